Context: an optimization exercise on an open-source flow, tuned for small area. The choices shown serve that exercise and are no tape-out recipe. At most, simulation tests tie the RTL to the original design; equivalence was not proved. Runs are listed by start time; runs that overlapped did not see each other's results, and the first one shown may already differ from the original design. Not every run is shown, and edits may drop behaviour that the tests do not exercise. No functional check of the RTL was part of runs 5 to 7 and 30.

--- flow/run.sh ---
#!/bin/bash
# synth_recipe.tcl (not shown) runs the flow's synth.tcl, then flattens the netlist and writes it again
# the make line also repeats each setting of config.mk as NAME=value (left out here)
make -C /OpenROAD-flow-scripts/flow DESIGN_CONFIG=/design/flow/config.mk WORK_HOME=/design/flow/orfs CLKGATE_MAP_FILE= SYNTH_SCRIPT=/design/flow/synth_recipe.tcl finish
--- flow/design.v ---
module LUT2 #(parameter [3:0] INIT = 4'h0) (input I0, I1, output O);
  assign O = INIT[{I1, I0}];
endmodule
module LUT3 #(parameter [7:0] INIT = 8'h00) (input I0, I1, I2, output O);
  assign O = INIT[{I2, I1, I0}];
endmodule
module LUT4 #(parameter [15:0] INIT = 16'h0000) (input I0, I1, I2, I3, output O);
  assign O = INIT[{I3, I2, I1, I0}];
endmodule
module MUXF5 (input I0, I1, S, output O);
  assign O = S ? I1 : I0;
endmodule
module MUXF6 (input I0, I1, S, output O);
  assign O = S ? I1 : I0;
endmodule
module MUXCY (input DI, CI, S, output O);
  assign O = S ? CI : DI;
endmodule
module XORCY (input LI, CI, output O);
  assign O = LI ^ CI;
endmodule
module MULT_AND (input I0, I1, output LO);
  assign LO = I0 & I1;
endmodule
module FD (input GSR, input D, C, output reg Q);
  always @(posedge C)
    if (GSR) Q <= 1'b0;
    else     Q <= D;
endmodule
module FDE (input GSR, input D, CE, C, output reg Q);
  always @(posedge C)
    if (GSR)     Q <= 1'b0;
    else if (CE) Q <= D;
endmodule
module FDR (input GSR, input D, R, C, output reg Q);
  always @(posedge C)
    if (GSR | R) Q <= 1'b0;
    else         Q <= D;
endmodule
module FDRE (input GSR, input D, CE, R, C, output reg Q);
  always @(posedge C)
    if (GSR | R) Q <= 1'b0;
    else if (CE) Q <= D;
endmodule
module FDRS (input GSR, input D, R, S, C, output reg Q);
  always @(posedge C)
    if (GSR | R) Q <= 1'b0;
    else if (S)  Q <= 1'b1;
    else         Q <= D;
endmodule
module SRL16E #(parameter [15:0] INIT = 16'h0000) (input GSR, input D, CE, CLK, A0, A1, A2, A3, output Q);
  reg [15:0] sr;
  always @(posedge CLK)
    if (GSR)     sr <= INIT;
    else if (CE) sr <= {sr[14:0], D};
  assign Q = sr[{A3, A2, A1, A0}];
endmodule
`timescale 1 ps / 1ps
module bbfifo_16x8
       (gsr, data_in,
   	data_out,
   	reset,
   	write,
   	read,
   	full,
		half_full,
	   data_present,
      clk);
input 	[7:0] 	data_in;
output 	[7:0] 	data_out;
input 		reset;
input 		write; 
input 		read;
output 		full;
output 		half_full;
output 		data_present;
input 		clk;
input gsr;   
wire [3:0] 	pointer;
wire [3:0] 	next_count;
wire [3:0] 	half_count;
wire [2:0] 	count_carry;
wire 		pointer_zero;
wire 		pointer_full;
wire 		decode_data_present;
wire 		data_present_int;
wire 		valid_write;
     SRL16E #(.INIT(16'h0000)) data_srl_0 
     ( .GSR(gsr),   	.D(data_in[0]),
            .CE(valid_write),
            .CLK(clk),
            .A0(pointer[0]),
            .A1(pointer[1]),
            .A2(pointer[2]),
            .A3(pointer[3]),
            .Q(data_out[0]) ) ; 
     SRL16E #(.INIT(16'h0000)) data_srl_1 
     ( .GSR(gsr),   	.D(data_in[1]),
            .CE(valid_write),
            .CLK(clk),
            .A0(pointer[0]),
            .A1(pointer[1]),
            .A2(pointer[2]),
            .A3(pointer[3]),
            .Q(data_out[1]) ) ; 
     SRL16E #(.INIT(16'h0000)) data_srl_2 
     ( .GSR(gsr),   	.D(data_in[2]),
            .CE(valid_write),
            .CLK(clk),
            .A0(pointer[0]),
            .A1(pointer[1]),
            .A2(pointer[2]),
            .A3(pointer[3]),
            .Q(data_out[2]) ) ; 
     SRL16E #(.INIT(16'h0000)) data_srl_3 
     ( .GSR(gsr),   	.D(data_in[3]),
            .CE(valid_write),
            .CLK(clk),
            .A0(pointer[0]),
            .A1(pointer[1]),
            .A2(pointer[2]),
            .A3(pointer[3]),
            .Q(data_out[3]) ) ; 
     SRL16E #(.INIT(16'h0000)) data_srl_4 
     ( .GSR(gsr),   	.D(data_in[4]),
            .CE(valid_write),
            .CLK(clk),
            .A0(pointer[0]),
            .A1(pointer[1]),
            .A2(pointer[2]),
            .A3(pointer[3]),
            .Q(data_out[4]) ) ; 
     SRL16E #(.INIT(16'h0000)) data_srl_5 
     ( .GSR(gsr),   	.D(data_in[5]),
            .CE(valid_write),
            .CLK(clk),
            .A0(pointer[0]),
            .A1(pointer[1]),
            .A2(pointer[2]),
            .A3(pointer[3]),
            .Q(data_out[5]) ) ; 
     SRL16E #(.INIT(16'h0000)) data_srl_6
     ( .GSR(gsr),   	.D(data_in[6]),
            .CE(valid_write),
            .CLK(clk),
            .A0(pointer[0]),
            .A1(pointer[1]),
            .A2(pointer[2]),
            .A3(pointer[3]),
            .Q(data_out[6]) ) ; 
     SRL16E #(.INIT(16'h0000)) data_srl_7 
     ( .GSR(gsr),   	.D(data_in[7]),
            .CE(valid_write),
            .CLK(clk),
            .A0(pointer[0]),
            .A1(pointer[1]),
            .A2(pointer[2]),
            .A3(pointer[3]),
            .Q(data_out[7]) ) ; 
     FDRE register_bit_0
     ( .GSR(gsr), 	.D(next_count[0]),
            .Q(pointer[0]),
            .CE(data_present_int),
            .R(reset),
            .C(clk) );
     LUT4 #(.INIT(16'h6606)) count_lut_0
     ( 	.I0(pointer[0]),
            .I1(read),
            .I2(pointer_zero),
            .I3(write),
            .O(half_count[0]) ) ;
     FDRE register_bit_1
     ( .GSR(gsr), 	.D(next_count[1]),
            .Q(pointer[1]),
            .CE(data_present_int),
            .R(reset),
            .C(clk) );
     LUT4 #(.INIT(16'h6606)) count_lut_1
     ( 	.I0(pointer[1]),
            .I1(read),
            .I2(pointer_zero),
            .I3(write),
            .O(half_count[1]) ) ;
     FDRE register_bit_2
     ( .GSR(gsr), 	.D(next_count[2]),
            .Q(pointer[2]),
            .CE(data_present_int),
            .R(reset),
            .C(clk) );
     LUT4 #(.INIT(16'h6606)) count_lut_2
     ( 	.I0(pointer[2]),
            .I1(read),
            .I2(pointer_zero),
            .I3(write),
            .O(half_count[2]) ) ;
     FDRE register_bit_3
     ( .GSR(gsr), 	.D(next_count[3]),
            .Q(pointer[3]),
            .CE(data_present_int),
            .R(reset),
            .C(clk) );
     LUT4 #(.INIT(16'h6606)) count_lut_3
     ( 	.I0(pointer[3]),
            .I1(read),
            .I2(pointer_zero),
            .I3(write),
            .O(half_count[3]) ) ;
     	MUXCY count_muxcy_0
      ( 	.DI(pointer[0]),
            .CI(valid_write),
            .S(half_count[0]),
            .O(count_carry[0]) );
     	XORCY count_xor_0
      ( 	.LI(half_count[0]),
            .CI(valid_write),
            .O(next_count[0]) );
      MUXCY count_muxcy_1 
      ( 	.DI(pointer[1]),
            .CI(count_carry[0]),
            .S(half_count[1]),
            .O(count_carry[1]) );
      XORCY count_xor_1
      ( 	.LI(half_count[1]),
            .CI(count_carry[0]),
            .O(next_count[1]) );
	MUXCY count_muxcy_2 
      ( 	.DI(pointer[2]),
            .CI(count_carry[1]),
            .S(half_count[2]),
            .O(count_carry[2]) );
      XORCY count_xor_2
      ( 	.LI(half_count[2]),
            .CI(count_carry[1]),
            .O(next_count[2]) );
      XORCY count_xor
      ( 	.LI(half_count[3]),
            .CI(count_carry[2]),
            .O(next_count[3]) );
  	LUT4 #(.INIT(16'h0001)) zero_lut
	( 	.I0(pointer[0]),
            .I1(pointer[1]),
            .I2(pointer[2]),
            .I3(pointer[3]),
            .O(pointer_zero ) ) ;
  	LUT4 #(.INIT(16'h8000)) full_lut
	( 	.I0(pointer[0]),
            .I1(pointer[1]),
            .I2(pointer[2]),
            .I3(pointer[3]),
            .O(pointer_full ) ) ;
  	LUT4 #(.INIT(16'hBFA0)) dp_lut
  	( 	.I0(write),
            .I1(read),
            .I2(pointer_zero),
            .I3(data_present_int),
            .O(decode_data_present ) ) ;
	FDR dp_flop
	( .GSR(gsr), 	.D(decode_data_present),
            .Q(data_present_int),
            .R(reset),
            .C(clk) );
  	LUT3 #(.INIT(8'hC4)) valid_lut
  	( 	.I0(pointer_full),
            .I1(write),
            .I2(read),
            .O(valid_write ) ) ;
  	assign full = pointer_full;  
	assign half_full = pointer[3];  
  	assign data_present = data_present_int;	 
endmodule
`timescale 1 ps / 1ps
module kcuart_tx
     (gsr, data_in,
      send_character,
      en_16_x_baud,
      serial_out,
      Tx_complete,
      clk);
input 	[7:0]	data_in;
input       	send_character;
input       	en_16_x_baud;
output		serial_out;
output		Tx_complete;
input 		clk;
input gsr;   
wire 		data_01;
wire 		data_23;
wire 		data_45;
wire 		data_67;
wire 		data_0123;
wire 		data_4567;
wire 		data_01234567;
wire 	[2:0] 	bit_select;
wire 	[2:0] 	next_count;
wire 	[2:0] 	mask_count;
wire 	[2:0] 	mask_count_carry;
wire 	[2:0] 	count_carry;
wire 		ready_to_start;
wire 		decode_Tx_start;
wire 		Tx_start;
wire 		decode_Tx_run;
wire 		Tx_run;
wire 		decode_hot_state;
wire 		hot_state;
wire 		hot_delay;
wire 		Tx_bit;
wire 		decode_Tx_stop;
wire 		Tx_stop;
wire 		decode_Tx_complete;
  	LUT4 #(.INIT(16'hE4FF))mux1_lut
  	  ( .I0(bit_select[0]),
   	    .I1(data_in[0]),
            .I2(data_in[1]),
            .I3(Tx_run),
            .O(data_01) ) ;
  	LUT4 #(.INIT(16'hE4FF)) mux2_lut 
  	(   .I0(bit_select[0]),
            .I1(data_in[2]),
            .I2(data_in[3]),
            .I3(Tx_run),
            .O(data_23) ) ;
  	LUT4 #(.INIT(16'hE4FF)) mux3_lut
  	   (.I0(bit_select[0]),
            .I1(data_in[4]),
            .I2(data_in[5]),
            .I3(Tx_run),
            .O(data_45) ) ;
  	LUT4 #(.INIT(16'hE4FF)) mux4_lut
  	   (.I0(bit_select[0]),
            .I1(data_in[6]),
            .I2(data_in[7]),
            .I3(Tx_run),
            .O(data_67) ) ;
  	MUXF5 mux5_muxf5
  		(		.I1(data_23),
            .I0(data_01),
            .S(bit_select[1]),
            .O(data_0123) );
  	MUXF5 mux6_muxf5
  		( 		.I1(data_67),
            .I0(data_45),
            .S(bit_select[1]),
            .O(data_4567) );
  	MUXF6 mux7_muxf6
  		(		.I1(data_4567),
            .I0(data_0123),
            .S(bit_select[2]),
            .O(data_01234567) );
  	FDRS pipeline_serial
   	( .GSR(gsr),   .D(data_01234567),
            .Q(serial_out),
            .R(Tx_start),
            .S(Tx_stop),
            .C(clk) ) ;
	FDRE register_bit_0
   	( .GSR(gsr),.D(next_count[0]),
         .Q(bit_select[0]),
         .CE(en_16_x_baud),
         .R(Tx_start),
         .C(clk) );
	LUT2 #(.INIT(4'h8)) count_lut_0
     	(.I0(bit_select[0]),
         .I1(Tx_run),
         .O(mask_count[0]) ) ;
   MULT_AND mask_and_0
   	(.I0(bit_select[0]),
       	 .I1(Tx_run),
         .LO(mask_count_carry[0]) );
	MUXCY count_muxcy_0
   	( .DI(mask_count_carry[0]),
         .CI(Tx_bit),
         .S(mask_count[0]),
         .O(count_carry[0]) );
	XORCY count_xor_0
   	(.LI(mask_count[0]),
         .CI(Tx_bit),
         .O(next_count[0]) );
	FDRE register_bit_1
     	( .GSR(gsr),.D(next_count[1]),
         .Q(bit_select[1]),
         .CE(en_16_x_baud),
         .R(Tx_start),
         .C(clk) );
	LUT2 #(.INIT(4'h8)) count_lut_1
     	(.I0(bit_select[1]),
         .I1(Tx_run),
         .O(mask_count[1]) ) ;
   MULT_AND mask_and_1
     	( 	.I0(bit_select[1]),
         .I1(Tx_run),
         .LO(mask_count_carry[1]) );
	MUXCY count_muxcy_1
   	( 	.DI(mask_count_carry[1]),
         .CI(count_carry[0]),
         .S(mask_count[1]),
         .O(count_carry[1]) );
	XORCY count_xor_1
     	( 	.LI(mask_count[1]),
         .CI(count_carry[0]),
         .O(next_count[1]) );
	FDRE register_bit_2
     	( .GSR(gsr), 	.D(next_count[2]),
         .Q(bit_select[2]),
         .CE(en_16_x_baud),
         .R(Tx_start),
         .C(clk) );
  	LUT2 #(.INIT(4'h8)) count_lut_2
   	( 	.I0(bit_select[2]),
         .I1(Tx_run),
         .O(mask_count[2]) ) ;
	MULT_AND mask_and_2
     	( 	.I0(bit_select[2]),
         .I1(Tx_run),
         .LO(mask_count_carry[2]) );
	MUXCY count_muxcy_2
   	( 	.DI(mask_count_carry[2]),
         .CI(count_carry[1]),
         .S(mask_count[2]) ,
         .O(count_carry[2]) );
	XORCY count_xor_2
		( 	.LI(mask_count[2]),
         .CI(count_carry[1]),
         .O(next_count[2]) );
  	LUT3 #(.INIT(8'h10)) ready_lut
  		( 	.I0(Tx_run),
         .I1(Tx_start),
         .I2(send_character),
         .O(ready_to_start ) ) ;
  	LUT4 #(.INIT(16'h0190)) start_lut
  		( 	.I0(Tx_bit),
         .I1(Tx_stop),
         .I2(ready_to_start),
         .I3(Tx_start),
         .O(decode_Tx_start ) ) ;
  	FDE Tx_start_reg
  	( .GSR(gsr),	.D(decode_Tx_start),
      .Q(Tx_start),
      .CE(en_16_x_baud),
      .C(clk) );
  	LUT4 #(.INIT(16'h1540)) run_lut
  	( 	.I0(count_carry[2]),
      .I1(Tx_bit),
      .I2(Tx_start),
      .I3(Tx_run),
		.O(decode_Tx_run ) ) ;
  	FDE Tx_run_reg
  	( .GSR(gsr),	.D(decode_Tx_run),
      .Q(Tx_run),
      .CE(en_16_x_baud),
      .C(clk) );
  	LUT3 #(.INIT(8'h94)) hot_state_lut
  	(	.I0(Tx_stop),
      .I1(ready_to_start),
      .I2(Tx_bit),
      .O(decode_hot_state) ) ;
  	FDE hot_state_reg
  	( .GSR(gsr),	.D(decode_hot_state),
      .Q(hot_state),
      .CE(en_16_x_baud),
      .C(clk) );
  	SRL16E  #(.INIT(16'h0000)) delay14_srl
  	( .GSR(gsr),	.D(hot_state),
      .CE(en_16_x_baud),
      .CLK(clk),
      .A0(1'b1),
      .A1(1'b0),
      .A2(1'b1),
      .A3(1'b1),
      .Q(hot_delay) ) ;
  	FDE Tx_bit_reg
  	( .GSR(gsr),	.D(hot_delay),
     	.Q(Tx_bit),
      .CE(en_16_x_baud),
      .C(clk) );
  	LUT4 #(.INIT(16'h0180)) stop_lut
  	(	.I0(Tx_bit),
      .I1(Tx_run),
      .I2(count_carry[2]),
      .I3(Tx_stop),	  
      .O(decode_Tx_stop) ) ;
  FDE Tx_stop_reg
  ( .GSR(gsr), 	    .D(decode_Tx_stop),
            .Q(Tx_stop),
            .CE(en_16_x_baud),
            .C(clk) );
  LUT2 #(.INIT(4'h8)) complete_lut
  ( 	    .I0(count_carry[2]),
            .I1(en_16_x_baud),
            .O(decode_Tx_complete) ) ;
  FD Tx_complete_reg
  ( .GSR(gsr), 	     .D(decode_Tx_complete),
             .Q(Tx_complete),
             .C(clk) );
endmodule
`timescale 1 ps / 1ps
module kcuart_rx
     (gsr, serial_in,
      data_out,
      data_strobe,
      en_16_x_baud,
      clk);
input 		serial_in;
output [7:0] 	data_out;
output 		data_strobe;
input 		en_16_x_baud;
input 		clk;
input gsr;   
wire 		sync_serial        ;
wire 		stop_bit           ;
wire 	[7:0] 	data_int     ;
wire 	[7:0] 	data_delay   ;
wire 		start_delay        ;
wire 		start_bit          ;
wire 		edge_delay         ;
wire 		start_edge         ;
wire 		decode_valid_char  ;
wire 		valid_char         ;
wire 		decode_purge       ;
wire 		purge              ;
wire 	[8:0] 	valid_srl_delay   ;
wire 	[8:0] 	valid_reg_delay   ;
wire 		decode_data_strobe ;
FD sync_reg
( .GSR(gsr), 	.D(serial_in),
      .Q(sync_serial),
      .C(clk) );
FD stop_reg
( .GSR(gsr), 	.D(sync_serial),
      .Q(stop_bit),
      .C(clk) );
	SRL16E #(.INIT(16'h0000)) delay15_srl_0
	( .GSR(gsr),  	.D(data_int[1]),
	      .CE(en_16_x_baud),
      	.CLK(clk),
	      .A0(1'b0),
	      .A1(1'b1),
	      .A2(1'b1),
	      .A3(1'b1),
	      .Q(data_delay[0] )) ;
       SRL16E #(.INIT(16'h0000)) delay15_srl_1
       ( .GSR(gsr),   	.D(data_int[2]),
            .CE(en_16_x_baud),
            .CLK(clk),
            .A0(1'b0),
            .A1(1'b1),
            .A2(1'b1),
            .A3(1'b1),
            .Q(data_delay[1] )) ;
      SRL16E #(.INIT(16'h0000)) delay15_srl_2
      ( .GSR(gsr),   	.D(data_int[3]),
            .CE(en_16_x_baud),
            .CLK(clk),
            .A0(1'b0),
            .A1(1'b1),
            .A2(1'b1),
            .A3(1'b1),
            .Q(data_delay[2] )) ;
      SRL16E #(.INIT(16'h0000)) delay15_srl_3
      ( .GSR(gsr),   	.D(data_int[4]),
            .CE(en_16_x_baud),
            .CLK(clk),
            .A0(1'b0),
            .A1(1'b1),
            .A2(1'b1),
            .A3(1'b1),
            .Q(data_delay[3] )) ;
      SRL16E #(.INIT(16'h0000)) delay15_srl_4
      ( .GSR(gsr),   	.D(data_int[5]),
            .CE(en_16_x_baud),
            .CLK(clk),
            .A0(1'b0),
            .A1(1'b1),
            .A2(1'b1),
            .A3(1'b1),
            .Q(data_delay[4] )) ;
      SRL16E #(.INIT(16'h0000)) delay15_srl_5
      ( .GSR(gsr),   	.D(data_int[6]),
            .CE(en_16_x_baud),
            .CLK(clk),
            .A0(1'b0),
            .A1(1'b1),
            .A2(1'b1),
            .A3(1'b1),
            .Q(data_delay[5] )) ;
      SRL16E #(.INIT(16'h0000)) delay15_srl_6
      ( .GSR(gsr),   	.D(data_int[7]),
            .CE(en_16_x_baud),
            .CLK(clk),
            .A0(1'b0),
            .A1(1'b1),
            .A2(1'b1),
            .A3(1'b1),
            .Q(data_delay[6] )) ;
	SRL16E #(.INIT(16'h0000)) delay15_srl_7
      ( .GSR(gsr),   	.D(stop_bit),
            .CE(en_16_x_baud),
            .CLK(clk),
            .A0(1'b0),
            .A1(1'b1),
            .A2(1'b1),
            .A3(1'b1),
            .Q(data_delay[7]) ) ;
	FDE data_reg_0
      ( .GSR(gsr), 	.D(data_delay[0]),
            .Q(data_int[0]),
            .CE(en_16_x_baud),
            .C(clk) );
	FDE data_reg_1
      ( .GSR(gsr), 	.D(data_delay[1]),
		.Q(data_int[1]),
            .CE(en_16_x_baud),
            .C(clk) );
	FDE data_reg_2
      ( .GSR(gsr), 	.D(data_delay[2]),
            .Q(data_int[2]),
            .CE(en_16_x_baud),
            .C(clk) );
	FDE data_reg_3
      ( .GSR(gsr), 	.D(data_delay[3]),
            .Q(data_int[3]),
            .CE(en_16_x_baud),
            .C(clk) );
	FDE data_reg_4
      ( .GSR(gsr), 	.D(data_delay[4]),
            .Q(data_int[4]),
            .CE(en_16_x_baud),
            .C(clk) );
	FDE data_reg_5
      ( .GSR(gsr), 	.D(data_delay[5]),
            .Q(data_int[5]),
            .CE(en_16_x_baud),
            .C(clk) );
	FDE data_reg_6
      ( .GSR(gsr), 	.D(data_delay[6]),
            .Q(data_int[6]),
            .CE(en_16_x_baud),
            .C(clk) );
	FDE data_reg_7
      ( .GSR(gsr), 	.D(data_delay[7]),
            .Q(data_int[7]),
            .CE(en_16_x_baud),
            .C(clk) );
  assign data_out = data_int;
  	SRL16E #(.INIT(16'h0000)) start_srl
  	( .GSR(gsr),   	.D(data_int[0]),
            .CE(en_16_x_baud),
            .CLK(clk),
            .A0(1'b0),
            .A1(1'b1),
            .A2(1'b1),
            .A3(1'b1),
            .Q(start_delay ) ) ;
	FDE start_reg
   	( .GSR(gsr), 	.D(start_delay),
            .Q(start_bit),
            .CE(en_16_x_baud),
            .C(clk) );
  	SRL16E #(.INIT(16'h0000)) edge_srl
  	( .GSR(gsr),   	.D(start_bit),
            .CE(en_16_x_baud),
            .CLK(clk),
            .A0(1'b1),
            .A1(1'b0),
            .A2(1'b1),
            .A3(1'b0),
            .Q(edge_delay ) ) ;
  	FDE edge_reg
   	( .GSR(gsr), 	.D(edge_delay),
            .Q(start_edge),
            .CE(en_16_x_baud),
            .C(clk) );
  	LUT4 #(.INIT(16'h0040)) valid_lut
	( 	.I0(purge),
            .I1(stop_bit),
            .I2(start_edge),
            .I3(edge_delay),
            .O(decode_valid_char ) ) ;  
  	FDE valid_reg
   	( .GSR(gsr), 	.D(decode_valid_char),
            .Q(valid_char),
            .CE(en_16_x_baud),
            .C(clk) );
  	LUT3 #(.INIT(8'h54)) purge_lut
  	( 	.I0(valid_reg_delay[8]),
            .I1(valid_char),
            .I2(purge),
            .O(decode_purge ) ) ;
  	FDE purge_reg
   	( .GSR(gsr), 	.D(decode_purge),
            .Q(purge),
            .CE(en_16_x_baud),
            .C(clk) );
	SRL16E #(.INIT(16'h0000)) valid_delay15_srl_0
      ( .GSR(gsr),   	.D(valid_char),
            .CE(en_16_x_baud),
            .CLK(clk),
            .A0(1'b0),
            .A1(1'b1),
            .A2(1'b1),
            .A3(1'b1),
            .Q(valid_srl_delay[0] ) ) ;
	SRL16E #(.INIT(16'h0000)) valid_delay16_srl_1
      ( .GSR(gsr),   	.D(valid_reg_delay[0]),
            .CE(en_16_x_baud),
            .CLK(clk),
            .A0(1'b1),
            .A1(1'b1),
            .A2(1'b1),
            .A3(1'b1),
            .Q(valid_srl_delay[1] ) ) ;
	SRL16E #(.INIT(16'h0000)) valid_delay16_srl_2
      ( .GSR(gsr),   	.D(valid_reg_delay[1]),
            .CE(en_16_x_baud),
            .CLK(clk),
            .A0(1'b1),
            .A1(1'b1),
            .A2(1'b1),
            .A3(1'b1),
            .Q(valid_srl_delay[2] ) ) ;
	SRL16E #(.INIT(16'h0000)) valid_delay16_srl_3
      ( .GSR(gsr),   	.D(valid_reg_delay[2]),
            .CE(en_16_x_baud),
            .CLK(clk),
            .A0(1'b1),
            .A1(1'b1),
            .A2(1'b1),
            .A3(1'b1),
            .Q(valid_srl_delay[3] ) ) ;
	SRL16E #(.INIT(16'h0000)) valid_delay16_srl_4
      ( .GSR(gsr),   	.D(valid_reg_delay[3]),
            .CE(en_16_x_baud),
            .CLK(clk),
            .A0(1'b1),
            .A1(1'b1),
            .A2(1'b1),
            .A3(1'b1),
            .Q(valid_srl_delay[4] ) ) ;
	SRL16E #(.INIT(16'h0000)) valid_delay16_srl_5
      ( .GSR(gsr),   	.D(valid_reg_delay[4]),
            .CE(en_16_x_baud),
            .CLK(clk),
            .A0(1'b1),
            .A1(1'b1),
            .A2(1'b1),
            .A3(1'b1),
            .Q(valid_srl_delay[5] ) ) ;
	SRL16E #(.INIT(16'h0000)) valid_delay16_srl_6
      ( .GSR(gsr),   	.D(valid_reg_delay[5]),
            .CE(en_16_x_baud),
            .CLK(clk),
            .A0(1'b1),
            .A1(1'b1),
            .A2(1'b1),
            .A3(1'b1),
            .Q(valid_srl_delay[6] ) ) ;
	SRL16E #(.INIT(16'h0000)) valid_delay16_srl_7
      ( .GSR(gsr),   	.D(valid_reg_delay[6]),
            .CE(en_16_x_baud),
            .CLK(clk),
            .A0(1'b1),
            .A1(1'b1),
            .A2(1'b1),
            .A3(1'b1),
            .Q(valid_srl_delay[7] ) ) ;
	SRL16E #(.INIT(16'h0000)) valid_delay16_srl_8
      ( .GSR(gsr),   	.D(valid_reg_delay[7]),
            .CE(en_16_x_baud),
            .CLK(clk),
            .A0(1'b1),
            .A1(1'b1),
            .A2(1'b1),
            .A3(1'b1),
            .Q(valid_srl_delay[8] ) ) ;
     	FDE valid_data_reg_0
      ( .GSR(gsr), 	.D(valid_srl_delay[0]),
            .Q(valid_reg_delay[0]),
            .CE(en_16_x_baud),
            .C(clk) );
	FDE valid_data_reg_1
      ( .GSR(gsr), 	.D(valid_srl_delay[1]),
            .Q(valid_reg_delay[1]),
            .CE(en_16_x_baud),
            .C(clk) );
	FDE valid_data_reg_2
      ( .GSR(gsr), 	.D(valid_srl_delay[2]),
            .Q(valid_reg_delay[2]),
            .CE(en_16_x_baud),
            .C(clk) );
     	FDE valid_data_reg_3
     	( .GSR(gsr), 	.D(valid_srl_delay[3]),
            .Q(valid_reg_delay[3]),
            .CE(en_16_x_baud),
            .C(clk) );
     	FDE valid_data_reg_4
     	( .GSR(gsr), 	.D(valid_srl_delay[4]),
            .Q(valid_reg_delay[4]),
            .CE(en_16_x_baud),
            .C(clk) );
     	FDE valid_data_reg_5
     	( .GSR(gsr), 	.D(valid_srl_delay[5]),
            .Q(valid_reg_delay[5]),
            .CE(en_16_x_baud),
            .C(clk) );
	FDE valid_data_reg_6
      ( .GSR(gsr), 	.D(valid_srl_delay[6]),
            .Q(valid_reg_delay[6]),
            .CE(en_16_x_baud),
            .C(clk) );
     FDE valid_data_reg_7
     ( .GSR(gsr), 	.D(valid_srl_delay[7]),
            .Q(valid_reg_delay[7]),
            .CE(en_16_x_baud),
            .C(clk) );
     FDE valid_data_reg_8
     ( .GSR(gsr), 	.D(valid_srl_delay[8]),
            .Q(valid_reg_delay[8]),
            .CE(en_16_x_baud),
            .C(clk) );
		LUT2 #(.INIT(4'h8)) strobe_lut
  		( 		.I0(valid_char),
         	.I1(en_16_x_baud),
            .O(decode_data_strobe ) ) ;
  		FD strobe_reg
   	( .GSR(gsr), 		.D(decode_data_strobe),
            .Q(data_strobe),
            .C(clk) );
endmodule
`timescale 1 ps / 1ps
module uart_tx
(
input [7:0] 	data_in,
input 	write_buffer,
input 	reset_buffer,
input   en_16_x_baud,
output 	serial_out,
output 	buffer_full,
output 	buffer_half_full,
input 	clk,
input   gsr   
);
wire [7:0] 	fifo_data_out;
wire  	fifo_data_present;
wire  	fifo_read;
kcuart_tx kcuart
(	.data_in(fifo_data_out),
    	.send_character(fifo_data_present),
    	.en_16_x_baud(en_16_x_baud),
    	.serial_out(serial_out),
    	.Tx_complete(fifo_read),
    	.clk(clk),
    	.gsr(gsr));
bbfifo_16x8 buf_0
(	.data_in(data_in),
    	.data_out(fifo_data_out),
    	.reset(reset_buffer),
    	.write(write_buffer),
    	.read(fifo_read),
    	.full(buffer_full),
    	.half_full(buffer_half_full),
    	.data_present(fifo_data_present),
    	.clk(clk),
    	.gsr(gsr));
endmodule
`timescale 1 ps / 1ps
module uart_rx
(	
input 	serial_in,
output [7:0] data_out,
input 	read_buffer,
input 	reset_buffer,
input 	en_16_x_baud,
output 	buffer_data_present,
output 	buffer_full,
output 	buffer_half_full,
input 	clk,
input   gsr   
);
wire [7:0] uart_data_out;
wire  fifo_write;
kcuart_rx kcuart
(	.serial_in(serial_in),
    	.data_out(uart_data_out),
    	.data_strobe(fifo_write),
    	.en_16_x_baud(en_16_x_baud),
    	.clk(clk),
    	.gsr(gsr));
bbfifo_16x8 buf_0
(	.data_in(uart_data_out),
    	.data_out(data_out),
    	.reset(reset_buffer),
    	.write(fifo_write),
    	.read(read_buffer),
    	.full(buffer_full),
    	.half_full(buffer_half_full),
    	.data_present(buffer_data_present),
    	.clk(clk),
    	.gsr(gsr));
endmodule
module uart (
  input        clk,
  input        rst,               
  input        en_16_x_baud,      
  input  [7:0] tx_data_in,
  input        tx_write_buffer,
  input        tx_reset_buffer,
  output       tx_serial_out,
  output       tx_buffer_full,
  output       tx_buffer_half_full,
  input        rx_serial_in,
  output [7:0] rx_data_out,
  input        rx_read_buffer,
  input        rx_reset_buffer,
  output       rx_buffer_data_present,
  output       rx_buffer_full,
  output       rx_buffer_half_full
);
  uart_tx transmit (
    .data_in(tx_data_in),
    .write_buffer(tx_write_buffer),
    .reset_buffer(tx_reset_buffer),
    .en_16_x_baud(en_16_x_baud),
    .serial_out(tx_serial_out),
    .buffer_full(tx_buffer_full),
    .buffer_half_full(tx_buffer_half_full),
    .clk(clk),
    .gsr(rst));
  uart_rx receive (
    .serial_in(rx_serial_in),
    .data_out(rx_data_out),
    .read_buffer(rx_read_buffer),
    .reset_buffer(rx_reset_buffer),
    .en_16_x_baud(en_16_x_baud),
    .buffer_data_present(rx_buffer_data_present),
    .buffer_full(rx_buffer_full),
    .buffer_half_full(rx_buffer_half_full),
    .clk(clk),
    .gsr(rst));
endmodule
--- flow/constraint.sdc ---
create_clock -name core_clock -period 5.0 [get_ports {clk}]
set_input_delay 1.0000 -clock core_clock [delete_from_list [all_inputs] [get_ports {clk}]]
set_output_delay 1.0000 -clock core_clock [all_outputs]
set_load 0.01 [all_outputs]
--- flow/config.mk ---
export PLATFORM = sky130hd
export DESIGN_NAME = uart
export DESIGN_NICKNAME = uart
export VERILOG_FILES = /design/flow/design.v
export SDC_FILE = /design/flow/constraint.sdc
export NUM_CORES = 8
export LEC_CHECK = 0
export CAP_MARGIN = 20
export CORE_MARGIN = 2
export CORE_UTILIZATION = 40
export SLEW_MARGIN = 20
==> results.rst, run 1 <==
.. list-table::
   :header-rows: 1

   * - Metric
     - Value
   * - Status
     - complete, no violations
   * - CTS tree
     - yes
   * - Clk Latency, worst-skew pair
     - about 0.62 ns
   * - I/O pins
     - 30
   * - Kind of critical path
     - flop to output port
   * - Worst path required time
     - 4.00 ns
   * - Crit. End Element
     - output port
   * - Number of CTS-inserted buffers
     - 60
   * - Max-cap viol count
     - 0
   * - First drt pass iteration count
     - 5
   * - Sum of routed wire length over all layers
     - about 42 mm
   * - Most common library cells after synthesis
     - 598 x sky130_fd_sc_hd__dfxtp_1, 548 x sky130_fd_sc_hd__nand2_1, 382 x sky130_fd_sc_hd__mux2i_1, 339 x sky130_fd_sc_hd__nor2_1, 275 x sky130_fd_sc_hd__a21oi_1
   * - PostCTS Resize Cnt
     - 0
   * - Routability congestion estimate
     - between 0.7 and 0.8
   * - CTS clk-pin slew, worst paths
     - approximately 0.060 ns
   * - Cell chain of the critical path
     - buf_4 -> mux4_2 -> mux4_2 -> clkdlybuf4s50_1
   * - Pins Over Slew Limit
     - 0
   * - Combined global-route utilization of all metal layers
     - between 10% and 20%
   * - CTS H-Tree Depth
     - 2
   * - Category of cells accounting for the largest share of critical-path delay
     - buffers and inverters
   * - Time the worst path needs with I/O delays and setup
     - approximately 4.2 ns
   * - Antenna Violating Nets Remaining
     - 0
   * - Post-synthesis async set-or-reset flop share
     - 0%
   * - Library cell with the highest instance count after synthesis
     - sky130_fd_sc_hd__dfxtp_1
   * - Die boundary height
     - about 250 µm
   * - Area grow syn2layout
     - 11.75%
   * - Initial antenna violation count
     - 0
   * - Worst Path Buf+Inv
     - 2
   * - Final clock period utilization by the worst path
     - a little over four fifths
   * - Primary flip-flop cell chosen by synthesis mapping
     - sky130_fd_sc_hd__dfxtp_1
   * - Via count
     - 16.36k
   * - CTS Sinks
     - between 500 and 600
   * - Post-DR vias/cell
     - ~5.0
   * - Cell seen most often among critical-path stages
     - sky130_fd_sc_hd__mux4_2
   * - Unique masters post-synth
     - 48
   * - Number of enable-type register cells in the synthesized netlist
     - 0
   * - Cell type contributing the most total cell area after synthesis
     - sky130_fd_sc_hd__dfxtp_1
   * - Transition time of the tightest slew-check pin
     - ~1.0 ns
   * - Warning count from the yosys run
     - 6
   * - Buffers inserted during post-CTS setup optimization
     - 0
   * - Site row count
     - 88
   * - Total congestion overflow after global routing
     - 0
   * - WL/cell
     - roughly 13 µm
   * - Cell chosen for the clock root
     - sky130_fd_sc_hd__clkbuf_16
   * - Worst Setup Start Kind
     - flop
   * - Die footprint
     - approximately 0.06 mm²
   * - Global-route wire length before repair
     - roughly 73 mm
   * - Final-stage net count
     - 2,468
   * - Critical path fanouts, max
     - 21
   * - Remaining design rule violation count
     - 0
   * - Syn_area_per_cell
     - 9.196 µm²
   * - Final-report hold violation count
     - 0
   * - Worst slew margin relative to its limit
     - between 30% and 40%
   * - Peak per-stage delay on the critical path
     - between 0.7 and 0.8 ns
   * - Maximum count of clock buffers along a single path
     - 3
   * - Placed wire-length estimate after detailed placement
     - around 25 mm
   * - Class of the tightest hold or removal check
     - flop to flop
   * - Share of the synthesized area in the top cell type
     - 51.34%
   * - Synthesized netlist net count
     - 2,557
   * - Worst clock skew
     - between 0.02 and 0.025 ns
   * - Via count of the first global-routing pass
     - between 15k and 20k
   * - Final-layout fill cell count
     - around 5.5k
   * - Critical-path top delay cell
     - sky130_fd_sc_hd__dfxtp_1
   * - Buffers added on ports
     - 29
   * - Core area
     - a little under 0.06 mm²
   * - Gate Count Post-Synth
     - between 2k and 3k
   * - Die outline width
     - approximately 250 µm
   * - Total of flip-flops plus latches after synthesis
     - 598
   * - Netlist area before placement
     - 0.02332 mm²
   * - Final setup fails
     - 0
   * - Most area-consuming cells after synthesis
     - sky130_fd_sc_hd__dfxtp_1 51%, sky130_fd_sc_hd__mux2i_1 16%, sky130_fd_sc_hd__nand2_1 8.8%
   * - Highest achievable clock rate
     - roughly 240 MHz
   * - Diode count
     - 0
   * - Fraction of layout cells with a size suffix above 1
     - 7.246%
   * - Starting utilization of the core area
     - slightly above 40%
   * - Hold_buf cts
     - 0
   * - RSZ-0062 raised after global routing
     - false
   * - Final sum of negative setup slack
     - 0 ns
   * - Pin count of the biggest net entering global routing
     - 140
   * - Endpoint arrival time on the critical path
     - 3.18 ns
   * - Sequential-to-total area share from yosys stat
     - approximately 51%
   * - Number of design-rule violations left by the first detailed-router iteration
     - ~1.1k
==> cells in the final DEF, fill, tap and decap left out, drive strengths merged, types with 10 or more instances in the layout <==
cell             n
dfxtp          598
nand2          548
mux2i          382
nor2           339
a21oi          275
clkbuf          84
mux4            41
clkdlybuf4s50   27
buf             25
o21ai           23
clkinv          19
inv             14
a22oi           13
nor3            10
==> final timing paths <==
kind | cells past startpoint | slack [ns] | endpoint | from
worst max-delay path | 4 | 0.82 | rx_data_out[2] | receive.buf_0.register_bit_1.Q
worst min-delay path | 2 | 0.45 | receive.buf_0.data_srl_1.sr[15] | receive.buf_0.data_srl_1.sr[15]
worst max register to register | 7 | 2.23 | transmit.kcuart.pipeline_serial.Q | transmit.kcuart.register_bit_1.Q
worst min register to register | 2 | 0.45 | receive.buf_0.data_srl_1.sr[15] | receive.buf_0.data_srl_1.sr[15]
==> metrics by stage <==
step / cells / hold WS [ns] / worst slack, ns / utilization, % / cell area, µm²
after floorplan: 2536 / 0.4138 / 2.240 / - / 23320
after global placement: 3149 / 0.4396 / 1.469 / 41.54 / 23970
after detailed placement: 3149 / 0.4469 / 1.408 / 41.54 / 23970
after CTS: 3262 / 0.4513 / 0.7478 / 45.13 / 26040
after global routing: 3263 / 0.4693 / 0.6691 / 45.17 / 26060
final: 3263 / 0.4527 / 0.8184 / 45.17 / 26060
==> worst reg2reg max path, cell delays in order, from the launching register on <==
cell,delay [ns]
sky130_fd_sc_hd__dfxtp_2,0.56
sky130_fd_sc_hd__buf_4,0.43
sky130_fd_sc_hd__mux4_1,0.62
sky130_fd_sc_hd__mux2_2,0.29
sky130_fd_sc_hd__nand2_1,0.09
sky130_fd_sc_hd__a41oi_1,0.17
sky130_fd_sc_hd__o21ai_1,0.16
sky130_fd_sc_hd__o2111ai_1,0.25
==> metal layers <==
metal  vias to the layer above  global-route usage [%]  wire length, µm
met1                      7723                   18.59            20780
met3                        65                   2.128             1335
li1                       8347                       -                -
met4                         0                   5.062             1032
met2                       220                   22.91            19040
met5                         -                       0                0
==> layout make-up <==
type / count / area (µm²) / area share, %
Inverter: 12 / 45.04 / 0.1728
Clock inverter: 29 / 311.5 / 1.196
Timing Repair Buffer: 52 / 585.6 / 2.247
Clock buffer: 84 / 1762 / 6.760
Multi-Input combinational cell: 1723 / 10420 / 40.00
Sequential cell: 598 / 11980 / 45.95
Tap cell: 765 / 957.2 / 3.673
==> cells by family after synthesis <==
family	Yosys count	synth area share, %
adders and majority gates	5	0.2683
DFF	598	51.34
AOI/OAI and AO/OA	343	7.817
and+or+nand+nor	950	15.97
muxes	425	20.49
buffers and inverters	215	4.126
Power of run 1 is not shown: the default activity estimate is doubtful for this run.
==> run 2, diff against run 1 <==
==> flow/design.v (replaced) <==
module bbfifo_16x8 (
  input        clk,
  input        gsr,
  input  [7:0] data_in,
  output [7:0] data_out,
  input        reset,
  input        write,
  input        read,
  output       full,
  output       half_full,
  output       data_present
);
  reg [127:0] sr;
  reg [3:0]   pointer;
  reg         dp;
  wire pz = (pointer == 4'd0);
  wire valid_write = write & (~full | read);
  always @(posedge clk)
    if (valid_write) sr <= {sr[119:0], data_in};
  always @(posedge clk)
    if (gsr | reset) begin
      pointer <= 4'd0;
      dp      <= 1'b0;
    end else if (dp) begin
      if (pz & ~write) begin
        pointer <= 4'd0;
        if (read) dp <= 1'b0;
      end else
        pointer <= pointer + {3'b000, valid_write} - {3'b000, read};
    end else
      dp <= write;
  assign data_out     = sr[{pointer, 3'b000} +: 8];
  assign full         = &pointer;
  assign half_full    = pointer[3];
  assign data_present = dp;
endmodule
module kcuart_tx (
  input        clk,
  input        gsr,
  input  [7:0] data_in,
  input        send_character,
  input        en_16_x_baud,
  output reg   serial_out,
  output reg   Tx_complete
);
  reg [3:0] state;
  reg [3:0] phase;
  wire idle     = (state == 4'd9);
  wire bit_end  = en_16_x_baud & (&phase);
  always @(posedge clk)
    if (gsr) begin
      state <= 4'd9;
      phase <= 4'd0;
    end else begin
      if (en_16_x_baud & ~idle) phase <= phase + 4'd1;
      if (idle) begin
        if (en_16_x_baud & send_character) state <= 4'd15;
      end else if (bit_end) begin
        if (state == 4'd8) state <= send_character ? 4'd15 : 4'd9;
        else               state <= state + 4'd1;
      end
    end
  always @(posedge clk) begin
    serial_out  <= ~gsr & (state != 4'd15) & (state[3] | data_in[state[2:0]]);
    Tx_complete <= ~gsr & bit_end & (state == 4'd7);
  end
endmodule
module kcuart_rx (
  input            clk,
  input            gsr,
  input            serial_in,
  output reg [7:0] data_out,
  output reg       data_strobe,
  input            en_16_x_baud
);
  reg       sync_serial, stop_bit;
  reg       armed;     
  reg       active;
  reg [7:0] count;     
  wire sample = active & (count[3:0] == 4'd7) & (count[7:4] >= 4'd1) & (count[7:4] <= 4'd8);
  wire done   = active & (count == 8'd150);
  always @(posedge clk) begin
    sync_serial <= ~gsr & serial_in;
    stop_bit    <= ~gsr & sync_serial;
    data_strobe <= ~gsr & en_16_x_baud & done;
  end
  always @(posedge clk)
    if (gsr) begin
      armed  <= 1'b0;
      active <= 1'b0;
      count  <= 8'd0;
    end else if (en_16_x_baud) begin
      if (active) begin
        count <= count + 8'd1;
        if (done) begin
          active <= 1'b0;
          armed  <= 1'b1;
        end
      end else begin
        armed <= stop_bit;
        if (armed & ~stop_bit) begin
          active <= 1'b1;
          count  <= 8'd0;
        end
      end
    end
  always @(posedge clk)
    if (en_16_x_baud & sample) data_out <= {stop_bit, data_out[7:1]};
endmodule
module uart_tx (
  input  [7:0] data_in,
  input        write_buffer,
  input        reset_buffer,
  input        en_16_x_baud,
  output       serial_out,
  output       buffer_full,
  output       buffer_half_full,
  input        clk,
  input        gsr
);
  wire [7:0] fifo_data_out;
  wire       fifo_data_present;
  wire       fifo_read;
  kcuart_tx kcuart (
    .clk(clk), .gsr(gsr), .data_in(fifo_data_out), .send_character(fifo_data_present),
    .en_16_x_baud(en_16_x_baud), .serial_out(serial_out), .Tx_complete(fifo_read));
  bbfifo_16x8 buf_0 (
    .clk(clk), .gsr(gsr), .data_in(data_in), .data_out(fifo_data_out), .reset(reset_buffer),
    .write(write_buffer), .read(fifo_read), .full(buffer_full), .half_full(buffer_half_full),
    .data_present(fifo_data_present));
endmodule
module uart_rx (
  input        serial_in,
  output [7:0] data_out,
  input        read_buffer,
  input        reset_buffer,
  input        en_16_x_baud,
  output       buffer_data_present,
  output       buffer_full,
  output       buffer_half_full,
  input        clk,
  input        gsr
);
  wire [7:0] uart_data_out;
  wire       fifo_write;
  kcuart_rx kcuart (
    .clk(clk), .gsr(gsr), .serial_in(serial_in), .data_out(uart_data_out),
    .data_strobe(fifo_write), .en_16_x_baud(en_16_x_baud));
  bbfifo_16x8 buf_0 (
    .clk(clk), .gsr(gsr), .data_in(uart_data_out), .data_out(data_out), .reset(reset_buffer),
    .write(fifo_write), .read(read_buffer), .full(buffer_full), .half_full(buffer_half_full),
    .data_present(buffer_data_present));
endmodule
module uart (
  input        clk,
  input        rst,               
  input        en_16_x_baud,      
  input  [7:0] tx_data_in,
  input        tx_write_buffer,
  input        tx_reset_buffer,
  output       tx_serial_out,
  output       tx_buffer_full,
  output       tx_buffer_half_full,
  input        rx_serial_in,
  output [7:0] rx_data_out,
  input        rx_read_buffer,
  input        rx_reset_buffer,
  output       rx_buffer_data_present,
  output       rx_buffer_full,
  output       rx_buffer_half_full
);
  uart_tx transmit (
    .data_in(tx_data_in),
    .write_buffer(tx_write_buffer),
    .reset_buffer(tx_reset_buffer),
    .en_16_x_baud(en_16_x_baud),
    .serial_out(tx_serial_out),
    .buffer_full(tx_buffer_full),
    .buffer_half_full(tx_buffer_half_full),
    .clk(clk),
    .gsr(rst));
  uart_rx receive (
    .serial_in(rx_serial_in),
    .data_out(rx_data_out),
    .read_buffer(rx_read_buffer),
    .reset_buffer(rx_reset_buffer),
    .en_16_x_baud(en_16_x_baud),
    .buffer_data_present(rx_buffer_data_present),
    .buffer_full(rx_buffer_full),
    .buffer_half_full(rx_buffer_half_full),
    .clk(clk),
    .gsr(rst));
endmodule
==> results.rst, run 2 <==
.. list-table::
   :header-rows: 1

   * - Metric
     - Value
   * - Xor and xnor area share after synthesis
     - 0.9675%
   * - Cell type contributing the most total cell area after synthesis
     - sky130_fd_sc_hd__edfxtp_1
   * - Diode count
     - 0
   * - Die boundary height
     - approximately 180 µm
   * - Cell chain of the critical path
     - buf_4 -> mux4_2 -> mux4_2 -> clkdlybuf4s50_1
   * - CTS tree
     - yes
   * - Max-cap viol count
     - 0
   * - Class of the tightest hold or removal check
     - flop to flop
   * - Netlist area before placement
     - 0.01177 mm²
   * - Buffers inserted during post-CTS setup optimization
     - 0
   * - Clk Latency, worst-skew pair
     - between 0.5 and 0.6 ns
   * - Post-synthesis async set-or-reset flop share
     - 0%
   * - Critical-path top delay cell
     - sky130_fd_sc_hd__dfxtp_2
   * - Die outline width
     - between 150 and 200 µm
   * - Largest registers
     - receive.buf_0.sr (128), transmit.buf_0.sr (128)
   * - Placed wire-length estimate after detailed placement
     - 12.35 mm
   * - Share of the synthesized area in the top cell type
     - ~67%
   * - Critical path fanouts, max
     - 18
   * - Die footprint
     - about 0.031 mm²
   * - Fraction of synthesized area in multiplexers
     - around 15%
   * - Number of design-rule violations left by the first detailed-router iteration
     - between 500 and 600
   * - Post-synthesis share of cell area spent on and, or, nand and nor gates
     - 4.497%
   * - Sequential cell area
     - 0.008591 mm²
   * - Remaining design rule violation count
     - 0
   * - CTS Sinks
     - slightly below 300
   * - Commonest non-fill, non-tap cells in the layout
     - 264 x sky130_fd_sc_hd__edfxtp_1, 63 x sky130_fd_sc_hd__mux4_2, 31 x sky130_fd_sc_hd__clkbuf_16, 31 x sky130_fd_sc_hd__dfxtp_1, 29 x sky130_fd_sc_hd__clkdlybuf4s50_1
   * - Final sum of negative setup slack
     - 0 ns
   * - Worst clock skew
     - 0.01935 ns
   * - RSZ-0062 raised after global routing
     - false
   * - CTS clk-pin slew, worst paths
     - about 0.06 ns
   * - Kind of critical path
     - flop to output port
   * - Core utilization of the finished layout
     - between 40% and 50%
   * - Global-route wire length before repair
     - about 33 mm
   * - Warning count from the yosys run
     - 3
   * - Category of cells accounting for the largest share of critical-path delay
     - multiplexers
   * - Endpoint arrival time on the critical path
     - 3.14 ns
   * - Syn_area_per_cell
     - just under 20 µm²
   * - PostCTS Resize Cnt
     - 0
   * - WL/cell
     - about 19 µm
   * - Final-layout fill cell count
     - roughly 2.4k
   * - Worst slew margin relative to its limit
     - between 20 and 30%
   * - Commonest non-fill, non-tap cell in the layout
     - sky130_fd_sc_hd__edfxtp_1
   * - Maximum count of clock buffers along a single path
     - 3
   * - Cell seen most often among critical-path stages
     - sky130_fd_sc_hd__mux4_2
   * - Layout Cell Area excl Fill
     - between 0.01 and 0.015 mm²
   * - Highest achievable clock rate
     - approximately 240 MHz
   * - Time the worst path needs with I/O delays and setup
     - slightly above 4 ns
   * - Buffers added on ports
     - 29
   * - Via count of the first global-routing pass
     - slightly below 6k
   * - Routability congestion estimate
     - roughly 0.8
   * - Synth Area in Compound Gates
     - just under 3%
   * - Post-DR vias/cell
     - between 5 and 6
   * - CTS H-Tree Depth
     - 1
   * - Number of CTS-inserted buffers
     - 31
   * - Most area-consuming cells after synthesis
     - sky130_fd_sc_hd__edfxtp_1 67%, sky130_fd_sc_hd__mux4_2 12%, sky130_fd_sc_hd__dfxtp_1 5.6%
   * - Final clock period utilization by the worst path
     - between 80% and 90%
   * - Placed standard-cell area
     - ~0.013 mm²
   * - Site row count
     - 62
   * - Primary flip-flop cell chosen by synthesis mapping
     - sky130_fd_sc_hd__edfxtp_1
   * - Worst path required time
     - around 4 ns
   * - Pin count of the biggest net entering global routing
     - between 90 and 100
   * - Final-stage net count
     - 687
   * - Number of enable-type register cells in the synthesized netlist
     - between 200 and 300
   * - Core area
     - around 0.029 mm²
   * - Worst Setup Start Kind
     - flop
   * - Pins Over Slew Limit
     - 0
   * - Library cell with the highest instance count after synthesis
     - sky130_fd_sc_hd__edfxtp_1
   * - Most common library cells after synthesis
     - 264 x sky130_fd_sc_hd__edfxtp_1, 63 x sky130_fd_sc_hd__mux4_2, 33 x sky130_fd_sc_hd__dfxtp_1, 26 x sky130_fd_sc_hd__nand2_1, 20 x sky130_fd_sc_hd__nor2_1
   * - Main combinational cell family by area after synthesis
     - multiplexers
   * - Gate Count Post-Synth
     - ~600
   * - Crit. End Element
     - output port
   * - Transition time of the tightest slew-check pin
     - between 1 and 1.5 ns
   * - Total congestion overflow after global routing
     - 0
   * - Starting utilization of the core area
     - roughly two fifths
   * - Sum of routed wire length over all layers
     - slightly above 20 mm
   * - Status
     - complete, no violations
   * - Peak per-stage delay on the critical path
     - approximately 0.73 ns
   * - Final setup fails
     - 0
   * - Synthesized netlist net count
     - 638
   * - Multi-input combinational cell area
     - around 0.003 mm²
   * - Unique masters post-synth
     - 52
   * - Final-report hold violation count
     - 0
   * - Initial antenna violation count
     - 0
   * - Worst Path Buf+Inv
     - 2
   * - Cell chosen for the clock root
     - sky130_fd_sc_hd__clkbuf_16
   * - Antenna Violating Nets Remaining
     - 0
   * - Combined global-route utilization of all metal layers
     - between 10% and 20%
   * - Area grow syn2layout
     - 14.76%
   * - Hold_buf cts
     - 0
   * - Fraction of layout cells with a size suffix above 1
     - roughly a fifth
   * - Sequential-to-total area share from yosys stat
     - approximately 73%
   * - Adder-cell area share of the yosys netlist
     - between 2 and 2.5%
   * - I/O pins
     - 30
   * - Total of flip-flops plus latches after synthesis
     - about 300
   * - Via count
     - between 5k and 6k
   * - First drt pass iteration count
     - 5
-- run 2: cell count changes after synthesis, moves of 16 or more --
cell	delta
sky130_fd_sc_hd__a21oi_1	-262
sky130_fd_sc_hd__buf_2	-66
sky130_fd_sc_hd__mux2i_1	-378
sky130_fd_sc_hd__o21ai_0	-16
sky130_fd_sc_hd__mux4_2	+24
sky130_fd_sc_hd__edfxtp_1	+264
sky130_fd_sc_hd__dfxtp_1	-565
sky130_fd_sc_hd__nand2_1	-522
sky130_fd_sc_hd__clkbuf_1	-97
sky130_fd_sc_hd__nor2_1	-319
-- run 2: per-stage QoR --
| stage | std cells | setup slack [ns] | hold WS, ns |
|---|---|---|---|
| global route | 1062 | 0.6443 | 0.4406 |
| floorplan | 604 | 0.04822 | 0.4003 |
| CTS | 1062 | 0.7778 | 0.4255 |
| finish | 1062 | 0.8643 | 0.4264 |
| detailed placement | 1004 | 1.369 | 0.4185 |
| global placement | 1003 | 1.414 | 0.4065 |
-- run 2: cells by family (layout without fill, tap and decap cells) --
kind of cell               count (synthesis)  count (layout)
and+or+nand+nor                          108             108
DFF                                      297             297
buffers and inverters                     39             113
AOI/OAI and AO/OA                         51              51
adders and majority gates                 18              18
xor gates and xnor gates                  13              13
muxes                                     78              78
-- run 2: cell type report --
cell class / instances / share of cell area, %
clock buffers: 37 / 6.059
inverters: 14 / 0.3891
multi-input cells: 268 / 22.13
repair buffers: 41 / 3.178
clock inverters: 21 / 1.075
well taps: 384 / 3.558
flip-flops and latches: 297 / 63.61
-- run 2: path summary, 6_finish.rpt --
path | start | to | slack [ns] | cells after the start
max | receive.buf_0.pointer[0] | rx_data_out[6] | 0.86 | 4
min | receive.kcuart.data_out[0] | receive.buf_0.sr[0] | 0.43 | 0
max reg2reg | receive.buf_0.pointer[1] | receive.buf_0.pointer[2] | 2.26 | 8
min reg2reg | receive.kcuart.data_out[0] | receive.buf_0.sr[0] | 0.43 | 0
-- run 2: worst register-to-register path: stages (launching register included) --
cell                        delay, ns
sky130_fd_sc_hd__dfxtp_1         0.57
sky130_fd_sc_hd__buf_4           0.45
sky130_fd_sc_hd__and3_1          0.39
sky130_fd_sc_hd__o21ai_0         0.14
sky130_fd_sc_hd__ha_1            0.25
sky130_fd_sc_hd__fa_1            0.42
sky130_fd_sc_hd__xor2_1          0.17
sky130_fd_sc_hd__a2bb2oi_1       0.13
sky130_fd_sc_hd__nor3_1          0.06
-- run 2: per-layer routing --
metal,wire length (µm),share of wire (%),GRT usage [%]
met2,9882,49,22.28
met1,9073,45,18.03
met5,0,0,0
met3,874,4.3,2.727
met4,324,1.6,3.099
Power of run 2 is not shown: the default activity estimate is doubtful for this run.
==> run 3, diff against run 2 <==
--- a/flow/config.mk
+++ b/flow/config.mk
@@ -10,2 +10,3 @@
 export CORE_UTILIZATION = 40
+export CTS_BUF_LIST = sky130_fd_sc_hd__clkbuf_4
 export SLEW_MARGIN = 20
==> results.rst, run 3 <==
.. list-table::
   :header-rows: 1

   * - Metric
     - Value
   * - Library cell with the highest instance count after synthesis
     - sky130_fd_sc_hd__edfxtp_1
   * - Endpoint arrival time on the critical path
     - 3.27 ns
   * - Starting utilization of the core area
     - 40.78%
   * - PostCTS Resize Cnt
     - 0
   * - Worst clock skew
     - between 0.05 and 0.06 ns
   * - Commonest non-fill, non-tap cells in the layout
     - 264 x sky130_fd_sc_hd__edfxtp_1, 117 x sky130_fd_sc_hd__clkbuf_4, 63 x sky130_fd_sc_hd__mux4_2
   * - Via count of the first global-routing pass
     - 6,442
   * - Share of the synthesized area in the top cell type
     - about two thirds
   * - Cell type contributing the most total cell area after synthesis
     - sky130_fd_sc_hd__edfxtp_1
   * - Kind of critical path
     - flop to output port
   * - Fraction of layout cells with a size suffix above 1
     - roughly 28%
   * - Clk Latency, worst-skew pair
     - 0.68 ns
   * - Number of placed instances, taps included
     - between 1k and 1.5k
   * - Via count
     - roughly 6k
   * - Worst Setup Start Kind
     - flop
   * - Class of the tightest hold or removal check
     - flop to flop
   * - Number of CTS-inserted buffers
     - 79
   * - Initial antenna violation count
     - 1
   * - Final setup fails
     - 0
   * - WL/cell
     - roughly 18 µm
   * - Critical path fanouts, max
     - 18
   * - Sum of routed wire length over all layers
     - between 20 and 25 mm
   * - Gate Count Post-Synth
     - 604
   * - Global-route wire length before repair
     - roughly 34 mm
   * - Syn_area_per_cell
     - 19.48 µm²
   * - Unique masters post-synth
     - 52
   * - RSZ-0062 raised after global routing
     - false
   * - Total of flip-flops plus latches after synthesis
     - about 300
   * - First drt pass iteration count
     - 7
   * - I/O pins
     - 30
   * - Primary flip-flop cell chosen by synthesis mapping
     - sky130_fd_sc_hd__edfxtp_1
   * - Placed wire-length estimate after detailed placement
     - ~12 mm
   * - CTS clk-pin slew, worst paths
     - around 0.070 ns
   * - Die boundary height
     - 175.5 µm
   * - Routability congestion estimate
     - between 0.7 and 0.8
   * - Total congestion overflow after global routing
     - 0
   * - Site row count
     - between 60 and 70
   * - Final-report hold violation count
     - 0
   * - CTS tree
     - yes
   * - Die footprint
     - a little over 0.03 mm²
   * - Highest achievable clock rate
     - ~230 MHz
   * - CTS Sinks
     - ~300
   * - Post-synthesis async set-or-reset flop share
     - 0%
   * - Most common library cells after synthesis
     - 264 x sky130_fd_sc_hd__edfxtp_1, 63 x sky130_fd_sc_hd__mux4_2, 33 x sky130_fd_sc_hd__dfxtp_1, 26 x sky130_fd_sc_hd__nand2_1, 20 x sky130_fd_sc_hd__nor2_1
   * - Antenna Violating Nets Remaining
     - 0
   * - Sequential-to-total area share from yosys stat
     - between 70% and 80%
   * - Pins Over Slew Limit
     - 0
   * - Status
     - complete, no violations
   * - Pin count of the biggest net entering global routing
     - between 90 and 100
   * - Transition time of the tightest slew-check pin
     - just over 1 ns
   * - Core area
     - 0.02886 mm²
   * - Remaining design rule violation count
     - 0
   * - Final sum of negative setup slack
     - 0 ns
   * - Post-route non-filler standard cell count
     - around 1.1k
   * - Crit. End Element
     - output port
   * - Worst path required time
     - 4.00 ns
   * - CTS H-Tree Depth
     - 3
   * - Final-layout fill cell count
     - 2,443
   * - Worst slew margin relative to its limit
     - a little under a third
   * - Post-DR vias/cell
     - ~5.3
   * - Final clock period utilization by the worst path
     - a little under nine tenths
   * - Die outline width
     - 175.5 µm
   * - Area grow syn2layout
     - 15.18%
   * - Commonest non-fill, non-tap cell in the layout
     - sky130_fd_sc_hd__edfxtp_1
   * - Time the worst path needs with I/O delays and setup
     - 4.266 ns
   * - Largest registers
     - receive.buf_0.sr (128), transmit.buf_0.sr (128)
   * - Most area-consuming cells after synthesis
     - sky130_fd_sc_hd__edfxtp_1 67%, sky130_fd_sc_hd__mux4_2 12%, sky130_fd_sc_hd__dfxtp_1 5.6%
   * - Buffers added on ports
     - 29
   * - Netlist area before placement
     - 0.01177 mm²
   * - Buffers inserted during post-CTS setup optimization
     - 0
   * - Hold_buf cts
     - 0
   * - Warning count from the yosys run
     - 3
   * - Max-cap viol count
     - 0
   * - Maximum count of clock buffers along a single path
     - 3
   * - Final-stage net count
     - 735
   * - Combined global-route utilization of all metal layers
     - 13.84%
   * - Number of design-rule violations left by the first detailed-router iteration
     - between 400 and 500
   * - Number of enable-type register cells in the synthesized netlist
     - ~260
   * - Synthesized netlist net count
     - roughly 640
   * - Cell chosen for the clock root
     - sky130_fd_sc_hd__clkbuf_4
## run 3: cells by family (layout without fill, tap and decap cells)
group / Yosys count / in the layout / share of synthesized area (%)
compound gates: 51 / 51 / 2.923
xor+xnor: 13 / 13 / 0.9675
fa+ha+maj: 18 / 18 / 2.041
buf+inv: 39 / 189 / 1.871
flops: 297 / 297 / 72.97
mux: 78 / 78 / 14.72
other cells: 0 / 2 / 0
simple gates: 108 / 108 / 4.497
## run 3: cell type report
cell class	count	area (µm²)	share of cell area [%]
clock buffers	117	878.3	6.480
clock inverters	17	135.1	0.9969
inverters	14	52.55	0.3877
flip-flops and latches	297	8591	63.37
diodes	2	5.005	0.03692
multi-input cells	268	2989	22.05
well taps	384	480.5	3.544
repair buffers	41	424.2	3.129
## run 3: path summary, 6_finish.rpt
check,from,to,slack [ns],cells after the start
worst min register to register,transmit.buf_0.sr[55],transmit.buf_0.sr[63],0.42,0
worst min-delay path,transmit.buf_0.sr[55],transmit.buf_0.sr[63],0.42,0
worst max-delay path,receive.buf_0.pointer[0],rx_data_out[6],0.73,4
worst max register to register,receive.buf_0.pointer[0],receive.buf_0.pointer[2],2.29,8
## run 3: per-layer routing
| metal | GRT usage [%] | vias up | part of all wire (%) | wire length (µm) |
|---|---|---|---|---|
| met1 | 18.18 | 3108 | 45 | 9263 |
| met3 | 3.420 | 38 | 4.0 | 835 |
| met5 | 0 | - | 0 | 0 |
| met4 | 6.336 | 0 | 2.2 | 459 |
| li1 | - | 2700 | - | - |
| met2 | 21.92 | 149 | 49 | 10250 |
## run 3: critical path, cell delays in order, from the launching register on
cell                              delay, ns
sky130_fd_sc_hd__dfxtp_2               0.74
sky130_fd_sc_hd__buf_4                 0.34
sky130_fd_sc_hd__mux4_2                0.52
sky130_fd_sc_hd__mux4_2                0.50
sky130_fd_sc_hd__clkdlybuf4s50_1       0.49
## run 3: metrics by stage
step / utilization, % / hold WS [ns] / area (µm²) / setup WS [ns]
6_report: 46.97 / 0.4185 / 13560 / 0.7342
5_1_grt: 46.97 / 0.4226 / 13560 / 0.4812
4_1_cts: 46.96 / 0.4107 / 13550 / 0.6237
3_5_place_dp: 43.45 / 0.4185 / 12540 / 1.369
3_3_place_gp: 43.35 / 0.4065 / 12510 / 1.414
2_1_floorplan: - / 0.4003 / 11780 / 0.04822
Power of run 3 is not shown: the default activity estimate is doubtful for this run.
==> run 4, diff against run 3 <==
--- a/flow/config.mk
+++ b/flow/config.mk
@@ -10,3 +10,4 @@
 export CORE_UTILIZATION = 40
-export CTS_BUF_LIST = sky130_fd_sc_hd__clkbuf_4
+export CTS_BUF_LIST = sky130_fd_sc_hd__clkbuf_8
+export CTS_CLUSTER_SIZE = 30
 export SLEW_MARGIN = 20
==> results.rst, run 4 <==
.. list-table::
   :header-rows: 1

   * - Metric
     - Value
   * - Status
     - complete, no violations
   * - Primary flip-flop cell chosen by synthesis mapping
     - sky130_fd_sc_hd__edfxtp_1
   * - Highest achievable clock rate
     - 241.7 MHz
   * - Final-stage net count
     - roughly 700
   * - Reg-to-reg slack, setup
     - approximately 2.3 ns
   * - Starting utilization of the core area
     - between 40% and 50%
   * - Antenna Violating Nets Remaining
     - 0
   * - Gate Count Post-Synth
     - around 600
   * - Most common library cells after synthesis
     - 264 x sky130_fd_sc_hd__edfxtp_1, 63 x sky130_fd_sc_hd__mux4_2, 33 x sky130_fd_sc_hd__dfxtp_1, 26 x sky130_fd_sc_hd__nand2_1, 20 x sky130_fd_sc_hd__nor2_1
   * - Worst slew margin relative to its limit
     - a little under a third
   * - Worst setup endpoint
     - rx_data_out[6]
   * - Worst clock skew
     - roughly 0.037 ns
   * - Crit. End Element
     - output port
   * - PostCTS Resize Cnt
     - 0
   * - Stages on worst setup path
     - 4
   * - Cell chosen for the clock root
     - sky130_fd_sc_hd__clkbuf_8
   * - Site row count
     - 62
   * - Total congestion overflow after global routing
     - 0
   * - Netlist area before placement
     - around 0.012 mm²
   * - Worst Path Buf+Inv
     - 2
   * - Synth Area in Compound Gates
     - approximately 2.9%
   * - Initial antenna violation count
     - 0
   * - Sum of routed wire length over all layers
     - 20.46 mm
   * - Crit path from
     - receive.buf_0.pointer[0]
   * - Remaining design rule violation count
     - 0
   * - Via count
     - 5,848
   * - Time the worst path needs with I/O delays and setup
     - between 4 and 5 ns
   * - Class of the tightest hold or removal check
     - flop to flop
   * - CTS tree
     - yes
   * - Worst R2R Path Depth
     - 8
   * - CTS clk-pin slew, worst paths
     - 0.06 ns
   * - Worst path required time
     - around 4.0 ns
   * - Hold_buf cts
     - 0
   * - Min-Delay Path Depth
     - 0
   * - Clk Latency, worst-skew pair
     - around 0.57 ns
   * - Syn_area_per_cell
     - 19.48 µm²
   * - Fraction of layout cells with a size suffix above 1
     - around 20%
   * - Final sum of negative setup slack
     - 0 ns
   * - WL/cell
     - around 19 µm
   * - Final-layout fill cell count
     - between 2k and 2.5k
   * - Area grow syn2layout
     - 14.49%
   * - Endpoint arrival time on the critical path
     - about 3.1 ns
   * - CTS H-Tree Depth
     - 2
   * - Commonest non-fill, non-tap cell in the layout
     - sky130_fd_sc_hd__edfxtp_1
   * - Warning count from the yosys run
     - 3
   * - Terminus of the critical flop-to-flop path
     - receive.buf_0.pointer[2]
   * - Diode count
     - 0
   * - First drt pass iteration count
     - 5
   * - Kind of critical path
     - flop to output port
   * - Buffers inserted during post-CTS setup optimization
     - 0
   * - Global-route wire length before repair
     - roughly 33 mm
   * - Cell seen most often among critical-path stages
     - sky130_fd_sc_hd__mux4_2
   * - RSZ-0062 raised after global routing
     - false
   * - Number of enable-type register cells in the synthesized netlist
     - roughly 260
   * - Worst Setup Start Kind
     - flop
   * - Final-report hold violation count
     - 0
   * - Cell chain of the critical path
     - buf_4 -> mux4_2 -> mux4_2 -> clkdlybuf4s50_1
   * - Sequential-to-total area share from yosys stat
     - ~73%
   * - Combined global-route utilization of all metal layers
     - 13.54%
   * - Total of flip-flops plus latches after synthesis
     - 297
   * - Core area
     - roughly 0.029 mm²
   * - Die outline width
     - about 180 µm
   * - Number of design-rule violations left by the first detailed-router iteration
     - about 470
   * - Share of the synthesized area in the top cell type
     - just under 70%
   * - Transition time of the tightest slew-check pin
     - between 1 and 1.5 ns
   * - Post-synthesis share of cell area spent on and, or, nand and nor gates
     - ~4.5%
   * - Max-cap viol count
     - 0
   * - Unique masters post-synth
     - between 50 and 60
   * - Pin count of the biggest net entering global routing
     - a little under 100
   * - Core utilization of the finished layout
     - approximately 47%
   * - Cell type contributing the most total cell area after synthesis
     - sky130_fd_sc_hd__edfxtp_1
   * - Synthesized netlist net count
     - 638
   * - Fraction of synthesized area in multiplexers
     - 14.72%
   * - Critical path fanouts, max
     - 18
   * - Most area-consuming cells after synthesis
     - sky130_fd_sc_hd__edfxtp_1 67%, sky130_fd_sc_hd__mux4_2 12%, sky130_fd_sc_hd__dfxtp_1 5.6%
   * - Critical-path top delay cell
     - sky130_fd_sc_hd__dfxtp_2
   * - Post-DR vias/cell
     - around 5.3
   * - Main combinational cell family by area after synthesis
     - multiplexers
   * - Die boundary height
     - roughly 180 µm
   * - Xor and xnor area share after synthesis
     - less than 1%
   * - Die footprint
     - ~0.031 mm²
   * - Category of cells accounting for the largest share of critical-path delay
     - multiplexers
   * - CTS Sinks
     - between 200 and 300
   * - Placed wire-length estimate after detailed placement
     - 12.35 mm
   * - Via count of the first global-routing pass
     - 6,135
   * - R2r startpoint
     - receive.buf_0.pointer[0]
   * - Library cell with the highest instance count after synthesis
     - sky130_fd_sc_hd__edfxtp_1
   * - Buffers added on ports
     - 29
   * - Final setup fails
     - 0
   * - Peak per-stage delay on the critical path
     - 0.73 ns
   * - Worst hold slack across all endpoints
     - 0.4125 ns
   * - Post-synthesis async set-or-reset flop share
     - 0%
   * - Pins Over Slew Limit
     - 0
   * - Final clock period utilization by the worst path
     - around 83%
   * - Number of CTS-inserted buffers
     - between 40 and 50
   * - Routability congestion estimate
     - 0.7968
   * - I/O pins
     - 30
   * - Largest registers
     - receive.buf_0.sr (128), transmit.buf_0.sr (128)
   * - Maximum count of clock buffers along a single path
     - 3
   * - Commonest non-fill, non-tap cells in the layout
     - 264 x sky130_fd_sc_hd__edfxtp_1, 63 x sky130_fd_sc_hd__mux4_2, 53 x sky130_fd_sc_hd__clkbuf_8
   * - Adder-cell area share of the yosys netlist
     - between 2 and 2.5%
==> run 4: cell type report <==
class / count / area, µm² / share of cell area (%)
well taps: 384 / 480.5 / 3.566
repair buffers: 41 / 424.2 / 3.148
flip-flops and latches: 297 / 8591 / 63.76
clock inverters: 37 / 207.7 / 1.541
clock buffers: 53 / 729.5 / 5.414
multi-input cells: 268 / 2989 / 22.18
inverters: 14 / 52.55 / 0.3900
==> run 4: cells by family (layout without fill, tap and decap cells) <==
group                      count (synthesis)  count (layout)
and+or+nand+nor                          108             108
xor gates and xnor gates                  13              13
buffers and inverters                     39             145
DFF                                      297             297
adders and majority gates                 18              18
muxes                                     78              78
AOI/OAI and AO/OA                         51              51
==> run 4: metal layers <==
layer	routed length (µm)	vias up	GRT usage [%]
li1	-	2608	-
met1	9104	3047	18.31
met2	9927	146	21.82
met3	944	47	3.117
met4	479	0	4.545
met5	0	-	0
==> run 4: worst min-delay path by stage <==
| stage | slack (ns) | endpoint | from |
|---|---|---|---|
| floorplan | 0.40 | receive.buf_0.sr[0] | receive.kcuart.data_out[0] |
| global placement | 0.41 | receive.buf_0.sr[0] | receive.kcuart.data_out[0] |
| detailed placement | 0.42 | receive.buf_0.sr[0] | receive.kcuart.data_out[0] |
| CTS | 0.42 | transmit.buf_0.sr[18] | transmit.buf_0.sr[10] |
| global route | 0.44 | transmit.buf_0.sr[58] | transmit.buf_0.sr[50] |
| finish | 0.41 | transmit.buf_0.sr[18] | transmit.buf_0.sr[10] |
==> run 4: through the flow <==
| step | worst slack (ns) | instance area (µm²) | std cells |
|---|---|---|---|
| final | 0.8627 | 13470 | 1094 |
| after global routing | 0.6362 | 13470 | 1094 |
| after CTS | 0.7539 | 13480 | 1094 |
| after detailed placement | 1.369 | 12540 | 1004 |
| after global placement | 1.414 | 12510 | 1003 |
| after floorplan | 0.04822 | 11780 | 604 |
Power of run 4 is not shown: the default activity estimate is doubtful for this run.
==> run 5, diff against run 4 <==
--- a/flow/design.v
+++ b/flow/design.v
@@ -32,2 +32,43 @@
   assign data_out     = sr[{pointer, 3'b000} +: 8];
+  assign full         = &pointer;
+  assign half_full    = pointer[3];
+  assign data_present = dp;
+endmodule
+module rxfifo_16x8 (
+  input        clk,
+  input        gsr,
+  input  [7:0] data_in,
+  output [7:0] data_out,
+  input        reset,
+  input        write,
+  input        read,
+  output       full,
+  output       half_full,
+  output       data_present
+);
+  reg [7:0]   st [0:15];
+  reg [3:0]   pointer;
+  reg         dp;
+  wire pz = (pointer == 4'd0);
+  wire valid_write = write & (~full | read);
+  always @(posedge clk)
+    if (read | ~dp) st[0] <= dp ? st[1] : data_in;
+  integer i;
+  always @(posedge clk)
+    for (i = 1; i < 16; i = i + 1)
+      if (read | ~dp | (pointer < i))
+        st[i] <= (i == 15) ? data_in : st[(i + 1) % 16];
+  always @(posedge clk)
+    if (gsr | reset) begin
+      pointer <= 4'd0;
+      dp      <= 1'b0;
+    end else if (dp) begin
+      if (pz & ~write) begin
+        pointer <= 4'd0;
+        if (read) dp <= 1'b0;
+      end else
+        pointer <= pointer + {3'b000, valid_write} - {3'b000, read};
+    end else
+      dp <= write;
+  assign data_out     = st[0];
   assign full         = &pointer;
@@ -76,10 +117,10 @@
   reg       sync_serial, stop_bit;
-  reg       armed;     
-  reg       active;
-  reg [7:0] count;     
-  wire sample = active & (count[3:0] == 4'd7) & (count[7:4] >= 4'd1) & (count[7:4] <= 4'd8);
-  wire done   = active & (count == 8'd150);
+  reg [7:0] count;
+  wire unarmed = (count == 8'd255);
+  wire idle    = (count == 8'd0);
+  wire sample  = (count[3:0] == 4'd8) & (count[7:4] >= 4'd1) & (count[7:4] <= 4'd8);
+  wire done    = (count == 8'd151);
   always @(posedge clk) begin
-    sync_serial <= ~gsr & serial_in;
-    stop_bit    <= ~gsr & sync_serial;
+    sync_serial <= serial_in;
+    stop_bit    <= sync_serial;
     data_strobe <= ~gsr & en_16_x_baud & done;
@@ -87,20 +128,9 @@
   always @(posedge clk)
-    if (gsr) begin
-      armed  <= 1'b0;
-      active <= 1'b0;
-      count  <= 8'd0;
-    end else if (en_16_x_baud) begin
-      if (active) begin
+    if (gsr)
+      count <= 8'd255;
+    else if (en_16_x_baud) begin
+      if (done)
+        count <= 8'd0;
+      else if ((unarmed & stop_bit) | (idle & ~stop_bit) | ~(unarmed | idle))
         count <= count + 8'd1;
-        if (done) begin
-          active <= 1'b0;
-          armed  <= 1'b1;
-        end
-      end else begin
-        armed <= stop_bit;
-        if (armed & ~stop_bit) begin
-          active <= 1'b1;
-          count  <= 8'd0;
-        end
-      end
     end
@@ -148,3 +178,3 @@
     .data_strobe(fifo_write), .en_16_x_baud(en_16_x_baud));
-  bbfifo_16x8 buf_0 (
+  rxfifo_16x8 buf_0 (
     .clk(clk), .gsr(gsr), .data_in(uart_data_out), .data_out(data_out), .reset(reset_buffer),
==> results.rst, run 5 <==
.. list-table::
   :header-rows: 1

   * - Metric
     - Value
   * - Status
     - complete, no violations
   * - Transition time of the tightest slew-check pin
     - 0.8695 ns
   * - Cell chain of the critical path
     - ha_1 -> and3_1 -> clkdlybuf4s50_1
   * - Time the worst path needs with I/O delays and setup
     - about 3.4 ns
   * - Fraction of layout cells with a size suffix above 1
     - 14.86%
   * - Global-route wire length before repair
     - around 31 mm
   * - Commonest non-fill, non-tap cell in the layout
     - sky130_fd_sc_hd__edfxtp_1
   * - Remaining design rule violation count
     - 0
   * - Clk Latency, worst-skew pair
     - roughly 0.57 ns
   * - Class of the tightest hold or removal check
     - flop to flop
   * - CTS clk-pin slew, worst paths
     - around 0.06 ns
   * - Die boundary height
     - roughly 170 µm
   * - Most common library cells after synthesis
     - 264 x sky130_fd_sc_hd__edfxtp_1, 34 x sky130_fd_sc_hd__nand2_1, 31 x sky130_fd_sc_hd__dfxtp_1, 25 x sky130_fd_sc_hd__mux2i_1
   * - Total of flip-flops plus latches after synthesis
     - ~300
   * - Gate Count Post-Synth
     - approximately 620
   * - Multi-input combinational cell area
     - between 0.002 and 0.0025 mm²
   * - Worst clock skew
     - just over 0.04 ns
   * - Diode count
     - 0
   * - Starting utilization of the core area
     - between 40% and 50%
   * - Buffers added on ports
     - 29
   * - Netlist area before placement
     - ~0.011 mm²
   * - Via count
     - roughly 5.5k
   * - Placed wire-length estimate after detailed placement
     - roughly 12 mm
   * - CTS tree
     - yes
   * - I/O pins
     - 30
   * - Largest registers
     - receive.buf_0.st (128), transmit.buf_0.sr (128)
   * - Routability congestion estimate
     - around 0.84
   * - Area grow syn2layout
     - 14.41%
   * - Sum of routed wire length over all layers
     - about 20 mm
   * - RSZ-0062 raised after global routing
     - false
   * - Final setup fails
     - 0
   * - Number of placed instances, taps included
     - between 1k and 1.5k
   * - Pin count of the biggest net entering global routing
     - about 50
   * - Number of enable-type register cells in the synthesized netlist
     - 264
   * - CTS Sinks
     - around 300
   * - Hold_buf cts
     - 0
   * - Synthesized netlist net count
     - 657
   * - Library cell with the highest instance count after synthesis
     - sky130_fd_sc_hd__edfxtp_1
   * - Kind of critical path
     - flop to output port
   * - CTS H-Tree Depth
     - 2
   * - Sequential-to-total area share from yosys stat
     - roughly 77%
   * - Core area
     - 0.02710 mm²
   * - Site row count
     - 60
   * - Final-report hold violation count
     - 0
   * - PostCTS Resize Cnt
     - 0
   * - Antenna Violating Nets Remaining
     - 0
   * - Primary flip-flop cell chosen by synthesis mapping
     - sky130_fd_sc_hd__edfxtp_1
   * - Worst Setup Start Kind
     - flop
   * - Max-cap viol count
     - 0
   * - Number of CTS-inserted buffers
     - 46
   * - Final-layout fill cell count
     - 2,293
   * - Initial antenna violation count
     - 0
   * - Crit. End Element
     - output port
   * - Share of the synthesized area in the top cell type
     - 71.38%
   * - Pins Over Slew Limit
     - 0
   * - Maximum count of clock buffers along a single path
     - 3
   * - Highest achievable clock rate
     - just under 300 MHz
   * - Commonest non-fill, non-tap cells in the layout
     - 264 x sky130_fd_sc_hd__edfxtp_1, 54 x sky130_fd_sc_hd__clkbuf_8, 34 x sky130_fd_sc_hd__nand2_1
   * - Unique masters post-synth
     - 55
   * - Total congestion overflow after global routing
     - 0
   * - Critical-path top delay cell
     - sky130_fd_sc_hd__dfxtp_1
   * - Combined global-route utilization of all metal layers
     - around 14%
   * - WL/cell
     - approximately 18 µm
   * - Worst path required time
     - about 4.0 ns
   * - Most area-consuming cells after synthesis
     - sky130_fd_sc_hd__edfxtp_1 71%, sky130_fd_sc_hd__dfxtp_1 5.6%, sky130_fd_sc_hd__mux4_2 3.0%
   * - Endpoint arrival time on the critical path
     - approximately 2.5 ns
   * - Worst slew margin relative to its limit
     - between 40% and 50%
   * - Post-DR vias/cell
     - ~5
   * - Final-stage net count
     - between 700 and 800
   * - Final clock period utilization by the worst path
     - 68.97%
   * - Buffers inserted during post-CTS setup optimization
     - 0
   * - Warning count from the yosys run
     - 5
   * - Critical path fanouts, max
     - 18
   * - Die outline width
     - between 150 and 200 µm
   * - First drt pass iteration count
     - 5
   * - Post-route non-filler standard cell count
     - 1,092
   * - Die footprint
     - 0.02911 mm²
   * - Cell chosen for the clock root
     - sky130_fd_sc_hd__clkbuf_8
   * - Syn_area_per_cell
     - around 18 µm²
   * - Cell type contributing the most total cell area after synthesis
     - sky130_fd_sc_hd__edfxtp_1
   * - Number of design-rule violations left by the first detailed-router iteration
     - 324
   * - Post-synthesis async set-or-reset flop share
     - 0%
   * - Final sum of negative setup slack
     - 0 ns
   * - Sequential cell area
     - around 0.0085 mm²
   * - Via count of the first global-routing pass
     - a little under 6k
   * - Peak per-stage delay on the critical path
     - about 0.78 ns
[run 5: cell count changes in the layout (fill, tap and decap cells not counted), sizes merged, moves of 6 or more]
cell   change
o21ai      +8
buf        -7
inv        -6
mux2      +11
nand2      +8
nor2       -7
mux2i     +21
mux4      -55
nand4      +8
[run 5: metal layers]
layer,part of all wire [%],global-route usage (%),vias up
met5,0,0,-
met4,2.2,5.611,0
met3,4.9,3.262,38
met2,48,21.88,138
met1,45,18.46,2800
li1,-,-,2572
[run 5: worst paths after layout]
kind	from	to	slack, ns	cells past startpoint
setup / recovery	transmit.buf_0.pointer[2]	tx_buffer_full	1.55	3
hold / removal	receive.kcuart.sync_serial	receive.kcuart.stop_bit	0.34	0
setup reg to reg	transmit.buf_0.pointer[0]	transmit.kcuart.serial_out	2.25	7
hold reg to reg	receive.kcuart.sync_serial	receive.kcuart.stop_bit	0.34	0
[run 5: cells by family after synthesis]
logic type / share of synthesized area (%)
buf+inv: 1.938
fa+ha+maj: 2.389
simple gates: 5.870
mux: 7.222
xor+xnor: 1.025
compound gates: 4.586
flops: 76.97
[run 5: cell type report]
cell class                      instances  share of cell area, %
Clock inverter                         32                  1.172
Sequential cell                       295                  67.29
Inverter                               16                 0.4727
Tap cell                              372                  3.663
Timing Repair Buffer                   36                  3.033
Multi-Input combinational cell        287                  18.52
Clock buffer                           54                  5.849
[run 5: critical path, delay by kind of cell, from the launching register on]
family        cells  cell delay, ns
flops             1            0.78
buf+inv           1            0.58
simple gates      1            0.27
fa+ha+maj         1            0.26
[run 5: through the flow]
stage                     cell area (µm²)  hold WS (ns)  worst slack, ns  util [%]
after floorplan                     11110        0.3096        0.0005205         -
after global placement              11780        0.3186            1.914     43.47
after detailed placement            11780        0.3249            1.790     43.47
after CTS                           12670        0.3385            1.488     46.76
after global routing                12710        0.3444            1.415     46.88
final                               12710        0.3392            1.552     46.88
Power of run 5 is not shown: the default activity estimate is doubtful for this run.
==> run 6, diff against run 5 <==
--- a/flow/config.mk
+++ b/flow/config.mk
@@ -10,4 +10,2 @@
 export CORE_UTILIZATION = 40
-export CTS_BUF_LIST = sky130_fd_sc_hd__clkbuf_8
-export CTS_CLUSTER_SIZE = 30
 export SLEW_MARGIN = 20
==> results.rst, run 6 <==
.. list-table::
   :header-rows: 1

   * - Metric
     - Value
   * - CTS Sinks
     - just under 300
   * - Crit path from
     - transmit.buf_0.pointer[2]
   * - Total of flip-flops plus latches after synthesis
     - a little under 300
   * - Remaining design rule violation count
     - 0
   * - Pins Over Slew Limit
     - 0
   * - Transition time of the tightest slew-check pin
     - 0.8665 ns
   * - Cell type contributing the most total cell area after synthesis
     - sky130_fd_sc_hd__edfxtp_1
   * - Buffers inserted during post-CTS setup optimization
     - 0
   * - Largest registers
     - receive.buf_0.st (128), transmit.buf_0.sr (128)
   * - Buffers added on ports
     - 29
   * - Worst Setup Start Kind
     - flop
   * - Via count of the first global-routing pass
     - 5,593
   * - Unique masters post-synth
     - 55
   * - PostCTS Resize Cnt
     - 0
   * - Worst clock skew
     - around 0.013 ns
   * - Final sum of negative setup slack
     - 0 ns
   * - Sequential-to-total area share from yosys stat
     - a little under 80%
   * - Stages on worst setup path
     - 3
   * - Reg-to-reg slack, setup
     - ~2.2 ns
   * - R2r startpoint
     - transmit.buf_0.pointer[0]
   * - Status
     - complete, no violations
   * - Most common library cells after synthesis
     - 264 x sky130_fd_sc_hd__edfxtp_1, 34 x sky130_fd_sc_hd__nand2_1, 31 x sky130_fd_sc_hd__dfxtp_1, 25 x sky130_fd_sc_hd__mux2i_1
   * - Final-layout fill cell count
     - 2,255
   * - Placed standard-cell area
     - 0.01178 mm²
   * - Share of the synthesized area in the top cell type
     - roughly 71%
   * - Via count
     - around 5.5k
   * - Antenna Violating Nets Remaining
     - 0
   * - Maximum count of clock buffers along a single path
     - 3
   * - Cell chosen for the clock root
     - sky130_fd_sc_hd__clkbuf_16
   * - Core area
     - ~0.027 mm²
   * - CTS tree
     - yes
   * - Max-cap viol count
     - 0
   * - Endpoint arrival time on the critical path
     - roughly 2.4 ns
   * - Layout Cell Area excl Fill
     - around 0.013 mm²
   * - Worst slew margin relative to its limit
     - a little over two fifths
   * - Critical-path top delay cell
     - sky130_fd_sc_hd__dfxtp_1
   * - Die footprint
     - 0.02911 mm²
   * - Time the worst path needs with I/O delays and setup
     - around 3.4 ns
   * - Final-stage net count
     - about 700
   * - Critical path fanouts, max
     - 18
   * - Cell chain of the critical path
     - ha_1 -> and3_1 -> clkdlybuf4s50_1
   * - Hold_buf cts
     - 0
   * - I/O pins
     - 30
   * - Final-report hold violation count
     - 0
   * - Die boundary height
     - 170.6 µm
   * - Combined global-route utilization of all metal layers
     - a little over an eighth
   * - CTS clk-pin slew, worst paths
     - about 0.060 ns
   * - Die outline width
     - approximately 170 µm
   * - Library cell with the highest instance count after synthesis
     - sky130_fd_sc_hd__edfxtp_1
   * - Synthesized netlist net count
     - approximately 660
   * - Initial antenna violation count
     - 0
   * - Number of enable-type register cells in the synthesized netlist
     - between 200 and 300
   * - Area grow syn2layout
     - 15.86%
   * - Worst hold slack across all endpoints
     - approximately 0.34 ns
   * - Warning count from the yosys run
     - 5
   * - Primary flip-flop cell chosen by synthesis mapping
     - sky130_fd_sc_hd__edfxtp_1
   * - Worst setup endpoint
     - tx_buffer_full
   * - Highest achievable clock rate
     - 290.8 MHz
   * - Worst path required time
     - roughly 4 ns
   * - Netlist area before placement
     - around 0.011 mm²
   * - Category of cells accounting for the largest share of critical-path delay
     - flip-flops
   * - Commonest non-fill, non-tap cell in the layout
     - sky130_fd_sc_hd__edfxtp_1
   * - Number of CTS-inserted buffers
     - 30
   * - Placed wire-length estimate after detailed placement
     - ~12 mm
   * - Terminus of the critical flop-to-flop path
     - transmit.kcuart.serial_out
   * - First drt pass iteration count
     - 7
   * - Fraction of layout cells with a size suffix above 1
     - 13.23%
   * - Gate Count Post-Synth
     - 621
   * - Final setup fails
     - 0
   * - Worst Path Buf+Inv
     - 1
   * - Number of design-rule violations left by the first detailed-router iteration
     - slightly below 400
   * - Final clock period utilization by the worst path
     - roughly 69%
   * - Worst R2R Path Depth
     - 7
   * - Peak per-stage delay on the critical path
     - 0.77 ns
   * - RSZ-0062 raised after global routing
     - false
   * - Diode count
     - 0
   * - Core utilization of the finished layout
     - ~47%
   * - Routability congestion estimate
     - about 0.84
   * - Class of the tightest hold or removal check
     - flop to flop
   * - Total congestion overflow after global routing
     - 0
   * - CTS H-Tree Depth
     - 1
   * - Pin count of the biggest net entering global routing
     - between 50 and 60
   * - Starting utilization of the core area
     - 40.98%
   * - WL/cell
     - about 18 µm
   * - Kind of critical path
     - flop to output port
   * - Crit. End Element
     - output port
   * - Post-synthesis async set-or-reset flop share
     - 0%
   * - Commonest non-fill, non-tap cells in the layout
     - 264 x sky130_fd_sc_hd__edfxtp_1, 34 x sky130_fd_sc_hd__nand2_1, 31 x sky130_fd_sc_hd__clkbuf_16
   * - Post-DR vias/cell
     - 5.157
   * - Clk Latency, worst-skew pair
     - roughly 0.55 ns
   * - Most area-consuming cells after synthesis
     - sky130_fd_sc_hd__edfxtp_1 71%, sky130_fd_sc_hd__dfxtp_1 5.6%, sky130_fd_sc_hd__mux4_2 3.0%
   * - Sum of routed wire length over all layers
     - between 15 and 20 mm
   * - Global-route wire length before repair
     - about 31 mm
   * - Syn_area_per_cell
     - between 15 and 20 µm²
   * - Site row count
     - 60
run 6: kinds of logic (layout without fill, tap and decap cells):
logic type | count (synthesis) | in the layout | share of synthesized area [%]
flip-flops | 295 | 295 | 76.97
AND/OR/NAND/NOR | 127 | 127 | 5.870
AO/OA/AOI/OAI | 72 | 72 | 4.586
multiplexers | 55 | 55 | 7.222
buffers and inverters | 39 | 106 | 1.938
adder cells (fa/ha/maj) | 20 | 20 | 2.389
XOR/XNOR | 13 | 13 | 1.025
run 6: worst reg2reg max path: cells and delay by family, from the launching register on:
kind	cells	cell delay [ns]
DFF	1	0.90
muxes	2	0.87
buffers and inverters	1	0.54
and+or+nand+nor	4	0.37
run 6: worst min path at each step:
stage / startpoint / to / slack (ns) / cells after the start
after global placement: receive.kcuart.sync_serial / receive.kcuart.stop_bit / 0.32 / 0
after CTS: receive.kcuart.sync_serial / receive.kcuart.stop_bit / 0.34 / 0
after detailed placement: receive.kcuart.sync_serial / receive.kcuart.stop_bit / 0.32 / 0
after floorplan: receive.kcuart.sync_serial / receive.kcuart.stop_bit / 0.31 / 0
final: receive.kcuart.sync_serial / receive.kcuart.stop_bit / 0.34 / 0
after global routing: receive.kcuart.sync_serial / receive.kcuart.stop_bit / 0.34 / 0
run 6: area by class of cell:
class	instances	area, µm²	share of cell area (%)
Sequential cell	295	8549	66.44
Timing Repair Buffer	35	380.4	2.956
Inverter	16	60.06	0.4667
Multi-Input combinational cell	287	2354	18.29
Clock buffer	36	814.5	6.330
Tap cell	372	465.4	3.617
Clock inverter	19	244.0	1.896
run 6: through the flow:
step / setup slack, ns / instances
after floorplan: 0.0005205 / 621
after global placement: 1.914 / 1004
after detailed placement: 1.790 / 1004
after CTS: 1.511 / 1059
after global routing: 1.443 / 1060
final: 1.561 / 1060
run 6: per-layer routing:
| metal | wire, µm | global-route usage [%] | vias to the layer above |
|---|---|---|---|
| met1 | 8676 | 18.48 | 2762 |
| li1 | - | - | 2524 |
| met5 | 0 | 0 | - |
| met4 | 491 | 4.645 | 0 |
| met2 | 9181 | 21.53 | 141 |
| met3 | 986 | 2.799 | 39 |
Power of run 6 is not shown: the default activity estimate is doubtful for this run.
==> run 7, diff against run 6 <==
--- a/flow/config.mk
+++ b/flow/config.mk
@@ -10,2 +10,5 @@
 export CORE_UTILIZATION = 40
+export CTS_BUF_LIST = sky130_fd_sc_hd__clkbuf_16
+export CTS_CLUSTER_DIAMETER = 60
+export CTS_CLUSTER_SIZE = 25
 export SLEW_MARGIN = 20
==> results.rst, run 7 <==
.. list-table::
   :header-rows: 1

   * - Metric
     - Value
   * - Status
     - complete, no violations
   * - Worst path required time
     - around 4.0 ns
   * - Diode count
     - 0
   * - Syn_area_per_cell
     - approximately 18 µm²
   * - Number of design-rule violations left by the first detailed-router iteration
     - 406
   * - Time the worst path needs with I/O delays and setup
     - 3.439 ns
   * - Fraction of layout cells with a size suffix above 1
     - a little under an eighth
   * - Antenna Violating Nets Remaining
     - 0
   * - Commonest non-fill, non-tap cell in the layout
     - sky130_fd_sc_hd__edfxtp_1
   * - Post-synthesis async set-or-reset flop share
     - 0%
   * - Most area-consuming cells after synthesis
     - sky130_fd_sc_hd__edfxtp_1 71%, sky130_fd_sc_hd__dfxtp_1 5.6%, sky130_fd_sc_hd__mux4_2 3.0%
   * - Worst slew margin relative to its limit
     - between 40 and 50%
   * - Commonest non-fill, non-tap cells in the layout
     - 264 x sky130_fd_sc_hd__edfxtp_1, 34 x sky130_fd_sc_hd__nand2_1, 30 x sky130_fd_sc_hd__dfxtp_1
   * - Total congestion overflow after global routing
     - 0
   * - Final clock period utilization by the worst path
     - between 60% and 70%
   * - Final-stage net count
     - just under 700
   * - CTS clk-pin slew, worst paths
     - about 0.090 ns
   * - Final setup fails
     - 0
   * - Global-route wire length before repair
     - between 30 and 40 mm
   * - I/O pins
     - 30
   * - Largest registers
     - receive.buf_0.st (128), transmit.buf_0.sr (128)
   * - Unique masters post-synth
     - 55
   * - Via count
     - 5,371
   * - Hold_buf cts
     - 0
   * - Cell chosen for the clock root
     - sky130_fd_sc_hd__clkbuf_16
   * - Initial antenna violation count
     - 0
   * - Buffers added on ports
     - 29
   * - Crit. End Element
     - output port
   * - Via count of the first global-routing pass
     - ~5.5k
   * - Endpoint arrival time on the critical path
     - around 2.4 ns
   * - Clk Latency, worst-skew pair
     - between 0.5 and 0.6 ns
   * - Buffers inserted during post-CTS setup optimization
     - 0
   * - Total of flip-flops plus latches after synthesis
     - 295
   * - Transition time of the tightest slew-check pin
     - ~0.9 ns
   * - Gate Count Post-Synth
     - 621
   * - Die footprint
     - around 0.029 mm²
   * - Worst Setup Start Kind
     - flop
   * - Remaining design rule violation count
     - 0
   * - Final-report hold violation count
     - 0
   * - Critical-path top delay cell
     - sky130_fd_sc_hd__dfxtp_1
   * - Maximum count of clock buffers along a single path
     - 3
   * - Combined global-route utilization of all metal layers
     - around an eighth
   * - Category of cells accounting for the largest share of critical-path delay
     - flip-flops
   * - Share of the synthesized area in the top cell type
     - a little under three quarters
   * - Library cell with the highest instance count after synthesis
     - sky130_fd_sc_hd__edfxtp_1
   * - Die outline width
     - roughly 170 µm
   * - Pin count of the biggest net entering global routing
     - 51
   * - Post-DR vias/cell
     - 5.150
   * - CTS H-Tree Depth
     - 1
   * - Peak per-stage delay on the critical path
     - a little under 0.8 ns
   * - Worst clock skew
     - around 0.014 ns
   * - Primary flip-flop cell chosen by synthesis mapping
     - sky130_fd_sc_hd__edfxtp_1
   * - Core area
     - around 0.027 mm²
   * - Starting utilization of the core area
     - between 40 and 50%
   * - Synthesized netlist net count
     - ~660
   * - Final sum of negative setup slack
     - 0 ns
   * - Cell type contributing the most total cell area after synthesis
     - sky130_fd_sc_hd__edfxtp_1
   * - WL/cell
     - roughly 18 µm
   * - Placed wire-length estimate after detailed placement
     - 12.25 mm
   * - Routability congestion estimate
     - 0.8368
   * - Kind of critical path
     - flop to output port
   * - Sequential-to-total area share from yosys stat
     - 76.97%
   * - Max-cap viol count
     - 0
   * - Site row count
     - 60
   * - First drt pass iteration count
     - 5
   * - Number of enable-type register cells in the synthesized netlist
     - between 200 and 300
   * - Area grow syn2layout
     - 13.10%
   * - Critical path fanouts, max
     - 18
   * - Netlist area before placement
     - between 0.01 and 0.015 mm²
   * - PostCTS Resize Cnt
     - 0
   * - Highest achievable clock rate
     - 290.8 MHz
   * - Most common library cells after synthesis
     - 264 x sky130_fd_sc_hd__edfxtp_1, 34 x sky130_fd_sc_hd__nand2_1, 31 x sky130_fd_sc_hd__dfxtp_1, 25 x sky130_fd_sc_hd__mux2i_1
   * - Warning count from the yosys run
     - 5
   * - CTS Sinks
     - 295
   * - Number of CTS-inserted buffers
     - 21
   * - Pins Over Slew Limit
     - 0
   * - Die boundary height
     - ~170 µm
   * - Class of the tightest hold or removal check
     - flop to flop
   * - Cell chain of the critical path
     - ha_1 -> and3_1 -> clkdlybuf4s50_1
   * - CTS tree
     - yes
   * - Worst Path Buf+Inv
     - 1
   * - RSZ-0062 raised after global routing
     - false
   * - Sum of routed wire length over all layers
     - around 19 mm
-- run 7: cell counts after synthesis --
No cell type changed its count.
-- run 7: layout make-up --
cell class / instances / area, µm²
clock buffers: 21 / 525.5
clock inverters: 17 / 226.5
fillers: 2283 / 14540
inverters: 16 / 60.06
multi-input cells: 287 / 2354
flip-flops and latches: 295 / 8549
well taps: 372 / 465.4
repair buffers: 35 / 380.4
-- run 7: path summary, 6_finish.rpt --
| path | cells past startpoint | start | end | slack (ns) |
|---|---|---|---|---|
| max | 3 | transmit.buf_0.pointer[2] | tx_buffer_full | 1.56 |
| min reg2reg | 0 | receive.kcuart.sync_serial | receive.kcuart.stop_bit | 0.34 |
| max reg2reg | 6 | transmit.buf_0.pointer[0] | transmit.kcuart.serial_out | 2.23 |
| min | 0 | receive.kcuart.sync_serial | receive.kcuart.stop_bit | 0.34 |
-- run 7: cell families after synthesis --
| group | after synthesis | synth area share, % |
|---|---|---|
| compound gates | 72 | 4.586 |
| xor+xnor | 13 | 1.025 |
| fa+ha+maj | 20 | 2.389 |
| buf+inv | 39 | 1.938 |
| flops | 295 | 76.97 |
| mux | 55 | 7.222 |
| simple gates | 127 | 5.870 |
-- run 7: worst register-to-register path, cell delays in order (launching register included) --
cell and delay, ns:
sky130_fd_sc_hd__dfxtp_2 0.90, sky130_fd_sc_hd__buf_4 0.54, sky130_fd_sc_hd__mux4_2 0.56, sky130_fd_sc_hd__o22ai_1 0.16, sky130_fd_sc_hd__nor4_1 0.09, sky130_fd_sc_hd__a2111oi_4 0.35, sky130_fd_sc_hd__nor3_2 0.06
-- run 7: metal layers --
| layer | track usage, % | wire length (µm) | vias up |
|---|---|---|---|
| li1 | - | - | 2498 |
| met1 | 18.59 | 8623 | 2730 |
| met2 | 21.25 | 9120 | 115 |
| met3 | 2.313 | 823 | 28 |
| met4 | 4.422 | 501 | 0 |
| met5 | 0 | 0 | - |
-- run 7: through the flow --
stage,util (%),setup slack [ns],hold WS [ns],std cells,instance area (µm²)
2_1_floorplan,-,0.0005205,0.3096,621,11110
3_3_place_gp,43.47,1.914,0.3186,1004,11780
3_5_place_dp,43.47,1.790,0.3249,1004,11780
4_1_cts,46.25,1.529,0.3430,1042,12530
5_1_grt,46.35,1.455,0.3491,1043,12560
6_report,46.35,1.561,0.3430,1043,12560
Power of run 7 is not shown: the default activity estimate is doubtful for this run.
==> run 8, diff against run 7 <==
--- a/flow/design.v
+++ b/flow/design.v
@@ -4,3 +4,4 @@
   input  [7:0] data_in,
-  output [7:0] data_out,
+  input  [2:0] bit_select,
+  output       data_bit,
   input        reset,
@@ -31,3 +32,12 @@
       dp <= write;
-  assign data_out     = sr[{pointer, 3'b000} +: 8];
+  wire [15:0] byte_sel = 16'd1 << pointer;
+  wire [7:0]  bit_sel  = 8'd1 << bit_select;
+  wire [15:0] bits;
+  genvar k;
+  generate
+    for (k = 0; k < 16; k = k + 1) begin : rd
+      assign bits[k] = |(sr[8*k +: 8] & bit_sel);
+    end
+  endgenerate
+  assign data_bit     = |(bits & byte_sel);
   assign full         = &pointer;
@@ -80,3 +90,4 @@
   input        gsr,
-  input  [7:0] data_in,
+  output [2:0] bit_select,
+  input        data_bit,
   input        send_character,
@@ -88,2 +99,3 @@
   reg [3:0] phase;
+  assign bit_select = state[2:0];
   wire idle     = (state == 4'd9);
@@ -104,3 +116,3 @@
   always @(posedge clk) begin
-    serial_out  <= ~gsr & (state != 4'd15) & (state[3] | data_in[state[2:0]]);
+    serial_out  <= ~gsr & (state != 4'd15) & (state[3] | data_bit);
     Tx_complete <= ~gsr & bit_end & (state == 4'd7);
@@ -150,3 +162,4 @@
 );
-  wire [7:0] fifo_data_out;
+  wire [2:0] bit_select;
+  wire       fifo_data_bit;
   wire       fifo_data_present;
@@ -154,6 +167,6 @@
   kcuart_tx kcuart (
-    .clk(clk), .gsr(gsr), .data_in(fifo_data_out), .send_character(fifo_data_present),
+    .clk(clk), .gsr(gsr), .bit_select(bit_select), .data_bit(fifo_data_bit), .send_character(fifo_data_present),
     .en_16_x_baud(en_16_x_baud), .serial_out(serial_out), .Tx_complete(fifo_read));
   bbfifo_16x8 buf_0 (
-    .clk(clk), .gsr(gsr), .data_in(data_in), .data_out(fifo_data_out), .reset(reset_buffer),
+    .clk(clk), .gsr(gsr), .data_in(data_in), .bit_select(bit_select), .data_bit(fifo_data_bit), .reset(reset_buffer),
     .write(write_buffer), .read(fifo_read), .full(buffer_full), .half_full(buffer_half_full),
--- a/flow/config.mk
+++ b/flow/config.mk
@@ -11,4 +11,4 @@
 export CTS_BUF_LIST = sky130_fd_sc_hd__clkbuf_16
-export CTS_CLUSTER_DIAMETER = 60
-export CTS_CLUSTER_SIZE = 25
+export CTS_CLUSTER_DIAMETER = 50
+export CTS_CLUSTER_SIZE = 40
 export SLEW_MARGIN = 20
==> results.rst, run 8 <==
.. list-table::
   :header-rows: 1

   * - Metric
     - Value
   * - Min-Delay Path Depth
     - 0
   * - R2r startpoint
     - transmit.kcuart.state[2]
   * - CTS tree
     - yes
   * - Hold_buf cts
     - 0
   * - Syn_area_per_cell
     - roughly 17 µm²
   * - Cell type contributing the most total cell area after synthesis
     - sky130_fd_sc_hd__edfxtp_1
   * - Clk Latency, worst-skew pair
     - about 0.55 ns
   * - Buffers added on ports
     - 29
   * - Time the worst path needs with I/O delays and setup
     - between 3 and 4 ns
   * - CTS H-Tree Depth
     - 1
   * - Worst path required time
     - 4.00 ns
   * - Kind of critical path
     - flop to output port
   * - Final-stage net count
     - between 700 and 800
   * - Worst slew margin relative to its limit
     - between 30% and 40%
   * - RSZ-0062 raised after global routing
     - false
   * - Die footprint
     - 0.02849 mm²
   * - Diode count
     - 0
   * - Die boundary height
     - between 150 and 200 µm
   * - Crit. End Element
     - output port
   * - Final-layout fill cell count
     - 2,235
   * - CTS clk-pin slew, worst paths
     - around 0.06 ns
   * - Final setup fails
     - 0
   * - Endpoint arrival time on the critical path
     - ~2.2 ns
   * - Unique masters post-synth
     - 51
   * - Site row count
     - 60
   * - Post-synthesis async set-or-reset flop share
     - 0%
   * - Final clock period utilization by the worst path
     - between 60% and 70%
   * - First drt pass iteration count
     - 5
   * - Maximum count of clock buffers along a single path
     - 3
   * - Die outline width
     - 168.8 µm
   * - Placed wire-length estimate after detailed placement
     - about 12 mm
   * - Sequential-to-total area share from yosys stat
     - 78.71%
   * - Status
     - complete, no violations
   * - Sum of routed wire length over all layers
     - around 19 mm
   * - Largest registers
     - receive.buf_0.st (128), transmit.buf_0.sr (128)
   * - Critical path fanouts, max
     - 10
   * - WL/cell
     - 18.10 µm
   * - Antenna Violating Nets Remaining
     - 0
   * - Most area-consuming cells after synthesis
     - sky130_fd_sc_hd__edfxtp_1 73%, sky130_fd_sc_hd__dfxtp_1 5.7%, sky130_fd_sc_hd__ha_1 2.4%
   * - Buffers inserted during post-CTS setup optimization
     - 0
   * - CTS Sinks
     - ~300
   * - Starting utilization of the core area
     - 40.52%
   * - Core area
     - 0.02680 mm²
   * - Warning count from the yosys run
     - 5
   * - Primary flip-flop cell chosen by synthesis mapping
     - sky130_fd_sc_hd__edfxtp_1
   * - Final-report hold violation count
     - 0
   * - Number of enable-type register cells in the synthesized netlist
     - 264
   * - Cell chosen for the clock root
     - sky130_fd_sc_hd__clkbuf_16
   * - I/O pins
     - 30
   * - PostCTS Resize Cnt
     - 0
   * - Transition time of the tightest slew-check pin
     - 1.022 ns
   * - Pins Over Slew Limit
     - 0
   * - Worst R2R Path Depth
     - 9
   * - Final sum of negative setup slack
     - 0 ns
   * - Reg-to-reg slack, setup
     - just over 2 ns
   * - Via count of the first global-routing pass
     - between 5k and 6k
   * - Number of CTS-inserted buffers
     - 28
   * - Gate Count Post-Synth
     - ~640
   * - Terminus of the critical flop-to-flop path
     - transmit.kcuart.serial_out
   * - Combined global-route utilization of all metal layers
     - between 10% and 20%
   * - Initial antenna violation count
     - 0
   * - Most common library cells after synthesis
     - 264 x sky130_fd_sc_hd__edfxtp_1, 64 x sky130_fd_sc_hd__nand2_1, 31 x sky130_fd_sc_hd__dfxtp_1, 21 x sky130_fd_sc_hd__ha_1, 20 x sky130_fd_sc_hd__a222oi_1
   * - Netlist area before placement
     - around 0.011 mm²
   * - Pin count of the biggest net entering global routing
     - a little under 60
   * - Via count
     - around 5.7k
   * - Hold path start
     - receive.kcuart.sync_serial
   * - Class of the tightest hold or removal check
     - flop to flop
   * - Number of design-rule violations left by the first detailed-router iteration
     - between 500 and 600
   * - Area grow syn2layout
     - 15.31%
   * - Library cell with the highest instance count after synthesis
     - sky130_fd_sc_hd__edfxtp_1
   * - Share of the synthesized area in the top cell type
     - about 73%
   * - Synthesized netlist net count
     - 682
   * - Total of flip-flops plus latches after synthesis
     - 295
   * - Commonest non-fill, non-tap cell in the layout
     - sky130_fd_sc_hd__edfxtp_1
   * - Highest achievable clock rate
     - about 310 MHz
   * - Fraction of layout cells with a size suffix above 1
     - between 10% and 20%
   * - Remaining design rule violation count
     - 0
   * - Total congestion overflow after global routing
     - 0
   * - Max-cap viol count
     - 0
   * - Routability congestion estimate
     - between 0.8 and 0.9
   * - Worst Setup Start Kind
     - flop
   * - Commonest non-fill, non-tap cells in the layout
     - 264 x sky130_fd_sc_hd__edfxtp_1, 64 x sky130_fd_sc_hd__nand2_1, 31 x sky130_fd_sc_hd__dfxtp_1
   * - Worst clock skew
     - roughly 0.032 ns
   * - Global-route wire length before repair
     - between 30 and 40 mm
   * - Post-DR vias/cell
     - 5.431
   * - Destination of the worst hold path
     - receive.kcuart.stop_bit
run 8: metal layers:
metal	wire (µm)	vias up	global-route usage, %
li1	-	2623	-
met5	0	-	0
met4	313	0	3.223
met2	9046	159	21.31
met1	8612	2859	18.90
met3	926	29	2.198
run 8: worst max-delay path, stage by stage, from the launching register on:
cell,delay (ns)
sky130_fd_sc_hd__dfxtp_1,0.59
sky130_fd_sc_hd__ha_1,0.21
sky130_fd_sc_hd__and3_1,0.28
sky130_fd_sc_hd__clkdlybuf4s50_1,0.59
run 8: cell families after synthesis:
kind of cell	count (synthesis)	synth area share (%)
buf+inv	48	2.051
xor+xnor	8	0.6452
compound gates	120	8.433
mux	16	1.613
simple gates	133	5.760
flops	295	78.71
fa+ha+maj	23	2.788
run 8: layout make-up:
type,instances,area [µm²],share of cell area [%]
Inverter,17,63.81,0.5095
Tap cell,341,426.7,3.407
Clock inverter,24,287.8,2.298
Multi-Input combinational cell,300,2101,16.77
Sequential cell,295,8548,68.26
Timing Repair Buffer,39,395.4,3.157
Clock buffer,28,700.7,5.595
run 8: metrics by stage:
| stage | hold WS (ns) | cell area [µm²] | utilization (%) | setup slack, ns | instances |
|---|---|---|---|---|---|
| 3_3_place_gp | 0.3165 | 11500 | 42.92 | 1.858 | 990 |
| 5_1_grt | 0.3481 | 12520 | 46.73 | 1.703 | 1044 |
| 4_1_cts | 0.3304 | 12490 | 46.61 | 1.785 | 1042 |
| 2_1_floorplan | 0.3096 | 10860 | - | 0.02146 | 643 |
| 3_5_place_dp | 0.3153 | 11500 | 42.92 | 1.763 | 990 |
| 6_report | 0.3284 | 12520 | 46.73 | 1.779 | 1044 |
run 8: how the worst max path moves through the flow:
stage,startpoint,endpoint,slack (ns),depth (start not counted)
after floorplan,tx_write_buffer,transmit.buf_0.sr[0],0.02,2
after global routing,transmit.buf_0.pointer[3],tx_buffer_full,1.70,3
final,transmit.buf_0.pointer[3],tx_buffer_full,1.78,3
after global placement,tx_write_buffer,transmit.buf_0.sr[36],1.86,4
after CTS,transmit.buf_0.pointer[3],tx_buffer_full,1.79,3
after detailed placement,tx_write_buffer,transmit.buf_0.sr[30],1.76,4
Power of run 8 is not shown: the default activity estimate is doubtful for this run.
==> run 9, diff against run 8 <==
--- a/flow/config.mk
+++ b/flow/config.mk
@@ -11,4 +11,4 @@
 export CTS_BUF_LIST = sky130_fd_sc_hd__clkbuf_16
-export CTS_CLUSTER_DIAMETER = 50
-export CTS_CLUSTER_SIZE = 40
+export CTS_CLUSTER_DIAMETER = 60
+export CTS_CLUSTER_SIZE = 30
 export SLEW_MARGIN = 20
==> results.rst, run 9 <==
.. list-table::
   :header-rows: 1

   * - Metric
     - Value
   * - Worst Setup Start Kind
     - flop
   * - Unique masters post-synth
     - 51
   * - Placed standard-cell area
     - about 0.012 mm²
   * - Via count of the first global-routing pass
     - 5,612
   * - Transition time of the tightest slew-check pin
     - around 1.1 ns
   * - Peak per-stage delay on the critical path
     - 0.61 ns
   * - Initial antenna violation count
     - 0
   * - Area grow syn2layout
     - 12.57%
   * - Pins Over Slew Limit
     - 0
   * - Pin count of the biggest net entering global routing
     - 59
   * - Fraction of layout cells with a size suffix above 1
     - under 10%
   * - Number of design-rule violations left by the first detailed-router iteration
     - approximately 590
   * - Largest registers
     - receive.buf_0.st (128), transmit.buf_0.sr (128)
   * - CTS Sinks
     - between 200 and 300
   * - Cell chosen for the clock root
     - sky130_fd_sc_hd__clkbuf_16
   * - Hold path start
     - receive.kcuart.sync_serial
   * - Final setup fails
     - 0
   * - Combined global-route utilization of all metal layers
     - 13.31%
   * - Layout Cell Area excl Fill
     - ~0.012 mm²
   * - Clk Latency, worst-skew pair
     - about 0.53 ns
   * - Sequential-to-total area share from yosys stat
     - between 70 and 80%
   * - Maximum count of clock buffers along a single path
     - 3
   * - Antenna Violating Nets Remaining
     - 0
   * - Category of cells accounting for the largest share of critical-path delay
     - flip-flops
   * - Endpoint arrival time on the critical path
     - between 2 and 2.5 ns
   * - Warning count from the yosys run
     - 5
   * - Worst slew margin relative to its limit
     - 27.04%
   * - Hold_buf cts
     - 0
   * - CTS H-Tree Depth
     - 1
   * - Primary flip-flop cell chosen by synthesis mapping
     - sky130_fd_sc_hd__edfxtp_1
   * - Worst clock skew
     - 0.02039 ns
   * - Share of the synthesized area in the top cell type
     - about 73%
   * - Worst path required time
     - about 4.0 ns
   * - Buffers inserted during post-CTS setup optimization
     - 0
   * - Library cell with the highest instance count after synthesis
     - sky130_fd_sc_hd__edfxtp_1
   * - Diode count
     - 0
   * - Core area
     - approximately 0.027 mm²
   * - Highest achievable clock rate
     - between 300 and 400 MHz
   * - Critical-path top delay cell
     - sky130_fd_sc_hd__dfxtp_1
   * - I/O pins
     - 30
   * - Number of CTS-inserted buffers
     - 20
   * - Post-synthesis async set-or-reset flop share
     - 0%
   * - Synthesized netlist net count
     - around 680
   * - Routability congestion estimate
     - roughly 0.83
   * - Status
     - complete, no violations
   * - Buffers added on ports
     - 29
   * - Sum of routed wire length over all layers
     - roughly 19 mm
   * - CTS clk-pin slew, worst paths
     - approximately 0.090 ns
   * - Class of the tightest hold or removal check
     - flop to flop
   * - Number of enable-type register cells in the synthesized netlist
     - between 200 and 300
   * - Syn_area_per_cell
     - 16.89 µm²
   * - Cell type contributing the most total cell area after synthesis
     - sky130_fd_sc_hd__edfxtp_1
   * - Global-route wire length before repair
     - a little over 30 mm
   * - First drt pass iteration count
     - 6
   * - Site row count
     - 60
   * - Netlist area before placement
     - around 0.011 mm²
   * - Final clock period utilization by the worst path
     - 64.36%
   * - Final-stage net count
     - 710
   * - Kind of critical path
     - flop to output port
   * - WL/cell
     - between 15 and 20 µm
   * - Final-layout fill cell count
     - roughly 2.3k
   * - Final sum of negative setup slack
     - 0 ns
   * - Max-cap viol count
     - 0
   * - Gate Count Post-Synth
     - 643
   * - Total of flip-flops plus latches after synthesis
     - between 200 and 300
   * - Cell chain of the critical path
     - ha_1 -> and3_1 -> clkdlybuf4s50_1
   * - Placed wire-length estimate after detailed placement
     - between 10 and 15 mm
   * - PostCTS Resize Cnt
     - 0
   * - R2r startpoint
     - transmit.kcuart.state[2]
   * - Commonest non-fill, non-tap cells in the layout
     - 264 x sky130_fd_sc_hd__edfxtp_1, 64 x sky130_fd_sc_hd__nand2_1, 31 x sky130_fd_sc_hd__dfxtp_1
   * - Remaining design rule violation count
     - 0
   * - Most area-consuming cells after synthesis
     - sky130_fd_sc_hd__edfxtp_1 73%, sky130_fd_sc_hd__dfxtp_1 5.7%, sky130_fd_sc_hd__ha_1 2.4%
   * - Via count
     - 5,632
   * - Most common library cells after synthesis
     - 264 x sky130_fd_sc_hd__edfxtp_1, 64 x sky130_fd_sc_hd__nand2_1, 31 x sky130_fd_sc_hd__dfxtp_1, 21 x sky130_fd_sc_hd__ha_1, 20 x sky130_fd_sc_hd__a222oi_1
   * - Worst Path Buf+Inv
     - 1
   * - Critical path fanouts, max
     - 10
   * - Die boundary height
     - ~170 µm
   * - Die footprint
     - approximately 0.028 mm²
   * - Die outline width
     - 168.8 µm
   * - Time the worst path needs with I/O delays and setup
     - approximately 3.2 ns
   * - Crit path from
     - transmit.buf_0.pointer[3]
   * - Starting utilization of the core area
     - about two fifths
   * - Total congestion overflow after global routing
     - 0
   * - CTS tree
     - yes
   * - RSZ-0062 raised after global routing
     - false
   * - Final-report hold violation count
     - 0
   * - Commonest non-fill, non-tap cell in the layout
     - sky130_fd_sc_hd__edfxtp_1
   * - Crit. End Element
     - output port
   * - Post-DR vias/cell
     - about 5.5
[run 9: cell counts after synthesis]
Identical to the previous run, type by type.
[run 9: layout make-up]
cell class	instances	area (µm²)	area share (%)
clock buffers	21	525.5	4.298
repair buffers	37	362.8	2.968
inverters	17	63.81	0.5220
flip-flops and latches	295	8548	69.92
multi-input cells	300	2101	17.18
clock inverters	15	197.7	1.617
well taps	341	426.7	3.490
[run 9: final timing paths]
check	to	slack (ns)	depth (start not counted)
hold reg to reg	receive.kcuart.stop_bit	0.34	0
setup / recovery	tx_buffer_full	1.78	3
hold / removal	receive.kcuart.stop_bit	0.34	0
setup reg to reg	transmit.kcuart.serial_out	2.04	9
[run 9: cell families (layout without fill, tap and decap cells)]
family	count (synthesis)	in the layout	share of synthesized area [%]
adders and majority gates	23	23	2.788
DFF	295	295	78.71
muxes	16	16	1.613
buffers and inverters	48	90	2.051
xor gates and xnor gates	8	8	0.6452
and+or+nand+nor	133	133	5.760
AOI/OAI and AO/OA	120	120	8.433
[run 9: worst register-to-register path, cell delays in order, from the launching register on]
cell and delay (ns):
sky130_fd_sc_hd__dfxtp_1 0.32, sky130_fd_sc_hd__buf_4 0.33, sky130_fd_sc_hd__inv_1 0.33, sky130_fd_sc_hd__ha_1 0.52, sky130_fd_sc_hd__a22o_1 0.30, sky130_fd_sc_hd__or3_1 0.31, sky130_fd_sc_hd__a211oi_1 0.28, sky130_fd_sc_hd__nor3_1 0.11
sky130_fd_sc_hd__nor4_2 0.24, sky130_fd_sc_hd__a21oi_1 0.09
[run 9: stage by stage]
step	hold slack, ns	utilization, %	instances	setup WS [ns]
final	0.3359	45.62	1026	1.782
after global routing	0.3537	45.62	1026	1.712
after CTS	0.3370	45.62	1026	1.789
after detailed placement	0.3153	42.92	990	1.763
after global placement	0.3165	42.92	990	1.858
after floorplan	0.3096	-	643	0.02146
[run 9: layer usage]
metal  up-vias  part of all wire (%)  track usage (%)
li1       2592                     -                -
met2       146                    48            21.56
met3        24                   4.4            1.917
met5         -                     0                0
met1      2870                    45            18.93
met4         0                   2.2            3.673
Power of run 9 is not shown: the default activity estimate is doubtful for this run.
==> run 10, diff against run 9 <==
==> flow/flow/run.sh (new file) <==
#!/bin/bash
# Own layout flow: the standard ORFS flow (same make targets, same config.mk and
# flow settings, same synthesis script and register mapping), with three changes:
#  1. ABC maps the combinational logic with the area-oriented script flow/area.abc
#     instead of ORFS's delay-oriented one (ORFS's synth.tcl is used otherwise unchanged);
#  2. clock tree synthesis gets explicit clustering settings and no dummy loads;
#  3. the port buffers that buffer_ports inserts are sky130_fd_sc_hd__buf_1.
# Each tool's output goes to orfs/logs (ORFS's own logs) and to make.log here.
set -euo pipefail
W=$(pwd)
export FLOW_OWN_ABC="$W/flow/area.abc"
export CTS_ARGS="-sink_clustering_enable -repair_clock_nets -sink_clustering_size 30 -sink_clustering_max_diameter 60 -buf_list sky130_fd_sc_hd__clkbuf_16 -dont_use_dummy_load"
export BUFFER_PORTS_ARGS="-buffer_cell sky130_fd_sc_hd__buf_1"

# standard.sh's make command line, with our synthesis script in place of synth_recipe.tcl
cmd=$(grep '^make ' standard.sh)
cmd=${cmd//"SYNTH_SCRIPT=$W/synth_recipe.tcl"/"SYNTH_SCRIPT=$W/flow/synth.tcl"}
cmd=${cmd//'"${@:-finish}"'/finish}
echo "$cmd" > make_cmd.txt
eval "$cmd" > make.log 2>&1

results=$W/orfs/results/$FLOW_PLATFORM/uart/base
: # left out here: write the final layout as DEF
==> flow/flow/area.abc (new file) <==
&get -n
&st
&dch -f
&nf -R 1000
&put
==> flow/flow/synth.tcl (new file) <==
# synth_recipe.tcl (the standard flow's synthesis), except that ORFS's synth.tcl is run with its ABC
# call using the script in $FLOW_OWN_ABC; everything else is ORFS's synth.tcl as it is.
proc synth {args} { yosys synth -nofsm -noshare {*}$args }
set fh [open $::env(SCRIPTS_DIR)/synth.tcl]
set orfs_synth [read $fh]
close $fh
set from {log_cmd abc {*}$abc_args}
set to {log_cmd abc -script $::env(FLOW_OWN_ABC) {*}[lrange $abc_args 2 end]}
if {[string first $from $orfs_synth] < 0} { error "ORFS synth.tcl has no ABC call to replace" }
set orfs_synth [string map [list $from $to] $orfs_synth]
eval $orfs_synth
# left out here: clear keep_hierarchy, flatten, clean up, hide names made inside functions, write 1_2_yosys.v
==> flow/standard.sh (new file) <==
#!/bin/bash
# synth_recipe.tcl (not shown) runs the flow's synth.tcl, then flattens the netlist and writes it again
# the make line also repeats each setting of config.mk as NAME=value (left out here)
make -C /OpenROAD-flow-scripts/flow DESIGN_CONFIG=/design/flow/config.mk WORK_HOME=/design/flow/orfs CLKGATE_MAP_FILE= SYNTH_SCRIPT=/design/flow/synth_recipe.tcl "${@:-finish}"
--- a/flow/config.mk
+++ b/flow/config.mk
@@ -10,5 +10,2 @@
 export CORE_UTILIZATION = 40
-export CTS_BUF_LIST = sky130_fd_sc_hd__clkbuf_16
-export CTS_CLUSTER_DIAMETER = 60
-export CTS_CLUSTER_SIZE = 30
 export SLEW_MARGIN = 20
removed: flow/run.sh
==> results.rst, run 10 <==
.. list-table::
   :header-rows: 1

   * - Metric
     - Value
   * - Pin count of the biggest net entering global routing
     - a little over 80
   * - Final clock period utilization by the worst path
     - between 60% and 70%
   * - Crit. End Element
     - flop
   * - Commonest non-fill, non-tap cells in the layout
     - 264 x sky130_fd_sc_hd__edfxtp_1, 32 x sky130_fd_sc_hd__a222oi_1, 31 x sky130_fd_sc_hd__dfxtp_1
   * - Kind of critical path
     - flop to flop
   * - Met1 usage
     - 18.28%
   * - Worst clock skew
     - 0.05190 ns
   * - Max-cap viol count
     - 0
   * - Post-synthesis async set-or-reset flop share
     - 0%
   * - Number of CTS-inserted buffers
     - 19
   * - Class of the tightest hold or removal check
     - flop to flop
   * - Worst R2R Path Depth
     - 11
   * - Syn_area_per_cell
     - between 15 and 20 µm²
   * - Total congestion overflow after global routing
     - 0
   * - CTS clk-pin slew, worst paths
     - ~0.08 ns
   * - Die footprint
     - around 0.028 mm²
   * - Sequential-to-total area share from yosys stat
     - 80.77%
   * - Unique masters post-synth
     - 41
   * - Worst Setup Start Kind
     - flop
   * - Netlist area before placement
     - approximately 0.011 mm²
   * - Critical path fanouts, max
     - 16
   * - Most area-consuming cells after synthesis
     - sky130_fd_sc_hd__edfxtp_1 75%, sky130_fd_sc_hd__dfxtp_1 5.9%, sky130_fd_sc_hd__a222oi_1 3.0%
   * - Site row count
     - a little under 60
   * - Final-layout fill cell count
     - 2,275
   * - CTS Sinks
     - roughly 300
   * - Status
     - complete, no violations
   * - Fraction of layout cells with a size suffix above 1
     - 4.468%
   * - Antenna Violating Nets Remaining
     - 0
   * - Global-route track usage on met3
     - 2.020%
   * - Die outline width
     - 166.7 µm
   * - Initial antenna violation count
     - 0
   * - Peak per-stage delay on the critical path
     - around 0.56 ns
   * - PostCTS Resize Cnt
     - 0
   * - Warning count from the yosys run
     - 5
   * - Number of enable-type register cells in the synthesized netlist
     - about 260
   * - Sum of routed wire length over all layers
     - between 15 and 20 mm
   * - Critical-path top delay cell
     - sky130_fd_sc_hd__and2_0
   * - Worst slew margin relative to its limit
     - 25.99%
   * - Via count of the first global-routing pass
     - approximately 5.3k
   * - Combined global-route utilization of all metal layers
     - around an eighth
   * - Final-stage net count
     - 690
   * - Min-Delay Path Depth
     - 0
   * - Maximum count of clock buffers along a single path
     - 3
   * - Number of design-rule violations left by the first detailed-router iteration
     - around 650
   * - Worst path required time
     - 5.33 ns
   * - Clk Latency, worst-skew pair
     - a little over 0.5 ns
   * - Buffers inserted during post-CTS setup optimization
     - 0
   * - Largest registers
     - receive.buf_0.st (128), transmit.buf_0.sr (128)
   * - Total of flip-flops plus latches after synthesis
     - ~300
   * - Cell chain of the critical path
     - clkinv_1 -> ha_1 -> and2_0 -> a222oi_1 -> nand3_1 -> nand4_1 -> o41ai_1 -> a311oi_1 -> nand4_1 -> nor3_1 -> a311oi_1
   * - CTS H-Tree Depth
     - 1
   * - Placed wire-length estimate after detailed placement
     - about 12 mm
   * - Routability congestion estimate
     - between 0.8 and 0.9
   * - I/O pins
     - 30
   * - Cell chosen for the clock root
     - sky130_fd_sc_hd__clkbuf_16
   * - RSZ-0062 raised after global routing
     - false
   * - Synthesized netlist net count
     - around 630
   * - Global-route wire length before repair
     - just under 30 mm
   * - Diode count
     - 0
   * - CTS tree
     - yes
   * - Library cell with the highest instance count after synthesis
     - sky130_fd_sc_hd__edfxtp_1
   * - Core area
     - about 0.026 mm²
   * - Gate Count Post-Synth
     - between 500 and 600
   * - Remaining design rule violation count
     - 0
   * - First drt pass iteration count
     - 7
   * - Via count
     - between 5k and 6k
   * - Transition time of the tightest slew-check pin
     - 1.110 ns
   * - Time the worst path needs with I/O delays and setup
     - 3.079 ns
   * - Die boundary height
     - approximately 170 µm
   * - Primary flip-flop cell chosen by synthesis mapping
     - sky130_fd_sc_hd__edfxtp_1
   * - Post-DR vias/cell
     - roughly 5.5
   * - Buffers added on ports
     - 29
   * - WL/cell
     - between 15 and 20 µm
   * - Hold_buf cts
     - 0
   * - Area grow syn2layout
     - 10.20%
   * - Final sum of negative setup slack
     - 0 ns
   * - Cell type contributing the most total cell area after synthesis
     - sky130_fd_sc_hd__edfxtp_1
   * - Met2 Use GR
     - 21.36%
   * - Endpoint arrival time on the critical path
     - ~3.4 ns
   * - Pins Over Slew Limit
     - 0
   * - Final-report hold violation count
     - 0
   * - Final setup fails
     - 0
   * - Share of the synthesized area in the top cell type
     - 74.90%
   * - Commonest non-fill, non-tap cell in the layout
     - sky130_fd_sc_hd__edfxtp_1
   * - Highest achievable clock rate
     - about 320 MHz
   * - Busiest grt layer
     - met2
   * - Starting utilization of the core area
     - about two fifths
   * - Most common library cells after synthesis
     - 264 x sky130_fd_sc_hd__edfxtp_1, 32 x sky130_fd_sc_hd__a222oi_1, 31 x sky130_fd_sc_hd__dfxtp_1, 26 x sky130_fd_sc_hd__nand3_1, 26 x sky130_fd_sc_hd__nor2_1
[run 10: worst max-delay path: cells and delay by family (launching register included)]
family | cells | cell delay [ns]
AND/OR/NAND/NOR | 5 | 1.23
AO/OA/AOI/OAI | 4 | 0.88
flip-flops | 1 | 0.42
adder cells (fa/ha/maj) | 1 | 0.23
buffers and inverters | 1 | 0.15
[run 10: worst paths after layout]
| path | startpoint | to | slack, ns |
|---|---|---|---|
| min | receive.kcuart.sync_serial | receive.kcuart.stop_bit | 0.32 |
| min reg2reg | receive.kcuart.sync_serial | receive.kcuart.stop_bit | 0.32 |
| max reg2reg | transmit.kcuart.state[0] | transmit.kcuart.serial_out | 1.92 |
| max | transmit.kcuart.state[0] | transmit.kcuart.serial_out | 1.92 |
[run 10: cell type report]
cell class | count | area, µm² | area share (%)
Clock buffer | 19 | 475.5 | 4.076
Inverter | 18 | 67.56 | 0.5793
Multi-Input combinational cell | 280 | 1984 | 17.01
Sequential cell | 295 | 8548 | 73.29
Tap cell | 335 | 419.2 | 3.594
Timing Repair Buffer | 37 | 168.9 | 1.448
[run 10: routing by layer]
layer | share of wire (%) | wire (µm) | vias to the layer above
li1 | - | - | 2508
met1 | 44 | 7995 | 2728
met2 | 49 | 8811 | 179
met4 | 1.6 | 290 | 0
met3 | 5.9 | 1067 | 22
met5 | 0 | 0 | -
[run 10: cells by family (layout without fill, tap and decap cells)]
logic type / after synthesis / in the layout / share of synthesized area [%]
DFF: 295 / 295 / 80.77
and+or+nand+nor: 133 / 133 / 6.254
AOI/OAI and AO/OA: 106 / 106 / 7.791
adders and majority gates: 23 / 23 / 2.861
buffers and inverters: 18 / 74 / 0.6383
xor gates and xnor gates: 9 / 9 / 0.7448
muxes: 9 / 9 / 0.9458
[run 10: metrics by stage]
stage | cells | area [µm²] | hold slack, ns | worst slack (ns) | util, %
2_1_floorplan | 593 | 10600 | 0.3096 | 0.5693 | -
3_3_place_gp | 965 | 11180 | 0.3105 | 1.923 | 43.04
3_5_place_dp | 965 | 11180 | 0.3147 | 1.795 | 43.04
4_1_cts | 984 | 11660 | 0.3273 | 1.977 | 44.87
5_1_grt | 984 | 11660 | 0.3366 | 1.731 | 44.89
6_report | 984 | 11660 | 0.3243 | 1.921 | 44.89
Power of run 10 is not shown: the default activity estimate is doubtful for this run.
==> run 11, diff against run 10 <==
--- a/flow/flow/run.sh
+++ b/flow/flow/run.sh
@@ -11,3 +11,3 @@
 export FLOW_OWN_ABC="$W/flow/area.abc"
-export CTS_ARGS="-sink_clustering_enable -repair_clock_nets -sink_clustering_size 30 -sink_clustering_max_diameter 60 -buf_list sky130_fd_sc_hd__clkbuf_16 -dont_use_dummy_load"
+export CTS_ARGS="-sink_clustering_enable -repair_clock_nets -sink_clustering_size 20 -sink_clustering_max_diameter 50 -buf_list sky130_fd_sc_hd__clkbuf_8 -dont_use_dummy_load"
 export BUFFER_PORTS_ARGS="-buffer_cell sky130_fd_sc_hd__buf_1"
==> results.rst, run 11 <==
.. list-table::
   :header-rows: 1

   * - Metric
     - Value
   * - Worst R2R Path Depth
     - 11
   * - Global-route wire length before repair
     - a little under 30 mm
   * - PostCTS Resize Cnt
     - 0
   * - Final-stage net count
     - 697
   * - Critical-path top delay cell
     - sky130_fd_sc_hd__and2_0
   * - Cell chosen for the clock root
     - sky130_fd_sc_hd__clkbuf_8
   * - CTS Sinks
     - approximately 300
   * - Gate Count Post-Synth
     - 593
   * - Warning count from the yosys run
     - 5
   * - Total of flip-flops plus latches after synthesis
     - about 300
   * - Hold_buf cts
     - 0
   * - Critical path fanouts, max
     - 16
   * - Terminus of the critical flop-to-flop path
     - transmit.kcuart.serial_out
   * - Commonest non-fill, non-tap cells in the layout
     - 264 x sky130_fd_sc_hd__edfxtp_1, 32 x sky130_fd_sc_hd__a222oi_1, 31 x sky130_fd_sc_hd__dfxtp_1
   * - Area grow syn2layout
     - 9.091%
   * - Crit path from
     - transmit.kcuart.state[0]
   * - Remaining design rule violation count
     - 0
   * - Met1 usage
     - between 10% and 20%
   * - Final sum of negative setup slack
     - 0 ns
   * - Most common library cells after synthesis
     - 264 x sky130_fd_sc_hd__edfxtp_1, 32 x sky130_fd_sc_hd__a222oi_1, 31 x sky130_fd_sc_hd__dfxtp_1, 26 x sky130_fd_sc_hd__nand3_1, 26 x sky130_fd_sc_hd__nor2_1
   * - Class of the tightest hold or removal check
     - flop to flop
   * - Share of the synthesized area in the top cell type
     - 74.90%
   * - Syn_area_per_cell
     - ~18 µm²
   * - CTS H-Tree Depth
     - 1
   * - Via count of the first global-routing pass
     - 5,399
   * - Pin count of the biggest net entering global routing
     - 83
   * - Placed wire-length estimate after detailed placement
     - between 10 and 15 mm
   * - Number of CTS-inserted buffers
     - 26
   * - Sequential-to-total area share from yosys stat
     - approximately 81%
   * - Most area-consuming cells after synthesis
     - sky130_fd_sc_hd__edfxtp_1 75%, sky130_fd_sc_hd__dfxtp_1 5.9%, sky130_fd_sc_hd__a222oi_1 3.0%
   * - Diode count
     - 0
   * - Clk Latency, worst-skew pair
     - between 0.5 and 0.6 ns
   * - Post-DR vias/cell
     - 5.549
   * - Unique masters post-synth
     - 41
   * - Layout Cell Area excl Fill
     - between 0.01 and 0.015 mm²
   * - Maximum count of clock buffers along a single path
     - 3
   * - Die boundary height
     - about 170 µm
   * - Synthesized netlist net count
     - 632
   * - Stages on worst setup path
     - 11
   * - Antenna Violating Nets Remaining
     - 0
   * - CTS tree
     - yes
   * - Category of cells accounting for the largest share of critical-path delay
     - simple AND/OR/NAND/NOR gates
   * - Min-Delay Path Depth
     - 0
   * - Number of design-rule violations left by the first detailed-router iteration
     - 622
   * - Final clock period utilization by the worst path
     - ~60%
   * - Highest achievable clock rate
     - 333.0 MHz
   * - Cell type contributing the most total cell area after synthesis
     - sky130_fd_sc_hd__edfxtp_1
   * - Worst Path Buf+Inv
     - 1
   * - Final-report hold violation count
     - 0
   * - Via count
     - 5,499
   * - Library cell with the highest instance count after synthesis
     - sky130_fd_sc_hd__edfxtp_1
   * - Netlist area before placement
     - 0.01058 mm²
   * - Number of enable-type register cells in the synthesized netlist
     - approximately 260
   * - I/O pins
     - 30
   * - Sum of routed wire length over all layers
     - 18.21 mm
   * - Cell chain of the critical path
     - clkinv_1 -> ha_1 -> and2_0 -> a222oi_1 -> nand3_1 -> nand4_1 -> o41ai_1 -> a311oi_1 -> nand4_1 -> nor3_1 -> a311oi_1
   * - Initial antenna violation count
     - 0
   * - Pins Over Slew Limit
     - 0
   * - Status
     - complete, no violations
   * - Total congestion overflow after global routing
     - 0
   * - WL/cell
     - 18.37 µm
   * - Worst Setup Start Kind
     - flop
   * - Transition time of the tightest slew-check pin
     - between 1 and 1.5 ns
   * - Routability congestion estimate
     - just under 0.9
   * - Starting utilization of the core area
     - slightly above 40%
   * - Site row count
     - about 60
   * - Max-cap viol count
     - 0
   * - RSZ-0062 raised after global routing
     - false
   * - Fraction of layout cells with a size suffix above 1
     - under 10%
   * - Endpoint arrival time on the critical path
     - around 3.4 ns
   * - Primary flip-flop cell chosen by synthesis mapping
     - sky130_fd_sc_hd__edfxtp_1
   * - Met2 Use GR
     - 21.42%
   * - Reg-to-reg slack, setup
     - between 1.5 and 2 ns
   * - Busiest grt layer
     - met2
   * - Placed standard-cell area
     - around 0.011 mm²
   * - CTS clk-pin slew, worst paths
     - about 0.1 ns
   * - Worst clock skew
     - 0.05165 ns
   * - Post-synthesis async set-or-reset flop share
     - 0%
   * - Die footprint
     - around 0.028 mm²
   * - Core area
     - 0.02598 mm²
   * - Commonest non-fill, non-tap cell in the layout
     - sky130_fd_sc_hd__edfxtp_1
   * - Worst slew margin relative to its limit
     - between 20% and 30%
   * - Worst path required time
     - ~5.4 ns
   * - Kind of critical path
     - flop to flop
   * - Buffers inserted during post-CTS setup optimization
     - 0
   * - Worst setup endpoint
     - transmit.kcuart.serial_out
   * - Peak per-stage delay on the critical path
     - 0.54 ns
   * - Largest registers
     - receive.buf_0.st (128), transmit.buf_0.sr (128)
   * - R2r startpoint
     - transmit.kcuart.state[0]
   * - Die outline width
     - between 150 and 200 µm
   * - Final setup fails
     - 0
   * - Combined global-route utilization of all metal layers
     - roughly an eighth
   * - First drt pass iteration count
     - 6
   * - Crit. End Element
     - flop
   * - Global-route track usage on met3
     - under 10%
   * - Buffers added on ports
     - 29
   * - Time the worst path needs with I/O delays and setup
     - 3.003 ns
==> run 11: cells by family after synthesis <==
logic type	Yosys count	share of synthesized area, %
flops	295	80.77
mux	9	0.9458
fa+ha+maj	23	2.861
buf+inv	18	0.6383
compound gates	106	7.791
xor+xnor	9	0.7448
simple gates	133	6.254
==> run 11: worst min-delay path by stage <==
stage	startpoint	slack, ns	to
floorplan	receive.kcuart.sync_serial	0.31	receive.kcuart.stop_bit
global placement	receive.kcuart.sync_serial	0.31	receive.kcuart.stop_bit
detailed placement	receive.kcuart.sync_serial	0.31	receive.kcuart.stop_bit
CTS	receive.kcuart.sync_serial	0.34	receive.kcuart.stop_bit
global route	receive.kcuart.sync_serial	0.35	receive.kcuart.stop_bit
finish	receive.kcuart.sync_serial	0.33	receive.kcuart.stop_bit
==> run 11: stage by stage <==
| step | utilization (%) | hold WS [ns] | cells | worst slack [ns] |
|---|---|---|---|---|
| floorplan | - | 0.3096 | 593 | 0.5693 |
| global placement | 43.04 | 0.3105 | 965 | 1.923 |
| detailed placement | 43.04 | 0.3147 | 965 | 1.795 |
| CTS | 44.41 | 0.3379 | 991 | 2.024 |
| global route | 44.43 | 0.3479 | 991 | 1.794 |
| finish | 44.43 | 0.3342 | 991 | 1.997 |
==> run 11: per-layer routing <==
layer,share of wire (%),vias up
met2,48,195
met5,0,-
met4,2.5,0
li1,-,2516
met1,44,2749
met3,6.2,39
==> run 11: layout make-up <==
cell class              instances  area [µm²]
fillers                      2281       14440
flip-flops and latches        295        8548
multi-input cells             280        1984
well taps                     335       419.2
clock buffers                  26       357.8
repair buffers                 37       168.9
inverters                      18       67.56
==> run 11: worst reg2reg max path: cells and delay by family (launching register included) <==
kind	cells	cell delay, ns
flops	1	0.43
buf+inv	1	0.15
compound gates	4	0.87
fa+ha+maj	1	0.23
simple gates	5	1.20
Power of run 11 is not shown: the default activity estimate is doubtful for this run.
==> run 12, diff against run 11 <==
--- a/flow/flow/run.sh
+++ b/flow/flow/run.sh
@@ -11,3 +11,3 @@
 export FLOW_OWN_ABC="$W/flow/area.abc"
-export CTS_ARGS="-sink_clustering_enable -repair_clock_nets -sink_clustering_size 20 -sink_clustering_max_diameter 50 -buf_list sky130_fd_sc_hd__clkbuf_8 -dont_use_dummy_load"
+export CTS_ARGS="-sink_clustering_enable -repair_clock_nets -sink_clustering_size 30 -sink_clustering_max_diameter 60 -buf_list {sky130_fd_sc_hd__clkbuf_4 sky130_fd_sc_hd__clkbuf_8 sky130_fd_sc_hd__clkbuf_16} -dont_use_dummy_load"
 export BUFFER_PORTS_ARGS="-buffer_cell sky130_fd_sc_hd__buf_1"
==> results.rst, run 12 <==
.. list-table::
   :header-rows: 1

   * - Metric
     - Value
   * - Worst R2R Path Depth
     - 11
   * - Die boundary height
     - roughly 170 µm
   * - Hold_buf cts
     - 0
   * - Library cell with the highest instance count after synthesis
     - sky130_fd_sc_hd__edfxtp_1
   * - Die footprint
     - about 0.028 mm²
   * - Commonest non-fill, non-tap cells in the layout
     - 264 x sky130_fd_sc_hd__edfxtp_1, 32 x sky130_fd_sc_hd__a222oi_1, 31 x sky130_fd_sc_hd__dfxtp_1
   * - Share of the synthesized area in the top cell type
     - between 70% and 80%
   * - I/O pins
     - 30
   * - Unique masters post-synth
     - 41
   * - Gate Count Post-Synth
     - 593
   * - Worst clock skew
     - a little over 0.05 ns
   * - Routability congestion estimate
     - around 0.9
   * - Min-Delay Path Depth
     - 0
   * - Most common library cells after synthesis
     - 264 x sky130_fd_sc_hd__edfxtp_1, 32 x sky130_fd_sc_hd__a222oi_1, 31 x sky130_fd_sc_hd__dfxtp_1, 26 x sky130_fd_sc_hd__nand3_1, 26 x sky130_fd_sc_hd__nor2_1
   * - Via count of the first global-routing pass
     - between 5k and 6k
   * - Final sum of negative setup slack
     - 0 ns
   * - WL/cell
     - 18.46 µm
   * - Worst path required time
     - roughly 5.3 ns
   * - Number of enable-type register cells in the synthesized netlist
     - approximately 260
   * - Antenna Violating Nets Remaining
     - 0
   * - Warning count from the yosys run
     - 5
   * - Worst slew margin relative to its limit
     - approximately a quarter
   * - Core utilization of the finished layout
     - 44.89%
   * - Global-route wire length before repair
     - ~29 mm
   * - CTS tree
     - yes
   * - CTS H-Tree Depth
     - 1
   * - Netlist area before placement
     - 0.01058 mm²
   * - Class of the tightest hold or removal check
     - flop to flop
   * - Critical path fanouts, max
     - 16
   * - Total congestion overflow after global routing
     - 0
   * - Starting utilization of the core area
     - between 40 and 50%
   * - Core area
     - around 0.026 mm²
   * - Sum of routed wire length over all layers
     - roughly 18 mm
   * - Cell type contributing the most total cell area after synthesis
     - sky130_fd_sc_hd__edfxtp_1
   * - Most area-consuming cells after synthesis
     - sky130_fd_sc_hd__edfxtp_1 75%, sky130_fd_sc_hd__dfxtp_1 5.9%, sky130_fd_sc_hd__a222oi_1 3.0%
   * - Final setup fails
     - 0
   * - Post-DR vias/cell
     - approximately 5.5
   * - Site row count
     - 59
   * - Kind of critical path
     - flop to flop
   * - Final clock period utilization by the worst path
     - between 60% and 70%
   * - Area grow syn2layout
     - 10.20%
   * - RSZ-0062 raised after global routing
     - false
   * - Highest achievable clock rate
     - around 320 MHz
   * - Sequential-to-total area share from yosys stat
     - 80.77%
   * - Post-synthesis async set-or-reset flop share
     - 0%
   * - Post-route non-filler standard cell count
     - around 980
   * - Final-report hold violation count
     - 0
   * - Endpoint arrival time on the critical path
     - approximately 3.4 ns
   * - Initial antenna violation count
     - 0
   * - CTS clk-pin slew, worst paths
     - 0.08 ns
   * - Number of CTS-inserted buffers
     - 19
   * - PostCTS Resize Cnt
     - 0
   * - Remaining design rule violation count
     - 0
   * - Crit. End Element
     - flop
   * - Placed wire-length estimate after detailed placement
     - 11.88 mm
   * - Time the worst path needs with I/O delays and setup
     - 3.079 ns
   * - Worst Setup Start Kind
     - flop
   * - Primary flip-flop cell chosen by synthesis mapping
     - sky130_fd_sc_hd__edfxtp_1
   * - Final-stage net count
     - a little under 700
   * - Cell chosen for the clock root
     - sky130_fd_sc_hd__clkbuf_16
   * - Number of design-rule violations left by the first detailed-router iteration
     - around 650
   * - Number of placed instances, taps included
     - 965
   * - Max-cap viol count
     - 0
   * - Syn_area_per_cell
     - approximately 18 µm²
   * - Buffers added on ports
     - 29
   * - Synthesized netlist net count
     - approximately 630
   * - Via count
     - 5,437
   * - Die outline width
     - about 170 µm
   * - Pin count of the biggest net entering global routing
     - 83
   * - Diode count
     - 0
   * - Commonest non-fill, non-tap cell in the layout
     - sky130_fd_sc_hd__edfxtp_1
   * - Pins Over Slew Limit
     - 0
   * - Transition time of the tightest slew-check pin
     - approximately 1.1 ns
   * - Fraction of layout cells with a size suffix above 1
     - 4.468%
   * - Largest registers
     - receive.buf_0.st (128), transmit.buf_0.sr (128)
   * - First drt pass iteration count
     - 7
   * - Maximum count of clock buffers along a single path
     - 3
   * - Buffers inserted during post-CTS setup optimization
     - 0
   * - CTS Sinks
     - 295
   * - Combined global-route utilization of all metal layers
     - roughly an eighth
   * - Status
     - complete, no violations
   * - Clk Latency, worst-skew pair
     - around 0.51 ns
   * - Total of flip-flops plus latches after synthesis
     - 295
[run 12: area by class of cell]
class | instances | area (µm²)
Clock buffer | 19 | 475.5
Sequential cell | 295 | 8548
Multi-Input combinational cell | 280 | 1984
Inverter | 18 | 67.56
Timing Repair Buffer | 37 | 168.9
Tap cell | 335 | 419.2
Fill cell | 2275 | 14320
[run 12: per-stage QoR]
stage               setup slack [ns]  hold WS [ns]  instance area (µm²)
floorplan                     0.5693        0.3096                10600
global placement               1.923        0.3105                11180
detailed placement             1.795        0.3147                11180
CTS                            1.977        0.3273                11660
global route                   1.731        0.3366                11660
finish                         1.921        0.3243                11660
[run 12: metal layers]
metal  routed length [µm]  global-route usage [%]  up-vias
li1                     -                       -     2508
met2                 8811                   21.36      179
met3                 1067                   2.020       22
met5                    0                       0        -
met4                  290                   3.223        0
met1                 7995                   18.28     2728
[run 12: final timing paths]
path                                                 start                         end  slack (ns)
worst max-delay path              transmit.kcuart.state[0]  transmit.kcuart.serial_out        1.92
worst min-delay path            receive.kcuart.sync_serial     receive.kcuart.stop_bit        0.32
worst max register to register    transmit.kcuart.state[0]  transmit.kcuart.serial_out        1.92
worst min register to register  receive.kcuart.sync_serial     receive.kcuart.stop_bit        0.32
[run 12: critical path, stage by stage, from the launching register on]
cell	delay (ns)
sky130_fd_sc_hd__dfxtp_1	0.42
sky130_fd_sc_hd__clkinv_1	0.15
sky130_fd_sc_hd__ha_1	0.23
sky130_fd_sc_hd__and2_0	0.56
sky130_fd_sc_hd__a222oi_1	0.51
sky130_fd_sc_hd__nand3_1	0.21
sky130_fd_sc_hd__nand4_1	0.16
sky130_fd_sc_hd__o41ai_1	0.08
sky130_fd_sc_hd__a311oi_1	0.22
sky130_fd_sc_hd__nand4_1	0.13
sky130_fd_sc_hd__nor3_1	0.17
sky130_fd_sc_hd__a311oi_1	0.07
[run 12: kinds of logic after synthesis]
family / share of synthesized area [%]
flip-flops: 80.77
AND/OR/NAND/NOR: 6.254
AO/OA/AOI/OAI: 7.791
adder cells (fa/ha/maj): 2.861
buffers and inverters: 0.6383
XOR/XNOR: 0.7448
multiplexers: 0.9458
Power of run 12 is not shown: the default activity estimate is doubtful for this run.
==> run 13, diff against run 12 <==
--- a/flow/design.v
+++ b/flow/design.v
@@ -130,9 +130,8 @@
   reg [7:0] count;
-  wire unarmed = (count == 8'd255);
-  wire idle    = (count == 8'd0);
-  wire sample  = (count[3:0] == 4'd8) & (count[7:4] >= 4'd1) & (count[7:4] <= 4'd8);
-  wire done    = (count == 8'd151);
+  wire idle   = (count == 8'd0);
+  wire sample = count[7] & (count[3:0] == 4'd0);
+  wire done   = (count == 8'd255);
   always @(posedge clk) begin
-    sync_serial <= serial_in;
-    stop_bit    <= sync_serial;
+    sync_serial <= gsr | serial_in;
+    stop_bit    <= gsr | sync_serial;
     data_strobe <= ~gsr & en_16_x_baud & done;
@@ -141,8 +140,6 @@
     if (gsr)
-      count <= 8'd255;
+      count <= 8'd0;
     else if (en_16_x_baud) begin
-      if (done)
-        count <= 8'd0;
-      else if ((unarmed & stop_bit) | (idle & ~stop_bit) | ~(unarmed | idle))
-        count <= count + 8'd1;
+      if (~idle)          count <= count + 8'd1;
+      else if (~stop_bit) count <= 8'd105;
     end
--- a/flow/flow/run.sh
+++ b/flow/flow/run.sh
@@ -10,4 +10,5 @@
 W=$(pwd)
+if [ -f flow/params.sh ]; then source flow/params.sh; fi
 export FLOW_OWN_ABC="$W/flow/area.abc"
-export CTS_ARGS="-sink_clustering_enable -repair_clock_nets -sink_clustering_size 30 -sink_clustering_max_diameter 60 -buf_list {sky130_fd_sc_hd__clkbuf_4 sky130_fd_sc_hd__clkbuf_8 sky130_fd_sc_hd__clkbuf_16} -dont_use_dummy_load"
+export CTS_ARGS="-sink_clustering_enable -repair_clock_nets -sink_clustering_size ${CTS_SIZE:-20} -sink_clustering_max_diameter ${CTS_DIAM:-50} -buf_list sky130_fd_sc_hd__clkbuf_${CTS_BUF:-8} -dont_use_dummy_load"
 export BUFFER_PORTS_ARGS="-buffer_cell sky130_fd_sc_hd__buf_1"
==> results.rst, run 13 <==
.. list-table::
   :header-rows: 1

   * - Metric
     - Value
   * - Status
     - complete, no violations
   * - Number of design-rule violations left by the first detailed-router iteration
     - between 600 and 700
   * - Worst clock skew
     - roughly 0.056 ns
   * - CTS Sinks
     - 295
   * - Via count of the first global-routing pass
     - roughly 5.4k
   * - Clk Latency, worst-skew pair
     - ~0.55 ns
   * - Netlist area before placement
     - 0.01054 mm²
   * - Commonest non-fill, non-tap cells in the layout
     - 264 x sky130_fd_sc_hd__edfxtp_1, 32 x sky130_fd_sc_hd__a222oi_1, 31 x sky130_fd_sc_hd__dfxtp_1
   * - Antenna Violating Nets Remaining
     - 0
   * - Gate Count Post-Synth
     - 581
   * - Worst path required time
     - ~5.4 ns
   * - DR WL met3
     - 879 µm
   * - RSZ-0062 raised after global routing
     - false
   * - Highest achievable clock rate
     - 329.6 MHz
   * - Core area
     - between 0.02 and 0.03 mm²
   * - Library cell with the highest instance count after synthesis
     - sky130_fd_sc_hd__edfxtp_1
   * - Area grow syn2layout
     - 8.621%
   * - Post-DR vias/cell
     - around 5.4
   * - Met2 layer wire length in the routed design
     - approximately 9 mm
   * - Total of flip-flops plus latches after synthesis
     - slightly below 300
   * - Largest registers
     - receive.buf_0.st (128), transmit.buf_0.sr (128)
   * - PostCTS Resize Cnt
     - 0
   * - Number of CTS-inserted buffers
     - 23
   * - Warning count from the yosys run
     - 5
   * - Time the worst path needs with I/O delays and setup
     - roughly 3.0 ns
   * - Post-synthesis async set-or-reset flop share
     - 0%
   * - Buffers added on ports
     - 29
   * - Unique masters post-synth
     - 42
   * - Cell type contributing the most total cell area after synthesis
     - sky130_fd_sc_hd__edfxtp_1
   * - Critical path fanouts, max
     - 16
   * - Share of the synthesized area in the top cell type
     - approximately three quarters
   * - Most common library cells after synthesis
     - 264 x sky130_fd_sc_hd__edfxtp_1, 32 x sky130_fd_sc_hd__a222oi_1, 31 x sky130_fd_sc_hd__dfxtp_1, 24 x sky130_fd_sc_hd__nand2_1
   * - Syn_area_per_cell
     - about 18 µm²
   * - Buffers inserted during post-CTS setup optimization
     - 0
   * - Final clock period utilization by the worst path
     - between 60% and 70%
   * - Worst Setup Start Kind
     - flop
   * - Die footprint
     - about 0.028 mm²
   * - Metal-1 WL
     - between 7 and 8 mm
   * - CTS tree
     - yes
   * - Final-stage net count
     - roughly 680
   * - Maximum count of clock buffers along a single path
     - 3
   * - Final setup fails
     - 0
   * - Cell chosen for the clock root
     - sky130_fd_sc_hd__clkbuf_8
   * - Commonest non-fill, non-tap cell in the layout
     - sky130_fd_sc_hd__edfxtp_1
   * - Max-cap viol count
     - 0
   * - Synthesized netlist net count
     - 620
   * - Final-layout fill cell count
     - about 2.2k
   * - CTS H-Tree Depth
     - 1
   * - Starting utilization of the core area
     - 40.55%
   * - Number of enable-type register cells in the synthesized netlist
     - roughly 260
   * - Remaining design rule violation count
     - 0
   * - Pins Over Slew Limit
     - 0
   * - Via count
     - about 5.3k
   * - Final-report hold violation count
     - 0
   * - First drt pass iteration count
     - 8
   * - Routability congestion estimate
     - ~0.86
   * - Endpoint arrival time on the critical path
     - 3.44 ns
   * - Class of the tightest hold or removal check
     - flop to flop
   * - Fraction of layout cells with a size suffix above 1
     - under 10%
   * - Die outline width
     - between 150 and 200 µm
   * - Global-route wire length before repair
     - approximately 28 mm
   * - Worst slew margin relative to its limit
     - between 20 and 30%
   * - CTS clk-pin slew, worst paths
     - roughly 0.11 ns
   * - Initial antenna violation count
     - 0
   * - Primary flip-flop cell chosen by synthesis mapping
     - sky130_fd_sc_hd__edfxtp_1
   * - Sum of routed wire length over all layers
     - roughly 18 mm
   * - Hold_buf cts
     - 0
   * - Transition time of the tightest slew-check pin
     - 1.078 ns
   * - Combined global-route utilization of all metal layers
     - between 10% and 20%
   * - Kind of critical path
     - flop to flop
   * - Most area-consuming cells after synthesis
     - sky130_fd_sc_hd__edfxtp_1 75%, sky130_fd_sc_hd__dfxtp_1 5.9%, sky130_fd_sc_hd__a222oi_1 3.0%
   * - Final sum of negative setup slack
     - 0 ns
   * - Die boundary height
     - 166.3 µm
   * - Pin count of the biggest net entering global routing
     - between 70 and 80
   * - Placed wire-length estimate after detailed placement
     - approximately 12 mm
   * - Crit. End Element
     - flop
   * - I/O pins
     - 30
   * - Sequential-to-total area share from yosys stat
     - 81.13%
   * - Total congestion overflow after global routing
     - 0
   * - Site row count
     - 59
   * - Top routing layer used
     - met4
   * - WL/cell
     - 18.28 µm
   * - Diode count
     - 0
[run 13: layout make-up]
class | count | area, µm² | area share [%]
clock buffer | 23 | 316.6 | 2.766
inverter | 17 | 63.81 | 0.5576
multi-input combinational | 269 | 1936 | 16.91
sequential | 295 | 8548 | 74.69
tap | 335 | 419.2 | 3.662
timing repair buffer | 36 | 161.4 | 1.410
[run 13: final timing paths]
check                                 from                    endpoint  slack, ns  cells after the start
setup reg to reg  transmit.kcuart.state[0]  transmit.kcuart.serial_out       1.97                     11
hold / removal     receive.buf_0.st[12][4]     receive.buf_0.st[11][4]       0.38                      0
hold reg to reg    receive.buf_0.st[12][4]     receive.buf_0.st[11][4]       0.38                      0
setup / recovery  transmit.kcuart.state[0]  transmit.kcuart.serial_out       1.97                     11
[run 13: worst max-delay path, cell delays in order, from the launching register on]
cell and delay, ns:
sky130_fd_sc_hd__dfxtp_1 0.45, sky130_fd_sc_hd__clkinv_1 0.16, sky130_fd_sc_hd__ha_1 0.23, sky130_fd_sc_hd__and2_0 0.54, sky130_fd_sc_hd__a222oi_1 0.40, sky130_fd_sc_hd__nand2_1 0.09
sky130_fd_sc_hd__a221oi_1 0.41, sky130_fd_sc_hd__nor3_1 0.09, sky130_fd_sc_hd__a31oi_1 0.16, sky130_fd_sc_hd__o2111ai_1 0.13, sky130_fd_sc_hd__nor2_1 0.17, sky130_fd_sc_hd__a311oi_1 0.06
[run 13: kinds of logic (layout without fill, tap and decap cells)]
family                     after synthesis  in the layout  share of synthesized area (%)
AOI/OAI and AO/OA                      103            103                          7.529
buffers and inverters                   17             76                         0.6056
DFF                                    295            295                          81.13
and+or+nand+nor                        122            122                          5.914
adders and majority gates               23             23                          2.874
muxes                                    9              9                         0.9500
xor gates and xnor gates                12             12                         0.9975
[run 13: per-layer routing]
metal | vias up | global-route usage, %
met2 | 137 | 21.23
met3 | 30 | 1.883
met4 | 0 | 3.936
li1 | 2465 | -
met1 | 2666 | 17.04
met5 | - | 0
[run 13: stage by stage]
stage               setup slack, ns  util, %  std cells  instance area, µm²  hold WS (ns)
global placement              1.878    42.83        952               11130        0.4002
CTS                           1.969    44.04        975               11440        0.3901
global route                  1.642    44.04        975               11440        0.3854
finish                        1.966    44.04        975               11440        0.3802
floorplan                    0.5693        -        581               10550        0.3909
detailed placement            1.738    42.83        952               11130        0.4045
Power of run 13 is not shown: the default activity estimate is doubtful for this run.
==> run 14, diff against run 13 <==
--- a/flow/design.v
+++ b/flow/design.v
@@ -20,2 +20,4 @@
     if (valid_write) sr <= {sr[119:0], data_in};
+  wire inc = dp & write & ~read & ~full;
+  wire dec = dp & read & ~write & ~pz;
   always @(posedge clk)
@@ -24,10 +26,10 @@
       dp      <= 1'b0;
-    end else if (dp) begin
-      if (pz & ~write) begin
-        pointer <= 4'd0;
-        if (read) dp <= 1'b0;
+    end else begin
+      if (inc)      pointer <= pointer + 4'd1;
+      else if (dec) pointer <= pointer - 4'd1;
+      if (dp) begin
+        if (pz & read & ~write) dp <= 1'b0;
       end else
-        pointer <= pointer + {3'b000, valid_write} - {3'b000, read};
-    end else
-      dp <= write;
+        dp <= write;
+    end
   wire [15:0] byte_sel = 16'd1 << pointer;
@@ -62,3 +64,2 @@
   wire pz = (pointer == 4'd0);
-  wire valid_write = write & (~full | read);
   always @(posedge clk)
@@ -70,2 +71,4 @@
         st[i] <= (i == 15) ? data_in : st[(i + 1) % 16];
+  wire inc = dp & write & ~read & ~full;
+  wire dec = dp & read & ~write & ~pz;
   always @(posedge clk)
@@ -74,10 +77,10 @@
       dp      <= 1'b0;
-    end else if (dp) begin
-      if (pz & ~write) begin
-        pointer <= 4'd0;
-        if (read) dp <= 1'b0;
+    end else begin
+      if (inc)      pointer <= pointer + 4'd1;
+      else if (dec) pointer <= pointer - 4'd1;
+      if (dp) begin
+        if (pz & read & ~write) dp <= 1'b0;
       end else
-        pointer <= pointer + {3'b000, valid_write} - {3'b000, read};
-    end else
-      dp <= write;
+        dp <= write;
+    end
   assign data_out     = st[0];
==> flow/flow/area.abc (replaced) <==
strash
&get -n
&st
&dch -f
&nf -R 1000
&put
strash
&get -n
&st
&dch -f
&nf -R 1000
&put
strash
&get -n
&st
&dch -f
&nf -R 1000
&put
strash
&get -n
&st
&dch -f
&nf -R 1000
&put
==> flow/flow/params.sh (new file) <==
CTS_SIZE=16
CTS_DIAM=45
CTS_BUF=8
--- a/flow/flow/synth.tcl
+++ b/flow/flow/synth.tcl
@@ -1,4 +1,7 @@
 # synth_recipe.tcl (the standard flow's synthesis), except that ORFS's synth.tcl is run with its ABC
-# call using the script in $FLOW_OWN_ABC; everything else is ORFS's synth.tcl as it is.
+# call using the script in $FLOW_OWN_ABC and without its adder mapping; everything else
+# is ORFS's synth.tcl as it is.
 proc synth {args} { yosys synth -nofsm -noshare {*}$args }
+# no separate full/half-adder mapping: ABC maps the counters' logic with the rest
+set ::env(ADDER_MAP_FILE) ""
 set fh [open $::env(SCRIPTS_DIR)/synth.tcl]
==> results.rst, run 14 <==
.. list-table::
   :header-rows: 1

   * - Metric
     - Value
   * - CTS Sinks
     - about 300
   * - Library cell with the highest instance count after synthesis
     - sky130_fd_sc_hd__edfxtp_1
   * - Cell chosen for the clock root
     - sky130_fd_sc_hd__clkbuf_8
   * - Buffers added on ports
     - 29
   * - Unique masters post-synth
     - approximately 40
   * - Most common library cells after synthesis
     - 264 x sky130_fd_sc_hd__edfxtp_1, 31 x sky130_fd_sc_hd__dfxtp_1, 27 x sky130_fd_sc_hd__nor2_1, 26 x sky130_fd_sc_hd__a222oi_1
   * - WL/cell
     - 18.77 µm
   * - Busiest grt layer
     - met2
   * - Die outline width
     - 163.5 µm
   * - Placed wire-length estimate after detailed placement
     - roughly 12 mm
   * - Multi-input combinational cell area
     - ~0.0016 mm²
   * - Sequential-to-total area share from yosys stat
     - between 80% and 90%
   * - Post-synthesis async set-or-reset flop share
     - 0%
   * - Met2 Use GR
     - roughly 22%
   * - Warning count from the yosys run
     - 5
   * - Class of the tightest hold or removal check
     - flop to flop
   * - Cell type contributing the most total cell area after synthesis
     - sky130_fd_sc_hd__edfxtp_1
   * - Fraction of layout cells with a size suffix above 1
     - under 10%
   * - Met1 usage
     - 17.70%
   * - Starting utilization of the core area
     - roughly two fifths
   * - Remaining design rule violation count
     - 0
   * - PostCTS Resize Cnt
     - 0
   * - Crit. End Element
     - output port
   * - Final-layout fill cell count
     - roughly 2.2k
   * - CTS clk-pin slew, worst paths
     - 0.09 ns
   * - Global-route wire length before repair
     - 27.46 mm
   * - Final-stage net count
     - ~630
   * - Worst hold slack across all endpoints
     - a little under 0.4 ns
   * - Via count
     - around 5.2k
   * - Largest registers
     - receive.buf_0.st (128), transmit.buf_0.sr (128)
   * - Combined global-route utilization of all metal layers
     - roughly an eighth
   * - Number of design-rule violations left by the first detailed-router iteration
     - 598
   * - Clk Latency, worst-skew pair
     - 0.55 ns
   * - Final clock period utilization by the worst path
     - 57.01%
   * - CTS H-Tree Depth
     - 1
   * - Syn_area_per_cell
     - about 19 µm²
   * - Commonest non-fill, non-tap cells in the layout
     - 264 x sky130_fd_sc_hd__edfxtp_1, 31 x sky130_fd_sc_hd__dfxtp_1, 29 x sky130_fd_sc_hd__buf_1
   * - Commonest non-fill, non-tap cell in the layout
     - sky130_fd_sc_hd__edfxtp_1
   * - Area grow syn2layout
     - 9.938%
   * - Gate Count Post-Synth
     - approximately 550
   * - Total congestion overflow after global routing
     - 0
   * - Kind of critical path
     - flop to output port
   * - Antenna Violating Nets Remaining
     - 0
   * - Maximum count of clock buffers along a single path
     - 3
   * - Global-route track usage on met3
     - between 2 and 2.5%
   * - Number of enable-type register cells in the synthesized netlist
     - approximately 260
   * - I/O pins
     - 30
   * - Final sum of negative setup slack
     - 0 ns
   * - Final setup fails
     - 0
   * - Netlist area before placement
     - 0.01017 mm²
   * - Initial antenna violation count
     - 0
   * - Pins Over Slew Limit
     - 0
   * - Synthesized netlist net count
     - 564
   * - Share of the synthesized area in the top cell type
     - 77.92%
   * - Primary flip-flop cell chosen by synthesis mapping
     - sky130_fd_sc_hd__edfxtp_1
   * - Die footprint
     - roughly 0.027 mm²
   * - Sequential cell area
     - 0.008548 mm²
   * - RSZ-0062 raised after global routing
     - false
   * - Worst path required time
     - around 4.0 ns
   * - Sum of routed wire length over all layers
     - about 18 mm
   * - Worst clock skew
     - 0.03534 ns
   * - Via count of the first global-routing pass
     - around 5.2k
   * - Routability congestion estimate
     - 0.8198
   * - Time the worst path needs with I/O delays and setup
     - approximately 2.9 ns
   * - Buffers inserted during post-CTS setup optimization
     - 0
   * - Endpoint arrival time on the critical path
     - approximately 1.9 ns
   * - Critical path fanouts, max
     - 7
   * - Highest achievable clock rate
     - between 300 and 400 MHz
   * - Post-DR vias/cell
     - 5.506
   * - Transition time of the tightest slew-check pin
     - 1.030 ns
   * - Site row count
     - 58
   * - Diode count
     - 0
   * - Core area
     - roughly 0.025 mm²
   * - Pin count of the biggest net entering global routing
     - 60
   * - Number of CTS-inserted buffers
     - 27
   * - Max-cap viol count
     - 0
   * - Final-report hold violation count
     - 0
   * - CTS tree
     - yes
   * - Most area-consuming cells after synthesis
     - sky130_fd_sc_hd__edfxtp_1 78%, sky130_fd_sc_hd__dfxtp_1 6.1%, sky130_fd_sc_hd__a222oi_1 2.6%
   * - First drt pass iteration count
     - 8
   * - Die boundary height
     - ~160 µm
   * - Total of flip-flops plus latches after synthesis
     - a little under 300
   * - Worst slew margin relative to its limit
     - between 30% and 40%
   * - Status
     - complete, no violations
   * - Worst Setup Start Kind
     - flop
   * - Hold_buf cts
     - 0
-- run 14: changes by cell type in the layout (fill, tap and decap cells not counted), sizes merged, moves of 4 or more --
cell | before | now
a221oi | 1 | 5
a222oi | 32 | 26
a22o | 0 | 4
a41oi | 0 | 5
and3 | 14 | 6
buf | 36 | 41
clkbuf | 23 | 27
clkinv | 17 | 7
ha | 21 | 0
nor2 | 20 | 27
nor2b | 7 | 2
nor3b | 0 | 5
xor2 | 7 | 2
-- run 14: area by class of cell --
type | instances | area share, %
clock buffer | 27 | 3.323
inverter | 7 | 0.2349
multi-input combinational | 246 | 14.54
sequential | 295 | 76.43
tap | 330 | 3.692
timing repair buffer | 41 | 1.779
-- run 14: worst paths after layout --
| path | startpoint | to | slack (ns) | cells past startpoint |
|---|---|---|---|---|
| max | transmit.buf_0.pointer[0] | tx_buffer_full | 2.15 | 4 |
| min | receive.buf_0.st[12][7] | receive.buf_0.st[11][7] | 0.40 | 0 |
| max reg2reg | transmit.kcuart.state[0] | transmit.kcuart.serial_out | 2.34 | 11 |
| min reg2reg | receive.buf_0.st[12][7] | receive.buf_0.st[11][7] | 0.40 | 0 |
-- run 14: cells by family after synthesis --
kind of cell / count (synthesis) / synth area share (%)
buffers and inverters: 7 / 0.2583
AOI/OAI and AO/OA: 110 / 8.215
muxes: 9 / 0.9839
DFF: 295 / 84.02
and+or+nand+nor: 118 / 5.744
xor gates and xnor gates: 9 / 0.7749
-- run 14: routing by layer --
| metal | part of all wire (%) | wire length (µm) |
|---|---|---|
| met5 | 0 | 0 |
| met4 | 2.0 | 352 |
| met3 | 6.0 | 1066 |
| met2 | 49 | 8763 |
| met1 | 43 | 7570 |
-- run 14: critical path: stages, from the launching register on --
cell                       delay, ns
sky130_fd_sc_hd__dfxtp_1        0.43
sky130_fd_sc_hd__and2_0         0.37
sky130_fd_sc_hd__nand3_1        0.24
sky130_fd_sc_hd__clkinv_1       0.10
sky130_fd_sc_hd__buf_1          0.15
-- run 14: metrics by stage --
step | util [%] | cells | instance area, µm² | setup WS, ns
finish | 44.54 | 946 | 11180 | 2.150
global route | 44.54 | 946 | 11180 | 2.002
CTS | 44.54 | 946 | 11180 | 2.126
detailed placement | 43.06 | 919 | 10810 | 1.950
global placement | 43.06 | 919 | 10810 | 1.978
floorplan | - | 548 | 10170 | 0.6276
Power of run 14 is not shown: the default activity estimate is doubtful for this run.
==> run 15, diff against run 14 <==
removed: flow/flow/params.sh
==> results.rst, run 15 <==
.. list-table::
   :header-rows: 1

   * - Metric
     - Value
   * - Met2 layer wire length in the routed design
     - ~8.6 mm
   * - Area grow syn2layout
     - 9.802%
   * - Cell chosen for the clock root
     - sky130_fd_sc_hd__clkbuf_8
   * - Final-report hold violation count
     - 0
   * - R2r startpoint
     - transmit.kcuart.state[1]
   * - WL/cell
     - about 19 µm
   * - Sum of routed wire length over all layers
     - between 15 and 20 mm
   * - CTS Sinks
     - just under 300
   * - Crit. End Element
     - output port
   * - Worst path required time
     - around 4.0 ns
   * - Sequential-to-total area share from yosys stat
     - approximately 84%
   * - Worst setup endpoint
     - tx_buffer_full
   * - First drt pass iteration count
     - 8
   * - Worst Setup Start Kind
     - flop
   * - I/O pins
     - 30
   * - Warning count from the yosys run
     - 5
   * - Post-DR vias/cell
     - 5.505
   * - Global-route wire length before repair
     - ~27 mm
   * - Total of flip-flops plus latches after synthesis
     - a little under 300
   * - Antenna Violating Nets Remaining
     - 0
   * - Class of the tightest hold or removal check
     - flop to flop
   * - Pin count of the biggest net entering global routing
     - 60
   * - Initial antenna violation count
     - 0
   * - Core area
     - ~0.025 mm²
   * - Status
     - complete, no violations
   * - Clk Latency, worst-skew pair
     - ~0.58 ns
   * - Highest achievable clock rate
     - between 300 and 400 MHz
   * - Unique masters post-synth
     - just over 40
   * - Die boundary height
     - approximately 160 µm
   * - Buffers inserted during post-CTS setup optimization
     - 0
   * - Diode count
     - 0
   * - Max-cap viol count
     - 0
   * - Cell type contributing the most total cell area after synthesis
     - sky130_fd_sc_hd__edfxtp_1
   * - Critical path fanouts, max
     - 7
   * - Final-stage net count
     - 633
   * - Kind of critical path
     - flop to output port
   * - DR WL met3
     - 1.077 mm
   * - Number of enable-type register cells in the synthesized netlist
     - roughly 260
   * - Pins Over Slew Limit
     - 0
   * - Commonest non-fill, non-tap cells in the layout
     - 264 x sky130_fd_sc_hd__edfxtp_1, 31 x sky130_fd_sc_hd__dfxtp_1, 29 x sky130_fd_sc_hd__buf_1
   * - Number of CTS-inserted buffers
     - 26
   * - Total congestion overflow after global routing
     - 0
   * - Buffers added on ports
     - 29
   * - Commonest non-fill, non-tap cell in the layout
     - sky130_fd_sc_hd__edfxtp_1
   * - Fraction of layout cells with a size suffix above 1
     - 6.992%
   * - Hold path start
     - receive.buf_0.st[12][7]
   * - Share of the synthesized area in the top cell type
     - a little under 80%
   * - PostCTS Resize Cnt
     - 0
   * - Starting utilization of the core area
     - about two fifths
   * - Placed wire-length estimate after detailed placement
     - ~12 mm
   * - Gate Count Post-Synth
     - approximately 550
   * - Worst slew margin relative to its limit
     - slightly above 30%
   * - Largest registers
     - receive.buf_0.st (128), transmit.buf_0.sr (128)
   * - CTS tree
     - yes
   * - Via count
     - 5,202
   * - Final setup fails
     - 0
   * - Time the worst path needs with I/O delays and setup
     - 2.877 ns
   * - Syn_area_per_cell
     - around 19 µm²
   * - CTS clk-pin slew, worst paths
     - approximately 0.11 ns
   * - Hold_buf cts
     - 0
   * - CTS H-Tree Depth
     - 1
   * - Via count of the first global-routing pass
     - between 5k and 6k
   * - Number of design-rule violations left by the first detailed-router iteration
     - ~500
   * - Endpoint arrival time on the critical path
     - 1.88 ns
   * - RSZ-0062 raised after global routing
     - false
   * - Crit path from
     - transmit.buf_0.pointer[0]
   * - Primary flip-flop cell chosen by synthesis mapping
     - sky130_fd_sc_hd__edfxtp_1
   * - Site row count
     - between 50 and 60
   * - Worst R2R Path Depth
     - 11
   * - Netlist area before placement
     - between 0.01 and 0.015 mm²
   * - Transition time of the tightest slew-check pin
     - 1.030 ns
   * - Remaining design rule violation count
     - 0
   * - Routability congestion estimate
     - just over 0.8
   * - Combined global-route utilization of all metal layers
     - roughly an eighth
   * - Post-synthesis async set-or-reset flop share
     - 0%
   * - Reg-to-reg slack, setup
     - ~2.3 ns
   * - Synthesized netlist net count
     - between 500 and 600
   * - Most common library cells after synthesis
     - 264 x sky130_fd_sc_hd__edfxtp_1, 31 x sky130_fd_sc_hd__dfxtp_1, 27 x sky130_fd_sc_hd__nor2_1, 26 x sky130_fd_sc_hd__a222oi_1
   * - Terminus of the critical flop-to-flop path
     - transmit.kcuart.serial_out
   * - Metal-1 WL
     - between 7 and 8 mm
   * - Final sum of negative setup slack
     - 0 ns
   * - Maximum count of clock buffers along a single path
     - 3
   * - Final clock period utilization by the worst path
     - between 50% and 60%
   * - Top routing layer used
     - met4
   * - Library cell with the highest instance count after synthesis
     - sky130_fd_sc_hd__edfxtp_1
   * - Most area-consuming cells after synthesis
     - sky130_fd_sc_hd__edfxtp_1 78%, sky130_fd_sc_hd__dfxtp_1 6.1%, sky130_fd_sc_hd__a222oi_1 2.6%
   * - Worst clock skew
     - a little over 0.07 ns
   * - Die footprint
     - about 0.027 mm²
   * - Die outline width
     - between 150 and 200 µm
==> run 15: changes by cell type in the layout (fill, tap and decap cells not counted) <==
| cell | delta |
|---|---|
| sky130_fd_sc_hd__clkbuf_8 | -1 |
==> run 15: cell type report <==
type                       count  area [µm²]
timing repair buffer          41       198.9
tap                          330       412.9
fill                        2168       13940
inverter                       7       26.28
multi-input combinational    246        1627
clock buffer                  26       357.8
sequential                   295        8548
==> run 15: cell families (layout without fill, tap and decap cells) <==
group	count (synthesis)	after routing	share of synthesized area [%]
multiplexers	9	9	0.9839
buffers and inverters	7	74	0.2583
AND/OR/NAND/NOR	118	118	5.744
AO/OA/AOI/OAI	110	110	8.215
XOR/XNOR	9	9	0.7749
flip-flops	295	295	84.02
==> run 15: critical path: stages, from the launching register on <==
cell	delay [ns]
sky130_fd_sc_hd__dfxtp_1	0.44
sky130_fd_sc_hd__and2_0	0.37
sky130_fd_sc_hd__nand3_1	0.24
sky130_fd_sc_hd__clkinv_1	0.10
sky130_fd_sc_hd__buf_1	0.15
==> run 15: per-layer routing <==
metal / vias to the layer above / GRT usage [%]
met4: 0 / 5.024
met1: 2625 / 17.47
li1: 2377 / -
met5: - / 0
met2: 163 / 22.02
met3: 37 / 2.285
==> run 15: worst min path at each step <==
stage | endpoint | slack [ns] | cells past startpoint
floorplan | receive.kcuart.stop_bit | 0.39 | 1
global placement | receive.kcuart.stop_bit | 0.40 | 1
detailed placement | receive.buf_0.st[11][5] | 0.40 | 0
CTS | receive.buf_0.st[11][7] | 0.36 | 0
global route | receive.buf_0.st[11][7] | 0.37 | 0
finish | receive.buf_0.st[11][7] | 0.35 | 0
==> run 15: stage by stage <==
stage	util, %	setup WS [ns]	instance area (µm²)	hold slack [ns]	instances
6_report	44.49	2.123	11170	0.3507	945
5_1_grt	44.49	1.977	11170	0.3735	945
4_1_cts	44.49	2.105	11170	0.3599	945
3_5_place_dp	43.06	1.950	10810	0.4045	919
3_3_place_gp	43.06	1.978	10810	0.3952	919
2_1_floorplan	-	0.6276	10170	0.3909	548
Power of run 15 is not shown: the default activity estimate is doubtful for this run.
==> run 16, diff against run 15 <==
--- a/flow/config.mk
+++ b/flow/config.mk
@@ -7,5 +7,5 @@
 export LEC_CHECK = 0
-export CAP_MARGIN = 20
+export CAP_MARGIN = 0
 export CORE_MARGIN = 2
 export CORE_UTILIZATION = 40
-export SLEW_MARGIN = 20
+export SLEW_MARGIN = 0
==> results.rst, run 16 <==
.. list-table::
   :header-rows: 1

   * - Metric
     - Value
   * - Cell chosen for the clock root
     - sky130_fd_sc_hd__clkbuf_8
   * - Final sum of negative setup slack
     - 0 ns
   * - Total of flip-flops plus latches after synthesis
     - roughly 300
   * - Commonest non-fill, non-tap cells in the layout
     - 264 x sky130_fd_sc_hd__edfxtp_1, 31 x sky130_fd_sc_hd__dfxtp_1, 29 x sky130_fd_sc_hd__buf_1
   * - Worst Setup Start Kind
     - flop
   * - Antenna Violating Nets Remaining
     - 0
   * - Endpoint arrival time on the critical path
     - around 1.9 ns
   * - Syn_area_per_cell
     - roughly 19 µm²
   * - Worst path required time
     - around 4 ns
   * - Final clock period utilization by the worst path
     - approximately 57%
   * - Final-stage net count
     - between 600 and 700
   * - Site row count
     - 58
   * - Number of design-rule violations left by the first detailed-router iteration
     - 510
   * - Reg-to-reg slack, setup
     - 2.31 ns
   * - Library cell with the highest instance count after synthesis
     - sky130_fd_sc_hd__edfxtp_1
   * - PostCTS Resize Cnt
     - 0
   * - DR WL met3
     - 1.056 mm
   * - Kind of critical path
     - flop to output port
   * - Critical path fanouts, max
     - 7
   * - Via count
     - roughly 5.2k
   * - Pins Over Slew Limit
     - 0
   * - Most area-consuming cells after synthesis
     - sky130_fd_sc_hd__edfxtp_1 78%, sky130_fd_sc_hd__dfxtp_1 6.1%, sky130_fd_sc_hd__a222oi_1 2.6%
   * - Number of enable-type register cells in the synthesized netlist
     - about 260
   * - Worst clock skew
     - approximately 0.069 ns
   * - Worst setup margin
     - ~2.1 ns
   * - Sum of routed wire length over all layers
     - 17.71 mm
   * - Pin count of the biggest net entering global routing
     - 60
   * - Max-cap viol count
     - 0
   * - Starting utilization of the core area
     - between 40% and 50%
   * - Primary flip-flop cell chosen by synthesis mapping
     - sky130_fd_sc_hd__edfxtp_1
   * - Global-route wire length before repair
     - approximately 27 mm
   * - Sequential-to-total area share from yosys stat
     - 84.02%
   * - Die footprint
     - ~0.027 mm²
   * - Most common library cells after synthesis
     - 264 x sky130_fd_sc_hd__edfxtp_1, 31 x sky130_fd_sc_hd__dfxtp_1, 27 x sky130_fd_sc_hd__nor2_1, 26 x sky130_fd_sc_hd__a222oi_1
   * - Worst Setup Slack post-DPL
     - 1.950 ns
   * - CTS Sinks
     - a little under 300
   * - Placed wire-length estimate after detailed placement
     - 11.53 mm
   * - I/O pins
     - 30
   * - Hold_buf cts
     - 0
   * - Final-report hold violation count
     - 0
   * - Die outline width
     - ~160 µm
   * - Routability congestion estimate
     - a little over 0.8
   * - WL/cell
     - roughly 19 µm
   * - Met2 layer wire length in the routed design
     - around 8.6 mm
   * - Class of the tightest hold or removal check
     - flop to flop
   * - Core utilization of the finished layout
     - 44.49%
   * - Initial antenna violation count
     - 0
   * - Area grow syn2layout
     - 9.802%
   * - Gate Count Post-Synth
     - 548
   * - Post-DR vias/cell
     - 5.499
   * - CTS H-Tree Depth
     - 1
   * - Final setup fails
     - 0
   * - Top routing layer used
     - met4
   * - Core area
     - ~0.025 mm²
   * - Share of the synthesized area in the top cell type
     - 77.92%
   * - First drt pass iteration count
     - 8
   * - Cell type contributing the most total cell area after synthesis
     - sky130_fd_sc_hd__edfxtp_1
   * - Clk Latency, worst-skew pair
     - around 0.58 ns
   * - Warning count from the yosys run
     - 5
   * - Unique masters post-synth
     - about 40
   * - Buffers inserted during post-CTS setup optimization
     - 0
   * - RSZ-0062 raised after global routing
     - false
   * - Die boundary height
     - about 160 µm
   * - Commonest non-fill, non-tap cell in the layout
     - sky130_fd_sc_hd__edfxtp_1
   * - Remaining design rule violation count
     - 0
   * - Fraction of layout cells with a size suffix above 1
     - under 10%
   * - CTS tree
     - yes
   * - Synthesized netlist net count
     - between 500 and 600
   * - Transition time of the tightest slew-check pin
     - roughly 1.1 ns
   * - Highest achievable clock rate
     - roughly 350 MHz
   * - Crit. End Element
     - output port
   * - Time the worst path needs with I/O delays and setup
     - between 2 and 3 ns
   * - Worst hold slack across all endpoints
     - roughly 0.35 ns
   * - Metal-1 WL
     - 7.583 mm
   * - Number of CTS-inserted buffers
     - 26
   * - Total congestion overflow after global routing
     - 0
   * - Status
     - complete, no violations
   * - Netlist area before placement
     - slightly above 0.01 mm²
   * - Post-synthesis async set-or-reset flop share
     - 0%
   * - Buffers added on ports
     - 29
   * - Diode count
     - 0
   * - Maximum count of clock buffers along a single path
     - 3
   * - Combined global-route utilization of all metal layers
     - roughly an eighth
   * - Via count of the first global-routing pass
     - around 5.3k
   * - Worst slew margin relative to its limit
     - 26.99%
   * - CTS clk-pin slew, worst paths
     - about 0.11 ns
   * - Largest registers
     - receive.buf_0.st (128), transmit.buf_0.sr (128)
-- run 16: kinds of logic (layout without fill, tap and decap cells) --
| logic type | count (synthesis) | count (layout) | synth area share, % |
|---|---|---|---|
| buf+inv | 7 | 74 | 0.2583 |
| mux | 9 | 9 | 0.9839 |
| flops | 295 | 295 | 84.02 |
| xor+xnor | 9 | 9 | 0.7749 |
| compound gates | 110 | 110 | 8.215 |
| simple gates | 118 | 118 | 5.744 |
-- run 16: worst max-delay path, stage by stage, from the launching register on --
cell	delay, ns
sky130_fd_sc_hd__dfxtp_1	0.44
sky130_fd_sc_hd__and2_0	0.37
sky130_fd_sc_hd__nand3_1	0.24
sky130_fd_sc_hd__clkinv_1	0.10
sky130_fd_sc_hd__buf_1	0.15
-- run 16: layout make-up --
| type | instances | area [µm²] |
|---|---|---|
| clock buffer | 26 | 357.8 |
| fill | 2168 | 13940 |
| inverter | 7 | 26.28 |
| multi-input combinational | 246 | 1627 |
| sequential | 295 | 8548 |
| tap | 330 | 412.9 |
| timing repair buffer | 41 | 198.9 |
-- run 16: per-stage QoR --
stage | cell area (µm²) | cells
after floorplan | 10170 | 548
after global placement | 10810 | 919
after detailed placement | 10810 | 919
after CTS | 11170 | 945
after global routing | 11170 | 945
final | 11170 | 945
-- run 16: final timing paths --
| path | depth (start not counted) | endpoint | start |
|---|---|---|---|
| setup / recovery | 4 | tx_buffer_full | transmit.buf_0.pointer[0] |
| hold / removal | 0 | receive.buf_0.st[11][7] | receive.buf_0.st[12][7] |
| setup reg to reg | 11 | transmit.kcuart.serial_out | transmit.kcuart.state[1] |
| hold reg to reg | 0 | receive.buf_0.st[11][7] | receive.buf_0.st[12][7] |
-- run 16: layer usage --
metal	GRT usage [%]	vias to the layer above
met5	0	-
met4	5.024	0
met3	2.285	35
met2	22.02	172
met1	17.47	2612
li1	-	2378
Power of run 16 is not shown: the default activity estimate is doubtful for this run.
==> run 17, diff against run 16 <==
--- a/flow/config.mk
+++ b/flow/config.mk
@@ -7,5 +7,6 @@
 export LEC_CHECK = 0
-export CAP_MARGIN = 0
+export CAP_MARGIN = 20
 export CORE_MARGIN = 2
-export CORE_UTILIZATION = 40
-export SLEW_MARGIN = 0
+export CORE_UTILIZATION = 60
+export PLACE_DENSITY = 0.8
+export SLEW_MARGIN = 20
==> results.rst, run 17 <==
.. list-table::
   :header-rows: 1

   * - Metric
     - Value
   * - Crit. End Element
     - flop
   * - CTS Sinks
     - around 300
   * - Netlist area before placement
     - 0.01017 mm²
   * - Worst setup margin
     - approximately 2.1 ns
   * - Worst slew margin relative to its limit
     - around a third
   * - Reg-to-reg slack, setup
     - between 2 and 2.5 ns
   * - I/O pins
     - 30
   * - R2r startpoint
     - transmit.kcuart.state[2]
   * - Warning count from the yosys run
     - 5
   * - Hold path start
     - receive.buf_0.st[13][6]
   * - Destination of the worst hold path
     - receive.buf_0.st[12][6]
   * - CTS H-Tree Depth
     - 1
   * - Starting utilization of the core area
     - 61.35%
   * - Met1 usage
     - between 20 and 30%
   * - Worst Setup Start Kind
     - flop
   * - Cell chain of the critical path
     - clkinv_1 -> nor3b_2 -> a22o_1 -> a21oi_1 -> nand3_1 -> nand4b_1 -> a31oi_1 -> a41oi_1 -> nand4_1 -> a311oi_1 -> a221oi_1
   * - Sequential-to-total area share from yosys stat
     - 84.02%
   * - Area grow syn2layout
     - 8.019%
   * - Worst hold slack across all endpoints
     - slightly above 0.4 ns
   * - Met2 Use GR
     - between 30% and 40%
   * - Diode count
     - 0
   * - Total congestion overflow after global routing
     - 0
   * - WL/cell
     - between 20 and 25 µm
   * - Busiest grt layer
     - met2
   * - Cell chosen for the clock root
     - sky130_fd_sc_hd__clkbuf_8
   * - Max-cap viol count
     - 0
   * - Critical path fanouts, max
     - 10
   * - Via count
     - approximately 5.3k
   * - Highest achievable clock rate
     - between 300 and 400 MHz
   * - Global-route track usage on met3
     - roughly 3.6%
   * - Die footprint
     - 0.01801 mm²
   * - Kind of critical path
     - flop to flop
   * - Clk Latency, worst-skew pair
     - around 0.54 ns
   * - Routability congestion estimate
     - approximately 0.84
   * - Syn_area_per_cell
     - between 15 and 20 µm²
   * - Crit path from
     - transmit.kcuart.state[2]
   * - Core area
     - ~0.017 mm²
   * - Worst path required time
     - about 5.4 ns
   * - Cell type contributing the most total cell area after synthesis
     - sky130_fd_sc_hd__edfxtp_1
   * - Final setup fails
     - 0
   * - Peak per-stage delay on the critical path
     - 0.84 ns
   * - Die boundary height
     - roughly 130 µm
   * - Synthesized netlist net count
     - about 560
   * - Most area-consuming cells after synthesis
     - sky130_fd_sc_hd__edfxtp_1 78%, sky130_fd_sc_hd__dfxtp_1 6.1%, sky130_fd_sc_hd__a222oi_1 2.6%
   * - Number of enable-type register cells in the synthesized netlist
     - ~260
   * - Commonest non-fill, non-tap cell in the layout
     - sky130_fd_sc_hd__edfxtp_1
   * - Post-synthesis async set-or-reset flop share
     - 0%
   * - Initial antenna violation count
     - 0
   * - Post-DR vias/cell
     - between 6 and 7
   * - Remaining design rule violation count
     - 0
   * - Placed wire-length estimate after detailed placement
     - between 10 and 15 mm
   * - Fraction of layout cells with a size suffix above 1
     - under 10%
   * - Min-Delay Path Depth
     - 0
   * - Combined global-route utilization of all metal layers
     - 19.80%
   * - Antenna Violating Nets Remaining
     - 0
   * - Class of the tightest hold or removal check
     - flop to flop
   * - Pin count of the biggest net entering global routing
     - 65
   * - Site row count
     - 47
   * - Maximum count of clock buffers along a single path
     - 3
   * - Total of flip-flops plus latches after synthesis
     - roughly 300
   * - Final-stage net count
     - 629
   * - Buffers inserted during post-CTS setup optimization
     - 0
   * - Hold_buf cts
     - 0
   * - Largest registers
     - receive.buf_0.st (128), transmit.buf_0.sr (128)
   * - Transition time of the tightest slew-check pin
     - between 1 and 1.5 ns
   * - Buffers added on ports
     - 29
   * - Sum of routed wire length over all layers
     - 17.47 mm
   * - CTS tree
     - yes
   * - Time the worst path needs with I/O delays and setup
     - 2.873 ns
   * - Number of design-rule violations left by the first detailed-router iteration
     - between 700 and 800
   * - Primary flip-flop cell chosen by synthesis mapping
     - sky130_fd_sc_hd__edfxtp_1
   * - Unique masters post-synth
     - between 40 and 50
   * - Worst clock skew
     - roughly 0.049 ns
   * - Terminus of the critical flop-to-flop path
     - transmit.kcuart.serial_out
   * - Pins Over Slew Limit
     - 0
   * - Library cell with the highest instance count after synthesis
     - sky130_fd_sc_hd__edfxtp_1
   * - CTS clk-pin slew, worst paths
     - about 0.11 ns
   * - RSZ-0062 raised after global routing
     - false
   * - Endpoint arrival time on the critical path
     - 3.29 ns
   * - Final-report hold violation count
     - 0
   * - PostCTS Resize Cnt
     - 0
   * - Final sum of negative setup slack
     - 0 ns
   * - Worst Setup Slack post-DPL
     - ~2.0 ns
   * - Final-layout fill cell count
     - 1,094
   * - Gate Count Post-Synth
     - 548
   * - Die outline width
     - roughly 130 µm
   * - Number of CTS-inserted buffers
     - 23
   * - Most common library cells after synthesis
     - 264 x sky130_fd_sc_hd__edfxtp_1, 31 x sky130_fd_sc_hd__dfxtp_1, 27 x sky130_fd_sc_hd__nor2_1, 26 x sky130_fd_sc_hd__a222oi_1
   * - Worst R2R Path Depth
     - 11
   * - First drt pass iteration count
     - 8
   * - Critical-path top delay cell
     - sky130_fd_sc_hd__nor3b_2
   * - Via count of the first global-routing pass
     - between 5k and 6k
   * - Global-route wire length before repair
     - 27.47 mm
   * - Commonest non-fill, non-tap cells in the layout
     - 264 x sky130_fd_sc_hd__edfxtp_1, 31 x sky130_fd_sc_hd__dfxtp_1, 29 x sky130_fd_sc_hd__buf_1
   * - Status
     - complete, no violations
   * - Final clock period utilization by the worst path
     - 57.46%
   * - Share of the synthesized area in the top cell type
     - just under 80%
==> run 17: cell type report <==
cell class	count	area, µm²	share of cell area (%)
clock buffers	23	316.6	2.881
inverters	7	26.28	0.2391
multi-input cells	246	1632	14.85
flip-flops and latches	295	8548	77.79
well taps	220	275.3	2.505
repair buffers	40	191.4	1.742
==> run 17: worst max-delay path by stage <==
| stage | end | slack [ns] | cells after the start |
|---|---|---|---|
| after floorplan | transmit.buf_0.sr[0] | 0.63 | 1 |
| after global placement | receive.buf_0.st[10][1] | 2.06 | 4 |
| after detailed placement | receive.buf_0.st[10][1] | 1.97 | 4 |
| after CTS | tx_buffer_full | 2.13 | 4 |
| after global routing | transmit.kcuart.serial_out | 1.92 | 11 |
| final | transmit.kcuart.serial_out | 2.13 | 11 |
==> run 17: cell families (layout without fill, tap and decap cells) <==
logic type      count (synthesis)  count (layout)  share of synthesized area [%]
buf+inv                         7              70                         0.2583
mux                             9               9                         0.9839
xor+xnor                        9               9                         0.7749
compound gates                110             110                          8.215
simple gates                  118             118                          5.744
flops                         295             295                          84.02
==> run 17: critical path: cells and delay by family, from the launching register on <==
family          cells  cell delay [ns]
simple gates        4             1.23
compound gates      6             0.86
flops               1             0.45
buf+inv             1             0.24
==> run 17: stage by stage <==
step	util, %	instance area (µm²)	cells
after CTS	66.27	10990	831
after floorplan	-	10170	548
final	66.27	10990	831
after global placement	64.33	10670	808
after detailed placement	64.36	10670	808
after global routing	66.27	10990	831
==> run 17: routing by layer <==
metal	routed length (µm)	up-vias
li1	-	2366
met1	7234	2642
met2	8389	253
met3	1530	27
met4	312	0
met5	0	-
Power of run 17 is not shown: the default activity estimate is doubtful for this run.
==> run 18, diff against run 17 <==
--- a/flow/config.mk
+++ b/flow/config.mk
@@ -9,4 +9,4 @@
 export CORE_MARGIN = 2
-export CORE_UTILIZATION = 60
-export PLACE_DENSITY = 0.8
+export CORE_UTILIZATION = 40
+export GPL_TIMING_DRIVEN = 0
 export SLEW_MARGIN = 20
==> results.rst, run 18 <==
.. list-table::
   :header-rows: 1

   * - Metric
     - Value
   * - Most common library cells after synthesis
     - 264 x sky130_fd_sc_hd__edfxtp_1, 31 x sky130_fd_sc_hd__dfxtp_1, 27 x sky130_fd_sc_hd__nor2_1, 26 x sky130_fd_sc_hd__a222oi_1
   * - Worst Path Buf+Inv
     - 2
   * - Final sum of negative setup slack
     - 0 ns
   * - Post-synthesis async set-or-reset flop share
     - 0%
   * - Global-route track usage on met3
     - under 10%
   * - Area grow syn2layout
     - 10.02%
   * - Buffers inserted during post-CTS setup optimization
     - 0
   * - Pins Over Slew Limit
     - 0
   * - Critical-path top delay cell
     - sky130_fd_sc_hd__nor3b_2
   * - Clk Latency, worst-skew pair
     - about 0.57 ns
   * - Category of cells accounting for the largest share of critical-path delay
     - simple AND/OR/NAND/NOR gates
   * - Via count of the first global-routing pass
     - about 5.2k
   * - CTS Sinks
     - a little under 300
   * - Cell chain of the critical path
     - clkinv_1 -> nor3b_2 -> buf_4 -> a22o_1 -> a21oi_1 -> nand3_1 -> nand4b_1 -> a31oi_1 -> a41oi_1 -> nand4_1 -> a311oi_1 -> a221oi_1
   * - Transition time of the tightest slew-check pin
     - between 1 and 1.5 ns
   * - Maximum count of clock buffers along a single path
     - 3
   * - Worst path required time
     - ~5.4 ns
   * - Netlist area before placement
     - just over 0.01 mm²
   * - Final-stage net count
     - 628
   * - Core utilization of the finished layout
     - between 40 and 50%
   * - Cell chosen for the clock root
     - sky130_fd_sc_hd__clkbuf_8
   * - Number of design-rule violations left by the first detailed-router iteration
     - 520
   * - Worst slew margin relative to its limit
     - 29.15%
   * - Worst Setup Start Kind
     - flop
   * - Number of enable-type register cells in the synthesized netlist
     - 264
   * - Worst clock skew
     - 0.04172 ns
   * - Kind of critical path
     - flop to flop
   * - Starting utilization of the core area
     - between 40% and 50%
   * - Worst setup margin
     - 1.934 ns
   * - Met2 Use GR
     - between 20% and 30%
   * - Library cell with the highest instance count after synthesis
     - sky130_fd_sc_hd__edfxtp_1
   * - Total of flip-flops plus latches after synthesis
     - around 300
   * - Most area-consuming cells after synthesis
     - sky130_fd_sc_hd__edfxtp_1 78%, sky130_fd_sc_hd__dfxtp_1 6.1%, sky130_fd_sc_hd__a222oi_1 2.6%
   * - Multi-input combinational cell area
     - around 0.0016 mm²
   * - Largest registers
     - receive.buf_0.st (128), transmit.buf_0.sr (128)
   * - Sum of routed wire length over all layers
     - ~17 mm
   * - CTS H-Tree Depth
     - 1
   * - CTS clk-pin slew, worst paths
     - roughly 0.080 ns
   * - Gate Count Post-Synth
     - approximately 550
   * - Crit. End Element
     - flop
   * - Final-report hold violation count
     - 0
   * - Time the worst path needs with I/O delays and setup
     - about 3.1 ns
   * - Max-cap viol count
     - 0
   * - Synthesized netlist net count
     - 564
   * - Endpoint arrival time on the critical path
     - approximately 3.5 ns
   * - Critical path fanouts, max
     - 9
   * - Sequential cell area
     - 0.008548 mm²
   * - CTS tree
     - yes
   * - Commonest non-fill, non-tap cell in the layout
     - sky130_fd_sc_hd__edfxtp_1
   * - Peak per-stage delay on the critical path
     - between 0.6 and 0.7 ns
   * - Hold_buf cts
     - 0
   * - RSZ-0062 raised after global routing
     - false
   * - Post-DR vias/cell
     - 5.526
   * - Die boundary height
     - ~160 µm
   * - Cell type contributing the most total cell area after synthesis
     - sky130_fd_sc_hd__edfxtp_1
   * - PostCTS Resize Cnt
     - 0
   * - Busiest grt layer
     - met2
   * - Status
     - complete, no violations
   * - WL/cell
     - 18.61 µm
   * - Pin count of the biggest net entering global routing
     - 55
   * - Syn_area_per_cell
     - roughly 19 µm²
   * - Fraction of layout cells with a size suffix above 1
     - roughly 7%
   * - Highest achievable clock rate
     - about 330 MHz
   * - Final-layout fill cell count
     - approximately 2.2k
   * - Die footprint
     - roughly 0.027 mm²
   * - Warning count from the yosys run
     - 5
   * - Placed wire-length estimate after detailed placement
     - between 10 and 15 mm
   * - Number of CTS-inserted buffers
     - 26
   * - Commonest non-fill, non-tap cells in the layout
     - 264 x sky130_fd_sc_hd__edfxtp_1, 31 x sky130_fd_sc_hd__dfxtp_1, 28 x sky130_fd_sc_hd__buf_1
   * - Die outline width
     - 163.5 µm
   * - Sequential-to-total area share from yosys stat
     - roughly 84%
   * - Worst Setup Slack post-DPL
     - a little under 2 ns
   * - Post-route non-filler standard cell count
     - 940
   * - Global-route wire length before repair
     - roughly 27 mm
   * - Final clock period utilization by the worst path
     - just over 60%
   * - Diode count
     - 0
   * - Class of the tightest hold or removal check
     - flop to flop
   * - Remaining design rule violation count
     - 0
   * - Site row count
     - between 50 and 60
   * - Buffers added on ports
     - 29
   * - Total congestion overflow after global routing
     - 0
   * - Met1 usage
     - between 10% and 20%
   * - Unique masters post-synth
     - around 40
   * - First drt pass iteration count
     - 6
   * - Routability congestion estimate
     - ~0.86
   * - Primary flip-flop cell chosen by synthesis mapping
     - sky130_fd_sc_hd__edfxtp_1
   * - I/O pins
     - 30
   * - Combined global-route utilization of all metal layers
     - a little over an eighth
   * - Via count
     - 5,194
   * - Antenna Violating Nets Remaining
     - 0
   * - Number of placed instances, taps included
     - roughly 910
   * - Final setup fails
     - 0
   * - Share of the synthesized area in the top cell type
     - 77.92%
   * - Initial antenna violation count
     - 1
   * - Core area
     - 0.02511 mm²
## run 18: cells by family after synthesis
kind of cell / synth area share (%)
buf+inv: 0.2583
simple gates: 5.744
flops: 84.02
xor+xnor: 0.7749
compound gates: 8.215
mux: 0.9839
## run 18: final cells by class
| cell class | instances | share of cell area, % |
|---|---|---|
| clock buffer | 26 | 3.197 |
| inverter | 7 | 0.2347 |
| multi-input combinational | 246 | 14.67 |
| sequential | 295 | 76.37 |
| tap | 330 | 3.689 |
| timing repair buffer | 36 | 1.844 |
## run 18: metal layers
layer	part of all wire (%)	up-vias
met3	5.9	26
met2	51	172
met5	0	-
met4	1.8	0
met1	42	2629
li1	-	2367
## run 18: worst paths after layout
kind	startpoint	slack, ns	depth (start not counted)	to
worst min-delay path	receive.buf_0.st[13][7]	0.40	0	receive.buf_0.st[12][7]
worst min register to register	receive.buf_0.st[13][7]	0.40	0	receive.buf_0.st[12][7]
worst max register to register	transmit.kcuart.state[2]	1.93	12	transmit.kcuart.serial_out
worst max-delay path	transmit.kcuart.state[2]	1.93	12	transmit.kcuart.serial_out
## run 18: metrics by stage
step | hold slack [ns] | area (µm²)
final | 0.3999 | 11190
after global routing | 0.3924 | 11190
after CTS | 0.3953 | 11190
after detailed placement | 0.4045 | 10830
after global placement | 0.3998 | 10700
after floorplan | 0.3909 | 10170
Power of run 18 is not shown: the default activity estimate is doubtful for this run.
==> run 19, diff against run 18 <==
==> flow/flow/params.sh (new file) <==
CTS_SIZE=10
CTS_DIAM=40
CTS_BUF=4
--- a/flow/config.mk
+++ b/flow/config.mk
@@ -10,3 +10,2 @@
 export CORE_UTILIZATION = 40
-export GPL_TIMING_DRIVEN = 0
 export SLEW_MARGIN = 20
==> results.rst, run 19 <==
.. list-table::
   :header-rows: 1

   * - Metric
     - Value
   * - Status
     - complete, no violations
   * - Min-Delay Path Depth
     - 0
   * - Warning count from the yosys run
     - 5
   * - Critical path fanouts, max
     - 7
   * - Placed standard-cell area
     - 0.01081 mm²
   * - Starting utilization of the core area
     - approximately two fifths
   * - Final clock period utilization by the worst path
     - about 60%
   * - Primary flip-flop cell chosen by synthesis mapping
     - sky130_fd_sc_hd__edfxtp_1
   * - Final-layout fill cell count
     - 2,184
   * - Final-report hold violation count
     - 0
   * - Clk Latency, worst-skew pair
     - 0.62 ns
   * - Crit. End Element
     - output port
   * - Fraction of layout cells with a size suffix above 1
     - 8.917%
   * - Sum of routed wire length over all layers
     - ~18 mm
   * - WL/cell
     - 18.72 µm
   * - Global-route wire length before repair
     - approximately 28 mm
   * - Transition time of the tightest slew-check pin
     - roughly 1.0 ns
   * - Die footprint
     - ~0.027 mm²
   * - Cell chain of the critical path
     - and2_0 -> nand3_1 -> clkinv_1 -> buf_1
   * - Kind of critical path
     - flop to output port
   * - Placed wire-length estimate after detailed placement
     - 11.53 mm
   * - Number of design-rule violations left by the first detailed-router iteration
     - between 500 and 600
   * - Class of the tightest hold or removal check
     - flop to flop
   * - Worst path required time
     - roughly 4 ns
   * - Max-cap viol count
     - 0
   * - I/O pins
     - 30
   * - Layout Cell Area excl Fill
     - between 0.01 and 0.015 mm²
   * - CTS tree
     - yes
   * - Final sum of negative setup slack
     - 0 ns
   * - PostCTS Resize Cnt
     - 0
   * - Critical-path top delay cell
     - sky130_fd_sc_hd__dfxtp_1
   * - Hold_buf cts
     - 0
   * - Worst R2R Path Depth
     - 11
   * - Post-route non-filler standard cell count
     - roughly 960
   * - Cell chosen for the clock root
     - sky130_fd_sc_hd__clkbuf_4
   * - Endpoint arrival time on the critical path
     - between 1.5 and 2 ns
   * - Core area
     - about 0.025 mm²
   * - First drt pass iteration count
     - 5
   * - Synthesized netlist net count
     - between 500 and 600
   * - Buffers added on ports
     - 29
   * - Worst slew margin relative to its limit
     - slightly above 30%
   * - Via count of the first global-routing pass
     - around 5.4k
   * - Category of cells accounting for the largest share of critical-path delay
     - simple AND/OR/NAND/NOR gates
   * - Commonest non-fill, non-tap cells in the layout
     - 264 x sky130_fd_sc_hd__edfxtp_1, 39 x sky130_fd_sc_hd__clkbuf_4, 31 x sky130_fd_sc_hd__dfxtp_1
   * - Peak per-stage delay on the critical path
     - ~0.47 ns
   * - Worst clock skew
     - 0.04814 ns
   * - Highest achievable clock rate
     - approximately 340 MHz
   * - Share of the synthesized area in the top cell type
     - between 70% and 80%
   * - Maximum count of clock buffers along a single path
     - 3
   * - Number of enable-type register cells in the synthesized netlist
     - 264
   * - Post-synthesis async set-or-reset flop share
     - 0%
   * - Total of flip-flops plus latches after synthesis
     - between 200 and 300
   * - Die outline width
     - around 160 µm
   * - Via count
     - roughly 5.3k
   * - Worst hold slack across all endpoints
     - 0.3737 ns
   * - Largest registers
     - receive.buf_0.st (128), transmit.buf_0.sr (128)
   * - Library cell with the highest instance count after synthesis
     - sky130_fd_sc_hd__edfxtp_1
   * - Sequential-to-total area share from yosys stat
     - between 80% and 90%
   * - Syn_area_per_cell
     - ~19 µm²
   * - Netlist area before placement
     - between 0.01 and 0.015 mm²
   * - Unique masters post-synth
     - roughly 40
   * - Worst Setup Start Kind
     - flop
   * - RSZ-0062 raised after global routing
     - false
   * - Routability congestion estimate
     - 0.8198
   * - Initial antenna violation count
     - 1
   * - Final setup fails
     - 0
   * - Antenna Violating Nets Remaining
     - 0
   * - Combined global-route utilization of all metal layers
     - between 10% and 20%
   * - CTS H-Tree Depth
     - 2
   * - Area grow syn2layout
     - 9.188%
   * - Number of CTS-inserted buffers
     - 39
   * - Most area-consuming cells after synthesis
     - sky130_fd_sc_hd__edfxtp_1 78%, sky130_fd_sc_hd__dfxtp_1 6.1%, sky130_fd_sc_hd__a222oi_1 2.6%
   * - Remaining design rule violation count
     - 0
   * - Number of placed instances, taps included
     - 919
   * - Gate Count Post-Synth
     - 548
   * - Site row count
     - 58
   * - Pin count of the biggest net entering global routing
     - 60
   * - Buffers inserted during post-CTS setup optimization
     - 0
   * - Time the worst path needs with I/O delays and setup
     - 2.949 ns
   * - Stages on worst setup path
     - 4
   * - Post-DR vias/cell
     - 5.475
   * - Cell type contributing the most total cell area after synthesis
     - sky130_fd_sc_hd__edfxtp_1
   * - Die boundary height
     - between 150 and 200 µm
   * - Final-stage net count
     - about 650
   * - Commonest non-fill, non-tap cell in the layout
     - sky130_fd_sc_hd__edfxtp_1
   * - Worst Path Buf+Inv
     - 2
   * - CTS clk-pin slew, worst paths
     - about 0.090 ns
   * - Total congestion overflow after global routing
     - 0
   * - Pins Over Slew Limit
     - 0
   * - CTS Sinks
     - a little under 300
   * - Most common library cells after synthesis
     - 264 x sky130_fd_sc_hd__edfxtp_1, 31 x sky130_fd_sc_hd__dfxtp_1, 27 x sky130_fd_sc_hd__nor2_1, 26 x sky130_fd_sc_hd__a222oi_1
run 19: routing by layer:
layer,global-route usage [%],wire (µm),part of all wire (%),up-vias
li1,-,-,-,2420
met5,0,0,0,-
met4,5.781,480,2.7,0
met3,2.895,1081,6.0,37
met1,17.68,7657,43,2632
met2,22.06,8732,49,162
run 19: logic make-up after synthesis:
kind of cell    share of synthesized area [%]
compound gates                          8.215
simple gates                            5.744
flops                                   84.02
buf+inv                                0.2583
xor+xnor                               0.7749
mux                                    0.9839
run 19: worst paths after layout:
| path | from | endpoint | slack [ns] |
|---|---|---|---|
| worst max-delay path | transmit.buf_0.pointer[1] | tx_buffer_full | 2.05 |
| worst min-delay path | receive.buf_0.st[15][7] | receive.buf_0.st[14][7] | 0.37 |
| worst max register to register | transmit.kcuart.state[0] | transmit.kcuart.serial_out | 2.26 |
| worst min register to register | receive.buf_0.st[15][7] | receive.buf_0.st[14][7] | 0.37 |
run 19: through the flow:
step,util (%),setup WS [ns]
6_report,44.24,2.051
5_1_grt,44.24,1.899
4_1_cts,44.23,2.022
3_5_place_dp,43.06,1.950
3_3_place_gp,43.06,1.978
2_1_floorplan,-,0.6276
run 19: cell type report:
type	count	area, µm²	share of cell area (%)
flip-flops and latches	295	8548	76.95
inverters	7	26.28	0.2365
multi-input cells	246	1627	14.64
well taps	330	412.9	3.717
clock buffers	39	292.8	2.636
repair buffers	41	198.9	1.791
diodes	1	2.502	0.02253
Power of run 19 is not shown: the default activity estimate is doubtful for this run.
==> run 20, diff against run 19 <==
--- a/flow/config.mk
+++ b/flow/config.mk
@@ -9,3 +9,4 @@
 export CORE_MARGIN = 2
-export CORE_UTILIZATION = 40
+export CORE_UTILIZATION = 75
+export PLACE_DENSITY = 0.9
 export SLEW_MARGIN = 20
removed: flow/flow/params.sh
==> results.rst, run 20 <==
.. list-table::
   :header-rows: 1

   * - Metric
     - Value
   * - Site row count
     - 42
   * - Buffers added on ports
     - 29
   * - RSZ-0062 raised after global routing
     - false
   * - Library cell with the highest instance count after synthesis
     - sky130_fd_sc_hd__edfxtp_1
   * - Terminus of the critical flop-to-flop path
     - transmit.kcuart.serial_out
   * - Placed standard-cell area
     - about 0.011 mm²
   * - Critical path fanouts, max
     - 7
   * - Post-DR vias/cell
     - 7.013
   * - Diode count
     - 0
   * - R2r startpoint
     - transmit.kcuart.state[1]
   * - Largest registers
     - receive.buf_0.st (128), transmit.buf_0.sr (128)
   * - Critical-path top delay cell
     - sky130_fd_sc_hd__dfxtp_1
   * - Global-route track usage on met3
     - 5.377%
   * - Commonest non-fill, non-tap cells in the layout
     - 264 x sky130_fd_sc_hd__edfxtp_1, 31 x sky130_fd_sc_hd__dfxtp_1, 29 x sky130_fd_sc_hd__buf_1
   * - Transition time of the tightest slew-check pin
     - just under 1 ns
   * - Total of flip-flops plus latches after synthesis
     - 295
   * - Die boundary height
     - approximately 120 µm
   * - Final-report hold violation count
     - 0
   * - Maximum count of clock buffers along a single path
     - 3
   * - Final setup fails
     - 0
   * - CTS Sinks
     - ~300
   * - Crit. End Element
     - output port
   * - Crit path from
     - transmit.buf_0.pointer[1]
   * - Die outline width
     - ~120 µm
   * - Worst clock skew
     - a little over 0.06 ns
   * - Most common library cells after synthesis
     - 264 x sky130_fd_sc_hd__edfxtp_1, 31 x sky130_fd_sc_hd__dfxtp_1, 27 x sky130_fd_sc_hd__nor2_1, 26 x sky130_fd_sc_hd__a222oi_1
   * - Final clock period utilization by the worst path
     - roughly 59%
   * - Pin count of the biggest net entering global routing
     - 79
   * - Buffers inserted during post-CTS setup optimization
     - 0
   * - Max-cap viol count
     - 0
   * - Time the worst path needs with I/O delays and setup
     - 2.973 ns
   * - Number of CTS-inserted buffers
     - 20
   * - Busiest grt layer
     - met2
   * - Remaining design rule violation count
     - 0
   * - Warning count from the yosys run
     - 5
   * - First drt pass iteration count
     - 8
   * - Total congestion overflow after global routing
     - 0
   * - Most area-consuming cells after synthesis
     - sky130_fd_sc_hd__edfxtp_1 78%, sky130_fd_sc_hd__dfxtp_1 6.1%, sky130_fd_sc_hd__a222oi_1 2.6%
   * - Reg-to-reg slack, setup
     - between 2 and 2.5 ns
   * - Syn_area_per_cell
     - between 15 and 20 µm²
   * - Cell type contributing the most total cell area after synthesis
     - sky130_fd_sc_hd__edfxtp_1
   * - I/O pins
     - 30
   * - Endpoint arrival time on the critical path
     - 1.97 ns
   * - Antenna Violating Nets Remaining
     - 0
   * - Class of the tightest hold or removal check
     - flop to flop
   * - WL/cell
     - 24.34 µm
   * - Pins Over Slew Limit
     - 0
   * - Global-route wire length before repair
     - 29.12 mm
   * - Share of the synthesized area in the top cell type
     - between 70% and 80%
   * - Unique masters post-synth
     - between 40 and 50
   * - Worst setup endpoint
     - tx_buffer_full
   * - Gate Count Post-Synth
     - about 550
   * - Sequential-to-total area share from yosys stat
     - between 80% and 90%
   * - Met1 usage
     - between 30% and 40%
   * - Cell chain of the critical path
     - and2_0 -> nand3_1 -> clkinv_1 -> buf_1
   * - Final sum of negative setup slack
     - 0 ns
   * - Placed wire-length estimate after detailed placement
     - 12.35 mm
   * - Highest achievable clock rate
     - between 300 and 400 MHz
   * - Via count of the first global-routing pass
     - 5,472
   * - Clk Latency, worst-skew pair
     - 0.54 ns
   * - Hold_buf cts
     - 0
   * - Commonest non-fill, non-tap cell in the layout
     - sky130_fd_sc_hd__edfxtp_1
   * - Number of enable-type register cells in the synthesized netlist
     - between 200 and 300
   * - Initial antenna violation count
     - 0
   * - Layout Cell Area excl Fill
     - approximately 0.011 mm²
   * - Via count
     - roughly 5.5k
   * - Worst slew margin relative to its limit
     - 34.13%
   * - Met2 Use GR
     - between 40% and 50%
   * - Netlist area before placement
     - between 0.01 and 0.015 mm²
   * - Primary flip-flop cell chosen by synthesis mapping
     - sky130_fd_sc_hd__edfxtp_1
   * - Worst path required time
     - 4.00 ns
   * - Status
     - complete, no violations
   * - Peak per-stage delay on the critical path
     - between 0.4 and 0.5 ns
   * - Core area
     - 0.01324 mm²
   * - Worst Setup Start Kind
     - flop
   * - Final-layout fill cell count
     - roughly 570
   * - CTS tree
     - yes
   * - PostCTS Resize Cnt
     - 0
   * - Sum of routed wire length over all layers
     - roughly 19 mm
   * - CTS clk-pin slew, worst paths
     - between 0.1 and 0.15 ns
   * - Area grow syn2layout
     - 7.158%
   * - Cell chosen for the clock root
     - sky130_fd_sc_hd__clkbuf_8
   * - Synthesized netlist net count
     - about 560
   * - Die footprint
     - 0.01451 mm²
   * - Worst R2R Path Depth
     - 9
   * - Kind of critical path
     - flop to output port
   * - Fraction of layout cells with a size suffix above 1
     - around 5.9%
   * - Final-stage net count
     - 625
   * - Number of design-rule violations left by the first detailed-router iteration
     - between 900 and 1k
   * - Post-synthesis async set-or-reset flop share
     - 0%
   * - CTS H-Tree Depth
     - 1
   * - Starting utilization of the core area
     - roughly three quarters
   * - Combined global-route utilization of all metal layers
     - a little over a quarter
   * - Routability congestion estimate
     - 0.8630
## run 20: changes by cell type in the layout (fill, tap and decap cells not counted), sizes merged
cell    delta
clkbuf    -19
buf        -2
diode      -1
## run 20: cell families after synthesis
kind of cell	Yosys count	synth area share [%]
DFF	295	84.02
and+or+nand+nor	118	5.744
AOI/OAI and AO/OA	110	8.215
xor gates and xnor gates	9	0.7749
muxes	9	0.9839
buffers and inverters	7	0.2583
## run 20: critical path, delay by kind of cell (launching register included)
family	cells	cell delay, ns
AND/OR/NAND/NOR	2	0.68
flip-flops	1	0.48
buffers and inverters	2	0.31
## run 20: worst min-delay path by stage
stage / from / end / slack (ns) / cells after the start
floorplan: receive.kcuart.sync_serial / receive.kcuart.stop_bit / 0.39 / 1
global placement: receive.buf_0.st[8][4] / receive.buf_0.st[7][4] / 0.40 / 0
detailed placement: receive.buf_0.st[13][4] / receive.buf_0.st[12][4] / 0.40 / 0
CTS: receive.buf_0.st[10][3] / receive.buf_0.st[9][3] / 0.39 / 0
global route: receive.buf_0.st[11][4] / receive.buf_0.st[10][4] / 0.40 / 0
finish: receive.buf_0.st[11][4] / receive.buf_0.st[10][4] / 0.38 / 0
## run 20: cell type report
class | count | area [µm²] | area share, %
Sequential cell | 295 | 8548 | 78.41
Multi-Input combinational cell | 246 | 1638 | 15.02
Clock buffer | 20 | 275.3 | 2.525
Tap cell | 176 | 220.2 | 2.020
Timing Repair Buffer | 39 | 193.9 | 1.779
Inverter | 7 | 26.28 | 0.2410
## run 20: layer usage
layer,routed length (µm),vias up
li1,-,2359
met1,7070,2673
met2,9269,401
met3,2165,58
met4,553,0
met5,0,-
## run 20: stage by stage
step	worst slack (ns)	utilization [%]	std cells	hold WS [ns]
after floorplan	0.6276	-	548	0.3909
after global placement	2.089	80.12	762	0.4006
after detailed placement	1.897	80.12	762	0.4045
after CTS	1.842	82.20	782	0.3918
after global routing	1.868	82.32	783	0.3981
final	2.027	82.32	783	0.3822
Power of run 20 is not shown: the default activity estimate is doubtful for this run.
==> run 21, diff against run 20 <==
==> flow/flow/params.sh (new file) <==
CTS_SIZE=10
CTS_DIAM=40
CTS_BUF=4
--- a/flow/config.mk
+++ b/flow/config.mk
@@ -9,4 +9,4 @@
 export CORE_MARGIN = 2
-export CORE_UTILIZATION = 75
-export PLACE_DENSITY = 0.9
+export CORE_UTILIZATION = 60
+export PLACE_DENSITY = 0.8
 export SLEW_MARGIN = 20
==> results.rst, run 21 <==
.. list-table::
   :header-rows: 1

   * - Metric
     - Value
   * - CTS H-Tree Depth
     - 2
   * - Share of the synthesized area in the top cell type
     - 77.92%
   * - Maximum count of clock buffers along a single path
     - 3
   * - Worst path required time
     - ~4.0 ns
   * - Combined global-route utilization of all metal layers
     - between 20% and 30%
   * - Global-route wire length before repair
     - 27.93 mm
   * - Sum of routed wire length over all layers
     - about 18 mm
   * - First drt pass iteration count
     - 6
   * - Crit. End Element
     - output port
   * - Time the worst path needs with I/O delays and setup
     - about 2.9 ns
   * - Number of design-rule violations left by the first detailed-router iteration
     - 716
   * - Syn_area_per_cell
     - around 19 µm²
   * - RSZ-0062 raised after global routing
     - false
   * - Post-synthesis async set-or-reset flop share
     - 0%
   * - Class of the tightest hold or removal check
     - flop to flop
   * - Initial antenna violation count
     - 1
   * - Starting utilization of the core area
     - around three fifths
   * - Synthesized netlist net count
     - about 560
   * - Remaining design rule violation count
     - 0
   * - Unique masters post-synth
     - between 40 and 50
   * - Peak per-stage delay on the critical path
     - ~0.46 ns
   * - Worst Setup Start Kind
     - flop
   * - Via count
     - between 5k and 6k
   * - Routability congestion estimate
     - between 0.8 and 0.9
   * - Fraction of layout cells with a size suffix above 1
     - ~8.6%
   * - Commonest non-fill, non-tap cells in the layout
     - 264 x sky130_fd_sc_hd__edfxtp_1, 37 x sky130_fd_sc_hd__clkbuf_4, 31 x sky130_fd_sc_hd__dfxtp_1
   * - Antenna Violating Nets Remaining
     - 0
   * - Buffers inserted during post-CTS setup optimization
     - 0
   * - Final clock period utilization by the worst path
     - 58.77%
   * - CTS Sinks
     - just under 300
   * - Total of flip-flops plus latches after synthesis
     - roughly 300
   * - Site row count
     - 47
   * - Clk Latency, worst-skew pair
     - between 0.6 and 0.7 ns
   * - Number of enable-type register cells in the synthesized netlist
     - 264
   * - Largest registers
     - receive.buf_0.st (128), transmit.buf_0.sr (128)
   * - Gate Count Post-Synth
     - approximately 550
   * - Pin count of the biggest net entering global routing
     - 65
   * - Kind of critical path
     - flop to output port
   * - Status
     - complete, no violations
   * - Final-stage net count
     - around 640
   * - Transition time of the tightest slew-check pin
     - around 1 ns
   * - Warning count from the yosys run
     - 5
   * - Final-report hold violation count
     - 0
   * - Highest achievable clock rate
     - about 340 MHz
   * - CTS clk-pin slew, worst paths
     - 0.09 ns
   * - Library cell with the highest instance count after synthesis
     - sky130_fd_sc_hd__edfxtp_1
   * - Endpoint arrival time on the critical path
     - roughly 1.9 ns
   * - Cell chosen for the clock root
     - sky130_fd_sc_hd__clkbuf_4
   * - Most common library cells after synthesis
     - 264 x sky130_fd_sc_hd__edfxtp_1, 31 x sky130_fd_sc_hd__dfxtp_1, 27 x sky130_fd_sc_hd__nor2_1, 26 x sky130_fd_sc_hd__a222oi_1
   * - Placed wire-length estimate after detailed placement
     - approximately 12 mm
   * - Critical-path top delay cell
     - sky130_fd_sc_hd__dfxtp_1
   * - Via count of the first global-routing pass
     - 5,344
   * - Post-DR vias/cell
     - roughly 6.4
   * - Pins Over Slew Limit
     - 0
   * - Final sum of negative setup slack
     - 0 ns
   * - PostCTS Resize Cnt
     - 0
   * - Area grow syn2layout
     - 7.662%
   * - Number of CTS-inserted buffers
     - 37
   * - Primary flip-flop cell chosen by synthesis mapping
     - sky130_fd_sc_hd__edfxtp_1
   * - Commonest non-fill, non-tap cell in the layout
     - sky130_fd_sc_hd__edfxtp_1
   * - Most area-consuming cells after synthesis
     - sky130_fd_sc_hd__edfxtp_1 78%, sky130_fd_sc_hd__dfxtp_1 6.1%, sky130_fd_sc_hd__a222oi_1 2.6%
   * - Cell chain of the critical path
     - and2_0 -> nand3_1 -> clkinv_1 -> buf_1
   * - Sequential-to-total area share from yosys stat
     - between 80% and 90%
   * - Final setup fails
     - 0
   * - Hold_buf cts
     - 0
   * - Buffers added on ports
     - 29
   * - Netlist area before placement
     - about 0.01 mm²
   * - I/O pins
     - 30
   * - Total congestion overflow after global routing
     - 0
   * - Worst slew margin relative to its limit
     - around a third
   * - WL/cell
     - roughly 21 µm
   * - Critical path fanouts, max
     - 7
   * - Max-cap viol count
     - 0
   * - Die footprint
     - about 0.018 mm²
   * - Core area
     - around 0.017 mm²
   * - Die outline width
     - 134.2 µm
   * - Cell type contributing the most total cell area after synthesis
     - sky130_fd_sc_hd__edfxtp_1
   * - CTS tree
     - yes
   * - Die boundary height
     - about 130 µm
   * - Worst clock skew
     - just under 0.07 ns
## run 21: cell count changes in the layout (fill, tap and decap cells not counted), sizes merged
cell    delta
buf        +1
diode      +1
clkbuf    +17
## run 21: cell families (layout without fill, tap and decap cells)
kind of cell / count (synthesis) / after routing / synth area share, %
XOR/XNOR: 9 / 9 / 0.7749
flip-flops: 295 / 295 / 84.02
AND/OR/NAND/NOR: 118 / 118 / 5.744
AO/OA/AOI/OAI: 110 / 110 / 8.215
multiplexers: 9 / 9 / 0.9839
buffers and inverters: 7 / 84 / 0.2583
other: 0 / 1 / 0
## run 21: critical path: cells and delay by family (launching register included)
family	cells	cell delay (ns)
simple gates	2	0.62
buf+inv	2	0.28
flops	1	0.46
## run 21: final cells by class
cell class / count / area (µm²)
diodes: 1 / 2.502
well taps: 220 / 275.3
inverters: 7 / 26.28
multi-input cells: 246 / 1632
repair buffers: 40 / 191.4
clock buffers: 37 / 277.8
fillers: 1124 / 5630
flip-flops and latches: 295 / 8548
## run 21: final timing paths
kind / start / end / slack [ns] / cells past startpoint
worst max register to register: transmit.kcuart.state[2] / transmit.kcuart.serial_out / 2.11 / 11
worst min register to register: transmit.buf_0.sr[20] / transmit.buf_0.sr[28] / 0.41 / 0
worst max-delay path: transmit.buf_0.pointer[0] / tx_buffer_full / 2.06 / 4
worst min-delay path: transmit.buf_0.sr[20] / transmit.buf_0.sr[28] / 0.41 / 0
## run 21: per-stage QoR
step,cells,hold slack (ns),area (µm²),util [%],worst slack (ns)
final,846,0.4082,10950,66.05,2.062
after global placement,808,0.4012,10670,64.33,2.057
after CTS,845,0.4074,10950,66.03,2.030
after floorplan,548,0.3909,10170,-,0.6276
after detailed placement,808,0.4045,10670,64.36,1.974
after global routing,846,0.4162,10950,66.05,1.890
## run 21: routing by layer
metal	routed length, µm	GRT usage (%)	vias up
li1	-	-	2408
met1	7114	28.42	2678
met2	8535	31.75	277
met3	1673	4.951	34
met4	413	7.602	0
met5	0	0	-
Power of run 21 is not shown: the default activity estimate is doubtful for this run.
==> run 22, diff against run 21 <==
==> flow/flow/params.sh (replaced) <==
CTS_SIZE=20
CTS_DIAM=65
CTS_BUF=8
--- a/flow/config.mk
+++ b/flow/config.mk
@@ -9,4 +9,3 @@
 export CORE_MARGIN = 2
-export CORE_UTILIZATION = 60
-export PLACE_DENSITY = 0.8
+export CORE_UTILIZATION = 40
 export SLEW_MARGIN = 20
==> results.rst, run 22 <==
.. list-table::
   :header-rows: 1

   * - Metric
     - Value
   * - Status
     - complete, no violations
   * - Core area
     - between 0.02 and 0.03 mm²
   * - Adder-cell area share of the yosys netlist
     - 0%
   * - Total congestion overflow after global routing
     - 0
   * - Unique masters post-synth
     - 41
   * - Cell type contributing the most total cell area after synthesis
     - sky130_fd_sc_hd__edfxtp_1
   * - Transition time of the tightest slew-check pin
     - roughly 1.0 ns
   * - Layout Cell Area excl Fill
     - between 0.01 and 0.015 mm²
   * - Final-stage net count
     - approximately 630
   * - Final-report hold violation count
     - 0
   * - Worst setup margin
     - ~2.1 ns
   * - Worst Setup Start Kind
     - flop
   * - Sequential-to-total area share from yosys stat
     - a little over four fifths
   * - CTS clk-pin slew, worst paths
     - around 0.11 ns
   * - Clk Latency, worst-skew pair
     - roughly 0.53 ns
   * - Post-DR vias/cell
     - 5.471
   * - Post-synthesis async set-or-reset flop share
     - 0%
   * - Crit. End Element
     - output port
   * - Commonest non-fill, non-tap cell in the layout
     - sky130_fd_sc_hd__edfxtp_1
   * - Combined global-route utilization of all metal layers
     - 13.14%
   * - Hold_buf cts
     - 0
   * - Buffers inserted during post-CTS setup optimization
     - 0
   * - Gate Count Post-Synth
     - between 500 and 600
   * - Fraction of synthesized area in multiplexers
     - 0.9839%
   * - Starting utilization of the core area
     - between 40% and 50%
   * - Placed standard-cell area
     - 0.01081 mm²
   * - Netlist area before placement
     - 0.01017 mm²
   * - Global-route wire length before repair
     - around 27 mm
   * - Syn_area_per_cell
     - roughly 19 µm²
   * - Post-synthesis share of cell area spent on and, or, nand and nor gates
     - 5.743%
   * - Placed wire-length estimate after detailed placement
     - roughly 12 mm
   * - PostCTS Resize Cnt
     - 0
   * - Most area-consuming cells after synthesis
     - sky130_fd_sc_hd__edfxtp_1 78%, sky130_fd_sc_hd__dfxtp_1 6.1%, sky130_fd_sc_hd__a222oi_1 2.6%
   * - Number of design-rule violations left by the first detailed-router iteration
     - between 500 and 600
   * - Number of CTS-inserted buffers
     - 19
   * - Endpoint arrival time on the critical path
     - 1.88 ns
   * - Fraction of layout cells with a size suffix above 1
     - just under 6%
   * - Buffers added on ports
     - 29
   * - Most common library cells after synthesis
     - 264 x sky130_fd_sc_hd__edfxtp_1, 31 x sky130_fd_sc_hd__dfxtp_1, 27 x sky130_fd_sc_hd__nor2_1, 26 x sky130_fd_sc_hd__a222oi_1
   * - I/O pins
     - 30
   * - Routability congestion estimate
     - around 0.82
   * - Synthesized netlist net count
     - ~560
   * - Antenna Violating Nets Remaining
     - 0
   * - Cell chosen for the clock root
     - sky130_fd_sc_hd__clkbuf_8
   * - Die boundary height
     - between 150 and 200 µm
   * - Die outline width
     - ~160 µm
   * - Area grow syn2layout
     - 8.855%
   * - Diode count
     - 0
   * - CTS Sinks
     - about 300
   * - RSZ-0062 raised after global routing
     - false
   * - Xor and xnor area share after synthesis
     - less than 1%
   * - Warning count from the yosys run
     - 5
   * - First drt pass iteration count
     - 5
   * - Highest achievable clock rate
     - between 300 and 400 MHz
   * - Worst clock skew
     - roughly 0.047 ns
   * - Post-route non-filler standard cell count
     - around 940
   * - Main combinational cell family by area after synthesis
     - compound AO/OA/AOI/OAI gates
   * - Final clock period utilization by the worst path
     - 57.66%
   * - Class of the tightest hold or removal check
     - flop to flop
   * - Via count
     - approximately 5.1k
   * - Final setup fails
     - 0
   * - Primary flip-flop cell chosen by synthesis mapping
     - sky130_fd_sc_hd__edfxtp_1
   * - Maximum count of clock buffers along a single path
     - 3
   * - Die footprint
     - between 0.02 and 0.03 mm²
   * - Worst slew margin relative to its limit
     - about a third
   * - Time the worst path needs with I/O delays and setup
     - about 2.9 ns
   * - Remaining design rule violation count
     - 0
   * - Kind of critical path
     - flop to output port
   * - Pin count of the biggest net entering global routing
     - 60
   * - Total of flip-flops plus latches after synthesis
     - about 300
   * - CTS tree
     - yes
   * - Max-cap viol count
     - 0
   * - Final sum of negative setup slack
     - 0 ns
   * - Synth Area in Compound Gates
     - ~8%
   * - Critical path fanouts, max
     - 7
   * - Commonest non-fill, non-tap cells in the layout
     - 264 x sky130_fd_sc_hd__edfxtp_1, 31 x sky130_fd_sc_hd__dfxtp_1, 29 x sky130_fd_sc_hd__buf_1
   * - CTS H-Tree Depth
     - 1
   * - Largest registers
     - receive.buf_0.st (128), transmit.buf_0.sr (128)
   * - Pins Over Slew Limit
     - 0
   * - Library cell with the highest instance count after synthesis
     - sky130_fd_sc_hd__edfxtp_1
   * - Via count of the first global-routing pass
     - 5,214
   * - Worst path required time
     - ~4.0 ns
   * - WL/cell
     - ~19 µm
   * - Sum of routed wire length over all layers
     - approximately 18 mm
   * - Worst Setup Slack post-DPL
     - 1.950 ns
   * - Site row count
     - 58
   * - Initial antenna violation count
     - 0
   * - Share of the synthesized area in the top cell type
     - around 78%
   * - Number of placed instances, taps included
     - 919
   * - Number of enable-type register cells in the synthesized netlist
     - 264
   * - Final-layout fill cell count
     - ~2.2k
## run 22: cell types whose count changed in the layout (fill, tap and decap cells not counted), sizes merged
| cell | previous run | this run |
|---|---|---|
| diode | 1 | 0 |
| buf | 40 | 41 |
| clkbuf | 37 | 19 |
## run 22: routing by layer
metal | routed length [µm] | vias up | GRT usage, % | part of all wire [%]
met5 | 0 | - | 0 | 0
met4 | 349 | 0 | 4.346 | 2.0
met3 | 1011 | 25 | 2.158 | 5.7
met2 | 8694 | 163 | 22.04 | 49
met1 | 7593 | 2585 | 17.56 | 43
li1 | - | 2359 | - | -
## run 22: layout make-up
cell class	instances	area, µm²	share of cell area (%)
clock buffers	19	261.5	2.361
inverters	7	26.28	0.2373
multi-input cells	246	1627	14.69
flip-flops and latches	295	8548	77.19
well taps	330	412.9	3.728
repair buffers	41	198.9	1.796
## run 22: path summary, 6_finish.rpt
kind                                   from                         end  slack (ns)  cells past startpoint
setup reg to reg   transmit.kcuart.state[0]  transmit.kcuart.serial_out        2.31                     11
hold reg to reg       transmit.buf_0.sr[18]       transmit.buf_0.sr[26]        0.41                      0
hold / removal        transmit.buf_0.sr[18]       transmit.buf_0.sr[26]        0.41                      0
setup / recovery  transmit.buf_0.pointer[1]              tx_buffer_full        2.12                      4
## run 22: stage by stage
stage	hold slack (ns)	util, %
3_5_place_dp	0.4045	43.06
6_report	0.4088	44.11
2_1_floorplan	0.3909	-
3_3_place_gp	0.3952	43.06
5_1_grt	0.4164	44.11
4_1_cts	0.4044	44.11
## run 22: kinds of logic (layout without fill, tap and decap cells)
kind of cell / after synthesis / count (layout)
muxes: 9 / 9
xor gates and xnor gates: 9 / 9
AOI/OAI and AO/OA: 110 / 110
DFF: 295 / 295
and+or+nand+nor: 118 / 118
buffers and inverters: 7 / 67
## run 22: critical path, cell delays in order (launching register included)
cell	delay (ns)
sky130_fd_sc_hd__dfxtp_1	0.49
sky130_fd_sc_hd__and2_0	0.38
sky130_fd_sc_hd__nand3_1	0.24
sky130_fd_sc_hd__clkinv_1	0.10
sky130_fd_sc_hd__buf_1	0.15
Power of run 22 is not shown: the default activity estimate is doubtful for this run.
==> run 23, diff against run 22 <==
--- a/flow/flow/run.sh
+++ b/flow/flow/run.sh
@@ -12,3 +12,3 @@
 export FLOW_OWN_ABC="$W/flow/area.abc"
-export CTS_ARGS="-sink_clustering_enable -repair_clock_nets -sink_clustering_size ${CTS_SIZE:-20} -sink_clustering_max_diameter ${CTS_DIAM:-50} -buf_list sky130_fd_sc_hd__clkbuf_${CTS_BUF:-8} -dont_use_dummy_load"
+export CTS_ARGS="${CTS_ARGS_OVERRIDE:--sink_clustering_enable -repair_clock_nets -sink_clustering_size ${CTS_SIZE:-20} -sink_clustering_max_diameter ${CTS_DIAM:-50} -buf_list sky130_fd_sc_hd__clkbuf_${CTS_BUF:-8} -dont_use_dummy_load}"
 export BUFFER_PORTS_ARGS="-buffer_cell sky130_fd_sc_hd__buf_1"
==> flow/flow/params.sh (replaced) <==
CTS_ARGS_OVERRIDE="-sink_clustering_enable -repair_clock_nets -buf_list sky130_fd_sc_hd__clkbuf_8 -dont_use_dummy_load"
==> results.rst, run 23 <==
.. list-table::
   :header-rows: 1

   * - Metric
     - Value
   * - Placed wire-length estimate after detailed placement
     - 11.53 mm
   * - Share of the synthesized area in the top cell type
     - a little under 80%
   * - Maximum count of clock buffers along a single path
     - 3
   * - Final-stage net count
     - 651
   * - I/O pins
     - 30
   * - Initial antenna violation count
     - 0
   * - Worst clock skew
     - a little over 0.02 ns
   * - CTS clk-pin slew, worst paths
     - 0.06 ns
   * - Worst R2R Path Depth
     - 11
   * - Sum of routed wire length over all layers
     - between 15 and 20 mm
   * - Site row count
     - 58
   * - Synthesized netlist net count
     - ~560
   * - Combined global-route utilization of all metal layers
     - around 14%
   * - Worst Setup Start Kind
     - flop
   * - Syn_area_per_cell
     - 18.56 µm²
   * - Post-synthesis async set-or-reset flop share
     - 0%
   * - RSZ-0062 raised after global routing
     - false
   * - Pins Over Slew Limit
     - 0
   * - Primary flip-flop cell chosen by synthesis mapping
     - sky130_fd_sc_hd__edfxtp_1
   * - Class of the tightest hold or removal check
     - flop to flop
   * - Final clock period utilization by the worst path
     - 56.69%
   * - CTS H-Tree Depth
     - 2
   * - CTS tree
     - yes
   * - Buffers inserted during post-CTS setup optimization
     - 0
   * - R2r startpoint
     - transmit.kcuart.state[0]
   * - Transition time of the tightest slew-check pin
     - about 1 ns
   * - Clk Latency, worst-skew pair
     - 0.53 ns
   * - Cell type contributing the most total cell area after synthesis
     - sky130_fd_sc_hd__edfxtp_1
   * - Antenna Violating Nets Remaining
     - 0
   * - Core utilization of the finished layout
     - a little under half
   * - Remaining design rule violation count
     - 0
   * - Global-route wire length before repair
     - roughly 28 mm
   * - Area grow syn2layout
     - 12.24%
   * - Post-DR vias/cell
     - ~5.5
   * - Largest registers
     - receive.buf_0.st (128), transmit.buf_0.sr (128)
   * - Worst slew margin relative to its limit
     - approximately a third
   * - Critical path fanouts, max
     - 7
   * - Endpoint arrival time on the critical path
     - ~1.8 ns
   * - Most area-consuming cells after synthesis
     - sky130_fd_sc_hd__edfxtp_1 78%, sky130_fd_sc_hd__dfxtp_1 6.1%, sky130_fd_sc_hd__a222oi_1 2.6%
   * - Warning count from the yosys run
     - 5
   * - Fraction of layout cells with a size suffix above 1
     - between 9 and 10%
   * - First drt pass iteration count
     - 5
   * - Status
     - complete, no violations
   * - Unique masters post-synth
     - 41
   * - Via count of the first global-routing pass
     - ~5.4k
   * - Buffers added on ports
     - 29
   * - Total of flip-flops plus latches after synthesis
     - between 200 and 300
   * - PostCTS Resize Cnt
     - 0
   * - Number of enable-type register cells in the synthesized netlist
     - 264
   * - Number of CTS-inserted buffers
     - 44
   * - Core area
     - ~0.025 mm²
   * - Terminus of the critical flop-to-flop path
     - transmit.kcuart.serial_out
   * - Time the worst path needs with I/O delays and setup
     - between 2 and 3 ns
   * - Kind of critical path
     - flop to output port
   * - Number of design-rule violations left by the first detailed-router iteration
     - around 580
   * - Starting utilization of the core area
     - approximately 41%
   * - Routability congestion estimate
     - around 0.8
   * - Crit. End Element
     - output port
   * - Commonest non-fill, non-tap cells in the layout
     - 264 x sky130_fd_sc_hd__edfxtp_1, 44 x sky130_fd_sc_hd__clkbuf_8, 31 x sky130_fd_sc_hd__dfxtp_1
   * - Hold_buf cts
     - 0
   * - Diode count
     - 0
   * - Final sum of negative setup slack
     - 0 ns
   * - Sequential-to-total area share from yosys stat
     - between 80% and 90%
   * - Library cell with the highest instance count after synthesis
     - sky130_fd_sc_hd__edfxtp_1
   * - Gate Count Post-Synth
     - 548
   * - Max-cap viol count
     - 0
   * - Final setup fails
     - 0
   * - Cell chosen for the clock root
     - sky130_fd_sc_hd__clkbuf_8
   * - Worst path required time
     - ~4 ns
   * - Total congestion overflow after global routing
     - 0
   * - CTS Sinks
     - 295
   * - Die outline width
     - about 160 µm
   * - Commonest non-fill, non-tap cell in the layout
     - sky130_fd_sc_hd__edfxtp_1
   * - Final-report hold violation count
     - 0
   * - Crit path from
     - transmit.buf_0.pointer[1]
   * - Worst setup endpoint
     - tx_buffer_full
   * - Netlist area before placement
     - just over 0.01 mm²
   * - Highest achievable clock rate
     - between 300 and 400 MHz
   * - WL/cell
     - 18.77 µm
   * - Most common library cells after synthesis
     - 264 x sky130_fd_sc_hd__edfxtp_1, 31 x sky130_fd_sc_hd__dfxtp_1, 27 x sky130_fd_sc_hd__nor2_1, 26 x sky130_fd_sc_hd__a222oi_1
   * - Final-layout fill cell count
     - ~2.2k
   * - Die footprint
     - approximately 0.027 mm²
   * - Via count
     - 5,305
   * - Die boundary height
     - ~160 µm
   * - Pin count of the biggest net entering global routing
     - 60
   * - Reg-to-reg slack, setup
     - 2.31 ns
[run 23: layout make-up]
| type | instances | area (µm²) | area share, % |
|---|---|---|---|
| clock buffer | 44 | 605.6 | 5.304 |
| inverter | 7 | 26.28 | 0.2301 |
| multi-input combinational | 246 | 1627 | 14.24 |
| sequential | 295 | 8548 | 74.86 |
| tap | 330 | 412.9 | 3.616 |
| timing repair buffer | 41 | 198.9 | 1.742 |
[run 23: worst min-delay path by stage]
stage	to	depth (start not counted)	from	slack (ns)
3_3_place_gp	receive.kcuart.stop_bit	1	receive.kcuart.sync_serial	0.40
4_1_cts	receive.buf_0.st[2][2]	0	receive.buf_0.st[3][2]	0.41
5_1_grt	receive.buf_0.st[11][7]	0	receive.buf_0.st[12][7]	0.42
6_report	receive.buf_0.st[2][2]	0	receive.buf_0.st[3][2]	0.40
3_5_place_dp	receive.buf_0.st[11][5]	0	receive.buf_0.st[12][5]	0.40
2_1_floorplan	receive.kcuart.stop_bit	1	receive.kcuart.sync_serial	0.39
[run 23: cell families (layout without fill, tap and decap cells)]
family / after synthesis / after routing / synth area share [%]
flip-flops: 295 / 295 / 84.02
AND/OR/NAND/NOR: 118 / 118 / 5.744
AO/OA/AOI/OAI: 110 / 110 / 8.215
XOR/XNOR: 9 / 9 / 0.7749
multiplexers: 9 / 9 / 0.9839
buffers and inverters: 7 / 92 / 0.2583
[run 23: worst max-delay path, cell delays in order, from the launching register on]
cell                       delay (ns)
sky130_fd_sc_hd__dfxtp_1         0.45
sky130_fd_sc_hd__and2_0          0.37
sky130_fd_sc_hd__nand3_1         0.24
sky130_fd_sc_hd__clkinv_1        0.10
sky130_fd_sc_hd__buf_1           0.15
[run 23: through the flow]
stage / hold slack (ns) / cell area, µm² / worst slack (ns) / std cells
6_report: 0.4018 / 11420 / 2.166 / 963
3_3_place_gp: 0.3952 / 10810 / 1.978 / 919
4_1_cts: 0.4060 / 11420 / 2.138 / 963
3_5_place_dp: 0.4045 / 10810 / 1.950 / 919
2_1_floorplan: 0.3909 / 10170 / 0.6276 / 548
5_1_grt: 0.4186 / 11420 / 1.956 / 963
[run 23: routing by layer]
metal	wire length (µm)	global-route usage, %
met5	0	0
met3	1159	3.276
met4	421	5.861
met2	8919	22.21
met1	7578	17.66
Power of run 23 is not shown: the default activity estimate is doubtful for this run.
==> run 24, diff against run 23 <==
--- a/flow/flow/run.sh
+++ b/flow/flow/run.sh
@@ -12,3 +12,3 @@
 export FLOW_OWN_ABC="$W/flow/area.abc"
-export CTS_ARGS="${CTS_ARGS_OVERRIDE:--sink_clustering_enable -repair_clock_nets -sink_clustering_size ${CTS_SIZE:-20} -sink_clustering_max_diameter ${CTS_DIAM:-50} -buf_list sky130_fd_sc_hd__clkbuf_${CTS_BUF:-8} -dont_use_dummy_load}"
+export CTS_ARGS="-sink_clustering_enable -repair_clock_nets -sink_clustering_size ${CTS_SIZE:-20} -sink_clustering_max_diameter ${CTS_DIAM:-50} -buf_list sky130_fd_sc_hd__clkbuf_${CTS_BUF:-8} -dont_use_dummy_load"
 export BUFFER_PORTS_ARGS="-buffer_cell sky130_fd_sc_hd__buf_1"
==> flow/flow/params.sh (replaced) <==
CTS_SIZE=20
CTS_DIAM=70
CTS_BUF=8
--- a/flow/config.mk
+++ b/flow/config.mk
@@ -9,3 +9,4 @@
 export CORE_MARGIN = 2
-export CORE_UTILIZATION = 40
+export CORE_UTILIZATION = 60
+export PLACE_DENSITY = 0.8
 export SLEW_MARGIN = 20
==> results.rst, run 24 <==
.. list-table::
   :header-rows: 1

   * - Metric
     - Value
   * - Status
     - complete, no violations
   * - Combined global-route utilization of all metal layers
     - 19.80%
   * - Hold_buf cts
     - 0
   * - Final-stage net count
     - 624
   * - CTS clk-pin slew, worst paths
     - 0.11 ns
   * - Unique masters post-synth
     - a little over 40
   * - Worst Setup Start Kind
     - flop
   * - Core area
     - ~0.017 mm²
   * - Final-layout fill cell count
     - roughly 1.1k
   * - Critical path fanouts, max
     - 7
   * - Antenna Violating Nets Remaining
     - 0
   * - Via count of the first global-routing pass
     - about 5.2k
   * - Remaining design rule violation count
     - 0
   * - Most common library cells after synthesis
     - 264 x sky130_fd_sc_hd__edfxtp_1, 31 x sky130_fd_sc_hd__dfxtp_1, 27 x sky130_fd_sc_hd__nor2_1, 26 x sky130_fd_sc_hd__a222oi_1
   * - Transition time of the tightest slew-check pin
     - 1.012 ns
   * - Worst clock skew
     - 0.01824 ns
   * - Reg-to-reg slack, setup
     - roughly 2.2 ns
   * - Final sum of negative setup slack
     - 0 ns
   * - Buffers inserted during post-CTS setup optimization
     - 0
   * - Cell chosen for the clock root
     - sky130_fd_sc_hd__clkbuf_8
   * - Die outline width
     - about 130 µm
   * - Clk Latency, worst-skew pair
     - 0.51 ns
   * - Largest registers
     - receive.buf_0.st (128), transmit.buf_0.sr (128)
   * - Pins Over Slew Limit
     - 0
   * - Synthesized netlist net count
     - ~560
   * - Starting utilization of the core area
     - approximately three fifths
   * - Endpoint arrival time on the critical path
     - ~1.9 ns
   * - Worst slew margin relative to its limit
     - between 30% and 40%
   * - Number of design-rule violations left by the first detailed-router iteration
     - 729
   * - Site row count
     - 47
   * - PostCTS Resize Cnt
     - 0
   * - Via count
     - ~5.3k
   * - Total congestion overflow after global routing
     - 0
   * - First drt pass iteration count
     - 7
   * - Primary flip-flop cell chosen by synthesis mapping
     - sky130_fd_sc_hd__edfxtp_1
   * - Warning count from the yosys run
     - 5
   * - Post-DR vias/cell
     - about 6.4
   * - Class of the tightest hold or removal check
     - flop to flop
   * - Area grow syn2layout
     - 7.343%
   * - Max-cap viol count
     - 0
   * - Most area-consuming cells after synthesis
     - sky130_fd_sc_hd__edfxtp_1 78%, sky130_fd_sc_hd__dfxtp_1 6.1%, sky130_fd_sc_hd__a222oi_1 2.6%
   * - Maximum count of clock buffers along a single path
     - 3
   * - Sum of routed wire length over all layers
     - ~18 mm
   * - Crit. End Element
     - output port
   * - Syn_area_per_cell
     - 18.56 µm²
   * - Routability congestion estimate
     - 0.8445
   * - Pin count of the biggest net entering global routing
     - 65
   * - Library cell with the highest instance count after synthesis
     - sky130_fd_sc_hd__edfxtp_1
   * - Number of CTS-inserted buffers
     - 18
   * - Share of the synthesized area in the top cell type
     - 77.92%
   * - CTS tree
     - yes
   * - Diode count
     - 0
   * - Worst path required time
     - approximately 4.0 ns
   * - Final-report hold violation count
     - 0
   * - Fraction of layout cells with a size suffix above 1
     - under 10%
   * - Kind of critical path
     - flop to output port
   * - Highest achievable clock rate
     - ~350 MHz
   * - Placed wire-length estimate after detailed placement
     - roughly 12 mm
   * - CTS H-Tree Depth
     - 1
   * - Gate Count Post-Synth
     - roughly 550
   * - Cell type contributing the most total cell area after synthesis
     - sky130_fd_sc_hd__edfxtp_1
   * - Number of enable-type register cells in the synthesized netlist
     - 264
   * - WL/cell
     - 21.35 µm
   * - I/O pins
     - 30
   * - Sequential-to-total area share from yosys stat
     - between 80% and 90%
   * - RSZ-0062 raised after global routing
     - false
   * - Time the worst path needs with I/O delays and setup
     - around 2.9 ns
   * - Final setup fails
     - 0
   * - Die footprint
     - ~0.018 mm²
   * - Global-route wire length before repair
     - 27.35 mm
   * - Total of flip-flops plus latches after synthesis
     - a little under 300
   * - Global-route track usage on met3
     - 3.590%
   * - Final clock period utilization by the worst path
     - a little under three fifths
   * - Initial antenna violation count
     - 0
   * - Commonest non-fill, non-tap cells in the layout
     - 264 x sky130_fd_sc_hd__edfxtp_1, 31 x sky130_fd_sc_hd__dfxtp_1, 29 x sky130_fd_sc_hd__buf_1
   * - Commonest non-fill, non-tap cell in the layout
     - sky130_fd_sc_hd__edfxtp_1
   * - Die boundary height
     - 134.2 µm
   * - Buffers added on ports
     - 29
   * - Met2 Use GR
     - roughly 32%
   * - Met1 usage
     - 27.98%
   * - Busiest grt layer
     - met2
   * - Post-synthesis async set-or-reset flop share
     - 0%
   * - Netlist area before placement
     - roughly 0.010 mm²
   * - CTS Sinks
     - just under 300
run 24: cell counts after synthesis:
Identical to the previous run, type by type.
run 24: cells by family (layout without fill, tap and decap cells):
kind of cell / Yosys count / count (layout) / share of synthesized area, %
compound gates: 110 / 110 / 8.215
xor+xnor: 9 / 9 / 0.7749
buf+inv: 7 / 65 / 0.2583
flops: 295 / 295 / 84.02
mux: 9 / 9 / 0.9839
simple gates: 118 / 118 / 5.744
run 24: per-stage QoR:
step                      hold slack [ns]  setup slack (ns)  cells  utilization [%]  cell area (µm²)
after global routing               0.4273             1.971    826            65.85            10920
after global placement             0.4012             2.057    808            64.33            10670
after CTS                          0.4243             2.134    826            65.85            10920
final                              0.4149             2.148    826            65.85            10920
after floorplan                    0.3909            0.6276    548                -            10170
after detailed placement           0.4045             1.974    808            64.36            10670
run 24: worst max-delay path, cell delays in order, from the launching register on:
cell	delay [ns]
sky130_fd_sc_hd__dfxtp_1	0.45
sky130_fd_sc_hd__and2_0	0.39
sky130_fd_sc_hd__nand3_1	0.24
sky130_fd_sc_hd__clkinv_1	0.11
sky130_fd_sc_hd__buf_1	0.16
run 24: path summary, 6_finish.rpt:
path | from | endpoint | cells after the start
setup / recovery | transmit.buf_0.pointer[0] | tx_buffer_full | 4
hold / removal | receive.buf_0.st[4][1] | receive.buf_0.st[3][1] | 0
hold reg to reg | receive.buf_0.st[4][1] | receive.buf_0.st[3][1] | 0
setup reg to reg | transmit.kcuart.state[2] | transmit.kcuart.serial_out | 11
run 24: layout make-up:
| cell class | instances | area, µm² | area share, % |
|---|---|---|---|
| Sequential cell | 295 | 8548 | 78.28 |
| Inverter | 7 | 26.28 | 0.2406 |
| Timing Repair Buffer | 40 | 191.4 | 1.753 |
| Clock buffer | 18 | 247.7 | 2.269 |
| Tap cell | 220 | 275.3 | 2.521 |
| Multi-Input combinational cell | 246 | 1632 | 14.94 |
run 24: routing by layer:
metal	up-vias	wire, µm
li1	2353	-
met1	2624	7225
met2	249	8581
met3	31	1524
met4	0	306
met5	-	0
Power of run 24 is not shown: the default activity estimate is doubtful for this run.
==> run 25, diff against run 24 <==
--- a/flow/design.v
+++ b/flow/design.v
@@ -128,3 +128,3 @@
   output reg [7:0] data_out,
-  output reg       data_strobe,
+  output           data_strobe,
   input            en_16_x_baud
@@ -133,9 +133,8 @@
   reg [7:0] count;
-  wire idle   = (count == 8'd0);
+  wire idle   = (count == 8'd1);
   wire sample = count[7] & (count[3:0] == 4'd0);
-  wire done   = (count == 8'd255);
+  assign data_strobe = (count == 8'd0);
   always @(posedge clk) begin
-    sync_serial <= gsr | serial_in;
+    sync_serial <= serial_in;
     stop_bit    <= gsr | sync_serial;
-    data_strobe <= ~gsr & en_16_x_baud & done;
   end
@@ -143,7 +142,7 @@
     if (gsr)
-      count <= 8'd0;
-    else if (en_16_x_baud) begin
-      if (~idle)          count <= count + 8'd1;
-      else if (~stop_bit) count <= 8'd105;
-    end
+      count <= 8'd1;
+    else if (data_strobe | (en_16_x_baud & ~idle))
+      count <= count + 8'd1;
+    else if (en_16_x_baud & ~stop_bit)
+      count <= 8'd105;
   always @(posedge clk)
--- a/flow/flow/run.sh
+++ b/flow/flow/run.sh
@@ -12,3 +12,3 @@
 export FLOW_OWN_ABC="$W/flow/area.abc"
-export CTS_ARGS="-sink_clustering_enable -repair_clock_nets -sink_clustering_size ${CTS_SIZE:-20} -sink_clustering_max_diameter ${CTS_DIAM:-50} -buf_list sky130_fd_sc_hd__clkbuf_${CTS_BUF:-8} -dont_use_dummy_load"
+export CTS_ARGS="${CTS_ARGS_OVERRIDE:--sink_clustering_enable -repair_clock_nets -sink_clustering_size ${CTS_SIZE:-20} -sink_clustering_max_diameter ${CTS_DIAM:-65} -buf_list sky130_fd_sc_hd__clkbuf_${CTS_BUF:-8} -dont_use_dummy_load}"
 export BUFFER_PORTS_ARGS="-buffer_cell sky130_fd_sc_hd__buf_1"
--- a/flow/config.mk
+++ b/flow/config.mk
@@ -9,4 +9,3 @@
 export CORE_MARGIN = 2
-export CORE_UTILIZATION = 60
-export PLACE_DENSITY = 0.8
+export CORE_UTILIZATION = 40
 export SLEW_MARGIN = 20
removed: flow/flow/params.sh
==> results.rst, run 25 <==
.. list-table::
   :header-rows: 1

   * - Metric
     - Value
   * - Final setup fails
     - 0
   * - Transition time of the tightest slew-check pin
     - about 1.0 ns
   * - Time the worst path needs with I/O delays and setup
     - 2.882 ns
   * - Placed wire-length estimate after detailed placement
     - between 10 and 15 mm
   * - Warning count from the yosys run
     - 5
   * - Post-synthesis async set-or-reset flop share
     - 0%
   * - Netlist area before placement
     - a little over 0.01 mm²
   * - Worst setup margin
     - 2.118 ns
   * - Unique masters post-synth
     - 42
   * - Most common library cells after synthesis
     - 264 x sky130_fd_sc_hd__edfxtp_1, 30 x sky130_fd_sc_hd__dfxtp_1, 27 x sky130_fd_sc_hd__a222oi_1, 26 x sky130_fd_sc_hd__nand2_1, 25 x sky130_fd_sc_hd__nor2_1
   * - Commonest non-fill, non-tap cells in the layout
     - 264 x sky130_fd_sc_hd__edfxtp_1, 30 x sky130_fd_sc_hd__dfxtp_1, 29 x sky130_fd_sc_hd__buf_1
   * - Routability congestion estimate
     - 0.7858
   * - Hold_buf cts
     - 0
   * - Buffers added on ports
     - 29
   * - Worst clock skew
     - around 0.027 ns
   * - Synthesized netlist net count
     - ~560
   * - Fraction of layout cells with a size suffix above 1
     - under 10%
   * - Initial antenna violation count
     - 0
   * - Syn_area_per_cell
     - between 15 and 20 µm²
   * - Via count
     - slightly above 5k
   * - CTS H-Tree Depth
     - 1
   * - Die outline width
     - 163.2 µm
   * - Primary flip-flop cell chosen by synthesis mapping
     - sky130_fd_sc_hd__edfxtp_1
   * - PostCTS Resize Cnt
     - 0
   * - Pins Over Slew Limit
     - 0
   * - Diode count
     - 0
   * - Total congestion overflow after global routing
     - 0
   * - Die footprint
     - between 0.02 and 0.03 mm²
   * - Final clock period utilization by the worst path
     - between 50 and 60%
   * - Total of flip-flops plus latches after synthesis
     - between 200 and 300
   * - First drt pass iteration count
     - 7
   * - Clk Latency, worst-skew pair
     - between 0.5 and 0.6 ns
   * - Via count of the first global-routing pass
     - between 5k and 6k
   * - Final-stage net count
     - 618
   * - Sum of routed wire length over all layers
     - 17.63 mm
   * - Final-report hold violation count
     - 0
   * - Highest achievable clock rate
     - 347.0 MHz
   * - Number of CTS-inserted buffers
     - 18
   * - Worst slew margin relative to its limit
     - between 30% and 40%
   * - CTS Sinks
     - 294
   * - Worst Setup Slack post-DPL
     - between 2 and 2.5 ns
   * - Post-route non-filler standard cell count
     - 930
   * - Post-DR vias/cell
     - approximately 5.6
   * - CTS tree
     - yes
   * - Antenna Violating Nets Remaining
     - 0
   * - Library cell with the highest instance count after synthesis
     - sky130_fd_sc_hd__edfxtp_1
   * - Share of the synthesized area in the top cell type
     - 78.20%
   * - Most area-consuming cells after synthesis
     - sky130_fd_sc_hd__edfxtp_1 78%, sky130_fd_sc_hd__dfxtp_1 5.9%, sky130_fd_sc_hd__a222oi_1 2.7%
   * - Global-route wire length before repair
     - between 20 and 30 mm
   * - Die boundary height
     - 163.2 µm
   * - Sequential-to-total area share from yosys stat
     - 84.13%
   * - Critical path fanouts, max
     - 11
   * - Kind of critical path
     - flop to output port
   * - Area grow syn2layout
     - 8.442%
   * - Number of enable-type register cells in the synthesized netlist
     - between 200 and 300
   * - Worst Setup Start Kind
     - flop
   * - Buffers inserted during post-CTS setup optimization
     - 0
   * - Layout Cell Area excl Fill
     - about 0.011 mm²
   * - RSZ-0062 raised after global routing
     - false
   * - Commonest non-fill, non-tap cell in the layout
     - sky130_fd_sc_hd__edfxtp_1
   * - Number of placed instances, taps included
     - about 910
   * - Endpoint arrival time on the critical path
     - around 1.9 ns
   * - CTS clk-pin slew, worst paths
     - 0.12 ns
   * - Worst path required time
     - about 4 ns
   * - Site row count
     - 58
   * - I/O pins
     - 30
   * - Largest registers
     - receive.buf_0.st (128), transmit.buf_0.sr (128)
   * - Cell type contributing the most total cell area after synthesis
     - sky130_fd_sc_hd__edfxtp_1
   * - Core area
     - approximately 0.025 mm²
   * - Combined global-route utilization of all metal layers
     - 13.33%
   * - Cell chosen for the clock root
     - sky130_fd_sc_hd__clkbuf_8
   * - Placed standard-cell area
     - around 0.011 mm²
   * - Maximum count of clock buffers along a single path
     - 3
   * - Crit. End Element
     - output port
   * - Starting utilization of the core area
     - between 40% and 50%
   * - Max-cap viol count
     - 0
   * - Class of the tightest hold or removal check
     - flop to flop
   * - WL/cell
     - ~19 µm
   * - Final sum of negative setup slack
     - 0 ns
   * - Gate Count Post-Synth
     - between 500 and 600
   * - Pin count of the biggest net entering global routing
     - 73
   * - Number of design-rule violations left by the first detailed-router iteration
     - between 400 and 500
   * - Status
     - complete, no violations
   * - Remaining design rule violation count
     - 0
==> run 25: cell families after synthesis <==
family | synth area share [%]
xor gates and xnor gates | 0.6912
buffers and inverters | 0.1481
AOI/OAI and AO/OA | 8.504
and+or+nand+nor | 5.640
DFF | 84.13
muxes | 0.8887
==> run 25: layer usage <==
layer	global-route usage, %	up-vias	routed length [µm]
li1	-	2357	-
met1	18.88	2603	7760
met2	21.44	177	8427
met3	2.133	29	1077
met4	3.902	0	367
met5	0	-	0
==> run 25: critical path: stages, from the launching register on <==
cell                      delay [ns]
sky130_fd_sc_hd__dfxtp_1        0.58
sky130_fd_sc_hd__nand2_1        0.25
sky130_fd_sc_hd__nor2_1         0.33
sky130_fd_sc_hd__buf_1          0.19
==> run 25: path summary, 6_finish.rpt <==
kind,from,cells after the start,endpoint,slack [ns]
worst max-delay path,transmit.buf_0.pointer[1],3,tx_buffer_full,2.12
worst min-delay path,receive.kcuart.sync_serial,1,receive.kcuart.stop_bit,0.42
worst max register to register,transmit.kcuart.state[0],9,transmit.kcuart.serial_out,2.30
worst min register to register,receive.kcuart.sync_serial,1,receive.kcuart.stop_bit,0.42
==> run 25: per-stage QoR <==
step / hold slack [ns] / utilization [%]
after global placement: 0.4013 / 42.90
final: 0.4242 / 43.91
after global routing: 0.4303 / 43.91
after floorplan: 0.3909 / -
after CTS: 0.4283 / 43.91
after detailed placement: 0.4003 / 42.92
==> run 25: final cells by class <==
type	count	area [µm²]
Clock buffer	18	247.7
Fill cell	2170	14040
Inverter	4	15.01
Multi-Input combinational cell	247	1620
Sequential cell	294	8528
Tap cell	330	412.9
Timing Repair Buffer	37	168.9
Power of run 25 is not shown: the default activity estimate is doubtful for this run.
==> run 26, diff against run 25 <==
==> flow/flow/area.abc (replaced) <==
strash
&get -n
&st
&dch -f
&nf -R 1000 -p -F 8 -C 32
&put
strash
&get -n
&st
&dch -f
&nf -R 1000 -p -F 8 -C 32
&put
strash
&get -n
&st
&dch -f
&nf -R 1000 -p -F 8 -C 32
&put
strash
&get -n
&st
&dch -f
&nf -R 1000 -p -F 8 -C 32
&put
strash
&get -n
&st
&dch -f
&nf -R 1000 -p -F 8 -C 32
&put
strash
&get -n
&st
&dch -f
&nf -R 1000 -p -F 8 -C 32
&put
strash
&get -n
&st
&dch -f
&nf -R 1000 -p -F 8 -C 32
&put
strash
&get -n
&st
&dch -f
&nf -R 1000 -p -F 8 -C 32
&put
strash
&get -n
&st
&dch -f
&nf -R 1000 -p -F 8 -C 32
&put
strash
&get -n
&st
&dch -f
&nf -R 1000 -p -F 8 -C 32
&put
strash
&get -n
&st
&dch -f
&nf -R 1000 -p -F 8 -C 32
&put
strash
&get -n
&st
&dch -f
&nf -R 1000 -p -F 8 -C 32
&put
strash
&get -n
&st
&dch -f
&nf -R 1000 -p -F 8 -C 32
&put
strash
&get -n
&st
&dch -f
&nf -R 1000 -p -F 8 -C 32
&put
strash
&get -n
&st
&dch -f
&nf -R 1000 -p -F 8 -C 32
&put
strash
&get -n
&st
&dch -f
&nf -R 1000 -p -F 8 -C 32
&put
==> results.rst, run 26 <==
.. list-table::
   :header-rows: 1

   * - Metric
     - Value
   * - Status
     - complete, no violations
   * - Commonest non-fill, non-tap cells in the layout
     - 264 x sky130_fd_sc_hd__edfxtp_1, 32 x sky130_fd_sc_hd__a222oi_1, 31 x sky130_fd_sc_hd__nand2_1
   * - Share of the synthesized area in the top cell type
     - just under 80%
   * - RSZ-0062 raised after global routing
     - false
   * - Area grow syn2layout
     - 8.822%
   * - Total of flip-flops plus latches after synthesis
     - about 300
   * - Netlist area before placement
     - roughly 0.010 mm²
   * - Post-DR vias/cell
     - ~5.6
   * - Syn_area_per_cell
     - ~19 µm²
   * - Via count of the first global-routing pass
     - between 5k and 6k
   * - Antenna Violating Nets Remaining
     - 0
   * - Routability congestion estimate
     - slightly below 0.8
   * - Most area-consuming cells after synthesis
     - sky130_fd_sc_hd__edfxtp_1 79%, sky130_fd_sc_hd__dfxtp_1 6.0%, sky130_fd_sc_hd__a222oi_1 3.2%
   * - Core area
     - about 0.025 mm²
   * - PostCTS Resize Cnt
     - 0
   * - Crit. End Element
     - output port
   * - Post-synthesis async set-or-reset flop share
     - 0%
   * - CTS clk-pin slew, worst paths
     - about 0.11 ns
   * - Buffers inserted during post-CTS setup optimization
     - 0
   * - Cell type contributing the most total cell area after synthesis
     - sky130_fd_sc_hd__edfxtp_1
   * - Final clock period utilization by the worst path
     - between 50 and 60%
   * - Most common library cells after synthesis
     - 264 x sky130_fd_sc_hd__edfxtp_1, 32 x sky130_fd_sc_hd__a222oi_1, 31 x sky130_fd_sc_hd__nand2_1, 30 x sky130_fd_sc_hd__dfxtp_1, 19 x sky130_fd_sc_hd__a21oi_1
   * - Kind of critical path
     - flop to output port
   * - Buffers added on ports
     - 29
   * - Commonest non-fill, non-tap cell in the layout
     - sky130_fd_sc_hd__edfxtp_1
   * - Transition time of the tightest slew-check pin
     - 0.9900 ns
   * - Sequential-to-total area share from yosys stat
     - about 85%
   * - Via count
     - 5,158
   * - Number of enable-type register cells in the synthesized netlist
     - 264
   * - Highest achievable clock rate
     - roughly 360 MHz
   * - Critical-path top delay cell
     - sky130_fd_sc_hd__dfxtp_1
   * - Die boundary height
     - between 150 and 200 µm
   * - Peak per-stage delay on the critical path
     - 0.73 ns
   * - Gate Count Post-Synth
     - 532
   * - Clk Latency, worst-skew pair
     - ~0.55 ns
   * - Warning count from the yosys run
     - 5
   * - Primary flip-flop cell chosen by synthesis mapping
     - sky130_fd_sc_hd__edfxtp_1
   * - Final-report hold violation count
     - 0
   * - Diode count
     - 0
   * - Initial antenna violation count
     - 2
   * - CTS tree
     - yes
   * - Fraction of layout cells with a size suffix above 1
     - under 10%
   * - Post-route non-filler standard cell count
     - 919
   * - I/O pins
     - 30
   * - Pins Over Slew Limit
     - 0
   * - Unique masters post-synth
     - 42
   * - Critical path fanouts, max
     - 13
   * - Maximum count of clock buffers along a single path
     - 3
   * - Worst clock skew
     - ~0.068 ns
   * - Remaining design rule violation count
     - 0
   * - Cell chain of the critical path
     - nand4_1 -> clkinv_1 -> buf_1
   * - Core utilization of the finished layout
     - a little over two fifths
   * - WL/cell
     - a little under 20 µm
   * - R2r startpoint
     - transmit.kcuart.state[0]
   * - Number of design-rule violations left by the first detailed-router iteration
     - between 600 and 700
   * - Pin count of the biggest net entering global routing
     - 69
   * - Die outline width
     - approximately 160 µm
   * - Endpoint arrival time on the critical path
     - ~1.8 ns
   * - Site row count
     - 58
   * - Class of the tightest hold or removal check
     - flop to flop
   * - Hold_buf cts
     - 0
   * - Category of cells accounting for the largest share of critical-path delay
     - flip-flops
   * - Hold path start
     - receive.buf_0.st[14][3]
   * - Sum of routed wire length over all layers
     - between 15 and 20 mm
   * - First drt pass iteration count
     - 6
   * - Combined global-route utilization of all metal layers
     - between 10% and 20%
   * - Largest registers
     - receive.buf_0.st (128), transmit.buf_0.sr (128)
   * - Destination of the worst hold path
     - receive.buf_0.st[13][3]
   * - Time the worst path needs with I/O delays and setup
     - about 2.8 ns
   * - Worst R2R Path Depth
     - 9
   * - Reg-to-reg slack, setup
     - 2.27 ns
   * - Number of CTS-inserted buffers
     - 20
   * - Global-route wire length before repair
     - roughly 28 mm
   * - Library cell with the highest instance count after synthesis
     - sky130_fd_sc_hd__edfxtp_1
   * - Worst path required time
     - ~4.0 ns
   * - Final-stage net count
     - between 600 and 700
   * - Synthesized netlist net count
     - about 550
   * - Die footprint
     - approximately 0.026 mm²
   * - Total congestion overflow after global routing
     - 0
   * - Starting utilization of the core area
     - between 40 and 50%
   * - Max-cap viol count
     - 0
   * - Number of placed instances, taps included
     - between 800 and 900
   * - Min-Delay Path Depth
     - 0
   * - Final sum of negative setup slack
     - 0 ns
   * - Cell chosen for the clock root
     - sky130_fd_sc_hd__clkbuf_8
   * - Terminus of the critical flop-to-flop path
     - transmit.kcuart.serial_out
   * - CTS Sinks
     - 294
   * - Worst Path Buf+Inv
     - 2
   * - Worst Setup Start Kind
     - flop
   * - CTS H-Tree Depth
     - 1
   * - Final setup fails
     - 0
   * - Placed wire-length estimate after detailed placement
     - between 10 and 15 mm
   * - Worst slew margin relative to its limit
     - roughly a third
==> run 26: cell type report <==
class / instances / area [µm²]
Fill cell: 2210 / 13990
Clock buffer: 20 / 275.3
Tap cell: 330 / 412.9
Sequential cell: 294 / 8528
Multi-Input combinational cell: 235 / 1577
Inverter: 3 / 11.26
Timing Repair Buffer: 37 / 168.9
==> run 26: kinds of logic after synthesis <==
group	count (synthesis)	share of synthesized area, %
XOR/XNOR	7	0.6080
multiplexers	9	0.9927
flip-flops	294	84.58
buffers and inverters	3	0.1117
AND/OR/NAND/NOR	97	4.740
AO/OA/AOI/OAI	122	8.971
==> run 26: metal layers <==
| layer | global-route usage (%) | wire (µm) | share of wire (%) | vias up |
|---|---|---|---|---|
| met4 | 3.540 | 362 | 2.0 | 2 |
| met2 | 22.48 | 8816 | 49 | 172 |
| met5 | 0 | 13 | 0.072 | - |
| met3 | 2.546 | 1107 | 6.1 | 28 |
| li1 | - | - | - | 2328 |
| met1 | 18.90 | 7874 | 43 | 2628 |
==> run 26: through the flow <==
step	hold WS [ns]	worst slack [ns]	instance area, µm²
after global routing	0.4118	2.056	10970
after floorplan	0.3909	0.6276	10080
final	0.4072	2.217	10970
after global placement	0.3999	2.149	10690
after detailed placement	0.4003	1.983	10700
after CTS	0.3976	2.186	10970
==> run 26: worst reg2reg max path: cells and delay by family (launching register included) <==
family | cells | cell delay [ns]
AOI/OAI and AO/OA | 6 | 1.31
and+or+nand+nor | 3 | 0.69
DFF | 1 | 0.57
==> run 26: how the worst max path moves through the flow <==
| stage | start | to | slack [ns] | cells after the start |
|---|---|---|---|---|
| final | transmit.buf_0.pointer[3] | tx_buffer_full | 2.22 | 3 |
| after global routing | transmit.kcuart.state[0] | transmit.kcuart.serial_out | 2.06 | 9 |
| after CTS | transmit.buf_0.pointer[3] | tx_buffer_full | 2.19 | 3 |
| after detailed placement | rx_read_buffer | receive.buf_0.pointer[1] | 1.98 | 7 |
| after global placement | rx_read_buffer | receive.buf_0.pointer[1] | 2.15 | 7 |
| after floorplan | tx_write_buffer | transmit.buf_0.sr[0] | 0.63 | 1 |
Power of run 26 is not shown: the default activity estimate is doubtful for this run.
==> run 27, diff against run 26 <==
==> flow/flow/params.sh (new file) <==
CTS_DIAM=70
--- a/flow/config.mk
+++ b/flow/config.mk
@@ -9,3 +9,4 @@
 export CORE_MARGIN = 2
-export CORE_UTILIZATION = 40
+export CORE_UTILIZATION = 60
+export PLACE_DENSITY = 0.8
 export SLEW_MARGIN = 20
==> results.rst, run 27 <==
.. list-table::
   :header-rows: 1

   * - Metric
     - Value
   * - Status
     - complete, no violations
   * - Final-stage net count
     - 604
   * - CTS clk-pin slew, worst paths
     - between 0.1 and 0.15 ns
   * - Fraction of synthesized area in multiplexers
     - less than 1%
   * - Post-synthesis async set-or-reset flop share
     - 0%
   * - Crit. End Element
     - flop
   * - Commonest non-fill, non-tap cell in the layout
     - sky130_fd_sc_hd__edfxtp_1
   * - Worst path required time
     - roughly 5.4 ns
   * - Number of CTS-inserted buffers
     - 18
   * - Cell chain of the critical path
     - and3b_1 -> a222oi_1 -> a31oi_1 -> nor4_1 -> a21oi_1 -> o21ai_0 -> a221oi_1
   * - Met2 layer wire length in the routed design
     - slightly above 8 mm
   * - Unique masters post-synth
     - between 40 and 50
   * - Final-report hold violation count
     - 0
   * - Worst Setup Slack post-DPL
     - between 2 and 2.5 ns
   * - Netlist area before placement
     - 0.01008 mm²
   * - Worst clock skew
     - 0.02350 ns
   * - Initial antenna violation count
     - 0
   * - Die boundary height
     - ~130 µm
   * - Final setup fails
     - 0
   * - Most area-consuming cells after synthesis
     - sky130_fd_sc_hd__edfxtp_1 79%, sky130_fd_sc_hd__dfxtp_1 6.0%, sky130_fd_sc_hd__a222oi_1 3.2%
   * - Starting utilization of the core area
     - 61.02%
   * - Die outline width
     - 133.6 µm
   * - Highest achievable clock rate
     - about 360 MHz
   * - Library cell with the highest instance count after synthesis
     - sky130_fd_sc_hd__edfxtp_1
   * - Syn_area_per_cell
     - about 19 µm²
   * - Via count of the first global-routing pass
     - between 5k and 6k
   * - Combined global-route utilization of all metal layers
     - slightly below 20%
   * - Reg-to-reg slack, setup
     - roughly 2.2 ns
   * - Placed wire-length estimate after detailed placement
     - 11.14 mm
   * - Cell chosen for the clock root
     - sky130_fd_sc_hd__clkbuf_8
   * - Transition time of the tightest slew-check pin
     - between 0.9 and 1 ns
   * - Site row count
     - 47
   * - PostCTS Resize Cnt
     - 0
   * - Total congestion overflow after global routing
     - 0
   * - Max-cap viol count
     - 0
   * - Clk Latency, worst-skew pair
     - approximately 0.52 ns
   * - Number of enable-type register cells in the synthesized netlist
     - 264
   * - Remaining design rule violation count
     - 0
   * - I/O pins
     - 30
   * - Worst Setup Start Kind
     - flop
   * - Peak per-stage delay on the critical path
     - between 0.5 and 0.6 ns
   * - Gate Count Post-Synth
     - roughly 530
   * - Routability congestion estimate
     - about 0.84
   * - Endpoint arrival time on the critical path
     - 3.15 ns
   * - Worst setup margin
     - approximately 2.2 ns
   * - First drt pass iteration count
     - 5
   * - Maximum count of clock buffers along a single path
     - 3
   * - Most common library cells after synthesis
     - 264 x sky130_fd_sc_hd__edfxtp_1, 32 x sky130_fd_sc_hd__a222oi_1, 31 x sky130_fd_sc_hd__nand2_1, 30 x sky130_fd_sc_hd__dfxtp_1, 19 x sky130_fd_sc_hd__a21oi_1
   * - Cell type contributing the most total cell area after synthesis
     - sky130_fd_sc_hd__edfxtp_1
   * - Share of the synthesized area in the top cell type
     - between 70% and 80%
   * - Diode count
     - 0
   * - Class of the tightest hold or removal check
     - flop to flop
   * - Total of flip-flops plus latches after synthesis
     - between 200 and 300
   * - Number of placed instances, taps included
     - about 790
   * - Post-synthesis share of cell area spent on and, or, nand and nor gates
     - roughly 4.7%
   * - Buffers added on ports
     - 29
   * - Category of cells accounting for the largest share of critical-path delay
     - simple AND/OR/NAND/NOR gates
   * - Warning count from the yosys run
     - 5
   * - Kind of critical path
     - flop to flop
   * - Top routing layer used
     - met4
   * - Xor and xnor area share after synthesis
     - less than 1%
   * - CTS H-Tree Depth
     - 1
   * - DR WL met3
     - 1.580 mm
   * - Fraction of layout cells with a size suffix above 1
     - approximately 5.5%
   * - Primary flip-flop cell chosen by synthesis mapping
     - sky130_fd_sc_hd__edfxtp_1
   * - RSZ-0062 raised after global routing
     - false
   * - Core area
     - 0.01652 mm²
   * - WL/cell
     - between 20 and 25 µm
   * - CTS Sinks
     - a little under 300
   * - Post-DR vias/cell
     - 6.392
   * - Number of design-rule violations left by the first detailed-router iteration
     - 799
   * - Critical-path top delay cell
     - sky130_fd_sc_hd__dfxtp_1
   * - Final clock period utilization by the worst path
     - 55.51%
   * - CTS tree
     - yes
   * - Pin count of the biggest net entering global routing
     - 71
   * - Worst slew margin relative to its limit
     - a little over a third
   * - Worst Path Buf+Inv
     - 0
   * - Commonest non-fill, non-tap cells in the layout
     - 264 x sky130_fd_sc_hd__edfxtp_1, 32 x sky130_fd_sc_hd__a222oi_1, 31 x sky130_fd_sc_hd__nand2_1
   * - Worst hold slack across all endpoints
     - 0.4086 ns
   * - Die footprint
     - roughly 0.018 mm²
   * - Synth Area in Compound Gates
     - under 10%
   * - Main combinational cell family by area after synthesis
     - compound AO/OA/AOI/OAI gates
   * - Adder-cell area share of the yosys netlist
     - 0%
   * - Via count
     - between 5k and 6k
   * - Time the worst path needs with I/O delays and setup
     - between 2 and 3 ns
   * - Antenna Violating Nets Remaining
     - 0
   * - Area grow syn2layout
     - 7.122%
   * - Synthesized netlist net count
     - ~550
   * - Global-route wire length before repair
     - roughly 26 mm
   * - Sequential-to-total area share from yosys stat
     - between 80% and 90%
   * - Buffers inserted during post-CTS setup optimization
     - 0
   * - Pins Over Slew Limit
     - 0
   * - Final sum of negative setup slack
     - 0 ns
   * - Critical path fanouts, max
     - 16
   * - Hold_buf cts
     - 0
   * - Sum of routed wire length over all layers
     - 17.25 mm
   * - Post-route non-filler standard cell count
     - ~800
   * - Largest registers
     - receive.buf_0.st (128), transmit.buf_0.sr (128)
   * - Metal-1 WL
     - between 7 and 8 mm
[run 27: cell counts after synthesis]
Identical to the previous run, type by type.
[run 27: path summary, 6_finish.rpt]
| path | end | depth (start not counted) | startpoint |
|---|---|---|---|
| min | receive.buf_0.st[8][2] | 0 | receive.buf_0.st[9][2] |
| max reg2reg | transmit.kcuart.serial_out | 7 | transmit.kcuart.state[0] |
| max | transmit.kcuart.serial_out | 7 | transmit.kcuart.state[0] |
| min reg2reg | receive.buf_0.st[8][2] | 0 | receive.buf_0.st[9][2] |
[run 27: cell type report]
type,instances,area (µm²)
flip-flops and latches,294,8528
fillers,1044,5723
multi-input cells,235,1577
well taps,220,275.3
clock buffers,18,247.7
repair buffers,36,162.7
inverters,3,11.26
[run 27: cell families after synthesis]
family,Yosys count
compound gates,122
xor+xnor,7
buf+inv,3
flops,294
mux,9
simple gates,97
[run 27: metal layers]
metal / up-vias / track usage (%)
li1: 2326 / -
met1: 2534 / 27.05
met2: 260 / 32.02
met3: 32 / 3.767
met4: 0 / 4.787
met5: - / 0
[run 27: stage by stage]
step	utilization (%)	cell area (µm²)
final	65.37	10800
after global routing	65.37	10800
after CTS	65.36	10800
after detailed placement	63.86	10550
after global placement	63.83	10550
after floorplan	-	10080
Power of run 27 is not shown: the default activity estimate is doubtful for this run.
==> run 28, diff against run 27 <==
--- a/flow/design.v
+++ b/flow/design.v
@@ -133,5 +133,5 @@
   reg [7:0] count;
-  wire idle   = (count == 8'd1);
-  wire sample = count[7] & (count[3:0] == 4'd0);
-  assign data_strobe = (count == 8'd0);
+  wire idle   = (count == 8'd0);
+  wire sample = (count[3:0] == 4'd8) & (count[7:4] != 4'd0) & (count[7:4] <= 4'd8);
+  assign data_strobe = (count == 8'd152);
   always @(posedge clk) begin
@@ -141,8 +141,6 @@
   always @(posedge clk)
-    if (gsr)
-      count <= 8'd1;
-    else if (data_strobe | (en_16_x_baud & ~idle))
+    if (gsr | data_strobe)
+      count <= 8'd0;
+    else if (en_16_x_baud & (~idle | ~stop_bit))
       count <= count + 8'd1;
-    else if (en_16_x_baud & ~stop_bit)
-      count <= 8'd105;
   always @(posedge clk)
==> results.rst, run 28 <==
.. list-table::
   :header-rows: 1

   * - Metric
     - Value
   * - Pins Over Slew Limit
     - 0
   * - Highest achievable clock rate
     - 354.5 MHz
   * - Via count of the first global-routing pass
     - 5,094
   * - Die boundary height
     - approximately 130 µm
   * - Transition time of the tightest slew-check pin
     - 1.011 ns
   * - Synthesized netlist net count
     - between 500 and 600
   * - Syn_area_per_cell
     - ~19 µm²
   * - RSZ-0062 raised after global routing
     - false
   * - First drt pass iteration count
     - 7
   * - Worst path required time
     - 4.00 ns
   * - Final clock period utilization by the worst path
     - a little under three fifths
   * - Post-DR vias/cell
     - about 6.3
   * - Number of CTS-inserted buffers
     - 18
   * - Buffers added on ports
     - 29
   * - Total congestion overflow after global routing
     - 0
   * - Diode count
     - 0
   * - CTS Sinks
     - between 200 and 300
   * - Pin count of the biggest net entering global routing
     - 63
   * - Post-route non-filler standard cell count
     - approximately 800
   * - Cell type contributing the most total cell area after synthesis
     - sky130_fd_sc_hd__edfxtp_1
   * - Hold_buf cts
     - 0
   * - Commonest non-fill, non-tap cell in the layout
     - sky130_fd_sc_hd__edfxtp_1
   * - Warning count from the yosys run
     - 5
   * - Netlist area before placement
     - approximately 0.010 mm²
   * - Reg-to-reg slack, setup
     - roughly 2.2 ns
   * - Cell chain of the critical path
     - nand2_1 -> clkinv_1 -> nand3_1 -> clkinv_1 -> buf_1
   * - Crit. End Element
     - output port
   * - Cell seen most often among critical-path stages
     - sky130_fd_sc_hd__clkinv_1
   * - Top routing layer used
     - met4
   * - CTS tree
     - yes
   * - Share of the synthesized area in the top cell type
     - between 70 and 80%
   * - CTS clk-pin slew, worst paths
     - roughly 0.11 ns
   * - Die outline width
     - between 100 and 150 µm
   * - Library cell with the highest instance count after synthesis
     - sky130_fd_sc_hd__edfxtp_1
   * - CTS H-Tree Depth
     - 1
   * - Unique masters post-synth
     - 40
   * - Max-cap viol count
     - 0
   * - Total of flip-flops plus latches after synthesis
     - between 200 and 300
   * - DR WL met3
     - between 1 and 1.5 mm
   * - Worst Setup Slack post-DPL
     - between 1.5 and 2 ns
   * - Worst slew margin relative to its limit
     - 31.87%
   * - Routability congestion estimate
     - 0.8743
   * - Buffers inserted during post-CTS setup optimization
     - 0
   * - Core utilization of the finished layout
     - 65.40%
   * - Global-route wire length before repair
     - 26.44 mm
   * - Worst setup margin
     - ~2.2 ns
   * - Clk Latency, worst-skew pair
     - 0.53 ns
   * - Die footprint
     - ~0.018 mm²
   * - Final sum of negative setup slack
     - 0 ns
   * - Core area
     - around 0.016 mm²
   * - Peak per-stage delay on the critical path
     - ~0.47 ns
   * - Post-synthesis async set-or-reset flop share
     - 0%
   * - Number of placed instances, taps included
     - 783
   * - Final-report hold violation count
     - 0
   * - Remaining design rule violation count
     - 0
   * - Metal-1 WL
     - between 7 and 8 mm
   * - Worst clock skew
     - about 0.019 ns
   * - WL/cell
     - around 21 µm
   * - Worst Setup Start Kind
     - flop
   * - Maximum count of clock buffers along a single path
     - 3
   * - Starting utilization of the core area
     - between 60% and 70%
   * - Most common library cells after synthesis
     - 264 x sky130_fd_sc_hd__edfxtp_1, 30 x sky130_fd_sc_hd__a222oi_1, 30 x sky130_fd_sc_hd__dfxtp_1, 22 x sky130_fd_sc_hd__a21oi_1, 20 x sky130_fd_sc_hd__nand2_1
   * - I/O pins
     - 30
   * - Primary flip-flop cell chosen by synthesis mapping
     - sky130_fd_sc_hd__edfxtp_1
   * - Sum of routed wire length over all layers
     - roughly 17 mm
   * - Cell chosen for the clock root
     - sky130_fd_sc_hd__clkbuf_8
   * - Placed wire-length estimate after detailed placement
     - 11.06 mm
   * - Commonest non-fill, non-tap cells in the layout
     - 264 x sky130_fd_sc_hd__edfxtp_1, 30 x sky130_fd_sc_hd__a222oi_1, 30 x sky130_fd_sc_hd__dfxtp_1
   * - Via count
     - roughly 5.1k
   * - Area grow syn2layout
     - 7.146%
   * - Number of enable-type register cells in the synthesized netlist
     - about 260
   * - Met2 layer wire length in the routed design
     - around 8.4 mm
   * - Sequential-to-total area share from yosys stat
     - roughly 85%
   * - Final setup fails
     - 0
   * - Antenna Violating Nets Remaining
     - 0
   * - Site row count
     - 47
   * - Time the worst path needs with I/O delays and setup
     - 2.821 ns
   * - Status
     - complete, no violations
   * - Kind of critical path
     - flop to output port
   * - Largest registers
     - receive.buf_0.st (128), transmit.buf_0.sr (128)
   * - Critical path fanouts, max
     - 7
   * - Critical-path top delay cell
     - sky130_fd_sc_hd__dfxtp_1
   * - Endpoint arrival time on the critical path
     - ~1.8 ns
   * - Class of the tightest hold or removal check
     - flop to flop
   * - Gate Count Post-Synth
     - 527
   * - Initial antenna violation count
     - 0
   * - Fraction of layout cells with a size suffix above 1
     - about 5.5%
   * - Final-stage net count
     - around 600
   * - Combined global-route utilization of all metal layers
     - around 19%
   * - PostCTS Resize Cnt
     - 0
   * - Number of design-rule violations left by the first detailed-router iteration
     - 616
   * - Most area-consuming cells after synthesis
     - sky130_fd_sc_hd__edfxtp_1 79%, sky130_fd_sc_hd__dfxtp_1 6.0%, sky130_fd_sc_hd__a222oi_1 3.0%
-- run 28: worst max-delay path, delay by kind of cell, from the launching register on --
kind	cells	cell delay (ns)
DFF	1	0.47
and+or+nand+nor	2	0.43
buffers and inverters	3	0.40
-- run 28: path summary, 6_finish.rpt --
| check | cells past startpoint | endpoint | from |
|---|---|---|---|
| max | 5 | tx_buffer_full | transmit.buf_0.pointer[0] |
| min | 0 | receive.buf_0.st[6][6] | receive.buf_0.st[7][6] |
| max reg2reg | 6 | receive.buf_0.pointer[1] | receive.buf_0.dp |
| min reg2reg | 0 | receive.buf_0.st[6][6] | receive.buf_0.st[7][6] |
-- run 28: layout make-up --
| cell class | instances | area, µm² |
|---|---|---|
| repair buffers | 36 | 162.7 |
| inverters | 4 | 15.01 |
| fillers | 1109 | 5697 |
| well taps | 220 | 275.3 |
| clock buffers | 18 | 247.7 |
| multi-input cells | 229 | 1540 |
| flip-flops and latches | 294 | 8528 |
-- run 28: cells by family after synthesis --
logic type	Yosys count	share of synthesized area, %
muxes	9	0.9959
xor gates and xnor gates	7	0.6100
DFF	294	84.85
buffers and inverters	4	0.1493
and+or+nand+nor	104	5.291
AOI/OAI and AO/OA	109	8.104
-- run 28: metrics by stage --
step	area, µm²	hold slack, ns
2_1_floorplan	10050	0.3909
3_3_place_gp	10520	0.4007
3_5_place_dp	10520	0.4045
4_1_cts	10770	0.4112
5_1_grt	10770	0.4258
6_report	10770	0.4232
-- run 28: routing by layer --
metal  GRT usage (%)  up-vias
met4           6.383        0
li1                -     2296
met1           26.19     2553
met2           32.67      199
met3           2.968       31
met5               0        -
Power of run 28 is not shown: the default activity estimate is doubtful for this run.
==> run 29, diff against run 28 <==
--- a/flow/flow/run.sh
+++ b/flow/flow/run.sh
@@ -10,5 +10,6 @@
 W=$(pwd)
+# optional overrides for experiments (CTS_ARGS_OVERRIDE, CTS_SIZE, CTS_DIAM, CTS_BUF)
 if [ -f flow/params.sh ]; then source flow/params.sh; fi
 export FLOW_OWN_ABC="$W/flow/area.abc"
-export CTS_ARGS="${CTS_ARGS_OVERRIDE:--sink_clustering_enable -repair_clock_nets -sink_clustering_size ${CTS_SIZE:-20} -sink_clustering_max_diameter ${CTS_DIAM:-65} -buf_list sky130_fd_sc_hd__clkbuf_${CTS_BUF:-8} -dont_use_dummy_load}"
+export CTS_ARGS="${CTS_ARGS_OVERRIDE:--sink_clustering_enable -repair_clock_nets -sink_clustering_size ${CTS_SIZE:-20} -sink_clustering_max_diameter ${CTS_DIAM:-70} -buf_list sky130_fd_sc_hd__clkbuf_${CTS_BUF:-8} -dont_use_dummy_load}"
 export BUFFER_PORTS_ARGS="-buffer_cell sky130_fd_sc_hd__buf_1"
removed: flow/flow/params.sh
==> results.rst, run 29 <==
.. list-table::
   :header-rows: 1

   * - Metric
     - Value
   * - Pin count of the biggest net entering global routing
     - between 60 and 70
   * - Final-layout fill cell count
     - between 1k and 1.5k
   * - Total congestion overflow after global routing
     - 0
   * - Gate Count Post-Synth
     - roughly 530
   * - Initial antenna violation count
     - 0
   * - Max-cap viol count
     - 0
   * - Maximum count of clock buffers along a single path
     - 3
   * - Hold_buf cts
     - 0
   * - Post-synthesis async set-or-reset flop share
     - 0%
   * - Fraction of layout cells with a size suffix above 1
     - between 5 and 6%
   * - Worst path required time
     - approximately 4.0 ns
   * - Synthesized netlist net count
     - between 500 and 600
   * - Primary flip-flop cell chosen by synthesis mapping
     - sky130_fd_sc_hd__edfxtp_1
   * - Sum of routed wire length over all layers
     - 16.98 mm
   * - Final clock period utilization by the worst path
     - a little under three fifths
   * - Die boundary height
     - 133.4 µm
   * - Time the worst path needs with I/O delays and setup
     - about 2.8 ns
   * - PostCTS Resize Cnt
     - 0
   * - Total of flip-flops plus latches after synthesis
     - 294
   * - Remaining design rule violation count
     - 0
   * - Starting utilization of the core area
     - between 60% and 70%
   * - Placed wire-length estimate after detailed placement
     - between 10 and 15 mm
   * - Final-stage net count
     - 599
   * - Diode count
     - 0
   * - Number of design-rule violations left by the first detailed-router iteration
     - just over 600
   * - Die footprint
     - approximately 0.018 mm²
   * - Crit. End Element
     - output port
   * - Cell chosen for the clock root
     - sky130_fd_sc_hd__clkbuf_8
   * - Share of the synthesized area in the top cell type
     - slightly below 80%
   * - Syn_area_per_cell
     - between 15 and 20 µm²
   * - Largest registers
     - receive.buf_0.st (128), transmit.buf_0.sr (128)
   * - Area grow syn2layout
     - 7.146%
   * - Final setup fails
     - 0
   * - Antenna Violating Nets Remaining
     - 0
   * - Unique masters post-synth
     - 40
   * - Buffers inserted during post-CTS setup optimization
     - 0
   * - Final-report hold violation count
     - 0
   * - First drt pass iteration count
     - 7
   * - Commonest non-fill, non-tap cells in the layout
     - 264 x sky130_fd_sc_hd__edfxtp_1, 30 x sky130_fd_sc_hd__a222oi_1, 30 x sky130_fd_sc_hd__dfxtp_1
   * - Final sum of negative setup slack
     - 0 ns
   * - Class of the tightest hold or removal check
     - flop to flop
   * - Worst clock skew
     - between 0.015 and 0.02 ns
   * - CTS clk-pin slew, worst paths
     - roughly 0.11 ns
   * - I/O pins
     - 30
   * - WL/cell
     - 21.20 µm
   * - Via count
     - roughly 5.1k
   * - Global-route wire length before repair
     - roughly 26 mm
   * - Multi-input combinational cell area
     - 0.001540 mm²
   * - RSZ-0062 raised after global routing
     - false
   * - Via count of the first global-routing pass
     - 5,094
   * - Kind of critical path
     - flop to output port
   * - Post-DR vias/cell
     - roughly 6.3
   * - Die outline width
     - approximately 130 µm
   * - Commonest non-fill, non-tap cell in the layout
     - sky130_fd_sc_hd__edfxtp_1
   * - CTS tree
     - yes
   * - CTS H-Tree Depth
     - 1
   * - Pins Over Slew Limit
     - 0
   * - Sequential cell area
     - between 0.008 and 0.009 mm²
   * - Number of CTS-inserted buffers
     - 18
   * - Core area
     - between 0.015 and 0.02 mm²
   * - Transition time of the tightest slew-check pin
     - approximately 1.0 ns
   * - Netlist area before placement
     - slightly above 0.01 mm²
   * - Endpoint arrival time on the critical path
     - 1.82 ns
   * - Worst Setup Start Kind
     - flop
   * - Combined global-route utilization of all metal layers
     - between 10% and 20%
   * - Warning count from the yosys run
     - 5
   * - Highest achievable clock rate
     - 354.5 MHz
   * - Status
     - complete, no violations
   * - Site row count
     - 47
   * - Library cell with the highest instance count after synthesis
     - sky130_fd_sc_hd__edfxtp_1
   * - Critical path fanouts, max
     - 7
   * - Clk Latency, worst-skew pair
     - between 0.5 and 0.6 ns
   * - Number of enable-type register cells in the synthesized netlist
     - between 200 and 300
   * - Cell type contributing the most total cell area after synthesis
     - sky130_fd_sc_hd__edfxtp_1
   * - Most common library cells after synthesis
     - 264 x sky130_fd_sc_hd__edfxtp_1, 30 x sky130_fd_sc_hd__a222oi_1, 30 x sky130_fd_sc_hd__dfxtp_1, 22 x sky130_fd_sc_hd__a21oi_1, 20 x sky130_fd_sc_hd__nand2_1
   * - Worst slew margin relative to its limit
     - about a third
   * - Routability congestion estimate
     - 0.8743
   * - Sequential-to-total area share from yosys stat
     - between 80 and 90%
   * - Most area-consuming cells after synthesis
     - sky130_fd_sc_hd__edfxtp_1 79%, sky130_fd_sc_hd__dfxtp_1 6.0%, sky130_fd_sc_hd__a222oi_1 3.0%
   * - Buffers added on ports
     - 29
   * - CTS Sinks
     - about 290
-- run 29: cell counts after synthesis --
No cell type changed its count.
-- run 29: cell type report --
class                           count  area share, %
Sequential cell                   294          79.19
Multi-Input combinational cell    229          14.30
Timing Repair Buffer               36          1.510
Tap cell                          220          2.556
Clock buffer                       18          2.300
Inverter                            4         0.1394
-- run 29: cells by family (layout without fill, tap and decap cells) --
logic type / count (synthesis) / after routing / share of synthesized area [%]
DFF: 294 / 294 / 84.85
buffers and inverters: 4 / 58 / 0.1493
AOI/OAI and AO/OA: 109 / 109 / 8.104
and+or+nand+nor: 104 / 104 / 5.291
xor gates and xnor gates: 7 / 7 / 0.6100
muxes: 9 / 9 / 0.9959
-- run 29: routing by layer --
metal  global-route usage [%]  up-vias  routed length [µm]
met5                        0        -                   0
met4                    6.383        0                 382
met3                    2.968       31                1090
met2                    32.67      199                8436
met1                    26.19     2553                7068
li1                         -     2296                   -
-- run 29: final timing paths --
path                                  start                       end  slack (ns)  depth (start not counted)
hold reg to reg      receive.buf_0.st[7][6]    receive.buf_0.st[6][6]        0.42                          0
hold / removal       receive.buf_0.st[7][6]    receive.buf_0.st[6][6]        0.42                          0
setup reg to reg           receive.buf_0.dp  receive.buf_0.pointer[1]        2.20                          6
setup / recovery  transmit.buf_0.pointer[0]            tx_buffer_full        2.18                          5
-- run 29: stage by stage --
stage	instance area [µm²]	std cells	setup slack (ns)	util, %	hold WS, ns
finish	10770	801	2.179	65.40	0.4232
global route	10770	801	1.950	65.40	0.4258
CTS	10770	801	2.182	65.40	0.4112
detailed placement	10520	783	1.780	63.89	0.4045
global placement	10520	783	2.142	63.86	0.4007
floorplan	10050	527	0.6276	-	0.3909
-- run 29: worst max-delay path, stage by stage, from the launching register on --
cell and delay, ns:
sky130_fd_sc_hd__dfxtp_1 0.47, sky130_fd_sc_hd__nand2_1 0.28, sky130_fd_sc_hd__clkinv_1 0.14, sky130_fd_sc_hd__nand3_1 0.15
sky130_fd_sc_hd__clkinv_1 0.09, sky130_fd_sc_hd__buf_1 0.17
Power of run 29 is not shown: the default activity estimate is doubtful for this run.
==> run 30, diff against run 29 <==
--- a/flow/design.v
+++ b/flow/design.v
@@ -36,10 +36,14 @@
   wire [7:0]  bit_sel  = 8'd1 << bit_select;
-  wire [15:0] bits;
-  genvar k;
+  wire [7:0]  planes;
+  genvar j, k;
   generate
-    for (k = 0; k < 16; k = k + 1) begin : rd
-      assign bits[k] = |(sr[8*k +: 8] & bit_sel);
+    for (j = 0; j < 8; j = j + 1) begin : rd
+      wire [15:0] plane;
+      for (k = 0; k < 16; k = k + 1) begin : bt
+        assign plane[k] = sr[8*k + j];
+      end
+      assign planes[j] = |(plane & byte_sel);
     end
   endgenerate
-  assign data_bit     = |(bits & byte_sel);
+  assign data_bit     = |(planes & bit_sel);
   assign full         = &pointer;
==> results.rst, run 30 <==
.. list-table::
   :header-rows: 1

   * - Metric
     - Value
   * - Status
     - complete, no violations
   * - Post-DR vias/cell
     - about 6.5
   * - Endpoint arrival time on the critical path
     - ~2.3 ns
   * - Via count
     - 5,236
   * - Die outline width
     - ~130 µm
   * - Most common library cells after synthesis
     - 264 x sky130_fd_sc_hd__edfxtp_1, 32 x sky130_fd_sc_hd__a222oi_1, 30 x sky130_fd_sc_hd__dfxtp_1, 26 x sky130_fd_sc_hd__nor2_1, 22 x sky130_fd_sc_hd__nand2_1
   * - Number of placed instances, taps included
     - approximately 790
   * - Reg-to-reg slack, setup
     - ~2 ns
   * - WL/cell
     - 22.14 µm
   * - Number of enable-type register cells in the synthesized netlist
     - about 260
   * - Met2 layer wire length in the routed design
     - approximately 8.3 mm
   * - Critical path fanouts, max
     - 10
   * - CTS clk-pin slew, worst paths
     - approximately 0.11 ns
   * - Peak per-stage delay on the critical path
     - about 0.76 ns
   * - Final clock period utilization by the worst path
     - approximately two thirds
   * - Gate Count Post-Synth
     - 534
   * - Total congestion overflow after global routing
     - 0
   * - Metal-1 WL
     - approximately 7.4 mm
   * - Die boundary height
     - 133.5 µm
   * - Share of the synthesized area in the top cell type
     - roughly four fifths
   * - I/O pins
     - 30
   * - Via count of the first global-routing pass
     - 5,103
   * - CTS Sinks
     - 294
   * - Cell type contributing the most total cell area after synthesis
     - sky130_fd_sc_hd__edfxtp_1
   * - Sequential-to-total area share from yosys stat
     - 84.71%
   * - Min-Delay Path Depth
     - 0
   * - Area grow syn2layout
     - 7.009%
   * - Routability congestion estimate
     - 0.8315
   * - RSZ-0062 raised after global routing
     - false
   * - Site row count
     - 47
   * - Kind of critical path
     - flop to output port
   * - Category of cells accounting for the largest share of critical-path delay
     - simple AND/OR/NAND/NOR gates
   * - CTS tree
     - yes
   * - Primary flip-flop cell chosen by synthesis mapping
     - sky130_fd_sc_hd__edfxtp_1
   * - Top routing layer used
     - met4
   * - Largest registers
     - receive.buf_0.st (128), transmit.buf_0.sr (128)
   * - First drt pass iteration count
     - 6
   * - Number of CTS-inserted buffers
     - 18
   * - Cell chain of the critical path
     - nand2_1 -> nor2_1 -> buf_1
   * - Die footprint
     - roughly 0.018 mm²
   * - Crit. End Element
     - output port
   * - Starting utilization of the core area
     - about three fifths
   * - DR WL met3
     - 1.828 mm
   * - Post-synthesis async set-or-reset flop share
     - 0%
   * - CTS H-Tree Depth
     - 1
   * - Destination of the worst hold path
     - receive.buf_0.st[8][1]
   * - Number of design-rule violations left by the first detailed-router iteration
     - roughly 870
   * - Worst slew margin relative to its limit
     - about 30%
   * - Time the worst path needs with I/O delays and setup
     - about 3.3 ns
   * - Syn_area_per_cell
     - around 19 µm²
   * - R2r startpoint
     - transmit.buf_0.pointer[0]
   * - Initial antenna violation count
     - 0
   * - Remaining design rule violation count
     - 0
   * - Netlist area before placement
     - between 0.01 and 0.015 mm²
   * - Terminus of the critical flop-to-flop path
     - transmit.kcuart.serial_out
   * - Worst Path Buf+Inv
     - 1
   * - Cell chosen for the clock root
     - sky130_fd_sc_hd__clkbuf_8
   * - Transition time of the tightest slew-check pin
     - roughly 1.0 ns
   * - Pins Over Slew Limit
     - 0
   * - Crit path from
     - transmit.buf_0.pointer[0]
   * - Final sum of negative setup slack
     - 0 ns
   * - Global-route wire length before repair
     - between 20 and 30 mm
   * - Final-stage net count
     - roughly 610
   * - Commonest non-fill, non-tap cells in the layout
     - 264 x sky130_fd_sc_hd__edfxtp_1, 32 x sky130_fd_sc_hd__a222oi_1, 30 x sky130_fd_sc_hd__dfxtp_1
   * - Class of the tightest hold or removal check
     - flop to flop
   * - Placed wire-length estimate after detailed placement
     - ~11 mm
   * - Diode count
     - 0
   * - Hold path start
     - receive.buf_0.st[9][1]
   * - Buffers added on ports
     - 29
   * - Warning count from the yosys run
     - 5
   * - Synthesized netlist net count
     - 550
   * - Critical-path top delay cell
     - sky130_fd_sc_hd__nor2_1
   * - Sum of routed wire length over all layers
     - 17.93 mm
   * - Combined global-route utilization of all metal layers
     - 20.28%
   * - Core area
     - 0.01647 mm²
   * - Unique masters post-synth
     - 38
   * - Post-route non-filler standard cell count
     - 810
   * - Worst path required time
     - 4.00 ns
   * - Antenna Violating Nets Remaining
     - 0
   * - Buffers inserted during post-CTS setup optimization
     - 0
   * - Worst Setup Start Kind
     - flop
   * - Most area-consuming cells after synthesis
     - sky130_fd_sc_hd__edfxtp_1 79%, sky130_fd_sc_hd__dfxtp_1 6.0%, sky130_fd_sc_hd__a222oi_1 3.2%
   * - Total of flip-flops plus latches after synthesis
     - slightly below 300
   * - Library cell with the highest instance count after synthesis
     - sky130_fd_sc_hd__edfxtp_1
   * - Final setup fails
     - 0
   * - Highest achievable clock rate
     - 303.5 MHz
   * - Commonest non-fill, non-tap cell in the layout
     - sky130_fd_sc_hd__edfxtp_1
   * - Pin count of the biggest net entering global routing
     - 50
   * - Maximum count of clock buffers along a single path
     - 3
   * - PostCTS Resize Cnt
     - 0
   * - Hold_buf cts
     - 0
   * - Clk Latency, worst-skew pair
     - roughly 0.53 ns
   * - Worst R2R Path Depth
     - 9
   * - Worst clock skew
     - approximately 0.023 ns
   * - Fraction of layout cells with a size suffix above 1
     - approximately 4.9%
   * - Final-report hold violation count
     - 0
   * - Max-cap viol count
     - 0
-- run 30: cells by family (layout without fill, tap and decap cells) --
| kind of cell | count (synthesis) | after routing | synth area share, % |
|---|---|---|---|
| buffers and inverters | 3 | 59 | 0.1118 |
| AOI/OAI and AO/OA | 103 | 103 | 7.718 |
| and+or+nand+nor | 118 | 118 | 5.854 |
| muxes | 9 | 9 | 0.9943 |
| DFF | 294 | 294 | 84.71 |
| xor gates and xnor gates | 7 | 7 | 0.6090 |
-- run 30: metal layers --
| layer | track usage, % | vias up |
|---|---|---|
| met3 | 3.881 | 34 |
| met4 | 6.324 | 0 |
| li1 | - | 2316 |
| met1 | 29.94 | 2562 |
| met5 | 0 | - |
| met2 | 31.36 | 324 |
-- run 30: area by class of cell --
class                      instances  area [µm²]
fill                            1058        5693
multi-input combinational        237        1534
sequential                       294        8528
clock buffer                      18       247.7
tap                              220       275.3
timing repair buffer              38       176.4
inverter                           3       11.26
-- run 30: metrics by stage --
step	worst slack [ns]	hold slack, ns	instance area, µm²	util, %
6_report	1.705	0.4047	10770	65.43
5_1_grt	1.586	0.4150	10770	65.43
4_1_cts	1.718	0.4063	10770	65.40
3_5_place_dp	1.817	0.4045	10520	63.89
3_3_place_gp	2.087	0.4006	10520	63.89
2_1_floorplan	0.3688	0.3909	10070	-
-- run 30: worst max-delay path by stage --
stage / to / slack [ns] / depth (start not counted)
after floorplan: transmit.buf_0.sr[0] / 0.37 / 1
after global placement: receive.buf_0.pointer[1] / 2.09 / 7
after detailed placement: receive.buf_0.pointer[1] / 1.82 / 7
after CTS: tx_buffer_full / 1.72 / 3
after global routing: tx_buffer_full / 1.59 / 3
final: tx_buffer_full / 1.71 / 3
Power of run 30 is not shown: the default activity estimate is doubtful for this run.
==> run 31, diff against run 30 <==
--- a/flow/design.v
+++ b/flow/design.v
@@ -36,14 +36,10 @@
   wire [7:0]  bit_sel  = 8'd1 << bit_select;
-  wire [7:0]  planes;
-  genvar j, k;
+  wire [15:0] bits;
+  genvar k;
   generate
-    for (j = 0; j < 8; j = j + 1) begin : rd
-      wire [15:0] plane;
-      for (k = 0; k < 16; k = k + 1) begin : bt
-        assign plane[k] = sr[8*k + j];
-      end
-      assign planes[j] = |(plane & byte_sel);
+    for (k = 0; k < 16; k = k + 1) begin : rd
+      assign bits[k] = |(sr[8*k +: 8] & bit_sel);
     end
   endgenerate
-  assign data_bit     = |(planes & bit_sel);
+  assign data_bit     = |(bits & byte_sel);
   assign full         = &pointer;
==> flow/flow/params.sh (new file) <==
CTS_ARGS_OVERRIDE="-sink_clustering_enable -repair_clock_nets -sink_clustering_size 20 -sink_clustering_max_diameter 70 -buf_list sky130_fd_sc_hd__clkbuf_8 -root_buf sky130_fd_sc_hd__clkbuf_4 -tree_buf sky130_fd_sc_hd__clkbuf_4 -dont_use_dummy_load"
==> results.rst, run 31 <==
.. list-table::
   :header-rows: 1

   * - Metric
     - Value
   * - Worst path required time
     - 4.00 ns
   * - Library cell with the highest instance count after synthesis
     - sky130_fd_sc_hd__edfxtp_1
   * - Crit path from
     - transmit.buf_0.pointer[0]
   * - Worst Setup Start Kind
     - flop
   * - Cell chosen for the clock root
     - sky130_fd_sc_hd__clkbuf_4
   * - Final-layout fill cell count
     - ~1.1k
   * - Number of CTS-inserted buffers
     - 18
   * - Multi-input combinational cell area
     - between 0.0015 and 0.002 mm²
   * - Die boundary height
     - 133.4 µm
   * - Destination of the worst hold path
     - receive.buf_0.st[9][2]
   * - Highest achievable clock rate
     - ~340 MHz
   * - Terminus of the critical flop-to-flop path
     - receive.buf_0.pointer[1]
   * - Time the worst path needs with I/O delays and setup
     - 2.921 ns
   * - Global-route wire length before repair
     - 26.45 mm
   * - Cell chain of the critical path
     - nand2_1 -> clkinv_1 -> nand3_1 -> clkinv_1 -> buf_1
   * - Buffers inserted during post-CTS setup optimization
     - 0
   * - First drt pass iteration count
     - 5
   * - Hold_buf cts
     - 0
   * - Cell type contributing the most total cell area after synthesis
     - sky130_fd_sc_hd__edfxtp_1
   * - Kind of critical path
     - flop to output port
   * - Synthesized netlist net count
     - about 540
   * - Transition time of the tightest slew-check pin
     - between 1 and 1.5 ns
   * - Critical-path top delay cell
     - sky130_fd_sc_hd__dfxtp_1
   * - Final clock period utilization by the worst path
     - a little under 60%
   * - CTS H-Tree Depth
     - 1
   * - Pins Over Slew Limit
     - 0
   * - Cell seen most often among critical-path stages
     - sky130_fd_sc_hd__clkinv_1
   * - Core area
     - between 0.015 and 0.02 mm²
   * - Area grow syn2layout
     - 6.984%
   * - Max-cap viol count
     - 0
   * - Initial antenna violation count
     - 1
   * - Min-Delay Path Depth
     - 0
   * - Die outline width
     - ~130 µm
   * - Class of the tightest hold or removal check
     - flop to flop
   * - Number of design-rule violations left by the first detailed-router iteration
     - 545
   * - Placed wire-length estimate after detailed placement
     - 11.06 mm
   * - Buffers added on ports
     - 29
   * - Total congestion overflow after global routing
     - 0
   * - Unique masters post-synth
     - 40
   * - Via count
     - 5,122
   * - Sequential cell area
     - between 0.008 and 0.009 mm²
   * - Gate Count Post-Synth
     - around 530
   * - Via count of the first global-routing pass
     - approximately 5.1k
   * - Primary flip-flop cell chosen by synthesis mapping
     - sky130_fd_sc_hd__edfxtp_1
   * - Worst clock skew
     - ~0.019 ns
   * - Starting utilization of the core area
     - 61.04%
   * - PostCTS Resize Cnt
     - 0
   * - CTS clk-pin slew, worst paths
     - between 0.1 and 0.15 ns
   * - Largest registers
     - receive.buf_0.st (128), transmit.buf_0.sr (128)
   * - Number of enable-type register cells in the synthesized netlist
     - between 200 and 300
   * - Clk Latency, worst-skew pair
     - ~0.64 ns
   * - Maximum count of clock buffers along a single path
     - 3
   * - Final-report hold violation count
     - 0
   * - Final sum of negative setup slack
     - 0 ns
   * - I/O pins
     - 30
   * - Share of the synthesized area in the top cell type
     - around 80%
   * - Most area-consuming cells after synthesis
     - sky130_fd_sc_hd__edfxtp_1 79%, sky130_fd_sc_hd__dfxtp_1 6.0%, sky130_fd_sc_hd__a222oi_1 3.0%
   * - Final-stage net count
     - around 600
   * - Crit. End Element
     - output port
   * - CTS Sinks
     - between 200 and 300
   * - Hold path start
     - receive.buf_0.st[10][2]
   * - Remaining design rule violation count
     - 0
   * - WL/cell
     - around 21 µm
   * - Post-synthesis async set-or-reset flop share
     - 0%
   * - Endpoint arrival time on the critical path
     - about 1.9 ns
   * - Site row count
     - 47
   * - CTS tree
     - yes
   * - Commonest non-fill, non-tap cells in the layout
     - 264 x sky130_fd_sc_hd__edfxtp_1, 30 x sky130_fd_sc_hd__a222oi_1, 30 x sky130_fd_sc_hd__dfxtp_1
   * - Syn_area_per_cell
     - between 15 and 20 µm²
   * - Total of flip-flops plus latches after synthesis
     - roughly 290
   * - Reg-to-reg slack, setup
     - 2.16 ns
   * - Sequential-to-total area share from yosys stat
     - 84.85%
   * - Final setup fails
     - 0
   * - Post-DR vias/cell
     - around 6.4
   * - Most common library cells after synthesis
     - 264 x sky130_fd_sc_hd__edfxtp_1, 30 x sky130_fd_sc_hd__a222oi_1, 30 x sky130_fd_sc_hd__dfxtp_1, 22 x sky130_fd_sc_hd__a21oi_1, 20 x sky130_fd_sc_hd__nand2_1
   * - Die footprint
     - 0.01780 mm²
   * - Status
     - complete, no violations
   * - Routability congestion estimate
     - a little under 0.9
   * - Critical path fanouts, max
     - 7
   * - Fraction of layout cells with a size suffix above 1
     - under 10%
   * - Worst R2R Path Depth
     - 6
   * - Sum of routed wire length over all layers
     - between 15 and 20 mm
   * - Worst slew margin relative to its limit
     - 32.22%
   * - Antenna Violating Nets Remaining
     - 0
   * - Commonest non-fill, non-tap cell in the layout
     - sky130_fd_sc_hd__edfxtp_1
   * - RSZ-0062 raised after global routing
     - false
   * - Netlist area before placement
     - 0.01005 mm²
   * - R2r startpoint
     - receive.buf_0.dp
   * - Pin count of the biggest net entering global routing
     - 63
   * - Peak per-stage delay on the critical path
     - between 0.4 and 0.5 ns
   * - Combined global-route utilization of all metal layers
     - 19.22%
   * - Warning count from the yosys run
     - 5
[run 31: cell types whose count changed after synthesis, sizes merged, moves of 3 or more]
cell	previous run	this run
a31oi	1	10
nor3	21	18
nor2	26	18
a21oi	19	22
o21ai	18	11
nand4	10	4
nand2b	7	2
a221oi	9	5
nand3	8	13
a22oi	9	13
[run 31: cells by family (layout without fill, tap and decap cells)]
logic type / after synthesis / count (layout) / share of synthesized area [%]
flops: 294 / 294 / 84.85
compound gates: 109 / 109 / 8.104
simple gates: 104 / 104 / 5.291
mux: 9 / 9 / 0.9959
xor+xnor: 7 / 7 / 0.6100
buf+inv: 4 / 58 / 0.1493
other cells: 0 / 1 / 0
[run 31: metrics by stage]
step                utilization [%]  hold WS (ns)  instance area [µm²]  setup slack (ns)  instances
CTS                           65.28        0.4015                10750             2.067        801
floorplan                         -        0.3909                10050            0.6276        527
detailed placement            63.89        0.4045                10520             1.780        783
finish                        65.30        0.4220                10750             2.079        802
global placement              63.86        0.4007                10520             2.142        783
global route                  65.30        0.4046                10750             1.884        802
[run 31: critical path, delay by kind of cell (launching register included)]
kind                   cells  cell delay, ns
and+or+nand+nor            2            0.43
buffers and inverters      3            0.41
DFF                        1            0.47
[run 31: worst max-delay path by stage]
| stage | to | depth (start not counted) | slack (ns) |
|---|---|---|---|
| 6_report | tx_buffer_full | 5 | 2.08 |
| 5_1_grt | tx_buffer_full | 5 | 1.88 |
| 4_1_cts | tx_buffer_full | 5 | 2.07 |
| 3_5_place_dp | receive.buf_0.pointer[1] | 7 | 1.78 |
| 3_3_place_gp | receive.buf_0.pointer[1] | 7 | 2.14 |
| 2_1_floorplan | transmit.buf_0.sr[0] | 1 | 0.63 |
[run 31: metal layers]
| metal | vias to the layer above | track usage (%) | wire length (µm) |
|---|---|---|---|
| li1 | 2290 | - | - |
| met1 | 2603 | 26.07 | 6984 |
| met2 | 195 | 32.70 | 8474 |
| met3 | 34 | 3.234 | 1181 |
| met4 | 0 | 5.615 | 336 |
| met5 | - | 0 | 0 |
[run 31: cell type report]
| cell class | instances | share of cell area [%] |
|---|---|---|
| flip-flops and latches | 294 | 79.31 |
| multi-input cells | 229 | 14.32 |
| well taps | 220 | 2.560 |
| clock buffers | 18 | 2.129 |
| repair buffers | 36 | 1.513 |
| inverters | 4 | 0.1396 |
| diodes | 1 | 0.02327 |
Power of run 31 is not shown: the default activity estimate is doubtful for this run.
==> run 32, diff against run 31 <==
==> flow/flow/params.sh (replaced) <==
CTS_ARGS_OVERRIDE="-sink_clustering_enable -repair_clock_nets -sink_clustering_size 20 -sink_clustering_max_diameter 70 -buf_list sky130_fd_sc_hd__clkbuf_8 -root_buf sky130_fd_sc_hd__clkbuf_2 -tree_buf sky130_fd_sc_hd__clkbuf_2 -dont_use_dummy_load"
==> results.rst, run 32 <==
.. list-table::
   :header-rows: 1

   * - Metric
     - Value
   * - Final clock period utilization by the worst path
     - between 60 and 70%
   * - First drt pass iteration count
     - 7
   * - Via count of the first global-routing pass
     - ~5.1k
   * - Most common library cells after synthesis
     - 264 x sky130_fd_sc_hd__edfxtp_1, 30 x sky130_fd_sc_hd__a222oi_1, 30 x sky130_fd_sc_hd__dfxtp_1, 22 x sky130_fd_sc_hd__a21oi_1, 20 x sky130_fd_sc_hd__nand2_1
   * - Min-Delay Path Depth
     - 1
   * - Remaining design rule violation count
     - 0
   * - Hold path start
     - rx_serial_in
   * - Cell chosen for the clock root
     - sky130_fd_sc_hd__clkbuf_2
   * - Warning count from the yosys run
     - 5
   * - Buffers added on ports
     - 29
   * - Time the worst path needs with I/O delays and setup
     - about 3.0 ns
   * - Primary flip-flop cell chosen by synthesis mapping
     - sky130_fd_sc_hd__edfxtp_1
   * - Largest registers
     - receive.buf_0.st (128), transmit.buf_0.sr (128)
   * - PostCTS Resize Cnt
     - 0
   * - Pin count of the biggest net entering global routing
     - 63
   * - Cell type contributing the most total cell area after synthesis
     - sky130_fd_sc_hd__edfxtp_1
   * - Post-DR vias/cell
     - between 6 and 7
   * - Pins Over Slew Limit
     - 0
   * - I/O pins
     - 30
   * - Final-report hold violation count
     - 0
   * - Netlist area before placement
     - a little over 0.01 mm²
   * - Terminus of the critical flop-to-flop path
     - receive.buf_0.pointer[1]
   * - Unique masters post-synth
     - 40
   * - Placed wire-length estimate after detailed placement
     - 11.06 mm
   * - Area grow syn2layout
     - 6.909%
   * - Number of enable-type register cells in the synthesized netlist
     - around 260
   * - Final setup fails
     - 0
   * - R2r startpoint
     - receive.buf_0.dp
   * - Clk Latency, worst-skew pair
     - approximately 0.76 ns
   * - Syn_area_per_cell
     - ~19 µm²
   * - Starting utilization of the core area
     - between 60% and 70%
   * - Hold_buf cts
     - 0
   * - Post-route non-filler standard cell count
     - about 800
   * - Final sum of negative setup slack
     - 0 ns
   * - Crit. End Element
     - output port
   * - Critical path fanouts, max
     - 7
   * - Sum of routed wire length over all layers
     - between 15 and 20 mm
   * - Routability congestion estimate
     - just under 0.9
   * - Status
     - complete, no violations
   * - Reg-to-reg slack, setup
     - 2.18 ns
   * - Antenna Violating Nets Remaining
     - 0
   * - Die footprint
     - about 0.018 mm²
   * - Sequential-to-total area share from yosys stat
     - 84.85%
   * - Transition time of the tightest slew-check pin
     - approximately 1.0 ns
   * - Most area-consuming cells after synthesis
     - sky130_fd_sc_hd__edfxtp_1 79%, sky130_fd_sc_hd__dfxtp_1 6.0%, sky130_fd_sc_hd__a222oi_1 3.0%
   * - Endpoint arrival time on the critical path
     - 2.05 ns
   * - Gate Count Post-Synth
     - approximately 530
   * - Number of CTS-inserted buffers
     - 18
   * - Destination of the worst hold path
     - receive.kcuart.sync_serial
   * - Total of flip-flops plus latches after synthesis
     - roughly 300
   * - Worst Setup Start Kind
     - flop
   * - Die outline width
     - between 100 and 150 µm
   * - Via count
     - 5,114
   * - Max-cap viol count
     - 0
   * - Worst setup margin
     - about 2 ns
   * - Number of design-rule violations left by the first detailed-router iteration
     - between 600 and 700
   * - Share of the synthesized area in the top cell type
     - between 70% and 80%
   * - Die boundary height
     - 133.4 µm
   * - Final-layout fill cell count
     - between 1k and 1.5k
   * - Commonest non-fill, non-tap cells in the layout
     - 264 x sky130_fd_sc_hd__edfxtp_1, 30 x sky130_fd_sc_hd__a222oi_1, 30 x sky130_fd_sc_hd__dfxtp_1
   * - Buffers inserted during post-CTS setup optimization
     - 0
   * - Kind of critical path
     - flop to output port
   * - Synthesized netlist net count
     - approximately 540
   * - Total congestion overflow after global routing
     - 0
   * - Worst Setup Slack post-DPL
     - approximately 1.8 ns
   * - Worst path required time
     - ~4 ns
   * - Site row count
     - 47
   * - Fraction of layout cells with a size suffix above 1
     - under 10%
   * - Core utilization of the finished layout
     - roughly 65%
   * - RSZ-0062 raised after global routing
     - false
   * - Worst clock skew
     - 0.02599 ns
   * - Library cell with the highest instance count after synthesis
     - sky130_fd_sc_hd__edfxtp_1
   * - Core area
     - between 0.015 and 0.02 mm²
   * - CTS tree
     - yes
   * - Commonest non-fill, non-tap cell in the layout
     - sky130_fd_sc_hd__edfxtp_1
   * - Number of placed instances, taps included
     - between 700 and 800
   * - Class of the tightest hold or removal check
     - input port to flop
   * - Worst slew margin relative to its limit
     - between 30 and 40%
   * - CTS clk-pin slew, worst paths
     - 0.11 ns
   * - Combined global-route utilization of all metal layers
     - 19.19%
   * - WL/cell
     - between 20 and 25 µm
   * - Post-synthesis async set-or-reset flop share
     - 0%
   * - Initial antenna violation count
     - 1
   * - Worst R2R Path Depth
     - 6
   * - Maximum count of clock buffers along a single path
     - 3
   * - Global-route wire length before repair
     - between 20 and 30 mm
   * - Highest achievable clock rate
     - 328.0 MHz
   * - Final-stage net count
     - approximately 600
   * - CTS H-Tree Depth
     - 1
   * - CTS Sinks
     - ~290
==> run 32: layout make-up <==
class / instances / area (µm²) / area share [%]
antenna: 1 / 2.502 / 0.02329
clock buffer: 18 / 221.5 / 2.061
inverter: 4 / 15.01 / 0.1397
multi-input combinational: 229 / 1540 / 14.33
sequential: 294 / 8528 / 79.37
tap: 220 / 275.3 / 2.562
timing repair buffer: 36 / 162.7 / 1.514
==> run 32: worst max path at each step <==
stage               depth (start not counted)  slack (ns)                  endpoint                      start
floorplan                                   1        0.63      transmit.buf_0.sr[0]            tx_write_buffer
global placement                            7        2.14  receive.buf_0.pointer[1]             rx_read_buffer
detailed placement                          7        1.78  receive.buf_0.pointer[1]             rx_read_buffer
CTS                                         5        1.94            tx_buffer_full  transmit.buf_0.pointer[0]
global route                                5        1.76            tx_buffer_full  transmit.buf_0.pointer[0]
finish                                      5        1.95            tx_buffer_full  transmit.buf_0.pointer[0]
==> run 32: per-stage QoR <==
| step | area [µm²] | hold slack (ns) |
|---|---|---|
| 5_1_grt | 10750 | 0.2753 |
| 2_1_floorplan | 10050 | 0.3909 |
| 6_report | 10750 | 0.3262 |
| 3_5_place_dp | 10520 | 0.4045 |
| 4_1_cts | 10740 | 0.2548 |
| 3_3_place_gp | 10520 | 0.4007 |
==> run 32: critical path, stage by stage, from the launching register on <==
cell	delay, ns
sky130_fd_sc_hd__dfxtp_1	0.47
sky130_fd_sc_hd__nand2_1	0.28
sky130_fd_sc_hd__clkinv_1	0.14
sky130_fd_sc_hd__nand3_1	0.15
sky130_fd_sc_hd__clkinv_1	0.09
sky130_fd_sc_hd__buf_1	0.17
==> run 32: cells by family after synthesis <==
logic type	Yosys count	synth area share, %
simple gates	104	5.291
flops	294	84.85
buf+inv	4	0.1493
compound gates	109	8.104
xor+xnor	7	0.6100
mux	9	0.9959
==> run 32: layer usage <==
| layer | share of wire (%) | global-route usage, % |
|---|---|---|
| met1 | 41 | 26.07 |
| met2 | 50 | 32.70 |
| met3 | 6.8 | 3.120 |
| met4 | 2.0 | 5.615 |
| met5 | 0 | 0 |
Power of run 32 is not shown: the default activity estimate is doubtful for this run.
==> run 33, diff against run 32 <==
==> flow/flow/params.sh (replaced) <==
CTS_ARGS_OVERRIDE="-sink_clustering_enable -repair_clock_nets -sink_clustering_size 20 -sink_clustering_max_diameter 70 -buf_list sky130_fd_sc_hd__clkbuf_8 -root_buf sky130_fd_sc_hd__clkbuf_4 -tree_buf sky130_fd_sc_hd__clkbuf_4 -dont_use_dummy_load"
--- a/flow/config.mk
+++ b/flow/config.mk
@@ -9,4 +9,4 @@
 export CORE_MARGIN = 2
-export CORE_UTILIZATION = 60
-export PLACE_DENSITY = 0.8
+export CORE_UTILIZATION = 75
+export PLACE_DENSITY = 0.9
 export SLEW_MARGIN = 20
==> results.rst, run 33 <==
.. list-table::
   :header-rows: 1

   * - Metric
     - Value
   * - Clk Latency, worst-skew pair
     - 0.61 ns
   * - Worst Setup Start Kind
     - flop
   * - Post-DR vias/cell
     - a little over 7
   * - Final clock period utilization by the worst path
     - about three fifths
   * - Final-stage net count
     - 600
   * - Share of the synthesized area in the top cell type
     - around four fifths
   * - Number of CTS-inserted buffers
     - 18
   * - Largest registers
     - receive.buf_0.st (128), transmit.buf_0.sr (128)
   * - Site row count
     - 42
   * - Worst Setup Slack post-DPL
     - between 1.5 and 2 ns
   * - Remaining design rule violation count
     - 0
   * - Total of flip-flops plus latches after synthesis
     - 294
   * - Placed wire-length estimate after detailed placement
     - about 12 mm
   * - Highest achievable clock rate
     - 328.8 MHz
   * - Cell chosen for the clock root
     - sky130_fd_sc_hd__clkbuf_4
   * - Area grow syn2layout
     - 6.411%
   * - First drt pass iteration count
     - 9
   * - Final-layout fill cell count
     - around 620
   * - Netlist area before placement
     - around 0.010 mm²
   * - Most common library cells after synthesis
     - 264 x sky130_fd_sc_hd__edfxtp_1, 30 x sky130_fd_sc_hd__a222oi_1, 30 x sky130_fd_sc_hd__dfxtp_1, 22 x sky130_fd_sc_hd__a21oi_1, 20 x sky130_fd_sc_hd__nand2_1
   * - Crit. End Element
     - flop
   * - Kind of critical path
     - flop to flop
   * - Worst slew margin relative to its limit
     - between 30% and 40%
   * - Global-route wire length before repair
     - around 28 mm
   * - Antenna Violating Nets Remaining
     - 0
   * - Total congestion overflow after global routing
     - 0
   * - CTS tree
     - yes
   * - Placed standard-cell area
     - between 0.01 and 0.015 mm²
   * - Initial antenna violation count
     - 0
   * - Sequential-to-total area share from yosys stat
     - between 80% and 90%
   * - Via count
     - 5,368
   * - Hold path start
     - receive.buf_0.st[10][1]
   * - Met1 usage
     - between 30% and 40%
   * - Time the worst path needs with I/O delays and setup
     - 3.042 ns
   * - Via count of the first global-routing pass
     - between 5k and 6k
   * - Class of the tightest hold or removal check
     - flop to flop
   * - Maximum count of clock buffers along a single path
     - 3
   * - Busiest grt layer
     - met2
   * - Pin count of the biggest net entering global routing
     - 71
   * - Combined global-route utilization of all metal layers
     - approximately 26%
   * - Terminus of the critical flop-to-flop path
     - transmit.kcuart.serial_out
   * - Final setup fails
     - 0
   * - Reg-to-reg slack, setup
     - between 1.5 and 2 ns
   * - Status
     - complete, no violations
   * - Critical-path top delay cell
     - sky130_fd_sc_hd__and3_1
   * - Endpoint arrival time on the critical path
     - about 3.6 ns
   * - Post-synthesis async set-or-reset flop share
     - 0%
   * - Commonest non-fill, non-tap cell in the layout
     - sky130_fd_sc_hd__edfxtp_1
   * - WL/cell
     - 24.19 µm
   * - Final sum of negative setup slack
     - 0 ns
   * - Min-Delay Path Depth
     - 0
   * - CTS H-Tree Depth
     - 1
   * - Max-cap viol count
     - 0
   * - Met2 Use GR
     - 42.00%
   * - Fraction of layout cells with a size suffix above 1
     - 5.498%
   * - Cell seen most often among critical-path stages
     - sky130_fd_sc_hd__a21oi_1
   * - Most area-consuming cells after synthesis
     - sky130_fd_sc_hd__edfxtp_1 79%, sky130_fd_sc_hd__dfxtp_1 6.0%, sky130_fd_sc_hd__a222oi_1 3.0%
   * - Worst path required time
     - 5.53 ns
   * - Layout Cell Area excl Fill
     - 0.01070 mm²
   * - Worst setup margin
     - 1.958 ns
   * - CTS clk-pin slew, worst paths
     - roughly 0.12 ns
   * - Die outline width
     - ~120 µm
   * - Hold_buf cts
     - 0
   * - Destination of the worst hold path
     - receive.buf_0.st[9][1]
   * - Worst clock skew
     - 0.03645 ns
   * - Transition time of the tightest slew-check pin
     - 0.9451 ns
   * - Core area
     - 0.01319 mm²
   * - Routability congestion estimate
     - 0.8544
   * - CTS Sinks
     - between 200 and 300
   * - Pins Over Slew Limit
     - 0
   * - Core utilization of the finished layout
     - 81.09%
   * - Worst R2R Path Depth
     - 8
   * - Cell chain of the critical path
     - and3_1 -> a222oi_1 -> a31oi_1 -> a221o_1 -> o21ai_0 -> a21oi_1 -> a21oi_1 -> a221oi_1
   * - Final-report hold violation count
     - 0
   * - Syn_area_per_cell
     - about 19 µm²
   * - Buffers added on ports
     - 29
   * - Diode count
     - 0
   * - RSZ-0062 raised after global routing
     - false
   * - Die footprint
     - 0.01434 mm²
   * - Number of design-rule violations left by the first detailed-router iteration
     - 999
   * - Sum of routed wire length over all layers
     - between 15 and 20 mm
   * - Peak per-stage delay on the critical path
     - 0.79 ns
   * - Die boundary height
     - between 100 and 150 µm
   * - PostCTS Resize Cnt
     - 0
   * - Gate Count Post-Synth
     - 527
   * - Critical path fanouts, max
     - 18
   * - I/O pins
     - 30
   * - Global-route track usage on met3
     - between 4 and 5%
   * - Synthesized netlist net count
     - roughly 540
   * - Buffers inserted during post-CTS setup optimization
     - 0
   * - Commonest non-fill, non-tap cells in the layout
     - 264 x sky130_fd_sc_hd__edfxtp_1, 30 x sky130_fd_sc_hd__a222oi_1, 30 x sky130_fd_sc_hd__dfxtp_1
   * - Unique masters post-synth
     - 40
   * - Number of enable-type register cells in the synthesized netlist
     - 264
   * - Cell type contributing the most total cell area after synthesis
     - sky130_fd_sc_hd__edfxtp_1
   * - Library cell with the highest instance count after synthesis
     - sky130_fd_sc_hd__edfxtp_1
   * - Primary flip-flop cell chosen by synthesis mapping
     - sky130_fd_sc_hd__edfxtp_1
   * - Starting utilization of the core area
     - between 70% and 80%
   * - Warning count from the yosys run
     - 5
   * - R2r startpoint
     - transmit.kcuart.state[0]
==> run 33: worst max-delay path by stage <==
stage | cells past startpoint | start | slack [ns] | to
final | 8 | transmit.kcuart.state[0] | 1.96 | transmit.kcuart.serial_out
after global routing | 8 | transmit.kcuart.state[0] | 1.83 | transmit.kcuart.serial_out
after CTS | 5 | transmit.buf_0.pointer[0] | 2.00 | tx_buffer_full
after detailed placement | 7 | rx_read_buffer | 1.86 | receive.buf_0.pointer[1]
after global placement | 7 | rx_read_buffer | 2.13 | receive.buf_0.pointer[1]
after floorplan | 1 | tx_write_buffer | 0.63 | transmit.buf_0.sr[0]
==> run 33: per-stage QoR <==
stage               instances  hold slack, ns
finish                    758          0.4174
global route              758          0.4252
CTS                       758          0.4096
detailed placement        740          0.4045
global placement          739          0.4002
floorplan                 527          0.3909
==> run 33: cell type report <==
class / count / area [µm²] / share of cell area (%)
Sequential cell: 294 / 8528 / 79.74
Multi-Input combinational cell: 229 / 1535 / 14.35
Clock buffer: 18 / 229.0 / 2.141
Tap cell: 176 / 220.2 / 2.059
Timing Repair Buffer: 37 / 167.7 / 1.568
Inverter: 4 / 15.01 / 0.1404
==> run 33: cell families (layout without fill, tap and decap cells) <==
kind of cell	count (synthesis)	after routing	synth area share [%]
buffers and inverters	4	59	0.1493
XOR/XNOR	7	7	0.6100
AO/OA/AOI/OAI	109	109	8.104
AND/OR/NAND/NOR	104	104	5.291
multiplexers	9	9	0.9959
flip-flops	294	294	84.85
==> run 33: worst max-delay path: cells and delay by family, from the launching register on <==
| family | cells | cell delay (ns) |
|---|---|---|
| DFF | 1 | 0.61 |
| and+or+nand+nor | 1 | 0.79 |
| AOI/OAI and AO/OA | 7 | 1.54 |
==> run 33: metal layers <==
layer / vias up / routed length (µm)
met5: - / 0
met4: 0 / 491
met3: 57 / 2004
met2: 397 / 8937
met1: 2617 / 6900
li1: 2297 / -
Power of run 33 is not shown: the default activity estimate is doubtful for this run.
==> run 34, diff against run 33 <==
==> flow/flow/run.sh (replaced) <==
#!/bin/bash
# Own layout flow: the standard ORFS flow (same make targets, same config.mk and
# flow settings, same register mapping), with three changes:
#  1. synthesis (flow/synth.tcl): ORFS's synth.tcl, but ABC maps the combinational logic
#     with the area-oriented script flow/area.abc instead of ORFS's delay-oriented one,
#     and adders are left to ABC instead of ORFS's half/full-adder mapping;
#  2. clock tree synthesis: clusters of at most 20 flip-flops within 70 um, each driven
#     by a clkbuf_8, a clkbuf_4 root and tree, and no dummy loads;
#  3. the port buffers that buffer_ports inserts are sky130_fd_sc_hd__buf_1.
# Each tool's output goes to orfs/logs (ORFS's own logs) and to make.log here.
set -euo pipefail
W=$(pwd)
# optional overrides for experiments (CTS_ARGS_OVERRIDE, CTS_SIZE, CTS_DIAM, CTS_BUF)
if [ -f flow/params.sh ]; then source flow/params.sh; fi
export FLOW_OWN_ABC="$W/flow/area.abc"
export CTS_ARGS="${CTS_ARGS_OVERRIDE:--sink_clustering_enable -repair_clock_nets -sink_clustering_size ${CTS_SIZE:-20} -sink_clustering_max_diameter ${CTS_DIAM:-70} -buf_list sky130_fd_sc_hd__clkbuf_${CTS_BUF:-8} -root_buf sky130_fd_sc_hd__clkbuf_4 -tree_buf sky130_fd_sc_hd__clkbuf_4 -dont_use_dummy_load}"
export BUFFER_PORTS_ARGS="-buffer_cell sky130_fd_sc_hd__buf_1"

# standard.sh's make command line, with our synthesis script in place of synth_recipe.tcl
cmd=$(grep '^make ' standard.sh)
cmd=${cmd//"SYNTH_SCRIPT=$W/synth_recipe.tcl"/"SYNTH_SCRIPT=$W/flow/synth.tcl"}
cmd=${cmd//'"${@:-finish}"'/finish}
echo "$cmd" > make_cmd.txt
eval "$cmd" > make.log 2>&1

results=$W/orfs/results/$FLOW_PLATFORM/uart/base
: # left out here: write the final layout as DEF
--- a/flow/config.mk
+++ b/flow/config.mk
@@ -9,4 +9,4 @@
 export CORE_MARGIN = 2
-export CORE_UTILIZATION = 75
-export PLACE_DENSITY = 0.9
+export CORE_UTILIZATION = 60
+export PLACE_DENSITY = 0.8
 export SLEW_MARGIN = 20
removed: flow/flow/params.sh
==> results.rst, run 34 <==
.. list-table::
   :header-rows: 1

   * - Metric
     - Value
   * - Via count
     - 5,122
   * - Most common library cells after synthesis
     - 264 x sky130_fd_sc_hd__edfxtp_1, 30 x sky130_fd_sc_hd__a222oi_1, 30 x sky130_fd_sc_hd__dfxtp_1, 22 x sky130_fd_sc_hd__a21oi_1, 20 x sky130_fd_sc_hd__nand2_1
   * - Max-cap viol count
     - 0
   * - Remaining design rule violation count
     - 0
   * - Starting utilization of the core area
     - 61.04%
   * - Worst slew margin relative to its limit
     - between 30% and 40%
   * - Die boundary height
     - between 100 and 150 µm
   * - Share of the synthesized area in the top cell type
     - 78.87%
   * - Core utilization of the finished layout
     - roughly 65%
   * - Final setup fails
     - 0
   * - Final sum of negative setup slack
     - 0 ns
   * - Final-stage net count
     - between 500 and 600
   * - Total of flip-flops plus latches after synthesis
     - 294
   * - Number of enable-type register cells in the synthesized netlist
     - about 260
   * - Pins Over Slew Limit
     - 0
   * - Worst path required time
     - ~4.0 ns
   * - First drt pass iteration count
     - 5
   * - Highest achievable clock rate
     - 342.4 MHz
   * - Cell chosen for the clock root
     - sky130_fd_sc_hd__clkbuf_4
   * - Crit path from
     - transmit.buf_0.pointer[0]
   * - Buffers inserted during post-CTS setup optimization
     - 0
   * - Final-layout fill cell count
     - 1,112
   * - Initial antenna violation count
     - 1
   * - Global-route wire length before repair
     - roughly 26 mm
   * - Via count of the first global-routing pass
     - 5,106
   * - Unique masters post-synth
     - 40
   * - Worst hold slack across all endpoints
     - between 0.4 and 0.5 ns
   * - Die footprint
     - 0.01780 mm²
   * - Multi-input combinational cell area
     - about 0.0015 mm²
   * - Commonest non-fill, non-tap cell in the layout
     - sky130_fd_sc_hd__edfxtp_1
   * - Hold path start
     - receive.buf_0.st[10][2]
   * - Routability congestion estimate
     - 0.8743
   * - Hold_buf cts
     - 0
   * - Time the worst path needs with I/O delays and setup
     - roughly 3 ns
   * - Fraction of layout cells with a size suffix above 1
     - under 10%
   * - Site row count
     - 47
   * - CTS clk-pin slew, worst paths
     - 0.11 ns
   * - Total congestion overflow after global routing
     - 0
   * - Crit. End Element
     - output port
   * - Layout Cell Area excl Fill
     - about 0.011 mm²
   * - Buffers added on ports
     - 29
   * - Status
     - complete, no violations
   * - Final-report hold violation count
     - 0
   * - Gate Count Post-Synth
     - 527
   * - Placed wire-length estimate after detailed placement
     - approximately 11 mm
   * - Sum of routed wire length over all layers
     - around 17 mm
   * - Cell type contributing the most total cell area after synthesis
     - sky130_fd_sc_hd__edfxtp_1
   * - Number of design-rule violations left by the first detailed-router iteration
     - about 550
   * - Die outline width
     - ~130 µm
   * - Clk Latency, worst-skew pair
     - between 0.6 and 0.7 ns
   * - Worst Setup Start Kind
     - flop
   * - Synthesized netlist net count
     - between 500 and 600
   * - CTS H-Tree Depth
     - 1
   * - Primary flip-flop cell chosen by synthesis mapping
     - sky130_fd_sc_hd__edfxtp_1
   * - RSZ-0062 raised after global routing
     - false
   * - PostCTS Resize Cnt
     - 0
   * - Area grow syn2layout
     - 6.984%
   * - Worst clock skew
     - 0.01942 ns
   * - R2r startpoint
     - receive.buf_0.dp
   * - Largest registers
     - receive.buf_0.st (128), transmit.buf_0.sr (128)
   * - Commonest non-fill, non-tap cells in the layout
     - 264 x sky130_fd_sc_hd__edfxtp_1, 30 x sky130_fd_sc_hd__a222oi_1, 30 x sky130_fd_sc_hd__dfxtp_1
   * - Transition time of the tightest slew-check pin
     - between 1 and 1.5 ns
   * - CTS tree
     - yes
   * - Antenna Violating Nets Remaining
     - 0
   * - CTS Sinks
     - 294
   * - Kind of critical path
     - flop to output port
   * - Pin count of the biggest net entering global routing
     - between 60 and 70
   * - Endpoint arrival time on the critical path
     - approximately 1.9 ns
   * - Placed standard-cell area
     - roughly 0.011 mm²
   * - Netlist area before placement
     - 0.01005 mm²
   * - Maximum count of clock buffers along a single path
     - 3
   * - Critical path fanouts, max
     - 7
   * - Number of CTS-inserted buffers
     - 18
   * - I/O pins
     - 30
   * - WL/cell
     - 21.17 µm
   * - Sequential cell area
     - 0.008528 mm²
   * - Post-DR vias/cell
     - about 6.4
   * - Sequential-to-total area share from yosys stat
     - a little over four fifths
   * - Post-synthesis async set-or-reset flop share
     - 0%
   * - Class of the tightest hold or removal check
     - flop to flop
   * - Most area-consuming cells after synthesis
     - sky130_fd_sc_hd__edfxtp_1 79%, sky130_fd_sc_hd__dfxtp_1 6.0%, sky130_fd_sc_hd__a222oi_1 3.0%
   * - Combined global-route utilization of all metal layers
     - 19.22%
   * - Core area
     - ~0.016 mm²
   * - Warning count from the yosys run
     - 5
   * - Library cell with the highest instance count after synthesis
     - sky130_fd_sc_hd__edfxtp_1
   * - Final clock period utilization by the worst path
     - between 50% and 60%
   * - Syn_area_per_cell
     - 19.07 µm²
-- run 34: through the flow --
stage | setup WS (ns) | instances
2_1_floorplan | 0.6276 | 527
3_3_place_gp | 2.142 | 783
3_5_place_dp | 1.780 | 783
4_1_cts | 2.067 | 801
5_1_grt | 1.884 | 802
6_report | 2.079 | 802
-- run 34: metal layers --
metal,wire length (µm),up-vias,global-route usage (%)
li1,-,2290,-
met1,6984,2603,26.07
met2,8474,195,32.70
met3,1181,34,3.234
met4,336,0,5.615
met5,0,-,0
-- run 34: final cells by class --
| class | instances | area share (%) |
|---|---|---|
| Antenna cell | 1 | 0.02327 |
| Clock buffer | 18 | 2.129 |
| Inverter | 4 | 0.1396 |
| Multi-Input combinational cell | 229 | 14.32 |
| Sequential cell | 294 | 79.31 |
| Tap cell | 220 | 2.560 |
| Timing Repair Buffer | 36 | 1.513 |
-- run 34: worst max-delay path, stage by stage, from the launching register on --
cell and delay [ns]:
sky130_fd_sc_hd__dfxtp_1 0.47, sky130_fd_sc_hd__nand2_1 0.28, sky130_fd_sc_hd__clkinv_1 0.15, sky130_fd_sc_hd__nand3_1 0.15, sky130_fd_sc_hd__clkinv_1 0.09, sky130_fd_sc_hd__buf_1 0.17
-- run 34: final timing paths --
check / slack, ns / cells past startpoint / to
setup reg to reg: 2.16 / 6 / receive.buf_0.pointer[1]
hold reg to reg: 0.42 / 0 / receive.buf_0.st[9][2]
setup / recovery: 2.08 / 5 / tx_buffer_full
hold / removal: 0.42 / 0 / receive.buf_0.st[9][2]
-- run 34: cell families (layout without fill, tap and decap cells) --
logic type      after synthesis  count (layout)  synth area share, %
xor+xnor                      7               7               0.6100
buf+inv                       4              58               0.1493
mux                           9               9               0.9959
simple gates                104             104                5.291
other cells                   0               1                    0
compound gates              109             109                8.104
flops                       294             294                84.85
Power of run 34 is not shown: the default activity estimate is doubtful for this run.
==> run 35, diff against run 34 <==
==> flow/run.sh (new file) <==
#!/bin/bash
# synth_recipe.tcl (not shown) runs the flow's synth.tcl, then flattens the netlist and writes it again
# the make line also repeats each setting of config.mk as NAME=value (left out here)
make -C /OpenROAD-flow-scripts/flow DESIGN_CONFIG=/design/flow/config.mk WORK_HOME=/design/flow/orfs CLKGATE_MAP_FILE= SYNTH_SCRIPT=/design/flow/synth_recipe.tcl finish
--- a/flow/config.mk
+++ b/flow/config.mk
@@ -9,4 +9,6 @@
 export CORE_MARGIN = 2
-export CORE_UTILIZATION = 60
-export PLACE_DENSITY = 0.8
+export CORE_UTILIZATION = 40
+export CTS_BUF_LIST = sky130_fd_sc_hd__clkbuf_16
+export CTS_CLUSTER_DIAMETER = 60
+export CTS_CLUSTER_SIZE = 30
 export SLEW_MARGIN = 20
removed: flow/flow/run.sh
removed: flow/flow/area.abc
removed: flow/flow/synth.tcl
removed: flow/standard.sh
==> results.rst, run 35 <==
.. list-table::
   :header-rows: 1

   * - Metric
     - Value
   * - Site row count
     - slightly below 60
   * - Synthesized netlist net count
     - 646
   * - Worst slew margin relative to its limit
     - between 20% and 30%
   * - I/O pins
     - 30
   * - Final-report hold violation count
     - 0
   * - Worst Setup Slack post-DPL
     - ~1.7 ns
   * - Unique masters post-synth
     - 54
   * - Final-stage net count
     - 674
   * - Maximum count of clock buffers along a single path
     - 3
   * - Time the worst path needs with I/O delays and setup
     - between 3 and 4 ns
   * - CTS H-Tree Depth
     - 1
   * - Final sum of negative setup slack
     - 0 ns
   * - WL/cell
     - approximately 19 µm
   * - Critical path fanouts, max
     - 14
   * - Clk Latency, worst-skew pair
     - 0.51 ns
   * - Largest registers
     - receive.buf_0.st (128), transmit.buf_0.sr (128)
   * - Combined global-route utilization of all metal layers
     - approximately an eighth
   * - Die outline width
     - between 150 and 200 µm
   * - Class of the tightest hold or removal check
     - flop to flop
   * - Top routing layer used
     - met4
   * - Total of flip-flops plus latches after synthesis
     - approximately 290
   * - Sum of routed wire length over all layers
     - about 19 mm
   * - Warning count from the yosys run
     - 5
   * - Starting utilization of the core area
     - 40.84%
   * - Antenna Violating Nets Remaining
     - 0
   * - Worst clock skew
     - between 0.015 and 0.02 ns
   * - Transition time of the tightest slew-check pin
     - about 1.1 ns
   * - CTS tree
     - yes
   * - Diode count
     - 0
   * - Endpoint arrival time on the critical path
     - about 2.4 ns
   * - Category of cells accounting for the largest share of critical-path delay
     - buffers and inverters
   * - Core area
     - approximately 0.026 mm²
   * - Cell chain of the critical path
     - nand4_1 -> inv_1 -> clkdlybuf4s50_1
   * - Hold_buf cts
     - 0
   * - Worst Path Buf+Inv
     - 2
   * - Number of design-rule violations left by the first detailed-router iteration
     - ~570
   * - Metal-1 WL
     - 8.637 mm
   * - Highest achievable clock rate
     - approximately 300 MHz
   * - Via count
     - between 5k and 6k
   * - Primary flip-flop cell chosen by synthesis mapping
     - sky130_fd_sc_hd__edfxtp_1
   * - Total congestion overflow after global routing
     - 0
   * - Status
     - complete, no violations
   * - Remaining design rule violation count
     - 0
   * - Area grow syn2layout
     - 12.42%
   * - Post-DR vias/cell
     - roughly 5.4
   * - CTS clk-pin slew, worst paths
     - roughly 0.090 ns
   * - Core utilization of the finished layout
     - a little under half
   * - Post-synthesis async set-or-reset flop share
     - 0%
   * - Gate Count Post-Synth
     - around 620
   * - Kind of critical path
     - flop to output port
   * - Peak per-stage delay on the critical path
     - ~0.66 ns
   * - Global-route wire length before repair
     - 29.40 mm
   * - Share of the synthesized area in the top cell type
     - about 74%
   * - Number of enable-type register cells in the synthesized netlist
     - about 260
   * - Pin count of the biggest net entering global routing
     - 58
   * - RSZ-0062 raised after global routing
     - false
   * - Commonest non-fill, non-tap cells in the layout
     - 264 x sky130_fd_sc_hd__edfxtp_1, 30 x sky130_fd_sc_hd__dfxtp_1, 29 x sky130_fd_sc_hd__clkdlybuf4s50_1
   * - Sequential-to-total area share from yosys stat
     - between 70% and 80%
   * - Critical-path top delay cell
     - sky130_fd_sc_hd__dfxtp_1
   * - DR WL met3
     - 1.005 mm
   * - PostCTS Resize Cnt
     - 0
   * - Netlist area before placement
     - approximately 0.011 mm²
   * - Number of CTS-inserted buffers
     - 20
   * - Die footprint
     - between 0.02 and 0.03 mm²
   * - Pins Over Slew Limit
     - 0
   * - Commonest non-fill, non-tap cell in the layout
     - sky130_fd_sc_hd__edfxtp_1
   * - Crit. End Element
     - output port
   * - Buffers inserted during post-CTS setup optimization
     - 0
   * - Met2 layer wire length in the routed design
     - between 8 and 9 mm
   * - Final clock period utilization by the worst path
     - between 60% and 70%
   * - CTS Sinks
     - between 200 and 300
   * - Die boundary height
     - approximately 170 µm
   * - Most area-consuming cells after synthesis
     - sky130_fd_sc_hd__edfxtp_1 74%, sky130_fd_sc_hd__dfxtp_1 5.6%, sky130_fd_sc_hd__a222oi_1 2.2%
   * - Worst Setup Start Kind
     - flop
   * - Initial antenna violation count
     - 0
   * - Cell chosen for the clock root
     - sky130_fd_sc_hd__clkbuf_16
   * - Final-layout fill cell count
     - about 2.3k
   * - Max-cap viol count
     - 0
   * - Routability congestion estimate
     - around 0.80
   * - Syn_area_per_cell
     - ~17 µm²
   * - Final setup fails
     - 0
   * - Worst setup margin
     - 1.614 ns
   * - Via count of the first global-routing pass
     - approximately 5.3k
   * - Cell type contributing the most total cell area after synthesis
     - sky130_fd_sc_hd__edfxtp_1
   * - Library cell with the highest instance count after synthesis
     - sky130_fd_sc_hd__edfxtp_1
   * - Most common library cells after synthesis
     - 264 x sky130_fd_sc_hd__edfxtp_1, 30 x sky130_fd_sc_hd__dfxtp_1, 26 x sky130_fd_sc_hd__nand2_1, 25 x sky130_fd_sc_hd__nor2_1, 23 x sky130_fd_sc_hd__a222oi_1
   * - Worst path required time
     - approximately 4 ns
   * - First drt pass iteration count
     - 17
   * - Placed wire-length estimate after detailed placement
     - 12.00 mm
   * - Buffers added on ports
     - 29
   * - Fraction of layout cells with a size suffix above 1
     - 9.726%
## run 35: cell types whose count changed after synthesis, moves of 8 or more
cell | previous run | this run
sky130_fd_sc_hd__inv_1 | 0 | 15
sky130_fd_sc_hd__clkbuf_1 | 0 | 16
sky130_fd_sc_hd__ha_1 | 0 | 13
sky130_fd_sc_hd__buf_2 | 0 | 11
sky130_fd_sc_hd__a21oi_1 | 22 | 14
sky130_fd_sc_hd__mux2_1 | 8 | 0
sky130_fd_sc_hd__mux2_2 | 0 | 10
## run 35: routing by layer
layer  vias up  global-route usage (%)
li1       2501                       -
met1      2747                   18.94
met2       141                   20.91
met3        20                   2.765
met4         0                   3.138
met5         -                       0
## run 35: metrics by stage
stage / hold slack [ns] / instance area [µm²] / instances
global route: 0.4252 / 12000 / 993
global placement: 0.3950 / 11300 / 957
CTS: 0.4185 / 11990 / 993
floorplan: 0.3895 / 10670 / 616
finish: 0.4144 / 12000 / 993
detailed placement: 0.3972 / 11310 / 957
## run 35: worst paths after layout
| kind | from | endpoint | slack [ns] | cells past startpoint |
|---|---|---|---|---|
| setup / recovery | transmit.buf_0.pointer[0] | tx_buffer_full | 1.61 | 3 |
| hold / removal | receive.kcuart.sync_serial | receive.kcuart.stop_bit | 0.41 | 1 |
| hold reg to reg | receive.kcuart.sync_serial | receive.kcuart.stop_bit | 0.41 | 1 |
| setup reg to reg | transmit.kcuart.state[1] | transmit.kcuart.serial_out | 2.09 | 9 |
## run 35: kinds of logic (layout without fill, tap and decap cells)
logic type	count (synthesis)	count (layout)	share of synthesized area (%)
fa+ha+maj	14	14	1.712
mux	12	12	1.243
flops	294	294	79.92
xor+xnor	18	18	1.477
buf+inv	45	87	1.852
compound gates	110	110	7.820
simple gates	123	123	5.980
## run 35: layout make-up
type,count,area (µm²),share of cell area [%]
Timing Repair Buffer,36,342.8,2.858
Tap cell,335,419.2,3.494
Sequential cell,294,8528,71.09
Inverter,15,56.30,0.4693
Clock inverter,16,181.4,1.512
Clock buffer,20,500.5,4.172
Multi-Input combinational cell,277,1968,16.41
Power of run 35 is not shown: the default activity estimate is doubtful for this run.
==> run 36, diff against run 35 <==
==> flow/flow/run.sh (new file) <==
#!/bin/bash
# Own layout flow: the standard ORFS flow (same make targets, same config.mk and
# flow settings, same register mapping), with three changes:
#  1. synthesis (flow/synth.tcl): ORFS's synth.tcl, but ABC maps the combinational logic
#     with the area-oriented script flow/area.abc instead of ORFS's delay-oriented one,
#     and adders are left to ABC instead of ORFS's half/full-adder mapping;
#  2. clock tree synthesis: clusters of at most 20 flip-flops within 70 um, each driven
#     by a clkbuf_8, a clkbuf_4 root and tree, and no dummy loads;
#  3. the port buffers that buffer_ports inserts are sky130_fd_sc_hd__buf_1.
# Each tool's output goes to orfs/logs (ORFS's own logs) and to make.log here.
set -euo pipefail
W=$(pwd)
# optional overrides for experiments (CTS_ARGS_OVERRIDE, CTS_SIZE, CTS_DIAM, CTS_BUF)
if [ -f flow/params.sh ]; then source flow/params.sh; fi
export FLOW_OWN_ABC="$W/flow/area.abc"
export CTS_ARGS="${CTS_ARGS_OVERRIDE:--sink_clustering_enable -repair_clock_nets -sink_clustering_size ${CTS_SIZE:-20} -sink_clustering_max_diameter ${CTS_DIAM:-70} -buf_list sky130_fd_sc_hd__clkbuf_${CTS_BUF:-8} -root_buf sky130_fd_sc_hd__clkbuf_4 -tree_buf sky130_fd_sc_hd__clkbuf_4 -dont_use_dummy_load}"
export BUFFER_PORTS_ARGS="-buffer_cell sky130_fd_sc_hd__buf_1"

# standard.sh's make command line, with our synthesis script in place of synth_recipe.tcl
cmd=$(grep '^make ' standard.sh)
cmd=${cmd//"SYNTH_SCRIPT=$W/synth_recipe.tcl"/"SYNTH_SCRIPT=$W/flow/synth.tcl"}
cmd=${cmd//'"${@:-finish}"'/finish}
echo "$cmd" > make_cmd.txt
eval "$cmd" > make.log 2>&1

results=$W/orfs/results/$FLOW_PLATFORM/uart/base
: # left out here: write the final layout as DEF
==> flow/flow/area.abc (new file) <==
strash
&get -n
&st
&dch -f
&nf -R 1000 -p -F 8 -C 32
&put
strash
&get -n
&st
&dch -f
&nf -R 1000 -p -F 8 -C 32
&put
strash
&get -n
&st
&dch -f
&nf -R 1000 -p -F 8 -C 32
&put
strash
&get -n
&st
&dch -f
&nf -R 1000 -p -F 8 -C 32
&put
strash
&get -n
&st
&dch -f
&nf -R 1000 -p -F 8 -C 32
&put
strash
&get -n
&st
&dch -f
&nf -R 1000 -p -F 8 -C 32
&put
strash
&get -n
&st
&dch -f
&nf -R 1000 -p -F 8 -C 32
&put
strash
&get -n
&st
&dch -f
&nf -R 1000 -p -F 8 -C 32
&put
strash
&get -n
&st
&dch -f
&nf -R 1000 -p -F 8 -C 32
&put
strash
&get -n
&st
&dch -f
&nf -R 1000 -p -F 8 -C 32
&put
strash
&get -n
&st
&dch -f
&nf -R 1000 -p -F 8 -C 32
&put
strash
&get -n
&st
&dch -f
&nf -R 1000 -p -F 8 -C 32
&put
strash
&get -n
&st
&dch -f
&nf -R 1000 -p -F 8 -C 32
&put
strash
&get -n
&st
&dch -f
&nf -R 1000 -p -F 8 -C 32
&put
strash
&get -n
&st
&dch -f
&nf -R 1000 -p -F 8 -C 32
&put
strash
&get -n
&st
&dch -f
&nf -R 1000 -p -F 8 -C 32
&put
==> flow/flow/params.sh (new file) <==
CTS_SIZE=22
CTS_DIAM=70
==> flow/flow/synth.tcl (new file) <==
# synth_recipe.tcl (the standard flow's synthesis), except that ORFS's synth.tcl is run with its ABC
# call using the script in $FLOW_OWN_ABC and without its adder mapping; everything else
# is ORFS's synth.tcl as it is.
proc synth {args} { yosys synth -nofsm -noshare {*}$args }
# no separate full/half-adder mapping: ABC maps the counters' logic with the rest
set ::env(ADDER_MAP_FILE) ""
set fh [open $::env(SCRIPTS_DIR)/synth.tcl]
set orfs_synth [read $fh]
close $fh
set from {log_cmd abc {*}$abc_args}
set to {log_cmd abc -script $::env(FLOW_OWN_ABC) {*}[lrange $abc_args 2 end]}
if {[string first $from $orfs_synth] < 0} { error "ORFS synth.tcl has no ABC call to replace" }
set orfs_synth [string map [list $from $to] $orfs_synth]
eval $orfs_synth
# left out here: clear keep_hierarchy, flatten, clean up, hide names made inside functions, write 1_2_yosys.v
==> flow/standard.sh (new file) <==
#!/bin/bash
# synth_recipe.tcl (not shown) runs the flow's synth.tcl, then flattens the netlist and writes it again
# the make line also repeats each setting of config.mk as NAME=value (left out here)
make -C /OpenROAD-flow-scripts/flow DESIGN_CONFIG=/design/flow/config.mk WORK_HOME=/design/flow/orfs CLKGATE_MAP_FILE= SYNTH_SCRIPT=/design/flow/synth_recipe.tcl "${@:-finish}"
--- a/flow/config.mk
+++ b/flow/config.mk
@@ -9,6 +9,4 @@
 export CORE_MARGIN = 2
-export CORE_UTILIZATION = 40
-export CTS_BUF_LIST = sky130_fd_sc_hd__clkbuf_16
-export CTS_CLUSTER_DIAMETER = 60
-export CTS_CLUSTER_SIZE = 30
+export CORE_UTILIZATION = 60
+export PLACE_DENSITY = 0.8
 export SLEW_MARGIN = 20
removed: flow/run.sh
==> results.rst, run 36 <==
.. list-table::
   :header-rows: 1

   * - Metric
     - Value
   * - Final clock period utilization by the worst path
     - between 50% and 60%
   * - Transition time of the tightest slew-check pin
     - 1.106 ns
   * - Fraction of layout cells with a size suffix above 1
     - 5.345%
   * - Max-cap viol count
     - 0
   * - Library cell with the highest instance count after synthesis
     - sky130_fd_sc_hd__edfxtp_1
   * - Most area-consuming cells after synthesis
     - sky130_fd_sc_hd__edfxtp_1 79%, sky130_fd_sc_hd__dfxtp_1 6.0%, sky130_fd_sc_hd__a222oi_1 3.0%
   * - Commonest non-fill, non-tap cell in the layout
     - sky130_fd_sc_hd__edfxtp_1
   * - Final-report hold violation count
     - 0
   * - Worst path required time
     - roughly 4.0 ns
   * - WL/cell
     - about 21 µm
   * - Unique masters post-synth
     - 40
   * - Synthesized netlist net count
     - 543
   * - Core area
     - 0.01647 mm²
   * - Sum of routed wire length over all layers
     - between 15 and 20 mm
   * - Combined global-route utilization of all metal layers
     - around a fifth
   * - Warning count from the yosys run
     - 5
   * - Via count of the first global-routing pass
     - between 5k and 6k
   * - Total of flip-flops plus latches after synthesis
     - about 300
   * - Area grow syn2layout
     - 6.846%
   * - Die outline width
     - approximately 130 µm
   * - Global-route wire length before repair
     - 26.43 mm
   * - Number of CTS-inserted buffers
     - 17
   * - Crit. End Element
     - output port
   * - Gate Count Post-Synth
     - about 530
   * - Commonest non-fill, non-tap cells in the layout
     - 264 x sky130_fd_sc_hd__edfxtp_1, 30 x sky130_fd_sc_hd__a222oi_1, 30 x sky130_fd_sc_hd__dfxtp_1
   * - Worst R2R Path Depth
     - 6
   * - Highest achievable clock rate
     - 340.6 MHz
   * - Reg-to-reg slack, setup
     - between 2 and 2.5 ns
   * - Endpoint arrival time on the critical path
     - between 1.5 and 2 ns
   * - Number of enable-type register cells in the synthesized netlist
     - 264
   * - Placed wire-length estimate after detailed placement
     - ~11 mm
   * - Kind of critical path
     - flop to output port
   * - Share of the synthesized area in the top cell type
     - just under 80%
   * - Destination of the worst hold path
     - receive.buf_0.st[6][6]
   * - CTS tree
     - yes
   * - Cell type contributing the most total cell area after synthesis
     - sky130_fd_sc_hd__edfxtp_1
   * - Worst clock skew
     - between 0.02 and 0.03 ns
   * - Terminus of the critical flop-to-flop path
     - receive.buf_0.pointer[1]
   * - Remaining design rule violation count
     - 0
   * - Time the worst path needs with I/O delays and setup
     - between 2 and 3 ns
   * - Buffers added on ports
     - 29
   * - Syn_area_per_cell
     - around 19 µm²
   * - Final setup fails
     - 0
   * - R2r startpoint
     - receive.buf_0.dp
   * - Critical path fanouts, max
     - 7
   * - Sequential-to-total area share from yosys stat
     - a little over four fifths
   * - Worst Setup Start Kind
     - flop
   * - Buffers inserted during post-CTS setup optimization
     - 0
   * - Netlist area before placement
     - roughly 0.010 mm²
   * - First drt pass iteration count
     - 6
   * - Maximum count of clock buffers along a single path
     - 3
   * - Via count
     - about 5.1k
   * - Cell chosen for the clock root
     - sky130_fd_sc_hd__clkbuf_4
   * - RSZ-0062 raised after global routing
     - false
   * - Final sum of negative setup slack
     - 0 ns
   * - Post-synthesis async set-or-reset flop share
     - 0%
   * - Class of the tightest hold or removal check
     - flop to flop
   * - Worst slew margin relative to its limit
     - approximately a quarter
   * - Hold_buf cts
     - 0
   * - PostCTS Resize Cnt
     - 0
   * - CTS clk-pin slew, worst paths
     - between 0.1 and 0.15 ns
   * - Die boundary height
     - 133.4 µm
   * - Starting utilization of the core area
     - approximately three fifths
   * - Min-Delay Path Depth
     - 0
   * - Clk Latency, worst-skew pair
     - approximately 0.64 ns
   * - Antenna Violating Nets Remaining
     - 0
   * - Core utilization of the finished layout
     - approximately 65%
   * - CTS H-Tree Depth
     - 1
   * - Worst hold slack across all endpoints
     - 0.4281 ns
   * - Number of design-rule violations left by the first detailed-router iteration
     - slightly above 600
   * - Most common library cells after synthesis
     - 264 x sky130_fd_sc_hd__edfxtp_1, 30 x sky130_fd_sc_hd__a222oi_1, 30 x sky130_fd_sc_hd__dfxtp_1, 22 x sky130_fd_sc_hd__a21oi_1, 20 x sky130_fd_sc_hd__nand2_1
   * - Total congestion overflow after global routing
     - 0
   * - Primary flip-flop cell chosen by synthesis mapping
     - sky130_fd_sc_hd__edfxtp_1
   * - Initial antenna violation count
     - 1
   * - Post-DR vias/cell
     - ~6.4
   * - CTS Sinks
     - ~290
   * - Hold path start
     - receive.buf_0.st[7][6]
   * - Pin count of the biggest net entering global routing
     - 63
   * - Largest registers
     - receive.buf_0.st (128), transmit.buf_0.sr (128)
   * - Site row count
     - 47
   * - Pins Over Slew Limit
     - 0
   * - I/O pins
     - 30
   * - Status
     - complete, no violations
   * - Routability congestion estimate
     - 0.8743
   * - Final-stage net count
     - 598
   * - Die footprint
     - 0.01780 mm²
run 36: worst max path at each step:
stage	cells after the start	to	from
6_report	5	tx_buffer_full	transmit.buf_0.pointer[0]
5_1_grt	5	tx_buffer_full	transmit.buf_0.pointer[0]
4_1_cts	5	tx_buffer_full	transmit.buf_0.pointer[0]
3_5_place_dp	7	receive.buf_0.pointer[1]	rx_read_buffer
3_3_place_gp	7	receive.buf_0.pointer[1]	rx_read_buffer
2_1_floorplan	1	transmit.buf_0.sr[0]	tx_write_buffer
run 36: final cells by class:
| class | count | area, µm² |
|---|---|---|
| tap | 220 | 275.3 |
| multi-input combinational | 229 | 1540 |
| clock buffer | 17 | 215.2 |
| inverter | 4 | 15.01 |
| antenna | 1 | 2.502 |
| timing repair buffer | 36 | 162.7 |
| sequential | 294 | 8528 |
| fill | 1107 | 5727 |
run 36: per-stage QoR:
stage	area (µm²)	std cells	setup slack, ns
2_1_floorplan	10050	527	0.6276
3_3_place_gp	10520	783	2.142
3_5_place_dp	10520	783	1.780
4_1_cts	10740	800	2.043
5_1_grt	10740	801	1.871
6_report	10740	801	2.064
run 36: cell families (layout without fill, tap and decap cells):
group	count (synthesis)	in the layout	synth area share (%)
AND/OR/NAND/NOR	104	104	5.291
buffers and inverters	4	57	0.1493
other	0	1	0
flip-flops	294	294	84.85
multiplexers	9	9	0.9959
AO/OA/AOI/OAI	109	109	8.104
XOR/XNOR	7	7	0.6100
run 36: per-layer routing:
metal  vias to the layer above  GRT usage [%]  wire length (µm)
li1                       2293              -                 -
met2                       229          32.53              8591
met1                      2560          26.05              6853
met4                         0          5.910               320
met5                         -              0                 0
met3                        27          3.501              1284
run 36: worst max-delay path, stage by stage, from the launching register on:
cell	delay, ns
sky130_fd_sc_hd__dfxtp_1	0.48
sky130_fd_sc_hd__nand2_1	0.28
sky130_fd_sc_hd__clkinv_1	0.15
sky130_fd_sc_hd__nand3_1	0.15
sky130_fd_sc_hd__clkinv_1	0.09
sky130_fd_sc_hd__buf_1	0.17
Power of run 36 is not shown: the default activity estimate is doubtful for this run.

==> port drivers added, routing unchanged <==
No port has a modelled driver above. Below, the same layouts with a new extraction and two added sets of constraints.
Step 1 assumes that a clkbuf_16 drives the clock port and a buf_2 every other input.
Step 2 also shifts input and output timing later by t, the mid clock arrival at the registers, as if the neighbouring blocks saw the same clock.
Three values: no drivers, after step 1, after step 2; two values: the first two.
run | shift t [ns] | slack for setup (ns) | latest minus earliest clock arrival (ns)
run 1 | 0.665 | 0.818 / 0.763 / 1.428 | 0.029 / 0.029
run 2 | 0.593 | 0.864 / 0.814 / 1.408 | 0.019 / 0.019
run 3 | 0.699 | 0.734 / 0.693 / 1.391 | 0.054 / 0.055
run 4 | 0.593 | 0.863 / 0.817 / 1.411 | 0.039 / 0.039
run 5 | 0.593 | 1.552 / 1.509 / 1.864 | 0.042 / 0.041
run 6 | 0.584 | 1.561 / 1.515 / 1.867 | 0.018 / 0.018
run 7 | 0.559 | 1.561 / 1.516 / 1.828 | 0.018 / 0.018
run 8 | 0.587 | 1.779 / 1.734 / 1.909 | 0.037 / 0.037
run 9 | 0.562 | 1.782 / 1.737 / 1.774 | 0.024 / 0.024
run 10 | 0.529 | 1.921 / 1.921 / 1.775 | 0.052 / 0.052
run 11 | 0.580 | 1.997 / 1.997 / 1.764 | 0.052 / 0.052
run 12 | 0.529 | 1.921 / 1.921 / 1.775 | 0.052 / 0.052
run 13 | 0.568 | 1.966 / 1.965 / 1.780 | 0.061 / 0.061
run 14 | 0.573 | 2.150 / 2.110 / 1.957 | 0.041 / 0.041
run 15 | 0.579 | 2.123 / 2.083 / 1.974 | 0.081 / 0.081
run 16 | 0.578 | 2.125 / 2.085 / 1.986 | 0.079 / 0.079
run 17 | 0.545 | 2.127 / 2.103 / 1.917 | 0.049 / 0.050
run 18 | 0.582 | 1.934 / 1.934 / 1.906 | 0.047 / 0.048
run 19 | 0.634 | 2.051 / 2.011 / 1.983 | 0.052 / 0.052
run 20 | 0.545 | 2.027 / 1.992 / 1.791 | 0.063 / 0.062
run 21 | 0.619 | 2.062 / 2.025 / 1.985 | 0.075 / 0.075
run 22 | 0.541 | 2.117 / 2.078 / 1.985 | 0.047 / 0.047
run 23 | 0.558 | 2.166 / 2.127 / 1.927 | 0.029 / 0.030
run 24 | 0.546 | 2.148 / 2.108 / 1.937 | 0.019 / 0.019
run 25 | 0.552 | 2.118 / 2.076 / 2.014 | 0.030 / 0.031
run 26 | 0.559 | 2.217 / 2.178 / 1.964 | 0.079 / 0.080
run 27 | 0.550 | 2.225 / 2.201 / 2.027 | 0.024 / 0.024
run 28 | 0.559 | 2.179 / 2.139 / 1.796 | 0.023 / 0.023
run 29 | 0.559 | 2.179 / 2.139 / 1.796 | 0.023 / 0.023
run 30 | 0.559 | 1.705 / 1.666 / 1.687 | 0.024 / 0.025
run 31 | 0.655 | 2.079 / 2.044 / 1.765 | 0.038 / 0.039
run 32 | 0.772 | 1.951 / 1.917 / 1.791 | 0.044 / 0.044
run 33 | 0.627 | 1.958 / 1.936 / 1.801 | 0.036 / 0.037
run 34 | 0.655 | 2.079 / 2.044 / 1.765 | 0.038 / 0.039
run 35 | 0.551 | 1.614 / 1.568 / 1.711 | 0.026 / 0.026
run 36 | 0.659 | 2.064 / 2.031 / 1.775 | 0.037 / 0.037
After both steps setup and hold are still met in every run listed.
